Context: an optimization exercise on an open-source flow, tuned for small area and a short achievable clock period. The choices shown serve that exercise and are no tape-out recipe.
At most, simulation tests tie the RTL to the original design; equivalence was not proved.
Order is by start time. A run may have started before the one above it ended, and the first run may already hold edits.
The series may have gaps, and a smaller design here may also do less where the tests do not look.
For runs 3 to 12, 17, 18, 26 to 28 and 31, only the layout was checked, not whether the RTL still works.

==> run.sh <==
#!/bin/bash
# synth_recipe.tcl (not shown) runs the flow's synth.tcl, then flattens the netlist and writes it again
# the make line also repeats each setting of config.mk as NAME=value (left out here)
make -C /OpenROAD-flow-scripts/flow DESIGN_CONFIG=/design/flow/config.mk WORK_HOME=/design/flow/orfs CLKGATE_MAP_FILE= SYNTH_SCRIPT=/design/flow/synth_recipe.tcl finish
==> config.mk <==
export PLATFORM = sky130hd
export DESIGN_NAME = uart_core
export DESIGN_NICKNAME = uart_core
export VERILOG_FILES = /design/flow/design.v
export SDC_FILE = /design/flow/constraint.sdc
export NUM_CORES = 4
export LEC_CHECK = 0
export CAP_MARGIN = 20
export CORE_MARGIN = 2
export CORE_UTILIZATION = 40
export SLEW_MARGIN = 20
==> constraint.sdc <==
create_clock -name core_clock -period 5.0 [get_ports {pclk}]
set_input_delay 1.0000 -clock core_clock [delete_from_list [all_inputs] [get_ports {pclk}]]
set_output_delay 1.0000 -clock core_clock [all_outputs]
set_load 0.01 [all_outputs]
==> design.v <==
`timescale 1ns/1ps
 `timescale 1ns/1ps
module uart_apb(
   apb_af, 		apb_brg, 	apb_bsel, 		apb_crx,	apb_d9, 
   apb_data,	apb_en, 	apb_rxff_rd,	apb_rxt,    apb_tx_en, prdata,
       uart_if,
   paddr, pclk, penable, prst_n, psel, pwdata, pwrite, rx_busy, 
   rx_data, rx_fe, rx_ov, rx_pe, rx_rxf, tx_busy, tx_txff_rd, rx_rxne
   );
input [31:0]	paddr;			 
input			pclk;			 
input			penable;		 
input			prst_n;			 
input			psel;			 
input   [31:0]	pwdata;			 
input			pwrite;			 
input			rx_busy;		 
input   [7:0]	rx_data;		 
input			rx_fe;			 
input			rx_ov;			 
input			rx_pe;			 
input			rx_rxf;			 
input			tx_busy;		 
input			tx_txff_rd;		 
input  			rx_rxne;
  output		apb_af;			 
  output reg [7:0]		apb_brg;		 
  output		apb_bsel;		 
  output		apb_crx;		 
  output		apb_d9;			 
  output  [7:0]	apb_data;			 
  output		apb_en;			 
  output		apb_rxff_rd;		 
  output [1:0]	apb_rxt;		 
  output		apb_tx_en;		 
  output reg [31:0]		prdata;			 
    output wire uart_if;
   wire uart_fif,uart_oif,uart_pif,uart_rif,uart_tif;	  
reg [2:0]		apb_se;
reg [4:0]		apb_ie;
reg [7:0]		apb_con;
reg ie_we;
reg dt_we;
reg br_we;
reg se_we;
reg con_we;
reg [4:0]txff_wptr;
reg [4:0]txff_rptr;
reg [7:0]temp[15:0];
wire apb_busy;
wire we;
wire rd;
wire real_br_en;
wire dt_we_txfifo;
wire dt_re_txfifo;
wire apb_ctx;
wire txff_txne;
wire txff_txnf; 
wire result_comp;
assign rd = psel & penable &(~pwrite);
assign we = psel & pwrite & penable;
assign apb_ctx = con_we & pwdata[5];
assign apb_crx = con_we & pwdata[6];
assign apb_rxff_rd = rd & (paddr[4:0]==5'h0c);
assign apb_busy = tx_busy | rx_busy;
assign apb_en = apb_se[0];
assign apb_d9 = apb_se[1];
assign apb_bsel = apb_se[2];
assign apb_rxt[1:0] = apb_con[4:3];
assign apb_tx_en = apb_en & txff_txne;
assign apb_af = apb_con[0] & apb_en;
assign real_br_en=(~apb_en)&br_we;
assign result_comp = (txff_rptr[3:0]==txff_wptr[3:0]);
assign apb_data=temp[txff_rptr[3:0]];
assign dt_we_txfifo=txff_txnf & dt_we;  
assign dt_re_txfifo= txff_txne & tx_txff_rd;
assign txff_txnf=~((txff_wptr[4]^txff_rptr[4]) & result_comp);
assign txff_txne=~( ~(txff_wptr[4]^txff_rptr[4]) & result_comp);
assign uart_fif=apb_ie[4] & rx_fe;
assign uart_pif=apb_ie[3] & rx_pe;
assign uart_oif=apb_ie[2] & rx_ov;
assign uart_rif=apb_ie[1] & rx_rxf;
assign uart_tif=apb_ie[0] & txff_txne;
assign uart_if=uart_fif | uart_pif | uart_oif | uart_rif | uart_tif;
  always @(*) begin
    case(paddr[6:0])
      7'h00:begin
       con_we=we;
       se_we=1'b0;
       br_we=1'b0;
       dt_we=1'b0;
       ie_we=1'b0;
        end
      7'h04: begin
       con_we=1'b0;
       se_we=we;
       br_we=1'b0;
       dt_we=1'b0;
       ie_we=1'b0;
             end
      7'h08: begin
       con_we=1'b0;
       se_we=1'b0;
       br_we=we;
       dt_we=1'b0;
       ie_we=1'b0;
             end
      7'h0C: begin 
       con_we=1'b0;
       se_we=1'b0;
       br_we=1'b0;
       dt_we=we;
       ie_we=1'b0;
             end
      7'h10: begin
       con_we=1'b0;
       se_we=1'b0;
       br_we=1'b0;
       dt_we=1'b0;
       ie_we=we;
             end
      default:begin
       con_we=1'b0;
       se_we=1'b0;
       br_we=1'b0;
       dt_we=1'b0;
       ie_we=1'b0;
              end
    endcase
  end
  always @(posedge pclk,negedge prst_n) begin
    if(~prst_n) apb_con<=  7'd0;
    else if(con_we) 
          apb_con<=  pwdata[6:0];
    end
  always @(posedge pclk,negedge prst_n) begin
    if(~prst_n) apb_se<=  3'd0;
    else if(se_we) 
          apb_se<=   pwdata[2:0];
    end
  always @(posedge pclk,negedge prst_n) begin
    if(~prst_n) apb_brg<=   8'd0;
    else if(real_br_en) 
          apb_brg<=   pwdata[7:0];
    end
  always @(posedge pclk,negedge prst_n) begin
    if(~prst_n) apb_ie<=   5'd0;
    else if(ie_we) 
          apb_ie<=   pwdata[4:0];
    end
  always @(posedge pclk) begin
     if(dt_we_txfifo)
    temp[txff_wptr[3:0]]<=   pwdata[7:0];
  end
  always @(*) begin
    casez(paddr[7:0])
      8'h00:prdata = {25'd0,apb_con[6:0]};
      8'h04:prdata = {24'd0,apb_busy,rx_rxne,txff_txnf,2'd0,apb_se[2:0]};
      8'h08:prdata = {24'd0,apb_brg[7:0]};
      8'h0c:prdata = {24'd0,rx_data[7:0]};
      8'h10:prdata = {27'd0,apb_ie[4:0]};
      8'h14:prdata = {27'd0,rx_fe,rx_pe,rx_ov,rx_rxf,txff_txne};
         8'h18:prdata=32'b0;
      default: prdata = 32'b0;
     endcase
  end
  always @(posedge pclk, negedge prst_n) 
    begin
      if(~prst_n) txff_wptr<=   5'd0;
      else 
        begin
          casez({dt_we_txfifo,apb_ctx})
             2'bz1: txff_wptr[4:0] <=   txff_rptr[4:0];
             2'b10: txff_wptr[4:0] <=   txff_wptr[4:0]+5'd1;
          endcase
        end
    end
  always @(posedge pclk,negedge prst_n) 
    begin
      if(~prst_n) txff_rptr <=   5'b0;
      else if(dt_re_txfifo)
        txff_rptr <=   txff_rptr+5'd1;
    end
endmodule
 `timescale 1ns/1ps
module uart_baud (
	brg_tx_shift,brg_rx_shift,
	pclk,prst_n,apb_brg, apb_en,apb_bsel);
input pclk,prst_n;
input apb_en;
input apb_bsel;
input [7:0]apb_brg;
output brg_tx_shift;
output brg_rx_shift;
reg [7:0] brg_rxcounter ;
reg [7:0] brg_txcounter ;
wire clr;
wire clr_txcounter ; 
wire clr_rxcounter; 
wire [7:0]sel_num;
assign clr 				= brg_rx_shift;
assign clr_txcounter 	= ((!apb_en) | brg_tx_shift);
assign clr_rxcounter 	= ((!apb_en) | clr);
assign sel_num 			= (apb_bsel)?8'd7:8'd15;
assign brg_tx_shift 	= (brg_txcounter ==sel_num) & brg_rx_shift;
assign brg_rx_shift 	= brg_rxcounter == apb_brg;
always @(posedge pclk,negedge prst_n)  
	if(!prst_n)
	brg_rxcounter <=  0;
	else if (clr_rxcounter)
	brg_rxcounter <=  0;
	else 
	brg_rxcounter <=  brg_rxcounter +8'd1;
always @(posedge pclk,negedge prst_n)  
	if (!prst_n)
	brg_txcounter <=  0;
	else if (clr_txcounter)
	brg_txcounter <=  0;
	else if (brg_rx_shift)
	brg_txcounter <=  brg_txcounter +8'd1;
endmodule
 `timescale 1ns/1ps
module uart_transmitter(
	pclk,	prst_n,		brg_tx_shift,	apb_d9,
	apb_af,	apb_tx_en,	apb_data,		uart_cts,
	tx_txff_rd,	uart_tx,	tx_busy);
parameter IDLE = 1'd0,
          TRANSMIT =1'd1;
input pclk;
input prst_n;
input brg_tx_shift;
input apb_d9;
input apb_af;
input apb_tx_en;
input [7:0] apb_data;
input uart_cts;
output tx_txff_rd;
output  uart_tx;
output  tx_busy;
wire tx_shift_en;
wire parity;
wire tx_complete;
wire [3:0] bit_shift;
wire uart_cts_mux;
wire fsm_en;
wire fsm_shift_en;
wire [9:0]  init_value;
reg [9:0] tx_shift_reg;
reg [3:0] sb_counter;
reg cur_state;
reg next_state;
assign tx_shift_en	=	brg_tx_shift & fsm_shift_en;
assign parity		=	^ apb_data[7:0];
assign init_value	=	(apb_d9) ?  {parity,apb_data[7:0],1'b0} : {1'b1,apb_data[7:0],1'b0}; 
assign bit_shift	=	(apb_d9) ? 4'd10 : 4'd9 ;	
assign tx_complete	=	(sb_counter == bit_shift) ;
assign uart_cts_mux	=	(apb_af) ? uart_cts : 1'b0;
assign fsm_en		=	(~uart_cts_mux) & apb_tx_en & brg_tx_shift;
assign tx_txff_rd	=	tx_complete	;
assign uart_tx		=	tx_shift_reg[0];
assign tx_busy		=	cur_state;
assign fsm_shift_en	=	cur_state;
always @ (posedge pclk,negedge prst_n)
begin
	if(~prst_n)
		tx_shift_reg<=  {10{1'b1}};
	else begin
		casez({fsm_en,tx_shift_en})
		2'b10 :   tx_shift_reg<= init_value;
		2'b?1 :   tx_shift_reg<= {1'b1,tx_shift_reg[9:1]};
		2'b00 :   tx_shift_reg<= tx_shift_reg;
		endcase
	end
end
always @ (posedge pclk, negedge prst_n)
	begin
	if(~prst_n)
		sb_counter<=4'b0;
	else
	begin
		casez({tx_complete,tx_shift_en})
		2'b1?:    sb_counter<= 4'b0;
		2'b01:    sb_counter<= sb_counter+4'b1;
		2'b00:    sb_counter<= sb_counter;
		endcase
	end		
end
always @ (posedge pclk, negedge prst_n)
begin
	if(~prst_n)
		cur_state<= IDLE;
	else
		cur_state<= next_state;
end
always @(*)
begin
	casez(cur_state)
	IDLE : begin
		if(~apb_tx_en)
			next_state	= IDLE;
		else if (fsm_en)
			next_state	= TRANSMIT;
		else  
			next_state	= IDLE;
	end
	TRANSMIT: begin
		if((~apb_tx_en)|tx_complete)
			next_state	= IDLE;
		else  
			next_state	= TRANSMIT;
	end
	endcase
end
endmodule
 `timescale 1ns/1ps
module uart_receiver(
  rx_data,	rx_rts,	rx_busy,	rx_rxne,	rx_ov,	rx_pe,	rx_fe,	rx_rxf,
  pclk		,  prst_n	,  apb_bsel		,  apb_rxt		,  apb_d9,	apb_en,  
  apb_crx	,  apb_af	,  apb_rxff_rd	,  brg_rx_shift	,  uart_rx
  );
parameter	IDLE		= 2'b00;
parameter	START_BIT	= 2'b01;
parameter	RECEIVE		= 2'b10;
output	rx_rts;
output 	rx_rxne;
output 	rx_fe;
output 	rx_pe;
output 	rx_ov;
output 	rx_rxf;
output 	[7:0]rx_data;
output  rx_busy;
input	[1:0] apb_rxt;
input   pclk;
input	prst_n;
input	apb_bsel;
input	apb_d9;
input	apb_en;
input	apb_crx;
input	apb_af;
input	apb_rxff_rd;
input	brg_rx_shift;
input	uart_rx;
wire	counter_en;
wire	set_samp_counter;
wire	samp_point;
wire	rx_shift_en;
wire	set_rx_bitcnt;
wire	clr_rx_bitcnt;
wire	rx_complete;
wire	start_en;
wire	pe;
wire	fe;
wire	fbit_comp;
wire	equal;
wire	rx_threshold;
wire 	[9:0]fifo_in;
wire	[9:0] rxfifo_out;
wire 	dt_we_rxfifo;
wire	dt_re_rxfifo;
wire 	overflow_set;
wire	clr_samp_counter;
wire	fsm_start_bit;
wire	fsm_receive ;
reg [4:0]rx_wptr,rx_rptr;
reg dt_we_rxfifo1;
reg dt_we_rxfifo2;
reg dt_we_rxfifo3;
reg [9:0]rx_memory[15:0];
reg rx_ov;  
reg [1:0] cur_state,next_state;
reg [3:0]samp_counter;
reg [3:0]rx_bitcounter;
reg [9:0]rx_shift_reg;
reg uart_rx1;
reg	uart_rx_sync;
reg	uart_rx2;
assign counter_en 		= fsm_receive | fsm_start_bit;
assign set_samp_counter = counter_en & brg_rx_shift;
assign samp_point 		= ~apb_bsel ? (samp_counter == 7):(samp_counter[2:0] == 3);
assign rx_shift_en 		= samp_point & brg_rx_shift;
assign set_rx_bitcnt 	= fsm_receive & rx_shift_en;
assign clr_rx_bitcnt 	= rx_complete;
assign rx_complete 		= rx_bitcounter == (apb_d9 ? 10:9);
assign start_en 		= ~uart_rx_sync & uart_rx2;
assign dt_we_rxfifo 	= ~rx_rxf &rx_complete;
assign dt_re_rxfifo 	= rx_rxne & apb_rxff_rd;
assign rx_threshold 	= (rx_wptr - rx_rptr) >=  (apb_rxt[1] ? (apb_rxt[0] ? 16 : 8) : (apb_rxt[0] ? 4 : 2));
assign overflow_set 	= rx_rxf & dt_we_rxfifo; 
assign pe				= ^rx_shift_reg[8:0];  
assign fe 				= !rx_shift_reg[9];    
assign fifo_in 			= apb_d9 ? {rx_shift_reg[7:0] , pe , fe} :{rx_shift_reg[8:1] , 1'b0 , fe};
assign rx_rts 			= (rx_threshold & apb_af);
assign rx_busy 			= |cur_state;
assign fsm_receive 		= cur_state[1];
assign fsm_start_bit 	= cur_state[0];
assign clr_samp_counter = ~rx_busy;  
assign rxfifo_out		= rx_memory[rx_rptr[3:0]];
assign rx_pe 			= rx_rxne & rxfifo_out[1]; 
assign rx_fe 			= rx_rxne & rxfifo_out[0];
assign rx_data 			=  rxfifo_out[9:2];
assign fbit_comp 		=  (rx_wptr[4] ^ rx_rptr[4]);
assign equal 			= (rx_wptr[3:0] == rx_rptr[3:0]);
assign rx_rxf 			= fbit_comp & equal;
assign rx_rxne 			= ~(~fbit_comp & equal);
always @(posedge pclk or negedge prst_n)
begin
	if(~prst_n ) 
		cur_state <=   IDLE;
	else if(~apb_en)
		cur_state <=  IDLE;
	else
		cur_state <=   next_state;
end
always @(*)
begin
	case (cur_state)
	IDLE:
		if(start_en)	next_state = START_BIT;
		else			next_state = cur_state;
	START_BIT: 
		if (uart_rx_sync)		next_state = IDLE;
		else if(rx_shift_en)	next_state = RECEIVE;
		else					next_state = cur_state;
	RECEIVE: 
		if(rx_complete)		next_state = IDLE;
		else				next_state = cur_state;
	default:
		next_state = cur_state;
    endcase
end
always @(posedge pclk or negedge prst_n )
begin
	if (~prst_n)    
		samp_counter <=   4'b0;
	else begin
	case ({set_samp_counter,clr_samp_counter})
		2'b00: samp_counter <=   samp_counter;
		2'b01: samp_counter <=   4'b0;
		2'b10: samp_counter <=   samp_counter + 4'd1;
		2'b11: samp_counter <=   4'b0;
		default: samp_counter <=   samp_counter;
	endcase
    end
end
always @(posedge pclk or negedge prst_n )
begin
	if (~prst_n)    
		rx_bitcounter <=   1'b0;
    else 
    case({set_rx_bitcnt, clr_rx_bitcnt})
		2'b00: rx_bitcounter <=   rx_bitcounter;
		2'b01: rx_bitcounter <=   1'b0;
		2'b10: rx_bitcounter <=   rx_bitcounter + 1'b1;
		2'b11: rx_bitcounter <=   1'b0;
		default: rx_bitcounter <=   rx_bitcounter;
    endcase
end
always @(posedge pclk or negedge prst_n)
begin
	if(~prst_n) begin
	uart_rx1 <=   1'b0;
	uart_rx_sync <=   1'b0;
	uart_rx2 <=   1'b0;
	dt_we_rxfifo1<=  1'b0;
	dt_we_rxfifo2<=  1'b0;
	dt_we_rxfifo3<=  1'b0;
	end
	else begin
	uart_rx1 <=   uart_rx;
	uart_rx_sync <=   uart_rx1;
	uart_rx2 <=   uart_rx_sync;
	dt_we_rxfifo1<=  dt_we_rxfifo;
	dt_we_rxfifo2<=  dt_we_rxfifo1;
	dt_we_rxfifo3<=  dt_we_rxfifo2;
	end
end
always @(posedge pclk)
begin
    if (rx_shift_en)
		rx_shift_reg <=    {uart_rx_sync, rx_shift_reg[9:1]} ;
end
always @(posedge pclk or negedge prst_n) 
begin
	if(~prst_n) 
		rx_rptr <=   5'd0;
	else begin
        if(dt_re_rxfifo) 
			rx_rptr <=   rx_rptr + 5'd1;
        else 
			rx_rptr <=   rx_rptr;
	end
end
always @(posedge pclk or negedge prst_n) 
begin
	if(~prst_n) 
		rx_wptr <=  5'd0;
	else begin
	case ({apb_crx,dt_we_rxfifo3})
		2'b00:  rx_wptr <=   rx_wptr;
		2'b01:  rx_wptr <=   rx_wptr + 5'd1;
		2'b10:  rx_wptr <=   rx_rptr;
		2'b11:  rx_wptr <=   rx_rptr;          
	endcase
	end
end
always @(posedge pclk)
begin
	if(dt_we_rxfifo | dt_we_rxfifo1)
		rx_memory[rx_wptr[3:0]] <=  fifo_in;
end
always @(posedge pclk) 
begin
    if(~prst_n)
		rx_ov <=   1'b0; 
    else begin
	case ({overflow_set , dt_re_rxfifo})
		2'b00:  rx_ov <=   rx_ov;
		2'b01:  rx_ov <=   1'b0;
		2'b10:  rx_ov <=   1'b1;
		2'b11:  rx_ov <=   1'b0;          
	endcase
    end
end    
endmodule
 `timescale 1ns/1ps
module uart_core ( 
   uart_tx,  
       uart_if,
   rx_rts, prdata,
   uart_rx, uart_cts, pwrite, pwdata, psel, prst_n, penable, pclk,
   paddr
   );
  output [31:0]		prdata;			 
  output		rx_rts;			 
  output		uart_if;		 
  output		uart_tx;		 
  input [31:0]		paddr;			 
  input			pclk;			 
  input			penable;		 
  input			prst_n;		 
  input			psel;			 
  input [31:0]		pwdata;			 
  input			pwrite;			 
  input			uart_cts;		 
  input			uart_rx;		 
  wire			apb_af;			 
  wire [7:0]		apb_brg;		 
  wire			apb_bsel;		 
  wire			apb_crx;		 
  wire			apb_d9;			 
  wire [7:0]		apb_data;		 
  wire			apb_en;			 
  wire			apb_rxff_rd;		 
  wire [1:0]		apb_rxt;		 
  wire			apb_tx_en;		 
  wire			brg_rx_shift;		 
  wire			brg_tx_shift;		 
  wire			rx_busy;		 
  wire [7:0]		rx_data;		 
  wire			rx_fe;			 
  wire			rx_ov;			 
  wire			rx_pe;			 
  wire			rx_rxf;			 
  wire			rx_rxne;		 
  wire			tx_busy;		 
  wire			tx_txff_rd;		 
  uart_apb apb( 
	       .apb_af			(apb_af),
	       .apb_brg			(apb_brg[7:0]),
	       .apb_bsel		(apb_bsel),
	       .apb_crx			(apb_crx),
	       .apb_d9			(apb_d9),
	       .apb_data		(apb_data[7:0]),
	       .apb_en			(apb_en),
	       .apb_rxff_rd		(apb_rxff_rd),
	       .apb_rxt			(apb_rxt[1:0]),
	       .apb_tx_en		(apb_tx_en),
	       .prdata			(prdata[31:0]),
	       .uart_if			(uart_if),
	       .paddr			(paddr[31:0]),
	       .pclk			(pclk),
	       .penable			(penable),
	       .prst_n		(prst_n),
	       .psel			(psel),
	       .pwdata			(pwdata[31:0]),
	       .pwrite			(pwrite),
	       .rx_busy			(rx_busy),
	       .rx_data			(rx_data[7:0]),
	       .rx_fe			(rx_fe),
	       .rx_ov			(rx_ov),
	       .rx_pe			(rx_pe),
	       .rx_rxf			(rx_rxf),
	       .tx_busy			(tx_busy),
	       .tx_txff_rd		(tx_txff_rd),
	       .rx_rxne			(rx_rxne));
  uart_baud baud( 
		 .brg_tx_shift		(brg_tx_shift),
		 .brg_rx_shift		(brg_rx_shift),
		 .pclk			(pclk),
		 .prst_n		(prst_n),
		 .apb_en		(apb_en),
		 .apb_bsel		(apb_bsel),
		 .apb_brg		(apb_brg[7:0]));
  uart_transmitter trans( 
			 .tx_txff_rd		(tx_txff_rd),
			 .uart_tx		(uart_tx),
			 .tx_busy		(tx_busy),
			 .pclk			(pclk),
			 .prst_n		(prst_n),
			 .brg_tx_shift		(brg_tx_shift),
			 .apb_d9		(apb_d9),
			 .apb_af		(apb_af),
			 .apb_tx_en		(apb_tx_en),
			 .apb_data		(apb_data[7:0]),
			 .uart_cts		(uart_cts));
  uart_receiver receiver ( 
			  .rx_rts		(rx_rts),
			  .rx_rxne		(rx_rxne),
			  .rx_fe		(rx_fe),
			  .rx_pe		(rx_pe),
			  .rx_ov		(rx_ov),
			  .rx_rxf		(rx_rxf),
			  .rx_data		(rx_data[7:0]),
			  .rx_busy		(rx_busy),
			  .apb_rxt		(apb_rxt[1:0]),
			  .pclk			(pclk),
			  .prst_n		(prst_n),
			  .apb_bsel		(apb_bsel),
			  .apb_d9		(apb_d9),
			  .apb_en		(apb_en),
			  .apb_crx		(apb_crx),
			  .apb_af		(apb_af),
			  .apb_rxff_rd		(apb_rxff_rd),
			  .brg_rx_shift		(brg_rx_shift),
			  .uart_rx		(uart_rx));
endmodule
==> impl_metrics.json, run 1 <==
{
  "synthFlopType": "edfxtp_1",
  "maxSlewViolCount": 0,
  "skew_ns": 0.0308,
  "grt_use_total_pct": 16.3,
  "diodes": 0,
  "hpwlAfterDp_um": 22500,
  "yosysWarningCount": 4,
  "reg2reg_from": "receiver.rx_bitcounter[0]",
  "antenna_found_initial": 0,
  "synthAdderAreaFrac_pct": 2.28,
  "area_growth_pct": 14.3,
  "fin_crit_sh_pct": 90.5,
  "hold_class": "flop to flop",
  "via_per_inst": 5.23,
  "status": "complete, no violations",
  "synth_top_family_by_area": "multiplexers",
  "synth-edff-count": 298,
  "ant_nets": 0,
  "cp-start-kind": "flop",
  "ys_async_sr_fraction_pct": 23.1,
  "muxShareOfSynthArea_pct": 13.6,
  "synth-compound-area-share_pct": 3.54,
  "yosys.area_share.xor_xnor_pct": 3.18,
  "crit_fanout": 5,
  "fmax_ghz": 0.221,
  "cts_buffers": 42,
  "drv_cap": 0,
  "cts-root-buf": "clkbuf_16",
  "multi_input_area_mm2": 0.00515,
  "fin_crit_ns": 4.53,
  "clkTransAtPathRegs_ns": 0.06,
  "yosysTopAreaCell": "edfxtp_1",
  "setup_viol": 0,
  "synth_top_area_share_pct": 53.3,
  "finalSetupTns_ns": 0,
  "gp_congestion": 0.811,
  "postSynthCellCount": 1037,
  "grt_overflow_total": 0,
  "synthSimpleGateAreaFrac_pct": 7.50,
  "hold_buffers": 0,
  "clk_latency_ns": 0.57,
  "core.rowCount": 75,
  "post_drt_wl_per_cell_um": 20.9,
  "cts_tree": "built",
  "worst_pin_slew_ns": 0.995,
  "nets": 1212,
  "worstPathArrival_ns": 3.53,
  "drtIter0Drc": 635,
  "hold_depth": 0,
  "crit_required_ns": 4.00,
  "die_height_um": 209,
  "ios": 106,
  "syn_avg_cell_area_um2": 16.2,
  "post_cts_buffers": 0,
  "crit_type": "flop to output pin",
  "hp-start": "receiver.dt_we_rxfifo2",
  "worstSetupStartpoint": "receiver.rx_wptr[0]",
  "grt_first_pass_wirelength_um": 54000,
  "io_buffers": 33,
  "dieArea_mm2": 0.0437,
  "synth-seq-area-share_pct": 66.9,
  "synthTopCellsByCount": "298 x edfxtp_1, 81 x nand2_1, 80 x dfrtp_1",
  "num_vias": 8800,
  "synth_area_leaders": "edfxtp_1 53%, dfrtp_1 12%, mux4_2 8.8%",
  "wl_um": 35200,
  "clkSinkCount": 389,
  "synth.most_common_cell": "edfxtp_1",
  "regArea_mm2": 0.0112,
  "hold_viol": 0,
  "drive_gt1_share_pct": 18.6,
  "n_fill_cell": 3601,
  "synth_cell_types": 54,
  "largest_register_ffs": 160,
  "relSlewSlack_pct": 33.2,
  "critPathCaptureType": "output pin",
  "cts_htree_levels": 2,
  "r2r_cells": 8,
  "grt_pass1_vias": 8961,
  "die_x_um": 209,
  "syn_area_mm2": 0.0168,
  "cts_max_path_buffers": 3,
  "cts_resized": 0,
  "grt_max_degree": 74,
  "firstDrtPassIters": 5,
  "grt_setup_unrepaired": "false",
  "drc": 0,
  "coreArea_mm2": 0.0417,
  "synth_seq_cells": 389,
  "initial_core_util_pct": 40.3
}
per-stage QoR:
stage | instances | cell area, um2 | hold slack (ns) | setup slack, ns | utilization, %
finish | 1684 | 19200 | 0.336 | 0.473 | 46.1
global route | 1684 | 19200 | 0.354 | 0.293 | 46.1
CTS | 1684 | 19200 | 0.331 | 0.431 | 46.1
detailed placement | 1606 | 17800 | 0.336 | 0.552 | 42.7
global placement | 1606 | 17800 | 0.334 | 0.563 | 42.7
floorplan | 1060 | 16900 | 0.331 | 1.14 | -
cell type report:
type                    count  area share [%]
flip-flops and latches    389            58.5
multi-input cells         580            26.8
well taps                 539            3.51
repair buffers             72            3.30
clock inverters            20            1.28
clock buffers              58            6.05
inverters                  26           0.508
kinds of logic after synthesis:
kind of cell	after synthesis
buffers and inverters	91
AND/OR/NAND/NOR	259
other	1
multiplexers	117
adder cells (fa/ha/maj)	30
AO/OA/AOI/OAI	89
flip-flops	389
XOR/XNOR	61
final timing paths:
path	to	slack (ns)
max in group asynchronous	apb.apb_brg[7]	3.60
max reg2reg	receiver.rx_memory[11][2]	1.88
min in group asynchronous	apb.txff_wptr[1]	0.59
max	rx_rts	0.47
min reg2reg	receiver.dt_we_rxfifo3	0.34
min	receiver.dt_we_rxfifo3	0.34
critical path, cell delays in order (launching register included):
cell	delay [ns]
dfrtp_1	0.44
inv_1	0.14
ha_1	0.16
inv_1	0.05
fa_1	0.47
inv_1	0.04
ha_1	0.27
nand2_1	0.06
nand2_1	0.06
a21o_1	0.17
a21oi_1	0.14
nor2b_1	0.06
o311a_1	0.38
clkdlybuf4s50_1	0.51
layout by cell type, fill, tap and decap left out, types with 6 or more instances in the layout:
master / Yosys / routed
mux4_1: 16 / 16
nor3_1: 11 / 11
nor3b_1: 6 / 6
conb_1: 1 / 24
a21oi_1: 14 / 14
ha_1: 29 / 29
mux2i_1: 8 / 8
nand2b_1: 11 / 11
and2_1: 21 / 21
nand2_1: 81 / 81
nor2b_1: 11 / 11
clkdlybuf4s50_1: 0 / 32
mux2_2: 27 / 27
nor2_1: 61 / 61
inv_1: 26 / 26
mux4_2: 66 / 66
clkbuf_16: 0 / 42
edfxtp_1: 298 / 298
clkinv_1: 0 / 6
xor2_1: 22 / 22
dfstp_2: 10 / 10
nand3_1: 16 / 16
nand4_1: 16 / 16
xnor2_1: 39 / 39
clkbuf_1: 20 / 11
a22oi_1: 31 / 31
dfrtp_1: 80 / 77
o21ai_0: 19 / 19
buf_4: 25 / 39
layer usage:
layer  up-vias  GRT usage [%]  share of wire (%)  wire length, um
li1       4066              -                  -                -
met1      4518           22.6                 45            15700
met2       156           26.9                 49            17200
met4         0           4.63                2.4              845
met5         -              0                  0                0
met3        60           2.46                4.1             1460
Power of run 1 is not shown: the default activity estimate is doubtful for this run.
==> run 2, diff against run 1 <==
--- a/config.mk
+++ b/config.mk
@@ -10,2 +10,3 @@
 export CORE_UTILIZATION = 40
+export SETUP_SLACK_MARGIN = 2.5
 export SLEW_MARGIN = 20
==> run 2 against run 1 <==
Register-to-register slack improved by 0.56 ns; wire length grew 2.5%; global-route usage grew 0.49 points; cell area is 5.3% higher; still clean; via count is 1.9% higher.
==> impl_metrics.json, run 2 <==
{
  "nets": 1257,
  "grt_overflow_total": 0,
  "hold_viol": 0,
  "drv_cap": 0,
  "clkTransAtPathRegs_ns": 0.06,
  "hpwlAfterDp_um": 23300,
  "num_vias": 8971,
  "synth_area_leaders": "edfxtp_1 53%, dfrtp_1 12%, mux4_2 8.8%",
  "r2r_cells": 10,
  "cts_htree_levels": 2,
  "r2r_slack_ns": 2.44,
  "drive_gt1_share_pct": 32.3,
  "critPathCaptureType": "output pin",
  "antenna_found_initial": 0,
  "synth_seq_cells": 389,
  "grt_first_pass_wirelength_um": 55300,
  "min_to": "receiver.dt_we_rxfifo3",
  "fin_crit_ns": 3.99,
  "synth_cell_types": 54,
  "maxSlewViolCount": 0,
  "initial_core_util_pct": 40.3,
  "die_height_um": 209,
  "n_fill_cell": 3521,
  "worstPathArrival_ns": 2.99,
  "ios": 106,
  "critPathTopFamily": "adder cells",
  "grt_setup_unrepaired": "true",
  "crit_type": "flop to output pin",
  "postSynthCellCount": 1037,
  "slowest_stage": "dfrtp_4",
  "post_drt_wl_per_cell_um": 20.9,
  "yosysTopAreaCell": "edfxtp_1",
  "hp-start": "receiver.dt_we_rxfifo2",
  "finalCoreUtilization_pct": 48.5,
  "drtIter0Drc": 668,
  "worst_pin_slew_ns": 0.908,
  "core.rowCount": 75,
  "synthFlopType": "edfxtp_1",
  "coreArea_mm2": 0.0417,
  "timing.rr.end": "receiver.rx_memory[6][5]",
  "mostFrequentLayoutCell": "edfxtp_1",
  "hold_depth": 0,
  "hold_class": "flop to flop",
  "cts_max_path_buffers": 3,
  "ant_nets": 0,
  "crit_path_cell_trace": "ha_4 > inv_2 > fa_2 > inv_2 > ha_4 > nand2_2 > nand2_1 > a21o_1 > a21oi_2 > nor2b_1 > o311a_1 > buf_2",
  "syn_avg_cell_area_um2": 16.2,
  "cts_buffers": 41,
  "fin_crit_sh_pct": 79.8,
  "synthTopCellsByCount": "298 x edfxtp_1, 81 x nand2_1, 80 x dfrtp_1",
  "grt_pass1_vias": 9295,
  "clkSinkCount": 389,
  "synth-seq-area-share_pct": 66.9,
  "yosysWarningCount": 4,
  "via_per_inst": 5.19,
  "synth.most_common_cell": "edfxtp_1",
  "layout_common_cells": "298 x edfxtp_1, 74 x dfrtp_1, 71 x mux4_2",
  "diodes": 0,
  "status": "complete, no violations",
  "ys_async_sr_fraction_pct": 23.1,
  "cts-root-buf": "clkbuf_16",
  "fmax_ghz": 0.250,
  "cp_num_cells": 12,
  "hold_buffers": 0,
  "skew_ns": 0.0195,
  "synth-edff-count": 298,
  "reg2reg_from": "receiver.rx_rptr[2]",
  "crit_fanout": 4,
  "gp_congestion": 0.803,
  "firstDrtPassIters": 5,
  "dpl-instance-area_mm2": 0.0179,
  "crit_required_ns": 4.00,
  "synth_top_area_share_pct": 53.3,
  "setup_viol": 0,
  "largest_register_ffs": 160,
  "critPathMaxStageDelay_ns": 0.52,
  "finish.instance_area_mm2": 0.0202,
  "finalSetupTns_ns": 0,
  "cts_tree": "built",
  "wl_um": 36100,
  "io_buffers": 33,
  "dieArea_mm2": 0.0437,
  "area_growth_pct": 20.3,
  "relSlewSlack_pct": 39.3,
  "syn_area_mm2": 0.0168,
  "worst-path-buf-inv": 3,
  "grt_use_total_pct": 16.8,
  "cp-start-kind": "flop",
  "die_x_um": 209,
  "clk_latency_ns": 0.56,
  "grt_max_degree": 62,
  "drc": 0
}
## run 2: cell counts after synthesis
Identical to the previous run, type by type.
## run 2: routing by layer
layer / vias up / GRT usage (%) / routed length [um]
met5: - / 0 / 0
met4: 0 / 5.17 / 881
met3: 52 / 3.38 / 1640
met2: 163 / 28.7 / 18100
met1: 4589 / 21.7 / 15500
li1: 4167 / - / -
## run 2: cells by family after synthesis
logic type	count (synthesis)	share of synthesized area, %
adder cells (fa/ha/maj)	30	2.28
AND/OR/NAND/NOR	259	7.50
XOR/XNOR	61	3.18
flip-flops	389	66.9
buffers and inverters	91	2.99
AO/OA/AOI/OAI	89	3.54
multiplexers	117	13.6
other	1	0.0223
## run 2: worst max path at each step
stage | start | endpoint | slack (ns)
6_report | receiver.rx_rptr[0] | rx_rts | 1.01
5_1_grt | receiver.rx_rptr[0] | rx_rts | 0.92
4_1_cts | receiver.rx_rptr[0] | rx_rts | 0.96
3_5_place_dp | paddr[5] | prdata[0] | 0.35
3_3_place_gp | paddr[5] | prdata[0] | 0.41
2_1_floorplan | receiver.rx_rptr[1] | rx_rts | 1.68
## run 2: repair_timing
action	4_1_cts	5_1_grt
pin swaps	28	18
cloned	1	1
endpoints found under the setup margin	337	319
setup buffers	39	20
resized for setup	147	54
## run 2: area by class of cell
type / instances / area (um2) / area share, %
clock buffer: 54 / 1120 / 5.53
clock inverter: 21 / 158 / 0.780
inverter: 26 / 105 / 0.520
multi-input combinational: 580 / 5720 / 28.3
sequential: 389 / 11200 / 55.6
tap: 539 / 674 / 3.34
timing repair buffer: 118 / 1200 / 5.92
## run 2: per-stage QoR
| stage | setup WS, ns | hold slack (ns) | std cells |
|---|---|---|---|
| final | 1.01 | 0.347 | 1727 |
| after global routing | 0.916 | 0.355 | 1727 |
| after CTS | 0.960 | 0.350 | 1706 |
| after global placement | 0.413 | 0.333 | 1591 |
| after floorplan | 1.68 | 0.331 | 1060 |
| after detailed placement | 0.351 | 0.337 | 1591 |
Power of run 2 is not shown: the default activity estimate is doubtful for this run.
==> run 3, diff against run 2 <==
==> design.v (replaced) <==
`timescale 1ns/1ps
 `timescale 1ns/1ps
module uart_core (
   uart_tx, uart_if, rx_rts, prdata,
   uart_rx, uart_cts, pwrite, pwdata, psel, prst_n, penable, pclk,
   paddr
   );
  output        uart_tx;
  output        uart_if;
  output        rx_rts;
  output [31:0] prdata;
  input         uart_rx;
  input         uart_cts;
  input         pwrite;
  input  [31:0] pwdata;
  input         psel;
  input         prst_n;
  input         penable;
  input         pclk;
  input  [31:0] paddr;
  wire acc     = psel & penable;
  wire we      = acc & pwrite;
  wire rd      = acc & ~pwrite;
  wire con_we  = we & (paddr[6:0] == 7'h00);
  wire se_we   = we & (paddr[6:0] == 7'h04);
  wire br_we   = we & (paddr[6:0] == 7'h08);
  wire dt_we   = we & (paddr[6:0] == 7'h0C);
  wire ie_we   = we & (paddr[6:0] == 7'h10);
  wire ctx     = con_we & pwdata[5];
  wire crx     = con_we & pwdata[6];
  wire rxff_rd = rd & (paddr[4:0] == 5'h0C);
  reg [6:0] con;
  reg [2:0] se;
  reg [7:0] brg;
  reg [4:0] ie;
  wire en   = se[0];
  wire d9   = se[1];
  wire bsel = se[2];
  wire af   = con[0] & en;
  always @(posedge pclk or negedge prst_n)
    if (!prst_n) begin
      con <= 7'd0;
      se  <= 3'd0;
      brg <= 8'd0;
      ie  <= 5'd0;
    end else begin
      if (con_we)      con <= pwdata[6:0];
      if (se_we)       se  <= pwdata[2:0];
      if (br_we & ~en) brg <= pwdata[7:0];
      if (ie_we)       ie  <= pwdata[4:0];
    end
  reg [7:0] rxc, txc;
  wire rx_tick = (rxc == brg);
  wire tx_tick = (txc == (bsel ? 8'd7 : 8'd15)) & rx_tick;
  always @(posedge pclk or negedge prst_n)
    if (!prst_n) begin
      rxc <= 8'd0;
      txc <= 8'd0;
    end else begin
      if (~en | rx_tick) rxc <= 8'd0;
      else               rxc <= rxc + 8'd1;
      if (~en | tx_tick) txc <= 8'd0;
      else if (rx_tick)  txc <= txc + 8'd1;
    end
  reg [4:0] tw, tr;
  reg [7:0] tmem [0:15];
  reg [3:0] sbc;
  wire t_eq   = (tw[3:0] == tr[3:0]);
  wire t_x    = tw[4] ^ tr[4];
  wire txnf   = ~(t_x & t_eq);
  wire txne   = ~(~t_x & t_eq);
  wire t_push = dt_we & txnf;
  wire tx_complete = (sbc == (d9 ? 4'd10 : 4'd9));
  wire t_pop  = txne & tx_complete;
  wire [4:0] tr_n = t_pop ? tr + 5'd1 : tr;
  always @(posedge pclk or negedge prst_n)
    if (!prst_n) begin
      tw <= 5'd0;
      tr <= 5'd0;
    end else begin
      if (ctx)         tw <= tr;
      else if (t_push) tw <= tw + 5'd1;
      tr <= tr_n;
    end
  always @(posedge pclk)
    if (t_push) tmem[tw[3:0]] <= pwdata[7:0];
  reg [9:0] tsr;
  reg       tst;
  wire [7:0] tdata  = tmem[tr[3:0]];
  wire       tx_en  = en & txne;
  wire       fsm_en = ~(af & uart_cts) & tx_en & tx_tick;
  wire       tsh    = tx_tick & tst;
  wire       tst_n  = tst ? (tx_en & ~tx_complete) : fsm_en;
  always @(posedge pclk or negedge prst_n)
    if (!prst_n) begin
      tsr <= 10'h3ff;
      sbc <= 4'd0;
      tst <= 1'b0;
    end else begin
      if (tsh)         tsr <= {1'b1, tsr[9:1]};
      else if (fsm_en) tsr <= {(d9 ? ^tdata : 1'b1), tdata, 1'b0};
      if (tx_complete) sbc <= 4'd0;
      else if (tsh)    sbc <= sbc + 4'd1;
      tst <= tst_n;
    end
  assign uart_tx = tsr[0];
  reg       rx1, rxs, rx2;
  reg [1:0] rst;
  reg [3:0] samp, bitc;
  reg [9:0] rsr;
  reg       we1, we2, we3;
  reg [4:0] rw, rr;
  reg [9:0] rmem [0:15];
  wire start_en    = ~rxs & rx2;
  wire rbusy       = rst[1] | rst[0];
  wire samp_pt     = ~bsel ? (samp == 4'd7) : (samp[2:0] == 3'd3);
  wire rsh         = samp_pt & rx_tick;
  wire rx_complete = (bitc == (d9 ? 4'd10 : 4'd9));
  reg [1:0] rst_nx;
  always @(*)
    case (rst)
      2'd0:    rst_nx = start_en ? 2'd1 : 2'd0;
      2'd1:    rst_nx = rxs ? 2'd0 : (rsh ? 2'd2 : 2'd1);
      2'd2:    rst_nx = rx_complete ? 2'd0 : 2'd2;
      default: rst_nx = 2'd3;
    endcase
  wire [1:0] rst_n = en ? rst_nx : 2'd0;
  wire r_eq   = (rw[3:0] == rr[3:0]);
  wire r_x    = rw[4] ^ rr[4];
  wire rxf    = r_x & r_eq;
  wire rxne   = ~(~r_x & r_eq);
  wire dt_wr  = ~rxf & rx_complete;
  wire mem_wr = dt_wr | we1;
  wire pe     = ^rsr[8:0];
  wire fe     = ~rsr[9];
  wire [9:0] fifo_in = d9 ? {rsr[7:0], pe, fe} : {rsr[8:1], 1'b0, fe};
  wire r_pop  = rxne & rxff_rd;
  wire [4:0] rr_n = r_pop ? rr + 5'd1 : rr;
  wire [4:0] rw_i = we3 ? rw + 5'd1 : rw;           
  wire [4:0] rw_n = crx ? rr : rw_i;
  always @(posedge pclk or negedge prst_n)
    if (!prst_n) begin
      rx1  <= 1'b0;
      rxs  <= 1'b0;
      rx2  <= 1'b0;
      rst  <= 2'd0;
      samp <= 4'd0;
      bitc <= 4'd0;
      we1  <= 1'b0;
      we2  <= 1'b0;
      we3  <= 1'b0;
      rw   <= 5'd0;
      rr   <= 5'd0;
    end else begin
      rx1 <= uart_rx;
      rxs <= rx1;
      rx2 <= rxs;
      rst <= rst_n;
      if (~rbusy)       samp <= 4'd0;
      else if (rx_tick) samp <= samp + 4'd1;
      if (rx_complete)        bitc <= 4'd0;
      else if (rst[1] & rsh)  bitc <= bitc + 4'd1;
      we1 <= dt_wr;
      we2 <= we1;
      we3 <= we2;
      rw  <= rw_n;
      rr  <= rr_n;
    end
  always @(posedge pclk)
    if (rsh) rsr <= {rxs, rsr[9:1]};
  always @(posedge pclk)
    if (mem_wr) rmem[rw[3:0]] <= fifo_in;
  wire [3:0] rr1   = rr[3:0] + 4'd1;
  wire [9:0] h0    = rmem[rr[3:0]];
  wire [1:0] h1    = rmem[rr1][1:0];
  wire       byp0  = mem_wr & (rw[3:0] == rr[3:0]);
  wire       byp1  = mem_wr & (rw[3:0] == rr1);
  wire [9:0] hd_i  = byp0 ? fifo_in : h0;              
  wire [1:0] hp_1  = byp1 ? fifo_in[1:0] : h1;         
  wire [4:0] ie_n  = ie_we ? pwdata[4:0] : ie;
  wire [6:0] con_n = con_we ? pwdata[6:0] : con;
  wire [2:0] se_n  = se_we ? pwdata[2:0] : se;
  wire       rxf_n  = (rw_n[4] ^ rr_n[4]) & (rw_n[3:0] == rr_n[3:0]);
  wire       rxne_n = ~(~(rw_n[4] ^ rr_n[4]) & (rw_n[3:0] == rr_n[3:0]));
  wire [1:0] hfp_n  = r_pop ? hp_1 : hd_i[1:0];
  wire [4:0] tw_n   = ctx ? tr : (t_push ? tw + 5'd1 : tw);
  wire       txne_n = ~(~(tw_n[4] ^ tr_n[4]) & (tw_n[3:0] == tr_n[3:0]));
  wire       if_n   = (ie_n[4] & rxne_n & hfp_n[0]) | (ie_n[3] & rxne_n & hfp_n[1]) |
                      (ie_n[1] & rxf_n) | (ie_n[0] & txne_n);
  wire [5:0] rdiff_n = {1'b0, rw_n} - {1'b0, rr_n};
  wire [4:0] rthr_n  = con_n[4] ? (con_n[3] ? 5'd16 : 5'd8) : (con_n[3] ? 5'd4 : 5'd2);
  wire       rts_n   = con_n[0] & se_n[0] & (rdiff_n[5] | (rdiff_n[4:0] >= rthr_n));
  wire       rxf_i  = (rw_i[4] ^ rr[4]) & (rw_i[3:0] == rr[3:0]);
  wire       rxne_i = ~(~(rw_i[4] ^ rr[4]) & (rw_i[3:0] == rr[3:0]));
  wire       txnf_i = ~((tw[4] ^ tr_n[4]) & (tw[3:0] == tr_n[3:0]));
  wire       txne_i = ~(~(tw[4] ^ tr_n[4]) & (tw[3:0] == tr_n[3:0]));
  wire       busy_i = tst_n | rst_n[1] | rst_n[0];
  reg  [7:0] prd_nx;
  always @(*)
    case (paddr[7:0])
      8'h00:   prd_nx = {1'b0, con};
      8'h04:   prd_nx = {busy_i, rxne_i, txnf_i, 2'b0, se};
      8'h08:   prd_nx = brg;
      8'h0c:   prd_nx = hd_i[9:2];
      8'h10:   prd_nx = {3'b0, ie};
      8'h14:   prd_nx = {3'b0, rxne_i & hd_i[0], rxne_i & hd_i[1], 1'b0, rxf_i, txne_i};
      default: prd_nx = 8'd0;
    endcase
  reg [7:0] prd;
  reg       if_q, rts_q;
  always @(posedge pclk)
    prd <= prd_nx;
  always @(posedge pclk or negedge prst_n)
    if (!prst_n) begin
      if_q  <= 1'b0;
      rts_q <= 1'b0;
    end else begin
      if_q  <= if_n;
      rts_q <= rts_n;
    end
  assign prdata  = {24'd0, prd};
  assign uart_if = if_q;
  assign rx_rts  = rts_q;
endmodule
--- a/config.mk
+++ b/config.mk
@@ -10,3 +10,3 @@
 export CORE_UTILIZATION = 40
-export SETUP_SLACK_MARGIN = 2.5
+export SETUP_SLACK_MARGIN = 3.0
 export SLEW_MARGIN = 20
==> run 3 against run 2 <==
Highest routed layer unchanged; critical path depth grew 2; cell area grew 20%; still clean on timing, DRC and antenna; area after synthesis increased by 7.7%.
==> impl_metrics.json, run 3 <==
{
  "r2r_cells": 14,
  "maxSlewViolCount": 0,
  "cts_tree": "built",
  "finalSetupTns_ns": 0,
  "postSynthCellCount": 1236,
  "syn_avg_cell_area_um2": 14.6,
  "post_drt_wl_per_cell_um": 23.8,
  "drtIter0Drc": 1053,
  "synth-seq-area-share_pct": 63.1,
  "syn_area_mm2": 0.0181,
  "worstPathArrival_ns": 3.80,
  "nets": 1572,
  "drive_gt1_share_pct": 40.5,
  "clkSinkCount": 398,
  "drv_cap": 0,
  "grt_setup_unrepaired": "true",
  "worst_pin_slew_ns": 0.989,
  "synth-edff-count": 298,
  "status": "complete, no violations",
  "wl_um": 50000,
  "synth_top_family_by_area": "multiplexers",
  "drc": 0,
  "worstSetupStartpoint": "rw[3]",
  "largest_register_ffs": 160,
  "yosysWarningCount": 1,
  "dieArea_mm2": 0.0470,
  "die_height_um": 217,
  "synth_seq_cells": 398,
  "hold_viol": 0,
  "core.rowCount": 77,
  "layout.cells.non_filler": 2100,
  "skew_ns": 0.0220,
  "r2r_slack_ns": 1.67,
  "relSlewSlack_pct": 33.9,
  "grt_pass1_vias": 11600,
  "synth_top_area_share_pct": 49.4,
  "diodes": 0,
  "io_buffers": 33,
  "timing.rr.end": "rts_q",
  "cts-root-buf": "clkbuf_16",
  "fmax_ghz": 0.300,
  "reg2reg_from": "rw[3]",
  "synth-compound-area-share_pct": 6.31,
  "cts_htree_levels": 2,
  "num_vias": 11700,
  "hpwlAfterDp_um": 28100,
  "area_growth_pct": 33.9,
  "cts_buffers": 42,
  "muxShareOfSynthArea_pct": 13.2,
  "cp-start-kind": "flop",
  "synth.most_common_cell": "edfxtp_1",
  "place_inst": 1832,
  "synthFlopType": "edfxtp_1",
  "ys_async_sr_fraction_pct": 23.1,
  "crit_required_ns": 5.46,
  "grt_first_pass_wirelength_um": 73600,
  "gp_congestion": 0.869,
  "yosys.area_share.xor_xnor_pct": 4.11,
  "mostFrequentLayoutCell": "edfxtp_1",
  "ant_nets": 0,
  "yosysTopAreaCell": "edfxtp_1",
  "clkTransAtPathRegs_ns": 0.07,
  "firstDrtPassIters": 5,
  "setup_viol": 0,
  "critPathCaptureType": "flop",
  "cts_max_path_buffers": 3,
  "hold_class": "flop to flop",
  "fin_crit_sh_pct": 66.7,
  "initial_core_util_pct": 40.8,
  "crit_fanout": 4,
  "fin_crit_ns": 3.33,
  "via_per_inst": 5.56,
  "crit_path_end": "rts_q",
  "clk_latency_ns": 0.58,
  "die_x_um": 217,
  "ios": 106,
  "coreArea_mm2": 0.0444,
  "synth_area_leaders": "edfxtp_1 49%, dfrtp_1 11%, mux4_2 7.1%",
  "grt_use_total_pct": 21.0,
  "crit_type": "flop to flop",
  "n_fill_cell": 3421,
  "antenna_found_initial": 0,
  "grt_max_degree": 65,
  "synthAdderAreaFrac_pct": 1.73,
  "synthTopCellsByCount": "298 x edfxtp_1, 88 x nand2_1, 82 x dfrtp_1",
  "synth_cell_types": 75,
  "layout_common_cells": "298 x edfxtp_1, 114 x buf_4, 69 x nand2_1",
  "synthSimpleGateAreaFrac_pct": 8.49,
  "grt_overflow_total": 0
}
-- run 3: metrics by stage --
stage	cell area, um2	util (%)	setup slack (ns)	hold slack (ns)
CTS	23600	53.2	1.64	0.354
finish	24200	54.6	1.67	0.353
floorplan	19000	-	1.20	0.331
global route	24200	54.6	1.55	0.369
detailed placement	19700	44.3	0.252	0.340
global placement	19700	44.3	0.292	0.336
-- run 3: repair_timing --
| action | 4_1_cts | 5_1_grt |
|---|---|---|
| cloned | 13 | 1 |
| buffers inserted | 133 | 45 |
| hold buffers | 0 | 0 |
| setup endpoints to repair | 387 | 361 |
| resized for setup | 328 | 52 |
| pin swaps | 105 | 48 |
-- run 3: per-layer routing --
metal,vias to the layer above,global-route usage (%),wire [um]
li1,5194,-,-
met1,6020,27.2,20700
met2,352,36.2,25100
met3,108,3.27,2570
met4,0,6.78,1590
met5,-,0,0
-- run 3: area by class of cell --
type | instances | area, um2 | share of cell area [%]
clock inverters | 13 | 185 | 0.764
repair buffers | 247 | 2790 | 11.5
inverters | 34 | 135 | 0.557
flip-flops and latches | 398 | 11500 | 47.3
clock buffers | 63 | 1280 | 5.29
well taps | 592 | 741 | 3.06
multi-input cells | 753 | 7650 | 31.6
-- run 3: worst max-delay path, stage by stage, from the launching register on --
cell	delay, ns
dfrtp_4	0.48
xor2_1	0.20
or4_4	0.57
o21a_4	0.24
mux2i_4	0.19
mux2_4	0.34
inv_2	0.08
ha_4	0.12
a21oi_2	0.04
o21bai_1	0.14
a21oi_1	0.10
xnor2_1	0.13
ha_1	0.30
a211oi_2	0.21
a21oi_1	0.08
-- run 3: logic make-up (layout without fill, tap and decap cells) --
logic type / after synthesis / count (layout)
adder cells (fa/ha/maj): 25 / 25
AO/OA/AOI/OAI: 159 / 159
AND/OR/NAND/NOR: 296 / 300
buffers and inverters: 112 / 357
other: 1 / 24
flip-flops: 398 / 398
multiplexers: 164 / 164
XOR/XNOR: 81 / 81
-- run 3: worst min path at each step --
stage	from	endpoint	slack, ns	cells after the start
detailed placement	rx1	rxs	0.34	0
global route	rx1	rxs	0.37	0
global placement	rx1	rxs	0.34	0
CTS	rx1	rxs	0.35	0
finish	rx1	rxs	0.35	0
floorplan	rx1	rxs	0.33	0
Power of run 3 is not shown: the default activity estimate is doubtful for this run.
==> run 4, diff against run 3 <==
--- a/design.v
+++ b/design.v
@@ -20,13 +20,22 @@
   input  [31:0] paddr;
-  wire acc     = psel & penable;
-  wire we      = acc & pwrite;
-  wire rd      = acc & ~pwrite;
-  wire con_we  = we & (paddr[6:0] == 7'h00);
-  wire se_we   = we & (paddr[6:0] == 7'h04);
-  wire br_we   = we & (paddr[6:0] == 7'h08);
-  wire dt_we   = we & (paddr[6:0] == 7'h0C);
-  wire ie_we   = we & (paddr[6:0] == 7'h10);
-  wire ctx     = con_we & pwdata[5];
-  wire crx     = con_we & pwdata[6];
-  wire rxff_rd = rd & (paddr[4:0] == 5'h0C);
+  wire setup = psel & ~penable;
+  reg  con_we, se_we, br_we, dt_we, ie_we, rxff_rd;
+  always @(posedge pclk or negedge prst_n)
+    if (!prst_n) begin
+      con_we  <= 1'b0;
+      se_we   <= 1'b0;
+      br_we   <= 1'b0;
+      dt_we   <= 1'b0;
+      ie_we   <= 1'b0;
+      rxff_rd <= 1'b0;
+    end else begin
+      con_we  <= setup &  pwrite & (paddr[6:0] == 7'h00);
+      se_we   <= setup &  pwrite & (paddr[6:0] == 7'h04);
+      br_we   <= setup &  pwrite & (paddr[6:0] == 7'h08);
+      dt_we   <= setup &  pwrite & (paddr[6:0] == 7'h0C);
+      ie_we   <= setup &  pwrite & (paddr[6:0] == 7'h10);
+      rxff_rd <= setup & ~pwrite & (paddr[4:0] == 5'h0C);
+    end
+  wire ctx = con_we & pwdata[5];
+  wire crx = con_we & pwdata[6];
   reg [6:0] con;
@@ -180,14 +189,24 @@
   wire [4:0] ie_n  = ie_we ? pwdata[4:0] : ie;
-  wire [6:0] con_n = con_we ? pwdata[6:0] : con;
-  wire [2:0] se_n  = se_we ? pwdata[2:0] : se;
-  wire       rxf_n  = (rw_n[4] ^ rr_n[4]) & (rw_n[3:0] == rr_n[3:0]);
-  wire       rxne_n = ~(~(rw_n[4] ^ rr_n[4]) & (rw_n[3:0] == rr_n[3:0]));
+  wire [1:0] rxt_n = con_we ? pwdata[4:3] : con[4:3];
+  wire       af_n  = con_we ? (pwdata[0] & se[0]) : (se_we ? (con[0] & pwdata[0]) : af);
+  wire       rxf_u  = (rw_i[4] ^ rr_n[4]) & (rw_i[3:0] == rr_n[3:0]);
+  wire       rxne_u = ~(~(rw_i[4] ^ rr_n[4]) & (rw_i[3:0] == rr_n[3:0]));
+  wire       rxf_n  = crx ? 1'b0  : rxf_u;
+  wire       rxne_n = crx ? r_pop : rxne_u;
   wire [1:0] hfp_n  = r_pop ? hp_1 : hd_i[1:0];
-  wire [4:0] tw_n   = ctx ? tr : (t_push ? tw + 5'd1 : tw);
-  wire       txne_n = ~(~(tw_n[4] ^ tr_n[4]) & (tw_n[3:0] == tr_n[3:0]));
+  wire [4:0] tw_u   = t_push ? tw + 5'd1 : tw;
+  wire       txne_u = ~(~(tw_u[4] ^ tr_n[4]) & (tw_u[3:0] == tr_n[3:0]));
+  wire       txne_n = ctx ? t_pop : txne_u;
   wire       if_n   = (ie_n[4] & rxne_n & hfp_n[0]) | (ie_n[3] & rxne_n & hfp_n[1]) |
                       (ie_n[1] & rxf_n) | (ie_n[0] & txne_n);
-  wire [5:0] rdiff_n = {1'b0, rw_n} - {1'b0, rr_n};
-  wire [4:0] rthr_n  = con_n[4] ? (con_n[3] ? 5'd16 : 5'd8) : (con_n[3] ? 5'd4 : 5'd2);
-  wire       rts_n   = con_n[0] & se_n[0] & (rdiff_n[5] | (rdiff_n[4:0] >= rthr_n));
+  wire [5:0] rdiff_u = {1'b0, rw_i} - {1'b0, rr_n};
+  reg        rthr_u;
+  always @(*)
+    case (rxt_n)
+      2'd0: rthr_u = rdiff_u[5] | (|rdiff_u[4:1]);
+      2'd1: rthr_u = rdiff_u[5] | (|rdiff_u[4:2]);
+      2'd2: rthr_u = rdiff_u[5] | (|rdiff_u[4:3]);
+      2'd3: rthr_u = rdiff_u[5] | rdiff_u[4];
+    endcase
+  wire       rts_n   = af_n & (crx ? r_pop : rthr_u);
   wire       rxf_i  = (rw_i[4] ^ rr[4]) & (rw_i[3:0] == rr[3:0]);
--- a/config.mk
+++ b/config.mk
@@ -9,4 +9,4 @@
 export CORE_MARGIN = 2
-export CORE_UTILIZATION = 40
-export SETUP_SLACK_MARGIN = 3.0
+export CORE_UTILIZATION = 60
+export SETUP_SLACK_MARGIN = 2.5
 export SLEW_MARGIN = 20
==> run 4 against run 3 <==
Still clean; cell area down 10%; setup slack better by 0.24 ns; clock skew down 0.0043 ns; global-route usage up 6.7 points; via count down 11%; non-clock buffer count down 104; area after synthesis about the same; flip-flop and latch count up 6; die area down 33%; first-iteration DRC count down 25%; count of clock-buffer cells in the layout down 9; hold slack worse by 0.019 ns; critical path type unchanged; highest routed layer unchanged.
==> impl_metrics.json, run 4 <==
{
  "post_drt_wl_per_cell_um": 24.8,
  "hpwlAfterDp_um": 25900,
  "ys_async_sr_fraction_pct": 24.3,
  "die_x_um": 178,
  "drc": 0,
  "clkTransAtPathRegs_ns": 0.06,
  "syn_avg_cell_area_um2": 15.8,
  "synth.most_common_cell": "edfxtp_1",
  "clkSinkCount": 404,
  "io_buffers": 33,
  "cts_htree_levels": 2,
  "crit_required_ns": 5.41,
  "status": "complete, no violations",
  "synthTopCellsByCount": "298 x edfxtp_1, 97 x mux4_2, 88 x dfrtp_1",
  "fmax_ghz": 0.323,
  "synthFlopType": "edfxtp_1",
  "yosysTopAreaCell": "edfxtp_1",
  "cts-root-buf": "clkbuf_16",
  "critPathMaxStageDelay_ns": 0.56,
  "area_growth_pct": 20.1,
  "synth-seq-area-share_pct": 64.0,
  "hold_class": "flop to flop",
  "grt_use_total_pct": 27.6,
  "diodes": 0,
  "synth_area_leaders": "edfxtp_1 49%, dfrtp_1 12%, mux4_2 12%",
  "wl_um": 42300,
  "coreArea_mm2": 0.0296,
  "hold_viol": 0,
  "firstDrtPassIters": 5,
  "synth_seq_cells": 404,
  "crit_type": "flop to flop",
  "core.rowCount": 63,
  "hold_buffers": 0,
  "postSynthCellCount": 1145,
  "relSlewSlack_pct": 38.0,
  "cts_max_path_buffers": 3,
  "muxShareOfSynthArea_pct": 15.2,
  "initial_core_util_pct": 61.1,
  "maxSlewViolCount": 0,
  "ant_nets": 0,
  "synth_top_area_share_pct": 49.5,
  "nets": 1373,
  "grt_setup_unrepaired": "true",
  "cts_tree": "built",
  "synth_top_family_by_area": "multiplexers",
  "finalSetupTns_ns": 0,
  "synthAdderAreaFrac_pct": 1.51,
  "slowest_stage": "or4_4",
  "synth-compound-area-share_pct": 5.22,
  "drtIter0Drc": 789,
  "n_fill_cell": 1881,
  "setup_viol": 0,
  "worst_pin_slew_ns": 0.930,
  "dieArea_mm2": 0.0316,
  "antenna_found_initial": 0,
  "grt_first_pass_wirelength_um": 63900,
  "synth_cell_types": 80,
  "grt_pass1_vias": 10400,
  "largest_register_ffs": 160,
  "yosys.area_share.xor_xnor_pct": 4.29,
  "die_height_um": 178,
  "fin_crit_ns": 3.10,
  "drive_gt1_share_pct": 32.0,
  "crit_path_cell_trace": "buf_12 > xor2_4 > or4_4 > o21ai_4 > buf_4 > a21oi_1 > nor2b_4 > ha_4 > a211oi_4 > maj3_2 > o2111ai_1 > o2111ai_2 > o211ai_1",
  "gp_congestion": 0.839,
  "yosysWarningCount": 1,
  "skew_ns": 0.0177,
  "num_vias": 10400,
  "ios": 106,
  "grt_overflow_total": 0,
  "grt_max_degree": 69,
  "critPathCaptureType": "flop",
  "mostFrequentLayoutCell": "edfxtp_1",
  "worstPathArrival_ns": 3.51,
  "drv_cap": 0,
  "fin_crit_sh_pct": 61.9,
  "crit_fanout": 5,
  "clk_latency_ns": 0.55,
  "synthSimpleGateAreaFrac_pct": 6.75,
  "layout_common_cells": "298 x edfxtp_1, 97 x mux4_2, 82 x buf_4",
  "cp-start-kind": "flop",
  "cts_buffers": 42,
  "syn_area_mm2": 0.0181,
  "via_per_inst": 6.14,
  "r2r_slack_ns": 1.90,
  "synth-edff-count": 298
}
-- run 4: cell count changes after synthesis, sizes merged, moves of 12 or more --
cell,previous run,this run
xnor2,45,57
nand2,88,51
mux4,57,97
mux2i,77,27
nor2,60,77
a221oi,17,1
-- run 4: critical path: cells and delay by family (launching register included) --
kind / cells / cell delay, ns
adders and majority gates: 2 / 0.43
DFF: 1 / 0.40
AOI/OAI and AO/OA: 6 / 0.91
and+or+nand+nor: 2 / 0.73
xor gates and xnor gates: 1 / 0.15
buffers and inverters: 2 / 0.32
-- run 4: layout make-up --
| class | instances | area (um2) | share of cell area (%) |
|---|---|---|---|
| Sequential cell | 404 | 11600 | 53.4 |
| Inverter | 32 | 123 | 0.564 |
| Multi-Input combinational cell | 658 | 6660 | 30.6 |
| Clock buffer | 54 | 1140 | 5.23 |
| Tap cell | 390 | 488 | 2.24 |
| Timing Repair Buffer | 143 | 1490 | 6.86 |
| Clock inverter | 22 | 225 | 1.04 |
-- run 4: logic make-up (layout without fill, tap and decap cells) --
| group | count (synthesis) | after routing |
|---|---|---|
| AND/OR/NAND/NOR | 244 | 244 |
| buffers and inverters | 106 | 251 |
| other | 1 | 24 |
| XOR/XNOR | 85 | 85 |
| multiplexers | 150 | 150 |
| adder cells (fa/ha/maj) | 22 | 22 |
| AO/OA/AOI/OAI | 133 | 133 |
| flip-flops | 404 | 404 |
-- run 4: per-stage QoR --
| stage | util, % | setup WS [ns] | hold WS (ns) | std cells | area, um2 |
|---|---|---|---|---|---|
| after floorplan | - | 1.95 | 0.331 | 1168 | 18300 |
| after CTS | 72.0 | 1.91 | 0.331 | 1677 | 21300 |
| after global routing | 73.3 | 1.79 | 0.342 | 1703 | 21700 |
| after global placement | 63.7 | 1.33 | 0.332 | 1547 | 18900 |
| final | 73.3 | 1.90 | 0.334 | 1703 | 21700 |
| after detailed placement | 63.7 | 1.30 | 0.335 | 1547 | 18900 |
-- run 4: what timing repair did --
action,4_1_cts,5_1_grt
setup buffers,49,23
resized for setup,142,42
endpoints found under the setup margin,309,204
pin swaps,34,32
cloned,5,3
-- run 4: final timing paths --
path	endpoint	from	depth (start not counted)
setup / recovery	rts_q	rr[3]	13
hold / removal	rxs	rx1	0
setup reg to reg	rts_q	rr[3]	13
hold reg to reg	rxs	rx1	0
max in group asynchronous	tsr[9]	prst_n	2
min in group asynchronous	tr[0]	prst_n	1
-- run 4: routing by layer --
| layer | part of all wire (%) | track usage (%) | vias to the layer above |
|---|---|---|---|
| li1 | - | - | 4643 |
| met1 | 40 | 36.2 | 5388 |
| met2 | 52 | 48.3 | 334 |
| met3 | 4.6 | 3.75 | 83 |
| met4 | 3.1 | 8.50 | 0 |
| met5 | 0 | 0 | - |
Power of run 4 is not shown: the default activity estimate is doubtful for this run.
==> run 5, diff against run 4 <==
--- a/config.mk
+++ b/config.mk
@@ -9,4 +9,4 @@
 export CORE_MARGIN = 2
-export CORE_UTILIZATION = 60
-export SETUP_SLACK_MARGIN = 2.5
+export CORE_UTILIZATION = 40
+export SETUP_SLACK_MARGIN = 2.7
 export SLEW_MARGIN = 20
==> run 5 against run 4 <==
Register-to-register slack got worse by 0.11 ns; sequential share of layout area fell by 1.7 points; still clean on timing, DRC and antenna; highest routed layer unchanged; via count rose by 1.5%; cell area rose by 3.2%; synthesized cell count did not move; utilization fell by 23 points; global-route usage fell by 8.7 points; first-iteration DRC count rose by 20%; non-clock buffer count rose by 30; setup slack got worse by 0.11 ns; largest cell class unchanged; count of clock-buffer cells in the layout fell by 1.
==> impl_metrics.json, run 5 <==
{
  "cts_buffers": 43,
  "regArea_mm2": 0.0116,
  "synth.most_common_cell": "edfxtp_1",
  "synth-compound-area-share_pct": 5.22,
  "hpwlAfterDp_um": 25900,
  "r2r_cells": 12,
  "cts_tree": "built",
  "grt_overflow_total": 0,
  "slowest_stage": "or4_4",
  "antenna_found_initial": 0,
  "multi_input_area_mm2": 0.00678,
  "critPathCaptureType": "flop",
  "synth_cell_types": 80,
  "setup_viol": 0,
  "postSynthCellCount": 1145,
  "die_height_um": 217,
  "finalSetupTns_ns": 0,
  "synthAdderAreaFrac_pct": 1.51,
  "fmax_ghz": 0.312,
  "critPathMaxStageDelay_ns": 0.58,
  "cts_htree_levels": 2,
  "gp_congestion": 0.788,
  "yosys.area_share.xor_xnor_pct": 4.29,
  "maxSlewViolCount": 0,
  "synth_seq_cells": 404,
  "hold_viol": 0,
  "yosysTopAreaCell": "edfxtp_1",
  "post_drt_wl_per_cell_um": 22.6,
  "relSlewSlack_pct": 35.1,
  "hold_depth": 0,
  "ios": 106,
  "drc": 0,
  "worst-path-buf-inv": 1,
  "num_vias": 10600,
  "clkTransAtPathRegs_ns": 0.06,
  "fin_crit_ns": 3.21,
  "firstDrtPassIters": 5,
  "synthSimpleGateAreaFrac_pct": 6.75,
  "clk_latency_ns": 0.58,
  "coreArea_mm2": 0.0444,
  "cts-root-buf": "clkbuf_16",
  "crit_required_ns": 5.42,
  "nets": 1411,
  "wl_um": 44100,
  "status": "complete, no violations",
  "die_x_um": 217,
  "grt_use_total_pct": 18.9,
  "synth-edff-count": 298,
  "layout_common_cells": "298 x edfxtp_1, 101 x buf_4, 97 x mux4_2",
  "r2r_slack_ns": 1.79,
  "grt_pass1_vias": 10700,
  "crit_fanout": 5,
  "synthTopCellsByCount": "298 x edfxtp_1, 97 x mux4_2, 88 x dfrtp_1",
  "initial_core_util_pct": 40.7,
  "syn_area_mm2": 0.0181,
  "reg2reg_from": "rr[1]",
  "timing.rr.end": "rts_q",
  "critPathTopFamily": "compound AO/OA/AOI/OAI gates",
  "synth_top_area_share_pct": 49.5,
  "area_growth_pct": 24.0,
  "grt_max_degree": 81,
  "cp-start-kind": "flop",
  "core.rowCount": 77,
  "grt_setup_unrepaired": "true",
  "cts_max_path_buffers": 3,
  "grt_first_pass_wirelength_um": 66400,
  "syn_avg_cell_area_um2": 15.8,
  "drtIter0Drc": 949,
  "n_fill_cell": 3632,
  "muxShareOfSynthArea_pct": 15.2,
  "synth_area_leaders": "edfxtp_1 49%, dfrtp_1 12%, mux4_2 12%",
  "worstSetupStartpoint": "rr[1]",
  "skew_ns": 0.0141,
  "finalCoreUtilization_pct": 50.5,
  "ys_async_sr_fraction_pct": 24.3,
  "ant_nets": 0,
  "cp_num_cells": 12,
  "hold_buffers": 0,
  "hold_class": "flop to flop",
  "hp-start": "rx1",
  "mostFrequentLayoutCell": "edfxtp_1",
  "synth_top_family_by_area": "multiplexers",
  "dieArea_mm2": 0.0470,
  "worst_pin_slew_ns": 0.970,
  "synth-seq-area-share_pct": 64.0,
  "diodes": 0,
  "drv_cap": 0,
  "yosysWarningCount": 1,
  "worstPathArrival_ns": 3.63,
  "clkSinkCount": 404,
  "crit_type": "flop to flop",
  "synthFlopType": "edfxtp_1",
  "crit_path_end": "rts_q",
  "drive_gt1_share_pct": 34.0,
  "fin_crit_sh_pct": 64.1,
  "io_buffers": 33,
  "crit_path_cell_trace": "xor2_4 > or4_4 > o21ai_4 > xnor2_2 > ha_2 > inv_2 > ha_4 > a211oi_4 > maj3_2 > o31a_1 > o2111ai_2 > o211ai_1",
  "via_per_inst": 5.45,
  "largest_register_ffs": 160
}
-- run 5: cell counts after synthesis --
No cell type changed its count.
-- run 5: worst min-delay path by stage --
stage                     slack [ns]  end
after floorplan                 0.33  rxs
after global placement          0.34  rxs
after detailed placement        0.34  rxs
after CTS                       0.35  rxs
after global routing            0.37  rxs
final                           0.35  rxs
-- run 5: cell type report --
class                      count  area share [%]
clock buffer                  53            5.10
clock inverter                27            1.11
inverter                      32           0.535
multi-input combinational    665            30.2
sequential                   404            51.7
tap                          592            3.30
timing repair buffer         173            8.00
-- run 5: stage by stage --
stage / instances / setup WS, ns / hold WS, ns / area [um2]
after global placement: 1745 / 1.33 / 0.336 / 19100
after floorplan: 1168 / 1.95 / 0.331 / 18400
after detailed placement: 1745 / 1.25 / 0.340 / 19100
after CTS: 1917 / 1.88 / 0.353 / 22000
final: 1946 / 1.79 / 0.349 / 22400
after global routing: 1946 / 1.70 / 0.367 / 22400
-- run 5: timing repair --
item                       4_1_cts  5_1_grt
buffers inserted                80       27
resized for setup              162       43
cloned                          12        2
pin swaps                       40       22
setup endpoints to repair      335      256
-- run 5: cells by family (layout without fill, tap and decap cells) --
| kind of cell | count (synthesis) | count (layout) |
|---|---|---|
| simple gates | 244 | 251 |
| fa+ha+maj | 22 | 22 |
| mux | 150 | 150 |
| compound gates | 133 | 133 |
| xor+xnor | 85 | 85 |
| buf+inv | 106 | 285 |
| other cells | 1 | 24 |
| flops | 404 | 404 |
-- run 5: routing by layer --
metal	wire length, um	vias to the layer above	track usage [%]	part of all wire, %
met4	1560	0	7.24	3.5
met1	18300	5440	25.0	42
met2	21700	320	31.4	49
met5	0	-	0	0
met3	2530	93	3.28	5.7
li1	-	4752	-	-
Power of run 5 is not shown: the default activity estimate is doubtful for this run.
==> run 6, diff against run 5 <==
--- a/design.v
+++ b/design.v
@@ -76,6 +76,3 @@
   reg [3:0] sbc;
-  wire t_eq   = (tw[3:0] == tr[3:0]);
-  wire t_x    = tw[4] ^ tr[4];
-  wire txnf   = ~(t_x & t_eq);
-  wire txne   = ~(~t_x & t_eq);
+  reg       txne, txnf;
   wire t_push = dt_we & txnf;
@@ -84,10 +81,19 @@
   wire [4:0] tr_n = t_pop ? tr + 5'd1 : tr;
-  always @(posedge pclk or negedge prst_n)
-    if (!prst_n) begin
-      tw <= 5'd0;
-      tr <= 5'd0;
-    end else begin
-      if (ctx)         tw <= tr;
-      else if (t_push) tw <= tw + 5'd1;
-      tr <= tr_n;
+  wire [4:0] tw_u = t_push ? tw + 5'd1 : tw;
+  wire [4:0] tw_n = ctx ? tr : tw_u;
+  wire txne_u = ~((tw_u[4] == tr_n[4]) & (tw_u[3:0] == tr_n[3:0]));
+  wire txnf_u = ~((tw_u[4] != tr_n[4]) & (tw_u[3:0] == tr_n[3:0]));
+  wire txne_n = ctx ? t_pop : txne_u;
+  wire txnf_n = ctx | txnf_u;
+  always @(posedge pclk or negedge prst_n)
+    if (!prst_n) begin
+      tw   <= 5'd0;
+      tr   <= 5'd0;
+      txne <= 1'b0;
+      txnf <= 1'b1;
+    end else begin
+      tw   <= tw_n;
+      tr   <= tr_n;
+      txne <= txne_n;
+      txnf <= txnf_n;
     end
@@ -97,2 +103,3 @@
   reg       tst;
+  reg       tpar;
   wire [7:0] tdata  = tmem[tr[3:0]];
@@ -102,10 +109,14 @@
   wire       tst_n  = tst ? (tx_en & ~tx_complete) : fsm_en;
-  always @(posedge pclk or negedge prst_n)
-    if (!prst_n) begin
-      tsr <= 10'h3ff;
-      sbc <= 4'd0;
-      tst <= 1'b0;
+  wire       tload  = fsm_en & ~tsh;
+  always @(posedge pclk or negedge prst_n)
+    if (!prst_n) begin
+      tsr  <= 10'h3ff;
+      sbc  <= 4'd0;
+      tst  <= 1'b0;
+      tpar <= 1'b0;
     end else begin
       if (tsh)         tsr <= {1'b1, tsr[9:1]};
-      else if (fsm_en) tsr <= {(d9 ? ^tdata : 1'b1), tdata, 1'b0};
+      else if (tload)  tsr <= {1'b1, tdata, 1'b0};
+      else if (tpar)   tsr[9] <= ^tsr[8:1];
+      tpar <= tload & d9;
       if (tx_complete) sbc <= 4'd0;
@@ -120,4 +131,2 @@
   reg       we1, we2, we3;
-  reg [4:0] rw, rr;
-  reg [9:0] rmem [0:15];
   wire start_en    = ~rxs & rx2;
@@ -136,15 +145,2 @@
   wire [1:0] rst_n = en ? rst_nx : 2'd0;
-  wire r_eq   = (rw[3:0] == rr[3:0]);
-  wire r_x    = rw[4] ^ rr[4];
-  wire rxf    = r_x & r_eq;
-  wire rxne   = ~(~r_x & r_eq);
-  wire dt_wr  = ~rxf & rx_complete;
-  wire mem_wr = dt_wr | we1;
-  wire pe     = ^rsr[8:0];
-  wire fe     = ~rsr[9];
-  wire [9:0] fifo_in = d9 ? {rsr[7:0], pe, fe} : {rsr[8:1], 1'b0, fe};
-  wire r_pop  = rxne & rxff_rd;
-  wire [4:0] rr_n = r_pop ? rr + 5'd1 : rr;
-  wire [4:0] rw_i = we3 ? rw + 5'd1 : rw;           
-  wire [4:0] rw_n = crx ? rr : rw_i;
   always @(posedge pclk or negedge prst_n)
@@ -157,7 +153,2 @@
       bitc <= 4'd0;
-      we1  <= 1'b0;
-      we2  <= 1'b0;
-      we3  <= 1'b0;
-      rw   <= 5'd0;
-      rr   <= 5'd0;
     end else begin
@@ -171,7 +162,2 @@
       else if (rst[1] & rsh)  bitc <= bitc + 4'd1;
-      we1 <= dt_wr;
-      we2 <= we1;
-      we3 <= we2;
-      rw  <= rw_n;
-      rr  <= rr_n;
     end
@@ -179,11 +165,45 @@
     if (rsh) rsr <= {rxs, rsr[9:1]};
-  always @(posedge pclk)
-    if (mem_wr) rmem[rw[3:0]] <= fifo_in;
-  wire [3:0] rr1   = rr[3:0] + 4'd1;
-  wire [9:0] h0    = rmem[rr[3:0]];
-  wire [1:0] h1    = rmem[rr1][1:0];
-  wire       byp0  = mem_wr & (rw[3:0] == rr[3:0]);
-  wire       byp1  = mem_wr & (rw[3:0] == rr1);
-  wire [9:0] hd_i  = byp0 ? fifo_in : h0;              
-  wire [1:0] hp_1  = byp1 ? fifo_in[1:0] : h1;         
+  reg [4:0] rw, rr;
+  reg       rxne, rxf;
+  reg [9:0] rq [0:15];
+  wire dt_wr  = ~rxf & rx_complete;
+  wire mem_wr = dt_wr | we1;
+  wire pe     = ^rsr[8:0];
+  wire fe     = ~rsr[9];
+  wire [9:0] fifo_in = d9 ? {rsr[7:0], pe, fe} : {rsr[8:1], 1'b0, fe};
+  wire r_pop  = rxne & rxff_rd;
+  wire [4:0] rr_n = r_pop ? rr + 5'd1 : rr;
+  wire [4:0] rw_u = we3 ? rw + 5'd1 : rw;
+  wire [4:0] rw_n = crx ? rr : rw_u;
+  wire rxne_u = ~((rw_u[4] == rr_n[4]) & (rw_u[3:0] == rr_n[3:0]));
+  wire rxf_u  =  (rw_u[4] != rr_n[4]) & (rw_u[3:0] == rr_n[3:0]);
+  wire rxne_n = crx ? r_pop : rxne_u;
+  wire rxf_n  = ~crx & rxf_u;
+  always @(posedge pclk or negedge prst_n)
+    if (!prst_n) begin
+      we1  <= 1'b0;
+      we2  <= 1'b0;
+      we3  <= 1'b0;
+      rw   <= 5'd0;
+      rr   <= 5'd0;
+      rxne <= 1'b0;
+      rxf  <= 1'b0;
+    end else begin
+      we1  <= dt_wr;
+      we2  <= we1;
+      we3  <= we2;
+      rw   <= rw_n;
+      rr   <= rr_n;
+      rxne <= rxne_n;
+      rxf  <= rxf_n;
+    end
+  wire [3:0] widx = rw[3:0] - rr_n[3:0];
+  reg  [9:0] rq_n [0:15];
+  integer k;
+  always @(*)
+    for (k = 0; k < 16; k = k + 1)
+      rq_n[k] = (mem_wr & (widx == k)) ? fifo_in : (r_pop ? rq[(k + 1) % 16] : rq[k]);
+  always @(posedge pclk)
+    for (k = 0; k < 16; k = k + 1)
+      rq[k] <= rq_n[k];
   wire [4:0] ie_n  = ie_we ? pwdata[4:0] : ie;
@@ -191,13 +211,6 @@
   wire       af_n  = con_we ? (pwdata[0] & se[0]) : (se_we ? (con[0] & pwdata[0]) : af);
-  wire       rxf_u  = (rw_i[4] ^ rr_n[4]) & (rw_i[3:0] == rr_n[3:0]);
-  wire       rxne_u = ~(~(rw_i[4] ^ rr_n[4]) & (rw_i[3:0] == rr_n[3:0]));
-  wire       rxf_n  = crx ? 1'b0  : rxf_u;
-  wire       rxne_n = crx ? r_pop : rxne_u;
-  wire [1:0] hfp_n  = r_pop ? hp_1 : hd_i[1:0];
-  wire [4:0] tw_u   = t_push ? tw + 5'd1 : tw;
-  wire       txne_u = ~(~(tw_u[4] ^ tr_n[4]) & (tw_u[3:0] == tr_n[3:0]));
-  wire       txne_n = ctx ? t_pop : txne_u;
-  wire       if_n   = (ie_n[4] & rxne_n & hfp_n[0]) | (ie_n[3] & rxne_n & hfp_n[1]) |
-                      (ie_n[1] & rxf_n) | (ie_n[0] & txne_n);
-  wire [5:0] rdiff_u = {1'b0, rw_i} - {1'b0, rr_n};
+  wire [9:0] hd_n  = rq_n[0];
+  wire       if_n  = (ie_n[4] & rxne_n & hd_n[0]) | (ie_n[3] & rxne_n & hd_n[1]) |
+                     (ie_n[1] & rxf_n) | (ie_n[0] & txne_n);
+  wire [5:0] rdiff_u = {1'b0, rw_u} - {1'b0, rr_n};
   reg        rthr_u;
@@ -210,8 +223,4 @@
     endcase
-  wire       rts_n   = af_n & (crx ? r_pop : rthr_u);
-  wire       rxf_i  = (rw_i[4] ^ rr[4]) & (rw_i[3:0] == rr[3:0]);
-  wire       rxne_i = ~(~(rw_i[4] ^ rr[4]) & (rw_i[3:0] == rr[3:0]));
-  wire       txnf_i = ~((tw[4] ^ tr_n[4]) & (tw[3:0] == tr_n[3:0]));
-  wire       txne_i = ~(~(tw[4] ^ tr_n[4]) & (tw[3:0] == tr_n[3:0]));
-  wire       busy_i = tst_n | rst_n[1] | rst_n[0];
+  wire       rts_n = af_n & (crx ? r_pop : rthr_u);
+  wire       busy_n = tst_n | rst_n[1] | rst_n[0];
   reg  [7:0] prd_nx;
@@ -220,7 +229,7 @@
       8'h00:   prd_nx = {1'b0, con};
-      8'h04:   prd_nx = {busy_i, rxne_i, txnf_i, 2'b0, se};
+      8'h04:   prd_nx = {busy_n, rxne_n, txnf_n, 2'b0, se};
       8'h08:   prd_nx = brg;
-      8'h0c:   prd_nx = hd_i[9:2];
+      8'h0c:   prd_nx = hd_n[9:2];
       8'h10:   prd_nx = {3'b0, ie};
-      8'h14:   prd_nx = {3'b0, rxne_i & hd_i[0], rxne_i & hd_i[1], 1'b0, rxf_i, txne_i};
+      8'h14:   prd_nx = {3'b0, rxne_n & hd_n[0], rxne_n & hd_n[1], 1'b0, rxf_n, txne_n};
       default: prd_nx = 8'd0;
--- a/config.mk
+++ b/config.mk
@@ -9,4 +9,4 @@
 export CORE_MARGIN = 2
-export CORE_UTILIZATION = 40
-export SETUP_SLACK_MARGIN = 2.7
+export CORE_UTILIZATION = 60
+export SETUP_SLACK_MARGIN = 2.4
 export SLEW_MARGIN = 20
==> run 6 against run 5 <==
Still clean; first-iteration DRC count up 5.8%; fmax up 11%; register-to-register slack better by 0.31 ns; sequential share of layout area down 0.90 points; clock skew up 0.0061 ns; critical path depth unchanged; hold slack better by 0.0023 ns; synthesized cell count up 8.8%; flip-flop and latch count up 5; global-route usage up 7.4 points; largest cell class unchanged; highest routed layer unchanged.
==> impl_metrics.json, run 6 <==
{
  "status": "complete, no violations",
  "via_per_inst": 6.02,
  "yosys.area_share.xor_xnor_pct": 3.51,
  "muxShareOfSynthArea_pct": 16.8,
  "dieArea_mm2": 0.0323,
  "clkTransAtPathRegs_ns": 0.06,
  "syn_area_mm2": 0.0185,
  "synthTopCellsByCount": "288 x edfxtp_1, 160 x mux2_2, 92 x dfrtp_1",
  "worstPathArrival_ns": 3.18,
  "hpwlAfterDp_um": 25000,
  "r2r_cells": 12,
  "clkSinkCount": 409,
  "grt_first_pass_wirelength_um": 65700,
  "grt_max_degree": 66,
  "layout_common_cells": "288 x edfxtp_1, 112 x mux2_4, 88 x dfrtp_1",
  "crit_type": "flop to flop",
  "crit_path_cell_trace": "ha_1 > and3_4 > nor2_4 > xnor2_2 > ha_4 > a21oi_4 > buf_6 > buf_6 > a211oi_4 > buf_6 > buf_16 > mux2_2",
  "synth_top_family_by_area": "multiplexers",
  "drv_cap": 0,
  "core.rowCount": 64,
  "synth_area_leaders": "edfxtp_1 47%, dfrtp_1 12%, mux2_2 9.7%",
  "largest_register_ffs": 160,
  "grt_use_total_pct": 26.4,
  "cts_max_path_buffers": 3,
  "crit_fanout": 6,
  "synthAdderAreaFrac_pct": 1.46,
  "slowest_stage": "dfrtp_1",
  "ant_nets": 0,
  "critPathCaptureType": "flop",
  "synthSimpleGateAreaFrac_pct": 6.80,
  "worst_pin_slew_ns": 0.886,
  "crit_top_cell": "buf_6",
  "fmax_ghz": 0.346,
  "ys_async_sr_fraction_pct": 25.2,
  "gp_congestion": 0.828,
  "synth.most_common_cell": "edfxtp_1",
  "grt_pass1_vias": 11000,
  "io_buffers": 33,
  "die_height_um": 180,
  "maxSlewViolCount": 0,
  "synth-edff-count": 288,
  "post_drt_wl_per_cell_um": 23.8,
  "yosysWarningCount": 3,
  "finalSetupTns_ns": 0,
  "synth_cell_types": 78,
  "initial_core_util_pct": 60.7,
  "fin_crit_ns": 2.89,
  "hold_buffers": 0,
  "ios": 106,
  "coreArea_mm2": 0.0305,
  "synth-seq-area-share_pct": 62.7,
  "hold_class": "flop to flop",
  "critPathMaxStageDelay_ns": 0.40,
  "multi_input_area_mm2": 0.00770,
  "hold_depth": 0,
  "area_growth_pct": 23.3,
  "cp-start-kind": "flop",
  "critPathTopFamily": "buffers and inverters",
  "cts_buffers": 42,
  "cts-root-buf": "clkbuf_16",
  "n_fill_cell": 1821,
  "synth_top_area_share_pct": 46.7,
  "fin_crit_sh_pct": 57.9,
  "num_vias": 11000,
  "regArea_mm2": 0.0116,
  "crit_required_ns": 5.29,
  "synth_seq_cells": 409,
  "drtIter0Drc": 1004,
  "cp_num_cells": 12,
  "synth-compound-area-share_pct": 5.67,
  "mostFrequentLayoutCell": "edfxtp_1",
  "finalCoreUtilization_pct": 74.8,
  "die_x_um": 180,
  "yosysTopAreaCell": "edfxtp_1",
  "worst-path-buf-inv": 4,
  "relSlewSlack_pct": 41.0,
  "synthFlopType": "edfxtp_1",
  "drive_gt1_share_pct": 36.8,
  "grt_overflow_total": 0,
  "grt_setup_unrepaired": "true",
  "cts_htree_levels": 2,
  "skew_ns": 0.0202,
  "clk_latency_ns": 0.54,
  "drc": 0,
  "antenna_found_initial": 0,
  "diodes": 0,
  "setup_viol": 0,
  "hold_viol": 0,
  "wl_um": 43600,
  "firstDrtPassIters": 6,
  "cts_tree": "built",
  "nets": 1496,
  "syn_avg_cell_area_um2": 14.9,
  "postSynthCellCount": 1246
}
## run 6: cell count changes after synthesis, sizes merged, moves of 9 or more
cell,delta
a22oi,+12
clkbuf,+9
dfxtp,+10
edfxtp,-10
mux2,+151
mux4,-57
nand2,+10
o21ai,+9
xnor2,-21
## run 6: what timing repair did
item / 4_1_cts / 5_1_grt
gates cloned: 22 / 1
setup endpoints to repair: 346 / 330
pin swaps: 41 / 34
resized for setup: 253 / 54
buffers inserted: 76 / 16
## run 6: cell type report
cell class,instances,area share [%]
multi-input combinational,765,33.7
sequential,409,50.8
inverter,35,0.576
tap,396,2.17
clock inverter,18,0.614
clock buffer,58,4.96
timing repair buffer,151,7.11
## run 6: final timing paths
kind / startpoint / to / slack, ns
worst max-delay path: rr[0] / rq[11][8] / 2.11
worst min-delay path: we2 / we3 / 0.35
worst max register to register: rr[0] / rq[11][8] / 2.11
worst min register to register: we2 / we3 / 0.35
max in group asynchronous: prst_n / tr[0] / 3.35
min in group asynchronous: prst_n / txc[0] / 0.58
## run 6: through the flow
stage          worst slack, ns  hold slack, ns  std cells  cell area [um2]
2_1_floorplan             2.11           0.331       1269            18700
3_3_place_gp              1.15           0.337       1641            19200
3_5_place_dp              1.16           0.339       1641            19200
4_1_cts                   2.19           0.353       1815            22400
5_1_grt                   2.07           0.356       1832            22800
6_report                  2.11           0.352       1832            22800
## run 6: kinds of logic (layout without fill, tap and decap cells)
logic type | Yosys count | in the layout
other | 1 | 24
flip-flops | 409 | 409
multiplexers | 237 | 237
AND/OR/NAND/NOR | 250 | 263
XOR/XNOR | 67 | 67
adder cells (fa/ha/maj) | 21 | 21
buffers and inverters | 111 | 262
AO/OA/AOI/OAI | 150 | 153
## run 6: metal layers
metal  up-vias  GRT usage, %  routed length, um
li1       4968             -                  -
met1      5632          40.2              19700
met2       365          40.4              20400
met3        71          4.34               2630
met4         0          6.05                977
met5         -             0                  0
## run 6: worst register-to-register path, cell delays in order, from the launching register on
cell,delay [ns]
dfrtp_1,0.40
ha_1,0.28
and3_4,0.23
nor2_4,0.05
xnor2_2,0.23
ha_4,0.20
a21oi_4,0.05
buf_6,0.16
buf_6,0.14
a211oi_4,0.30
buf_6,0.18
buf_16,0.12
mux2_2,0.32
Power of run 6 is not shown: the default activity estimate is doubtful for this run.
==> run 7, diff against run 6 <==
--- a/config.mk
+++ b/config.mk
@@ -10,3 +10,3 @@
 export CORE_UTILIZATION = 60
-export SETUP_SLACK_MARGIN = 2.4
+export SETUP_SLACK_MARGIN = 2.8
 export SLEW_MARGIN = 20
==> run 7 against run 6 <==
Sequential share of layout area is 0.58 points lower; register-to-register slack got worse by 0.05 ns; cell area increased by 1.2%; wire length decreased by 1.2%; fmax fell by 1.6%; utilization rose by 0.92 points; critical endpoint is now prd[7].
==> impl_metrics.json, run 7 <==
{
  "fmax_ghz": 0.340,
  "cts_htree_levels": 2,
  "drive_gt1_share_pct": 40.3,
  "ios": 106,
  "synth_top_area_share_pct": 46.7,
  "firstDrtPassIters": 6,
  "skew_ns": 0.0164,
  "worstSetupStartpoint": "rr[1]",
  "grt_pass1_vias": 11000,
  "use_met3_pct": 5.06,
  "cts-root-buf": "clkbuf_16",
  "wl_um": 43100,
  "fin_crit_ns": 2.94,
  "r2r_slack_ns": 2.06,
  "cts_max_path_buffers": 3,
  "worstPathArrival_ns": 3.36,
  "grt_first_pass_wirelength_um": 63200,
  "grt_use_met1_pct": 37.0,
  "die_height_um": 180,
  "hold_class": "flop to flop",
  "postSynthCellCount": 1246,
  "synth_cell_types": 78,
  "grt_busiest_layer": "met2",
  "num_vias": 11100,
  "hp-start": "we2",
  "cts_buffers": 43,
  "fin_crit_sh_pct": 58.8,
  "clk_latency_ns": 0.55,
  "synth_area_leaders": "edfxtp_1 47%, dfrtp_1 12%, mux2_2 9.7%",
  "largest_register_ffs": 160,
  "relSlewSlack_pct": 36.2,
  "core.rowCount": 64,
  "grt_max_degree": 74,
  "gp_congestion": 0.817,
  "diodes": 0,
  "ys_async_sr_fraction_pct": 25.2,
  "r2r_cells": 12,
  "cts_tree": "built",
  "drv_cap": 0,
  "yosysTopAreaCell": "edfxtp_1",
  "ant_nets": 0,
  "antenna_found_initial": 0,
  "synth.most_common_cell": "edfxtp_1",
  "critPathCaptureType": "flop",
  "place_ws_ns": 1.16,
  "maxSlewViolCount": 0,
  "layout_setup_ws_ns": 2.06,
  "mostFrequentLayoutCell": "edfxtp_1",
  "clkSinkCount": 409,
  "timing.rr.end": "prd[7]",
  "synth-edff-count": 288,
  "grt_setup_unrepaired": "true",
  "crit_required_ns": 5.42,
  "nets": 1510,
  "cp-start-kind": "flop",
  "worst_pin_slew_ns": 0.957,
  "synth-seq-area-share_pct": 62.7,
  "post_drt_wl_per_cell_um": 23.3,
  "hold_viol": 0,
  "synthTopCellsByCount": "288 x edfxtp_1, 160 x mux2_2, 92 x dfrtp_1",
  "grtUsageMet2_pct": 39.5,
  "crit_path_end": "prd[7]",
  "grt_use_total_pct": 25.3,
  "crit_type": "flop to flop",
  "hold_buffers": 0,
  "io_buffers": 33,
  "initial_core_util_pct": 60.7,
  "die_x_um": 180,
  "drc": 0,
  "grt_overflow_total": 0,
  "syn_avg_cell_area_um2": 14.9,
  "reg2reg_from": "rr[1]",
  "clkTransAtPathRegs_ns": 0.06,
  "hpwlAfterDp_um": 24600,
  "dieArea_mm2": 0.0323,
  "status": "complete, no violations",
  "setup_viol": 0,
  "yosysWarningCount": 3,
  "synthFlopType": "edfxtp_1",
  "syn_area_mm2": 0.0185,
  "synth_seq_cells": 409,
  "via_per_inst": 6.01,
  "area_growth_pct": 24.9,
  "layout_common_cells": "288 x edfxtp_1, 99 x mux2_2, 81 x dfrtp_1",
  "crit_fanout": 8,
  "drtIter0Drc": 1177,
  "coreArea_mm2": 0.0305,
  "finalSetupTns_ns": 0
}
## run 7: cell counts after synthesis
Identical to the previous run, type by type.
## run 7: cells by family after synthesis
group                      Yosys count  share of synthesized area [%]
AOI/OAI and AO/OA                  150                           5.67
xor gates and xnor gates            67                           3.51
adders and majority gates           21                           1.46
buffers and inverters              111                           3.04
DFF                                409                           62.7
muxes                              237                           16.8
other                                1                         0.0203
and+or+nand+nor                    250                           6.80
## run 7: critical path: stages, from the launching register on
cell	delay (ns)
dfrtp_1	0.44
buf_6	0.13
buf_6	0.09
a21boi_4	0.28
nor2_4	0.09
xnor2_2	0.20
ha_4	0.26
nor2b_4	0.14
o21a_1	0.18
o31ai_4	0.09
a21o_4	0.25
mux2_4	0.33
a221o_1	0.33
## run 7: final cells by class
class / count / area [um2]
Timing Repair Buffer: 168 / 1820
Clock inverter: 28 / 228
Tap cell: 396 / 495
Inverter: 35 / 131
Sequential cell: 409 / 11600
Fill cell: 1830 / 7400
Multi-Input combinational cell: 761 / 7720
Clock buffer: 50 / 1100
## run 7: worst min path at each step
stage           to  slack [ns]  cells past startpoint
6_report       we3        0.35                      0
5_1_grt        rxs        0.37                      0
4_1_cts        we3        0.35                      0
3_5_place_dp   we3        0.34                      0
3_3_place_gp   we3        0.34                      0
2_1_floorplan  rxs        0.33                      0
## run 7: per-layer routing
metal / share of wire, % / vias to the layer above / wire length, um
li1: - / 4998 / -
met1: 45 / 5689 / 19200
met2: 47 / 342 / 20500
met3: 5.8 / 80 / 2510
met4: 2.1 / 0 / 900
met5: 0 / - / 0
## run 7: what timing repair did
| action | CTS | global route |
|---|---|---|
| setup endpoints to repair | 404 | 349 |
| pin swaps | 35 | 54 |
| buffers inserted | 69 | 42 |
| gates cloned | 17 | 6 |
| gates resized for setup | 172 | 172 |
| hold endpoints to repair | 0 | 0 |
## run 7: metrics by stage
| step | hold WS (ns) | utilization, % | cell area, um2 | cells |
|---|---|---|---|---|
| 5_1_grt | 0.366 | 75.7 | 23100 | 1847 |
| 2_1_floorplan | 0.331 | - | 18700 | 1269 |
| 6_report | 0.350 | 75.7 | 23100 | 1847 |
| 3_3_place_gp | 0.337 | 63.0 | 19200 | 1635 |
| 3_5_place_dp | 0.337 | 63.0 | 19200 | 1635 |
| 4_1_cts | 0.351 | 71.9 | 21900 | 1799 |
Power of run 7 is not shown: the default activity estimate is doubtful for this run.
==> run 8, diff against run 7 <==
--- a/design.v
+++ b/design.v
@@ -61,13 +61,21 @@
   reg [7:0] rxc, txc;
-  wire rx_tick = (rxc == brg);
-  wire tx_tick = (txc == (bsel ? 8'd7 : 8'd15)) & rx_tick;
-  always @(posedge pclk or negedge prst_n)
-    if (!prst_n) begin
-      rxc <= 8'd0;
-      txc <= 8'd0;
-    end else begin
-      if (~en | rx_tick) rxc <= 8'd0;
-      else               rxc <= rxc + 8'd1;
-      if (~en | tx_tick) txc <= 8'd0;
-      else if (rx_tick)  txc <= txc + 8'd1;
+  reg       rx_tick, tx_tick;
+  wire [7:0] rxc_n   = (~en | rx_tick) ? 8'd0 : rxc + 8'd1;
+  wire [7:0] txc_n   = (~en | tx_tick) ? 8'd0 : (rx_tick ? txc + 8'd1 : txc);
+  wire       brg_ld  = br_we & ~en;
+  wire       rxtk_n  = (~en | rx_tick) ? (brg_ld ? (pwdata[7:0] == 8'd0) : (brg == 8'd0))
+                                       : (rxc + 8'd1 == brg);
+  wire       bsel_n  = se_we ? pwdata[2] : bsel;
+  wire       txtk_n  = (txc_n == (bsel_n ? 8'd7 : 8'd15)) & rxtk_n;
+  always @(posedge pclk or negedge prst_n)
+    if (!prst_n) begin
+      rxc     <= 8'd0;
+      txc     <= 8'd0;
+      rx_tick <= 1'b1;
+      tx_tick <= 1'b0;
+    end else begin
+      rxc     <= rxc_n;
+      txc     <= txc_n;
+      rx_tick <= rxtk_n;
+      tx_tick <= txtk_n;
     end
@@ -78,3 +86,4 @@
   wire t_push = dt_we & txnf;
-  wire tx_complete = (sbc == (d9 ? 4'd10 : 4'd9));
+  reg  tx_complete;                    
+  wire d9_n = se_we ? pwdata[1] : d9;
   wire t_pop  = txne & tx_complete;
@@ -110,2 +119,3 @@
   wire       tload  = fsm_en & ~tsh;
+  wire [3:0] sbc_n  = tx_complete ? 4'd0 : (tsh ? sbc + 4'd1 : sbc);
   always @(posedge pclk or negedge prst_n)
@@ -114,2 +124,3 @@
       sbc  <= 4'd0;
+      tx_complete <= 1'b0;
       tst  <= 1'b0;
@@ -121,4 +132,4 @@
       tpar <= tload & d9;
-      if (tx_complete) sbc <= 4'd0;
-      else if (tsh)    sbc <= sbc + 4'd1;
+      sbc  <= sbc_n;
+      tx_complete <= (sbc_n == (d9_n ? 4'd10 : 4'd9));
       tst <= tst_n;
@@ -135,3 +146,4 @@
   wire rsh         = samp_pt & rx_tick;
-  wire rx_complete = (bitc == (d9 ? 4'd10 : 4'd9));
+  reg  rx_complete;                    
+  wire [3:0] bitc_n = rx_complete ? 4'd0 : ((rst[1] & rsh) ? bitc + 4'd1 : bitc);
   reg [1:0] rst_nx;
@@ -153,2 +165,3 @@
       bitc <= 4'd0;
+      rx_complete <= 1'b0;
     end else begin
@@ -160,4 +173,4 @@
       else if (rx_tick) samp <= samp + 4'd1;
-      if (rx_complete)        bitc <= 4'd0;
-      else if (rst[1] & rsh)  bitc <= bitc + 4'd1;
+      bitc <= bitc_n;
+      rx_complete <= (bitc_n == (d9_n ? 4'd10 : 4'd9));
     end
@@ -166,2 +179,3 @@
   reg [4:0] rw, rr;
+  reg [3:0] wo;                        
   reg       rxne, rxf;
@@ -190,2 +204,3 @@
       rxf  <= 1'b0;
+      wo   <= 4'd0;
     end else begin
@@ -198,4 +213,5 @@
       rxf  <= rxf_n;
-    end
-  wire [3:0] widx = rw[3:0] - rr_n[3:0];
+      wo   <= rw_n[3:0] - rr_n[3:0];
+    end
+  wire [15:0] wdec = 16'd1 << wo;
   reg  [9:0] rq_n [0:15];
@@ -204,3 +220,4 @@
     for (k = 0; k < 16; k = k + 1)
-      rq_n[k] = (mem_wr & (widx == k)) ? fifo_in : (r_pop ? rq[(k + 1) % 16] : rq[k]);
+      rq_n[k] = (mem_wr & (r_pop ? wdec[(k + 1) % 16] : wdec[k])) ? fifo_in
+                : (r_pop ? rq[(k + 1) % 16] : rq[k]);
   always @(posedge pclk)
@@ -208,18 +225,26 @@
       rq[k] <= rq_n[k];
-  wire [4:0] ie_n  = ie_we ? pwdata[4:0] : ie;
-  wire [1:0] rxt_n = con_we ? pwdata[4:3] : con[4:3];
-  wire       af_n  = con_we ? (pwdata[0] & se[0]) : (se_we ? (con[0] & pwdata[0]) : af);
   wire [9:0] hd_n  = rq_n[0];
-  wire       if_n  = (ie_n[4] & rxne_n & hd_n[0]) | (ie_n[3] & rxne_n & hd_n[1]) |
-                     (ie_n[1] & rxf_n) | (ie_n[0] & txne_n);
-  wire [5:0] rdiff_u = {1'b0, rw_u} - {1'b0, rr_n};
-  reg        rthr_u;
-  always @(*)
-    case (rxt_n)
-      2'd0: rthr_u = rdiff_u[5] | (|rdiff_u[4:1]);
-      2'd1: rthr_u = rdiff_u[5] | (|rdiff_u[4:2]);
-      2'd2: rthr_u = rdiff_u[5] | (|rdiff_u[4:3]);
-      2'd3: rthr_u = rdiff_u[5] | rdiff_u[4];
+  wire       fe_n  = rxne_u & hd_n[0];
+  wire       pe_n  = rxne_u & hd_n[1];
+  wire       if_0  = (ie[4] & fe_n) | (ie[3] & pe_n) | (ie[1] & rxf_u) | (ie[0] & txne_u);
+  wire       if_ie = (pwdata[4] & fe_n) | (pwdata[3] & pe_n) | (pwdata[1] & rxf_u) | (pwdata[0] & txne_u);
+  wire       if_cn = (~pwdata[6] & ((ie[4] & fe_n) | (ie[3] & pe_n) | (ie[1] & rxf_u))) |
+                     (ie[0] & (pwdata[5] ? t_pop : txne_u));
+  wire       if_n  = ie_we ? if_ie : (con_we ? if_cn : if_0);
+  wire [5:0] rd0 = {1'b0, rw_u} - {1'b0, rr};
+  wire [5:0] rd1 = {1'b0, rw_u} - {1'b0, rr + 5'd1};
+  function thr;
+    input [1:0] t;
+    input [5:0] d;
+    case (t)
+      2'd0: thr = d[5] | (|d[4:1]);
+      2'd1: thr = d[5] | (|d[4:2]);
+      2'd2: thr = d[5] | (|d[4:3]);
+      2'd3: thr = d[5] | d[4];
     endcase
-  wire       rts_n = af_n & (crx ? r_pop : rthr_u);
+  endfunction
+  wire       rts_0  = af & (r_pop ? thr(con[4:3], rd1) : thr(con[4:3], rd0));
+  wire       rts_se = con[0] & pwdata[0] & thr(con[4:3], rd0);
+  wire       rts_cn = pwdata[0] & en & ~pwdata[6] & thr(pwdata[4:3], rd0);
+  wire       rts_n  = se_we ? rts_se : (con_we ? rts_cn : rts_0);
   wire       busy_n = tst_n | rst_n[1] | rst_n[0];
==> run 8 against run 7 <==
Still clean on timing, DRC and antenna; wire length is 6.6% lower; setup slack improved by 0.25 ns; sequential share of layout area increased by 4.3 points; via count is 1.9% higher; first-iteration DRC count fell by 23%; register-to-register slack better by 0.25 ns; cell area decreased by 6.2%; count of clock-buffer cells in the layout grew 10; cell count is 5.4% higher; non-clock buffer count is 65 lower; global-route usage decreased by 0.36 points; largest cell class unchanged.
==> impl_metrics.json, run 8 <==
{
  "drc": 0,
  "syn_avg_cell_area_um2": 12.8,
  "synth-seq-area-share_pct": 63.9,
  "crit_required_ns": 5.42,
  "cts_buffers": 43,
  "postSynthCellCount": 1442,
  "yosysTopAreaCell": "edfxtp_1",
  "drv_cap": 0,
  "grt_max_degree": 77,
  "diodes": 0,
  "status": "complete, no violations",
  "grt_pass1_vias": 11300,
  "gp_congestion": 0.806,
  "synth_top_family_by_area": "simple AND/OR/NAND/NOR gates",
  "synthFlopType": "edfxtp_1",
  "cp-start-kind": "flop",
  "cts_htree_levels": 2,
  "skew_ns": 0.0228,
  "area_growth_pct": 17.4,
  "yosysWarningCount": 3,
  "io_buffers": 33,
  "initial_core_util_pct": 60.7,
  "dieArea_mm2": 0.0322,
  "post_drt_wl_per_cell_um": 20.7,
  "grt_setup_unrepaired": "true",
  "critPathMaxStageDelay_ns": 0.45,
  "synth_top_area_share_pct": 46.8,
  "maxSlewViolCount": 0,
  "synth.most_common_cell": "edfxtp_1",
  "slowest_stage": "dfrtp_2",
  "drive_gt1_share_pct": 23.7,
  "synthTopCellsByCount": "288 x edfxtp_1, 197 x nand2_1, 129 x nor2_1",
  "ios": 106,
  "hold_viol": 0,
  "setup_viol": 0,
  "yosys.area_share.xor_xnor_pct": 4.18,
  "firstDrtPassIters": 8,
  "crit_fanout": 3,
  "synth-edff-count": 288,
  "die_height_um": 179,
  "grt_use_total_pct": 24.9,
  "layout_common_cells": "288 x edfxtp_1, 173 x nand2_1, 120 x nor2_1",
  "clkTransAtPathRegs_ns": 0.06,
  "cts_max_path_buffers": 3,
  "wl_um": 40300,
  "fin_crit_sh_pct": 53.7,
  "cts_tree": "built",
  "via_per_inst": 5.82,
  "crit_top_cell": "ha_4",
  "clkSinkCount": 417,
  "synth_cell_types": 70,
  "antenna_found_initial": 0,
  "clk_latency_ns": 0.55,
  "hold_buffers": 0,
  "dpl-instance-area_mm2": 0.0192,
  "synth_seq_cells": 417,
  "synth-compound-area-share_pct": 7.48,
  "cts-root-buf": "clkbuf_16",
  "nets": 1615,
  "synth_area_leaders": "edfxtp_1 47%, dfrtp_1 13%, mux4_2 4.9%",
  "syn_area_mm2": 0.0185,
  "fmax_ghz": 0.372,
  "muxShareOfSynthArea_pct": 8.51,
  "finalSetupTns_ns": 0,
  "coreArea_mm2": 0.0304,
  "crit_path_cell_trace": "ha_4 > nand2_4 > xor2_4 > inv_2 > ha_4 > nor2_1 > a211oi_2 > buf_4 > a31o_2 > a22oi_2 > o311ai_2 > nand2_1 > o211a_1",
  "synthSimpleGateAreaFrac_pct": 10.6,
  "fin_crit_ns": 2.69,
  "worst_pin_slew_ns": 0.928,
  "synthAdderAreaFrac_pct": 1.95,
  "core.rowCount": 64,
  "die_x_um": 179,
  "critPathCaptureType": "flop",
  "crit_type": "flop to flop",
  "ant_nets": 0,
  "hold_class": "flop to flop",
  "grt_first_pass_wirelength_um": 63100,
  "worstPathArrival_ns": 3.10,
  "mostFrequentLayoutCell": "edfxtp_1",
  "relSlewSlack_pct": 38.1,
  "finish.instance_area_mm2": 0.0217,
  "ys_async_sr_fraction_pct": 26.6,
  "drtIter0Drc": 904,
  "grt_overflow_total": 0,
  "hpwlAfterDp_um": 25600,
  "num_vias": 11300,
  "largest_register_ffs": 160
}
## run 8: changes by cell type after synthesis, sizes merged, moves of 11 or more
cell | before | now
o21ai | 40 | 115
nor2 | 82 | 129
nand2 | 61 | 197
mux2 | 177 | 36
a22oi | 20 | 9
xnor2 | 36 | 47
clkbuf | 32 | 60
a21oi | 27 | 58
## run 8: cell type report
type / count / area (um2)
Sequential cell: 417 / 11800
Fill cell: 2094 / 8750
Multi-Input combinational cell: 916 / 6880
Clock buffer: 60 / 1260
Timing Repair Buffer: 103 / 957
Tap cell: 396 / 495
Inverter: 36 / 135
Clock inverter: 18 / 123
## run 8: path summary, 6_finish.rpt
path	cells after the start	slack, ns	end	start
setup / recovery	13	2.31	rts_q	rw[0]
hold / removal	0	0.35	we3	we2
min in group asynchronous	1	0.46	rw[4]	prst_n
setup reg to reg	13	2.31	rts_q	rw[0]
hold reg to reg	0	0.35	we3	we2
max in group asynchronous	2	3.51	txnf	prst_n
## run 8: per-stage QoR
stage                     cells  hold slack (ns)  worst slack (ns)  util (%)
final                      1946            0.355              2.31      71.2
after global placement     1819            0.336              1.38      63.0
after detailed placement   1819            0.339              1.34      63.0
after floorplan            1465            0.331              2.45         -
after global routing       1946            0.363              2.17      71.2
after CTS                  1926            0.352              2.28      69.7
## run 8: cell families (layout without fill, tap and decap cells)
group / Yosys count / after routing
adder cells (fa/ha/maj): 27 / 27
XOR/XNOR: 81 / 81
multiplexers: 102 / 102
AND/OR/NAND/NOR: 444 / 446
flip-flops: 417 / 417
other: 1 / 24
AO/OA/AOI/OAI: 236 / 236
buffers and inverters: 134 / 217
## run 8: critical path, delay by kind of cell (launching register included)
family	cells	cell delay, ns
flops	1	0.45
buf+inv	2	0.27
xor+xnor	1	0.16
compound gates	5	1.04
fa+ha+maj	2	0.45
simple gates	3	0.20
## run 8: per-layer routing
layer | vias to the layer above | share of wire, % | track usage [%]
li1 | 5321 | - | -
met1 | 5648 | 43 | 34.7
met2 | 285 | 50 | 42.1
met3 | 65 | 4.6 | 3.34
met4 | 0 | 2.0 | 6.21
met5 | - | 0 | 0
## run 8: what timing repair did
action,4_1_cts,5_1_grt
setup buffers,27,19
gates resized for setup,137,70
pin swaps,29,28
endpoints found under the setup margin,291,107
cloned,2,1
Power of run 8 is not shown: the default activity estimate is doubtful for this run.
==> run 9, diff against run 8 <==
--- a/design.v
+++ b/design.v
@@ -178,3 +178,3 @@
     if (rsh) rsr <= {rxs, rsr[9:1]};
-  reg [4:0] rw, rr;
+  reg [4:0] rwu, rr;
   reg [3:0] wo;                        
@@ -189,8 +189,10 @@
   wire [4:0] rr_n = r_pop ? rr + 5'd1 : rr;
-  wire [4:0] rw_u = we3 ? rw + 5'd1 : rw;
-  wire [4:0] rw_n = crx ? rr : rw_u;
-  wire rxne_u = ~((rw_u[4] == rr_n[4]) & (rw_u[3:0] == rr_n[3:0]));
-  wire rxf_u  =  (rw_u[4] != rr_n[4]) & (rw_u[3:0] == rr_n[3:0]);
+  wire [5:0] rd0  = {1'b0, rwu} - {1'b0, rr};
+  wire [5:0] rd1  = {1'b0, rwu} + {1'b1, ~rr};
+  wire [5:0] rdn  = r_pop ? rd1 : rd0;
+  wire rxne_u = |rdn[4:0];
+  wire rxf_u  = (rdn[4:0] == 5'd16);
   wire rxne_n = crx ? r_pop : rxne_u;
   wire rxf_n  = ~crx & rxf_u;
+  wire [4:0] rw_n = crx ? rr : rwu;
   always @(posedge pclk or negedge prst_n)
@@ -200,3 +202,3 @@
       we3  <= 1'b0;
-      rw   <= 5'd0;
+      rwu  <= 5'd0;
       rr   <= 5'd0;
@@ -209,3 +211,3 @@
       we3  <= we2;
-      rw   <= rw_n;
+      rwu  <= rw_n + {4'd0, we2};
       rr   <= rr_n;
@@ -213,3 +215,3 @@
       rxf  <= rxf_n;
-      wo   <= rw_n[3:0] - rr_n[3:0];
+      wo   <= crx ? 4'd0 : rdn[3:0];
     end
@@ -233,4 +235,2 @@
   wire       if_n  = ie_we ? if_ie : (con_we ? if_cn : if_0);
-  wire [5:0] rd0 = {1'b0, rw_u} - {1'b0, rr};
-  wire [5:0] rd1 = {1'b0, rw_u} - {1'b0, rr + 5'd1};
   function thr;
@@ -245,3 +245,4 @@
   endfunction
-  wire       rts_0  = af & (r_pop ? thr(con[4:3], rd1) : thr(con[4:3], rd0));
+  wire [5:0] rd1t   = (&rr) ? {1'b0, rwu} : rd1;
+  wire       rts_0  = af & (r_pop ? thr(con[4:3], rd1t) : thr(con[4:3], rd0));
   wire       rts_se = con[0] & pwdata[0] & thr(con[4:3], rd0);
--- a/config.mk
+++ b/config.mk
@@ -10,3 +10,3 @@
 export CORE_UTILIZATION = 60
-export SETUP_SLACK_MARGIN = 2.8
+export SETUP_SLACK_MARGIN = 3.0
 export SLEW_MARGIN = 20
==> run 9 against run 8 <==
Still clean on timing, DRC and antenna; count of clock-buffer cells in the layout increased by 1; synthesized cell count rose by 2.0%; non-clock buffer count up 73; utilization increased by 6.7 points; first-iteration DRC count rose by 37%; clock skew down 0.0048 ns; setup slack improved by 0.10 ns; fmax rose by 4.1%.
==> impl_metrics.json, run 9 <==
{
  "status": "complete, no violations",
  "post_drt_wl_per_cell_um": 22.9,
  "crit_required_ns": 5.43,
  "synth-edff-count": 288,
  "muxShareOfSynthArea_pct": 7.39,
  "die_height_um": 179,
  "maxSlewViolCount": 0,
  "clk_latency_ns": 0.55,
  "syn_avg_cell_area_um2": 12.5,
  "synthTopCellsByCount": "288 x edfxtp_1, 248 x nand2_1, 157 x o21ai_0",
  "hold_buffers": 0,
  "mostFrequentLayoutCell": "edfxtp_1",
  "syn_area_mm2": 0.0183,
  "yosys.area_share.xor_xnor_pct": 3.52,
  "crit_fanout": 5,
  "hold_class": "flop to flop",
  "yosysWarningCount": 3,
  "fmax_ghz": 0.387,
  "synth_cell_types": 69,
  "clkSinkCount": 416,
  "grt_max_degree": 60,
  "skew_ns": 0.0179,
  "drtIter0Drc": 1237,
  "slowest_stage": "dfrtp_1",
  "cp-start-kind": "flop",
  "drive_gt1_share_pct": 36.4,
  "core.rowCount": 64,
  "dieArea_mm2": 0.0320,
  "num_vias": 12600,
  "fin_crit_sh_pct": 51.6,
  "synth-compound-area-share_pct": 8.36,
  "area_growth_pct": 29.0,
  "ios": 106,
  "cts_buffers": 43,
  "n_fill_cell": 1774,
  "synth.most_common_cell": "edfxtp_1",
  "hold_viol": 0,
  "fin_crit_ns": 2.58,
  "finalSetupTns_ns": 0,
  "io_buffers": 33,
  "worstPathArrival_ns": 3.01,
  "wl_um": 47300,
  "largest_register_ffs": 160,
  "cts-root-buf": "clkbuf_16",
  "grt_pass1_vias": 11100,
  "hpwlAfterDp_um": 25100,
  "antenna_found_initial": 1,
  "die_x_um": 179,
  "synth_top_area_share_pct": 47.2,
  "ant_nets": 0,
  "drc": 0,
  "setup_viol": 0,
  "layout_common_cells": "288 x edfxtp_1, 158 x nand2_1, 88 x buf_4",
  "finish.instance_area_mm2": 0.0237,
  "cts_tree": "built",
  "critPathMaxStageDelay_ns": 0.38,
  "crit_path_cell_trace": "inv_2 > ha_4 > and3b_1 > or3b_4 > a21o_1 > a221oi_4 > and2_4 > a211oi_2 > a2111o_1",
  "via_per_inst": 6.12,
  "synth_top_family_by_area": "simple AND/OR/NAND/NOR gates",
  "grt_overflow_total": 0,
  "yosysTopAreaCell": "edfxtp_1",
  "nets": 1731,
  "synthAdderAreaFrac_pct": 1.72,
  "diodes": 0,
  "grt_setup_unrepaired": "true",
  "worst_pin_slew_ns": 1.00,
  "postSynthCellCount": 1471,
  "crit_type": "flop to flop",
  "synthSimpleGateAreaFrac_pct": 11.4,
  "ys_async_sr_fraction_pct": 26.4,
  "critPathCaptureType": "flop",
  "cts_max_path_buffers": 3,
  "clkTransAtPathRegs_ns": 0.06,
  "drv_cap": 0,
  "gp_congestion": 0.813,
  "synth_seq_cells": 416,
  "coreArea_mm2": 0.0303,
  "firstDrtPassIters": 6,
  "synth-seq-area-share_pct": 64.2,
  "initial_core_util_pct": 60.4,
  "synthFlopType": "edfxtp_1",
  "synth_area_leaders": "edfxtp_1 47%, dfrtp_1 13%, nand2_1 5.1%",
  "grt_first_pass_wirelength_um": 63200,
  "grt_use_total_pct": 26.3,
  "relSlewSlack_pct": 33.3,
  "cts_htree_levels": 2,
  "dpl-instance-area_mm2": 0.0191
}
## run 9: cell types whose count changed in the layout (fill, tap and decap cells not counted), moves of 22 or more
cell | previous run | this run
nand2_2 | 12 | 62
nor2_1 | 120 | 79
o21ai_2 | 2 | 41
o21ai_0 | 105 | 70
o21ai_1 | 4 | 39
buf_4 | 58 | 88
a21oi_1 | 54 | 27
buf_6 | 8 | 30
## run 9: through the flow
stage	hold slack (ns)	std cells	util (%)	setup slack [ns]
CTS	0.442	1977	70.8	2.43
global route	0.460	2066	78.0	2.37
global placement	0.426	1845	62.9	1.79
detailed placement	0.430	1845	62.9	1.70
floorplan	0.331	1494	-	2.49
finish	0.441	2066	78.0	2.42
## run 9: final timing paths
path | startpoint | end | cells after the start | slack (ns)
worst min register to register | rxs | rx2 | 0 | 0.44
worst max register to register | rr[2] | if_q | 9 | 2.42
worst min-delay path | rxs | rx2 | 0 | 0.44
max in group asynchronous | prst_n | wo[3] | 2 | 3.52
worst max-delay path | rr[2] | if_q | 9 | 2.42
min in group asynchronous | prst_n | sbc[3] | 1 | 0.54
## run 9: metal layers
metal	GRT usage, %	vias up	routed length (um)
li1	-	5670	-
met1	40.9	6324	20000
met2	38.2	566	22200
met3	5.30	85	4010
met4	6.40	2	1020
met5	0	-	13
## run 9: cells by family (layout without fill, tap and decap cells)
logic type                 Yosys count  after routing
and+or+nand+nor                    478            503
xor gates and xnor gates            69             69
buffers and inverters              137            287
adders and majority gates           24             24
DFF                                416            416
muxes                               83             83
other                                1             24
AOI/OAI and AO/OA                  263            264
## run 9: final cells by class
| cell class | instances | area, um2 | area share, % |
|---|---|---|---|
| tap | 396 | 495 | 2.09 |
| timing repair buffer | 176 | 1940 | 8.21 |
| sequential | 416 | 11800 | 49.9 |
| clock buffer | 61 | 1220 | 5.15 |
| clock inverter | 18 | 131 | 0.555 |
| multi-input combinational | 967 | 7940 | 33.5 |
| inverter | 32 | 120 | 0.508 |
## run 9: worst max-delay path: cells and delay by family (launching register included)
| family | cells | cell delay, ns |
|---|---|---|
| compound gates | 4 | 0.95 |
| fa+ha+maj | 1 | 0.24 |
| buf+inv | 1 | 0.10 |
| flops | 1 | 0.38 |
| simple gates | 3 | 0.80 |
## run 9: repair_timing
item	4_1_cts	5_1_grt
buffers inserted	47	55
cloned	6	34
gates resized for setup	217	374
endpoints found under the setup margin	428	368
pin swaps	34	130
Power of run 9 is not shown: the default activity estimate is doubtful for this run.
==> run 10, diff against run 9 <==
--- a/config.mk
+++ b/config.mk
@@ -10,3 +10,3 @@
 export CORE_UTILIZATION = 60
-export SETUP_SLACK_MARGIN = 3.0
+export SETUP_SLACK_MARGIN = 2.8
 export SLEW_MARGIN = 20
==> run 10 against run 9 <==
Cell count shrank 4.2%; wire length shrank 14%; via count shrank 8.5%; setup slack gained 0.051 ns; non-clock buffer count shrank 69; synthesized cell count is the same.
==> impl_metrics.json, run 10 <==
{
  "status": "complete, no violations",
  "grt_use_total_pct": 25.0,
  "synth-seq-area-share_pct": 64.2,
  "synthTopCellsByCount": "288 x edfxtp_1, 248 x nand2_1, 157 x o21ai_0",
  "hold_viol": 0,
  "die_x_um": 179,
  "hold_class": "flop to flop",
  "crit_required_ns": 5.41,
  "ios": 106,
  "grt_overflow_total": 0,
  "grt_max_degree": 54,
  "synth.most_common_cell": "edfxtp_1",
  "synth_cell_types": 69,
  "synth-edff-count": 288,
  "yosysTopAreaCell": "edfxtp_1",
  "syn_avg_cell_area_um2": 12.5,
  "antenna_found_initial": 0,
  "worstPathArrival_ns": 2.94,
  "clk_latency_ns": 0.54,
  "area_growth_pct": 18.0,
  "r2r_slack_ns": 2.47,
  "fin_crit_ns": 2.53,
  "synth_top_area_share_pct": 47.2,
  "r2r_cells": 10,
  "ys_async_sr_fraction_pct": 26.4,
  "reg2reg_from": "rwu[0]",
  "layout_common_cells": "288 x edfxtp_1, 228 x nand2_1, 147 x o21ai_0",
  "drc": 0,
  "drv_cap": 0,
  "grt_setup_unrepaired": "true",
  "cts_max_path_buffers": 3,
  "crit_fanout": 3,
  "firstDrtPassIters": 5,
  "cts_htree_levels": 2,
  "yosysWarningCount": 3,
  "largest_register_ffs": 160,
  "core.rowCount": 64,
  "timing.rr.end": "if_q",
  "finalSetupTns_ns": 0,
  "worstSetupStartpoint": "rwu[0]",
  "post_drt_wl_per_cell_um": 20.5,
  "relSlewSlack_pct": 30.7,
  "critPathCaptureType": "flop",
  "dpl-instance-area_mm2": 0.0190,
  "fin_crit_sh_pct": 50.6,
  "worst_pin_slew_ns": 1.04,
  "synth_seq_cells": 416,
  "cp-start-kind": "flop",
  "mostFrequentLayoutCell": "edfxtp_1",
  "syn_area_mm2": 0.0183,
  "io_buffers": 33,
  "coreArea_mm2": 0.0303,
  "synth_area_leaders": "edfxtp_1 47%, dfrtp_1 13%, nand2_1 5.1%",
  "wl_um": 40700,
  "drive_gt1_share_pct": 21.9,
  "skew_ns": 0.0193,
  "postSynthCellCount": 1471,
  "synthFlopType": "edfxtp_1",
  "hpwlAfterDp_um": 24900,
  "finish.instance_area_mm2": 0.0216,
  "cts-root-buf": "clkbuf_16",
  "grt_first_pass_wirelength_um": 60400,
  "clkSinkCount": 416,
  "setup_viol": 0,
  "crit_path_end": "if_q",
  "crit_type": "flop to flop",
  "ant_nets": 0,
  "gp_congestion": 0.806,
  "dieArea_mm2": 0.0320,
  "initial_core_util_pct": 60.4,
  "via_per_inst": 5.84,
  "drtIter0Drc": 1125,
  "die_height_um": 179,
  "fmax_ghz": 0.395,
  "num_vias": 11600,
  "grt_pass1_vias": 10800,
  "clkTransAtPathRegs_ns": 0.06,
  "cts_buffers": 43,
  "nets": 1643,
  "cts_tree": "built",
  "maxSlewViolCount": 0
}
[run 10: cell type report]
| class | count | area (um2) |
|---|---|---|
| antenna | 1 | 2.50 |
| tap | 396 | 495 |
| clock inverter | 27 | 269 |
| timing repair buffer | 107 | 1020 |
| fill | 2069 | 8700 |
| multi-input combinational | 948 | 6790 |
| inverter | 32 | 120 |
| sequential | 416 | 11800 |
| clock buffer | 53 | 1160 |
[run 10: worst min path at each step]
| stage | start | to | slack [ns] | cells past startpoint |
|---|---|---|---|---|
| floorplan | rx1 | rxs | 0.33 | 0 |
| global placement | rx1 | rxs | 0.43 | 0 |
| detailed placement | rxs | rx2 | 0.45 | 0 |
| CTS | rx1 | rxs | 0.46 | 0 |
| global route | rx1 | rxs | 0.47 | 0 |
| finish | rx1 | rxs | 0.46 | 0 |
[run 10: kinds of logic (layout without fill, tap and decap cells)]
kind of cell | after synthesis | count (layout) | share of synthesized area [%]
simple gates | 478 | 484 | 11.4
compound gates | 263 | 264 | 8.36
mux | 83 | 83 | 7.39
buf+inv | 137 | 219 | 3.41
xor+xnor | 69 | 69 | 3.52
other cells | 1 | 25 | 0.0204
fa+ha+maj | 24 | 24 | 1.72
flops | 416 | 416 | 64.2
[run 10: per-layer routing]
| metal | wire (um) | vias up | track usage, % |
|---|---|---|---|
| li1 | - | 5443 | - |
| met1 | 18800 | 5727 | 38.6 |
| met2 | 18100 | 336 | 36.5 |
| met3 | 3020 | 61 | 5.43 |
| met4 | 752 | 0 | 6.06 |
| met5 | 0 | - | 0 |
[run 10: what timing repair did]
item,CTS,global route
resized for setup,127,76
setup endpoints to repair,327,255
pin swaps,22,30
hold buffers,0,0
cloned,0,9
endpoints found under the hold margin,0,0
setup buffers,30,17
[run 10: per-stage QoR]
step                utilization (%)  hold WS [ns]  setup slack (ns)  instances
detailed placement             62.5         0.452              1.82       1843
finish                         71.3         0.464              2.47       1980
CTS                            69.3         0.461              2.46       1953
floorplan                         -         0.331              2.49       1494
global route                   71.3         0.466              2.39       1979
global placement               62.5         0.432              1.82       1843
[run 10: worst max-delay path, stage by stage (launching register included)]
cell      delay (ns)
dfrtp_1         0.40
inv_2           0.10
buf_6           0.10
ha_4            0.11
and3b_1         0.18
or3b_1          0.38
a21o_1          0.21
a221oi_4        0.35
and2_4          0.21
a211oi_1        0.05
a2111o_1        0.35
Power of run 10 is not shown: the default activity estimate is doubtful for this run.
==> run 11, diff against run 10 <==
--- a/design.v
+++ b/design.v
@@ -113,2 +113,3 @@
   reg       tpar;
+  reg       ntx;                       
   wire [7:0] tdata  = tmem[tr[3:0]];
@@ -127,2 +128,3 @@
       tpar <= 1'b0;
+      ntx  <= 1'b0;
     end else begin
@@ -132,2 +134,4 @@
       tpar <= tload & d9;
+      if (tsh)         ntx <= ~tsr[1];
+      else if (tload)  ntx <= 1'b1;
       sbc  <= sbc_n;
@@ -136,3 +140,3 @@
     end
-  assign uart_tx = tsr[0];
+  assign uart_tx = ~ntx;
   reg       rx1, rxs, rx2;
@@ -189,7 +193,23 @@
   wire [4:0] rr_n = r_pop ? rr + 5'd1 : rr;
-  wire [5:0] rd0  = {1'b0, rwu} - {1'b0, rr};
-  wire [5:0] rd1  = {1'b0, rwu} + {1'b1, ~rr};
+  function [5:0] inc6;
+    input [5:0] x;
+    integer i;
+    for (i = 0; i < 6; i = i + 1) inc6[i] = x[i] ^ (&(x | ~((6'd1 << i) - 6'd1)));
+  endfunction
+  function [5:0] dec6;
+    input [5:0] x;
+    integer i;
+    for (i = 0; i < 6; i = i + 1) dec6[i] = x[i] ^ ~(|(x & ((6'd1 << i) - 6'd1)));
+  endfunction
+  reg  [5:0] rd;
+  wire [5:0] rd0  = rd;
+  wire [5:0] rd1  = dec6(rd);
   wire [5:0] rdn  = r_pop ? rd1 : rd0;
-  wire rxne_u = |rdn[4:0];
-  wire rxf_u  = (rdn[4:0] == 5'd16);
+  wire rxne_u = r_pop ? (rd[4:0] != 5'd1)  : (rd[4:0] != 5'd0);
+  wire rxf_u  = r_pop ? (rd[4:0] == 5'd17) : (rd[4:0] == 5'd16);
+  wire rr31   = &rr;
+  wire rwu31  = &rwu;
+  wire [5:0] rd_s = (we2 & ~r_pop) ? inc6(rd) : ((r_pop & ~we2) ? rd1 : rd);
+  wire [5:0] rd_u = rd_s ^ {(we2 & rwu31) ^ (r_pop & rr31), 5'd0};
+  wire [5:0] rd_c = we2 ? (rr31 ? 6'd33 : 6'd1) : 6'd0;
   wire rxne_n = crx ? r_pop : rxne_u;
@@ -204,2 +224,3 @@
       rr   <= 5'd0;
+      rd   <= 6'd0;
       rxne <= 1'b0;
@@ -213,2 +234,3 @@
       rr   <= rr_n;
+      rd   <= crx ? rd_c : rd_u;
       rxne <= rxne_n;
@@ -245,3 +267,3 @@
   endfunction
-  wire [5:0] rd1t   = (&rr) ? {1'b0, rwu} : rd1;
+  wire [5:0] rd1t   = rr31 ? {1'b0, rwu} : rd1;
   wire       rts_0  = af & (r_pop ? thr(con[4:3], rd1t) : thr(con[4:3], rd0));
--- a/config.mk
+++ b/config.mk
@@ -10,2 +10,4 @@
 export CORE_UTILIZATION = 60
+export CTS_CLUSTER_DIAMETER = 50
+export CTS_CLUSTER_SIZE = 20
 export SETUP_SLACK_MARGIN = 2.8
==> run 11 against run 10 <==
Critical path type unchanged; via count grew 1.1%; flip-flop and latch count grew 6; largest cell class unchanged; fmax shrank 2.9%; non-clock buffer count shrank 12.
==> impl_metrics.json, run 11 <==
{
  "fmax_ghz": 0.384,
  "clkTransAtPathRegs_ns": 0.07,
  "cp-start-kind": "flop",
  "worst_pin_slew_ns": 0.960,
  "initial_core_util_pct": 60.8,
  "grt_setup_unrepaired": "true",
  "gp_congestion": 0.805,
  "hp-start": "rx1",
  "nets": 1623,
  "syn_area_mm2": 0.0185,
  "synthFlopType": "edfxtp_1",
  "crit_required_ns": 5.36,
  "grt_max_degree": 47,
  "relSlewSlack_pct": 35.8,
  "critPathCaptureType": "flop",
  "grt_overflow_total": 0,
  "fin_crit_sh_pct": 52.1,
  "status": "complete, no violations",
  "die_x_um": 180,
  "cts_tree": "built",
  "critPathMaxStageDelay_ns": 0.51,
  "io_buffers": 33,
  "cts_htree_levels": 2,
  "r2r_slack_ns": 2.40,
  "num_vias": 11700,
  "via_per_inst": 5.98,
  "cts-root-buf": "clkbuf_16",
  "synth_top_area_share_pct": 46.7,
  "synthTopCellsByCount": "288 x edfxtp_1, 239 x nand2_1, 169 x o21ai_0",
  "clk_latency_ns": 0.54,
  "yosysTopAreaCell": "edfxtp_1",
  "crit_type": "flop to flop",
  "ys_async_sr_fraction_pct": 27.5,
  "maxSlewViolCount": 0,
  "mostFrequentLayoutCell": "edfxtp_1",
  "worstPathArrival_ns": 2.97,
  "core.rowCount": 64,
  "coreArea_mm2": 0.0305,
  "ios": 106,
  "hold_depth": 0,
  "ant_nets": 0,
  "crit_fanout": 4,
  "die_height_um": 180,
  "area_growth_pct": 16.2,
  "synth_area_leaders": "edfxtp_1 47%, dfrtp_1 14%, nand2_1 4.8%",
  "slowest_stage": "dfrtp_4",
  "clkSinkCount": 422,
  "r2r_cells": 7,
  "cts_max_path_buffers": 3,
  "synth.most_common_cell": "edfxtp_1",
  "wl_um": 41300,
  "hpwlAfterDp_um": 25000,
  "syn_avg_cell_area_um2": 12.5,
  "synth-seq-area-share_pct": 64.3,
  "n_fill_cell": 2064,
  "setup_viol": 0,
  "finalSetupTns_ns": 0,
  "largest_register_ffs": 160,
  "post_drt_wl_per_cell_um": 21.1,
  "grt_first_pass_wirelength_um": 64100,
  "grt_pass1_vias": 11400,
  "drc": 0,
  "finish.instance_area_mm2": 0.0215,
  "synth_seq_cells": 422,
  "dpl-instance-area_mm2": 0.0191,
  "hold_viol": 0,
  "grt_use_total_pct": 25.5,
  "hold_class": "flop to flop",
  "cts_buffers": 38,
  "skew_ns": 0.0325,
  "yosysWarningCount": 3,
  "crit_path_cell_trace": "ha_4 > and3_4 > or3_1 > a211o_1 > a221o_2 > o21ai_0 > a32oi_2",
  "postSynthCellCount": 1478,
  "timing.rr.end": "if_q",
  "drive_gt1_share_pct": 20.1,
  "drv_cap": 0,
  "synth_cell_types": 73,
  "min_to": "rxs",
  "layout_common_cells": "288 x edfxtp_1, 212 x nand2_1, 164 x o21ai_0",
  "fin_crit_ns": 2.60,
  "dieArea_mm2": 0.0323,
  "synth-edff-count": 288,
  "hold_buffers": 0,
  "diodes": 0,
  "reg2reg_from": "tr[0]",
  "antenna_found_initial": 0,
  "firstDrtPassIters": 5,
  "drtIter0Drc": 1050
}
run 11: cell families after synthesis:
kind of cell    Yosys count  share of synthesized area (%)
simple gates            463                           11.2
flops                   422                           64.3
compound gates          275                           8.86
buf+inv                 135                           3.33
mux                      99                           7.64
xor+xnor                 61                           3.15
fa+ha+maj                22                           1.49
other cells               1                         0.0202
run 11: final cells by class:
type / count / area, um2 / area share [%]
Clock buffer: 41 / 1010 / 4.71
Clock inverter: 28 / 285 / 1.32
Inverter: 25 / 93.8 / 0.436
Multi-Input combinational cell: 948 / 6720 / 31.2
Sequential cell: 422 / 11900 / 55.5
Tap cell: 396 / 495 / 2.30
Timing Repair Buffer: 95 / 985 / 4.57
run 11: routing by layer:
metal,routed length (um),global-route usage [%]
met1,18700,38.6
met2,19200,39.5
met3,2370,3.40
met4,1010,6.73
met5,0,0
run 11: through the flow:
stage	hold WS [ns]	utilization (%)	worst slack [ns]	std cells
after floorplan	0.331	-	2.67	1501
after global routing	0.371	70.6	2.35	1955
final	0.361	70.6	2.40	1955
after detailed placement	0.343	62.6	1.71	1844
after global placement	0.335	62.6	1.80	1844
after CTS	0.358	69.0	2.37	1936
run 11: repair_timing:
item / CTS / global route
gates resized for setup: 136 / 68
gates cloned: 4 / 5
setup endpoints to repair: 310 / 211
setup buffers: 19 / 14
pin swaps: 11 / 14
run 11: worst max path at each step:
stage                   start     end  slack (ns)
global placement    pwdata[6]  rwu[4]        1.80
global route            tr[1]    if_q        2.35
finish                  tr[0]    if_q        2.40
detailed placement  pwdata[5]  prd[0]        1.71
CTS                     tr[1]    if_q        2.37
floorplan               tr[1]  prd[5]        2.67
run 11: worst max-delay path: cells and delay by family, from the launching register on:
family | cells | cell delay (ns)
adder cells (fa/ha/maj) | 1 | 0.24
flip-flops | 1 | 0.51
AND/OR/NAND/NOR | 2 | 0.50
AO/OA/AOI/OAI | 4 | 1.18
Power of run 11 is not shown: the default activity estimate is doubtful for this run.
==> run 12, diff against run 11 <==
--- a/config.mk
+++ b/config.mk
@@ -10,4 +10,2 @@
 export CORE_UTILIZATION = 60
-export CTS_CLUSTER_DIAMETER = 50
-export CTS_CLUSTER_SIZE = 20
 export SETUP_SLACK_MARGIN = 2.8
==> run 12 against run 11 <==
Highest routed layer unchanged; cell area increased by 0.32%; non-clock buffer count unchanged; global-route usage increased by 0.68 points; hold slack got worse by 0.0047 ns; first-iteration DRC count decreased by 4.0%; die area unchanged; area after synthesis unchanged; count of clock-buffer cells in the layout increased by 17; setup slack improved by 0.013 ns; fmax increased by 0.51%.
==> impl_metrics.json, run 12 <==
{
  "ant_nets": 0,
  "syn_avg_cell_area_um2": 12.5,
  "synthTopCellsByCount": "288 x edfxtp_1, 239 x nand2_1, 169 x o21ai_0",
  "cp-start-kind": "flop",
  "synth.most_common_cell": "edfxtp_1",
  "crit_type": "flop to flop",
  "diodes": 0,
  "num_vias": 11800,
  "synth_top_family_by_area": "simple AND/OR/NAND/NOR gates",
  "timing.rr.end": "prd[5]",
  "synth_area_leaders": "edfxtp_1 47%, dfrtp_1 14%, nand2_1 4.8%",
  "finalSetupTns_ns": 0,
  "synth_seq_cells": 422,
  "grt_setup_unrepaired": "true",
  "postSynthCellCount": 1478,
  "antenna_found_initial": 0,
  "fmax_ghz": 0.386,
  "min_to": "rxs",
  "core.rowCount": 64,
  "layout_common_cells": "288 x edfxtp_1, 213 x nand2_1, 165 x o21ai_0",
  "synth_top_area_share_pct": 46.7,
  "synthFlopType": "edfxtp_1",
  "nets": 1628,
  "yosysTopAreaCell": "edfxtp_1",
  "maxSlewViolCount": 0,
  "critPathCaptureType": "flop",
  "post_drt_wl_per_cell_um": 21.3,
  "drc": 0,
  "worst_pin_slew_ns": 0.963,
  "initial_core_util_pct": 60.8,
  "dieArea_mm2": 0.0323,
  "worstPathArrival_ns": 2.99,
  "grt_use_total_pct": 26.2,
  "drtIter0Drc": 1008,
  "ys_async_sr_fraction_pct": 27.5,
  "die_x_um": 180,
  "drive_gt1_share_pct": 19.4,
  "cts_max_path_buffers": 3,
  "grt_max_degree": 47,
  "fin_crit_sh_pct": 51.8,
  "cts-root-buf": "clkbuf_16",
  "r2r_cells": 7,
  "crit_required_ns": 5.40,
  "io_buffers": 33,
  "hold_buffers": 0,
  "skew_ns": 0.0255,
  "gp_congestion": 0.805,
  "cts_tree": "built",
  "setup_viol": 0,
  "r2r_slack_ns": 2.41,
  "clk_latency_ns": 0.55,
  "firstDrtPassIters": 5,
  "n_fill_cell": 2058,
  "fin_crit_ns": 2.59,
  "yosysWarningCount": 3,
  "synthSimpleGateAreaFrac_pct": 11.2,
  "yosys.area_share.xor_xnor_pct": 3.15,
  "hp-start": "rx1",
  "slowest_stage": "dfrtp_4",
  "die_height_um": 180,
  "critPathMaxStageDelay_ns": 0.50,
  "wl_um": 41800,
  "synth_cell_types": 73,
  "coreArea_mm2": 0.0305,
  "synth-edff-count": 288,
  "crit_fanout": 4,
  "ios": 106,
  "cts_buffers": 44,
  "grt_first_pass_wirelength_um": 65700,
  "clkTransAtPathRegs_ns": 0.06,
  "muxShareOfSynthArea_pct": 7.64,
  "grt_overflow_total": 0,
  "syn_area_mm2": 0.0185,
  "hold_class": "flop to flop",
  "grt_pass1_vias": 11600,
  "via_per_inst": 5.99,
  "synth-seq-area-share_pct": 64.3,
  "reg2reg_from": "tr[0]",
  "hold_depth": 0,
  "status": "complete, no violations",
  "clkSinkCount": 422,
  "hpwlAfterDp_um": 25000,
  "area_growth_pct": 16.5,
  "drv_cap": 0,
  "largest_register_ffs": 160,
  "synthAdderAreaFrac_pct": 1.49,
  "hold_viol": 0,
  "mostFrequentLayoutCell": "edfxtp_1",
  "synth-compound-area-share_pct": 8.86,
  "cts_htree_levels": 2,
  "crit_path_cell_trace": "ha_4 > and3_4 > or3_1 > a211o_1 > a221o_2 > nand3b_4 > a221o_1",
  "relSlewSlack_pct": 35.6
}
-- run 12: per-stage QoR --
step	std cells	setup WS [ns]	cell area (um2)	hold slack (ns)	utilization, %
final	1965	2.41	21600	0.356	70.8
after detailed placement	1844	1.71	19100	0.343	62.6
after global placement	1844	1.80	19100	0.335	62.6
after floorplan	1501	2.67	18600	0.331	-
after global routing	1965	2.36	21600	0.366	70.8
after CTS	1950	2.37	21200	0.355	69.4
-- run 12: worst max-delay path, delay by kind of cell, from the launching register on --
kind / cells / cell delay (ns)
AO/OA/AOI/OAI: 3 / 1.02
adder cells (fa/ha/maj): 1 / 0.24
flip-flops: 1 / 0.50
AND/OR/NAND/NOR: 3 / 0.67
-- run 12: cell type report --
cell class,count,area (um2),area share [%]
clock inverters,22,215,0.996
repair buffers,95,982,4.55
clock buffers,58,1170,5.43
well taps,396,495,2.29
multi-input cells,947,6700,31.0
inverters,25,93.8,0.434
flip-flops and latches,422,11900,55.3
-- run 12: routing by layer --
layer  global-route usage (%)  vias up  share of wire (%)
met3                     4.50       86                6.2
met2                     40.4      357                 46
met4                     8.29        0                2.9
met1                     38.5     5839                 45
met5                        0        -                  0
li1                         -     5483                  -
-- run 12: how the worst max path moves through the flow --
stage               startpoint  endpoint  slack, ns  depth (start not counted)
finish                   tr[0]    prd[5]       2.41                          7
global placement     pwdata[6]    rwu[4]       1.80                          9
global route             tr[1]    prd[5]       2.36                          8
detailed placement   pwdata[5]    prd[0]       1.71                          4
floorplan                tr[1]    prd[5]       2.67                          7
CTS                      tr[1]      if_q       2.37                          8
-- run 12: cells by family after synthesis --
family | count (synthesis)
mux | 99
simple gates | 463
buf+inv | 135
other cells | 1
flops | 422
compound gates | 275
xor+xnor | 61
fa+ha+maj | 22
-- run 12: timing repair --
action | in CTS | in global routing
pin swaps | 11 | 17
cloned | 7 | 1
buffers inserted | 19 | 14
setup endpoints to repair | 309 | 181
resized for setup | 138 | 71
Power of run 12 is not shown: the default activity estimate is doubtful for this run.
==> run 13, diff against run 12 <==
--- a/design.v
+++ b/design.v
@@ -85,2 +85,3 @@
   reg       txne, txnf;
+  reg [4:0] te;
   wire t_push = dt_we & txnf;
@@ -92,4 +93,7 @@
   wire [4:0] tw_n = ctx ? tr : tw_u;
-  wire txne_u = ~((tw_u[4] == tr_n[4]) & (tw_u[3:0] == tr_n[3:0]));
-  wire txnf_u = ~((tw_u[4] != tr_n[4]) & (tw_u[3:0] == tr_n[3:0]));
+  wire tinc   = t_push & ~t_pop;
+  wire tdec   = t_pop & ~t_push;
+  wire txne_u = tinc ? (te != 5'd31) : (tdec ? (te != 5'd1)  : (te != 5'd0));
+  wire txnf_u = tinc ? (te != 5'd15) : (tdec ? (te != 5'd17) : (te != 5'd16));
+  wire [4:0] te_u = tinc ? te + 5'd1 : (tdec ? te - 5'd1 : te);
   wire txne_n = ctx ? t_pop : txne_u;
@@ -102,2 +106,3 @@
       txnf <= 1'b1;
+      te   <= 5'd0;
     end else begin
@@ -107,2 +112,3 @@
       txnf <= txnf_n;
+      te   <= ctx ? {5{t_pop}} : te_u;
     end
--- a/config.mk
+++ b/config.mk
@@ -10,3 +10,5 @@
 export CORE_UTILIZATION = 60
-export SETUP_SLACK_MARGIN = 2.8
+export CTS_CLUSTER_DIAMETER = 50
+export CTS_CLUSTER_SIZE = 20
+export SETUP_SLACK_MARGIN = 3.1
 export SLEW_MARGIN = 20
==> run 13 against run 12 <==
Die area grew 1.2%; clock skew decreased by 0.0038 ns; critical endpoint unchanged; flip-flop and latch count is 3 higher.
==> impl_metrics.json, run 13 <==
{
  "drive_gt1_share_pct": 35.8,
  "synth_seq_cells": 425,
  "synth_cell_types": 75,
  "yosysWarningCount": 3,
  "status": "complete, no violations",
  "skew_ns": 0.0216,
  "grt_use_total_pct": 27.6,
  "syn_area_mm2": 0.0188,
  "grt_busiest_layer": "met2",
  "hold_viol": 0,
  "synthFlopType": "edfxtp_1",
  "drv_cap": 0,
  "nets": 1809,
  "grtUsageMet2_pct": 44.0,
  "synth-edff-count": 288,
  "dieArea_mm2": 0.0327,
  "fin_crit_ns": 2.22,
  "grt_pass1_vias": 12100,
  "synth_top_area_share_pct": 46.1,
  "wl_um": 49900,
  "num_vias": 13300,
  "io_buffers": 33,
  "coreArea_mm2": 0.0307,
  "yosys.area_share.xor_xnor_pct": 3.25,
  "synthAdderAreaFrac_pct": 1.93,
  "cts_tree": "built",
  "initial_core_util_pct": 61.2,
  "ys_async_sr_fraction_pct": 28.0,
  "die_height_um": 181,
  "synth_area_leaders": "edfxtp_1 46%, dfrtp_1 14%, nand2_1 4.9%",
  "muxShareOfSynthArea_pct": 7.11,
  "gp_congestion": 0.855,
  "grt_first_pass_wirelength_um": 69800,
  "synth_top_family_by_area": "simple AND/OR/NAND/NOR gates",
  "synth-seq-area-share_pct": 64.0,
  "synth.most_common_cell": "edfxtp_1",
  "maxSlewViolCount": 0,
  "grt_max_degree": 65,
  "core.rowCount": 64,
  "setup_viol": 0,
  "critPathCaptureType": "flop",
  "mostFrequentLayoutCell": "edfxtp_1",
  "post_drt_wl_per_cell_um": 23.4,
  "crit_type": "flop to flop",
  "synthSimpleGateAreaFrac_pct": 11.2,
  "firstDrtPassIters": 7,
  "finalSetupTns_ns": 0,
  "syn_avg_cell_area_um2": 12.4,
  "antenna_found_initial": 1,
  "via_per_inst": 6.24,
  "layout_common_cells": "288 x edfxtp_1, 186 x nand2_1, 114 x buf_4",
  "cts_buffers": 37,
  "finish.instance_area_mm2": 0.0241,
  "synthTopCellsByCount": "288 x edfxtp_1, 247 x nand2_1, 182 x o21ai_0",
  "ios": 106,
  "cts-root-buf": "clkbuf_16",
  "clkSinkCount": 425,
  "fin_crit_sh_pct": 44.3,
  "crit_required_ns": 5.39,
  "die_x_um": 181,
  "drtIter0Drc": 1273,
  "synth-compound-area-share_pct": 9.10,
  "clkTransAtPathRegs_ns": 0.07,
  "grt_overflow_total": 0,
  "hold_buffers": 0,
  "finalCoreUtilization_pct": 78.4,
  "clk_latency_ns": 0.55,
  "cp-start-kind": "flop",
  "postSynthCellCount": 1518,
  "grt_use_met1_pct": 39.2,
  "cts_max_path_buffers": 3,
  "diodes": 0,
  "fmax_ghz": 0.451,
  "hold_ws_ns": 0.350,
  "dpl-instance-area_mm2": 0.0195,
  "area_growth_pct": 28.2,
  "relSlewSlack_pct": 38.2,
  "yosysTopAreaCell": "edfxtp_1",
  "grt_setup_unrepaired": "true",
  "worst_pin_slew_ns": 0.927,
  "worstPathArrival_ns": 2.60,
  "drc": 0,
  "ant_nets": 0,
  "hold_class": "flop to flop",
  "cts_htree_levels": 2,
  "largest_register_ffs": 160,
  "crit_fanout": 6,
  "hpwlAfterDp_um": 26500,
  "use_met3_pct": 5.22
}
run 13: cell types whose count changed in the layout (fill, tap and decap cells not counted), sizes merged, moves of 9 or more:
| cell | change |
|---|---|
| xnor2 | +9 |
| inv | +15 |
| a22oi | +10 |
| o21ai | +17 |
| buf | +119 |
| nand2b | +10 |
| a211oi | -15 |
| or3 | +11 |
| nand2 | +18 |
| clkbuf | -11 |
| clkdlybuf4s50 | -9 |
| nor2 | -10 |
run 13: worst max-delay path, cell delays in order (launching register included):
cell and delay (ns):
dfstp_2 0.55, nand2_4 0.08, clkinv_4 0.07, ha_4 0.18
buf_6 0.11, nand3_2 0.06, nor2_1 0.10, mux2_4 0.17
o2111ai_4 0.10, a222oi_1 0.47, nand2_1 0.18
run 13: path summary, 6_finish.rpt:
check / from / to / slack [ns] / cells past startpoint
setup / recovery: txnf / prd[5] / 2.78 / 10
hold / removal: rx1 / rxs / 0.35 / 0
setup reg to reg: txnf / prd[5] / 2.78 / 10
hold reg to reg: rx1 / rxs / 0.35 / 0
max in group asynchronous: prst_n / rx_tick / 3.40 / 2
min in group asynchronous: prst_n / tw[2] / 0.58 / 1
run 13: repair_timing:
item / in CTS / in global routing
pin swaps: 55 / 117
resized for setup: 310 / 291
gates cloned: 16 / 25
endpoints found under the setup margin: 400 / 401
buffers inserted: 77 / 61
endpoints found under the hold margin: 0 / 0
run 13: cell type report:
class / count / area (um2)
repair buffers: 200 / 2010
inverters: 33 / 136
multi-input cells: 1012 / 8120
well taps: 396 / 495
clock buffers: 43 / 1010
flip-flops and latches: 425 / 12000
fillers: 1799 / 6610
clock inverters: 25 / 236
run 13: cells by family after synthesis:
family | Yosys count
flops | 425
fa+ha+maj | 29
xor+xnor | 68
buf+inv | 139
mux | 99
simple gates | 465
compound gates | 292
other cells | 1
run 13: through the flow:
stage          cells  worst slack (ns)
2_1_floorplan   1541              2.84
3_3_place_gp    1887              1.74
3_5_place_dp    1887              1.65
4_1_cts         2048              2.91
5_1_grt         2134              2.74
6_report        2134              2.78
run 13: metal layers:
metal,wire length (um),vias to the layer above
met5,0,-
met4,1430,0
met3,3840,106
met2,24300,611
met1,20300,6676
li1,-,5921
Power of run 13 is not shown: the default activity estimate is doubtful for this run.
==> run 14, diff against run 13 <==
--- a/config.mk
+++ b/config.mk
@@ -12,3 +12,3 @@
 export CTS_CLUSTER_SIZE = 20
-export SETUP_SLACK_MARGIN = 3.1
+export SETUP_SLACK_MARGIN = 2.9
 export SLEW_MARGIN = 20
==> run 14 against run 13 <==
Utilization shrank 7.5 points; highest routed layer unchanged; setup slack gained 0.095 ns; clock skew shrank 0.0059 ns.
==> impl_metrics.json, run 14 <==
{
  "grt_overflow_total": 0,
  "crit_fanout": 5,
  "worst_pin_slew_ns": 0.933,
  "ys_async_sr_fraction_pct": 28.0,
  "clkSinkCount": 425,
  "maxSlewViolCount": 0,
  "drive_gt1_share_pct": 20.9,
  "drtIter0Drc": 1032,
  "n_fill_cell": 2118,
  "relSlewSlack_pct": 37.8,
  "synth-edff-count": 288,
  "ios": 106,
  "synth_area_leaders": "edfxtp_1 46%, dfrtp_1 14%, nand2_1 4.9%",
  "cts_buffers": 39,
  "hold_class": "flop to flop",
  "nets": 1680,
  "synth.most_common_cell": "edfxtp_1",
  "num_vias": 11900,
  "min_to": "rxs",
  "synth-seq-area-share_pct": 64.0,
  "postSynthCellCount": 1518,
  "fmax_ghz": 0.471,
  "r2r_cells": 9,
  "hold_buffers": 0,
  "status": "complete, no violations",
  "via_per_inst": 5.93,
  "syn_avg_cell_area_um2": 12.4,
  "dieArea_mm2": 0.0327,
  "antenna_found_initial": 0,
  "timing.rr.end": "rx_complete",
  "drv_cap": 0,
  "grt_pass1_vias": 11500,
  "crit_required_ns": 5.43,
  "synth_cell_types": 75,
  "drc": 0,
  "hp-start": "rx1",
  "slowest_stage": "dfrtp_1",
  "hold_viol": 0,
  "crit_path_cell_trace": "ha_4 > ha_4 > and2_4 > o21ai_4 > inv_4 > and2_4 > or3_1 > a31o_1 > nor4b_2",
  "skew_ns": 0.0157,
  "hold_depth": 0,
  "die_height_um": 181,
  "worstPathArrival_ns": 2.55,
  "critPathMaxStageDelay_ns": 0.41,
  "layout_common_cells": "288 x edfxtp_1, 220 x nand2_1, 177 x o21ai_0",
  "cp-start-kind": "flop",
  "regArea_mm2": 0.0120,
  "multi_input_area_mm2": 0.00687,
  "yosysWarningCount": 3,
  "critPathCaptureType": "flop",
  "grt_use_total_pct": 25.8,
  "post_drt_wl_per_cell_um": 21.1,
  "synth_top_area_share_pct": 46.1,
  "grt_setup_unrepaired": "true",
  "firstDrtPassIters": 8,
  "synthTopCellsByCount": "288 x edfxtp_1, 247 x nand2_1, 182 x o21ai_0",
  "grt_first_pass_wirelength_um": 65300,
  "mostFrequentLayoutCell": "edfxtp_1",
  "synth_seq_cells": 425,
  "yosysTopAreaCell": "edfxtp_1",
  "synthFlopType": "edfxtp_1",
  "crit_type": "flop to flop",
  "fin_crit_ns": 2.12,
  "coreArea_mm2": 0.0307,
  "clkTransAtPathRegs_ns": 0.07,
  "clk_latency_ns": 0.53,
  "cts_htree_levels": 2,
  "wl_um": 42200,
  "reg2reg_from": "samp[0]",
  "cts-root-buf": "clkbuf_16",
  "grt_max_degree": 66,
  "cts_tree": "built",
  "io_buffers": 33,
  "area_growth_pct": 15.9,
  "r2r_slack_ns": 2.88,
  "hpwlAfterDp_um": 26300,
  "fin_crit_sh_pct": 42.4,
  "gp_congestion": 0.836,
  "finalSetupTns_ns": 0,
  "largest_register_ffs": 160,
  "syn_area_mm2": 0.0188,
  "core.rowCount": 64,
  "diodes": 0,
  "setup_viol": 0,
  "die_x_um": 181,
  "initial_core_util_pct": 61.2,
  "ant_nets": 0,
  "cts_max_path_buffers": 3
}
## run 14: changes by cell type in the layout (fill, tap and decap cells not counted), sizes merged, moves of 2 or more
cell          delta
dlygate4sd2      +3
or2              -6
nand2b           -4
nand2           -12
or3              -7
buf            -110
clkinvlp         +2
clkbuf           +2
dlymetal6s2s     +4
## run 14: through the flow
step	area [um2]	worst slack, ns	std cells	utilization (%)	hold WS (ns)
final	21800	2.88	2005	70.9	0.353
after global routing	21800	2.81	2005	70.9	0.357
after CTS	21400	2.71	1989	69.7	0.353
after detailed placement	19400	1.46	1884	63.2	0.337
after global placement	19400	1.44	1884	63.2	0.332
after floorplan	18900	2.84	1541	-	0.331
## run 14: kinds of logic (layout without fill, tap and decap cells)
logic type	Yosys count	in the layout	synth area share, %
AOI/OAI and AO/OA	292	292	9.10
xor gates and xnor gates	68	68	3.25
adders and majority gates	29	29	1.93
buffers and inverters	139	202	3.46
DFF	425	425	64.0
muxes	99	99	7.11
other	1	24	0.0200
and+or+nand+nor	465	470	11.2
## run 14: layer usage
| metal | vias to the layer above | GRT usage (%) | wire length (um) |
|---|---|---|---|
| met5 | - | 0 | 0 |
| met4 | 0 | 7.65 | 1200 |
| met3 | 80 | 5.06 | 3170 |
| met2 | 416 | 39.0 | 19000 |
| met1 | 5802 | 38.3 | 18900 |
| li1 | 5597 | - | - |
## run 14: how the worst max path moves through the flow
stage	from	to	slack, ns	depth (start not counted)
3_5_place_dp	pwdata[3]	rts_q	1.46	8
2_1_floorplan	paddr[1]	prd[4]	2.84	6
5_1_grt	samp[0]	rx_complete	2.81	9
6_report	samp[0]	rx_complete	2.88	9
4_1_cts	rd[0]	rts_q	2.71	9
3_3_place_gp	pwdata[3]	rts_q	1.44	8
## run 14: timing repair
item	4_1_cts	5_1_grt
endpoints found under the setup margin	341	226
setup buffers	28	14
gates cloned	7	2
pin swaps	20	23
gates resized for setup	159	85
## run 14: final cells by class
type,instances,share of cell area (%)
clock buffer,44,4.81
clock inverter,26,1.05
inverter,33,0.616
multi-input combinational,982,31.6
sequential,425,55.3
tap,396,2.28
timing repair buffer,99,4.34
## run 14: worst max-delay path, delay by kind of cell, from the launching register on
| kind | cells | cell delay, ns |
|---|---|---|
| buffers and inverters | 1 | 0.04 |
| and+or+nand+nor | 4 | 0.83 |
| AOI/OAI and AO/OA | 2 | 0.42 |
| DFF | 1 | 0.41 |
| adders and majority gates | 2 | 0.32 |
Power of run 14 is not shown: the default activity estimate is doubtful for this run.
==> run 15, diff against run 14 <==
--- a/config.mk
+++ b/config.mk
@@ -9,3 +9,3 @@
 export CORE_MARGIN = 2
-export CORE_UTILIZATION = 60
+export CORE_UTILIZATION = 70
 export CTS_CLUSTER_DIAMETER = 50
==> run 15 against run 14 <==
Non-clock buffer count rose by 2; critical path depth fell by 1; sequential share of layout area rose by 0.35 points; utilization rose by 12 points; via count rose by 5.3%; fmax fell by 0.78%; first-iteration DRC count rose by 45%; cell area fell by 0.66%; area after synthesis did not move; flip-flop and latch count did not move.
==> impl_metrics.json, run 15 <==
{
  "status": "complete, no violations",
  "drtIter0Drc": 1493,
  "crit_fanout": 8,
  "yosysTopAreaCell": "edfxtp_1",
  "num_vias": 12500,
  "synthAdderAreaFrac_pct": 1.93,
  "crit_required_ns": 5.42,
  "grt_pass1_vias": 12200,
  "synth_area_leaders": "edfxtp_1 46%, dfrtp_1 14%, nand2_1 4.9%",
  "relSlewSlack_pct": 34.5,
  "via_per_inst": 6.46,
  "initial_core_util_pct": 71.6,
  "finalSetupTns_ns": 0,
  "drive_gt1_share_pct": 21.1,
  "critPathCaptureType": "flop",
  "yosys.area_share.xor_xnor_pct": 3.25,
  "multi_input_area_mm2": 0.00690,
  "slowest_stage": "mux2i_4",
  "nets": 1679,
  "grt_max_degree": 62,
  "hold_class": "flop to flop",
  "antenna_found_initial": 0,
  "die_x_um": 168,
  "postSynthCellCount": 1518,
  "syn_area_mm2": 0.0188,
  "fin_crit_ns": 2.14,
  "synth-edff-count": 288,
  "hold_viol": 0,
  "synth_top_area_share_pct": 46.1,
  "die_height_um": 168,
  "fmax_ghz": 0.468,
  "grt_use_total_pct": 31.5,
  "synthSimpleGateAreaFrac_pct": 11.2,
  "ys_async_sr_fraction_pct": 28.0,
  "post_drt_wl_per_cell_um": 23.2,
  "grt_first_pass_wirelength_um": 67500,
  "setup_viol": 0,
  "drv_cap": 0,
  "clkTransAtPathRegs_ns": 0.07,
  "layout_common_cells": "288 x edfxtp_1, 221 x nand2_1, 176 x o21ai_0",
  "synth-compound-area-share_pct": 9.10,
  "crit_type": "flop to flop",
  "clkSinkCount": 425,
  "crit_path_cell_trace": "and2_4 > mux2i_4 > nor2_4 > buf_4 > nand3_1 > o21a_1 > inv_1 > a31o_2",
  "firstDrtPassIters": 6,
  "worstSetupStartpoint": "rxff_rd",
  "maxSlewViolCount": 0,
  "largest_register_ffs": 160,
  "yosysWarningCount": 3,
  "critPathMaxStageDelay_ns": 0.47,
  "core.rowCount": 59,
  "synthTopCellsByCount": "288 x edfxtp_1, 247 x nand2_1, 182 x o21ai_0",
  "gp_congestion": 0.848,
  "synth_top_family_by_area": "simple AND/OR/NAND/NOR gates",
  "ant_nets": 0,
  "syn_avg_cell_area_um2": 12.4,
  "drc": 0,
  "dieArea_mm2": 0.0281,
  "hp-start": "rx1",
  "skew_ns": 0.0232,
  "diodes": 0,
  "regArea_mm2": 0.0120,
  "coreArea_mm2": 0.0262,
  "ios": 106,
  "cts-root-buf": "clkbuf_16",
  "grt_overflow_total": 0,
  "reg2reg_from": "rxff_rd",
  "cts_tree": "built",
  "worst_pin_slew_ns": 0.978,
  "io_buffers": 33,
  "cts_htree_levels": 2,
  "fin_crit_sh_pct": 42.8,
  "cts_buffers": 37,
  "synth.most_common_cell": "edfxtp_1",
  "clk_latency_ns": 0.53,
  "mostFrequentLayoutCell": "edfxtp_1",
  "cts_max_path_buffers": 3,
  "hpwlAfterDp_um": 26600,
  "grt_setup_unrepaired": "true",
  "muxShareOfSynthArea_pct": 7.11,
  "wl_um": 44900,
  "synth_cell_types": 75,
  "synthFlopType": "edfxtp_1",
  "cp-start-kind": "flop",
  "worstPathArrival_ns": 2.56,
  "synth_seq_cells": 425,
  "synth-seq-area-share_pct": 64.0,
  "area_growth_pct": 15.2,
  "n_fill_cell": 1386
}
run 15: cell counts after synthesis:
No cell type changed its count.
run 15: cell families (layout without fill, tap and decap cells):
logic type      count (synthesis)  in the layout
buf+inv                       139            199
simple gates                  465            469
flops                         425            425
mux                            99             99
fa+ha+maj                      29             29
other cells                     1             24
xor+xnor                       68             68
compound gates                292            292
run 15: what timing repair did:
action | 4_1_cts | 5_1_grt
pin swaps | 10 | 27
endpoints found under the setup margin | 341 | 239
setup buffers | 18 | 23
gates cloned | 3 | 4
hold buffers | 0 | 0
resized for setup | 166 | 85
run 15: cell type report:
cell class / count / share of cell area (%)
Clock buffer: 42 / 4.51
Clock inverter: 23 / 1.09
Inverter: 33 / 0.620
Multi-Input combinational cell: 981 / 31.9
Sequential cell: 425 / 55.6
Tap cell: 335 / 1.94
Timing Repair Buffer: 101 / 4.27
run 15: final timing paths:
| kind | endpoint | cells past startpoint | slack, ns |
|---|---|---|---|
| worst max register to register | if_q | 8 | 2.86 |
| worst max-delay path | if_q | 8 | 2.86 |
| min in group asynchronous | txc[1] | 1 | 0.57 |
| max in group asynchronous | wo[1] | 2 | 3.46 |
| worst min-delay path | rxs | 0 | 0.35 |
| worst min register to register | rxs | 0 | 0.35 |
run 15: critical path: cells and delay by family (launching register included):
kind                   cells  cell delay (ns)
AOI/OAI and AO/OA          2             0.38
buffers and inverters      2             0.24
DFF                        1             0.45
muxes                      1             0.47
and+or+nand+nor            3             0.50
run 15: metrics by stage:
stage	std cells	utilization (%)	worst slack [ns]	instance area (um2)	hold slack (ns)
floorplan	1541	-	2.84	18900	0.331
global placement	1827	73.7	1.68	19300	0.334
detailed placement	1827	73.7	1.62	19300	0.335
CTS	1913	80.4	2.79	21100	0.349
global route	1940	82.4	2.77	21600	0.354
finish	1940	82.4	2.86	21600	0.349
run 15: routing by layer:
layer / track usage [%] / vias to the layer above / part of all wire, %
met5: 0 / - / 0
met2: 50.5 / 628 / 48
met1: 44.0 / 6189 / 40
met4: 10.6 / 0 / 2.9
met3: 6.22 / 107 / 9.0
li1: - / 5604 / -
Power of run 15 is not shown: the default activity estimate is doubtful for this run.
==> run 16, diff against run 15 <==
--- a/config.mk
+++ b/config.mk
@@ -9,5 +9,6 @@
 export CORE_MARGIN = 2
-export CORE_UTILIZATION = 70
-export CTS_CLUSTER_DIAMETER = 50
-export CTS_CLUSTER_SIZE = 20
+export CORE_UTILIZATION = 60
+export CTS_BUF_LIST = sky130_fd_sc_hd__clkbuf_16
+export CTS_CLUSTER_DIAMETER = 80
+export CTS_CLUSTER_SIZE = 32
 export SETUP_SLACK_MARGIN = 2.9
==> run 16 against run 15 <==
Register-to-register slack is essentially flat; area after synthesis unchanged; non-clock buffer count up 2; setup slack got worse by 0.014 ns; synthesized cell count unchanged; hold slack improved by 0.012 ns; critical path type unchanged; largest cell class unchanged.
==> impl_metrics.json, run 16 <==
{
  "skew_ns": 0.0226,
  "crit_path_cell_trace": "nand2_4 > clkinv_4 > ha_4 > nand3_1 > nor2_1 > mux2_4 > o2111ai_4 > a222oi_1 > nand2_1",
  "nets": 1667,
  "worst_pin_slew_ns": 0.906,
  "drive_gt1_share_pct": 19.5,
  "post_drt_wl_per_cell_um": 21.2,
  "grt_overflow_total": 0,
  "synthFlopType": "edfxtp_1",
  "synth_seq_cells": 425,
  "die_x_um": 181,
  "cts_htree_levels": 1,
  "grt_use_total_pct": 25.4,
  "status": "complete, no violations",
  "grt_max_degree": 66,
  "muxShareOfSynthArea_pct": 7.11,
  "synth_area_leaders": "edfxtp_1 46%, dfrtp_1 14%, nand2_1 4.9%",
  "yosys.area_share.xor_xnor_pct": 3.25,
  "finish.instance_area_mm2": 0.0211,
  "critPathMaxStageDelay_ns": 0.56,
  "crit_type": "flop to flop",
  "worstPathArrival_ns": 2.56,
  "largest_register_ffs": 160,
  "setup_viol": 0,
  "synth-seq-area-share_pct": 64.0,
  "crit_fanout": 8,
  "yosysTopAreaCell": "edfxtp_1",
  "clkTransAtPathRegs_ns": 0.11,
  "timing.rr.end": "prd[5]",
  "maxSlewViolCount": 0,
  "hold_class": "flop to flop",
  "hold_buffers": 0,
  "cts_max_path_buffers": 3,
  "grt_setup_unrepaired": "true",
  "relSlewSlack_pct": 39.6,
  "postSynthCellCount": 1518,
  "critPathCaptureType": "flop",
  "drv_cap": 0,
  "finalSetupTns_ns": 0,
  "die_height_um": 181,
  "cts_tree": "built",
  "ios": 106,
  "synth_top_area_share_pct": 46.1,
  "drc": 0,
  "crit_required_ns": 5.41,
  "cts-root-buf": "clkbuf_16",
  "synth.most_common_cell": "edfxtp_1",
  "layout_setup_ws_ns": 2.85,
  "synth_cell_types": 75,
  "fmax_ghz": 0.465,
  "clkSinkCount": 425,
  "synth_top_family_by_area": "simple AND/OR/NAND/NOR gates",
  "critPathTopFamily": "flip-flops",
  "fin_crit_ns": 2.15,
  "dpl-instance-area_mm2": 0.0194,
  "grt_pass1_vias": 11200,
  "n_fill_cell": 2224,
  "slowest_stage": "dfstp_2",
  "synth-edff-count": 288,
  "hp-start": "rx1",
  "cts_buffers": 19,
  "area_growth_pct": 12.4,
  "r2r_cells": 9,
  "diodes": 0,
  "io_buffers": 33,
  "min_to": "rxs",
  "layout.cells.non_filler": 1976,
  "syn_avg_cell_area_um2": 12.4,
  "antenna_found_initial": 0,
  "hpwlAfterDp_um": 26300,
  "ant_nets": 0,
  "reg2reg_from": "txnf",
  "gp_congestion": 0.836,
  "place_ws_ns": 1.46,
  "coreArea_mm2": 0.0307,
  "clk_latency_ns": 0.55,
  "syn_area_mm2": 0.0188,
  "yosysWarningCount": 3,
  "synthAdderAreaFrac_pct": 1.93,
  "grt_first_pass_wirelength_um": 64600,
  "hold_viol": 0,
  "cp_num_cells": 9,
  "mostFrequentLayoutCell": "edfxtp_1",
  "worst-path-buf-inv": 1,
  "place_inst": 1884,
  "via_per_inst": 5.96,
  "synthTopCellsByCount": "288 x edfxtp_1, 247 x nand2_1, 182 x o21ai_0",
  "r2r_slack_ns": 2.85,
  "cp-start-kind": "flop",
  "initial_core_util_pct": 61.2,
  "core.rowCount": 64,
  "drtIter0Drc": 1095,
  "synthSimpleGateAreaFrac_pct": 11.2,
  "num_vias": 11800,
  "multi_input_area_mm2": 0.00685,
  "firstDrtPassIters": 6,
  "dieArea_mm2": 0.0327,
  "hold_depth": 0,
  "regArea_mm2": 0.0120,
  "ys_async_sr_fraction_pct": 28.0,
  "fin_crit_sh_pct": 43.1,
  "synth-compound-area-share_pct": 9.10,
  "layout_common_cells": "288 x edfxtp_1, 220 x nand2_1, 178 x o21ai_0",
  "wl_um": 41900
}
-- run 16: final cells by class --
class / instances / area share, %
inverters: 33 / 0.623
repair buffers: 103 / 4.48
clock inverters: 15 / 0.807
flip-flops and latches: 425 / 57.0
multi-input cells: 985 / 32.4
clock buffers: 19 / 2.25
well taps: 396 / 2.35
-- run 16: worst reg2reg max path, stage by stage, from the launching register on --
cell and delay [ns]:
dfstp_2 0.56, nand2_4 0.07, clkinv_4 0.09, ha_4 0.18
nand3_1 0.11, nor2_1 0.13, mux2_4 0.17, o2111ai_4 0.13
a222oi_1 0.40, nand2_1 0.17
-- run 16: worst max path at each step --
stage,end,startpoint
detailed placement,rts_q,pwdata[3]
global placement,rts_q,pwdata[3]
floorplan,prd[4],paddr[1]
CTS,rts_q,pwdata[4]
finish,prd[5],txnf
global route,prd[5],txnf
-- run 16: logic make-up after synthesis --
family / count (synthesis)
AND/OR/NAND/NOR: 465
flip-flops: 425
AO/OA/AOI/OAI: 292
buffers and inverters: 139
multiplexers: 99
XOR/XNOR: 68
adder cells (fa/ha/maj): 29
other: 1
-- run 16: metal layers --
layer	track usage (%)	wire length (um)	vias to the layer above
met5	0	0	-
met4	6.10	1070	0
met3	3.85	2680	70
met2	39.1	19100	356
met1	38.5	19000	5799
li1	-	-	5557
-- run 16: what timing repair did --
item | 4_1_cts | 5_1_grt
setup buffers | 27 | 20
setup endpoints to repair | 340 | 212
endpoints found under the hold margin | 0 | 0
gates resized for setup | 173 | 68
gates cloned | 7 | 4
pin swaps | 18 | 24
-- run 16: stage by stage --
step                util, %  hold slack [ns]
CTS                    67.4            0.364
detailed placement     63.2            0.337
finish                 68.8            0.361
global route           68.8            0.369
global placement       63.2            0.332
floorplan                 -            0.331
Power of run 16 is not shown: the default activity estimate is doubtful for this run.
==> run 17, diff against run 16 <==
--- a/design.v
+++ b/design.v
@@ -69,14 +69,8 @@
   wire       txtk_n  = (txc_n == (bsel_n ? 8'd7 : 8'd15)) & rxtk_n;
-  always @(posedge pclk or negedge prst_n)
-    if (!prst_n) begin
-      rxc     <= 8'd0;
-      txc     <= 8'd0;
-      rx_tick <= 1'b1;
-      tx_tick <= 1'b0;
-    end else begin
-      rxc     <= rxc_n;
-      txc     <= txc_n;
-      rx_tick <= rxtk_n;
-      tx_tick <= txtk_n;
-    end
+  always @(posedge pclk) begin
+    rxc     <= rxc_n;
+    txc     <= txc_n;
+    rx_tick <= rxtk_n;
+    tx_tick <= txtk_n;
+  end
   reg [4:0] tw, tr;
@@ -129,3 +123,2 @@
     if (!prst_n) begin
-      tsr  <= 10'h3ff;
       sbc  <= 4'd0;
@@ -133,9 +126,4 @@
       tst  <= 1'b0;
-      tpar <= 1'b0;
       ntx  <= 1'b0;
     end else begin
-      if (tsh)         tsr <= {1'b1, tsr[9:1]};
-      else if (tload)  tsr <= {1'b1, tdata, 1'b0};
-      else if (tpar)   tsr[9] <= ^tsr[8:1];
-      tpar <= tload & d9;
       if (tsh)         ntx <= ~tsr[1];
@@ -146,2 +134,8 @@
     end
+  always @(posedge pclk) begin
+    if (tsh)         tsr <= {1'b1, tsr[9:1]};
+    else if (tload)  tsr <= {1'b1, tdata, 1'b0};
+    else if (tpar)   tsr[9] <= ^tsr[8:1];
+    tpar <= tload & d9;
+  end
   assign uart_tx = ~ntx;
--- a/config.mk
+++ b/config.mk
@@ -11,4 +11,4 @@
 export CTS_BUF_LIST = sky130_fd_sc_hd__clkbuf_16
-export CTS_CLUSTER_DIAMETER = 80
-export CTS_CLUSTER_SIZE = 32
+export CTS_CLUSTER_DIAMETER = 70
+export CTS_CLUSTER_SIZE = 25
 export SETUP_SLACK_MARGIN = 2.9
==> run 17 against run 16 <==
Still clean on timing, DRC and antenna; cell area is 0.40% higher; setup slack lost 0.12 ns; clock skew shrank 0.0025 ns; global-route usage up 0.25 points; cell count fell by 1.4%; wire length is 0.56% lower; fmax is 5.4% lower; count of clock-buffer cells in the layout up 7.
==> impl_metrics.json, run 17 <==
{
  "synthTopCellsByCount": "296 x edfxtp_1, 243 x nand2_1, 166 x o21ai_0",
  "layout_common_cells": "296 x edfxtp_1, 217 x nand2_1, 161 x o21ai_0",
  "use_met3_pct": 3.72,
  "finish.instance_area_mm2": 0.0212,
  "n_fill_cell": 2177,
  "initial_core_util_pct": 61.0,
  "yosys.area_share.xor_xnor_pct": 3.07,
  "clk_latency_ns": 0.57,
  "grtUsageMet2_pct": 39.5,
  "clkTransAtPathRegs_ns": 0.09,
  "worstSetupStartpoint": "tr[0]",
  "synth.most_common_cell": "edfxtp_1",
  "synth-seq-area-share_pct": 63.8,
  "largest_register_ffs": 160,
  "worstPathArrival_ns": 2.59,
  "via_per_inst": 5.97,
  "fin_crit_ns": 2.28,
  "synthFlopType": "edfxtp_1",
  "crit_path_cell_trace": "buf_12 > mux4_2 > mux4_2 > mux2_2",
  "cp-start-kind": "flop",
  "cts_buffers": 26,
  "ios": 106,
  "cts_tree": "built",
  "grt_first_pass_wirelength_um": 65100,
  "synth_area_leaders": "edfxtp_1 48%, dfrtp_1 12%, mux4_2 4.9%",
  "synth-edff-count": 296,
  "grt_max_degree": 65,
  "hold_viol": 0,
  "wl_um": 41600,
  "mostFrequentLayoutCell": "edfxtp_1",
  "place_inst": 1858,
  "firstDrtPassIters": 5,
  "synth_seq_cells": 425,
  "drtIter0Drc": 1192,
  "nets": 1634,
  "reg2reg_from": "tr[0]",
  "syn_avg_cell_area_um2": 12.5,
  "crit_type": "flop to flop",
  "synthSimpleGateAreaFrac_pct": 11.1,
  "critPathMaxStageDelay_ns": 0.56,
  "layout.cells.non_filler": 1948,
  "finalCoreUtilization_pct": 69.1,
  "setup_viol": 0,
  "grt_overflow_total": 0,
  "crit_fanout": 11,
  "clkSinkCount": 425,
  "muxShareOfSynthArea_pct": 8.33,
  "diodes": 0,
  "cts-root-buf": "clkbuf_16",
  "critPathCaptureType": "flop",
  "fin_crit_sh_pct": 45.5,
  "grt_setup_unrepaired": "true",
  "skew_ns": 0.0201,
  "synthAdderAreaFrac_pct": 1.94,
  "synth_top_area_share_pct": 47.5,
  "grt_use_total_pct": 25.6,
  "cts_htree_levels": 1,
  "die_x_um": 181,
  "grt_use_met1_pct": 40.1,
  "yosysTopAreaCell": "edfxtp_1",
  "synth-compound-area-share_pct": 8.41,
  "hold_class": "flop to flop",
  "antenna_found_initial": 0,
  "synth_cell_types": 75,
  "postSynthCellCount": 1491,
  "num_vias": 11600,
  "relSlewSlack_pct": 40.2,
  "slowest_stage": "mux4_2",
  "area_growth_pct": 13.2,
  "status": "complete, no violations",
  "syn_area_mm2": 0.0187,
  "core.rowCount": 64,
  "finalSetupTns_ns": 0,
  "post_drt_wl_per_cell_um": 21.4,
  "hp-start": "rx1",
  "dieArea_mm2": 0.0326,
  "drive_gt1_share_pct": 21.1,
  "ys_async_sr_fraction_pct": 21.4,
  "cts_max_path_buffers": 3,
  "drv_cap": 0,
  "hpwlAfterDp_um": 26700,
  "ant_nets": 0,
  "grt_pass1_vias": 11200,
  "fmax_ghz": 0.439,
  "crit_top_cell": "mux4_2",
  "worst_pin_slew_ns": 0.894,
  "grt_busiest_layer": "met1",
  "yosysWarningCount": 3,
  "gp_congestion": 0.876,
  "die_height_um": 181,
  "maxSlewViolCount": 0,
  "dpl-instance-area_mm2": 0.0193,
  "hold_buffers": 0,
  "coreArea_mm2": 0.0307,
  "drc": 0,
  "io_buffers": 33,
  "crit_required_ns": 5.32,
  "synth_top_family_by_area": "simple AND/OR/NAND/NOR gates"
}
run 17: cell count changes in the layout (fill, tap and decap cells not counted), moves of 9 or more:
cell	before	now
dfstp_2	10	1
o21ai_0	178	161
nor2_1	73	87
dfrtp_1	93	78
mux2i_1	49	28
dfxtp_1	13	31
a22oi_1	14	4
mux4_2	25	41
run 17: kinds of logic (layout without fill, tap and decap cells):
| group | Yosys count | in the layout |
|---|---|---|
| AO/OA/AOI/OAI | 272 | 272 |
| XOR/XNOR | 64 | 64 |
| adder cells (fa/ha/maj) | 29 | 29 |
| buffers and inverters | 135 | 169 |
| flip-flops | 425 | 425 |
| multiplexers | 101 | 101 |
| other | 1 | 24 |
| AND/OR/NAND/NOR | 464 | 468 |
run 17: final timing paths:
path	endpoint	slack [ns]	depth (start not counted)
setup / recovery	tsr[3]	2.72	4
hold / removal	rxs	0.36	0
setup reg to reg	tsr[3]	2.72	4
hold reg to reg	rxs	0.36	0
max in group asynchronous	rd[3]	3.53	2
min in group asynchronous	ntx	0.51	1
run 17: metrics by stage:
stage | hold slack (ns) | worst slack (ns)
3_3_place_gp | 0.341 | 1.60
5_1_grt | 0.370 | 2.67
2_1_floorplan | 0.331 | 2.76
6_report | 0.362 | 2.72
4_1_cts | 0.367 | 2.71
3_5_place_dp | 0.348 | 1.57
run 17: cell type report:
| cell class | instances | area (um2) | share of cell area (%) |
|---|---|---|---|
| clock buffer | 26 | 651 | 3.07 |
| clock inverter | 20 | 210 | 0.992 |
| inverter | 28 | 113 | 0.532 |
| multi-input combinational | 958 | 6900 | 32.6 |
| sequential | 425 | 12000 | 56.4 |
| tap | 396 | 495 | 2.34 |
| timing repair buffer | 95 | 855 | 4.03 |
run 17: critical path, delay by kind of cell, from the launching register on:
kind | cells | cell delay [ns]
flops | 1 | 0.48
buf+inv | 1 | 0.17
mux | 3 | 1.37
run 17: routing by layer:
layer	share of wire, %	routed length (um)
met5	0	0
met4	0.98	410
met3	6.1	2540
met2	45	18800
met1	48	19900
run 17: what timing repair did:
| item | in CTS | in global routing |
|---|---|---|
| setup buffers | 27 | 11 |
| endpoints found under the setup margin | 318 | 274 |
| pin swaps | 17 | 15 |
| resized for setup | 192 | 65 |
| gates cloned | 2 | 4 |
Power of run 17 is not shown: the default activity estimate is doubtful for this run.
==> run 18, diff against run 17 <==
--- a/config.mk
+++ b/config.mk
@@ -10,5 +10,4 @@
 export CORE_UTILIZATION = 60
-export CTS_BUF_LIST = sky130_fd_sc_hd__clkbuf_16
-export CTS_CLUSTER_DIAMETER = 70
-export CTS_CLUSTER_SIZE = 25
+export CTS_CLUSTER_DIAMETER = 50
+export CTS_CLUSTER_SIZE = 20
 export SETUP_SLACK_MARGIN = 2.9
==> run 18 against run 17 <==
Fmax down 0.22%; wire length up 2.0%; count of clock-buffer cells in the layout up 20; flip-flop and latch count unchanged; synthesized cell count unchanged; hold slack better by 0.0016 ns; register-to-register slack about the same; utilization up 1.4 points; first-iteration DRC count down 1.9%; sequential share of layout area down 1.1 points; largest cell class unchanged.
==> impl_metrics.json, run 18 <==
{
  "synth_seq_cells": 425,
  "slowest_stage": "mux4_2",
  "die_height_um": 181,
  "diodes": 0,
  "synth_cell_types": 75,
  "critPathTopFamily": "multiplexers",
  "hold_class": "flop to flop",
  "die_x_um": 181,
  "grt_first_pass_wirelength_um": 65600,
  "gp_congestion": 0.876,
  "post_drt_wl_per_cell_um": 21.5,
  "worst-path-buf-inv": 1,
  "ant_nets": 0,
  "drive_gt1_share_pct": 21.8,
  "dieArea_mm2": 0.0326,
  "n_fill_cell": 2123,
  "synth-edff-count": 296,
  "grt_overflow_total": 0,
  "fmax_ghz": 0.438,
  "maxSlewViolCount": 0,
  "antenna_found_initial": 0,
  "grt_use_total_pct": 26.0,
  "skew_ns": 0.0229,
  "initial_core_util_pct": 61.0,
  "core.rowCount": 64,
  "hold_viol": 0,
  "synth-seq-area-share_pct": 63.8,
  "grt_setup_unrepaired": "true",
  "coreArea_mm2": 0.0307,
  "cts_max_path_buffers": 3,
  "grt_pass1_vias": 11400,
  "cts-root-buf": "clkbuf_16",
  "wl_um": 42500,
  "crit_type": "flop to flop",
  "nets": 1647,
  "drv_cap": 0,
  "clkSinkCount": 425,
  "hpwlAfterDp_um": 26700,
  "crit_path_cell_trace": "buf_12 > mux4_2 > mux4_2 > mux2_2",
  "clk_latency_ns": 0.54,
  "synth_top_area_share_pct": 47.5,
  "route.met3.wl_um": 2910,
  "layout_common_cells": "296 x edfxtp_1, 217 x nand2_1, 161 x o21ai_0",
  "cts_buffers": 38,
  "wl_met2_um": 19100,
  "crit_fanout": 11,
  "clkTransAtPathRegs_ns": 0.07,
  "firstDrtPassIters": 5,
  "cts_tree": "built",
  "synth_area_leaders": "edfxtp_1 48%, dfrtp_1 12%, mux4_2 4.9%",
  "num_vias": 11800,
  "crit_top_cell": "mux4_2",
  "largest_register_ffs": 160,
  "setup_viol": 0,
  "r2r_slack_ns": 2.72,
  "highest_layer": "met4",
  "critPathMaxStageDelay_ns": 0.57,
  "finalSetupTns_ns": 0,
  "area_growth_pct": 15.5,
  "relSlewSlack_pct": 37.9,
  "drc": 0,
  "status": "complete, no violations",
  "fin_crit_ns": 2.28,
  "ios": 106,
  "critPathCaptureType": "flop",
  "crit_required_ns": 5.28,
  "via_per_inst": 5.96,
  "yosysWarningCount": 3,
  "postSynthCellCount": 1491,
  "drtIter0Drc": 1169,
  "ys_async_sr_fraction_pct": 21.4,
  "cts_htree_levels": 2,
  "worstPathArrival_ns": 2.56,
  "cp-start-kind": "flop",
  "io_buffers": 33,
  "wl_met1_um": 19800,
  "grt_max_degree": 65,
  "worst_pin_slew_ns": 0.927,
  "synthFlopType": "edfxtp_1",
  "syn_area_mm2": 0.0187,
  "fin_crit_sh_pct": 45.6,
  "mostFrequentLayoutCell": "edfxtp_1",
  "yosysTopAreaCell": "edfxtp_1",
  "synthTopCellsByCount": "296 x edfxtp_1, 243 x nand2_1, 166 x o21ai_0",
  "syn_avg_cell_area_um2": 12.5,
  "synth.most_common_cell": "edfxtp_1"
}
-- run 18: worst register-to-register path, cell delays in order, from the launching register on --
cell,delay [ns]
dfrtp_4,0.47
buf_12,0.17
mux4_2,0.57
mux4_2,0.54
mux2_2,0.28
-- run 18: cells by family (layout without fill, tap and decap cells) --
logic type,after synthesis,in the layout,share of synthesized area (%)
simple gates,464,466,11.1
flops,425,425,63.8
compound gates,272,272,8.41
buf+inv,135,194,3.41
mux,101,101,8.33
xor+xnor,64,64,3.07
fa+ha+maj,29,29,1.94
other cells,1,24,0.0200
-- run 18: path summary, 6_finish.rpt --
check	startpoint	endpoint	cells past startpoint
worst max-delay path	tr[0]	tsr[3]	4
worst min-delay path	rx1	rxs	0
worst max register to register	tr[0]	tsr[3]	4
worst min register to register	rx1	rxs	0
max in group asynchronous	prst_n	rd[2]	2
min in group asynchronous	prst_n	ntx	1
-- run 18: cell type report --
class / count / area (um2) / share of cell area (%)
clock buffers: 46 / 1090 / 5.03
well taps: 396 / 495 / 2.29
flip-flops and latches: 425 / 12000 / 55.3
inverters: 28 / 110 / 0.510
multi-input cells: 956 / 6870 / 31.8
clock inverters: 22 / 210 / 0.973
repair buffers: 98 / 878 / 4.07
-- run 18: metal layers --
metal  vias up  track usage [%]
li1       5495                -
met3        53             4.47
met2       368             39.2
met5         -                0
met1      5837             40.2
met4         0             5.35
-- run 18: what timing repair did --
item                                    CTS  global route
gates resized for setup                 177            65
gates cloned                              3             1
setup buffers                            24            17
pin swaps                                16            22
endpoints found under the setup margin  323           241
hold endpoints to repair                  0             0
hold buffers                              0             0
-- run 18: metrics by stage --
step	hold WS (ns)	std cells	utilization, %	area, um2	setup slack (ns)
2_1_floorplan	0.331	1514	-	18900	2.76
3_3_place_gp	0.341	1858	63.0	19300	1.60
3_5_place_dp	0.348	1858	63.0	19300	1.57
4_1_cts	0.362	1953	69.2	21200	2.72
5_1_grt	0.365	1971	70.4	21600	2.68
6_report	0.363	1971	70.4	21600	2.72
Power of run 18 is not shown: the default activity estimate is doubtful for this run.
==> run 19, diff against run 18 <==
--- a/design.v
+++ b/design.v
@@ -69,8 +69,14 @@
   wire       txtk_n  = (txc_n == (bsel_n ? 8'd7 : 8'd15)) & rxtk_n;
-  always @(posedge pclk) begin
-    rxc     <= rxc_n;
-    txc     <= txc_n;
-    rx_tick <= rxtk_n;
-    tx_tick <= txtk_n;
-  end
+  always @(posedge pclk or negedge prst_n)
+    if (!prst_n) begin
+      rxc     <= 8'd0;
+      txc     <= 8'd0;
+      rx_tick <= 1'b1;
+      tx_tick <= 1'b0;
+    end else begin
+      rxc     <= rxc_n;
+      txc     <= txc_n;
+      rx_tick <= rxtk_n;
+      tx_tick <= txtk_n;
+    end
   reg [4:0] tw, tr;
@@ -123,2 +129,3 @@
     if (!prst_n) begin
+      tsr  <= 10'h3ff;
       sbc  <= 4'd0;
@@ -126,4 +133,9 @@
       tst  <= 1'b0;
+      tpar <= 1'b0;
       ntx  <= 1'b0;
     end else begin
+      if (tsh)         tsr <= {1'b1, tsr[9:1]};
+      else if (tload)  tsr <= {1'b1, tdata, 1'b0};
+      else if (tpar)   tsr[9] <= ^tsr[8:1];
+      tpar <= tload & d9;
       if (tsh)         ntx <= ~tsr[1];
@@ -134,8 +146,2 @@
     end
-  always @(posedge pclk) begin
-    if (tsh)         tsr <= {1'b1, tsr[9:1]};
-    else if (tload)  tsr <= {1'b1, tdata, 1'b0};
-    else if (tpar)   tsr[9] <= ^tsr[8:1];
-    tpar <= tload & d9;
-  end
   assign uart_tx = ~ntx;
--- a/config.mk
+++ b/config.mk
@@ -10,4 +10,5 @@
 export CORE_UTILIZATION = 60
-export CTS_CLUSTER_DIAMETER = 50
-export CTS_CLUSTER_SIZE = 20
+export CTS_BUF_LIST = sky130_fd_sc_hd__clkbuf_16
+export CTS_CLUSTER_DIAMETER = 70
+export CTS_CLUSTER_SIZE = 25
 export SETUP_SLACK_MARGIN = 2.9
==> run 19 against run 18 <==
Still clean on timing, DRC and antenna; fmax up 6.3%; utilization is 0.75 points lower; sequential share of layout area grew 0.92 points; clock skew is 0.0027 ns lower; setup slack improved by 0.13 ns; count of clock-buffer cells in the layout decreased by 19; area after synthesis is 0.30% higher; highest routed layer unchanged.
==> impl_metrics.json, run 19 <==
{
  "hold_viol": 0,
  "synth_area_leaders": "edfxtp_1 46%, dfrtp_1 14%, nand2_1 4.9%",
  "diodes": 0,
  "postSynthCellCount": 1518,
  "worst_pin_slew_ns": 0.901,
  "post_drt_wl_per_cell_um": 21.0,
  "grt_use_total_pct": 25.4,
  "syn_avg_cell_area_um2": 12.4,
  "dpl-instance-area_mm2": 0.0194,
  "relSlewSlack_pct": 39.9,
  "maxSlewViolCount": 0,
  "grt_pass1_vias": 11300,
  "ant_nets": 0,
  "layout_common_cells": "288 x edfxtp_1, 220 x nand2_1, 178 x o21ai_0",
  "firstDrtPassIters": 5,
  "nets": 1675,
  "ys_async_sr_fraction_pct": 28.0,
  "crit_type": "flop to flop",
  "dieArea_mm2": 0.0327,
  "grt_overflow_total": 0,
  "drv_cap": 0,
  "finish.instance_area_mm2": 0.0214,
  "skew_ns": 0.0203,
  "synth.most_common_cell": "edfxtp_1",
  "cts_max_path_buffers": 3,
  "synthFlopType": "edfxtp_1",
  "antenna_found_initial": 0,
  "cts_tree": "built",
  "critPathCaptureType": "flop",
  "setup_viol": 0,
  "fin_crit_sh_pct": 42.9,
  "crit_fanout": 4,
  "cts-root-buf": "clkbuf_16",
  "largest_register_ffs": 160,
  "yosysWarningCount": 3,
  "initial_core_util_pct": 61.2,
  "drive_gt1_share_pct": 20.0,
  "synthTopCellsByCount": "288 x edfxtp_1, 247 x nand2_1, 182 x o21ai_0",
  "fmax_ghz": 0.466,
  "yosysTopAreaCell": "edfxtp_1",
  "die_x_um": 181,
  "mostFrequentLayoutCell": "edfxtp_1",
  "grt_setup_unrepaired": "true",
  "hpwlAfterDp_um": 26300,
  "hold_ws_ns": 0.355,
  "synth-seq-area-share_pct": 64.0,
  "cp-start-kind": "flop",
  "worstPathArrival_ns": 2.59,
  "place_ws_ns": 1.46,
  "via_per_inst": 5.95,
  "hold_class": "flop to flop",
  "cts_buffers": 27,
  "die_height_um": 181,
  "num_vias": 11800,
  "finalSetupTns_ns": 0,
  "synth_cell_types": 75,
  "status": "complete, no violations",
  "gp_congestion": 0.836,
  "synth_seq_cells": 425,
  "core.rowCount": 64,
  "drtIter0Drc": 900,
  "wl_um": 41700,
  "coreArea_mm2": 0.0307,
  "grt_max_degree": 66,
  "clkTransAtPathRegs_ns": 0.08,
  "crit_required_ns": 5.44,
  "drc": 0,
  "syn_area_mm2": 0.0188,
  "synth_top_area_share_pct": 46.1,
  "cts_htree_levels": 1,
  "clk_latency_ns": 0.57,
  "layout_setup_ws_ns": 2.85,
  "clkSinkCount": 425,
  "fin_crit_ns": 2.15,
  "synth-edff-count": 288,
  "ios": 106,
  "grt_first_pass_wirelength_um": 64600,
  "io_buffers": 33,
  "area_growth_pct": 13.9
}
==> run 19: cell count changes after synthesis, moves of 6 or more <==
cell	change
a22oi_1	+10
a31oi_1	-6
dfrtp_1	+18
dfstp_2	+10
dfxtp_1	-20
edfxtp_1	-8
mux2i_1	+17
mux4_2	-16
nand3_1	+7
nor2_1	-16
o21ai_0	+16
==> run 19: worst paths after layout <==
kind | start | to | slack (ns) | depth (start not counted)
worst max-delay path | rd[0] | rts_q | 2.85 | 9
worst min-delay path | rx1 | rxs | 0.36 | 0
worst max register to register | rd[0] | rts_q | 2.85 | 9
worst min register to register | rx1 | rxs | 0.36 | 0
max in group asynchronous | prst_n | wo[1] | 3.45 | 2
min in group asynchronous | prst_n | tw[0] | 0.55 | 1
==> run 19: logic make-up after synthesis <==
kind of cell,count (synthesis),synth area share [%]
AO/OA/AOI/OAI,292,9.10
XOR/XNOR,68,3.25
adder cells (fa/ha/maj),29,1.93
buffers and inverters,139,3.46
flip-flops,425,64.0
multiplexers,99,7.11
other,1,0.0200
AND/OR/NAND/NOR,465,11.2
==> run 19: routing by layer <==
layer  track usage (%)  wire (um)
met3              4.09       2860
met2              38.8      18800
met5                 0          0
met4              6.97        980
met1              38.3      19100
==> run 19: layout make-up <==
class / instances / area (um2)
timing repair buffer: 105 / 947
sequential: 425 / 12000
multi-input combinational: 983 / 6860
inverter: 33 / 136
fill: 2179 / 9300
tap: 396 / 495
clock buffer: 27 / 676
clock inverter: 21 / 238
==> run 19: stage by stage <==
step	instances	util, %
finish	1990	69.7
global route	1990	69.7
CTS	1964	68.2
detailed placement	1884	63.2
global placement	1884	63.2
floorplan	1541	-
==> run 19: repair_timing <==
action,CTS,global route
buffers inserted,26,23
resized for setup,165,73
pin swaps,16,21
cloned,6,3
endpoints found under the setup margin,339,197
hold buffers,0,0
==> run 19: worst max-delay path, cell delays in order (launching register included) <==
cell and delay, ns:
dfrtp_2 0.43, inv_1 0.13, ha_4 0.17, nor3b_4 0.18
ha_2 0.25, xnor2_1 0.16, nand3_1 0.11, o21ai_0 0.16
o211ai_1 0.15, a211o_1 0.29
Power of run 19 is not shown: the default activity estimate is doubtful for this run.
==> run 20, diff against run 19 <==
--- a/config.mk
+++ b/config.mk
@@ -9,7 +9,6 @@
 export CORE_MARGIN = 2
-export CORE_UTILIZATION = 60
-export CTS_BUF_LIST = sky130_fd_sc_hd__clkbuf_16
-export CTS_CLUSTER_DIAMETER = 70
-export CTS_CLUSTER_SIZE = 25
-export SETUP_SLACK_MARGIN = 2.9
+export CORE_UTILIZATION = 55
+export CTS_CLUSTER_DIAMETER = 50
+export CTS_CLUSTER_SIZE = 20
+export SETUP_SLACK_MARGIN = 2.95
 export SLEW_MARGIN = 20
==> run 20 against run 19 <==
Still clean on timing, DRC and antenna; utilization shrank 2.8 points; count of clock-buffer cells in the layout up 21; global-route usage down 1.1 points; first-iteration DRC count rose by 10%; cell count up 5.7%; via count increased by 2.4%; largest cell class unchanged; highest routed layer unchanged.
==> impl_metrics.json, run 20 <==
{
  "drtIter0Drc": 992,
  "synthSimpleGateAreaFrac_pct": 11.2,
  "grt_max_degree": 99,
  "grt_setup_unrepaired": "true",
  "drive_gt1_share_pct": 25.3,
  "mostFrequentLayoutCell": "edfxtp_1",
  "num_vias": 12100,
  "critPathCaptureType": "flop",
  "nets": 1722,
  "yosysTopAreaCell": "edfxtp_1",
  "firstDrtPassIters": 6,
  "ios": 106,
  "initial_core_util_pct": 56.0,
  "clk_latency_ns": 0.55,
  "synthTopCellsByCount": "288 x edfxtp_1, 247 x nand2_1, 182 x o21ai_0",
  "synthFlopType": "edfxtp_1",
  "yosys.area_share.xor_xnor_pct": 3.25,
  "core.rowCount": 67,
  "layout.cells.non_filler": 2103,
  "ant_nets": 0,
  "dieArea_mm2": 0.0356,
  "crit_required_ns": 5.43,
  "layout_common_cells": "288 x edfxtp_1, 222 x nand2_1, 157 x o21ai_0",
  "wl_um": 44300,
  "synth-edff-count": 288,
  "synthAdderAreaFrac_pct": 1.93,
  "area_growth_pct": 19.6,
  "synth_area_leaders": "edfxtp_1 46%, dfrtp_1 14%, nand2_1 4.9%",
  "setup_viol": 0,
  "finalCoreUtilization_pct": 66.9,
  "status": "complete, no violations",
  "finalSetupTns_ns": 0,
  "cts-root-buf": "clkbuf_16",
  "crit_type": "flop to flop",
  "syn_area_mm2": 0.0188,
  "synth.most_common_cell": "edfxtp_1",
  "r2r_cells": 9,
  "layout_setup_ws_ns": 2.86,
  "yosysWarningCount": 3,
  "postSynthCellCount": 1518,
  "worst_pin_slew_ns": 0.785,
  "synth_top_family_by_area": "simple AND/OR/NAND/NOR gates",
  "place_ws_ns": 1.53,
  "cts_buffers": 41,
  "ys_async_sr_fraction_pct": 28.0,
  "antenna_found_initial": 1,
  "drv_cap": 0,
  "synth-compound-area-share_pct": 9.10,
  "die_x_um": 189,
  "muxShareOfSynthArea_pct": 7.11,
  "maxSlewViolCount": 0,
  "fin_crit_sh_pct": 42.8,
  "io_buffers": 33,
  "cts_htree_levels": 2,
  "synth_seq_cells": 425,
  "cts_tree": "built",
  "gp_congestion": 0.858,
  "hpwlAfterDp_um": 26900,
  "use_met3_pct": 5.01,
  "fin_crit_ns": 2.14,
  "grt_busiest_layer": "met2",
  "hold_viol": 0,
  "coreArea_mm2": 0.0335,
  "clkTransAtPathRegs_ns": 0.07,
  "syn_avg_cell_area_um2": 12.4,
  "post_drt_wl_per_cell_um": 21.1,
  "synth_cell_types": 75,
  "die_height_um": 189,
  "largest_register_ffs": 160,
  "place_inst": 1937,
  "grt_overflow_total": 0,
  "synth_top_area_share_pct": 46.1,
  "relSlewSlack_pct": 47.5,
  "synth-seq-area-share_pct": 64.0,
  "crit_fanout": 5,
  "via_per_inst": 5.76,
  "cp-start-kind": "flop",
  "grt_use_met1_pct": 36.3,
  "grt_use_total_pct": 24.3,
  "grt_pass1_vias": 11400,
  "hold_class": "primary input to asynchronous set/reset pin",
  "drc": 0,
  "cts_max_path_buffers": 3,
  "fmax_ghz": 0.467,
  "grt_first_pass_wirelength_um": 66100,
  "clkSinkCount": 425,
  "grtUsageMet2_pct": 36.8,
  "worstPathArrival_ns": 2.57,
  "diodes": 0,
  "skew_ns": 0.0219
}
## run 20: changes by cell type in the layout (fill, tap and decap cells not counted), sizes merged, moves of 2 or more
cell	before	now
clkdlybuf4s50	8	5
dlygate4sd2	6	2
clkbuf	29	52
buf	84	118
inv	49	43
bufbuf	2	0
clkdlybuf4s15	1	3
clkinv	3	13
clkinvlp	1	3
## run 20: path summary, 6_finish.rpt
kind | from | end | slack [ns]
min in group core_clock | rx1 | rxs | 0.37
worst max-delay path | samp[1] | rx_complete | 2.86
worst min-delay path | prst_n | tw[2] | 0.37
max in group asynchronous | prst_n | con_we | 3.73
worst max register to register | samp[1] | rx_complete | 2.86
worst min register to register | rx1 | rxs | 0.37
## run 20: through the flow
step           instance area, um2  hold WS [ns]
6_report                    22400         0.369
5_1_grt                     22400         0.367
4_1_cts                     21500         0.359
3_5_place_dp                19500         0.361
3_3_place_gp                19500         0.370
2_1_floorplan               18900         0.331
## run 20: critical path, cell delays in order (launching register included)
cell	delay, ns
dfrtp_1	0.39
ha_2	0.19
ha_2	0.16
and2_4	0.14
o21ai_4	0.18
inv_6	0.03
and2_4	0.14
or3_1	0.33
a31o_1	0.23
nor4b_2	0.23
## run 20: cell type report
class / count / area (um2)
clock inverters: 28 / 327
inverters: 33 / 139
fillers: 2513 / 11100
multi-input cells: 986 / 7120
clock buffers: 48 / 1130
well taps: 448 / 561
flip-flops and latches: 425 / 12000
repair buffers: 135 / 1140
## run 20: cell families (layout without fill, tap and decap cells)
logic type | count (synthesis) | after routing
buffers and inverters | 139 | 244
adders and majority gates | 29 | 29
and+or+nand+nor | 465 | 474
other | 1 | 24
xor gates and xnor gates | 68 | 68
DFF | 425 | 425
muxes | 99 | 99
AOI/OAI and AO/OA | 292 | 292
## run 20: per-layer routing
layer | vias to the layer above | share of wire (%)
met5 | - | 0
met4 | 0 | 2.3
met3 | 63 | 6.4
met2 | 328 | 45
met1 | 6038 | 46
li1 | 5691 | -
## run 20: timing repair
item,in CTS,in global routing
hold buffers,0,0
hold endpoints to repair,0,0
gates resized for setup,204,126
setup endpoints to repair,366,321
pin swaps,22,39
gates cloned,1,8
buffers inserted,32,49
Power of run 20 is not shown: the default activity estimate is doubtful for this run.
==> run 21, diff against run 20 <==
--- a/design.v
+++ b/design.v
@@ -69,14 +69,8 @@
   wire       txtk_n  = (txc_n == (bsel_n ? 8'd7 : 8'd15)) & rxtk_n;
-  always @(posedge pclk or negedge prst_n)
-    if (!prst_n) begin
-      rxc     <= 8'd0;
-      txc     <= 8'd0;
-      rx_tick <= 1'b1;
-      tx_tick <= 1'b0;
-    end else begin
-      rxc     <= rxc_n;
-      txc     <= txc_n;
-      rx_tick <= rxtk_n;
-      tx_tick <= txtk_n;
-    end
+  always @(posedge pclk) begin
+    rxc     <= rxc_n;
+    txc     <= txc_n;
+    rx_tick <= rxtk_n;
+    tx_tick <= txtk_n;
+  end
   reg [4:0] tw, tr;
@@ -118,3 +112,4 @@
   reg       tst;
-  reg       tpar;
+  reg       tld, tpd9;
+  reg [7:0] trd;
   reg       ntx;                       
@@ -129,3 +124,2 @@
     if (!prst_n) begin
-      tsr  <= 10'h3ff;
       sbc  <= 4'd0;
@@ -133,9 +127,4 @@
       tst  <= 1'b0;
-      tpar <= 1'b0;
       ntx  <= 1'b0;
     end else begin
-      if (tsh)         tsr <= {1'b1, tsr[9:1]};
-      else if (tload)  tsr <= {1'b1, tdata, 1'b0};
-      else if (tpar)   tsr[9] <= ^tsr[8:1];
-      tpar <= tload & d9;
       if (tsh)         ntx <= ~tsr[1];
@@ -146,2 +135,9 @@
     end
+  always @(posedge pclk) begin
+    trd  <= tdata;
+    tld  <= tload;
+    if (tload) tpd9 <= d9;
+    if (tsh)      tsr <= {1'b1, tsr[9:1]};
+    else if (tld) tsr <= {(tpd9 ? ^trd : 1'b1), trd, tsr[0]};
+  end
   assign uart_tx = ~ntx;
--- a/config.mk
+++ b/config.mk
@@ -9,6 +9,6 @@
 export CORE_MARGIN = 2
-export CORE_UTILIZATION = 55
+export CORE_UTILIZATION = 60
 export CTS_CLUSTER_DIAMETER = 50
 export CTS_CLUSTER_SIZE = 20
-export SETUP_SLACK_MARGIN = 2.95
+export SETUP_SLACK_MARGIN = 2.9
 export SLEW_MARGIN = 20
==> run 21 against run 20 <==
Still clean on timing, DRC and antenna; count of clock-buffer cells in the layout increased by 1; utilization increased by 4.3 points; flip-flop and latch count up 9; critical path type is now primary input to flop; register-to-register slack improved by 0.06 ns; clock skew up 0.0053 ns; die area decreased by 8.0%; setup slack improved by 0.050 ns; first-iteration DRC count increased by 4.6%.
==> impl_metrics.json, run 21 <==
{
  "status": "complete, no violations",
  "clkSinkCount": 434,
  "drtIter0Drc": 1038,
  "die_height_um": 181,
  "synth_area_leaders": "edfxtp_1 47%, dfrtp_1 12%, mux4_2 4.9%",
  "yosysTopAreaCell": "edfxtp_1",
  "firstDrtPassIters": 5,
  "fin_crit_ns": 2.09,
  "layout_common_cells": "297 x edfxtp_1, 204 x nand2_1, 151 x o21ai_0",
  "wl_um": 41900,
  "maxSlewViolCount": 0,
  "core.rowCount": 64,
  "regArea_mm2": 0.0121,
  "n_fill_cell": 2090,
  "grt_max_degree": 71,
  "synth.most_common_cell": "edfxtp_1",
  "num_vias": 11700,
  "setup_viol": 0,
  "timing.rr.end": "prd[0]",
  "die_x_um": 181,
  "ant_nets": 0,
  "grt_setup_unrepaired": "true",
  "finalSetupTns_ns": 0,
  "multi_input_area_mm2": 0.00681,
  "cts-root-buf": "clkbuf_16",
  "fin_crit_sh_pct": 41.8,
  "synth_seq_cells": 434,
  "relSlewSlack_pct": 32.4,
  "finish.instance_area_mm2": 0.0219,
  "fmax_ghz": 0.478,
  "hold_buffers": 0,
  "coreArea_mm2": 0.0307,
  "cts_max_path_buffers": 3,
  "drv_cap": 0,
  "hold_class": "flop to flop",
  "post_drt_wl_per_cell_um": 21.2,
  "postSynthCellCount": 1472,
  "cts_htree_levels": 2,
  "cp-start-kind": "primary input",
  "yosysWarningCount": 3,
  "hpwlAfterDp_um": 25900,
  "reg2reg_from": "rxff_rd",
  "ios": 106,
  "cts_buffers": 39,
  "mostFrequentLayoutCell": "edfxtp_1",
  "synth-edff-count": 297,
  "synthFlopType": "edfxtp_1",
  "worst_pin_slew_ns": 1.01,
  "drc": 0,
  "grt_pass1_vias": 11000,
  "via_per_inst": 5.93,
  "grt_use_total_pct": 25.3,
  "dpl-instance-area_mm2": 0.0194,
  "synth-seq-area-share_pct": 64.5,
  "io_buffers": 33,
  "clkTransAtPathRegs_ns": 0.07,
  "cts_tree": "built",
  "largest_register_ffs": 160,
  "r2r_slack_ns": 2.92,
  "crit_fanout": 22,
  "grt_first_pass_wirelength_um": 63500,
  "hold_depth": 0,
  "crit_type": "primary input to flop",
  "crit_required_ns": 5.42,
  "syn_avg_cell_area_um2": 12.8,
  "dieArea_mm2": 0.0327,
  "critPathCaptureType": "flop",
  "drive_gt1_share_pct": 22.4,
  "synthTopCellsByCount": "297 x edfxtp_1, 231 x nand2_1, 160 x o21ai_0",
  "hp-start": "rxs",
  "synth_top_area_share_pct": 47.5,
  "antenna_found_initial": 1,
  "skew_ns": 0.0273,
  "nets": 1645,
  "r2r_cells": 6,
  "grt_overflow_total": 0,
  "hold_viol": 0,
  "ys_async_sr_fraction_pct": 21.0,
  "initial_core_util_pct": 61.1,
  "worstPathArrival_ns": 2.51,
  "min_to": "rx2",
  "area_growth_pct": 16.6,
  "synth_cell_types": 70,
  "clk_latency_ns": 0.55,
  "gp_congestion": 0.836,
  "syn_area_mm2": 0.0188
}
-- run 21: cell types whose count changed in the layout (fill, tap and decap cells not counted), moves of 14 or more --
| cell | delta |
|---|---|
| buf_4 | -30 |
| dfrtp_1 | -14 |
| dfxtp_1 | +23 |
| mux4_2 | +16 |
| nand2_1 | -18 |
| nor2_1 | +23 |
-- run 21: cell families (layout without fill, tap and decap cells) --
kind of cell	count (synthesis)	after routing	synth area share, %
adder cells (fa/ha/maj)	29	29	1.93
flip-flops	434	434	64.5
AND/OR/NAND/NOR	455	461	10.8
XOR/XNOR	69	69	3.29
buffers and inverters	127	202	3.27
AO/OA/AOI/OAI	254	254	7.70
multiplexers	103	103	8.47
other	1	25	0.0200
-- run 21: repair_timing --
item,CTS,global route
pin swaps,13,29
endpoints found under the setup margin,371,227
buffers inserted,20,30
resized for setup,166,94
gates cloned,3,5
-- run 21: critical path, stage by stage --
cell      delay (ns)
buf_2           0.37
nand2_1         0.29
and3_1          0.30
a221oi_2        0.28
a32oi_1         0.09
a21o_1          0.16
-- run 21: area by class of cell --
type	count	area share (%)
multi-input combinational	940	31.1
inverter	24	0.446
antenna	1	0.0114
tap	396	2.26
clock buffer	49	5.15
clock inverter	23	1.10
sequential	434	55.4
timing repair buffer	106	4.47
-- run 21: metal layers --
layer / wire [um] / vias to the layer above / track usage (%)
li1: - / 5471 / -
met1: 18900 / 5818 / 37.2
met2: 19500 / 369 / 39.9
met3: 2820 / 50 / 4.96
met4: 718 / 0 / 5.37
met5: 0 / - / 0
-- run 21: worst max path at each step --
stage | startpoint | to
CTS | rxne | rq[3][2]
detailed placement | pwdata[5] | if_q
floorplan | pwdata[1] | rx_complete
global route | tx_complete | if_q
global placement | pwdata[5] | if_q
finish | pwdata[6] | if_q
-- run 21: metrics by stage --
step	instances	util [%]	hold slack, ns	setup WS, ns
2_1_floorplan	1495	-	0.331	2.79
3_3_place_gp	1842	63.0	0.418	1.55
3_5_place_dp	1842	63.0	0.421	1.49
4_1_cts	1937	69.1	0.445	2.79
5_1_grt	1972	71.2	0.448	2.83
6_report	1973	71.2	0.454	2.91
Power of run 21 is not shown: the default activity estimate is doubtful for this run.
==> run 22, diff against run 21 <==
--- a/config.mk
+++ b/config.mk
@@ -10,4 +10,5 @@
 export CORE_UTILIZATION = 60
-export CTS_CLUSTER_DIAMETER = 50
-export CTS_CLUSTER_SIZE = 20
+export CTS_BUF_LIST = sky130_fd_sc_hd__clkbuf_16
+export CTS_CLUSTER_DIAMETER = 70
+export CTS_CLUSTER_SIZE = 25
 export SETUP_SLACK_MARGIN = 2.9
==> run 22 against run 21 <==
Non-clock buffer count shrank 10; wire length shrank 1.0%; cell count shrank 1.7%; cell area shrank 3.2%; register-to-register slack lost 0.06 ns; utilization shrank 2.3 points; hold slack lost 0.0072 ns; setup slack lost 0.052 ns; via count shrank 1.6%; critical path depth is the same.
==> impl_metrics.json, run 22 <==
{
  "status": "complete, no violations",
  "yosysTopAreaCell": "edfxtp_1",
  "worstSetupStartpoint": "rx_complete",
  "firstDrtPassIters": 5,
  "clkSinkCount": 434,
  "postSynthCellCount": 1472,
  "clkTransAtPathRegs_ns": 0.10,
  "mostFrequentLayoutCell": "edfxtp_1",
  "post_drt_wl_per_cell_um": 21.4,
  "worstPathArrival_ns": 2.44,
  "core.rowCount": 64,
  "hold_buffers": 0,
  "diodes": 0,
  "nets": 1623,
  "cp-start-kind": "flop",
  "drive_gt1_share_pct": 20.2,
  "synth_area_leaders": "edfxtp_1 47%, dfrtp_1 12%, mux4_2 4.9%",
  "reg2reg_from": "rx_complete",
  "crit_required_ns": 5.30,
  "largest_register_ffs": 160,
  "die_height_um": 181,
  "synth_cell_types": 70,
  "skew_ns": 0.0272,
  "synth-seq-area-share_pct": 64.5,
  "grt_max_degree": 71,
  "yosysWarningCount": 3,
  "ant_nets": 0,
  "antenna_found_initial": 1,
  "cts_htree_levels": 1,
  "layout_common_cells": "297 x edfxtp_1, 205 x nand2_1, 150 x o21ai_0",
  "critPathCaptureType": "flop",
  "grt_use_total_pct": 24.7,
  "fmax_ghz": 0.467,
  "drc": 0,
  "finalSetupTns_ns": 0,
  "wl_um": 41400,
  "grt_pass1_vias": 10700,
  "setup_viol": 0,
  "grt_overflow_total": 0,
  "synth_seq_cells": 434,
  "area_growth_pct": 12.8,
  "synth.most_common_cell": "edfxtp_1",
  "syn_avg_cell_area_um2": 12.8,
  "synth_top_area_share_pct": 47.5,
  "drv_cap": 0,
  "multi_input_area_mm2": 0.00671,
  "grt_setup_unrepaired": "true",
  "cts_max_path_buffers": 3,
  "place_inst": 1842,
  "die_x_um": 181,
  "n_fill_cell": 2179,
  "hold_class": "flop to flop",
  "crit_type": "flop to flop",
  "gp_congestion": 0.836,
  "grt_first_pass_wirelength_um": 62100,
  "hpwlAfterDp_um": 25900,
  "layout.cells.non_filler": 1940,
  "fin_crit_ns": 2.14,
  "ios": 106,
  "crit_path_end": "rq[6][1]",
  "hold_viol": 0,
  "cts-root-buf": "clkbuf_16",
  "coreArea_mm2": 0.0307,
  "dieArea_mm2": 0.0327,
  "via_per_inst": 5.94,
  "num_vias": 11500,
  "drtIter0Drc": 970,
  "fin_crit_sh_pct": 42.9,
  "synth-edff-count": 297,
  "initial_core_util_pct": 61.1,
  "regArea_mm2": 0.0121,
  "ys_async_sr_fraction_pct": 21.0,
  "cts_tree": "built",
  "cts_buffers": 27,
  "synthTopCellsByCount": "297 x edfxtp_1, 231 x nand2_1, 160 x o21ai_0",
  "timing.rr.end": "rq[6][1]",
  "worst_pin_slew_ns": 1.01,
  "maxSlewViolCount": 0,
  "clk_latency_ns": 0.57,
  "syn_area_mm2": 0.0188,
  "synthFlopType": "edfxtp_1",
  "r2r_cells": 6,
  "io_buffers": 33,
  "crit_fanout": 20,
  "relSlewSlack_pct": 32.4,
  "r2r_slack_ns": 2.86
}
-- run 22: cell counts after synthesis --
Identical to the previous run, type by type.
-- run 22: worst min path at each step --
stage,start,endpoint,slack [ns],cells past startpoint
after floorplan,rx1,rxs,0.33,0
after global placement,rxs,rx2,0.42,0
after detailed placement,rxs,rx2,0.42,0
after CTS,rx1,rxs,0.44,0
after global routing,rx1,rxs,0.44,0
final,rx1,rxs,0.45,0
-- run 22: final cells by class --
class,instances,area share (%)
clock buffers,27,3.19
repair buffers,96,4.00
well taps,396,2.34
inverters,24,0.466
clock inverters,23,1.07
flip-flops and latches,434,57.3
multi-input cells,940,31.7
-- run 22: per-stage QoR --
step                      util [%]  hold slack [ns]  cell area [um2]  worst slack, ns
after global routing          68.9            0.438            21200             2.73
after floorplan                  -            0.331            18900             2.79
after detailed placement      63.0            0.421            19400             1.49
final                         68.9            0.447            21200             2.86
after CTS                     67.3            0.443            20700             2.73
after global placement        63.0            0.418            19400             1.55
-- run 22: routing by layer --
layer | share of wire (%) | vias up | track usage [%]
met5 | 0 | - | 0
met4 | 1.7 | 0 | 4.55
met3 | 6.6 | 39 | 4.03
met2 | 46 | 350 | 39.1
met1 | 45 | 5720 | 36.9
li1 | - | 5416 | -
-- run 22: cells by family after synthesis --
group	synth area share, %
AOI/OAI and AO/OA	7.70
buffers and inverters	3.27
muxes	8.47
xor gates and xnor gates	3.29
DFF	64.5
and+or+nand+nor	10.8
other	0.0200
adders and majority gates	1.93
-- run 22: worst max-delay path, cell delays in order (launching register included) --
cell     delay, ns
dfrtp_2       0.49
and2b_2       0.28
nor2_2        0.31
nor3b_2       0.10
nor2b_1       0.16
buf_6         0.16
or2_2         0.37
-- run 22: timing repair --
item | 4_1_cts | 5_1_grt
endpoints found under the setup margin | 362 | 205
cloned | 2 | 6
buffers inserted | 17 | 23
pin swaps | 7 | 23
gates resized for setup | 160 | 71
Power of run 22 is not shown: the default activity estimate is doubtful for this run.
==> run 23, diff against run 22 <==
--- a/config.mk
+++ b/config.mk
@@ -13,3 +13,3 @@
 export CTS_CLUSTER_SIZE = 25
-export SETUP_SLACK_MARGIN = 2.9
+export SETUP_SLACK_MARGIN = 2.8
 export SLEW_MARGIN = 20
==> run 23 against run 22 <==
Still clean; wire length fell by 4.0%; via count fell by 1.9%; non-clock buffer count fell by 26; area after synthesis did not move; largest cell class unchanged.
==> impl_metrics.json, run 23 <==
{
  "status": "complete, no violations",
  "drtIter0Drc": 1048,
  "clkTransAtPathRegs_ns": 0.09,
  "grt_max_degree": 69,
  "critPathMaxStageDelay_ns": 0.36,
  "area_growth_pct": 10.3,
  "grt_setup_unrepaired": "true",
  "crit_type": "flop to output pin",
  "antenna_found_initial": 0,
  "ant_nets": 0,
  "critPathCaptureType": "output pin",
  "worst-path-buf-inv": 1,
  "largest_register_ffs": 160,
  "fmax_ghz": 0.460,
  "num_vias": 11300,
  "firstDrtPassIters": 5,
  "initial_core_util_pct": 61.1,
  "hp-start": "rx1",
  "synthFlopType": "edfxtp_1",
  "die_height_um": 181,
  "finalSetupTns_ns": 0,
  "ios": 106,
  "mostFrequentLayoutCell": "edfxtp_1",
  "clkSinkCount": 434,
  "fin_crit_ns": 2.17,
  "synth_top_area_share_pct": 47.5,
  "setup_viol": 0,
  "grt_first_pass_wirelength_um": 62200,
  "drive_gt1_share_pct": 16.5,
  "clk_latency_ns": 0.55,
  "io_buffers": 33,
  "cts_htree_levels": 1,
  "dieArea_mm2": 0.0327,
  "worstPathArrival_ns": 1.17,
  "drc": 0,
  "postSynthCellCount": 1472,
  "hold_class": "flop to flop",
  "synth_cell_types": 70,
  "via_per_inst": 5.93,
  "gp_congestion": 0.823,
  "syn_avg_cell_area_um2": 12.8,
  "n_fill_cell": 2229,
  "layout_common_cells": "297 x edfxtp_1, 208 x nand2_1, 157 x o21ai_0",
  "skew_ns": 0.0168,
  "yosysWarningCount": 3,
  "grt_pass1_vias": 10700,
  "nets": 1592,
  "hold_viol": 0,
  "synth-seq-area-share_pct": 64.5,
  "synth_area_leaders": "edfxtp_1 47%, dfrtp_1 12%, mux4_2 4.9%",
  "grt_overflow_total": 0,
  "crit_required_ns": 4.00,
  "die_x_um": 181,
  "fin_crit_sh_pct": 43.5,
  "cts_max_path_buffers": 3,
  "relSlewSlack_pct": 37.6,
  "yosysTopAreaCell": "edfxtp_1",
  "crit_path_cell_trace": "dlygate4sd2_1",
  "synthTopCellsByCount": "297 x edfxtp_1, 231 x nand2_1, 160 x o21ai_0",
  "worstSetupStartpoint": "prd[0]",
  "coreArea_mm2": 0.0307,
  "multi_input_area_mm2": 0.00654,
  "maxSlewViolCount": 0,
  "worst_pin_slew_ns": 0.937,
  "cts_tree": "built",
  "grt_use_total_pct": 24.6,
  "core.rowCount": 64,
  "ys_async_sr_fraction_pct": 21.0,
  "hold_buffers": 0,
  "crit_fanout": 1,
  "post_drt_wl_per_cell_um": 20.9,
  "slowest_stage": "dfxtp_2",
  "cts-root-buf": "clkbuf_16",
  "cts_buffers": 25,
  "synth-edff-count": 297,
  "syn_area_mm2": 0.0188,
  "regArea_mm2": 0.0121,
  "synth_seq_cells": 434,
  "critPathTopFamily": "flip-flops",
  "synth.most_common_cell": "edfxtp_1",
  "cp-start-kind": "flop",
  "diodes": 0,
  "hpwlAfterDp_um": 26100,
  "reg2reg_from": "txne",
  "wl_um": 39800,
  "drv_cap": 0
}
run 23: changes by cell type in the layout (fill, tap and decap cells not counted), moves of 3 or more:
cell and change:
o21ai_0 +7, inv_12 -3, dlygate4sd2_1 +4, buf_4 -20, buf_6 -4, nand2_4 -5, dfxtp_2 -3, nand2_1 +3
buf_2 -10, dfxtp_1 +3, o21ai_1 -6
run 23: path summary, 6_finish.rpt:
kind / slack (ns) / depth (start not counted) / endpoint
worst max-delay path: 2.83 / 1 / prdata[0]
worst min-delay path: 0.43 / 0 / rxs
worst max register to register: 2.85 / 7 / te[3]
worst min register to register: 0.43 / 0 / rxs
max in group asynchronous: 3.50 / 2 / wo[3]
min in group asynchronous: 0.55 / 1 / ntx
run 23: final cells by class:
type | count | share of cell area [%]
Multi-Input combinational cell | 937 | 31.5
Inverter | 24 | 0.465
Tap cell | 396 | 2.39
Sequential cell | 434 | 58.5
Clock inverter | 20 | 1.01
Clock buffer | 25 | 3.02
Timing Repair Buffer | 70 | 3.04
run 23: routing by layer:
layer	routed length (um)	vias to the layer above	global-route usage, %	part of all wire (%)
li1	-	5337	-	-
met1	18600	5626	38.9	47
met2	18300	290	37.6	46
met3	2100	50	2.62	5.3
met4	766	0	4.68	1.9
met5	0	-	0	0
run 23: cell families after synthesis:
family,after synthesis,synth area share [%]
AND/OR/NAND/NOR,455,10.8
flip-flops,434,64.5
AO/OA/AOI/OAI,254,7.70
buffers and inverters,127,3.27
multiplexers,103,8.47
XOR/XNOR,69,3.29
adder cells (fa/ha/maj),29,1.93
other,1,0.0200
run 23: through the flow:
step	utilization (%)	hold slack [ns]	worst slack, ns	instances	cell area [um2]
5_1_grt	67.4	0.438	2.70	1906	20700
6_report	67.4	0.428	2.83	1906	20700
4_1_cts	66.6	0.422	2.59	1901	20500
2_1_floorplan	-	0.331	2.79	1495	18900
3_5_place_dp	62.9	0.401	1.49	1842	19400
3_3_place_gp	62.9	0.401	1.55	1842	19400
run 23: what timing repair did:
action | in CTS | in global routing
cloned | 3 | 1
pin swaps | 3 | 10
gates resized for setup | 97 | 59
setup buffers | 11 | 4
setup endpoints to repair | 257 | 155
Power of run 23 is not shown: the default activity estimate is doubtful for this run.
==> run 24, diff against run 23 <==
==> flow/run.sh (new file) <==
#!/bin/bash
# Standard layout, with the clock tree built without dummy load cells.
# Everything else is the standard flow (standard.sh).
set -o pipefail
cp standard.sh std_copy.sh.txt 2>/dev/null
export CTS_ARGS="-sink_clustering_enable -repair_clock_nets -sink_clustering_size 25 -sink_clustering_max_diameter 70 -buf_list sky130_fd_sc_hd__clkbuf_16 -dont_use_dummy_load"
bash standard.sh finish > standard.log 2>&1
==> standard.sh (new file) <==
#!/bin/bash
# synth_recipe.tcl (not shown) runs the flow's synth.tcl, then flattens the netlist and writes it again
# the make line also repeats each setting of config.mk as NAME=value (left out here)
make -C /OpenROAD-flow-scripts/flow DESIGN_CONFIG=/design/flow/config.mk WORK_HOME=/design/flow/orfs CLKGATE_MAP_FILE= SYNTH_SCRIPT=/design/flow/synth_recipe.tcl "${@:-finish}"
--- a/config.mk
+++ b/config.mk
@@ -13,3 +13,3 @@
 export CTS_CLUSTER_SIZE = 25
-export SETUP_SLACK_MARGIN = 2.8
+export SETUP_SLACK_MARGIN = 2.9
 export SLEW_MARGIN = 20
removed: run.sh
==> run 24 against run 23 <==
Still clean on timing, DRC and antenna; utilization is 1.0 points higher; non-clock buffer count grew 25; clock skew increased by 0.029 ns; die area is the same; setup slack improved by 0.076 ns; global-route usage about the same; register-to-register slack gained 0.05 ns; area after synthesis unchanged.
==> impl_metrics.json, run 24 <==
{
  "status": "complete, no violations",
  "gp_congestion": 0.836,
  "area_growth_pct": 12.0,
  "multi_input_area_mm2": 0.00676,
  "postSynthCellCount": 1472,
  "mostFrequentLayoutCell": "edfxtp_1",
  "critPathMaxStageDelay_ns": 0.43,
  "finish.instance_area_mm2": 0.0210,
  "r2r_slack_ns": 2.90,
  "worstPathArrival_ns": 2.54,
  "crit_type": "flop to flop",
  "initial_core_util_pct": 61.1,
  "dieArea_mm2": 0.0327,
  "wl_um": 40900,
  "synth.most_common_cell": "edfxtp_1",
  "coreArea_mm2": 0.0307,
  "synth_top_area_share_pct": 47.5,
  "grt_overflow_total": 0,
  "worst_pin_slew_ns": 1.01,
  "layout_common_cells": "297 x edfxtp_1, 203 x nand2_1, 152 x o21ai_0",
  "largest_register_ffs": 160,
  "slowest_stage": "or4_4",
  "synthTopCellsByCount": "297 x edfxtp_1, 231 x nand2_1, 160 x o21ai_0",
  "post_drt_wl_per_cell_um": 21.3,
  "synth_seq_cells": 434,
  "via_per_inst": 5.98,
  "crit_fanout": 8,
  "synth-edff-count": 297,
  "diodes": 0,
  "ys_async_sr_fraction_pct": 21.0,
  "r2r_cells": 9,
  "maxSlewViolCount": 0,
  "ios": 106,
  "die_height_um": 181,
  "yosysTopAreaCell": "edfxtp_1",
  "cts_tree": "built",
  "synth_area_leaders": "edfxtp_1 47%, dfrtp_1 12%, mux4_2 4.9%",
  "critPathCaptureType": "flop",
  "grt_pass1_vias": 10700,
  "grt_setup_unrepaired": "true",
  "fin_crit_sh_pct": 42.0,
  "clkSinkCount": 434,
  "drc": 0,
  "cts_htree_levels": 1,
  "yosysWarningCount": 3,
  "die_x_um": 181,
  "place_ws_ns": 1.49,
  "crit_path_cell_trace": "nand2_2 > clkinv_4 > ha_4 > or4_4 > o21ai_4 > o21ai_4 > a221oi_2 > a32oi_1 > a21o_1",
  "antenna_found_initial": 0,
  "crit_top_cell": "o21ai_4",
  "syn_avg_cell_area_um2": 12.8,
  "io_buffers": 33,
  "hp-start": "rx1",
  "synth_cell_types": 70,
  "fin_crit_ns": 2.10,
  "skew_ns": 0.0454,
  "synthFlopType": "edfxtp_1",
  "ant_nets": 0,
  "hold_viol": 0,
  "grt_use_total_pct": 24.6,
  "timing.rr.end": "if_q",
  "dpl-instance-area_mm2": 0.0194,
  "hold_ws_ns": 0.435,
  "cts_max_path_buffers": 3,
  "crit_required_ns": 5.44,
  "clkTransAtPathRegs_ns": 0.09,
  "grt_first_pass_wirelength_um": 61900,
  "min_to": "rxs",
  "synth-seq-area-share_pct": 64.5,
  "cp-start-kind": "flop",
  "hold_class": "flop to flop",
  "firstDrtPassIters": 7,
  "regArea_mm2": 0.0121,
  "clk_latency_ns": 0.57,
  "core.rowCount": 64,
  "setup_viol": 0,
  "relSlewSlack_pct": 32.5,
  "drive_gt1_share_pct": 19.7,
  "syn_area_mm2": 0.0188,
  "drv_cap": 0,
  "num_vias": 11500,
  "hpwlAfterDp_um": 25900,
  "fmax_ghz": 0.477,
  "reg2reg_from": "dt_we",
  "hold_depth": 0,
  "nets": 1623,
  "hold_buffers": 0,
  "cts-root-buf": "clkbuf_16",
  "cts_buffers": 27,
  "n_fill_cell": 2209,
  "finalSetupTns_ns": 0,
  "grt_max_degree": 71,
  "layout_setup_ws_ns": 2.90,
  "drtIter0Drc": 865
}
==> run 24: logic make-up (layout without fill, tap and decap cells) <==
kind of cell | count (synthesis) | count (layout) | synth area share [%]
and+or+nand+nor | 455 | 462 | 10.8
DFF | 434 | 434 | 64.5
AOI/OAI and AO/OA | 254 | 254 | 7.70
buffers and inverters | 127 | 146 | 3.27
muxes | 103 | 103 | 8.47
xor gates and xnor gates | 69 | 69 | 3.29
adders and majority gates | 29 | 29 | 1.93
other | 1 | 24 | 0.0200
==> run 24: timing repair <==
action                     4_1_cts  5_1_grt
cloned                           3        7
resized for setup              166       83
buffers inserted                14       24
pin swaps                        5       22
setup endpoints to repair      365      265
==> run 24: worst max-delay path by stage <==
stage | startpoint | end | slack, ns | cells after the start
6_report | dt_we | if_q | 2.90 | 9
5_1_grt | wo[1] | rq[7][4] | 2.79 | 5
4_1_cts | rxff_rd | rq[3][2] | 2.72 | 7
3_5_place_dp | pwdata[5] | if_q | 1.49 | 7
3_3_place_gp | pwdata[5] | if_q | 1.55 | 7
2_1_floorplan | pwdata[1] | rx_complete | 2.79 | 4
==> run 24: area by class of cell <==
cell class	instances	area share (%)
Clock buffer	27	3.21
Multi-Input combinational cell	941	32.2
Sequential cell	434	57.7
Tap cell	396	2.36
Inverter	24	0.470
Timing Repair Buffer	95	4.12
==> run 24: stage by stage <==
step / util (%) / cells
after floorplan: - / 1495
after global placement: 63.0 / 1842
after detailed placement: 63.0 / 1842
after CTS: 66.7 / 1886
after global routing: 68.4 / 1917
final: 68.4 / 1917
==> run 24: routing by layer <==
layer | part of all wire (%) | GRT usage [%]
met5 | 0 | 0
met1 | 46 | 37.0
met2 | 47 | 39.0
met3 | 6.2 | 3.63
met4 | 1.7 | 4.42
==> run 24: worst max-delay path: cells and delay by family, from the launching register on <==
kind / cells / cell delay, ns
simple gates: 2 / 0.54
fa+ha+maj: 1 / 0.19
buf+inv: 1 / 0.07
flops: 1 / 0.39
compound gates: 5 / 0.79
Power of run 24 is not shown: the default activity estimate is doubtful for this run.
==> run 25, diff against run 24 <==
--- a/config.mk
+++ b/config.mk
@@ -13,3 +13,3 @@
 export CTS_CLUSTER_SIZE = 25
-export SETUP_SLACK_MARGIN = 2.9
+export SETUP_SLACK_MARGIN = 3.0
 export SLEW_MARGIN = 20
==> run 25 against run 24 <==
Count of clock-buffer cells in the layout grew 3; flip-flop and latch count is the same; non-clock buffer count grew 7; setup slack lost 0.030 ns; register-to-register slack is essentially flat; wire length grew 0.63%; sequential share of layout area shrank 0.40 points; cell area grew 0.82%; fmax shrank 1.4%; via count shrank 0.36%; largest cell class unchanged.
==> impl_metrics.json, run 25 <==
{
  "reg2reg_from": "samp[1]",
  "fmax_ghz": 0.470,
  "synth-edff-count": 297,
  "finalSetupTns_ns": 0,
  "largest_register_ffs": 160,
  "hpwlAfterDp_um": 26700,
  "r2r_slack_ns": 2.90,
  "r2r_cells": 9,
  "relSlewSlack_pct": 48.0,
  "post_drt_wl_per_cell_um": 21.4,
  "synthFlopType": "edfxtp_1",
  "synth_area_leaders": "edfxtp_1 47%, dfrtp_1 12%, mux4_2 4.9%",
  "critPathTopFamily": "flip-flops",
  "hold_viol": 0,
  "cp-start-kind": "flop",
  "postSynthCellCount": 1472,
  "status": "complete, no violations",
  "drc": 0,
  "drive_gt1_share_pct": 21.4,
  "grt_busiest_layer": "met2",
  "syn_avg_cell_area_um2": 12.8,
  "n_fill_cell": 2239,
  "die_height_um": 181,
  "ant_nets": 0,
  "crit_required_ns": 4.00,
  "cp_num_cells": 1,
  "skew_ns": 0.0592,
  "die_x_um": 181,
  "crit_type": "flop to output pin",
  "coreArea_mm2": 0.0307,
  "cts_tree": "built",
  "firstDrtPassIters": 6,
  "hold_class": "flop to flop",
  "slowest_stage": "dfrtp_1",
  "worstPathArrival_ns": 1.13,
  "grt_max_degree": 54,
  "maxSlewViolCount": 0,
  "synth_seq_cells": 434,
  "syn_area_mm2": 0.0188,
  "mostFrequentLayoutCell": "edfxtp_1",
  "ys_async_sr_fraction_pct": 21.0,
  "yosysTopAreaCell": "edfxtp_1",
  "clk_latency_ns": 0.58,
  "crit_fanout": 1,
  "dieArea_mm2": 0.0327,
  "fin_crit_ns": 2.13,
  "cts_max_path_buffers": 3,
  "fin_crit_sh_pct": 42.6,
  "core.rowCount": 64,
  "nets": 1627,
  "grtUsageMet2_pct": 41.2,
  "grt_use_total_pct": 25.6,
  "cts_htree_levels": 1,
  "worstSetupStartpoint": "if_q",
  "synth-seq-area-share_pct": 64.5,
  "worst_pin_slew_ns": 0.780,
  "cts_buffers": 30,
  "clkTransAtPathRegs_ns": 0.10,
  "cts-root-buf": "clkbuf_16",
  "worst-path-buf-inv": 1,
  "layout_common_cells": "297 x edfxtp_1, 203 x nand2_1, 146 x o21ai_0",
  "grt_setup_unrepaired": "true",
  "yosysWarningCount": 3,
  "ios": 106,
  "use_met3_pct": 3.77,
  "clkSinkCount": 434,
  "crit_path_end": "uart_if",
  "synth.most_common_cell": "edfxtp_1",
  "area_growth_pct": 12.9,
  "num_vias": 11400,
  "synthTopCellsByCount": "297 x edfxtp_1, 231 x nand2_1, 160 x o21ai_0",
  "grt_pass1_vias": 11400,
  "via_per_inst": 5.95,
  "grt_use_met1_pct": 37.3,
  "critPathMaxStageDelay_ns": 0.40,
  "gp_congestion": 0.821,
  "setup_viol": 0,
  "critPathCaptureType": "output pin",
  "hold_buffers": 0,
  "drv_cap": 0,
  "antenna_found_initial": 1,
  "synth_top_area_share_pct": 47.5,
  "drtIter0Drc": 876,
  "grt_overflow_total": 0,
  "timing.rr.end": "prd[7]",
  "diodes": 0,
  "initial_core_util_pct": 61.1,
  "wl_um": 41200,
  "synth_cell_types": 70,
  "grt_first_pass_wirelength_um": 64600,
  "crit_path_cell_trace": "buf_2",
  "io_buffers": 33
}
[run 25: worst reg2reg max path, cell delays in order, from the launching register on]
cell and delay [ns]:
dfrtp_1 0.41, ha_2 0.21, ha_4 0.16, nand2_4 0.05, a21boi_4 0.06, buf_4 0.15
or3b_4 0.40, a31oi_4 0.18, nor3_4 0.08, o31ai_2 0.30
[run 25: how the worst min path moves through the flow]
stage / from / end / slack [ns] / cells after the start
2_1_floorplan: rx1 / rxs / 0.33 / 0
3_3_place_gp: rxs / rx2 / 0.42 / 0
3_5_place_dp: rxs / rx2 / 0.44 / 0
4_1_cts: rx1 / rxs / 0.46 / 0
5_1_grt: rx1 / rxs / 0.46 / 0
6_report: rx1 / rxs / 0.45 / 0
[run 25: final cells by class]
type / count / area [um2] / area share (%)
clock buffers: 30 / 751 / 3.54
inverters: 24 / 97.6 / 0.460
multi-input cells: 935 / 6800 / 32.0
flip-flops and latches: 434 / 12200 / 57.3
well taps: 396 / 495 / 2.34
repair buffers: 102 / 918 / 4.33
[run 25: routing by layer]
| layer | up-vias | routed length, um |
|---|---|---|
| li1 | 5379 | - |
| met1 | 5706 | 18400 |
| met2 | 292 | 19500 |
| met3 | 51 | 2280 |
| met4 | 0 | 951 |
| met5 | - | 0 |
[run 25: logic make-up (layout without fill, tap and decap cells)]
group | count (synthesis) | count (layout) | share of synthesized area, %
compound gates | 254 | 254 | 7.70
xor+xnor | 69 | 69 | 3.29
fa+ha+maj | 29 | 29 | 1.93
buf+inv | 127 | 156 | 3.27
flops | 434 | 434 | 64.5
mux | 103 | 103 | 8.47
other cells | 1 | 24 | 0.0200
simple gates | 455 | 456 | 10.8
[run 25: metrics by stage]
step	hold WS, ns	cell area, um2	worst slack, ns	util, %	std cells
floorplan	0.331	19000	2.79	-	1495
global placement	0.418	19400	1.53	63.1	1845
global route	0.457	21200	2.83	69.0	1921
finish	0.452	21200	2.87	69.0	1921
detailed placement	0.444	19400	1.46	63.1	1845
CTS	0.461	20800	2.84	67.7	1901
[run 25: repair_timing]
item | CTS | global route
endpoints found under the setup margin | 363 | 291
cloned | 3 | 0
pin swaps | 9 | 28
gates resized for setup | 203 | 81
setup buffers | 23 | 20
Power of run 25 is not shown: the default activity estimate is doubtful for this run.
==> run 26, diff against run 25 <==
--- a/design.v
+++ b/design.v
@@ -21,21 +21,8 @@
   wire setup = psel & ~penable;
-  reg  con_we, se_we, br_we, dt_we, ie_we, rxff_rd;
-  always @(posedge pclk or negedge prst_n)
-    if (!prst_n) begin
-      con_we  <= 1'b0;
-      se_we   <= 1'b0;
-      br_we   <= 1'b0;
-      dt_we   <= 1'b0;
-      ie_we   <= 1'b0;
-      rxff_rd <= 1'b0;
-    end else begin
-      con_we  <= setup &  pwrite & (paddr[6:0] == 7'h00);
-      se_we   <= setup &  pwrite & (paddr[6:0] == 7'h04);
-      br_we   <= setup &  pwrite & (paddr[6:0] == 7'h08);
-      dt_we   <= setup &  pwrite & (paddr[6:0] == 7'h0C);
-      ie_we   <= setup &  pwrite & (paddr[6:0] == 7'h10);
-      rxff_rd <= setup & ~pwrite & (paddr[4:0] == 5'h0C);
-    end
-  wire ctx = con_we & pwdata[5];
-  wire crx = con_we & pwdata[6];
+  reg  con_we, se_we, br_we, t_push, ie_we, r_pop;
+  reg  [7:0] pwq;
+  always @(posedge pclk)
+    pwq <= pwdata[7:0];
+  wire ctx = con_we & pwq[5];
+  wire crx = con_we & pwq[6];
   reg [6:0] con;
@@ -55,6 +42,6 @@
     end else begin
-      if (con_we)      con <= pwdata[6:0];
-      if (se_we)       se  <= pwdata[2:0];
-      if (br_we & ~en) brg <= pwdata[7:0];
-      if (ie_we)       ie  <= pwdata[4:0];
+      if (con_we)      con <= pwq[6:0];
+      if (se_we)       se  <= pwq[2:0];
+      if (br_we & ~en) brg <= pwq[7:0];
+      if (ie_we)       ie  <= pwq[4:0];
     end
@@ -65,5 +52,5 @@
   wire       brg_ld  = br_we & ~en;
-  wire       rxtk_n  = (~en | rx_tick) ? (brg_ld ? (pwdata[7:0] == 8'd0) : (brg == 8'd0))
+  wire       rxtk_n  = (~en | rx_tick) ? (brg_ld ? (pwq == 8'd0) : (brg == 8'd0))
                                        : (rxc + 8'd1 == brg);
-  wire       bsel_n  = se_we ? pwdata[2] : bsel;
+  wire       bsel_n  = se_we ? pwq[2] : bsel;
   wire       txtk_n  = (txc_n == (bsel_n ? 8'd7 : 8'd15)) & rxtk_n;
@@ -80,5 +67,4 @@
   reg [4:0] te;
-  wire t_push = dt_we & txnf;
   reg  tx_complete;                    
-  wire d9_n = se_we ? pwdata[1] : d9;
+  wire d9_n = se_we ? pwq[1] : d9;
   wire t_pop  = txne & tx_complete;
@@ -109,3 +95,3 @@
   always @(posedge pclk)
-    if (t_push) tmem[tw[3:0]] <= pwdata[7:0];
+    if (t_push) tmem[tw[3:0]] <= pwq[7:0];
   reg [9:0] tsr;
@@ -193,3 +179,2 @@
   wire [9:0] fifo_in = d9 ? {rsr[7:0], pe, fe} : {rsr[8:1], 1'b0, fe};
-  wire r_pop  = rxne & rxff_rd;
   wire [4:0] rr_n = r_pop ? rr + 5'd1 : rr;
@@ -255,5 +240,5 @@
   wire       if_0  = (ie[4] & fe_n) | (ie[3] & pe_n) | (ie[1] & rxf_u) | (ie[0] & txne_u);
-  wire       if_ie = (pwdata[4] & fe_n) | (pwdata[3] & pe_n) | (pwdata[1] & rxf_u) | (pwdata[0] & txne_u);
-  wire       if_cn = (~pwdata[6] & ((ie[4] & fe_n) | (ie[3] & pe_n) | (ie[1] & rxf_u))) |
-                     (ie[0] & (pwdata[5] ? t_pop : txne_u));
+  wire       if_ie = (pwq[4] & fe_n) | (pwq[3] & pe_n) | (pwq[1] & rxf_u) | (pwq[0] & txne_u);
+  wire       if_cn = (~pwq[6] & ((ie[4] & fe_n) | (ie[3] & pe_n) | (ie[1] & rxf_u))) |
+                     (ie[0] & (pwq[5] ? t_pop : txne_u));
   wire       if_n  = ie_we ? if_ie : (con_we ? if_cn : if_0);
@@ -271,4 +256,4 @@
   wire       rts_0  = af & (r_pop ? thr(con[4:3], rd1t) : thr(con[4:3], rd0));
-  wire       rts_se = con[0] & pwdata[0] & thr(con[4:3], rd0);
-  wire       rts_cn = pwdata[0] & en & ~pwdata[6] & thr(pwdata[4:3], rd0);
+  wire       rts_se = con[0] & pwq[0] & thr(con[4:3], rd0);
+  wire       rts_cn = pwq[0] & en & ~pwq[6] & thr(pwq[4:3], rd0);
   wire       rts_n  = se_we ? rts_se : (con_we ? rts_cn : rts_0);
@@ -301,2 +286,18 @@
   assign rx_rts  = rts_q;
+  always @(posedge pclk or negedge prst_n)
+    if (!prst_n) begin
+      con_we  <= 1'b0;
+      se_we   <= 1'b0;
+      br_we   <= 1'b0;
+      t_push  <= 1'b0;
+      ie_we   <= 1'b0;
+      r_pop   <= 1'b0;
+    end else begin
+      con_we  <= setup &  pwrite & (paddr[6:0] == 7'h00);
+      se_we   <= setup &  pwrite & (paddr[6:0] == 7'h04);
+      br_we   <= setup &  pwrite & (paddr[6:0] == 7'h08);
+      t_push  <= setup &  pwrite & (paddr[6:0] == 7'h0C) & (t_pop ? (te != 5'd17) : (te != 5'd16));
+      ie_we   <= setup &  pwrite & (paddr[6:0] == 7'h10);
+      r_pop   <= setup & ~pwrite & (paddr[4:0] == 5'h0C) & (rd[4:0] != 5'd0);
+    end
 endmodule
--- a/config.mk
+++ b/config.mk
@@ -13,3 +13,3 @@
 export CTS_CLUSTER_SIZE = 25
-export SETUP_SLACK_MARGIN = 3.0
+export SETUP_SLACK_MARGIN = 2.9
 export SLEW_MARGIN = 20
==> run 26 against run 25 <==
Cell count is 1.7% higher; utilization is 1.5 points lower; cell area up 0.11%; critical path depth rose by 5; register-to-register slack lost 0.12 ns; clock skew fell by 0.015 ns.
==> impl_metrics.json, run 26 <==
{
  "synthTopCellsByCount": "297 x edfxtp_1, 209 x nand2_1, 152 x o21ai_0",
  "diodes": 0,
  "critPathCaptureType": "flop",
  "ant_nets": 0,
  "clkTransAtPathRegs_ns": 0.08,
  "die_height_um": 183,
  "synth-edff-count": 297,
  "dieArea_mm2": 0.0333,
  "clkSinkCount": 440,
  "grt_setup_unrepaired": "true",
  "synthFlopType": "edfxtp_1",
  "drtIter0Drc": 910,
  "status": "complete, no violations",
  "nets": 1652,
  "drive_gt1_share_pct": 19.5,
  "cp_num_cells": 6,
  "die_x_um": 183,
  "layout_setup_ws_ns": 2.78,
  "hp-start": "rx1",
  "maxSlewViolCount": 0,
  "grt_max_degree": 56,
  "crit_required_ns": 5.43,
  "gp_congestion": 0.834,
  "coreArea_mm2": 0.0315,
  "firstDrtPassIters": 5,
  "clk_latency_ns": 0.57,
  "ios": 106,
  "hold_buffers": 0,
  "via_per_inst": 5.94,
  "slowest_stage": "dfrtp_4",
  "cts_max_path_buffers": 3,
  "worstPathArrival_ns": 2.65,
  "core.rowCount": 65,
  "grt_first_pass_wirelength_um": 62400,
  "synth_seq_cells": 440,
  "crit_path_cell_trace": "xnor2_1 > o2111ai_4 > mux2i_1 > a32o_1 > a221o_1 > o32a_2",
  "crit_fanout": 6,
  "yosysTopAreaCell": "edfxtp_1",
  "hpwlAfterDp_um": 25500,
  "worst-path-buf-inv": 0,
  "worst_pin_slew_ns": 1.01,
  "mostFrequentLayoutCell": "edfxtp_1",
  "area_growth_pct": 11.0,
  "fmax_ghz": 0.451,
  "cts_htree_levels": 1,
  "syn_avg_cell_area_um2": 12.7,
  "synth.most_common_cell": "edfxtp_1",
  "wl_um": 40300,
  "synth_cell_types": 76,
  "finalSetupTns_ns": 0,
  "setup_viol": 0,
  "critPathMaxStageDelay_ns": 0.53,
  "grt_pass1_vias": 10900,
  "initial_core_util_pct": 60.8,
  "grt_overflow_total": 0,
  "cts-root-buf": "clkbuf_16",
  "hold_viol": 0,
  "reg2reg_from": "r_pop",
  "drc": 0,
  "layout_common_cells": "297 x edfxtp_1, 201 x nand2_1, 149 x o21ai_0",
  "hold_depth": 0,
  "skew_ns": 0.0445,
  "postSynthCellCount": 1512,
  "cts_buffers": 28,
  "grt_use_total_pct": 24.4,
  "cp-start-kind": "flop",
  "largest_register_ffs": 160,
  "fin_crit_sh_pct": 44.3,
  "drv_cap": 0,
  "ys_async_sr_fraction_pct": 20.2,
  "synth-seq-area-share_pct": 63.9,
  "cts_tree": "built",
  "worstSetupStartpoint": "r_pop",
  "critPathTopFamily": "compound AO/OA/AOI/OAI gates",
  "fin_crit_ns": 2.22,
  "crit_type": "flop to flop",
  "place_ws_ns": 2.15,
  "post_drt_wl_per_cell_um": 20.6,
  "syn_area_mm2": 0.0191,
  "num_vias": 11600,
  "io_buffers": 33,
  "hold_class": "flop to flop",
  "yosysWarningCount": 3,
  "synth_area_leaders": "edfxtp_1 47%, dfrtp_1 12%, dfxtp_1 5.6%",
  "antenna_found_initial": 0,
  "relSlewSlack_pct": 32.4,
  "synth_top_area_share_pct": 46.6,
  "r2r_cells": 6
}
## run 26: changes by cell type in the layout (fill, tap and decap cells not counted), sizes merged, moves of 10 or more
cell           delta
clkdlybuf4s50    +17
nand2b           +19
a21oi            +17
nand2            -21
o21ai            -13
buf              -11
mux2             +10
nor2             +19
mux2i            -11
## run 26: path summary, 6_finish.rpt
path | endpoint | slack [ns]
setup / recovery | if_q | 2.78
hold / removal | rxs | 0.37
setup reg to reg | if_q | 2.78
hold reg to reg | rxs | 0.37
max in group asynchronous | wo[1] | 3.48
min in group asynchronous | brg[3] | 0.49
## run 26: layer usage
metal / part of all wire (%) / vias up / global-route usage, % / wire (um)
met2: 46 / 297 / 37.9 / 18500
met3: 6.0 / 41 / 4.91 / 2410
met4: 1.6 / 0 / 4.26 / 663
li1: - / 5498 / - / -
met1: 46 / 5765 / 36.6 / 18700
met5: 0 / - / 0 / 0
## run 26: through the flow
stage | hold WS, ns | cell area (um2) | utilization [%] | instances
2_1_floorplan | 0.331 | 19200 | - | 1535
3_3_place_gp | 0.351 | 19700 | 62.7 | 1884
3_5_place_dp | 0.352 | 19700 | 62.7 | 1884
4_1_cts | 0.369 | 20700 | 65.8 | 1927
5_1_grt | 0.390 | 21200 | 67.5 | 1953
6_report | 0.368 | 21200 | 67.5 | 1953
## run 26: cell type report
class	instances	area, um2
fill	2272	10200
sequential	440	12300
clock buffer	28	701
inverter	28	105
multi-input combinational	964	6950
timing repair buffer	91	721
tap	402	503
## run 26: worst register-to-register path, stage by stage (launching register included)
cell,delay [ns]
dfrtp_4,0.53
xnor2_1,0.30
o2111ai_4,0.21
mux2i_1,0.23
a32o_1,0.32
a221o_1,0.30
o32a_2,0.21
## run 26: kinds of logic (layout without fill, tap and decap cells)
| logic type | Yosys count | after routing | share of synthesized area [%] |
|---|---|---|---|
| AOI/OAI and AO/OA | 270 | 270 | 8.32 |
| xor gates and xnor gates | 66 | 66 | 3.32 |
| adders and majority gates | 28 | 28 | 1.83 |
| buffers and inverters | 136 | 147 | 3.25 |
| DFF | 440 | 440 | 63.9 |
| muxes | 101 | 101 | 8.15 |
| other | 1 | 24 | 0.0196 |
| and+or+nand+nor | 470 | 475 | 11.2 |
## run 26: timing repair
action / CTS / global route
pin swaps: 9 / 17
buffers inserted: 13 / 22
endpoints found under the setup margin: 403 / 267
gates cloned: 2 / 4
resized for setup: 110 / 81
Power of run 26 is not shown: the default activity estimate is doubtful for this run.
==> run 27, diff against run 26 <==
--- a/config.mk
+++ b/config.mk
@@ -9,3 +9,3 @@
 export CORE_MARGIN = 2
-export CORE_UTILIZATION = 60
+export CORE_UTILIZATION = 65
 export CTS_BUF_LIST = sky130_fd_sc_hd__clkbuf_16
==> run 27 against run 26 <==
Clock skew is 0.0066 ns lower; hold slack better by 0.023 ns; wire length is 0.49% lower; critical path type unchanged; synthesized cell count stayed put; largest cell class unchanged; still clean on timing, DRC and antenna; utilization is 5.8 points higher.
==> impl_metrics.json, run 27 <==
{
  "ys_async_sr_fraction_pct": 20.2,
  "reg2reg_from": "r_pop",
  "via_per_inst": 6.11,
  "min_to": "rxs",
  "ant_nets": 0,
  "cp-start-kind": "flop",
  "status": "complete, no violations",
  "synth_top_area_share_pct": 46.6,
  "coreArea_mm2": 0.0289,
  "syn_area_mm2": 0.0191,
  "die_height_um": 176,
  "fin_crit_ns": 2.22,
  "antenna_found_initial": 0,
  "wl_um": 40100,
  "cts-root-buf": "clkbuf_16",
  "place_inst": 1863,
  "synth_area_leaders": "edfxtp_1 47%, dfrtp_1 12%, dfxtp_1 5.6%",
  "worstPathArrival_ns": 2.64,
  "nets": 1639,
  "yosys.area_share.xor_xnor_pct": 3.32,
  "firstDrtPassIters": 5,
  "post_drt_wl_per_cell_um": 20.9,
  "cts_buffers": 28,
  "grt_overflow_total": 0,
  "yosysTopAreaCell": "edfxtp_1",
  "initial_core_util_pct": 66.3,
  "setup_viol": 0,
  "layout_common_cells": "297 x edfxtp_1, 200 x nand2_1, 137 x o21ai_0",
  "relSlewSlack_pct": 38.7,
  "place_ws_ns": 2.22,
  "cts_tree": "built",
  "synthAdderAreaFrac_pct": 1.83,
  "clkTransAtPathRegs_ns": 0.08,
  "r2r_cells": 6,
  "finalCoreUtilization_pct": 73.2,
  "drive_gt1_share_pct": 18.7,
  "crit_fanout": 5,
  "synth-compound-area-share_pct": 8.32,
  "grt_pass1_vias": 11200,
  "synth_cell_types": 76,
  "synth-seq-area-share_pct": 63.9,
  "critPathCaptureType": "flop",
  "grt_max_degree": 56,
  "synthFlopType": "edfxtp_1",
  "largest_register_ffs": 160,
  "clk_latency_ns": 0.57,
  "hold_class": "flop to flop",
  "worstSetupStartpoint": "r_pop",
  "multi_input_area_mm2": 0.00689,
  "ios": 106,
  "muxShareOfSynthArea_pct": 8.15,
  "crit_type": "flop to flop",
  "synth.most_common_cell": "edfxtp_1",
  "layout_setup_ws_ns": 2.78,
  "layout.cells.non_filler": 1922,
  "fmax_ghz": 0.451,
  "synth_top_family_by_area": "simple AND/OR/NAND/NOR gates",
  "area_growth_pct": 10.4,
  "synthTopCellsByCount": "297 x edfxtp_1, 209 x nand2_1, 152 x o21ai_0",
  "grt_first_pass_wirelength_um": 62100,
  "drtIter0Drc": 1333,
  "yosysWarningCount": 3,
  "r2r_slack_ns": 2.78,
  "die_x_um": 176,
  "finalSetupTns_ns": 0,
  "hold_depth": 0,
  "diodes": 0,
  "mostFrequentLayoutCell": "edfxtp_1",
  "drc": 0,
  "regArea_mm2": 0.0123,
  "drv_cap": 0,
  "grt_setup_unrepaired": "true",
  "hold_viol": 0,
  "dieArea_mm2": 0.0308,
  "synth_seq_cells": 440,
  "crit_required_ns": 5.43,
  "synthSimpleGateAreaFrac_pct": 11.2,
  "gp_congestion": 0.849,
  "synth-edff-count": 297,
  "maxSlewViolCount": 0,
  "cts_max_path_buffers": 3,
  "n_fill_cell": 1945,
  "hpwlAfterDp_um": 25600,
  "num_vias": 11700,
  "worst_pin_slew_ns": 0.919,
  "timing.rr.end": "if_q",
  "core.rowCount": 62,
  "postSynthCellCount": 1512,
  "skew_ns": 0.0379,
  "fin_crit_sh_pct": 44.4,
  "hp-start": "rx1",
  "cts_htree_levels": 1,
  "grt_use_total_pct": 26.0,
  "clkSinkCount": 440,
  "syn_avg_cell_area_um2": 12.7,
  "io_buffers": 33
}
[run 27: cell count changes in the layout (fill, tap and decap cells not counted), sizes merged]
cell,delta
buf,-12
clkdlybuf4s50,-3
dlymetal6s2s,+3
clkbuf,+1
nand2b,-1
or3,-1
[run 27: how the worst max path moves through the flow]
stage | end | slack, ns | cells past startpoint
6_report | if_q | 2.78 | 6
5_1_grt | if_q | 2.72 | 6
4_1_cts | rq[5][1] | 2.63 | 5
3_5_place_dp | prd[3] | 2.22 | 7
3_3_place_gp | prd[3] | 2.26 | 7
2_1_floorplan | if_q | 2.94 | 9
[run 27: logic make-up (layout without fill, tap and decap cells)]
group | count (synthesis) | in the layout
AND/OR/NAND/NOR | 470 | 473
flip-flops | 440 | 440
AO/OA/AOI/OAI | 270 | 270
other | 1 | 24
buffers and inverters | 136 | 136
adder cells (fa/ha/maj) | 28 | 28
multiplexers | 101 | 101
XOR/XNOR | 66 | 66
[run 27: per-stage QoR]
stage / instance area [um2] / hold slack, ns
floorplan: 19200 / 0.331
global placement: 19700 / 0.365
detailed placement: 19700 / 0.363
CTS: 20600 / 0.381
global route: 21100 / 0.392
finish: 21100 / 0.391
[run 27: area by class of cell]
| cell class | count | area share [%] |
|---|---|---|
| flip-flops and latches | 440 | 58.0 |
| inverters | 28 | 0.497 |
| repair buffers | 80 | 3.32 |
| clock buffers | 28 | 3.32 |
| well taps | 384 | 2.27 |
| multi-input cells | 962 | 32.6 |
[run 27: timing repair]
| item | in CTS | in global routing |
|---|---|---|
| gates resized for setup | 101 | 101 |
| hold buffers | 0 | 0 |
| cloned | 0 | 4 |
| setup endpoints to repair | 355 | 287 |
| pin swaps | 6 | 25 |
| buffers inserted | 9 | 18 |
| hold endpoints to repair | 0 | 0 |
[run 27: worst max-delay path, cell delays in order, from the launching register on]
cell and delay [ns]:
dfrtp_2 0.47, nor2b_2 0.22, or2_1 0.33, nor3_4 0.26
and2_2 0.31, a2111oi_4 0.10, o32a_2 0.40
[run 27: layer usage]
metal / up-vias / track usage [%] / wire, um
li1: 5464 / - / -
met1: 5840 / 39.5 / 18100
met2: 382 / 41.5 / 18800
met3: 57 / 2.97 / 2430
met4: 0 / 5.17 / 679
met5: - / 0 / 0
Power of run 27 is not shown: the default activity estimate is doubtful for this run.
==> run 28, diff against run 27 <==
--- a/config.mk
+++ b/config.mk
@@ -9,3 +9,3 @@
 export CORE_MARGIN = 2
-export CORE_UTILIZATION = 65
+export CORE_UTILIZATION = 60
 export CTS_BUF_LIST = sky130_fd_sc_hd__clkbuf_16
@@ -13,3 +13,3 @@
 export CTS_CLUSTER_SIZE = 25
-export SETUP_SLACK_MARGIN = 2.9
+export SETUP_SLACK_MARGIN = 2.85
 export SLEW_MARGIN = 20
==> run 28 against run 27 <==
Still clean; utilization is 5.3 points lower; count of clock-buffer cells in the layout stayed put; hold slack worse by 0.030 ns; die area is 8.1% higher; wire length is 1.3% higher; clock skew is 0.038 ns higher; cell count is 2.5% higher; critical path type is now flop to output pin.
==> impl_metrics.json, run 28 <==
{
  "status": "complete, no violations",
  "nets": 1669,
  "largest_register_ffs": 160,
  "synth.most_common_cell": "edfxtp_1",
  "wl_met1_um": 18900,
  "synthTopCellsByCount": "297 x edfxtp_1, 209 x nand2_1, 152 x o21ai_0",
  "crit_type": "flop to output pin",
  "die_height_um": 183,
  "io_buffers": 33,
  "hold_ws_ns": 0.362,
  "grt_use_total_pct": 24.3,
  "diodes": 0,
  "cp-start-kind": "flop",
  "crit_required_ns": 4.00,
  "grt_pass1_vias": 11000,
  "synth_top_area_share_pct": 46.6,
  "skew_ns": 0.0761,
  "dieArea_mm2": 0.0333,
  "hold_depth": 0,
  "synth_area_leaders": "edfxtp_1 47%, dfrtp_1 12%, dfxtp_1 5.6%",
  "hold_buffers": 0,
  "layout_common_cells": "297 x edfxtp_1, 201 x nand2_1, 145 x o21ai_0",
  "muxShareOfSynthArea_pct": 8.15,
  "grt_max_degree": 49,
  "highest_layer": "met4",
  "drc": 0,
  "hold_class": "flop to flop",
  "mostFrequentLayoutCell": "edfxtp_1",
  "ant_nets": 0,
  "cts_tree": "built",
  "reg2reg_from": "rd[1]",
  "hpwlAfterDp_um": 25400,
  "area_growth_pct": 11.7,
  "synthAdderAreaFrac_pct": 1.83,
  "relSlewSlack_pct": 32.8,
  "worstSetupStartpoint": "ntx",
  "synthSimpleGateAreaFrac_pct": 11.2,
  "drv_cap": 0,
  "yosysWarningCount": 3,
  "n_fill_cell": 2274,
  "cts_htree_levels": 1,
  "clkSinkCount": 440,
  "wl_um": 40600,
  "yosysTopAreaCell": "edfxtp_1",
  "synth_cell_types": 76,
  "syn_avg_cell_area_um2": 12.7,
  "clk_latency_ns": 0.60,
  "hold_viol": 0,
  "firstDrtPassIters": 5,
  "synth_seq_cells": 440,
  "postSynthCellCount": 1512,
  "hp-start": "rx1",
  "ios": 106,
  "worstPathArrival_ns": 1.22,
  "drtIter0Drc": 865,
  "core.rowCount": 65,
  "cts_max_path_buffers": 3,
  "wl_met2_um": 18500,
  "setup_viol": 0,
  "fin_crit_sh_pct": 44.3,
  "synth-compound-area-share_pct": 8.32,
  "multi_input_area_mm2": 0.00694,
  "yosys.area_share.xor_xnor_pct": 3.32,
  "via_per_inst": 5.92,
  "r2r_cells": 9,
  "post_drt_wl_per_cell_um": 20.6,
  "ys_async_sr_fraction_pct": 20.2,
  "cts-root-buf": "clkbuf_16",
  "finalSetupTns_ns": 0,
  "clkTransAtPathRegs_ns": 0.10,
  "critPathCaptureType": "output pin",
  "synth-edff-count": 297,
  "finalCoreUtilization_pct": 67.9,
  "coreArea_mm2": 0.0315,
  "regArea_mm2": 0.0123,
  "grt_overflow_total": 0,
  "worst_pin_slew_ns": 1.00,
  "die_x_um": 183,
  "route.met3.wl_um": 2390,
  "initial_core_util_pct": 60.8,
  "grt_setup_unrepaired": "true",
  "antenna_found_initial": 0,
  "grt_first_pass_wirelength_um": 62300,
  "synth_top_family_by_area": "simple AND/OR/NAND/NOR gates",
  "syn_area_mm2": 0.0191,
  "gp_congestion": 0.823,
  "fmax_ghz": 0.451,
  "drive_gt1_share_pct": 19.8,
  "synth-seq-area-share_pct": 63.9,
  "fin_crit_ns": 2.22,
  "maxSlewViolCount": 0,
  "cts_buffers": 28,
  "crit_fanout": 2,
  "num_vias": 11700,
  "synthFlopType": "edfxtp_1"
}
==> run 28: cell types whose count changed in the layout (fill, tap and decap cells not counted), sizes merged <==
| cell | previous run | this run |
|---|---|---|
| nand2b | 28 | 30 |
| dlygate4sd2 | 0 | 1 |
| clkbuf | 29 | 32 |
| clkdlybuf4s50 | 18 | 21 |
| dlymetal6s2s | 3 | 0 |
| nand2 | 210 | 211 |
| clkdlybuf4s15 | 0 | 3 |
| buf | 58 | 78 |
==> run 28: path summary, 6_finish.rpt <==
kind,slack (ns),to
setup / recovery,2.78,uart_tx
hold / removal,0.36,rxs
setup reg to reg,2.85,if_q
hold reg to reg,0.36,rxs
max in group asynchronous,3.44,r_pop
min in group asynchronous,0.47,rwu[4]
==> run 28: layer usage <==
| layer | vias up | global-route usage (%) |
|---|---|---|
| met4 | 0 | 6.39 |
| met2 | 350 | 37.4 |
| met5 | - | 0 |
| li1 | 5536 | - |
| met1 | 5720 | 36.6 |
| met3 | 54 | 3.91 |
==> run 28: cell type report <==
type / count / area share (%)
repair buffers: 107 / 4.08
flip-flops and latches: 440 / 57.3
well taps: 402 / 2.35
multi-input cells: 965 / 32.5
clock buffers: 28 / 3.28
inverters: 28 / 0.492
==> run 28: cells by family after synthesis <==
family | count (synthesis)
compound gates | 270
xor+xnor | 66
fa+ha+maj | 28
buf+inv | 136
flops | 440
mux | 101
other cells | 1
simple gates | 470
==> run 28: critical path, stage by stage (launching register included) <==
cell	delay, ns
dfrtp_1	0.41
inv_2	0.10
buf_6	0.11
==> run 28: through the flow <==
step	cell area, um2	std cells	worst slack [ns]
final	21400	1970	2.78
after global routing	21400	1970	2.75
after CTS	20800	1929	2.74
after detailed placement	19700	1882	2.14
after global placement	19700	1882	2.17
after floorplan	19200	1535	2.85
==> run 28: repair_timing <==
action | in CTS | in global routing
setup buffers | 18 | 36
pin swaps | 5 | 26
cloned | 1 | 5
setup endpoints to repair | 283 | 238
resized for setup | 95 | 81
Power of run 28 is not shown: the default activity estimate is doubtful for this run.
==> run 29, diff against run 28 <==
==> design.v: back to that of run 21 <==
==> flow/run.sh (replaced) <==
#!/bin/bash
# Standard layout, with the clock tree built without dummy load cells.
# Everything else is the standard flow (standard.sh).
set -o pipefail
cp standard.sh std_copy.sh.txt 2>/dev/null
export CTS_ARGS="-sink_clustering_enable -repair_clock_nets -sink_clustering_size 20 -sink_clustering_max_diameter 60 -buf_list sky130_fd_sc_hd__clkbuf_16 -dont_use_dummy_load"
bash standard.sh finish > standard.log 2>&1
--- a/config.mk
+++ b/config.mk
@@ -13,3 +13,3 @@
 export CTS_CLUSTER_SIZE = 25
-export SETUP_SLACK_MARGIN = 2.85
+export SETUP_SLACK_MARGIN = 2.9
 export SLEW_MARGIN = 20
==> run 29 against run 28 <==
Die area down 1.8%; fmax up 4.6%; cell count down 2.4%; non-clock buffer count down 10; synthesized cell count down 2.6%; critical endpoint is now if_q; still clean; via count down 1.5%.
==> impl_metrics.json, run 29 <==
{
  "status": "complete, no violations",
  "worstPathArrival_ns": 2.59,
  "synth_top_area_share_pct": 47.5,
  "cts_htree_levels": 1,
  "cts_tree": "built",
  "layout_common_cells": "297 x edfxtp_1, 204 x nand2_1, 151 x o21ai_0",
  "grt_setup_unrepaired": "true",
  "grt_overflow_total": 0,
  "antenna_found_initial": 0,
  "wl_met1_um": 18400,
  "drc": 0,
  "synth-edff-count": 297,
  "core.rowCount": 64,
  "skew_ns": 0.0359,
  "initial_core_util_pct": 61.1,
  "area_growth_pct": 12.9,
  "cts_max_path_buffers": 3,
  "cts_buffers": 31,
  "hold_viol": 0,
  "fmax_ghz": 0.472,
  "cp-start-kind": "flop",
  "crit_required_ns": 5.47,
  "worst_pin_slew_ns": 0.844,
  "hold_class": "primary input to asynchronous set/reset pin",
  "maxSlewViolCount": 0,
  "finalCoreUtilization_pct": 69.0,
  "multi_input_area_mm2": 0.00679,
  "finish.instance_area_mm2": 0.0212,
  "via_per_inst": 5.97,
  "grt_max_degree": 71,
  "io_buffers": 33,
  "yosysTopAreaCell": "edfxtp_1",
  "syn_avg_cell_area_um2": 12.8,
  "grt_use_total_pct": 24.8,
  "wl_um": 41800,
  "synth_cell_types": 70,
  "highest_layer": "met4",
  "wl_met2_um": 19600,
  "syn_area_mm2": 0.0188,
  "fin_crit_ns": 2.12,
  "gp_congestion": 0.836,
  "route.met3.wl_um": 2970,
  "grt_pass1_vias": 10800,
  "synth-seq-area-share_pct": 64.5,
  "synth_area_leaders": "edfxtp_1 47%, dfrtp_1 12%, mux4_2 4.9%",
  "drv_cap": 0,
  "ios": 106,
  "ant_nets": 0,
  "yosysWarningCount": 3,
  "clkTransAtPathRegs_ns": 0.07,
  "hpwlAfterDp_um": 25900,
  "die_x_um": 181,
  "largest_register_ffs": 160,
  "relSlewSlack_pct": 43.5,
  "n_fill_cell": 2169,
  "cts-root-buf": "clkbuf_16",
  "hold_buffers": 0,
  "clkSinkCount": 434,
  "fin_crit_sh_pct": 42.4,
  "synthTopCellsByCount": "297 x edfxtp_1, 231 x nand2_1, 160 x o21ai_0",
  "place_ws_ns": 1.49,
  "critPathCaptureType": "flop",
  "coreArea_mm2": 0.0307,
  "crit_fanout": 5,
  "regArea_mm2": 0.0121,
  "dieArea_mm2": 0.0327,
  "synthFlopType": "edfxtp_1",
  "die_height_um": 181,
  "nets": 1628,
  "ys_async_sr_fraction_pct": 21.0,
  "grt_first_pass_wirelength_um": 62300,
  "crit_type": "flop to flop",
  "synth_seq_cells": 434,
  "setup_viol": 0,
  "mostFrequentLayoutCell": "edfxtp_1",
  "post_drt_wl_per_cell_um": 21.7,
  "layout_setup_ws_ns": 2.88,
  "finalSetupTns_ns": 0,
  "drtIter0Drc": 876,
  "synth.most_common_cell": "edfxtp_1",
  "firstDrtPassIters": 5,
  "postSynthCellCount": 1472,
  "drive_gt1_share_pct": 20.3,
  "dpl-instance-area_mm2": 0.0194,
  "num_vias": 11500,
  "diodes": 0,
  "clk_latency_ns": 0.57
}
run 29: worst paths after layout:
path / startpoint / endpoint / slack (ns) / cells after the start
max: tx_complete / if_q / 2.88 / 8
min: prst_n / sbc[2] / 0.32 / 1
max reg2reg: tx_complete / if_q / 2.88 / 8
min reg2reg: rxs / rx2 / 0.45 / 0
max in group asynchronous: prst_n / con[6] / 3.69 / 3
min in group core_clock: rxs / rx2 / 0.45 / 0
run 29: per-layer routing:
layer,GRT usage (%),vias to the layer above
met5,0,-
met3,4.03,56
met2,39.8,348
met1,36.5,5687
li1,-,5391
met4,4.72,0
run 29: repair_timing:
action / in CTS / in global routing
endpoints found under the setup margin: 364 / 229
buffers inserted: 20 / 20
gates cloned: 2 / 6
pin swaps: 9 / 23
resized for setup: 164 / 92
run 29: logic make-up after synthesis:
group / after synthesis / synth area share (%)
AO/OA/AOI/OAI: 254 / 7.70
multiplexers: 103 / 8.47
other: 1 / 0.0200
AND/OR/NAND/NOR: 455 / 10.8
buffers and inverters: 127 / 3.27
XOR/XNOR: 69 / 3.29
flip-flops: 434 / 64.5
adder cells (fa/ha/maj): 29 / 1.93
run 29: critical path, stage by stage, from the launching register on:
cell and delay, ns:
dfrtp_2 0.48, nand2_4 0.11, ha_4 0.20, or4_4 0.43
o21ai_4 0.18, o21ai_4 0.09, a221oi_2 0.27, a32oi_2 0.09
a21o_1 0.16
run 29: area by class of cell:
| cell class | instances | area share, % |
|---|---|---|
| tap | 396 | 2.34 |
| timing repair buffer | 97 | 4.33 |
| multi-input combinational | 940 | 32.0 |
| sequential | 434 | 57.2 |
| inverter | 24 | 0.466 |
| clock buffer | 31 | 3.66 |
run 29: through the flow:
stage	hold WS (ns)	cells
finish	0.319	1922
global placement	0.418	1842
global route	0.311	1922
detailed placement	0.421	1842
floorplan	0.331	1495
CTS	0.448	1895
Power of run 29 is not shown: the default activity estimate is doubtful for this run.
==> run 30, diff against run 29 <==
==> flow/run.sh (replaced) <==
#!/bin/bash
# Standard layout, with the clock tree built without dummy load cells.
# Everything else is the standard flow (standard.sh).
set -o pipefail
cp standard.sh std_copy.sh.txt 2>/dev/null
export CTS_ARGS="-sink_clustering_enable -repair_clock_nets -sink_clustering_size 25 -sink_clustering_max_diameter 70 -buf_list sky130_fd_sc_hd__clkbuf_16 -dont_use_dummy_load"
bash standard.sh finish > standard.log 2>&1
--- a/config.mk
+++ b/config.mk
@@ -9,3 +9,3 @@
 export CORE_MARGIN = 2
-export CORE_UTILIZATION = 60
+export CORE_UTILIZATION = 65
 export CTS_BUF_LIST = sky130_fd_sc_hd__clkbuf_16
==> run 30 against run 29 <==
Hold slack better by 0.11 ns; utilization is 4.3 points higher; first-iteration DRC count is 42% higher; largest cell class unchanged; highest routed layer unchanged.
==> impl_metrics.json, run 30 <==
{
  "grt_pass1_vias": 10800,
  "hold_buffers": 0,
  "syn_area_mm2": 0.0188,
  "regArea_mm2": 0.0121,
  "crit_required_ns": 5.44,
  "ios": 106,
  "cts_buffers": 25,
  "fmax_ghz": 0.470,
  "mostFrequentLayoutCell": "edfxtp_1",
  "synth_cell_types": 70,
  "hold_viol": 0,
  "yosysWarningCount": 3,
  "relSlewSlack_pct": 35.1,
  "grtUsageMet2_pct": 38.7,
  "num_vias": 11500,
  "coreArea_mm2": 0.0285,
  "ys_async_sr_fraction_pct": 21.0,
  "worst_pin_slew_ns": 0.970,
  "hpwlAfterDp_um": 25500,
  "crit_top_cell": "o21ai_4",
  "crit_path_cell_trace": "nand2_4 > ha_4 > or4_4 > o21ai_4 > o21ai_4 > a221oi_2 > a32oi_1 > a21o_1",
  "synthFlopType": "edfxtp_1",
  "multi_input_area_mm2": 0.00667,
  "via_per_inst": 6.07,
  "slowest_stage": "dfrtp_2",
  "diodes": 0,
  "ant_nets": 0,
  "synthTopCellsByCount": "297 x edfxtp_1, 231 x nand2_1, 160 x o21ai_0",
  "critPathTopFamily": "compound AO/OA/AOI/OAI gates",
  "syn_avg_cell_area_um2": 12.8,
  "use_met3_pct": 5.97,
  "setup_viol": 0,
  "yosysTopAreaCell": "edfxtp_1",
  "hold_class": "flop to flop",
  "grt_overflow_total": 0,
  "synth.most_common_cell": "edfxtp_1",
  "layout_common_cells": "297 x edfxtp_1, 204 x nand2_1, 153 x o21ai_0",
  "clkTransAtPathRegs_ns": 0.09,
  "cp-start-kind": "flop",
  "cts_tree": "built",
  "crit_type": "flop to flop",
  "drive_gt1_share_pct": 19.3,
  "io_buffers": 33,
  "core.rowCount": 62,
  "synth_top_area_share_pct": 47.5,
  "nets": 1618,
  "r2r_slack_ns": 2.87,
  "grt_setup_unrepaired": "true",
  "firstDrtPassIters": 5,
  "dieArea_mm2": 0.0303,
  "n_fill_cell": 1985,
  "post_drt_wl_per_cell_um": 21.3,
  "finalSetupTns_ns": 0,
  "clk_latency_ns": 0.57,
  "grt_busiest_layer": "met1",
  "critPathMaxStageDelay_ns": 0.46,
  "critPathCaptureType": "flop",
  "fin_crit_ns": 2.13,
  "largest_register_ffs": 160,
  "status": "complete, no violations",
  "initial_core_util_pct": 65.8,
  "grt_max_degree": 61,
  "synth-seq-area-share_pct": 64.5,
  "crit_fanout": 6,
  "synth_seq_cells": 434,
  "clkSinkCount": 434,
  "worst-path-buf-inv": 0,
  "drv_cap": 0,
  "wl_um": 40400,
  "skew_ns": 0.0527,
  "cts_max_path_buffers": 3,
  "grt_use_total_pct": 26.8,
  "synth_area_leaders": "edfxtp_1 47%, dfrtp_1 12%, mux4_2 4.9%",
  "die_height_um": 174,
  "maxSlewViolCount": 0,
  "gp_congestion": 0.884,
  "grt_first_pass_wirelength_um": 62000,
  "postSynthCellCount": 1472,
  "grt_use_met1_pct": 42.8,
  "synth-edff-count": 297,
  "area_growth_pct": 11.4,
  "drtIter0Drc": 1240,
  "fin_crit_sh_pct": 42.6,
  "cts_htree_levels": 1,
  "die_x_um": 174,
  "cts-root-buf": "clkbuf_16",
  "worstPathArrival_ns": 2.57,
  "drc": 0,
  "antenna_found_initial": 1
}
==> run 30: changes by cell type in the layout (fill, tap and decap cells not counted), moves of 3 or more <==
| cell | change |
|---|---|
| buf_2 | -3 |
| clkbuf_16 | -7 |
| clkdlybuf4s50_1 | +5 |
| dlymetal6s2s_1 | -3 |
| nor2_1 | -3 |
| nor2_2 | +4 |
==> run 30: final cells by class <==
type | count | area share (%)
multi-input cells | 937 | 31.9
flip-flops and latches | 434 | 58.0
clock buffers | 25 | 2.99
inverters | 24 | 0.454
repair buffers | 96 | 4.43
well taps | 384 | 2.29
==> run 30: kinds of logic (layout without fill, tap and decap cells) <==
group                      after synthesis  after routing  synth area share (%)
adders and majority gates               29             29                  1.93
DFF                                    434            434                  64.5
buffers and inverters                  127            145                  3.27
AOI/OAI and AO/OA                      254            254                  7.70
and+or+nand+nor                        455            458                  10.8
xor gates and xnor gates                69             69                  3.29
other                                    1             24                0.0200
muxes                                  103            103                  8.47
==> run 30: per-stage QoR <==
| stage | hold WS, ns | util (%) | cell area (um2) | cells | worst slack, ns |
|---|---|---|---|---|---|
| floorplan | 0.331 | - | 18900 | 1495 | 2.79 |
| detailed placement | 0.438 | 67.9 | 19400 | 1834 | 1.79 |
| global placement | 0.437 | 67.9 | 19400 | 1834 | 1.85 |
| global route | 0.457 | 73.3 | 20900 | 1900 | 2.79 |
| finish | 0.431 | 73.3 | 20900 | 1900 | 2.87 |
| CTS | 0.432 | 72.1 | 20600 | 1886 | 2.77 |
==> run 30: worst paths after layout <==
kind,startpoint,to,depth (start not counted)
hold reg to reg,rx1,rxs,0
hold / removal,rx1,rxs,0
setup reg to reg,tx_complete,if_q,8
setup / recovery,tx_complete,if_q,8
max in group asynchronous,prst_n,txnf,2
min in group asynchronous,prst_n,tx_complete,1
==> run 30: timing repair <==
item / in CTS / in global routing
buffers inserted: 22 / 13
pin swaps: 8 / 17
gates cloned: 5 / 1
resized for setup: 163 / 64
setup endpoints to repair: 318 / 164
==> run 30: metal layers <==
metal	vias up	share of wire, %
met1	5686	45
met5	-	0
met4	0	1.5
met2	444	44
met3	40	10
li1	5368	-
Power of run 30 is not shown: the default activity estimate is doubtful for this run.
==> run 31, diff against run 30 <==
--- a/design.v
+++ b/design.v
@@ -275,2 +275,7 @@
   wire       busy_n = tst_n | rst_n[1] | rst_n[0];
+  wire [9:0] hd_i   = (mem_wr & wdec[0]) ? fifo_in : rq[0];
+  wire       rxne_i = |rd[4:0];
+  wire       rxf_i  = (rd[4:0] == 5'd16);
+  wire       txne_i = t_pop ? (te != 5'd1)  : (te != 5'd0);
+  wire       txnf_i = t_pop ? (te != 5'd17) : (te != 5'd16);
   reg  [7:0] prd_nx;
@@ -279,7 +284,7 @@
       8'h00:   prd_nx = {1'b0, con};
-      8'h04:   prd_nx = {busy_n, rxne_n, txnf_n, 2'b0, se};
+      8'h04:   prd_nx = {busy_n, rxne_i, txnf_i, 2'b0, se};
       8'h08:   prd_nx = brg;
-      8'h0c:   prd_nx = hd_n[9:2];
+      8'h0c:   prd_nx = hd_i[9:2];
       8'h10:   prd_nx = {3'b0, ie};
-      8'h14:   prd_nx = {3'b0, rxne_n & hd_n[0], rxne_n & hd_n[1], 1'b0, rxf_n, txne_n};
+      8'h14:   prd_nx = {3'b0, rxne_i & hd_i[0], rxne_i & hd_i[1], 1'b0, rxf_i, txne_i};
       default: prd_nx = 8'd0;
--- a/config.mk
+++ b/config.mk
@@ -9,3 +9,3 @@
 export CORE_MARGIN = 2
-export CORE_UTILIZATION = 65
+export CORE_UTILIZATION = 60
 export CTS_BUF_LIST = sky130_fd_sc_hd__clkbuf_16
==> run 31 against run 30 <==
Still clean; clock skew increased by 0.0029 ns; die area increased by 10%; cell count increased by 4.0%; register-to-register slack about the same; critical path type unchanged.
==> impl_metrics.json, run 31 <==
{
  "status": "complete, no violations",
  "mostFrequentLayoutCell": "edfxtp_1",
  "cts-root-buf": "clkbuf_16",
  "io_buffers": 33,
  "ys_async_sr_fraction_pct": 21.0,
  "core.rowCount": 65,
  "crit_fanout": 20,
  "drc": 0,
  "synth_cell_types": 79,
  "grt_pass1_vias": 11300,
  "synth_seq_cells": 434,
  "hold_class": "flop to flop",
  "diodes": 0,
  "synthFlopType": "edfxtp_1",
  "grt_use_total_pct": 25.3,
  "grt_setup_unrepaired": "true",
  "setup_viol": 0,
  "wl_um": 41700,
  "min_to": "rxs",
  "synth_top_area_share_pct": 47.7,
  "yosysWarningCount": 3,
  "grtUsageMet2_pct": 37.3,
  "relSlewSlack_pct": 46.4,
  "place_inst": 1898,
  "initial_core_util_pct": 60.8,
  "reg2reg_from": "rxff_rd",
  "postSynthCellCount": 1526,
  "timing.rr.end": "rq[2][1]",
  "die_x_um": 183,
  "synth-edff-count": 305,
  "synth_area_leaders": "edfxtp_1 48%, dfrtp_1 12%, mux4_2 4.7%",
  "fin_crit_ns": 2.13,
  "r2r_slack_ns": 2.87,
  "num_vias": 11900,
  "cts_tree": "built",
  "coreArea_mm2": 0.0316,
  "nets": 1676,
  "drv_cap": 0,
  "cts_max_path_buffers": 3,
  "hold_buffers": 0,
  "fmax_ghz": 0.470,
  "grt_overflow_total": 0,
  "clk_latency_ns": 0.56,
  "grt_max_degree": 59,
  "via_per_inst": 6.05,
  "finalSetupTns_ns": 0,
  "dieArea_mm2": 0.0334,
  "crit_required_ns": 5.30,
  "fin_crit_sh_pct": 42.5,
  "clkTransAtPathRegs_ns": 0.09,
  "ios": 106,
  "syn_area_mm2": 0.0192,
  "r2r_cells": 5,
  "largest_register_ffs": 160,
  "drtIter0Drc": 1097,
  "ant_nets": 0,
  "cts_buffers": 26,
  "skew_ns": 0.0556,
  "grt_busiest_layer": "met1",
  "synth-seq-area-share_pct": 63.5,
  "post_drt_wl_per_cell_um": 21.1,
  "firstDrtPassIters": 5,
  "hp-start": "rx1",
  "die_height_um": 183,
  "area_growth_pct": 11.6,
  "antenna_found_initial": 1,
  "hpwlAfterDp_um": 26800,
  "grt_first_pass_wirelength_um": 64700,
  "cts_htree_levels": 1,
  "hold_depth": 0,
  "clkSinkCount": 434,
  "maxSlewViolCount": 0,
  "hold_viol": 0,
  "dpl-instance-area_mm2": 0.0198,
  "critPathCaptureType": "flop",
  "cp-start-kind": "flop",
  "layout_common_cells": "305 x edfxtp_1, 177 x nand2_1, 126 x o21ai_0",
  "drive_gt1_share_pct": 19.9,
  "grt_use_met1_pct": 40.5,
  "layout.cells.non_filler": 1976,
  "crit_type": "flop to flop",
  "finish.instance_area_mm2": 0.0214,
  "yosysTopAreaCell": "edfxtp_1",
  "syn_avg_cell_area_um2": 12.6,
  "worst_pin_slew_ns": 0.803,
  "synthTopCellsByCount": "305 x edfxtp_1, 193 x nand2_1, 138 x nor2_1",
  "worstPathArrival_ns": 2.43,
  "synth.most_common_cell": "edfxtp_1",
  "gp_congestion": 0.851,
  "use_met3_pct": 3.69
}
run 31: changes by cell type after synthesis, sizes merged, moves of 8 or more:
cell    delta
dfxtp      -8
nor2      +44
mux2      +10
buf       +11
o21ai     -33
a21oi     +48
nand2     -35
mux2i     -12
edfxtp     +8
run 31: logic make-up (layout without fill, tap and decap cells):
kind of cell,count (synthesis),count (layout),synth area share [%]
adders and majority gates,29,29,1.89
DFF,434,434,63.5
AOI/OAI and AO/OA,279,279,8.36
buffers and inverters,137,156,3.44
muxes,100,100,8.11
other,1,24,0.0195
xor gates and xnor gates,64,64,3.03
and+or+nand+nor,482,488,11.6
run 31: worst max path at each step:
stage	slack (ns)	from	to
CTS	2.82	wo[1]	rq[3][1]
floorplan	2.85	pwdata[6]	rwu[4]
finish	2.87	rxff_rd	rq[2][1]
global route	2.80	paddr[0]	prd[5]
detailed placement	1.70	pwdata[5]	if_q
global placement	1.75	pwdata[5]	if_q
run 31: critical path: stages, from the launching register on:
cell and delay [ns]:
dfrtp_2 0.44, and2_4 0.19, xnor2_2 0.16, nand2_2 0.16, or4_4 0.57, mux2_4 0.33
run 31: cell type report:
cell class | instances | area, um2
clock buffers | 26 | 651
fillers | 2300 | 10100
inverters | 28 | 105
multi-input cells | 984 | 6990
flip-flops and latches | 434 | 12200
well taps | 402 | 503
repair buffers | 102 | 951
run 31: metal layers:
metal	wire length [um]	part of all wire, %
met2	18200	44
met3	2840	6.8
met1	20000	48
met5	0	0
met4	698	1.7
run 31: per-stage QoR:
stage	hold slack, ns	worst slack (ns)	utilization [%]
after floorplan	0.331	2.85	-
after global placement	0.348	1.75	62.7
after detailed placement	0.342	1.70	62.7
after CTS	0.415	2.82	66.8
after global routing	0.422	2.80	67.9
final	0.410	2.87	67.9
run 31: timing repair:
item,CTS,global route
pin swaps,11,9
setup buffers,27,17
gates resized for setup,167,48
cloned,6,2
setup endpoints to repair,445,104
Power of run 31 is not shown: the default activity estimate is doubtful for this run.
==> run 32, diff against run 31 <==
--- a/design.v
+++ b/design.v
@@ -275,7 +275,2 @@
   wire       busy_n = tst_n | rst_n[1] | rst_n[0];
-  wire [9:0] hd_i   = (mem_wr & wdec[0]) ? fifo_in : rq[0];
-  wire       rxne_i = |rd[4:0];
-  wire       rxf_i  = (rd[4:0] == 5'd16);
-  wire       txne_i = t_pop ? (te != 5'd1)  : (te != 5'd0);
-  wire       txnf_i = t_pop ? (te != 5'd17) : (te != 5'd16);
   reg  [7:0] prd_nx;
@@ -284,7 +279,7 @@
       8'h00:   prd_nx = {1'b0, con};
-      8'h04:   prd_nx = {busy_n, rxne_i, txnf_i, 2'b0, se};
+      8'h04:   prd_nx = {busy_n, rxne_n, txnf_n, 2'b0, se};
       8'h08:   prd_nx = brg;
-      8'h0c:   prd_nx = hd_i[9:2];
+      8'h0c:   prd_nx = hd_n[9:2];
       8'h10:   prd_nx = {3'b0, ie};
-      8'h14:   prd_nx = {3'b0, rxne_i & hd_i[0], rxne_i & hd_i[1], 1'b0, rxf_i, txne_i};
+      8'h14:   prd_nx = {3'b0, rxne_n & hd_n[0], rxne_n & hd_n[1], 1'b0, rxf_n, txne_n};
       default: prd_nx = 8'd0;
--- a/config.mk
+++ b/config.mk
@@ -13,2 +13,3 @@
 export CTS_CLUSTER_SIZE = 25
+export GPL_ROUTABILITY_DRIVEN = 0
 export SETUP_SLACK_MARGIN = 2.9
==> run 32 against run 31 <==
Still clean on timing, DRC and antenna; hold slack improved by 0.025 ns; critical path depth increased by 4; area after synthesis decreased by 2.1%; setup slack improved by 0.028 ns; wire length decreased by 1.9%; first-iteration DRC count decreased by 21%; via count decreased by 4.0%.
==> impl_metrics.json, run 32 <==
{
  "ys_async_sr_fraction_pct": 21.0,
  "status": "complete, no violations",
  "coreArea_mm2": 0.0307,
  "synth_cell_types": 70,
  "syn_area_mm2": 0.0188,
  "crit_required_ns": 5.44,
  "yosysTopAreaCell": "edfxtp_1",
  "diodes": 0,
  "setup_viol": 0,
  "multi_input_area_mm2": 0.00676,
  "crit_path_end": "if_q",
  "synth-seq-area-share_pct": 64.5,
  "r2r_cells": 9,
  "largest_register_ffs": 160,
  "dieArea_mm2": 0.0327,
  "synth_area_leaders": "edfxtp_1 47%, dfrtp_1 12%, mux4_2 4.9%",
  "firstDrtPassIters": 7,
  "ios": 106,
  "fin_crit_ns": 2.10,
  "regArea_mm2": 0.0121,
  "initial_core_util_pct": 61.1,
  "cts_buffers": 27,
  "drv_cap": 0,
  "relSlewSlack_pct": 32.5,
  "worstSetupStartpoint": "dt_we",
  "cts-root-buf": "clkbuf_16",
  "grt_overflow_total": 0,
  "skew_ns": 0.0454,
  "grt_max_degree": 71,
  "mostFrequentLayoutCell": "edfxtp_1",
  "worst_pin_slew_ns": 1.01,
  "fin_crit_sh_pct": 42.0,
  "grt_pass1_vias": 10700,
  "reg2reg_from": "dt_we",
  "critPathCaptureType": "flop",
  "die_x_um": 181,
  "area_growth_pct": 12.0,
  "finalSetupTns_ns": 0,
  "grt_use_total_pct": 24.6,
  "via_per_inst": 5.98,
  "post_drt_wl_per_cell_um": 21.3,
  "layout_common_cells": "297 x edfxtp_1, 203 x nand2_1, 152 x o21ai_0",
  "grt_setup_unrepaired": "true",
  "postSynthCellCount": 1472,
  "hpwlAfterDp_um": 25900,
  "hold_class": "flop to flop",
  "drc": 0,
  "num_vias": 11500,
  "synth-edff-count": 297,
  "syn_avg_cell_area_um2": 12.8,
  "fmax_ghz": 0.477,
  "core.rowCount": 64,
  "nets": 1623,
  "wl_um": 40900,
  "n_fill_cell": 2209,
  "cts_max_path_buffers": 3,
  "grt_first_pass_wirelength_um": 61900,
  "clk_latency_ns": 0.57,
  "timing.rr.end": "if_q",
  "synthTopCellsByCount": "297 x edfxtp_1, 231 x nand2_1, 160 x o21ai_0",
  "layout_setup_ws_ns": 2.90,
  "synthFlopType": "edfxtp_1",
  "maxSlewViolCount": 0,
  "yosysWarningCount": 3,
  "hold_viol": 0,
  "clkTransAtPathRegs_ns": 0.09,
  "cts_htree_levels": 1,
  "antenna_found_initial": 0,
  "synth_seq_cells": 434,
  "hold_depth": 0,
  "clkSinkCount": 434,
  "place_ws_ns": 1.49,
  "crit_type": "flop to flop",
  "ant_nets": 0,
  "cts_tree": "built",
  "cp-start-kind": "flop",
  "synth.most_common_cell": "edfxtp_1",
  "drive_gt1_share_pct": 19.7,
  "io_buffers": 33,
  "synth_top_area_share_pct": 47.5,
  "r2r_slack_ns": 2.90,
  "crit_fanout": 8,
  "drtIter0Drc": 865,
  "die_height_um": 181,
  "worstPathArrival_ns": 2.54
}
-- run 32: what timing repair did --
item,4_1_cts,5_1_grt
hold buffers,0,0
gates cloned,3,7
pin swaps,5,22
setup endpoints to repair,365,265
resized for setup,166,83
setup buffers,14,24
-- run 32: per-stage QoR --
step	cell area [um2]	hold WS (ns)	instances	utilization, %
2_1_floorplan	18900	0.331	1495	-
3_3_place_gp	19400	0.418	1842	63.0
3_5_place_dp	19400	0.421	1842	63.0
4_1_cts	20500	0.422	1886	66.7
5_1_grt	21000	0.416	1917	68.4
6_report	21000	0.435	1917	68.4
-- run 32: layout make-up --
class                      instances  area share, %
multi-input combinational        941           32.2
sequential                       434           57.7
timing repair buffer              95           4.12
tap                              396           2.36
clock buffer                      27           3.21
inverter                          24          0.470
-- run 32: per-layer routing --
metal	part of all wire, %	up-vias	track usage (%)
met5	0	-	0
met4	1.7	0	4.42
met3	6.2	40	3.63
met2	47	317	39.0
met1	46	5724	37.0
li1	-	5388	-
-- run 32: worst min-delay path by stage --
stage / startpoint / endpoint / slack [ns]
2_1_floorplan: rx1 / rxs / 0.33
3_3_place_gp: rxs / rx2 / 0.42
3_5_place_dp: rxs / rx2 / 0.42
4_1_cts: rx1 / rxs / 0.42
5_1_grt: rx1 / rxs / 0.42
6_report: rx1 / rxs / 0.43
-- run 32: cell families (layout without fill, tap and decap cells) --
group / Yosys count / after routing / synth area share [%]
DFF: 434 / 434 / 64.5
other: 1 / 24 / 0.0200
buffers and inverters: 127 / 146 / 3.27
AOI/OAI and AO/OA: 254 / 254 / 7.70
muxes: 103 / 103 / 8.47
xor gates and xnor gates: 69 / 69 / 3.29
adders and majority gates: 29 / 29 / 1.93
and+or+nand+nor: 455 / 462 / 10.8
-- run 32: critical path, cell delays in order (launching register included) --
cell      delay [ns]
dfrtp_1         0.39
nand2_2         0.11
clkinv_4        0.07
ha_4            0.19
or4_4           0.43
o21ai_4         0.19
o21ai_4         0.11
a221oi_2        0.25
a32oi_1         0.08
a21o_1          0.16
Power of run 32 is not shown: the default activity estimate is doubtful for this run.
==> run 33, diff against run 32 <==
--- a/config.mk
+++ b/config.mk
@@ -13,3 +13,3 @@
 export CTS_CLUSTER_SIZE = 25
-export GPL_ROUTABILITY_DRIVEN = 0
+export GPL_TIMING_DRIVEN = 0
 export SETUP_SLACK_MARGIN = 2.9
==> run 33 against run 32 <==
Still clean on timing, DRC and antenna; highest routed layer unchanged; global-route usage grew 1.7 points; synthesized cell count unchanged; flip-flop and latch count stayed put.
==> impl_metrics.json, run 33 <==
{
  "status": "complete, no violations",
  "cts_htree_levels": 1,
  "post_drt_wl_per_cell_um": 21.4,
  "die_height_um": 181,
  "clkTransAtPathRegs_ns": 0.10,
  "place_ws_ns": 1.48,
  "hold_viol": 0,
  "synth-edff-count": 297,
  "synth_cell_types": 70,
  "dpl-instance-area_mm2": 0.0198,
  "initial_core_util_pct": 61.1,
  "hold_class": "primary input to asynchronous set/reset pin",
  "antenna_found_initial": 0,
  "synth_top_area_share_pct": 47.5,
  "ios": 106,
  "drc": 0,
  "hpwlAfterDp_um": 28800,
  "fin_crit_sh_pct": 42.7,
  "grt_setup_unrepaired": "true",
  "via_per_inst": 5.98,
  "place_inst": 1925,
  "synth_area_leaders": "edfxtp_1 47%, dfrtp_1 12%, mux4_2 4.9%",
  "clkSinkCount": 434,
  "dieArea_mm2": 0.0327,
  "yosysTopAreaCell": "edfxtp_1",
  "drv_cap": 0,
  "diodes": 0,
  "drive_gt1_share_pct": 22.6,
  "cts_buffers": 27,
  "synth-seq-area-share_pct": 64.5,
  "crit_fanout": 5,
  "cts_max_path_buffers": 3,
  "synth_seq_cells": 434,
  "setup_viol": 0,
  "num_vias": 11900,
  "grt_overflow_total": 0,
  "fmax_ghz": 0.468,
  "grt_pass1_vias": 11500,
  "hold_buffers": 0,
  "ys_async_sr_fraction_pct": 21.0,
  "crit_type": "flop to flop",
  "synthFlopType": "edfxtp_1",
  "critPathCaptureType": "flop",
  "synth.most_common_cell": "edfxtp_1",
  "core.rowCount": 64,
  "wl_um": 42600,
  "maxSlewViolCount": 0,
  "die_x_um": 181,
  "relSlewSlack_pct": 39.2,
  "n_fill_cell": 2202,
  "layout_setup_ws_ns": 2.86,
  "syn_area_mm2": 0.0188,
  "grt_max_degree": 68,
  "coreArea_mm2": 0.0307,
  "nets": 1698,
  "finalSetupTns_ns": 0,
  "r2r_cells": 8,
  "firstDrtPassIters": 5,
  "clk_latency_ns": 0.58,
  "io_buffers": 33,
  "skew_ns": 0.0545,
  "area_growth_pct": 14.5,
  "yosysWarningCount": 3,
  "grt_use_total_pct": 26.3,
  "worstPathArrival_ns": 2.53,
  "fin_crit_ns": 2.14,
  "ant_nets": 0,
  "grt_first_pass_wirelength_um": 66100,
  "postSynthCellCount": 1472,
  "drtIter0Drc": 1144,
  "largest_register_ffs": 160,
  "worst_pin_slew_ns": 0.912,
  "gp_congestion": 0.847,
  "mostFrequentLayoutCell": "edfxtp_1",
  "syn_avg_cell_area_um2": 12.8,
  "layout.cells.non_filler": 1992,
  "cts-root-buf": "clkbuf_16",
  "cp-start-kind": "flop",
  "layout_common_cells": "297 x edfxtp_1, 211 x nand2_1, 153 x o21ai_0",
  "cts_tree": "built",
  "synthTopCellsByCount": "297 x edfxtp_1, 231 x nand2_1, 160 x o21ai_0",
  "crit_required_ns": 5.40,
  "finish.instance_area_mm2": 0.0215
}
==> run 33: cell counts after synthesis <==
No cell type changed its count.
==> run 33: metal layers <==
layer | vias to the layer above | share of wire [%] | track usage, %
li1 | 5528 | - | -
met1 | 5964 | 44 | 39.2
met2 | 368 | 48 | 42.3
met3 | 62 | 6.2 | 3.35
met4 | 0 | 2.0 | 5.27
met5 | - | 0 | 0
==> run 33: logic make-up (layout without fill, tap and decap cells) <==
family                   Yosys count  in the layout  share of synthesized area (%)
buffers and inverters            127            227                           3.27
flip-flops                       434            434                           64.5
AND/OR/NAND/NOR                  455            456                           10.8
other                              1             24                         0.0200
AO/OA/AOI/OAI                    254            254                           7.70
multiplexers                     103            103                           8.47
adder cells (fa/ha/maj)           29             29                           1.93
XOR/XNOR                          69             69                           3.29
==> run 33: stage by stage <==
step / hold WS (ns) / util, %
CTS: 0.302 / 68.2
floorplan: 0.331 / -
global route: 0.305 / 70.0
global placement: 0.461 / 64.2
finish: 0.310 / 70.0
detailed placement: 0.455 / 64.4
==> run 33: worst paths after layout <==
kind | startpoint | end | slack [ns]
max | txne | if_q | 2.86
min | prst_n | rst[1] | 0.31
max reg2reg | txne | if_q | 2.86
min reg2reg | rxs | rx2 | 0.49
max in group asynchronous | prst_n | if_q | 4.00
min in group core_clock | rxs | rx2 | 0.49
==> run 33: area by class of cell <==
type	count	area [um2]	share of cell area, %
plain buffers	103	668	3.11
repair buffers	73	631	2.93
well taps	396	495	2.30
inverters	24	98.8	0.460
clock buffers	27	676	3.14
multi-input cells	935	6810	31.7
flip-flops and latches	434	12100	56.4
==> run 33: worst max-delay path, cell delays in order, from the launching register on <==
cell,delay [ns]
dfrtp_1,0.41
nand2_4,0.14
ha_4,0.21
or4_4,0.43
o21ai_4,0.18
o21ai_4,0.12
a221oi_2,0.23
a32oi_1,0.08
a21o_1,0.18
==> run 33: repair_timing <==
item	CTS	global route
pin swaps	10	25
cloned	0	1
setup endpoints to repair	350	326
gates resized for setup	191	132
setup buffers	16	23
Power of run 33 is not shown: the default activity estimate is doubtful for this run.
==> run 34, diff against run 33 <==
==> flow/run.sh (replaced) <==
#!/bin/bash
# Standard layout, with the clock tree built without dummy load cells.
# Everything else is the standard flow (standard.sh).
set -o pipefail
cp standard.sh std_copy.sh.txt 2>/dev/null
export CTS_ARGS="-sink_clustering_enable -repair_clock_nets -sink_clustering_size 28 -sink_clustering_max_diameter 70 -buf_list sky130_fd_sc_hd__clkbuf_16 -dont_use_dummy_load"
bash standard.sh finish > standard.log 2>&1
--- a/config.mk
+++ b/config.mk
@@ -13,3 +13,2 @@
 export CTS_CLUSTER_SIZE = 25
-export GPL_TIMING_DRIVEN = 0
 export SETUP_SLACK_MARGIN = 2.9
==> run 34 against run 33 <==
Critical endpoint unchanged; hold slack better by 0.11 ns; sequential share of layout area increased by 1.5 points; cell area fell by 2.6%; global-route usage down 1.6 points; area after synthesis unchanged; flip-flop and latch count unchanged; setup slack gained 0.0090 ns; count of clock-buffer cells in the layout decreased by 1; via count decreased by 3.9%.
==> impl_metrics.json, run 34 <==
{
  "status": "complete, no violations",
  "cts-root-buf": "clkbuf_16",
  "grt_pass1_vias": 10600,
  "die_x_um": 181,
  "area_growth_pct": 11.5,
  "slowest_stage": "dfrtp_2",
  "cp-start-kind": "flop",
  "synth_cell_types": 70,
  "io_buffers": 33,
  "clk_latency_ns": 0.56,
  "hpwlAfterDp_um": 25900,
  "core.rowCount": 64,
  "via_per_inst": 5.99,
  "drc": 0,
  "hold_viol": 0,
  "synth_area_leaders": "edfxtp_1 47%, dfrtp_1 12%, mux4_2 4.9%",
  "maxSlewViolCount": 0,
  "yosysWarningCount": 3,
  "clkSinkCount": 434,
  "worst_pin_slew_ns": 1.01,
  "grt_setup_unrepaired": "true",
  "synth.most_common_cell": "edfxtp_1",
  "die_height_um": 181,
  "synth-seq-area-share_pct": 64.5,
  "layout_setup_ws_ns": 2.87,
  "fmax_ghz": 0.470,
  "ios": 106,
  "crit_path_cell_trace": "nand2_4 > ha_4 > or4_4 > o21ai_4 > o21ai_4 > a221oi_2 > a32oi_1 > a21o_1",
  "wl_um": 41100,
  "critPathCaptureType": "flop",
  "hold_buffers": 0,
  "grt_use_total_pct": 24.7,
  "firstDrtPassIters": 5,
  "hold_ws_ns": 0.422,
  "finalCoreUtilization_pct": 68.1,
  "drtIter0Drc": 855,
  "yosysTopAreaCell": "edfxtp_1",
  "gp_congestion": 0.836,
  "cts_max_path_buffers": 3,
  "largest_register_ffs": 160,
  "cts_htree_levels": 1,
  "cts_tree": "built",
  "diodes": 0,
  "skew_ns": 0.0445,
  "nets": 1619,
  "clkTransAtPathRegs_ns": 0.10,
  "worstPathArrival_ns": 2.55,
  "drv_cap": 0,
  "num_vias": 11500,
  "crit_fanout": 6,
  "dieArea_mm2": 0.0327,
  "initial_core_util_pct": 61.1,
  "fin_crit_ns": 2.13,
  "syn_area_mm2": 0.0188,
  "mostFrequentLayoutCell": "edfxtp_1",
  "syn_avg_cell_area_um2": 12.8,
  "grt_overflow_total": 0,
  "layout_common_cells": "297 x edfxtp_1, 204 x nand2_1, 151 x o21ai_0",
  "synth-edff-count": 297,
  "post_drt_wl_per_cell_um": 21.5,
  "ys_async_sr_fraction_pct": 21.0,
  "synth_seq_cells": 434,
  "grt_first_pass_wirelength_um": 62100,
  "grt_max_degree": 71,
  "hold_class": "flop to flop",
  "critPathMaxStageDelay_ns": 0.47,
  "relSlewSlack_pct": 32.9,
  "setup_viol": 0,
  "synth_top_area_share_pct": 47.5,
  "antenna_found_initial": 0,
  "crit_required_ns": 5.43,
  "crit_top_cell": "o21ai_4",
  "postSynthCellCount": 1472,
  "synthFlopType": "edfxtp_1",
  "r2r_slack_ns": 2.87,
  "place_ws_ns": 1.49,
  "crit_type": "flop to flop",
  "synthTopCellsByCount": "297 x edfxtp_1, 231 x nand2_1, 160 x o21ai_0",
  "ant_nets": 0,
  "coreArea_mm2": 0.0307,
  "fin_crit_sh_pct": 42.6,
  "finalSetupTns_ns": 0,
  "drive_gt1_share_pct": 19.3,
  "cts_buffers": 26
}
-- run 34: cell counts after synthesis --
No cell type changed its count.
-- run 34: logic make-up (layout without fill, tap and decap cells) --
group	after synthesis	in the layout	share of synthesized area, %
adders and majority gates	29	29	1.93
and+or+nand+nor	455	461	10.8
DFF	434	434	64.5
buffers and inverters	127	143	3.27
xor gates and xnor gates	69	69	3.29
AOI/OAI and AO/OA	254	254	7.70
other	1	24	0.0200
muxes	103	103	8.47
-- run 34: cell type report --
| cell class | instances | area [um2] |
|---|---|---|
| Clock buffer | 26 | 651 |
| Fill cell | 2220 | 9800 |
| Inverter | 24 | 98.8 |
| Multi-Input combinational cell | 940 | 6730 |
| Sequential cell | 434 | 12100 |
| Tap cell | 396 | 495 |
| Timing Repair Buffer | 93 | 836 |
-- run 34: critical path, delay by kind of cell, from the launching register on --
kind / cells / cell delay [ns]
DFF: 1 / 0.47
AOI/OAI and AO/OA: 5 / 0.78
adders and majority gates: 1 / 0.20
and+or+nand+nor: 2 / 0.54
-- run 34: layer usage --
metal / up-vias / share of wire, % / global-route usage (%)
li1: 5373 / - / -
met1: 5710 / 46 / 37.2
met2: 331 / 46 / 39.6
met3: 45 / 6.4 / 3.35
met4: 0 / 1.7 / 4.39
met5: - / 0 / 0
-- run 34: path summary, 6_finish.rpt --
| check | start | end | cells past startpoint |
|---|---|---|---|
| min | rx1 | rxs | 0 |
| max in group asynchronous | prst_n | con[6] | 2 |
| min reg2reg | rx1 | rxs | 0 |
| max reg2reg | tx_complete | if_q | 8 |
| max | tx_complete | if_q | 8 |
| min in group asynchronous | prst_n | bitc[3] | 1 |
-- run 34: per-stage QoR --
stage	instances	area, um2
global placement	1842	19400
CTS	1887	20500
floorplan	1495	18900
global route	1913	21000
finish	1913	21000
detailed placement	1842	19400
-- run 34: what timing repair did --
action,4_1_cts,5_1_grt
hold endpoints to repair,0,0
setup buffers,17,20
gates cloned,2,6
pin swaps,10,22
setup endpoints to repair,369,239
resized for setup,164,77
Power of run 34 is not shown: the default activity estimate is doubtful for this run.
==> run 35, diff against run 34 <==
==> flow/run.sh (replaced) <==
#!/bin/bash
# Standard layout, with the clock tree built without dummy load cells.
# Everything else is the standard flow (standard.sh).
set -o pipefail
cp standard.sh std_copy.sh.txt 2>/dev/null
export CTS_ARGS="-sink_clustering_enable -repair_clock_nets -sink_clustering_size 30 -sink_clustering_max_diameter 80 -buf_list sky130_fd_sc_hd__clkbuf_16 -dont_use_dummy_load"
bash standard.sh finish > standard.log 2>&1
==> run 35 against run 34 <==
Register-to-register slack worse by 0.02 ns; cell count decreased by 0.37%; critical endpoint is now prd[3]; die area did not move; non-clock buffer count unchanged; sequential share of layout area rose by 0.34 points; utilization is 0.35 points lower; synthesized cell count did not move; wire length is 0.20% higher; global-route usage rose by 0.076 points; cell area down 0.51%; first-iteration DRC count is 15% higher.
==> impl_metrics.json, run 35 <==
{
  "syn_area_mm2": 0.0188,
  "gp_congestion": 0.836,
  "synthTopCellsByCount": "297 x edfxtp_1, 231 x nand2_1, 160 x o21ai_0",
  "largest_register_ffs": 160,
  "fin_crit_sh_pct": 43.0,
  "drive_gt1_share_pct": 19.4,
  "critPathCaptureType": "flop",
  "nets": 1612,
  "grt_setup_unrepaired": "true",
  "clk_latency_ns": 0.54,
  "synth_top_area_share_pct": 47.5,
  "multi_input_area_mm2": 0.00673,
  "hold_ws_ns": 0.455,
  "drc": 0,
  "firstDrtPassIters": 5,
  "synth-seq-area-share_pct": 64.5,
  "skew_ns": 0.0405,
  "crit_type": "primary input to flop",
  "die_height_um": 181,
  "cts_max_path_buffers": 3,
  "grt_max_degree": 71,
  "cts_tree": "built",
  "cts_htree_levels": 1,
  "drtIter0Drc": 981,
  "via_per_inst": 5.97,
  "regArea_mm2": 0.0121,
  "ys_async_sr_fraction_pct": 21.0,
  "drv_cap": 0,
  "hold_viol": 0,
  "worstSetupStartpoint": "paddr[3]",
  "n_fill_cell": 2208,
  "critPathMaxStageDelay_ns": 0.53,
  "finalSetupTns_ns": 0,
  "r2r_cells": 8,
  "die_x_um": 181,
  "worstPathArrival_ns": 2.57,
  "setup_viol": 0,
  "crit_fanout": 5,
  "timing.rr.end": "if_q",
  "synth_area_leaders": "edfxtp_1 47%, dfrtp_1 12%, mux4_2 4.9%",
  "clkTransAtPathRegs_ns": 0.11,
  "wl_um": 41200,
  "synthFlopType": "edfxtp_1",
  "relSlewSlack_pct": 33.0,
  "mostFrequentLayoutCell": "edfxtp_1",
  "synth_cell_types": 70,
  "hpwlAfterDp_um": 25900,
  "post_drt_wl_per_cell_um": 21.6,
  "cts_buffers": 19,
  "area_growth_pct": 10.9,
  "status": "complete, no violations",
  "yosysWarningCount": 3,
  "ios": 106,
  "syn_avg_cell_area_um2": 12.8,
  "hold_buffers": 0,
  "grt_use_total_pct": 24.8,
  "diodes": 0,
  "io_buffers": 33,
  "ant_nets": 0,
  "dieArea_mm2": 0.0327,
  "reg2reg_from": "tx_complete",
  "r2r_slack_ns": 2.85,
  "synth.most_common_cell": "edfxtp_1",
  "postSynthCellCount": 1472,
  "worst_pin_slew_ns": 1.01,
  "initial_core_util_pct": 61.1,
  "antenna_found_initial": 0,
  "slowest_stage": "clkdlybuf4s50_1",
  "maxSlewViolCount": 0,
  "clkSinkCount": 434,
  "crit_required_ns": 5.42,
  "grt_first_pass_wirelength_um": 62100,
  "grt_pass1_vias": 10600,
  "crit_path_end": "prd[3]",
  "fmax_ghz": 0.465,
  "cp-start-kind": "primary input",
  "crit_path_cell_trace": "clkdlybuf4s50_1 > nand2b_2 > nor2_4 > a221o_1 > a21o_1 > a31o_1",
  "cts-root-buf": "clkbuf_16",
  "core.rowCount": 64,
  "coreArea_mm2": 0.0307,
  "fin_crit_ns": 2.15,
  "grt_overflow_total": 0,
  "synth_seq_cells": 434,
  "hold_class": "flop to flop",
  "yosysTopAreaCell": "edfxtp_1",
  "num_vias": 11400,
  "synth-edff-count": 297,
  "layout_common_cells": "297 x edfxtp_1, 204 x nand2_1, 151 x o21ai_0"
}
run 35: cell counts after synthesis:
Identical to the previous run, type by type.
run 35: final cells by class:
type | count | area share (%)
sequential | 434 | 58.3
clock buffer | 19 | 2.28
timing repair buffer | 93 | 4.30
tap | 396 | 2.38
inverter | 24 | 0.474
multi-input combinational | 940 | 32.3
run 35: per-stage QoR:
step                setup slack [ns]  area [um2]  util, %  instances
finish                          2.85       20800     67.8       1906
CTS                             2.76       20400     66.3       1882
floorplan                       2.79       18900        -       1495
detailed placement              1.49       19400     63.0       1842
global route                    2.78       20800     67.8       1906
global placement                1.55       19400     63.0       1842
run 35: cell families after synthesis:
family,share of synthesized area (%)
compound gates,7.70
xor+xnor,3.29
fa+ha+maj,1.93
buf+inv,3.27
flops,64.5
mux,8.47
other cells,0.0200
simple gates,10.8
run 35: how the worst min path moves through the flow:
| stage | to | cells past startpoint | start |
|---|---|---|---|
| CTS | rx2 | 0 | rxs |
| finish | rx2 | 0 | rxs |
| floorplan | rxs | 0 | rx1 |
| global placement | rx2 | 0 | rxs |
| detailed placement | rx2 | 0 | rxs |
| global route | rxs | 0 | rx1 |
run 35: repair_timing:
item / in CTS / in global routing
setup endpoints to repair: 371 / 235
pin swaps: 13 / 23
resized for setup: 167 / 82
buffers inserted: 18 / 18
gates cloned: 3 / 6
run 35: metal layers:
metal | GRT usage, % | routed length [um] | up-vias
li1 | - | - | 5351
met1 | 37.2 | 18700 | 5669
met2 | 39.4 | 19300 | 327
met3 | 3.91 | 2570 | 34
met4 | 4.46 | 698 | 0
met5 | 0 | 0 | -
run 35: worst max-delay path: cells and delay by family:
| family | cells | cell delay (ns) |
|---|---|---|
| buf+inv | 1 | 0.53 |
| compound gates | 3 | 0.72 |
| simple gates | 2 | 0.32 |
Power of run 35 is not shown: the default activity estimate is doubtful for this run.

-- afterwards: timing with drivers on the ports --
In the flow no input, the clock included, has a driving cell. The finished layouts below were timed again as built, in two steps. Step 1 sets driving cells, clkbuf_16 on the clock port and buf_2 on the other inputs (assumed; they add their load-dependent delay and slew). Step 2 times the ports against the registers' clock, not the clock port: input delays grow and output delays shrink by t, the midpoint of the rising clock arrivals with the driver on. a / b / c = ideal / step 1 / step 2; a / b = the first two.
run	t (ns)	slack for setup (ns)	worst hold slack (ns)	worst register clock-pin slew, ns	worst slew at a driven data input, ns
run 1	0.607	0.473 / 0.419 / 0.481	0.336 / 0.336 / 0.336	0.06 / 0.06	0.06
run 2	0.605	1.008 / 0.954 / 1.318	0.347 / 0.347 / 0.347	0.06 / 0.06	0.04
run 3	0.625	1.667 / 1.667 / 1.094	0.353 / 0.353 / 0.353	0.07 / 0.07	0.07
run 4	0.593	1.903 / 1.903 / 1.865	0.334 / 0.334 / 0.334	0.06 / 0.06	0.05
run 5	0.632	1.794 / 1.794 / 1.665	0.349 / 0.349 / 0.349	0.06 / 0.06	0.06
run 6	0.589	2.106 / 2.106 / 1.806	0.352 / 0.352 / 0.352	0.06 / 0.06	0.03
run 7	0.595	2.060 / 2.060 / 1.887	0.350 / 0.350 / 0.350	0.06 / 0.06	0.04
run 8	0.589	2.314 / 2.314 / 2.212	0.355 / 0.355 / 0.355	0.06 / 0.06	0.04
run 9	0.592	2.419 / 2.419 / 2.389	0.441 / 0.441 / 0.441	0.07 / 0.07	0.04
run 10	0.587	2.470 / 2.470 / 2.236	0.464 / 0.464 / 0.464	0.06 / 0.06	0.04
run 11	0.578	2.395 / 2.395 / 2.035	0.361 / 0.361 / 0.361	0.08 / 0.08	0.04
run 12	0.588	2.408 / 2.408 / 2.024	0.356 / 0.356 / 0.356	0.06 / 0.06	0.04
run 13	0.593	2.783 / 2.783 / 2.392	0.350 / 0.350 / 0.350	0.08 / 0.08	0.04
run 14	0.571	2.878 / 2.872 / 2.396	0.353 / 0.353 / 0.353	0.08 / 0.08	0.03
run 15	0.575	2.861 / 2.861 / 2.361	0.349 / 0.349 / 0.349	0.08 / 0.08	0.05
run 16	0.586	2.847 / 2.839 / 2.317	0.361 / 0.361 / 0.361	0.12 / 0.12	0.04
run 17	0.615	2.724 / 2.724 / 2.323	0.362 / 0.362 / 0.362	0.10 / 0.10	0.05
run 18	0.579	2.719 / 2.719 / 2.412	0.363 / 0.363 / 0.363	0.08 / 0.08	0.04
run 19	0.611	2.854 / 2.829 / 2.299	0.355 / 0.355 / 0.355	0.10 / 0.10	0.04
run 20	0.589	2.859 / 2.858 / 2.452	0.369 / 0.337 / 0.369	0.08 / 0.08	0.03
run 21	0.580	2.909 / 2.868 / 2.353	0.454 / 0.454 / 0.454	0.08 / 0.08	0.04
run 22	0.613	2.857 / 2.845 / 2.282	0.447 / 0.447 / 0.447	0.10 / 0.10	0.03
run 23	0.593	2.826 / 2.775 / 2.271	0.428 / 0.428 / 0.428	0.10 / 0.10	0.04
run 24	0.599	2.902 / 2.873 / 2.360	0.435 / 0.435 / 0.435	0.09 / 0.09	0.03
run 25	0.606	2.872 / 2.820 / 2.339	0.452 / 0.452 / 0.452	0.10 / 0.10	0.04
run 26	0.600	2.785 / 2.779 / 2.318	0.368 / 0.368 / 0.368	0.10 / 0.10	0.04
run 27	0.600	2.782 / 2.782 / 2.316	0.391 / 0.391 / 0.391	0.09 / 0.09	0.04
run 28	0.609	2.783 / 2.733 / 2.310	0.362 / 0.362 / 0.362	0.10 / 0.10	0.03
run 29	0.607	2.881 / 2.839 / 2.359	0.319 / 0.293 / 0.450	0.08 / 0.08	0.03
run 30	0.589	2.871 / 2.871 / 2.340	0.431 / 0.431 / 0.431	0.09 / 0.09	0.04
run 31	0.587	2.874 / 2.849 / 2.360	0.410 / 0.410 / 0.410	0.09 / 0.09	0.03
run 32	0.599	2.902 / 2.873 / 2.360	0.435 / 0.435 / 0.435	0.09 / 0.09	0.03
run 33	0.601	2.863 / 2.863 / 2.311	0.310 / 0.298 / 0.492	0.10 / 0.10	0.05
run 34	0.591	2.872 / 2.857 / 2.321	0.422 / 0.422 / 0.422	0.10 / 0.10	0.04
run 35	0.570	2.852 / 2.854 / 2.308	0.455 / 0.455 / 0.455	0.11 / 0.11	0.04
After both steps every run listed still meets setup and hold. For run 22, which loses most, drivers alone change the setup slack by -0.012 ns; drivers and shift together by -0.575 ns.
